From an optimization exercise on the open Yosys and OpenROAD flow, aimed at small area; shortcuts taken in it are not production practice.
Only simulation tests tie the RTL to the original design; equivalence was not proved.
Order is by start time. A run may have started before the one above it ended, and the first run may already hold edits.
Not every run is shown, and edits may drop behaviour that the tests do not exercise.
Power figures rest on the tool's default switching activity, not on a simulated workload.

`design/flow/flow/run.sh`:
```
#!/bin/bash
# Layout flow: the standard synthesis, then an area-oriented re-mapping of
# the combinational logic only (every register instance is kept as the
# standard synthesis made it), then the standard ORFS flow from floorplan on,
# with small port buffers and a lighter clock tree.
set -euo pipefail
HERE=$(pwd)
R=$HERE/orfs/results/sky130hd/mc_core/base
LIB=$FLOW_HOME/platforms/sky130hd/lib/sky130_fd_sc_hd__tt_025C_1v80.lib

# 1. standard synthesis
bash standard.sh synth > flow_1_synth.log 2>&1

# 2. re-map combinational cells for area
cp $R/1_2_yosys.v $HERE/standard_synth.v
python3 flow/gen_map.py $LIB $HERE/cells_map.v > flow_2_genmap.log 2>&1
DU=$(awk '{printf "-dont_use %s ", $1}' flow/dont_use.txt)
cat > $HERE/remap.ys <<EOT
read_liberty -lib $LIB
read_verilog -sv $HERE/standard_synth.v
hierarchy -top $FLOW_TOP
techmap -map $HERE/cells_map.v
techmap
opt -purge
abc -script $HERE/flow/remap.abc -liberty $LIB $DU
opt_clean -purge
hilomap -singleton -hicell sky130_fd_sc_hd__conb_1 HI -locell sky130_fd_sc_hd__conb_1 LO
insbuf -buf sky130_fd_sc_hd__buf_4 A X
splitnets
opt_clean -purge
stat -liberty $LIB
check -assert -mapped
write_verilog -noattr -noexpr -nohex -nodec $HERE/remapped.v
EOT
yosys -l flow_2_remap.log -q -s $HERE/remap.ys > /dev/null 2>&1
cp $HERE/remapped.v $R/1_2_yosys.v
touch $R/1_2_yosys.v

# 3. floorplan to final layout
bash standard.sh \
  'BUFFER_PORTS_ARGS=-buffer_cell sky130_fd_sc_hd__buf_1' \
  'CTS_ARGS=-sink_clustering_enable -repair_clock_nets -dont_use_dummy_load -buf_list sky130_fd_sc_hd__clkbuf_8' \
  finish > flow_3_finish.log 2>&1
```
`design/flow/flow/dont_use.txt`:
```
sky130_fd_sc_hd__lpflow_bleeder_1
sky130_fd_sc_hd__lpflow_clkbufkapwr_1
sky130_fd_sc_hd__lpflow_clkbufkapwr_16
sky130_fd_sc_hd__lpflow_clkbufkapwr_2
sky130_fd_sc_hd__lpflow_clkbufkapwr_4
sky130_fd_sc_hd__lpflow_clkbufkapwr_8
sky130_fd_sc_hd__lpflow_clkinvkapwr_1
sky130_fd_sc_hd__lpflow_clkinvkapwr_16
sky130_fd_sc_hd__lpflow_clkinvkapwr_2
sky130_fd_sc_hd__lpflow_clkinvkapwr_4
sky130_fd_sc_hd__lpflow_clkinvkapwr_8
sky130_fd_sc_hd__lpflow_decapkapwr_12
sky130_fd_sc_hd__lpflow_decapkapwr_3
sky130_fd_sc_hd__lpflow_decapkapwr_4
sky130_fd_sc_hd__lpflow_decapkapwr_6
sky130_fd_sc_hd__lpflow_decapkapwr_8
sky130_fd_sc_hd__lpflow_inputiso0n_1
sky130_fd_sc_hd__lpflow_inputiso0p_1
sky130_fd_sc_hd__lpflow_inputiso1n_1
sky130_fd_sc_hd__lpflow_inputiso1p_1
sky130_fd_sc_hd__lpflow_inputisolatch_1
sky130_fd_sc_hd__lpflow_isobufsrc_1
sky130_fd_sc_hd__lpflow_isobufsrc_16
sky130_fd_sc_hd__lpflow_isobufsrc_2
sky130_fd_sc_hd__lpflow_isobufsrc_4
sky130_fd_sc_hd__lpflow_isobufsrc_8
sky130_fd_sc_hd__lpflow_isobufsrckapwr_16
sky130_fd_sc_hd__lpflow_lsbuf_lh_hl_isowell_tap_1
sky130_fd_sc_hd__lpflow_lsbuf_lh_hl_isowell_tap_2
sky130_fd_sc_hd__lpflow_lsbuf_lh_hl_isowell_tap_4
sky130_fd_sc_hd__lpflow_lsbuf_lh_isowell_4
sky130_fd_sc_hd__lpflow_lsbuf_lh_isowell_tap_1
sky130_fd_sc_hd__lpflow_lsbuf_lh_isowell_tap_2
sky130_fd_sc_hd__lpflow_lsbuf_lh_isowell_tap_4
sky130_fd_sc_hd__probe_p_8
sky130_fd_sc_hd__probec_p_8
```
`design/flow/flow/gen_map.py`:
```
#!/usr/bin/env python3
# Generate a Yosys techmap file that replaces every combinational sky130 cell
# by its logic function (taken from the liberty file), so that ABC can re-map it.
import re, sys
lib = open(sys.argv[1]).read()
out = open(sys.argv[2], 'w')
skip_re = re.compile(sys.argv[3]) if len(sys.argv) > 3 else None
pos = 0
cells = []
for m in re.finditer(r'\n\s*cell\s*\(\s*"?([A-Za-z0-9_]+)"?\s*\)\s*\{', lib):
    cells.append((m.start(), m.group(1)))
cells.append((len(lib), None))
n = 0
for (s, name), (e, _) in zip(cells, cells[1:]):
    body = lib[s:e]
    if re.search(r'\b(ff|latch|statetable)\s*\(', body):
        continue
    if skip_re and skip_re.search(name):
        continue
    pins = []
    for pm in re.finditer(r'\n\s*pin\s*\(\s*"?([A-Za-z0-9_]+)"?\s*\)\s*\{', body):
        pname = pm.group(1)
        # pin body until next pin( or end
        nxt = re.search(r'\n\s*pin\s*\(', body[pm.end():])
        pb = body[pm.end(): pm.end() + (nxt.start() if nxt else len(body))]
        d = re.search(r'direction\s*:\s*"?(\w+)"?', pb)
        f = re.search(r'\bfunction\s*:\s*"([^"]*)"', pb)
        pins.append((pname, d.group(1) if d else None, f.group(1) if f else None))
    ins = [p for p, d, f in pins if d == 'input']
    outs = [(p, f) for p, d, f in pins if d == 'output']
    if not outs or any(f is None for p, f in outs) or not ins and not outs:
        continue
    def conv(f):
        f = f.replace('!', '~').replace('+', '|').replace('*', '&')
        # implicit AND by whitespace between operands e.g. "A B"
        f = re.sub(r'([A-Za-z0-9_\)])\s+([A-Za-z0-9_~\(])', r'\1 & \2', f)
        return f
    ports = ins + [p for p, f in outs]
    out.write('(* techmap_celltype = "%s" *)\nmodule _map_%s (%s);\n' % (name, name, ', '.join(ports)))
    for p in ins:
        out.write('  input %s;\n' % p)
    for p, f in outs:
        out.write('  output %s;\n  assign %s = %s;\n' % (p, p, conv(f)))
    out.write('endmodule\n')
    n += 1
print("mapped", n, "cells", file=sys.stderr)
```
`design/flow/flow/remap.abc`:
```
strash
&get -n
&fraig -x
&put
scorr
dc2
strash
&get -n
&dch -f
&nf -R 1000
&put
```
`design/flow/standard.sh`:
```
#!/bin/bash
# synth_recipe.tcl (not shown) runs the flow's synth.tcl, then flattens the netlist and writes it again
# the make line also repeats each setting of config.mk as NAME=value (left out here)
make -C /OpenROAD-flow-scripts/flow DESIGN_CONFIG=/design/flow/config.mk WORK_HOME=/design/flow/orfs CLKGATE_MAP_FILE= SYNTH_SCRIPT=/design/flow/synth_recipe.tcl "${@:-finish}"
```
`design/flow/config.mk`:
```
export PLATFORM = sky130hd
export DESIGN_NAME = mc_core
export DESIGN_NICKNAME = mc_core
export VERILOG_FILES = /design/flow/design.v
export SDC_FILE = /design/flow/constraint.sdc
export NUM_CORES = 4
export LEC_CHECK = 0
export CAP_MARGIN = 20
export CORE_AREA = 10 10 710 710
export DIE_AREA = 0 0 720 720
export SLEW_MARGIN = 20
```
`design/flow/constraint.sdc`:
```
create_clock -name core_clock -period 10.0 [get_ports {clk}]
set_input_delay 2.0000 -clock core_clock [delete_from_list [all_inputs] [get_ports {clk}]]
set_output_delay 2.0000 -clock core_clock [all_outputs]
set_load 0.01 [all_outputs]
```
`design/flow/design.v`:
```
module bankmachine #(
	parameter [2:0] BA = 3'd0
) (
	input req_valid,
	output req_ready,
	input req_mw,
	input req_we,
	input [22:0] req_addr,
	output req_lock,
	output reg req_wdata_ready,
	output reg req_rdata_valid,
	input refresh_req,
	output reg refresh_gnt,
	output reg cmd_valid,
	input cmd_ready,
	input cmd_first,
	input cmd_last,
	output [16:0] cmd_payload_a,
	output [2:0] cmd_payload_ba,
	output reg cmd_payload_cas,
	output reg cmd_payload_ras,
	output reg cmd_payload_we,
	output reg cmd_payload_is_cmd,
	output reg cmd_payload_is_read,
	output reg cmd_payload_is_write,
	output reg cmd_payload_is_mw,
	input [7:0] bm_tRTP_cfg,
	input [7:0] bm_tWTP_cfg,
	input [7:0] bm_tRC_cfg,
	input [7:0] bm_tRAS_cfg,
	input [7:0] bm_tRP_cfg,
	input [7:0] bm_tRCD_cfg,
	input [7:0] bm_tCCDMW_cfg,
	input sys_clk,
	input sys_rst
);
reg [1:0] level;
reg produce;
reg consume;
reg [24:0] mem0;
reg [24:0] mem1;
wire lk_valid = (level != 2'd0);
assign req_ready = (level != 2'd2);
wire fifo_wr = req_valid & req_ready;
wire [24:0] head = consume ? mem1 : mem0;
wire [16:0] head_row = head[24:8];
reg src_valid;
reg src_we;
reg src_mw;
reg [22:0] src_addr;
wire src_ready = req_wdata_ready | req_rdata_valid;
wire load_src = (~src_valid) | src_ready;
wire fifo_rd = lk_valid & load_src;
assign req_lock = lk_valid | src_valid;
assign cmd_payload_ba = BA;
reg [16:0] row;
reg row_opened;
wire row_hit = (row == src_addr[22:6]);
reg [7:0] c_act;
reg [7:0] c_wr;
reg [7:0] c_rd;
reg [7:0] c_pre;
wire [7:0] l_rc   = bm_tRC_cfg - 8'd1;
wire [7:0] l_ras  = bm_tRAS_cfg - 8'd1;
wire [7:0] l_rcd  = bm_tRCD_cfg - 8'd1;
wire [7:0] l_wtp  = bm_tWTP_cfg - 8'd1;
wire [7:0] l_ccdmw = bm_tCCDMW_cfg - 8'd1;
wire [7:0] l_rtp  = bm_tRTP_cfg - 8'd1;
wire [7:0] l_rp   = bm_tRP_cfg - 8'd1;
wire trc_ready    = (c_act >= l_rc);
wire tras_ready   = (c_act >= l_ras);
wire trcd_ready   = (c_act >= l_rcd);
wire twtp_ready   = (c_wr >= l_wtp);
wire tccdmw_ready = (c_wr >= l_ccdmw);
wire trtp_ready   = (c_rd >= l_rtp);
wire trp_ready    = (c_pre >= l_rp);
reg [2:0] state;
reg [2:0] next_state;
reg row_open;
reg row_close;
reg row_col_n_addr_sel;
reg trp_start;
reg rdv_next;
reg wdr_next;
wire auto_precharge = lk_valid & src_valid & (head_row != src_addr[22:6]) & ~row_close;
assign cmd_payload_a = row_col_n_addr_sel ? src_addr[22:6] :
	{6'd0, auto_precharge, src_addr[5:0], 4'd0};
wire pre_ok = twtp_ready & trtp_ready & tras_ready;
always @(*) begin
	refresh_gnt = 1'b0;
	cmd_valid = 1'b0;
	cmd_payload_cas = 1'b0;
	cmd_payload_ras = 1'b0;
	cmd_payload_we = 1'b0;
	cmd_payload_is_cmd = 1'b0;
	cmd_payload_is_read = 1'b0;
	cmd_payload_is_write = 1'b0;
	cmd_payload_is_mw = 1'b0;
	row_open = 1'b0;
	row_close = 1'b1;
	row_col_n_addr_sel = 1'b0;
	trp_start = 1'b0;
	rdv_next = 1'b0;
	wdr_next = 1'b0;
	next_state = state;
	case (state)
		3'd1: begin
			if (pre_ok) begin
				cmd_valid = 1'b1;
				if (cmd_ready) begin
					next_state = 3'd5;
					trp_start = 1'b1;
				end
				cmd_payload_ras = 1'b1;
				cmd_payload_we = 1'b1;
				cmd_payload_is_cmd = 1'b1;
			end
		end
		3'd2: begin
			if (pre_ok) begin
				next_state = 3'd5;
				trp_start = 1'b1;
			end
		end
		3'd3: begin
			if (trc_ready) begin
				row_col_n_addr_sel = 1'b1;
				row_close = 1'b0;
				row_open = 1'b1;
				cmd_valid = 1'b1;
				cmd_payload_is_cmd = 1'b1;
				if (cmd_ready)
					next_state = 3'd6;
				cmd_payload_ras = 1'b1;
			end
		end
		3'd4: begin
			if (twtp_ready & tras_ready)
				refresh_gnt = 1'b1;
			cmd_payload_is_cmd = 1'b1;
			if (~refresh_req)
				next_state = 3'd0;
		end
		3'd5: begin
			row_close = 1'b0;
			if (trp_ready)
				next_state = 3'd3;
		end
		3'd6: begin
			row_close = 1'b0;
			if (trcd_ready)
				next_state = 3'd0;
		end
		default: begin
			row_close = 1'b0;
			if (refresh_req) begin
				next_state = 3'd4;
			end else if (src_valid) begin
				if (row_opened & row_hit) begin
					if (src_we) begin
						if (~src_mw | tccdmw_ready) begin
							cmd_valid = 1'b1;
							cmd_payload_is_mw = src_mw;
							wdr_next = cmd_ready;
							cmd_payload_is_write = 1'b1;
							cmd_payload_cas = 1'b1;
							cmd_payload_we = 1'b1;
						end
					end else begin
						cmd_valid = 1'b1;
						rdv_next = cmd_ready;
						cmd_payload_is_read = 1'b1;
						cmd_payload_cas = 1'b1;
					end
					if (cmd_valid & cmd_ready & auto_precharge)
						next_state = 3'd2;
				end else begin
					next_state = 3'd1;
				end
			end
		end
	endcase
end
wire acc = cmd_valid & cmd_ready;
always @(posedge sys_clk) begin
	if (fifo_wr & ~produce) mem0 <= {req_addr, req_mw, req_we};
	if (fifo_wr & produce) mem1 <= {req_addr, req_mw, req_we};
	if (load_src) begin
		{src_addr, src_mw, src_we} <= head;
	end
	if (row_open)
		row <= src_addr[22:6];
	if (sys_rst) begin
		level <= 2'd0;
		produce <= 1'b0;
		consume <= 1'b0;
		src_valid <= 1'b0;
		row_opened <= 1'b0;
		state <= 3'd0;
		req_rdata_valid <= 1'b0;
		req_wdata_ready <= 1'b0;
		c_act <= 8'hff;
		c_wr <= 8'hff;
		c_rd <= 8'hff;
		c_pre <= 8'hff;
	end else begin
		if (fifo_wr) produce <= ~produce;
		if (fifo_rd) consume <= ~consume;
		if (fifo_wr & ~fifo_rd) level <= level + 2'd1;
		else if (~fifo_wr & fifo_rd) level <= level - 2'd1;
		if (load_src) src_valid <= lk_valid;
		if (row_close) row_opened <= 1'b0;
		else if (row_open) row_opened <= 1'b1;
		state <= next_state;
		req_rdata_valid <= rdv_next;
		req_wdata_ready <= wdr_next;
		if (acc & row_open) c_act <= 8'd0; else if (c_act != 8'hff) c_act <= c_act + 8'd1;
		if (acc & cmd_payload_is_write) c_wr <= 8'd0; else if (c_wr != 8'hff) c_wr <= c_wr + 8'd1;
		if (acc & cmd_payload_is_read) c_rd <= 8'd0; else if (c_rd != 8'hff) c_rd <= c_rd + 8'd1;
		if (trp_start) c_pre <= 8'd0; else if (c_pre != 8'hff) c_pre <= c_pre + 8'd1;
	end
end
endmodule
module bankmachine_0 (
	input req_valid, output req_ready, input req_mw, input req_we, input [22:0] req_addr,
	output req_lock, output req_wdata_ready, output req_rdata_valid,
	input refresh_req, output refresh_gnt,
	output cmd_valid, input cmd_ready, input cmd_first, input cmd_last,
	output [16:0] cmd_payload_a, output [2:0] cmd_payload_ba,
	output cmd_payload_cas, output cmd_payload_ras, output cmd_payload_we,
	output cmd_payload_is_cmd, output cmd_payload_is_read, output cmd_payload_is_write, output cmd_payload_is_mw,
	input [7:0] bm_tRTP_cfg, input [7:0] bm_tWTP_cfg, input [7:0] bm_tRC_cfg, input [7:0] bm_tRAS_cfg,
	input [7:0] bm_tRP_cfg, input [7:0] bm_tRCD_cfg, input [7:0] bm_tCCDMW_cfg,
	input sys_clk, input sys_rst
);
bankmachine #(.BA(3'd0)) u (
	.req_valid(req_valid),
	.req_ready(req_ready),
	.req_mw(req_mw),
	.req_we(req_we),
	.req_addr(req_addr),
	.req_lock(req_lock),
	.req_wdata_ready(req_wdata_ready),
	.req_rdata_valid(req_rdata_valid),
	.refresh_req(refresh_req),
	.refresh_gnt(refresh_gnt),
	.cmd_valid(cmd_valid),
	.cmd_ready(cmd_ready),
	.cmd_first(cmd_first),
	.cmd_last(cmd_last),
	.cmd_payload_a(cmd_payload_a),
	.cmd_payload_ba(cmd_payload_ba),
	.cmd_payload_cas(cmd_payload_cas),
	.cmd_payload_ras(cmd_payload_ras),
	.cmd_payload_we(cmd_payload_we),
	.cmd_payload_is_cmd(cmd_payload_is_cmd),
	.cmd_payload_is_read(cmd_payload_is_read),
	.cmd_payload_is_write(cmd_payload_is_write),
	.cmd_payload_is_mw(cmd_payload_is_mw),
	.bm_tRTP_cfg(bm_tRTP_cfg),
	.bm_tWTP_cfg(bm_tWTP_cfg),
	.bm_tRC_cfg(bm_tRC_cfg),
	.bm_tRAS_cfg(bm_tRAS_cfg),
	.bm_tRP_cfg(bm_tRP_cfg),
	.bm_tRCD_cfg(bm_tRCD_cfg),
	.bm_tCCDMW_cfg(bm_tCCDMW_cfg),
	.sys_clk(sys_clk),
	.sys_rst(sys_rst)
);
endmodule
module bankmachine_1 (
	input req_valid, output req_ready, input req_mw, input req_we, input [22:0] req_addr,
	output req_lock, output req_wdata_ready, output req_rdata_valid,
	input refresh_req, output refresh_gnt,
	output cmd_valid, input cmd_ready, input cmd_first, input cmd_last,
	output [16:0] cmd_payload_a, output [2:0] cmd_payload_ba,
	output cmd_payload_cas, output cmd_payload_ras, output cmd_payload_we,
	output cmd_payload_is_cmd, output cmd_payload_is_read, output cmd_payload_is_write, output cmd_payload_is_mw,
	input [7:0] bm_tRTP_cfg, input [7:0] bm_tWTP_cfg, input [7:0] bm_tRC_cfg, input [7:0] bm_tRAS_cfg,
	input [7:0] bm_tRP_cfg, input [7:0] bm_tRCD_cfg, input [7:0] bm_tCCDMW_cfg,
	input sys_clk, input sys_rst
);
bankmachine #(.BA(3'd1)) u (
	.req_valid(req_valid),
	.req_ready(req_ready),
	.req_mw(req_mw),
	.req_we(req_we),
	.req_addr(req_addr),
	.req_lock(req_lock),
	.req_wdata_ready(req_wdata_ready),
	.req_rdata_valid(req_rdata_valid),
	.refresh_req(refresh_req),
	.refresh_gnt(refresh_gnt),
	.cmd_valid(cmd_valid),
	.cmd_ready(cmd_ready),
	.cmd_first(cmd_first),
	.cmd_last(cmd_last),
	.cmd_payload_a(cmd_payload_a),
	.cmd_payload_ba(cmd_payload_ba),
	.cmd_payload_cas(cmd_payload_cas),
	.cmd_payload_ras(cmd_payload_ras),
	.cmd_payload_we(cmd_payload_we),
	.cmd_payload_is_cmd(cmd_payload_is_cmd),
	.cmd_payload_is_read(cmd_payload_is_read),
	.cmd_payload_is_write(cmd_payload_is_write),
	.cmd_payload_is_mw(cmd_payload_is_mw),
	.bm_tRTP_cfg(bm_tRTP_cfg),
	.bm_tWTP_cfg(bm_tWTP_cfg),
	.bm_tRC_cfg(bm_tRC_cfg),
	.bm_tRAS_cfg(bm_tRAS_cfg),
	.bm_tRP_cfg(bm_tRP_cfg),
	.bm_tRCD_cfg(bm_tRCD_cfg),
	.bm_tCCDMW_cfg(bm_tCCDMW_cfg),
	.sys_clk(sys_clk),
	.sys_rst(sys_rst)
);
endmodule
module bankmachine_2 (
	input req_valid, output req_ready, input req_mw, input req_we, input [22:0] req_addr,
	output req_lock, output req_wdata_ready, output req_rdata_valid,
	input refresh_req, output refresh_gnt,
	output cmd_valid, input cmd_ready, input cmd_first, input cmd_last,
	output [16:0] cmd_payload_a, output [2:0] cmd_payload_ba,
	output cmd_payload_cas, output cmd_payload_ras, output cmd_payload_we,
	output cmd_payload_is_cmd, output cmd_payload_is_read, output cmd_payload_is_write, output cmd_payload_is_mw,
	input [7:0] bm_tRTP_cfg, input [7:0] bm_tWTP_cfg, input [7:0] bm_tRC_cfg, input [7:0] bm_tRAS_cfg,
	input [7:0] bm_tRP_cfg, input [7:0] bm_tRCD_cfg, input [7:0] bm_tCCDMW_cfg,
	input sys_clk, input sys_rst
);
bankmachine #(.BA(3'd2)) u (
	.req_valid(req_valid),
	.req_ready(req_ready),
	.req_mw(req_mw),
	.req_we(req_we),
	.req_addr(req_addr),
	.req_lock(req_lock),
	.req_wdata_ready(req_wdata_ready),
	.req_rdata_valid(req_rdata_valid),
	.refresh_req(refresh_req),
	.refresh_gnt(refresh_gnt),
	.cmd_valid(cmd_valid),
	.cmd_ready(cmd_ready),
	.cmd_first(cmd_first),
	.cmd_last(cmd_last),
	.cmd_payload_a(cmd_payload_a),
	.cmd_payload_ba(cmd_payload_ba),
	.cmd_payload_cas(cmd_payload_cas),
	.cmd_payload_ras(cmd_payload_ras),
	.cmd_payload_we(cmd_payload_we),
	.cmd_payload_is_cmd(cmd_payload_is_cmd),
	.cmd_payload_is_read(cmd_payload_is_read),
	.cmd_payload_is_write(cmd_payload_is_write),
	.cmd_payload_is_mw(cmd_payload_is_mw),
	.bm_tRTP_cfg(bm_tRTP_cfg),
	.bm_tWTP_cfg(bm_tWTP_cfg),
	.bm_tRC_cfg(bm_tRC_cfg),
	.bm_tRAS_cfg(bm_tRAS_cfg),
	.bm_tRP_cfg(bm_tRP_cfg),
	.bm_tRCD_cfg(bm_tRCD_cfg),
	.bm_tCCDMW_cfg(bm_tCCDMW_cfg),
	.sys_clk(sys_clk),
	.sys_rst(sys_rst)
);
endmodule
module bankmachine_3 (
	input req_valid, output req_ready, input req_mw, input req_we, input [22:0] req_addr,
	output req_lock, output req_wdata_ready, output req_rdata_valid,
	input refresh_req, output refresh_gnt,
	output cmd_valid, input cmd_ready, input cmd_first, input cmd_last,
	output [16:0] cmd_payload_a, output [2:0] cmd_payload_ba,
	output cmd_payload_cas, output cmd_payload_ras, output cmd_payload_we,
	output cmd_payload_is_cmd, output cmd_payload_is_read, output cmd_payload_is_write, output cmd_payload_is_mw,
	input [7:0] bm_tRTP_cfg, input [7:0] bm_tWTP_cfg, input [7:0] bm_tRC_cfg, input [7:0] bm_tRAS_cfg,
	input [7:0] bm_tRP_cfg, input [7:0] bm_tRCD_cfg, input [7:0] bm_tCCDMW_cfg,
	input sys_clk, input sys_rst
);
bankmachine #(.BA(3'd3)) u (
	.req_valid(req_valid),
	.req_ready(req_ready),
	.req_mw(req_mw),
	.req_we(req_we),
	.req_addr(req_addr),
	.req_lock(req_lock),
	.req_wdata_ready(req_wdata_ready),
	.req_rdata_valid(req_rdata_valid),
	.refresh_req(refresh_req),
	.refresh_gnt(refresh_gnt),
	.cmd_valid(cmd_valid),
	.cmd_ready(cmd_ready),
	.cmd_first(cmd_first),
	.cmd_last(cmd_last),
	.cmd_payload_a(cmd_payload_a),
	.cmd_payload_ba(cmd_payload_ba),
	.cmd_payload_cas(cmd_payload_cas),
	.cmd_payload_ras(cmd_payload_ras),
	.cmd_payload_we(cmd_payload_we),
	.cmd_payload_is_cmd(cmd_payload_is_cmd),
	.cmd_payload_is_read(cmd_payload_is_read),
	.cmd_payload_is_write(cmd_payload_is_write),
	.cmd_payload_is_mw(cmd_payload_is_mw),
	.bm_tRTP_cfg(bm_tRTP_cfg),
	.bm_tWTP_cfg(bm_tWTP_cfg),
	.bm_tRC_cfg(bm_tRC_cfg),
	.bm_tRAS_cfg(bm_tRAS_cfg),
	.bm_tRP_cfg(bm_tRP_cfg),
	.bm_tRCD_cfg(bm_tRCD_cfg),
	.bm_tCCDMW_cfg(bm_tCCDMW_cfg),
	.sys_clk(sys_clk),
	.sys_rst(sys_rst)
);
endmodule
module bankmachine_4 (
	input req_valid, output req_ready, input req_mw, input req_we, input [22:0] req_addr,
	output req_lock, output req_wdata_ready, output req_rdata_valid,
	input refresh_req, output refresh_gnt,
	output cmd_valid, input cmd_ready, input cmd_first, input cmd_last,
	output [16:0] cmd_payload_a, output [2:0] cmd_payload_ba,
	output cmd_payload_cas, output cmd_payload_ras, output cmd_payload_we,
	output cmd_payload_is_cmd, output cmd_payload_is_read, output cmd_payload_is_write, output cmd_payload_is_mw,
	input [7:0] bm_tRTP_cfg, input [7:0] bm_tWTP_cfg, input [7:0] bm_tRC_cfg, input [7:0] bm_tRAS_cfg,
	input [7:0] bm_tRP_cfg, input [7:0] bm_tRCD_cfg, input [7:0] bm_tCCDMW_cfg,
	input sys_clk, input sys_rst
);
bankmachine #(.BA(3'd4)) u (
	.req_valid(req_valid),
	.req_ready(req_ready),
	.req_mw(req_mw),
	.req_we(req_we),
	.req_addr(req_addr),
	.req_lock(req_lock),
	.req_wdata_ready(req_wdata_ready),
	.req_rdata_valid(req_rdata_valid),
	.refresh_req(refresh_req),
	.refresh_gnt(refresh_gnt),
	.cmd_valid(cmd_valid),
	.cmd_ready(cmd_ready),
	.cmd_first(cmd_first),
	.cmd_last(cmd_last),
	.cmd_payload_a(cmd_payload_a),
	.cmd_payload_ba(cmd_payload_ba),
	.cmd_payload_cas(cmd_payload_cas),
	.cmd_payload_ras(cmd_payload_ras),
	.cmd_payload_we(cmd_payload_we),
	.cmd_payload_is_cmd(cmd_payload_is_cmd),
	.cmd_payload_is_read(cmd_payload_is_read),
	.cmd_payload_is_write(cmd_payload_is_write),
	.cmd_payload_is_mw(cmd_payload_is_mw),
	.bm_tRTP_cfg(bm_tRTP_cfg),
	.bm_tWTP_cfg(bm_tWTP_cfg),
	.bm_tRC_cfg(bm_tRC_cfg),
	.bm_tRAS_cfg(bm_tRAS_cfg),
	.bm_tRP_cfg(bm_tRP_cfg),
	.bm_tRCD_cfg(bm_tRCD_cfg),
	.bm_tCCDMW_cfg(bm_tCCDMW_cfg),
	.sys_clk(sys_clk),
	.sys_rst(sys_rst)
);
endmodule
module bankmachine_5 (
	input req_valid, output req_ready, input req_mw, input req_we, input [22:0] req_addr,
	output req_lock, output req_wdata_ready, output req_rdata_valid,
	input refresh_req, output refresh_gnt,
	output cmd_valid, input cmd_ready, input cmd_first, input cmd_last,
	output [16:0] cmd_payload_a, output [2:0] cmd_payload_ba,
	output cmd_payload_cas, output cmd_payload_ras, output cmd_payload_we,
	output cmd_payload_is_cmd, output cmd_payload_is_read, output cmd_payload_is_write, output cmd_payload_is_mw,
	input [7:0] bm_tRTP_cfg, input [7:0] bm_tWTP_cfg, input [7:0] bm_tRC_cfg, input [7:0] bm_tRAS_cfg,
	input [7:0] bm_tRP_cfg, input [7:0] bm_tRCD_cfg, input [7:0] bm_tCCDMW_cfg,
	input sys_clk, input sys_rst
);
bankmachine #(.BA(3'd5)) u (
	.req_valid(req_valid),
	.req_ready(req_ready),
	.req_mw(req_mw),
	.req_we(req_we),
	.req_addr(req_addr),
	.req_lock(req_lock),
	.req_wdata_ready(req_wdata_ready),
	.req_rdata_valid(req_rdata_valid),
	.refresh_req(refresh_req),
	.refresh_gnt(refresh_gnt),
	.cmd_valid(cmd_valid),
	.cmd_ready(cmd_ready),
	.cmd_first(cmd_first),
	.cmd_last(cmd_last),
	.cmd_payload_a(cmd_payload_a),
	.cmd_payload_ba(cmd_payload_ba),
	.cmd_payload_cas(cmd_payload_cas),
	.cmd_payload_ras(cmd_payload_ras),
	.cmd_payload_we(cmd_payload_we),
	.cmd_payload_is_cmd(cmd_payload_is_cmd),
	.cmd_payload_is_read(cmd_payload_is_read),
	.cmd_payload_is_write(cmd_payload_is_write),
	.cmd_payload_is_mw(cmd_payload_is_mw),
	.bm_tRTP_cfg(bm_tRTP_cfg),
	.bm_tWTP_cfg(bm_tWTP_cfg),
	.bm_tRC_cfg(bm_tRC_cfg),
	.bm_tRAS_cfg(bm_tRAS_cfg),
	.bm_tRP_cfg(bm_tRP_cfg),
	.bm_tRCD_cfg(bm_tRCD_cfg),
	.bm_tCCDMW_cfg(bm_tCCDMW_cfg),
	.sys_clk(sys_clk),
	.sys_rst(sys_rst)
);
endmodule
module bankmachine_6 (
	input req_valid, output req_ready, input req_mw, input req_we, input [22:0] req_addr,
	output req_lock, output req_wdata_ready, output req_rdata_valid,
	input refresh_req, output refresh_gnt,
	output cmd_valid, input cmd_ready, input cmd_first, input cmd_last,
	output [16:0] cmd_payload_a, output [2:0] cmd_payload_ba,
	output cmd_payload_cas, output cmd_payload_ras, output cmd_payload_we,
	output cmd_payload_is_cmd, output cmd_payload_is_read, output cmd_payload_is_write, output cmd_payload_is_mw,
	input [7:0] bm_tRTP_cfg, input [7:0] bm_tWTP_cfg, input [7:0] bm_tRC_cfg, input [7:0] bm_tRAS_cfg,
	input [7:0] bm_tRP_cfg, input [7:0] bm_tRCD_cfg, input [7:0] bm_tCCDMW_cfg,
	input sys_clk, input sys_rst
);
bankmachine #(.BA(3'd6)) u (
	.req_valid(req_valid),
	.req_ready(req_ready),
	.req_mw(req_mw),
	.req_we(req_we),
	.req_addr(req_addr),
	.req_lock(req_lock),
	.req_wdata_ready(req_wdata_ready),
	.req_rdata_valid(req_rdata_valid),
	.refresh_req(refresh_req),
	.refresh_gnt(refresh_gnt),
	.cmd_valid(cmd_valid),
	.cmd_ready(cmd_ready),
	.cmd_first(cmd_first),
	.cmd_last(cmd_last),
	.cmd_payload_a(cmd_payload_a),
	.cmd_payload_ba(cmd_payload_ba),
	.cmd_payload_cas(cmd_payload_cas),
	.cmd_payload_ras(cmd_payload_ras),
	.cmd_payload_we(cmd_payload_we),
	.cmd_payload_is_cmd(cmd_payload_is_cmd),
	.cmd_payload_is_read(cmd_payload_is_read),
	.cmd_payload_is_write(cmd_payload_is_write),
	.cmd_payload_is_mw(cmd_payload_is_mw),
	.bm_tRTP_cfg(bm_tRTP_cfg),
	.bm_tWTP_cfg(bm_tWTP_cfg),
	.bm_tRC_cfg(bm_tRC_cfg),
	.bm_tRAS_cfg(bm_tRAS_cfg),
	.bm_tRP_cfg(bm_tRP_cfg),
	.bm_tRCD_cfg(bm_tRCD_cfg),
	.bm_tCCDMW_cfg(bm_tCCDMW_cfg),
	.sys_clk(sys_clk),
	.sys_rst(sys_rst)
);
endmodule
module bankmachine_7 (
	input req_valid, output req_ready, input req_mw, input req_we, input [22:0] req_addr,
	output req_lock, output req_wdata_ready, output req_rdata_valid,
	input refresh_req, output refresh_gnt,
	output cmd_valid, input cmd_ready, input cmd_first, input cmd_last,
	output [16:0] cmd_payload_a, output [2:0] cmd_payload_ba,
	output cmd_payload_cas, output cmd_payload_ras, output cmd_payload_we,
	output cmd_payload_is_cmd, output cmd_payload_is_read, output cmd_payload_is_write, output cmd_payload_is_mw,
	input [7:0] bm_tRTP_cfg, input [7:0] bm_tWTP_cfg, input [7:0] bm_tRC_cfg, input [7:0] bm_tRAS_cfg,
	input [7:0] bm_tRP_cfg, input [7:0] bm_tRCD_cfg, input [7:0] bm_tCCDMW_cfg,
	input sys_clk, input sys_rst
);
bankmachine #(.BA(3'd7)) u (
	.req_valid(req_valid),
	.req_ready(req_ready),
	.req_mw(req_mw),
	.req_we(req_we),
	.req_addr(req_addr),
	.req_lock(req_lock),
	.req_wdata_ready(req_wdata_ready),
	.req_rdata_valid(req_rdata_valid),
	.refresh_req(refresh_req),
	.refresh_gnt(refresh_gnt),
	.cmd_valid(cmd_valid),
	.cmd_ready(cmd_ready),
	.cmd_first(cmd_first),
	.cmd_last(cmd_last),
	.cmd_payload_a(cmd_payload_a),
	.cmd_payload_ba(cmd_payload_ba),
	.cmd_payload_cas(cmd_payload_cas),
	.cmd_payload_ras(cmd_payload_ras),
	.cmd_payload_we(cmd_payload_we),
	.cmd_payload_is_cmd(cmd_payload_is_cmd),
	.cmd_payload_is_read(cmd_payload_is_read),
	.cmd_payload_is_write(cmd_payload_is_write),
	.cmd_payload_is_mw(cmd_payload_is_mw),
	.bm_tRTP_cfg(bm_tRTP_cfg),
	.bm_tWTP_cfg(bm_tWTP_cfg),
	.bm_tRC_cfg(bm_tRC_cfg),
	.bm_tRAS_cfg(bm_tRAS_cfg),
	.bm_tRP_cfg(bm_tRP_cfg),
	.bm_tRCD_cfg(bm_tRCD_cfg),
	.bm_tCCDMW_cfg(bm_tCCDMW_cfg),
	.sys_clk(sys_clk),
	.sys_rst(sys_rst)
);
endmodule
module refresher_pos_8(
	output reg cmd_valid,
	input cmd_ready,
	output reg cmd_last,
	output reg [16:0] cmd_payload_a,
	output reg [2:0] cmd_payload_ba,
	output reg cmd_payload_cas,
	output reg cmd_payload_ras,
	output reg cmd_payload_we,
	input cmd_payload_is_mw,
	input [7:0] ref_tRP_cfg,
	input [7:0] ref_tRFC_cfg,
	input [11:0] ref_tREFI_cfg,
	input [3:0] ref_POSTPONE_cfg,
	input sys_clk,
	input sys_rst
);
wire wants_refresh;
wire timer_wait;
wire timer_done0;
wire [11:0] timer_count0;
wire timer_done1;
reg [11:0] timer_count1;
wire postponer_req_i;
reg postponer_req_o;
reg [3:0] postponer_count;
reg sequencer_start0;
wire sequencer_done0;
wire sequencer_start1;
reg sequencer_done1;
reg [7:0] sequencer_count0;
reg [3:0] sequencer_count1;
reg [1:0] refreshsequencer_state;
reg [1:0] refreshsequencer_next_state;
reg [7:0] sequencer_count0_next_value;
reg sequencer_count0_next_value_ce;
reg [1:0] fsm_state;
reg [1:0] fsm_next_state;
assign timer_wait = (~timer_done0);
assign postponer_req_i = timer_done0;
assign wants_refresh = postponer_req_o;
assign timer_done1 = (timer_count1 == 1'd0);
assign timer_done0 = timer_done1;
assign timer_count0 = timer_count1;
assign sequencer_start1 = (sequencer_start0 | (sequencer_count1 != 1'd0));
assign sequencer_done0 = (sequencer_done1 & (sequencer_count1 == 1'd0));
always @(*) begin
	cmd_payload_a <= 17'd0;
	cmd_payload_ba <= 3'd0;
	cmd_payload_cas <= 1'd0;
	cmd_payload_ras <= 1'd0;
	cmd_payload_we <= 1'd0;
	sequencer_done1 <= 1'd0;
	refreshsequencer_next_state <= 2'd0;
	sequencer_count0_next_value <= 8'd0;
	sequencer_count0_next_value_ce <= 1'd0;
	refreshsequencer_next_state <= refreshsequencer_state;
	case (refreshsequencer_state)
		1'd1: begin
			sequencer_count0_next_value <= (sequencer_count0 - 1'd1);
			sequencer_count0_next_value_ce <= 1'd1;
			if ((sequencer_count0 == (ref_tRFC_cfg - 1'd1))) begin
				cmd_payload_a <= 11'd1024;
				cmd_payload_ba <= 1'd0;
				cmd_payload_cas <= 1'd1;
				cmd_payload_ras <= 1'd1;
				cmd_payload_we <= 1'd0;
			end else begin
				if ((sequencer_count0 == 1'd0)) begin
					cmd_payload_a <= 1'd0;
					cmd_payload_ba <= 1'd0;
					cmd_payload_cas <= 1'd0;
					cmd_payload_ras <= 1'd0;
					cmd_payload_we <= 1'd0;
					refreshsequencer_next_state <= 2'd2;
				end
			end
		end
		2'd2: begin
			sequencer_done1 <= 1'd1;
			if (sequencer_start1) begin
				sequencer_count0_next_value <= ((ref_tRP_cfg + ref_tRFC_cfg) - 1'd1);
				sequencer_count0_next_value_ce <= 1'd1;
				cmd_payload_a <= 11'd1024;
				cmd_payload_ba <= 1'd0;
				cmd_payload_cas <= 1'd0;
				cmd_payload_ras <= 1'd1;
				cmd_payload_we <= 1'd1;
				refreshsequencer_next_state <= 1'd1;
			end else begin
				refreshsequencer_next_state <= 1'd0;
			end
		end
		default: begin
			if (sequencer_start1) begin
				sequencer_count0_next_value <= ((ref_tRP_cfg + ref_tRFC_cfg) - 1'd1);
				sequencer_count0_next_value_ce <= 1'd1;
				cmd_payload_a <= 11'd1024;
				cmd_payload_ba <= 1'd0;
				cmd_payload_cas <= 1'd0;
				cmd_payload_ras <= 1'd1;
				cmd_payload_we <= 1'd1;
				refreshsequencer_next_state <= 1'd1;
			end
		end
	endcase
end
always @(*) begin
	cmd_valid <= 1'd0;
	cmd_last <= 1'd0;
	sequencer_start0 <= 1'd0;
	fsm_next_state <= 2'd0;
	fsm_next_state <= fsm_state;
	case (fsm_state)
		1'd1: begin
			cmd_valid <= 1'd1;
			if (cmd_ready) begin
				sequencer_start0 <= 1'd1;
				fsm_next_state <= 2'd2;
			end
		end
		2'd2: begin
			cmd_valid <= 1'd1;
			if (sequencer_done0) begin
				cmd_valid <= 1'd0;
				cmd_last <= 1'd1;
				fsm_next_state <= 1'd0;
			end
		end
		default: begin
			if (1'd1) begin
				if (wants_refresh) begin
					fsm_next_state <= 1'd1;
				end
			end
		end
	endcase
end
always @(posedge sys_clk) begin
	if ((timer_wait & (~timer_done0))) begin
		timer_count1 <= (timer_count1 - 1'd1);
	end else begin
		timer_count1 <= (ref_tREFI_cfg - 1'd1);
	end
	postponer_req_o <= 1'd0;
	if (postponer_req_i) begin
		postponer_count <= (postponer_count - 1'd1);
		if ((postponer_count == 1'd0)) begin
			postponer_count <= (ref_POSTPONE_cfg - 1'd1);
			postponer_req_o <= 1'd1;
		end
	end
	if (sequencer_start0) begin
		sequencer_count1 <= (ref_POSTPONE_cfg - 1'd1);
	end else begin
		if (sequencer_done1) begin
			if ((sequencer_count1 != 1'd0)) begin
				sequencer_count1 <= (sequencer_count1 - 1'd1);
			end
		end
	end
	refreshsequencer_state <= refreshsequencer_next_state;
	if (sequencer_count0_next_value_ce) begin
		sequencer_count0 <= sequencer_count0_next_value;
	end
	fsm_state <= fsm_next_state;
	if (sys_rst) begin
		timer_count1 <= 12'd0;
		postponer_req_o <= 1'd0;
		postponer_count <= (ref_POSTPONE_cfg - 1'd1);
		sequencer_count0 <= 8'd0;
		sequencer_count1 <= 4'd0;
		refreshsequencer_state <= 2'd0;
		fsm_state <= 2'd0;
	end
end
endmodule
module multiplexer_b8(
	output [16:0] o_a,
	output [2:0] o_ba,
	output o_cas,
	output o_ras,
	output o_we,
	output o_mw,
	output [1:0] o_phase,
	input [255:0] interface_wdata,
	input [31:0] interface_wdata_we,
	output [255:0] interface_rdata,
	output [16:0] dfi_p0_address,
	output [2:0] dfi_p0_bank,
	output dfi_p0_cas_n,
	output dfi_p0_cs_n,
	output dfi_p0_ras_n,
	output dfi_p0_we_n,
	output dfi_p0_cke,
	output dfi_p0_odt,
	output dfi_p0_reset_n,
	input dfi_p0_act_n,
	output dfi_p0_mw,
	output [63:0] dfi_p0_wrdata,
	output dfi_p0_wrdata_en,
	output [7:0] dfi_p0_wrdata_mask,
	output dfi_p0_rddata_en,
	input [63:0] dfi_p0_rddata,
	input dfi_p0_rddata_valid,
	output [16:0] dfi_p1_address,
	output [2:0] dfi_p1_bank,
	output dfi_p1_cas_n,
	output dfi_p1_cs_n,
	output dfi_p1_ras_n,
	output dfi_p1_we_n,
	output dfi_p1_cke,
	output dfi_p1_odt,
	output dfi_p1_reset_n,
	input dfi_p1_act_n,
	output dfi_p1_mw,
	output [63:0] dfi_p1_wrdata,
	output dfi_p1_wrdata_en,
	output [7:0] dfi_p1_wrdata_mask,
	output dfi_p1_rddata_en,
	input [63:0] dfi_p1_rddata,
	input dfi_p1_rddata_valid,
	output [16:0] dfi_p2_address,
	output [2:0] dfi_p2_bank,
	output dfi_p2_cas_n,
	output dfi_p2_cs_n,
	output dfi_p2_ras_n,
	output dfi_p2_we_n,
	output dfi_p2_cke,
	output dfi_p2_odt,
	output dfi_p2_reset_n,
	input dfi_p2_act_n,
	output dfi_p2_mw,
	output [63:0] dfi_p2_wrdata,
	output dfi_p2_wrdata_en,
	output [7:0] dfi_p2_wrdata_mask,
	output dfi_p2_rddata_en,
	input [63:0] dfi_p2_rddata,
	input dfi_p2_rddata_valid,
	output [16:0] dfi_p3_address,
	output [2:0] dfi_p3_bank,
	output dfi_p3_cas_n,
	output dfi_p3_cs_n,
	output dfi_p3_ras_n,
	output dfi_p3_we_n,
	output dfi_p3_cke,
	output dfi_p3_odt,
	output dfi_p3_reset_n,
	input dfi_p3_act_n,
	output dfi_p3_mw,
	output [63:0] dfi_p3_wrdata,
	output dfi_p3_wrdata_en,
	output [7:0] dfi_p3_wrdata_mask,
	output dfi_p3_rddata_en,
	input [63:0] dfi_p3_rddata,
	input dfi_p3_rddata_valid,
	input cmd_valid,
	output reg cmd_ready,
	input cmd_first,
	input cmd_last,
	input [16:0] cmd_payload_a,
	input [2:0] cmd_payload_ba,
	input cmd_payload_cas,
	input cmd_payload_ras,
	input cmd_payload_we,
	input cmd_payload_is_cmd,
	input cmd_payload_is_read,
	input cmd_payload_is_write,
	input cmd_payload_is_mw,
	output refresh_req,
	input refresh_gnt,
	input cmd_valid_1,
	output reg cmd_ready_1,
	input cmd_first_1,
	input cmd_last_1,
	input [16:0] cmd_payload_a_1,
	input [2:0] cmd_payload_ba_1,
	input cmd_payload_cas_1,
	input cmd_payload_ras_1,
	input cmd_payload_we_1,
	input cmd_payload_is_cmd_1,
	input cmd_payload_is_read_1,
	input cmd_payload_is_write_1,
	input cmd_payload_is_mw_1,
	output refresh_req_1,
	input refresh_gnt_1,
	input cmd_valid_2,
	output reg cmd_ready_2,
	input cmd_first_2,
	input cmd_last_2,
	input [16:0] cmd_payload_a_2,
	input [2:0] cmd_payload_ba_2,
	input cmd_payload_cas_2,
	input cmd_payload_ras_2,
	input cmd_payload_we_2,
	input cmd_payload_is_cmd_2,
	input cmd_payload_is_read_2,
	input cmd_payload_is_write_2,
	input cmd_payload_is_mw_2,
	output refresh_req_2,
	input refresh_gnt_2,
	input cmd_valid_3,
	output reg cmd_ready_3,
	input cmd_first_3,
	input cmd_last_3,
	input [16:0] cmd_payload_a_3,
	input [2:0] cmd_payload_ba_3,
	input cmd_payload_cas_3,
	input cmd_payload_ras_3,
	input cmd_payload_we_3,
	input cmd_payload_is_cmd_3,
	input cmd_payload_is_read_3,
	input cmd_payload_is_write_3,
	input cmd_payload_is_mw_3,
	output refresh_req_3,
	input refresh_gnt_3,
	input cmd_valid_4,
	output reg cmd_ready_4,
	input cmd_first_4,
	input cmd_last_4,
	input [16:0] cmd_payload_a_4,
	input [2:0] cmd_payload_ba_4,
	input cmd_payload_cas_4,
	input cmd_payload_ras_4,
	input cmd_payload_we_4,
	input cmd_payload_is_cmd_4,
	input cmd_payload_is_read_4,
	input cmd_payload_is_write_4,
	input cmd_payload_is_mw_4,
	output refresh_req_4,
	input refresh_gnt_4,
	input cmd_valid_5,
	output reg cmd_ready_5,
	input cmd_first_5,
	input cmd_last_5,
	input [16:0] cmd_payload_a_5,
	input [2:0] cmd_payload_ba_5,
	input cmd_payload_cas_5,
	input cmd_payload_ras_5,
	input cmd_payload_we_5,
	input cmd_payload_is_cmd_5,
	input cmd_payload_is_read_5,
	input cmd_payload_is_write_5,
	input cmd_payload_is_mw_5,
	output refresh_req_5,
	input refresh_gnt_5,
	input cmd_valid_6,
	output reg cmd_ready_6,
	input cmd_first_6,
	input cmd_last_6,
	input [16:0] cmd_payload_a_6,
	input [2:0] cmd_payload_ba_6,
	input cmd_payload_cas_6,
	input cmd_payload_ras_6,
	input cmd_payload_we_6,
	input cmd_payload_is_cmd_6,
	input cmd_payload_is_read_6,
	input cmd_payload_is_write_6,
	input cmd_payload_is_mw_6,
	output refresh_req_6,
	input refresh_gnt_6,
	input cmd_valid_7,
	output reg cmd_ready_7,
	input cmd_first_7,
	input cmd_last_7,
	input [16:0] cmd_payload_a_7,
	input [2:0] cmd_payload_ba_7,
	input cmd_payload_cas_7,
	input cmd_payload_ras_7,
	input cmd_payload_we_7,
	input cmd_payload_is_cmd_7,
	input cmd_payload_is_read_7,
	input cmd_payload_is_write_7,
	input cmd_payload_is_mw_7,
	output refresh_req_7,
	input refresh_gnt_7,
	input cmd_valid_8,
	output reg cmd_ready_8,
	input cmd_first_8,
	input cmd_last_8,
	input [16:0] cmd_payload_a_8,
	input [2:0] cmd_payload_ba_8,
	input cmd_payload_cas_8,
	input cmd_payload_ras_8,
	input cmd_payload_we_8,
	input cmd_payload_is_cmd_8,
	input cmd_payload_is_read_8,
	input cmd_payload_is_write_8,
	input cmd_payload_is_mw_8,
	input [7:0] mul_tRRD_cfg,
	input [7:0] mul_tFAW_cfg,
	input [7:0] mul_tCCD_cfg,
	input [7:0] mul_WTR_LATENCY_cfg,
	input [7:0] mul_RTW_LATENCY_cfg,
	input [7:0] mul_READ_TIME_cfg,
	input [7:0] mul_WRITE_TIME_cfg,
	input [1:0] mul_rd_phase_cfg,
	input [1:0] mul_wr_phase_cfg,
	input [1:0] mul_rdcmd_phase_cfg,
	input [1:0] mul_wrcmd_phase_cfg,
	input sys_clk,
	input sys_rst
);
wire [7:0] b_valid   = {cmd_valid_8, cmd_valid_7, cmd_valid_6, cmd_valid_5, cmd_valid_4, cmd_valid_3, cmd_valid_2, cmd_valid_1};
wire [7:0] b_cas     = {cmd_payload_cas_8, cmd_payload_cas_7, cmd_payload_cas_6, cmd_payload_cas_5, cmd_payload_cas_4, cmd_payload_cas_3, cmd_payload_cas_2, cmd_payload_cas_1};
wire [7:0] b_ras     = {cmd_payload_ras_8, cmd_payload_ras_7, cmd_payload_ras_6, cmd_payload_ras_5, cmd_payload_ras_4, cmd_payload_ras_3, cmd_payload_ras_2, cmd_payload_ras_1};
wire [7:0] b_we      = {cmd_payload_we_8, cmd_payload_we_7, cmd_payload_we_6, cmd_payload_we_5, cmd_payload_we_4, cmd_payload_we_3, cmd_payload_we_2, cmd_payload_we_1};
wire [7:0] b_is_cmd  = {cmd_payload_is_cmd_8, cmd_payload_is_cmd_7, cmd_payload_is_cmd_6, cmd_payload_is_cmd_5, cmd_payload_is_cmd_4, cmd_payload_is_cmd_3, cmd_payload_is_cmd_2, cmd_payload_is_cmd_1};
wire [7:0] b_is_read = {cmd_payload_is_read_8, cmd_payload_is_read_7, cmd_payload_is_read_6, cmd_payload_is_read_5, cmd_payload_is_read_4, cmd_payload_is_read_3, cmd_payload_is_read_2, cmd_payload_is_read_1};
wire [7:0] b_is_write = {cmd_payload_is_write_8, cmd_payload_is_write_7, cmd_payload_is_write_6, cmd_payload_is_write_5, cmd_payload_is_write_4, cmd_payload_is_write_3, cmd_payload_is_write_2, cmd_payload_is_write_1};
wire [7:0] b_is_mw   = {cmd_payload_is_mw_8, cmd_payload_is_mw_7, cmd_payload_is_mw_6, cmd_payload_is_mw_5, cmd_payload_is_mw_4, cmd_payload_is_mw_3, cmd_payload_is_mw_2, cmd_payload_is_mw_1};
wire [16:0] b_a [0:7];
wire [2:0] b_ba [0:7];
assign b_a[0] = cmd_payload_a_1; assign b_a[1] = cmd_payload_a_2; assign b_a[2] = cmd_payload_a_3; assign b_a[3] = cmd_payload_a_4;
assign b_a[4] = cmd_payload_a_5; assign b_a[5] = cmd_payload_a_6; assign b_a[6] = cmd_payload_a_7; assign b_a[7] = cmd_payload_a_8;
assign b_ba[0] = cmd_payload_ba_1; assign b_ba[1] = cmd_payload_ba_2; assign b_ba[2] = cmd_payload_ba_3; assign b_ba[3] = cmd_payload_ba_4;
assign b_ba[4] = cmd_payload_ba_5; assign b_ba[5] = cmd_payload_ba_6; assign b_ba[6] = cmd_payload_ba_7; assign b_ba[7] = cmd_payload_ba_8;
reg [2:0] state;
reg [2:0] grant;
wire st_read  = (state == 3'd0) | (state > 3'd4);
wire st_write = (state == 3'd1);
wire st_ref   = (state == 3'd2);
wire want_reads  = st_read;
wire want_writes = st_write;
reg [7:0] c_act;       
reg [6:0] g1, g2, g3;  
reg [7:0] c_wr;        
reg [7:0] c_rd;        
reg [7:0] c_rw;        
reg tfaw_ready;
wire [7:0] l_rrd = mul_tRRD_cfg - 8'd1;
wire [7:0] l_ccd = mul_tCCD_cfg - 8'd1;
wire [7:0] l_wtr = mul_WTR_LATENCY_cfg - 8'd1;
wire [7:0] l_rtw = mul_RTW_LATENCY_cfg - 8'd1;
wire [7:0] l_rt  = mul_READ_TIME_cfg - 8'd1;
wire [7:0] l_wt  = mul_WRITE_TIME_cfg - 8'd1;
wire trrd_ready = (c_act >= l_rrd);
wire tccd_ready = (c_wr >= l_ccd) & (c_rd >= l_ccd);
wire twtr_ready = (c_wr >= l_wtr);
wire trtw_ready = (c_rd >= l_rtw);
wire max_time0 = (c_rw >= l_rt);
wire max_time1 = (c_rw >= l_wt);
wire ras_allowed = trrd_ready & tfaw_ready;
wire cas_allowed = tccd_ready;
wire g0_in = (c_act[7:6] == 2'd0) & ({2'd0, c_act[5:0]} < mul_tFAW_cfg);
wire g2_in = ~g2[6] & ({2'd0, g2[5:0]} < mul_tFAW_cfg);
wire g3_in = ~g3[6] & ({2'd0, g3[5:0]} < mul_tFAW_cfg);
wire faw_ge3 = g2_in;
wire faw_ge4 = g3_in;
wire [7:0] b_act = b_ras & ~b_cas & ~b_we;
wire [7:0] valids = b_valid & ((b_is_cmd & (~b_act | {8{ras_allowed}})) |
	(~(b_is_read ^ {8{want_reads}}) & ~(b_is_write ^ {8{want_writes}})));
wire sel_valid = valids[grant];
wire sel_cas = sel_valid & b_cas[grant];
wire sel_ras = sel_valid & b_ras[grant];
wire sel_we  = sel_valid & b_we[grant];
wire sel_mw  = sel_valid & b_is_mw[grant];
wire sel_is_read  = b_is_read[grant];
wire sel_is_write = b_is_write[grant];
wire sel_is_cmd   = b_is_cmd[grant];
wire sel_act = sel_ras & ~sel_cas & ~sel_we;
wire sel_ready = (st_read | st_write) & cas_allowed & (~sel_act | ras_allowed);
wire issue = sel_valid & sel_ready;
wire issue_read  = issue & sel_is_read;
wire issue_write = issue & sel_is_write;
wire issue_act   = issue & sel_act;
always @(*) begin
	cmd_ready_1 = issue & (grant == 3'd0);
	cmd_ready_2 = issue & (grant == 3'd1);
	cmd_ready_3 = issue & (grant == 3'd2);
	cmd_ready_4 = issue & (grant == 3'd3);
	cmd_ready_5 = issue & (grant == 3'd4);
	cmd_ready_6 = issue & (grant == 3'd5);
	cmd_ready_7 = issue & (grant == 3'd6);
	cmd_ready_8 = issue & (grant == 3'd7);
	cmd_ready = st_ref;
end
wire read_available  = |(b_valid & b_is_read);
wire write_available = |(b_valid & b_is_write);
wire go_to_refresh = refresh_gnt & refresh_gnt_1 & refresh_gnt_2 & refresh_gnt_3 &
	refresh_gnt_4 & refresh_gnt_5 & refresh_gnt_6 & refresh_gnt_7;
assign refresh_req = cmd_valid;
assign refresh_req_1 = cmd_valid;
assign refresh_req_2 = cmd_valid;
assign refresh_req_3 = cmd_valid;
assign refresh_req_4 = cmd_valid;
assign refresh_req_5 = cmd_valid;
assign refresh_req_6 = cmd_valid;
assign refresh_req_7 = cmd_valid;
reg [2:0] next_state;
always @(*) begin
	next_state = state;
	case (state)
		3'd1: begin
			if (read_available & (~write_available | max_time1)) next_state = 3'd3;
			if (go_to_refresh) next_state = 3'd2;
		end
		3'd2: if (cmd_last) next_state = 3'd0;
		3'd3: if (twtr_ready) next_state = 3'd0;
		3'd4: if (trtw_ready) next_state = 3'd1;
		default: begin
			if (write_available & (~read_available | max_time0)) next_state = 3'd4;
			if (go_to_refresh) next_state = 3'd2;
		end
	endcase
end
reg [2:0] next_grant;
integer k;
always @(*) begin
	next_grant = grant;
	for (k = 7; k >= 1; k = k - 1)
		if (valids[(grant + k) & 7]) next_grant = (grant + k) & 7;
end
wire grant_ce = sel_ready | ~sel_valid;
reg [16:0] o_a_q;
reg [2:0] o_ba_q;
reg o_cas_q, o_ras_q, o_we_q, o_mw_q;
reg [1:0] o_phase_q;
assign o_a = o_a_q; assign o_ba = o_ba_q; assign o_cas = o_cas_q; assign o_ras = o_ras_q;
assign o_we = o_we_q; assign o_mw = o_mw_q; assign o_phase = o_phase_q;
reg rd1, rd2, wr1, wr2;
wire ref_issue = st_ref & cmd_valid;
reg [1:0] cmd_phase;
always @(*) begin
	if (st_ref) cmd_phase = 2'd0;
	else if (st_write) cmd_phase = sel_is_write ? mul_wr_phase_cfg : mul_wrcmd_phase_cfg;
	else cmd_phase = sel_is_read ? mul_rd_phase_cfg : mul_rdcmd_phase_cfg;
end
always @(posedge sys_clk) begin
	o_a_q <= st_ref ? cmd_payload_a : b_a[grant];
	o_ba_q <= st_ref ? cmd_payload_ba : b_ba[grant];
	o_phase_q <= cmd_phase;
	if (sys_rst) begin
		o_cas_q <= 1'b0; o_ras_q <= 1'b0; o_we_q <= 1'b0; o_mw_q <= 1'b0;
		rd1 <= 1'b0; rd2 <= 1'b0; wr1 <= 1'b0; wr2 <= 1'b0;
		state <= 3'd0;
		grant <= 3'd0;
		c_act <= 8'hff; g1 <= 7'h7f; g2 <= 7'h7f; g3 <= 7'h7f;
		c_wr <= 8'hff; c_rd <= 8'hff; c_rw <= 8'hff;
		tfaw_ready <= 1'b1;
	end else begin
		o_cas_q <= st_ref ? (cmd_valid & cmd_payload_cas) : (issue & sel_cas);
		o_ras_q <= st_ref ? (cmd_valid & cmd_payload_ras) : (issue & sel_ras);
		o_we_q <= st_ref ? (cmd_valid & cmd_payload_we)  : (issue & sel_we);
		o_mw_q <= ~st_ref & issue & sel_mw;
		rd1 <= issue_read; rd2 <= rd1;
		wr1 <= issue_write; wr2 <= wr1;
		state <= next_state;
		if (grant_ce) grant <= next_grant;
		if (issue_act) begin
			c_act <= 8'd0;
			g1 <= (c_act[7] | (c_act[6:0] == 7'h7f)) ? 7'h7f : c_act[6:0] + 7'd1;
			g2 <= (g1 == 7'h7f) ? 7'h7f : g1 + 7'd1;
			g3 <= (g2 == 7'h7f) ? 7'h7f : g2 + 7'd1;
		end else begin
			if (c_act != 8'hff) c_act <= c_act + 8'd1;
			if (g1 != 7'h7f) g1 <= g1 + 7'd1;
			if (g2 != 7'h7f) g2 <= g2 + 7'd1;
			if (g3 != 7'h7f) g3 <= g3 + 7'd1;
		end
		if (~faw_ge4) tfaw_ready <= faw_ge3 ? ~issue_act : 1'b1;
		if (issue_write) c_wr <= 8'd0; else if (c_wr != 8'hff) c_wr <= c_wr + 8'd1;
		if (issue_read) c_rd <= 8'd0; else if (c_rd != 8'hff) c_rd <= c_rd + 8'd1;
		if (~(st_read | st_write)) c_rw <= 8'd0; else if (c_rw != 8'hff) c_rw <= c_rw + 8'd1;
	end
end
assign dfi_p0_address = o_a; assign dfi_p1_address = o_a; assign dfi_p2_address = o_a; assign dfi_p3_address = o_a;
assign dfi_p0_bank = o_ba; assign dfi_p1_bank = o_ba; assign dfi_p2_bank = o_ba; assign dfi_p3_bank = o_ba;
assign dfi_p0_cs_n = 1'b0; assign dfi_p1_cs_n = 1'b0; assign dfi_p2_cs_n = 1'b0; assign dfi_p3_cs_n = 1'b0;
assign dfi_p0_cas_n = ~(o_cas & (o_phase == 2'd0));
assign dfi_p1_cas_n = ~(o_cas & (o_phase == 2'd1));
assign dfi_p2_cas_n = ~(o_cas & (o_phase == 2'd2));
assign dfi_p3_cas_n = ~(o_cas & (o_phase == 2'd3));
assign dfi_p0_ras_n = ~(o_ras & (o_phase == 2'd0));
assign dfi_p1_ras_n = ~(o_ras & (o_phase == 2'd1));
assign dfi_p2_ras_n = ~(o_ras & (o_phase == 2'd2));
assign dfi_p3_ras_n = ~(o_ras & (o_phase == 2'd3));
assign dfi_p0_we_n = ~(o_we & (o_phase == 2'd0));
assign dfi_p1_we_n = ~(o_we & (o_phase == 2'd1));
assign dfi_p2_we_n = ~(o_we & (o_phase == 2'd2));
assign dfi_p3_we_n = ~(o_we & (o_phase == 2'd3));
assign dfi_p0_mw = o_mw & (o_phase == 2'd0);
assign dfi_p1_mw = o_mw & (o_phase == 2'd1);
assign dfi_p2_mw = o_mw & (o_phase == 2'd2);
assign dfi_p3_mw = o_mw & (o_phase == 2'd3);
assign dfi_p0_rddata_en = rd1 | rd2;
assign dfi_p1_rddata_en = 1'b0;
assign dfi_p2_rddata_en = 1'b0;
assign dfi_p3_rddata_en = 1'b0;
assign dfi_p0_wrdata_en = wr1 | wr2;
assign dfi_p1_wrdata_en = 1'b0;
assign dfi_p2_wrdata_en = 1'b0;
assign dfi_p3_wrdata_en = 1'b0;
assign dfi_p0_reset_n = 1'b1; assign dfi_p1_reset_n = 1'b1; assign dfi_p2_reset_n = 1'b1; assign dfi_p3_reset_n = 1'b1;
assign dfi_p0_cke = 1'b1; assign dfi_p1_cke = 1'b1; assign dfi_p2_cke = 1'b1; assign dfi_p3_cke = 1'b1;
assign dfi_p0_odt = 1'b1; assign dfi_p1_odt = 1'b1; assign dfi_p2_odt = 1'b1; assign dfi_p3_odt = 1'b1;
assign interface_rdata = {dfi_p3_rddata, dfi_p2_rddata, dfi_p1_rddata, dfi_p0_rddata};
assign {dfi_p3_wrdata, dfi_p2_wrdata, dfi_p1_wrdata, dfi_p0_wrdata} = interface_wdata;
assign {dfi_p3_wrdata_mask, dfi_p2_wrdata_mask, dfi_p1_wrdata_mask, dfi_p0_wrdata_mask} = ~interface_wdata_we;
endmodule
module crossbar_2ports(
	output [31:0] xb_wr_or,
	output [31:0] xb_rd_or,
	output reg interface_bank0_valid,
	input interface_bank0_ready,
	output reg interface_bank0_mw,
	output reg interface_bank0_we,
	output reg [22:0] interface_bank0_addr,
	input interface_bank0_lock,
	input interface_bank0_wdata_ready,
	input interface_bank0_rdata_valid,
	output reg interface_bank1_valid,
	input interface_bank1_ready,
	output reg interface_bank1_mw,
	output reg interface_bank1_we,
	output reg [22:0] interface_bank1_addr,
	input interface_bank1_lock,
	input interface_bank1_wdata_ready,
	input interface_bank1_rdata_valid,
	output reg interface_bank2_valid,
	input interface_bank2_ready,
	output reg interface_bank2_mw,
	output reg interface_bank2_we,
	output reg [22:0] interface_bank2_addr,
	input interface_bank2_lock,
	input interface_bank2_wdata_ready,
	input interface_bank2_rdata_valid,
	output reg interface_bank3_valid,
	input interface_bank3_ready,
	output reg interface_bank3_mw,
	output reg interface_bank3_we,
	output reg [22:0] interface_bank3_addr,
	input interface_bank3_lock,
	input interface_bank3_wdata_ready,
	input interface_bank3_rdata_valid,
	output reg interface_bank4_valid,
	input interface_bank4_ready,
	output reg interface_bank4_mw,
	output reg interface_bank4_we,
	output reg [22:0] interface_bank4_addr,
	input interface_bank4_lock,
	input interface_bank4_wdata_ready,
	input interface_bank4_rdata_valid,
	output reg interface_bank5_valid,
	input interface_bank5_ready,
	output reg interface_bank5_mw,
	output reg interface_bank5_we,
	output reg [22:0] interface_bank5_addr,
	input interface_bank5_lock,
	input interface_bank5_wdata_ready,
	input interface_bank5_rdata_valid,
	output reg interface_bank6_valid,
	input interface_bank6_ready,
	output reg interface_bank6_mw,
	output reg interface_bank6_we,
	output reg [22:0] interface_bank6_addr,
	input interface_bank6_lock,
	input interface_bank6_wdata_ready,
	input interface_bank6_rdata_valid,
	output reg interface_bank7_valid,
	input interface_bank7_ready,
	output reg interface_bank7_mw,
	output reg interface_bank7_we,
	output reg [22:0] interface_bank7_addr,
	input interface_bank7_lock,
	input interface_bank7_wdata_ready,
	input interface_bank7_rdata_valid,
	output reg [255:0] interface_wdata,
	output reg [31:0] interface_wdata_we,
	input [255:0] interface_rdata,
	input [7:0] crb_READ_LATENCY_cfg,
	input [7:0] crb_WRITE_LATENCY_cfg,
	input cmd_valid,
	output reg cmd_ready,
	input cmd_first,
	input cmd_last,
	input cmd_payload_mw,
	input cmd_payload_we,
	input [25:0] cmd_payload_addr,
	input wdata_valid,
	output reg wdata_ready,
	input wdata_first,
	input wdata_last,
	input [255:0] wdata_payload_data,
	input [31:0] wdata_payload_we,
	output reg rdata_valid,
	input rdata_ready,
	input rdata_first,
	input rdata_last,
	output reg [255:0] rdata_payload_data,
	input cmd_valid_1,
	output reg cmd_ready_1,
	input cmd_first_1,
	input cmd_last_1,
	input cmd_payload_mw_1,
	input cmd_payload_we_1,
	input [25:0] cmd_payload_addr_1,
	input wdata_valid_1,
	output reg wdata_ready_1,
	input wdata_first_1,
	input wdata_last_1,
	input [255:0] wdata_payload_data_1,
	input [31:0] wdata_payload_we_1,
	output reg rdata_valid_1,
	input rdata_ready_1,
	input rdata_first_1,
	input rdata_last_1,
	output reg [255:0] rdata_payload_data_1,
	input sys_clk,
	input sys_rst
);
wire [1:0] litedramcrossbar_roundrobin0_request;
reg litedramcrossbar_roundrobin0_grant;
wire litedramcrossbar_roundrobin0_ce;
wire [1:0] litedramcrossbar_roundrobin1_request;
reg litedramcrossbar_roundrobin1_grant;
wire litedramcrossbar_roundrobin1_ce;
wire [1:0] litedramcrossbar_roundrobin2_request;
reg litedramcrossbar_roundrobin2_grant;
wire litedramcrossbar_roundrobin2_ce;
wire [1:0] litedramcrossbar_roundrobin3_request;
reg litedramcrossbar_roundrobin3_grant;
wire litedramcrossbar_roundrobin3_ce;
wire [1:0] litedramcrossbar_roundrobin4_request;
reg litedramcrossbar_roundrobin4_grant;
wire litedramcrossbar_roundrobin4_ce;
wire [1:0] litedramcrossbar_roundrobin5_request;
reg litedramcrossbar_roundrobin5_grant;
wire litedramcrossbar_roundrobin5_ce;
wire [1:0] litedramcrossbar_roundrobin6_request;
reg litedramcrossbar_roundrobin6_grant;
wire litedramcrossbar_roundrobin6_ce;
wire [1:0] litedramcrossbar_roundrobin7_request;
reg litedramcrossbar_roundrobin7_grant;
wire litedramcrossbar_roundrobin7_ce;
wire litedramcrossbar_locked0 = 1'd0;
wire litedramcrossbar_locked1 = 1'd0;
wire litedramcrossbar_locked2 = 1'd0;
wire litedramcrossbar_locked3 = 1'd0;
wire litedramcrossbar_locked4 = 1'd0;
wire litedramcrossbar_locked5 = 1'd0;
wire litedramcrossbar_locked6 = 1'd0;
wire litedramcrossbar_locked7 = 1'd0;
wire litedramcrossbar_locked8 = 1'd0;
wire litedramcrossbar_locked9 = 1'd0;
wire litedramcrossbar_locked10 = 1'd0;
wire litedramcrossbar_locked11 = 1'd0;
wire litedramcrossbar_locked12 = 1'd0;
wire litedramcrossbar_locked13 = 1'd0;
wire litedramcrossbar_locked14 = 1'd0;
wire litedramcrossbar_locked15 = 1'd0;
reg litedramcrossbar_master_wdata_ready_dly_tappeddelayline00;
reg litedramcrossbar_master_wdata_ready_dly_tappeddelayline01;
reg litedramcrossbar_master_wdata_ready_dly_tappeddelayline02;
reg litedramcrossbar_master_wdata_ready_dly_tappeddelayline03;
reg litedramcrossbar_master_wdata_ready_dly_tappeddelayline04;
reg litedramcrossbar_master_wdata_ready_dly_tappeddelayline05;
reg litedramcrossbar_master_wdata_ready_dly_tappeddelayline06;
reg litedramcrossbar_master_wdata_ready_dly_tappeddelayline07;
reg litedramcrossbar_master_wdata_ready_dly_tappeddelayline08;
reg litedramcrossbar_master_wdata_ready_dly_tappeddelayline09;
reg litedramcrossbar_master_wdata_ready_dly_tappeddelayline010;
reg litedramcrossbar_master_wdata_ready_dly_tappeddelayline011;
reg litedramcrossbar_master_wdata_ready_dly_tappeddelayline012;
reg litedramcrossbar_master_wdata_ready_dly_tappeddelayline013;
reg litedramcrossbar_master_wdata_ready_dly_tappeddelayline014;
reg litedramcrossbar_master_wdata_ready_dly_tappeddelayline015;
reg litedramcrossbar_master_wdata_ready_dly_tappeddelayline016;
reg litedramcrossbar_master_wdata_ready_dly_tappeddelayline017;
reg litedramcrossbar_master_wdata_ready_dly_tappeddelayline018;
reg litedramcrossbar_master_wdata_ready_dly_tappeddelayline019;
reg litedramcrossbar_master_wdata_ready_dly_tappeddelayline020;
reg litedramcrossbar_master_wdata_ready_dly_tappeddelayline021;
reg litedramcrossbar_master_wdata_ready_dly_tappeddelayline022;
reg litedramcrossbar_master_wdata_ready_dly_tappeddelayline023;
reg litedramcrossbar_master_wdata_ready_dly_tappeddelayline024;
reg litedramcrossbar_master_wdata_ready_dly_tappeddelayline025;
reg litedramcrossbar_master_wdata_ready_dly_tappeddelayline026;
reg litedramcrossbar_master_wdata_ready_dly_tappeddelayline027;
reg litedramcrossbar_master_wdata_ready_dly_tappeddelayline028;
reg litedramcrossbar_master_wdata_ready_dly_tappeddelayline029;
reg litedramcrossbar_master_wdata_ready_dly_tappeddelayline030;
reg litedramcrossbar_master_wdata_ready_dly_tappeddelayline031;
reg litedramcrossbar_master_wdata_ready_dly_tappeddelayline10;
reg litedramcrossbar_master_wdata_ready_dly_tappeddelayline11;
reg litedramcrossbar_master_wdata_ready_dly_tappeddelayline12;
reg litedramcrossbar_master_wdata_ready_dly_tappeddelayline13;
reg litedramcrossbar_master_wdata_ready_dly_tappeddelayline14;
reg litedramcrossbar_master_wdata_ready_dly_tappeddelayline15;
reg litedramcrossbar_master_wdata_ready_dly_tappeddelayline16;
reg litedramcrossbar_master_wdata_ready_dly_tappeddelayline17;
reg litedramcrossbar_master_wdata_ready_dly_tappeddelayline18;
reg litedramcrossbar_master_wdata_ready_dly_tappeddelayline19;
reg litedramcrossbar_master_wdata_ready_dly_tappeddelayline110;
reg litedramcrossbar_master_wdata_ready_dly_tappeddelayline111;
reg litedramcrossbar_master_wdata_ready_dly_tappeddelayline112;
reg litedramcrossbar_master_wdata_ready_dly_tappeddelayline113;
reg litedramcrossbar_master_wdata_ready_dly_tappeddelayline114;
reg litedramcrossbar_master_wdata_ready_dly_tappeddelayline115;
reg litedramcrossbar_master_wdata_ready_dly_tappeddelayline116;
reg litedramcrossbar_master_wdata_ready_dly_tappeddelayline117;
reg litedramcrossbar_master_wdata_ready_dly_tappeddelayline118;
reg litedramcrossbar_master_wdata_ready_dly_tappeddelayline119;
reg litedramcrossbar_master_wdata_ready_dly_tappeddelayline120;
reg litedramcrossbar_master_wdata_ready_dly_tappeddelayline121;
reg litedramcrossbar_master_wdata_ready_dly_tappeddelayline122;
reg litedramcrossbar_master_wdata_ready_dly_tappeddelayline123;
reg litedramcrossbar_master_wdata_ready_dly_tappeddelayline124;
reg litedramcrossbar_master_wdata_ready_dly_tappeddelayline125;
reg litedramcrossbar_master_wdata_ready_dly_tappeddelayline126;
reg litedramcrossbar_master_wdata_ready_dly_tappeddelayline127;
reg litedramcrossbar_master_wdata_ready_dly_tappeddelayline128;
reg litedramcrossbar_master_wdata_ready_dly_tappeddelayline129;
reg litedramcrossbar_master_wdata_ready_dly_tappeddelayline130;
reg litedramcrossbar_master_wdata_ready_dly_tappeddelayline131;
reg litedramcrossbar_master_rdata_valid_dly_tappeddelayline00;
reg litedramcrossbar_master_rdata_valid_dly_tappeddelayline01;
reg litedramcrossbar_master_rdata_valid_dly_tappeddelayline02;
reg litedramcrossbar_master_rdata_valid_dly_tappeddelayline03;
reg litedramcrossbar_master_rdata_valid_dly_tappeddelayline04;
reg litedramcrossbar_master_rdata_valid_dly_tappeddelayline05;
reg litedramcrossbar_master_rdata_valid_dly_tappeddelayline06;
reg litedramcrossbar_master_rdata_valid_dly_tappeddelayline07;
reg litedramcrossbar_master_rdata_valid_dly_tappeddelayline08;
reg litedramcrossbar_master_rdata_valid_dly_tappeddelayline09;
reg litedramcrossbar_master_rdata_valid_dly_tappeddelayline010;
reg litedramcrossbar_master_rdata_valid_dly_tappeddelayline011;
reg litedramcrossbar_master_rdata_valid_dly_tappeddelayline012;
reg litedramcrossbar_master_rdata_valid_dly_tappeddelayline013;
reg litedramcrossbar_master_rdata_valid_dly_tappeddelayline014;
reg litedramcrossbar_master_rdata_valid_dly_tappeddelayline015;
reg litedramcrossbar_master_rdata_valid_dly_tappeddelayline016;
reg litedramcrossbar_master_rdata_valid_dly_tappeddelayline017;
reg litedramcrossbar_master_rdata_valid_dly_tappeddelayline018;
reg litedramcrossbar_master_rdata_valid_dly_tappeddelayline019;
reg litedramcrossbar_master_rdata_valid_dly_tappeddelayline020;
reg litedramcrossbar_master_rdata_valid_dly_tappeddelayline021;
reg litedramcrossbar_master_rdata_valid_dly_tappeddelayline022;
reg litedramcrossbar_master_rdata_valid_dly_tappeddelayline023;
reg litedramcrossbar_master_rdata_valid_dly_tappeddelayline024;
reg litedramcrossbar_master_rdata_valid_dly_tappeddelayline025;
reg litedramcrossbar_master_rdata_valid_dly_tappeddelayline026;
reg litedramcrossbar_master_rdata_valid_dly_tappeddelayline027;
reg litedramcrossbar_master_rdata_valid_dly_tappeddelayline028;
reg litedramcrossbar_master_rdata_valid_dly_tappeddelayline029;
reg litedramcrossbar_master_rdata_valid_dly_tappeddelayline030;
reg litedramcrossbar_master_rdata_valid_dly_tappeddelayline031;
reg litedramcrossbar_master_rdata_valid_dly_tappeddelayline10;
reg litedramcrossbar_master_rdata_valid_dly_tappeddelayline11;
reg litedramcrossbar_master_rdata_valid_dly_tappeddelayline12;
reg litedramcrossbar_master_rdata_valid_dly_tappeddelayline13;
reg litedramcrossbar_master_rdata_valid_dly_tappeddelayline14;
reg litedramcrossbar_master_rdata_valid_dly_tappeddelayline15;
reg litedramcrossbar_master_rdata_valid_dly_tappeddelayline16;
reg litedramcrossbar_master_rdata_valid_dly_tappeddelayline17;
reg litedramcrossbar_master_rdata_valid_dly_tappeddelayline18;
reg litedramcrossbar_master_rdata_valid_dly_tappeddelayline19;
reg litedramcrossbar_master_rdata_valid_dly_tappeddelayline110;
reg litedramcrossbar_master_rdata_valid_dly_tappeddelayline111;
reg litedramcrossbar_master_rdata_valid_dly_tappeddelayline112;
reg litedramcrossbar_master_rdata_valid_dly_tappeddelayline113;
reg litedramcrossbar_master_rdata_valid_dly_tappeddelayline114;
reg litedramcrossbar_master_rdata_valid_dly_tappeddelayline115;
reg litedramcrossbar_master_rdata_valid_dly_tappeddelayline116;
reg litedramcrossbar_master_rdata_valid_dly_tappeddelayline117;
reg litedramcrossbar_master_rdata_valid_dly_tappeddelayline118;
reg litedramcrossbar_master_rdata_valid_dly_tappeddelayline119;
reg litedramcrossbar_master_rdata_valid_dly_tappeddelayline120;
reg litedramcrossbar_master_rdata_valid_dly_tappeddelayline121;
reg litedramcrossbar_master_rdata_valid_dly_tappeddelayline122;
reg litedramcrossbar_master_rdata_valid_dly_tappeddelayline123;
reg litedramcrossbar_master_rdata_valid_dly_tappeddelayline124;
reg litedramcrossbar_master_rdata_valid_dly_tappeddelayline125;
reg litedramcrossbar_master_rdata_valid_dly_tappeddelayline126;
reg litedramcrossbar_master_rdata_valid_dly_tappeddelayline127;
reg litedramcrossbar_master_rdata_valid_dly_tappeddelayline128;
reg litedramcrossbar_master_rdata_valid_dly_tappeddelayline129;
reg litedramcrossbar_master_rdata_valid_dly_tappeddelayline130;
reg litedramcrossbar_master_rdata_valid_dly_tappeddelayline131;
reg litedramcrossbar_master_wdata_ready_dly0;
reg litedramcrossbar_master_wdata_ready_dly1;
reg litedramcrossbar_master_rdata_valid_dly0;
reg litedramcrossbar_master_rdata_valid_dly1;
wire [1:0] convert_roundrobin0_request;
reg convert_roundrobin0_grant;
wire convert_roundrobin0_ce;
wire [1:0] convert_roundrobin1_request;
reg convert_roundrobin1_grant;
wire convert_roundrobin1_ce;
wire [1:0] convert_roundrobin2_request;
reg convert_roundrobin2_grant;
wire convert_roundrobin2_ce;
wire [1:0] convert_roundrobin3_request;
reg convert_roundrobin3_grant;
wire convert_roundrobin3_ce;
wire [1:0] convert_roundrobin4_request;
reg convert_roundrobin4_grant;
wire convert_roundrobin4_ce;
wire [1:0] convert_roundrobin5_request;
reg convert_roundrobin5_grant;
wire convert_roundrobin5_ce;
wire [1:0] convert_roundrobin6_request;
reg convert_roundrobin6_grant;
wire convert_roundrobin6_ce;
wire [1:0] convert_roundrobin7_request;
reg convert_roundrobin7_grant;
wire convert_roundrobin7_ce;
wire convert_locked0 = 1'd0;
wire convert_locked1 = 1'd0;
wire convert_locked2 = 1'd0;
wire convert_locked3 = 1'd0;
wire convert_locked4 = 1'd0;
wire convert_locked5 = 1'd0;
wire convert_locked6 = 1'd0;
wire convert_locked7 = 1'd0;
wire convert_locked8 = 1'd0;
wire convert_locked9 = 1'd0;
wire convert_locked10 = 1'd0;
wire convert_locked11 = 1'd0;
wire convert_locked12 = 1'd0;
wire convert_locked13 = 1'd0;
wire convert_locked14 = 1'd0;
wire convert_locked15 = 1'd0;
reg convert_master_wdata_ready_dly_tappeddelayline00;
reg convert_master_wdata_ready_dly_tappeddelayline01;
reg convert_master_wdata_ready_dly_tappeddelayline02;
reg convert_master_wdata_ready_dly_tappeddelayline03;
reg convert_master_wdata_ready_dly_tappeddelayline04;
reg convert_master_wdata_ready_dly_tappeddelayline05;
reg convert_master_wdata_ready_dly_tappeddelayline06;
reg convert_master_wdata_ready_dly_tappeddelayline07;
reg convert_master_wdata_ready_dly_tappeddelayline08;
reg convert_master_wdata_ready_dly_tappeddelayline09;
reg convert_master_wdata_ready_dly_tappeddelayline010;
reg convert_master_wdata_ready_dly_tappeddelayline011;
reg convert_master_wdata_ready_dly_tappeddelayline012;
reg convert_master_wdata_ready_dly_tappeddelayline013;
reg convert_master_wdata_ready_dly_tappeddelayline014;
reg convert_master_wdata_ready_dly_tappeddelayline015;
reg convert_master_wdata_ready_dly_tappeddelayline016;
reg convert_master_wdata_ready_dly_tappeddelayline017;
reg convert_master_wdata_ready_dly_tappeddelayline018;
reg convert_master_wdata_ready_dly_tappeddelayline019;
reg convert_master_wdata_ready_dly_tappeddelayline020;
reg convert_master_wdata_ready_dly_tappeddelayline021;
reg convert_master_wdata_ready_dly_tappeddelayline022;
reg convert_master_wdata_ready_dly_tappeddelayline023;
reg convert_master_wdata_ready_dly_tappeddelayline024;
reg convert_master_wdata_ready_dly_tappeddelayline025;
reg convert_master_wdata_ready_dly_tappeddelayline026;
reg convert_master_wdata_ready_dly_tappeddelayline027;
reg convert_master_wdata_ready_dly_tappeddelayline028;
reg convert_master_wdata_ready_dly_tappeddelayline029;
reg convert_master_wdata_ready_dly_tappeddelayline030;
reg convert_master_wdata_ready_dly_tappeddelayline031;
reg convert_master_wdata_ready_dly_tappeddelayline10;
reg convert_master_wdata_ready_dly_tappeddelayline11;
reg convert_master_wdata_ready_dly_tappeddelayline12;
reg convert_master_wdata_ready_dly_tappeddelayline13;
reg convert_master_wdata_ready_dly_tappeddelayline14;
reg convert_master_wdata_ready_dly_tappeddelayline15;
reg convert_master_wdata_ready_dly_tappeddelayline16;
reg convert_master_wdata_ready_dly_tappeddelayline17;
reg convert_master_wdata_ready_dly_tappeddelayline18;
reg convert_master_wdata_ready_dly_tappeddelayline19;
reg convert_master_wdata_ready_dly_tappeddelayline110;
reg convert_master_wdata_ready_dly_tappeddelayline111;
reg convert_master_wdata_ready_dly_tappeddelayline112;
reg convert_master_wdata_ready_dly_tappeddelayline113;
reg convert_master_wdata_ready_dly_tappeddelayline114;
reg convert_master_wdata_ready_dly_tappeddelayline115;
reg convert_master_wdata_ready_dly_tappeddelayline116;
reg convert_master_wdata_ready_dly_tappeddelayline117;
reg convert_master_wdata_ready_dly_tappeddelayline118;
reg convert_master_wdata_ready_dly_tappeddelayline119;
reg convert_master_wdata_ready_dly_tappeddelayline120;
reg convert_master_wdata_ready_dly_tappeddelayline121;
reg convert_master_wdata_ready_dly_tappeddelayline122;
reg convert_master_wdata_ready_dly_tappeddelayline123;
reg convert_master_wdata_ready_dly_tappeddelayline124;
reg convert_master_wdata_ready_dly_tappeddelayline125;
reg convert_master_wdata_ready_dly_tappeddelayline126;
reg convert_master_wdata_ready_dly_tappeddelayline127;
reg convert_master_wdata_ready_dly_tappeddelayline128;
reg convert_master_wdata_ready_dly_tappeddelayline129;
reg convert_master_wdata_ready_dly_tappeddelayline130;
reg convert_master_wdata_ready_dly_tappeddelayline131;
reg convert_master_rdata_valid_dly_tappeddelayline00;
reg convert_master_rdata_valid_dly_tappeddelayline01;
reg convert_master_rdata_valid_dly_tappeddelayline02;
reg convert_master_rdata_valid_dly_tappeddelayline03;
reg convert_master_rdata_valid_dly_tappeddelayline04;
reg convert_master_rdata_valid_dly_tappeddelayline05;
reg convert_master_rdata_valid_dly_tappeddelayline06;
reg convert_master_rdata_valid_dly_tappeddelayline07;
reg convert_master_rdata_valid_dly_tappeddelayline08;
reg convert_master_rdata_valid_dly_tappeddelayline09;
reg convert_master_rdata_valid_dly_tappeddelayline010;
reg convert_master_rdata_valid_dly_tappeddelayline011;
reg convert_master_rdata_valid_dly_tappeddelayline012;
reg convert_master_rdata_valid_dly_tappeddelayline013;
reg convert_master_rdata_valid_dly_tappeddelayline014;
reg convert_master_rdata_valid_dly_tappeddelayline015;
reg convert_master_rdata_valid_dly_tappeddelayline016;
reg convert_master_rdata_valid_dly_tappeddelayline017;
reg convert_master_rdata_valid_dly_tappeddelayline018;
reg convert_master_rdata_valid_dly_tappeddelayline019;
reg convert_master_rdata_valid_dly_tappeddelayline020;
reg convert_master_rdata_valid_dly_tappeddelayline021;
reg convert_master_rdata_valid_dly_tappeddelayline022;
reg convert_master_rdata_valid_dly_tappeddelayline023;
reg convert_master_rdata_valid_dly_tappeddelayline024;
reg convert_master_rdata_valid_dly_tappeddelayline025;
reg convert_master_rdata_valid_dly_tappeddelayline026;
reg convert_master_rdata_valid_dly_tappeddelayline027;
reg convert_master_rdata_valid_dly_tappeddelayline028;
reg convert_master_rdata_valid_dly_tappeddelayline029;
reg convert_master_rdata_valid_dly_tappeddelayline030;
reg convert_master_rdata_valid_dly_tappeddelayline031;
reg convert_master_rdata_valid_dly_tappeddelayline10;
reg convert_master_rdata_valid_dly_tappeddelayline11;
reg convert_master_rdata_valid_dly_tappeddelayline12;
reg convert_master_rdata_valid_dly_tappeddelayline13;
reg convert_master_rdata_valid_dly_tappeddelayline14;
reg convert_master_rdata_valid_dly_tappeddelayline15;
reg convert_master_rdata_valid_dly_tappeddelayline16;
reg convert_master_rdata_valid_dly_tappeddelayline17;
reg convert_master_rdata_valid_dly_tappeddelayline18;
reg convert_master_rdata_valid_dly_tappeddelayline19;
reg convert_master_rdata_valid_dly_tappeddelayline110;
reg convert_master_rdata_valid_dly_tappeddelayline111;
reg convert_master_rdata_valid_dly_tappeddelayline112;
reg convert_master_rdata_valid_dly_tappeddelayline113;
reg convert_master_rdata_valid_dly_tappeddelayline114;
reg convert_master_rdata_valid_dly_tappeddelayline115;
reg convert_master_rdata_valid_dly_tappeddelayline116;
reg convert_master_rdata_valid_dly_tappeddelayline117;
reg convert_master_rdata_valid_dly_tappeddelayline118;
reg convert_master_rdata_valid_dly_tappeddelayline119;
reg convert_master_rdata_valid_dly_tappeddelayline120;
reg convert_master_rdata_valid_dly_tappeddelayline121;
reg convert_master_rdata_valid_dly_tappeddelayline122;
reg convert_master_rdata_valid_dly_tappeddelayline123;
reg convert_master_rdata_valid_dly_tappeddelayline124;
reg convert_master_rdata_valid_dly_tappeddelayline125;
reg convert_master_rdata_valid_dly_tappeddelayline126;
reg convert_master_rdata_valid_dly_tappeddelayline127;
reg convert_master_rdata_valid_dly_tappeddelayline128;
reg convert_master_rdata_valid_dly_tappeddelayline129;
reg convert_master_rdata_valid_dly_tappeddelayline130;
reg convert_master_rdata_valid_dly_tappeddelayline131;
reg convert_master_wdata_ready_dly0;
reg convert_master_wdata_ready_dly1;
reg convert_master_rdata_valid_dly0;
reg convert_master_rdata_valid_dly1;
reg [22:0] convert_comb_array_muxed0;
reg convert_comb_array_muxed1;
reg convert_comb_array_muxed2;
reg convert_comb_array_muxed3;
reg [22:0] convert_comb_array_muxed4;
reg convert_comb_array_muxed5;
reg convert_comb_array_muxed6;
reg convert_comb_array_muxed7;
reg [22:0] convert_comb_array_muxed8;
reg convert_comb_array_muxed9;
reg convert_comb_array_muxed10;
reg convert_comb_array_muxed11;
reg [22:0] convert_comb_array_muxed12;
reg convert_comb_array_muxed13;
reg convert_comb_array_muxed14;
reg convert_comb_array_muxed15;
reg [22:0] convert_comb_array_muxed16;
reg convert_comb_array_muxed17;
reg convert_comb_array_muxed18;
reg convert_comb_array_muxed19;
reg [22:0] convert_comb_array_muxed20;
reg convert_comb_array_muxed21;
reg convert_comb_array_muxed22;
reg convert_comb_array_muxed23;
reg [22:0] convert_comb_array_muxed24;
reg convert_comb_array_muxed25;
reg convert_comb_array_muxed26;
reg convert_comb_array_muxed27;
reg [22:0] convert_comb_array_muxed28;
reg convert_comb_array_muxed29;
reg convert_comb_array_muxed30;
reg convert_comb_array_muxed31;
reg convert_comb_array_muxed32;
reg convert_comb_array_muxed33;
reg convert_comb_array_muxed34;
reg convert_comb_array_muxed35;
reg [22:0] convert_comb_array_muxed36;
reg convert_comb_array_muxed37;
reg convert_comb_array_muxed38;
reg convert_comb_array_muxed39;
reg [22:0] convert_comb_array_muxed40;
reg convert_comb_array_muxed41;
reg convert_comb_array_muxed42;
reg convert_comb_array_muxed43;
reg [22:0] convert_comb_array_muxed44;
reg convert_comb_array_muxed45;
reg convert_comb_array_muxed46;
reg convert_comb_array_muxed47;
reg [22:0] convert_comb_array_muxed48;
reg convert_comb_array_muxed49;
reg convert_comb_array_muxed50;
reg convert_comb_array_muxed51;
reg [22:0] convert_comb_array_muxed52;
reg convert_comb_array_muxed53;
reg convert_comb_array_muxed54;
reg convert_comb_array_muxed55;
reg [22:0] convert_comb_array_muxed56;
reg convert_comb_array_muxed57;
reg convert_comb_array_muxed58;
reg convert_comb_array_muxed59;
reg [22:0] convert_comb_array_muxed60;
reg convert_comb_array_muxed61;
reg convert_comb_array_muxed62;
reg convert_comb_array_muxed63;
reg [22:0] convert_comb_array_muxed64;
reg convert_comb_array_muxed65;
reg convert_comb_array_muxed66;
reg convert_comb_array_muxed67;
reg convert_comb_array_muxed68;
reg convert_comb_array_muxed69;
reg convert_comb_array_muxed70;
reg convert_comb_array_muxed71;
reg convert_sync_array_muxed0;
reg convert_sync_array_muxed1;
reg convert_sync_array_muxed2;
reg convert_sync_array_muxed3;
reg convert_sync_array_muxed4;
reg convert_sync_array_muxed5;
reg convert_sync_array_muxed6;
reg convert_sync_array_muxed7;
assign litedramcrossbar_roundrobin0_request = {(((cmd_payload_addr_1[8:6] == 1'd0) & (~(((((((litedramcrossbar_locked1 | (interface_bank1_lock & (litedramcrossbar_roundrobin1_grant == 1'd1))) | (interface_bank2_lock & (litedramcrossbar_roundrobin2_grant == 1'd1))) | (interface_bank3_lock & (litedramcrossbar_roundrobin3_grant == 1'd1))) | (interface_bank4_lock & (litedramcrossbar_roundrobin4_grant == 1'd1))) | (interface_bank5_lock & (litedramcrossbar_roundrobin5_grant == 1'd1))) | (interface_bank6_lock & (litedramcrossbar_roundrobin6_grant == 1'd1))) | (interface_bank7_lock & (litedramcrossbar_roundrobin7_grant == 1'd1))))) & cmd_valid_1), (((cmd_payload_addr[8:6] == 1'd0) & (~(((((((litedramcrossbar_locked0 | (interface_bank1_lock & (litedramcrossbar_roundrobin1_grant == 1'd0))) | (interface_bank2_lock & (litedramcrossbar_roundrobin2_grant == 1'd0))) | (interface_bank3_lock & (litedramcrossbar_roundrobin3_grant == 1'd0))) | (interface_bank4_lock & (litedramcrossbar_roundrobin4_grant == 1'd0))) | (interface_bank5_lock & (litedramcrossbar_roundrobin5_grant == 1'd0))) | (interface_bank6_lock & (litedramcrossbar_roundrobin6_grant == 1'd0))) | (interface_bank7_lock & (litedramcrossbar_roundrobin7_grant == 1'd0))))) & cmd_valid)};
assign litedramcrossbar_roundrobin0_ce = ((~interface_bank0_valid) & (~interface_bank0_lock));
assign litedramcrossbar_roundrobin1_request = {(((cmd_payload_addr_1[8:6] == 1'd1) & (~(((((((litedramcrossbar_locked3 | (interface_bank0_lock & (litedramcrossbar_roundrobin0_grant == 1'd1))) | (interface_bank2_lock & (litedramcrossbar_roundrobin2_grant == 1'd1))) | (interface_bank3_lock & (litedramcrossbar_roundrobin3_grant == 1'd1))) | (interface_bank4_lock & (litedramcrossbar_roundrobin4_grant == 1'd1))) | (interface_bank5_lock & (litedramcrossbar_roundrobin5_grant == 1'd1))) | (interface_bank6_lock & (litedramcrossbar_roundrobin6_grant == 1'd1))) | (interface_bank7_lock & (litedramcrossbar_roundrobin7_grant == 1'd1))))) & cmd_valid_1), (((cmd_payload_addr[8:6] == 1'd1) & (~(((((((litedramcrossbar_locked2 | (interface_bank0_lock & (litedramcrossbar_roundrobin0_grant == 1'd0))) | (interface_bank2_lock & (litedramcrossbar_roundrobin2_grant == 1'd0))) | (interface_bank3_lock & (litedramcrossbar_roundrobin3_grant == 1'd0))) | (interface_bank4_lock & (litedramcrossbar_roundrobin4_grant == 1'd0))) | (interface_bank5_lock & (litedramcrossbar_roundrobin5_grant == 1'd0))) | (interface_bank6_lock & (litedramcrossbar_roundrobin6_grant == 1'd0))) | (interface_bank7_lock & (litedramcrossbar_roundrobin7_grant == 1'd0))))) & cmd_valid)};
assign litedramcrossbar_roundrobin1_ce = ((~interface_bank1_valid) & (~interface_bank1_lock));
assign litedramcrossbar_roundrobin2_request = {(((cmd_payload_addr_1[8:6] == 2'd2) & (~(((((((litedramcrossbar_locked5 | (interface_bank0_lock & (litedramcrossbar_roundrobin0_grant == 1'd1))) | (interface_bank1_lock & (litedramcrossbar_roundrobin1_grant == 1'd1))) | (interface_bank3_lock & (litedramcrossbar_roundrobin3_grant == 1'd1))) | (interface_bank4_lock & (litedramcrossbar_roundrobin4_grant == 1'd1))) | (interface_bank5_lock & (litedramcrossbar_roundrobin5_grant == 1'd1))) | (interface_bank6_lock & (litedramcrossbar_roundrobin6_grant == 1'd1))) | (interface_bank7_lock & (litedramcrossbar_roundrobin7_grant == 1'd1))))) & cmd_valid_1), (((cmd_payload_addr[8:6] == 2'd2) & (~(((((((litedramcrossbar_locked4 | (interface_bank0_lock & (litedramcrossbar_roundrobin0_grant == 1'd0))) | (interface_bank1_lock & (litedramcrossbar_roundrobin1_grant == 1'd0))) | (interface_bank3_lock & (litedramcrossbar_roundrobin3_grant == 1'd0))) | (interface_bank4_lock & (litedramcrossbar_roundrobin4_grant == 1'd0))) | (interface_bank5_lock & (litedramcrossbar_roundrobin5_grant == 1'd0))) | (interface_bank6_lock & (litedramcrossbar_roundrobin6_grant == 1'd0))) | (interface_bank7_lock & (litedramcrossbar_roundrobin7_grant == 1'd0))))) & cmd_valid)};
assign litedramcrossbar_roundrobin2_ce = ((~interface_bank2_valid) & (~interface_bank2_lock));
assign litedramcrossbar_roundrobin3_request = {(((cmd_payload_addr_1[8:6] == 2'd3) & (~(((((((litedramcrossbar_locked7 | (interface_bank0_lock & (litedramcrossbar_roundrobin0_grant == 1'd1))) | (interface_bank1_lock & (litedramcrossbar_roundrobin1_grant == 1'd1))) | (interface_bank2_lock & (litedramcrossbar_roundrobin2_grant == 1'd1))) | (interface_bank4_lock & (litedramcrossbar_roundrobin4_grant == 1'd1))) | (interface_bank5_lock & (litedramcrossbar_roundrobin5_grant == 1'd1))) | (interface_bank6_lock & (litedramcrossbar_roundrobin6_grant == 1'd1))) | (interface_bank7_lock & (litedramcrossbar_roundrobin7_grant == 1'd1))))) & cmd_valid_1), (((cmd_payload_addr[8:6] == 2'd3) & (~(((((((litedramcrossbar_locked6 | (interface_bank0_lock & (litedramcrossbar_roundrobin0_grant == 1'd0))) | (interface_bank1_lock & (litedramcrossbar_roundrobin1_grant == 1'd0))) | (interface_bank2_lock & (litedramcrossbar_roundrobin2_grant == 1'd0))) | (interface_bank4_lock & (litedramcrossbar_roundrobin4_grant == 1'd0))) | (interface_bank5_lock & (litedramcrossbar_roundrobin5_grant == 1'd0))) | (interface_bank6_lock & (litedramcrossbar_roundrobin6_grant == 1'd0))) | (interface_bank7_lock & (litedramcrossbar_roundrobin7_grant == 1'd0))))) & cmd_valid)};
assign litedramcrossbar_roundrobin3_ce = ((~interface_bank3_valid) & (~interface_bank3_lock));
assign litedramcrossbar_roundrobin4_request = {(((cmd_payload_addr_1[8:6] == 3'd4) & (~(((((((litedramcrossbar_locked9 | (interface_bank0_lock & (litedramcrossbar_roundrobin0_grant == 1'd1))) | (interface_bank1_lock & (litedramcrossbar_roundrobin1_grant == 1'd1))) | (interface_bank2_lock & (litedramcrossbar_roundrobin2_grant == 1'd1))) | (interface_bank3_lock & (litedramcrossbar_roundrobin3_grant == 1'd1))) | (interface_bank5_lock & (litedramcrossbar_roundrobin5_grant == 1'd1))) | (interface_bank6_lock & (litedramcrossbar_roundrobin6_grant == 1'd1))) | (interface_bank7_lock & (litedramcrossbar_roundrobin7_grant == 1'd1))))) & cmd_valid_1), (((cmd_payload_addr[8:6] == 3'd4) & (~(((((((litedramcrossbar_locked8 | (interface_bank0_lock & (litedramcrossbar_roundrobin0_grant == 1'd0))) | (interface_bank1_lock & (litedramcrossbar_roundrobin1_grant == 1'd0))) | (interface_bank2_lock & (litedramcrossbar_roundrobin2_grant == 1'd0))) | (interface_bank3_lock & (litedramcrossbar_roundrobin3_grant == 1'd0))) | (interface_bank5_lock & (litedramcrossbar_roundrobin5_grant == 1'd0))) | (interface_bank6_lock & (litedramcrossbar_roundrobin6_grant == 1'd0))) | (interface_bank7_lock & (litedramcrossbar_roundrobin7_grant == 1'd0))))) & cmd_valid)};
assign litedramcrossbar_roundrobin4_ce = ((~interface_bank4_valid) & (~interface_bank4_lock));
assign litedramcrossbar_roundrobin5_request = {(((cmd_payload_addr_1[8:6] == 3'd5) & (~(((((((litedramcrossbar_locked11 | (interface_bank0_lock & (litedramcrossbar_roundrobin0_grant == 1'd1))) | (interface_bank1_lock & (litedramcrossbar_roundrobin1_grant == 1'd1))) | (interface_bank2_lock & (litedramcrossbar_roundrobin2_grant == 1'd1))) | (interface_bank3_lock & (litedramcrossbar_roundrobin3_grant == 1'd1))) | (interface_bank4_lock & (litedramcrossbar_roundrobin4_grant == 1'd1))) | (interface_bank6_lock & (litedramcrossbar_roundrobin6_grant == 1'd1))) | (interface_bank7_lock & (litedramcrossbar_roundrobin7_grant == 1'd1))))) & cmd_valid_1), (((cmd_payload_addr[8:6] == 3'd5) & (~(((((((litedramcrossbar_locked10 | (interface_bank0_lock & (litedramcrossbar_roundrobin0_grant == 1'd0))) | (interface_bank1_lock & (litedramcrossbar_roundrobin1_grant == 1'd0))) | (interface_bank2_lock & (litedramcrossbar_roundrobin2_grant == 1'd0))) | (interface_bank3_lock & (litedramcrossbar_roundrobin3_grant == 1'd0))) | (interface_bank4_lock & (litedramcrossbar_roundrobin4_grant == 1'd0))) | (interface_bank6_lock & (litedramcrossbar_roundrobin6_grant == 1'd0))) | (interface_bank7_lock & (litedramcrossbar_roundrobin7_grant == 1'd0))))) & cmd_valid)};
assign litedramcrossbar_roundrobin5_ce = ((~interface_bank5_valid) & (~interface_bank5_lock));
assign litedramcrossbar_roundrobin6_request = {(((cmd_payload_addr_1[8:6] == 3'd6) & (~(((((((litedramcrossbar_locked13 | (interface_bank0_lock & (litedramcrossbar_roundrobin0_grant == 1'd1))) | (interface_bank1_lock & (litedramcrossbar_roundrobin1_grant == 1'd1))) | (interface_bank2_lock & (litedramcrossbar_roundrobin2_grant == 1'd1))) | (interface_bank3_lock & (litedramcrossbar_roundrobin3_grant == 1'd1))) | (interface_bank4_lock & (litedramcrossbar_roundrobin4_grant == 1'd1))) | (interface_bank5_lock & (litedramcrossbar_roundrobin5_grant == 1'd1))) | (interface_bank7_lock & (litedramcrossbar_roundrobin7_grant == 1'd1))))) & cmd_valid_1), (((cmd_payload_addr[8:6] == 3'd6) & (~(((((((litedramcrossbar_locked12 | (interface_bank0_lock & (litedramcrossbar_roundrobin0_grant == 1'd0))) | (interface_bank1_lock & (litedramcrossbar_roundrobin1_grant == 1'd0))) | (interface_bank2_lock & (litedramcrossbar_roundrobin2_grant == 1'd0))) | (interface_bank3_lock & (litedramcrossbar_roundrobin3_grant == 1'd0))) | (interface_bank4_lock & (litedramcrossbar_roundrobin4_grant == 1'd0))) | (interface_bank5_lock & (litedramcrossbar_roundrobin5_grant == 1'd0))) | (interface_bank7_lock & (litedramcrossbar_roundrobin7_grant == 1'd0))))) & cmd_valid)};
assign litedramcrossbar_roundrobin6_ce = ((~interface_bank6_valid) & (~interface_bank6_lock));
assign litedramcrossbar_roundrobin7_request = {(((cmd_payload_addr_1[8:6] == 3'd7) & (~(((((((litedramcrossbar_locked15 | (interface_bank0_lock & (litedramcrossbar_roundrobin0_grant == 1'd1))) | (interface_bank1_lock & (litedramcrossbar_roundrobin1_grant == 1'd1))) | (interface_bank2_lock & (litedramcrossbar_roundrobin2_grant == 1'd1))) | (interface_bank3_lock & (litedramcrossbar_roundrobin3_grant == 1'd1))) | (interface_bank4_lock & (litedramcrossbar_roundrobin4_grant == 1'd1))) | (interface_bank5_lock & (litedramcrossbar_roundrobin5_grant == 1'd1))) | (interface_bank6_lock & (litedramcrossbar_roundrobin6_grant == 1'd1))))) & cmd_valid_1), (((cmd_payload_addr[8:6] == 3'd7) & (~(((((((litedramcrossbar_locked14 | (interface_bank0_lock & (litedramcrossbar_roundrobin0_grant == 1'd0))) | (interface_bank1_lock & (litedramcrossbar_roundrobin1_grant == 1'd0))) | (interface_bank2_lock & (litedramcrossbar_roundrobin2_grant == 1'd0))) | (interface_bank3_lock & (litedramcrossbar_roundrobin3_grant == 1'd0))) | (interface_bank4_lock & (litedramcrossbar_roundrobin4_grant == 1'd0))) | (interface_bank5_lock & (litedramcrossbar_roundrobin5_grant == 1'd0))) | (interface_bank6_lock & (litedramcrossbar_roundrobin6_grant == 1'd0))))) & cmd_valid)};
assign litedramcrossbar_roundrobin7_ce = ((~interface_bank7_valid) & (~interface_bank7_lock));
assign convert_roundrobin0_request = {(((cmd_payload_addr_1[8:6] == 1'd0) & (~(((((((convert_locked1 | (interface_bank1_lock & (convert_roundrobin1_grant == 1'd1))) | (interface_bank2_lock & (convert_roundrobin2_grant == 1'd1))) | (interface_bank3_lock & (convert_roundrobin3_grant == 1'd1))) | (interface_bank4_lock & (convert_roundrobin4_grant == 1'd1))) | (interface_bank5_lock & (convert_roundrobin5_grant == 1'd1))) | (interface_bank6_lock & (convert_roundrobin6_grant == 1'd1))) | (interface_bank7_lock & (convert_roundrobin7_grant == 1'd1))))) & cmd_valid_1), (((cmd_payload_addr[8:6] == 1'd0) & (~(((((((convert_locked0 | (interface_bank1_lock & (convert_roundrobin1_grant == 1'd0))) | (interface_bank2_lock & (convert_roundrobin2_grant == 1'd0))) | (interface_bank3_lock & (convert_roundrobin3_grant == 1'd0))) | (interface_bank4_lock & (convert_roundrobin4_grant == 1'd0))) | (interface_bank5_lock & (convert_roundrobin5_grant == 1'd0))) | (interface_bank6_lock & (convert_roundrobin6_grant == 1'd0))) | (interface_bank7_lock & (convert_roundrobin7_grant == 1'd0))))) & cmd_valid)};
assign convert_roundrobin0_ce = ((~interface_bank0_valid) & (~interface_bank0_lock));
always @(*) begin
	interface_bank0_addr <= 23'd0;
	interface_bank0_addr <= convert_comb_array_muxed0;
	interface_bank0_addr <= convert_comb_array_muxed36;
end
always @(*) begin
	interface_bank0_we <= 1'd0;
	interface_bank0_we <= convert_comb_array_muxed1;
	interface_bank0_we <= convert_comb_array_muxed37;
end
always @(*) begin
	interface_bank0_mw <= 1'd0;
	interface_bank0_mw <= convert_comb_array_muxed2;
	interface_bank0_mw <= convert_comb_array_muxed38;
end
always @(*) begin
	interface_bank0_valid <= 1'd0;
	interface_bank0_valid <= convert_comb_array_muxed3;
	interface_bank0_valid <= convert_comb_array_muxed39;
end
assign convert_roundrobin1_request = {(((cmd_payload_addr_1[8:6] == 1'd1) & (~(((((((convert_locked3 | (interface_bank0_lock & (convert_roundrobin0_grant == 1'd1))) | (interface_bank2_lock & (convert_roundrobin2_grant == 1'd1))) | (interface_bank3_lock & (convert_roundrobin3_grant == 1'd1))) | (interface_bank4_lock & (convert_roundrobin4_grant == 1'd1))) | (interface_bank5_lock & (convert_roundrobin5_grant == 1'd1))) | (interface_bank6_lock & (convert_roundrobin6_grant == 1'd1))) | (interface_bank7_lock & (convert_roundrobin7_grant == 1'd1))))) & cmd_valid_1), (((cmd_payload_addr[8:6] == 1'd1) & (~(((((((convert_locked2 | (interface_bank0_lock & (convert_roundrobin0_grant == 1'd0))) | (interface_bank2_lock & (convert_roundrobin2_grant == 1'd0))) | (interface_bank3_lock & (convert_roundrobin3_grant == 1'd0))) | (interface_bank4_lock & (convert_roundrobin4_grant == 1'd0))) | (interface_bank5_lock & (convert_roundrobin5_grant == 1'd0))) | (interface_bank6_lock & (convert_roundrobin6_grant == 1'd0))) | (interface_bank7_lock & (convert_roundrobin7_grant == 1'd0))))) & cmd_valid)};
assign convert_roundrobin1_ce = ((~interface_bank1_valid) & (~interface_bank1_lock));
always @(*) begin
	interface_bank1_addr <= 23'd0;
	interface_bank1_addr <= convert_comb_array_muxed4;
	interface_bank1_addr <= convert_comb_array_muxed40;
end
always @(*) begin
	interface_bank1_we <= 1'd0;
	interface_bank1_we <= convert_comb_array_muxed5;
	interface_bank1_we <= convert_comb_array_muxed41;
end
always @(*) begin
	interface_bank1_mw <= 1'd0;
	interface_bank1_mw <= convert_comb_array_muxed6;
	interface_bank1_mw <= convert_comb_array_muxed42;
end
always @(*) begin
	interface_bank1_valid <= 1'd0;
	interface_bank1_valid <= convert_comb_array_muxed7;
	interface_bank1_valid <= convert_comb_array_muxed43;
end
assign convert_roundrobin2_request = {(((cmd_payload_addr_1[8:6] == 2'd2) & (~(((((((convert_locked5 | (interface_bank0_lock & (convert_roundrobin0_grant == 1'd1))) | (interface_bank1_lock & (convert_roundrobin1_grant == 1'd1))) | (interface_bank3_lock & (convert_roundrobin3_grant == 1'd1))) | (interface_bank4_lock & (convert_roundrobin4_grant == 1'd1))) | (interface_bank5_lock & (convert_roundrobin5_grant == 1'd1))) | (interface_bank6_lock & (convert_roundrobin6_grant == 1'd1))) | (interface_bank7_lock & (convert_roundrobin7_grant == 1'd1))))) & cmd_valid_1), (((cmd_payload_addr[8:6] == 2'd2) & (~(((((((convert_locked4 | (interface_bank0_lock & (convert_roundrobin0_grant == 1'd0))) | (interface_bank1_lock & (convert_roundrobin1_grant == 1'd0))) | (interface_bank3_lock & (convert_roundrobin3_grant == 1'd0))) | (interface_bank4_lock & (convert_roundrobin4_grant == 1'd0))) | (interface_bank5_lock & (convert_roundrobin5_grant == 1'd0))) | (interface_bank6_lock & (convert_roundrobin6_grant == 1'd0))) | (interface_bank7_lock & (convert_roundrobin7_grant == 1'd0))))) & cmd_valid)};
assign convert_roundrobin2_ce = ((~interface_bank2_valid) & (~interface_bank2_lock));
always @(*) begin
	interface_bank2_addr <= 23'd0;
	interface_bank2_addr <= convert_comb_array_muxed8;
	interface_bank2_addr <= convert_comb_array_muxed44;
end
always @(*) begin
	interface_bank2_we <= 1'd0;
	interface_bank2_we <= convert_comb_array_muxed9;
	interface_bank2_we <= convert_comb_array_muxed45;
end
always @(*) begin
	interface_bank2_mw <= 1'd0;
	interface_bank2_mw <= convert_comb_array_muxed10;
	interface_bank2_mw <= convert_comb_array_muxed46;
end
always @(*) begin
	interface_bank2_valid <= 1'd0;
	interface_bank2_valid <= convert_comb_array_muxed11;
	interface_bank2_valid <= convert_comb_array_muxed47;
end
assign convert_roundrobin3_request = {(((cmd_payload_addr_1[8:6] == 2'd3) & (~(((((((convert_locked7 | (interface_bank0_lock & (convert_roundrobin0_grant == 1'd1))) | (interface_bank1_lock & (convert_roundrobin1_grant == 1'd1))) | (interface_bank2_lock & (convert_roundrobin2_grant == 1'd1))) | (interface_bank4_lock & (convert_roundrobin4_grant == 1'd1))) | (interface_bank5_lock & (convert_roundrobin5_grant == 1'd1))) | (interface_bank6_lock & (convert_roundrobin6_grant == 1'd1))) | (interface_bank7_lock & (convert_roundrobin7_grant == 1'd1))))) & cmd_valid_1), (((cmd_payload_addr[8:6] == 2'd3) & (~(((((((convert_locked6 | (interface_bank0_lock & (convert_roundrobin0_grant == 1'd0))) | (interface_bank1_lock & (convert_roundrobin1_grant == 1'd0))) | (interface_bank2_lock & (convert_roundrobin2_grant == 1'd0))) | (interface_bank4_lock & (convert_roundrobin4_grant == 1'd0))) | (interface_bank5_lock & (convert_roundrobin5_grant == 1'd0))) | (interface_bank6_lock & (convert_roundrobin6_grant == 1'd0))) | (interface_bank7_lock & (convert_roundrobin7_grant == 1'd0))))) & cmd_valid)};
assign convert_roundrobin3_ce = ((~interface_bank3_valid) & (~interface_bank3_lock));
always @(*) begin
	interface_bank3_addr <= 23'd0;
	interface_bank3_addr <= convert_comb_array_muxed12;
	interface_bank3_addr <= convert_comb_array_muxed48;
end
always @(*) begin
	interface_bank3_we <= 1'd0;
	interface_bank3_we <= convert_comb_array_muxed13;
	interface_bank3_we <= convert_comb_array_muxed49;
end
always @(*) begin
	interface_bank3_mw <= 1'd0;
	interface_bank3_mw <= convert_comb_array_muxed14;
	interface_bank3_mw <= convert_comb_array_muxed50;
end
always @(*) begin
	interface_bank3_valid <= 1'd0;
	interface_bank3_valid <= convert_comb_array_muxed15;
	interface_bank3_valid <= convert_comb_array_muxed51;
end
assign convert_roundrobin4_request = {(((cmd_payload_addr_1[8:6] == 3'd4) & (~(((((((convert_locked9 | (interface_bank0_lock & (convert_roundrobin0_grant == 1'd1))) | (interface_bank1_lock & (convert_roundrobin1_grant == 1'd1))) | (interface_bank2_lock & (convert_roundrobin2_grant == 1'd1))) | (interface_bank3_lock & (convert_roundrobin3_grant == 1'd1))) | (interface_bank5_lock & (convert_roundrobin5_grant == 1'd1))) | (interface_bank6_lock & (convert_roundrobin6_grant == 1'd1))) | (interface_bank7_lock & (convert_roundrobin7_grant == 1'd1))))) & cmd_valid_1), (((cmd_payload_addr[8:6] == 3'd4) & (~(((((((convert_locked8 | (interface_bank0_lock & (convert_roundrobin0_grant == 1'd0))) | (interface_bank1_lock & (convert_roundrobin1_grant == 1'd0))) | (interface_bank2_lock & (convert_roundrobin2_grant == 1'd0))) | (interface_bank3_lock & (convert_roundrobin3_grant == 1'd0))) | (interface_bank5_lock & (convert_roundrobin5_grant == 1'd0))) | (interface_bank6_lock & (convert_roundrobin6_grant == 1'd0))) | (interface_bank7_lock & (convert_roundrobin7_grant == 1'd0))))) & cmd_valid)};
assign convert_roundrobin4_ce = ((~interface_bank4_valid) & (~interface_bank4_lock));
always @(*) begin
	interface_bank4_addr <= 23'd0;
	interface_bank4_addr <= convert_comb_array_muxed16;
	interface_bank4_addr <= convert_comb_array_muxed52;
end
always @(*) begin
	interface_bank4_we <= 1'd0;
	interface_bank4_we <= convert_comb_array_muxed17;
	interface_bank4_we <= convert_comb_array_muxed53;
end
always @(*) begin
	interface_bank4_mw <= 1'd0;
	interface_bank4_mw <= convert_comb_array_muxed18;
	interface_bank4_mw <= convert_comb_array_muxed54;
end
always @(*) begin
	interface_bank4_valid <= 1'd0;
	interface_bank4_valid <= convert_comb_array_muxed19;
	interface_bank4_valid <= convert_comb_array_muxed55;
end
assign convert_roundrobin5_request = {(((cmd_payload_addr_1[8:6] == 3'd5) & (~(((((((convert_locked11 | (interface_bank0_lock & (convert_roundrobin0_grant == 1'd1))) | (interface_bank1_lock & (convert_roundrobin1_grant == 1'd1))) | (interface_bank2_lock & (convert_roundrobin2_grant == 1'd1))) | (interface_bank3_lock & (convert_roundrobin3_grant == 1'd1))) | (interface_bank4_lock & (convert_roundrobin4_grant == 1'd1))) | (interface_bank6_lock & (convert_roundrobin6_grant == 1'd1))) | (interface_bank7_lock & (convert_roundrobin7_grant == 1'd1))))) & cmd_valid_1), (((cmd_payload_addr[8:6] == 3'd5) & (~(((((((convert_locked10 | (interface_bank0_lock & (convert_roundrobin0_grant == 1'd0))) | (interface_bank1_lock & (convert_roundrobin1_grant == 1'd0))) | (interface_bank2_lock & (convert_roundrobin2_grant == 1'd0))) | (interface_bank3_lock & (convert_roundrobin3_grant == 1'd0))) | (interface_bank4_lock & (convert_roundrobin4_grant == 1'd0))) | (interface_bank6_lock & (convert_roundrobin6_grant == 1'd0))) | (interface_bank7_lock & (convert_roundrobin7_grant == 1'd0))))) & cmd_valid)};
assign convert_roundrobin5_ce = ((~interface_bank5_valid) & (~interface_bank5_lock));
always @(*) begin
	interface_bank5_addr <= 23'd0;
	interface_bank5_addr <= convert_comb_array_muxed20;
	interface_bank5_addr <= convert_comb_array_muxed56;
end
always @(*) begin
	interface_bank5_we <= 1'd0;
	interface_bank5_we <= convert_comb_array_muxed21;
	interface_bank5_we <= convert_comb_array_muxed57;
end
always @(*) begin
	interface_bank5_mw <= 1'd0;
	interface_bank5_mw <= convert_comb_array_muxed22;
	interface_bank5_mw <= convert_comb_array_muxed58;
end
always @(*) begin
	interface_bank5_valid <= 1'd0;
	interface_bank5_valid <= convert_comb_array_muxed23;
	interface_bank5_valid <= convert_comb_array_muxed59;
end
assign convert_roundrobin6_request = {(((cmd_payload_addr_1[8:6] == 3'd6) & (~(((((((convert_locked13 | (interface_bank0_lock & (convert_roundrobin0_grant == 1'd1))) | (interface_bank1_lock & (convert_roundrobin1_grant == 1'd1))) | (interface_bank2_lock & (convert_roundrobin2_grant == 1'd1))) | (interface_bank3_lock & (convert_roundrobin3_grant == 1'd1))) | (interface_bank4_lock & (convert_roundrobin4_grant == 1'd1))) | (interface_bank5_lock & (convert_roundrobin5_grant == 1'd1))) | (interface_bank7_lock & (convert_roundrobin7_grant == 1'd1))))) & cmd_valid_1), (((cmd_payload_addr[8:6] == 3'd6) & (~(((((((convert_locked12 | (interface_bank0_lock & (convert_roundrobin0_grant == 1'd0))) | (interface_bank1_lock & (convert_roundrobin1_grant == 1'd0))) | (interface_bank2_lock & (convert_roundrobin2_grant == 1'd0))) | (interface_bank3_lock & (convert_roundrobin3_grant == 1'd0))) | (interface_bank4_lock & (convert_roundrobin4_grant == 1'd0))) | (interface_bank5_lock & (convert_roundrobin5_grant == 1'd0))) | (interface_bank7_lock & (convert_roundrobin7_grant == 1'd0))))) & cmd_valid)};
assign convert_roundrobin6_ce = ((~interface_bank6_valid) & (~interface_bank6_lock));
always @(*) begin
	interface_bank6_addr <= 23'd0;
	interface_bank6_addr <= convert_comb_array_muxed24;
	interface_bank6_addr <= convert_comb_array_muxed60;
end
always @(*) begin
	interface_bank6_we <= 1'd0;
	interface_bank6_we <= convert_comb_array_muxed25;
	interface_bank6_we <= convert_comb_array_muxed61;
end
always @(*) begin
	interface_bank6_mw <= 1'd0;
	interface_bank6_mw <= convert_comb_array_muxed26;
	interface_bank6_mw <= convert_comb_array_muxed62;
end
always @(*) begin
	interface_bank6_valid <= 1'd0;
	interface_bank6_valid <= convert_comb_array_muxed27;
	interface_bank6_valid <= convert_comb_array_muxed63;
end
assign convert_roundrobin7_request = {(((cmd_payload_addr_1[8:6] == 3'd7) & (~(((((((convert_locked15 | (interface_bank0_lock & (convert_roundrobin0_grant == 1'd1))) | (interface_bank1_lock & (convert_roundrobin1_grant == 1'd1))) | (interface_bank2_lock & (convert_roundrobin2_grant == 1'd1))) | (interface_bank3_lock & (convert_roundrobin3_grant == 1'd1))) | (interface_bank4_lock & (convert_roundrobin4_grant == 1'd1))) | (interface_bank5_lock & (convert_roundrobin5_grant == 1'd1))) | (interface_bank6_lock & (convert_roundrobin6_grant == 1'd1))))) & cmd_valid_1), (((cmd_payload_addr[8:6] == 3'd7) & (~(((((((convert_locked14 | (interface_bank0_lock & (convert_roundrobin0_grant == 1'd0))) | (interface_bank1_lock & (convert_roundrobin1_grant == 1'd0))) | (interface_bank2_lock & (convert_roundrobin2_grant == 1'd0))) | (interface_bank3_lock & (convert_roundrobin3_grant == 1'd0))) | (interface_bank4_lock & (convert_roundrobin4_grant == 1'd0))) | (interface_bank5_lock & (convert_roundrobin5_grant == 1'd0))) | (interface_bank6_lock & (convert_roundrobin6_grant == 1'd0))))) & cmd_valid)};
assign convert_roundrobin7_ce = ((~interface_bank7_valid) & (~interface_bank7_lock));
always @(*) begin
	interface_bank7_addr <= 23'd0;
	interface_bank7_addr <= convert_comb_array_muxed28;
	interface_bank7_addr <= convert_comb_array_muxed64;
end
always @(*) begin
	interface_bank7_we <= 1'd0;
	interface_bank7_we <= convert_comb_array_muxed29;
	interface_bank7_we <= convert_comb_array_muxed65;
end
always @(*) begin
	interface_bank7_mw <= 1'd0;
	interface_bank7_mw <= convert_comb_array_muxed30;
	interface_bank7_mw <= convert_comb_array_muxed66;
end
always @(*) begin
	interface_bank7_valid <= 1'd0;
	interface_bank7_valid <= convert_comb_array_muxed31;
	interface_bank7_valid <= convert_comb_array_muxed67;
end
always @(*) begin
	cmd_ready <= 1'd0;
	cmd_ready <= ((((((((1'd0 | (((litedramcrossbar_roundrobin0_grant == 1'd0) & ((cmd_payload_addr[8:6] == 1'd0) & (~(((((((litedramcrossbar_locked0 | (interface_bank1_lock & (litedramcrossbar_roundrobin1_grant == 1'd0))) | (interface_bank2_lock & (litedramcrossbar_roundrobin2_grant == 1'd0))) | (interface_bank3_lock & (litedramcrossbar_roundrobin3_grant == 1'd0))) | (interface_bank4_lock & (litedramcrossbar_roundrobin4_grant == 1'd0))) | (interface_bank5_lock & (litedramcrossbar_roundrobin5_grant == 1'd0))) | (interface_bank6_lock & (litedramcrossbar_roundrobin6_grant == 1'd0))) | (interface_bank7_lock & (litedramcrossbar_roundrobin7_grant == 1'd0)))))) & interface_bank0_ready)) | (((litedramcrossbar_roundrobin1_grant == 1'd0) & ((cmd_payload_addr[8:6] == 1'd1) & (~(((((((litedramcrossbar_locked2 | (interface_bank0_lock & (litedramcrossbar_roundrobin0_grant == 1'd0))) | (interface_bank2_lock & (litedramcrossbar_roundrobin2_grant == 1'd0))) | (interface_bank3_lock & (litedramcrossbar_roundrobin3_grant == 1'd0))) | (interface_bank4_lock & (litedramcrossbar_roundrobin4_grant == 1'd0))) | (interface_bank5_lock & (litedramcrossbar_roundrobin5_grant == 1'd0))) | (interface_bank6_lock & (litedramcrossbar_roundrobin6_grant == 1'd0))) | (interface_bank7_lock & (litedramcrossbar_roundrobin7_grant == 1'd0)))))) & interface_bank1_ready)) | (((litedramcrossbar_roundrobin2_grant == 1'd0) & ((cmd_payload_addr[8:6] == 2'd2) & (~(((((((litedramcrossbar_locked4 | (interface_bank0_lock & (litedramcrossbar_roundrobin0_grant == 1'd0))) | (interface_bank1_lock & (litedramcrossbar_roundrobin1_grant == 1'd0))) | (interface_bank3_lock & (litedramcrossbar_roundrobin3_grant == 1'd0))) | (interface_bank4_lock & (litedramcrossbar_roundrobin4_grant == 1'd0))) | (interface_bank5_lock & (litedramcrossbar_roundrobin5_grant == 1'd0))) | (interface_bank6_lock & (litedramcrossbar_roundrobin6_grant == 1'd0))) | (interface_bank7_lock & (litedramcrossbar_roundrobin7_grant == 1'd0)))))) & interface_bank2_ready)) | (((litedramcrossbar_roundrobin3_grant == 1'd0) & ((cmd_payload_addr[8:6] == 2'd3) & (~(((((((litedramcrossbar_locked6 | (interface_bank0_lock & (litedramcrossbar_roundrobin0_grant == 1'd0))) | (interface_bank1_lock & (litedramcrossbar_roundrobin1_grant == 1'd0))) | (interface_bank2_lock & (litedramcrossbar_roundrobin2_grant == 1'd0))) | (interface_bank4_lock & (litedramcrossbar_roundrobin4_grant == 1'd0))) | (interface_bank5_lock & (litedramcrossbar_roundrobin5_grant == 1'd0))) | (interface_bank6_lock & (litedramcrossbar_roundrobin6_grant == 1'd0))) | (interface_bank7_lock & (litedramcrossbar_roundrobin7_grant == 1'd0)))))) & interface_bank3_ready)) | (((litedramcrossbar_roundrobin4_grant == 1'd0) & ((cmd_payload_addr[8:6] == 3'd4) & (~(((((((litedramcrossbar_locked8 | (interface_bank0_lock & (litedramcrossbar_roundrobin0_grant == 1'd0))) | (interface_bank1_lock & (litedramcrossbar_roundrobin1_grant == 1'd0))) | (interface_bank2_lock & (litedramcrossbar_roundrobin2_grant == 1'd0))) | (interface_bank3_lock & (litedramcrossbar_roundrobin3_grant == 1'd0))) | (interface_bank5_lock & (litedramcrossbar_roundrobin5_grant == 1'd0))) | (interface_bank6_lock & (litedramcrossbar_roundrobin6_grant == 1'd0))) | (interface_bank7_lock & (litedramcrossbar_roundrobin7_grant == 1'd0)))))) & interface_bank4_ready)) | (((litedramcrossbar_roundrobin5_grant == 1'd0) & ((cmd_payload_addr[8:6] == 3'd5) & (~(((((((litedramcrossbar_locked10 | (interface_bank0_lock & (litedramcrossbar_roundrobin0_grant == 1'd0))) | (interface_bank1_lock & (litedramcrossbar_roundrobin1_grant == 1'd0))) | (interface_bank2_lock & (litedramcrossbar_roundrobin2_grant == 1'd0))) | (interface_bank3_lock & (litedramcrossbar_roundrobin3_grant == 1'd0))) | (interface_bank4_lock & (litedramcrossbar_roundrobin4_grant == 1'd0))) | (interface_bank6_lock & (litedramcrossbar_roundrobin6_grant == 1'd0))) | (interface_bank7_lock & (litedramcrossbar_roundrobin7_grant == 1'd0)))))) & interface_bank5_ready)) | (((litedramcrossbar_roundrobin6_grant == 1'd0) & ((cmd_payload_addr[8:6] == 3'd6) & (~(((((((litedramcrossbar_locked12 | (interface_bank0_lock & (litedramcrossbar_roundrobin0_grant == 1'd0))) | (interface_bank1_lock & (litedramcrossbar_roundrobin1_grant == 1'd0))) | (interface_bank2_lock & (litedramcrossbar_roundrobin2_grant == 1'd0))) | (interface_bank3_lock & (litedramcrossbar_roundrobin3_grant == 1'd0))) | (interface_bank4_lock & (litedramcrossbar_roundrobin4_grant == 1'd0))) | (interface_bank5_lock & (litedramcrossbar_roundrobin5_grant == 1'd0))) | (interface_bank7_lock & (litedramcrossbar_roundrobin7_grant == 1'd0)))))) & interface_bank6_ready)) | (((litedramcrossbar_roundrobin7_grant == 1'd0) & ((cmd_payload_addr[8:6] == 3'd7) & (~(((((((litedramcrossbar_locked14 | (interface_bank0_lock & (litedramcrossbar_roundrobin0_grant == 1'd0))) | (interface_bank1_lock & (litedramcrossbar_roundrobin1_grant == 1'd0))) | (interface_bank2_lock & (litedramcrossbar_roundrobin2_grant == 1'd0))) | (interface_bank3_lock & (litedramcrossbar_roundrobin3_grant == 1'd0))) | (interface_bank4_lock & (litedramcrossbar_roundrobin4_grant == 1'd0))) | (interface_bank5_lock & (litedramcrossbar_roundrobin5_grant == 1'd0))) | (interface_bank6_lock & (litedramcrossbar_roundrobin6_grant == 1'd0)))))) & interface_bank7_ready));
	cmd_ready <= ((((((((1'd0 | (((convert_roundrobin0_grant == 1'd0) & ((cmd_payload_addr[8:6] == 1'd0) & (~(((((((convert_locked0 | (interface_bank1_lock & (convert_roundrobin1_grant == 1'd0))) | (interface_bank2_lock & (convert_roundrobin2_grant == 1'd0))) | (interface_bank3_lock & (convert_roundrobin3_grant == 1'd0))) | (interface_bank4_lock & (convert_roundrobin4_grant == 1'd0))) | (interface_bank5_lock & (convert_roundrobin5_grant == 1'd0))) | (interface_bank6_lock & (convert_roundrobin6_grant == 1'd0))) | (interface_bank7_lock & (convert_roundrobin7_grant == 1'd0)))))) & interface_bank0_ready)) | (((convert_roundrobin1_grant == 1'd0) & ((cmd_payload_addr[8:6] == 1'd1) & (~(((((((convert_locked2 | (interface_bank0_lock & (convert_roundrobin0_grant == 1'd0))) | (interface_bank2_lock & (convert_roundrobin2_grant == 1'd0))) | (interface_bank3_lock & (convert_roundrobin3_grant == 1'd0))) | (interface_bank4_lock & (convert_roundrobin4_grant == 1'd0))) | (interface_bank5_lock & (convert_roundrobin5_grant == 1'd0))) | (interface_bank6_lock & (convert_roundrobin6_grant == 1'd0))) | (interface_bank7_lock & (convert_roundrobin7_grant == 1'd0)))))) & interface_bank1_ready)) | (((convert_roundrobin2_grant == 1'd0) & ((cmd_payload_addr[8:6] == 2'd2) & (~(((((((convert_locked4 | (interface_bank0_lock & (convert_roundrobin0_grant == 1'd0))) | (interface_bank1_lock & (convert_roundrobin1_grant == 1'd0))) | (interface_bank3_lock & (convert_roundrobin3_grant == 1'd0))) | (interface_bank4_lock & (convert_roundrobin4_grant == 1'd0))) | (interface_bank5_lock & (convert_roundrobin5_grant == 1'd0))) | (interface_bank6_lock & (convert_roundrobin6_grant == 1'd0))) | (interface_bank7_lock & (convert_roundrobin7_grant == 1'd0)))))) & interface_bank2_ready)) | (((convert_roundrobin3_grant == 1'd0) & ((cmd_payload_addr[8:6] == 2'd3) & (~(((((((convert_locked6 | (interface_bank0_lock & (convert_roundrobin0_grant == 1'd0))) | (interface_bank1_lock & (convert_roundrobin1_grant == 1'd0))) | (interface_bank2_lock & (convert_roundrobin2_grant == 1'd0))) | (interface_bank4_lock & (convert_roundrobin4_grant == 1'd0))) | (interface_bank5_lock & (convert_roundrobin5_grant == 1'd0))) | (interface_bank6_lock & (convert_roundrobin6_grant == 1'd0))) | (interface_bank7_lock & (convert_roundrobin7_grant == 1'd0)))))) & interface_bank3_ready)) | (((convert_roundrobin4_grant == 1'd0) & ((cmd_payload_addr[8:6] == 3'd4) & (~(((((((convert_locked8 | (interface_bank0_lock & (convert_roundrobin0_grant == 1'd0))) | (interface_bank1_lock & (convert_roundrobin1_grant == 1'd0))) | (interface_bank2_lock & (convert_roundrobin2_grant == 1'd0))) | (interface_bank3_lock & (convert_roundrobin3_grant == 1'd0))) | (interface_bank5_lock & (convert_roundrobin5_grant == 1'd0))) | (interface_bank6_lock & (convert_roundrobin6_grant == 1'd0))) | (interface_bank7_lock & (convert_roundrobin7_grant == 1'd0)))))) & interface_bank4_ready)) | (((convert_roundrobin5_grant == 1'd0) & ((cmd_payload_addr[8:6] == 3'd5) & (~(((((((convert_locked10 | (interface_bank0_lock & (convert_roundrobin0_grant == 1'd0))) | (interface_bank1_lock & (convert_roundrobin1_grant == 1'd0))) | (interface_bank2_lock & (convert_roundrobin2_grant == 1'd0))) | (interface_bank3_lock & (convert_roundrobin3_grant == 1'd0))) | (interface_bank4_lock & (convert_roundrobin4_grant == 1'd0))) | (interface_bank6_lock & (convert_roundrobin6_grant == 1'd0))) | (interface_bank7_lock & (convert_roundrobin7_grant == 1'd0)))))) & interface_bank5_ready)) | (((convert_roundrobin6_grant == 1'd0) & ((cmd_payload_addr[8:6] == 3'd6) & (~(((((((convert_locked12 | (interface_bank0_lock & (convert_roundrobin0_grant == 1'd0))) | (interface_bank1_lock & (convert_roundrobin1_grant == 1'd0))) | (interface_bank2_lock & (convert_roundrobin2_grant == 1'd0))) | (interface_bank3_lock & (convert_roundrobin3_grant == 1'd0))) | (interface_bank4_lock & (convert_roundrobin4_grant == 1'd0))) | (interface_bank5_lock & (convert_roundrobin5_grant == 1'd0))) | (interface_bank7_lock & (convert_roundrobin7_grant == 1'd0)))))) & interface_bank6_ready)) | (((convert_roundrobin7_grant == 1'd0) & ((cmd_payload_addr[8:6] == 3'd7) & (~(((((((convert_locked14 | (interface_bank0_lock & (convert_roundrobin0_grant == 1'd0))) | (interface_bank1_lock & (convert_roundrobin1_grant == 1'd0))) | (interface_bank2_lock & (convert_roundrobin2_grant == 1'd0))) | (interface_bank3_lock & (convert_roundrobin3_grant == 1'd0))) | (interface_bank4_lock & (convert_roundrobin4_grant == 1'd0))) | (interface_bank5_lock & (convert_roundrobin5_grant == 1'd0))) | (interface_bank6_lock & (convert_roundrobin6_grant == 1'd0)))))) & interface_bank7_ready));
end
always @(*) begin
	cmd_ready_1 <= 1'd0;
	cmd_ready_1 <= ((((((((1'd0 | (((litedramcrossbar_roundrobin0_grant == 1'd1) & ((cmd_payload_addr_1[8:6] == 1'd0) & (~(((((((litedramcrossbar_locked1 | (interface_bank1_lock & (litedramcrossbar_roundrobin1_grant == 1'd1))) | (interface_bank2_lock & (litedramcrossbar_roundrobin2_grant == 1'd1))) | (interface_bank3_lock & (litedramcrossbar_roundrobin3_grant == 1'd1))) | (interface_bank4_lock & (litedramcrossbar_roundrobin4_grant == 1'd1))) | (interface_bank5_lock & (litedramcrossbar_roundrobin5_grant == 1'd1))) | (interface_bank6_lock & (litedramcrossbar_roundrobin6_grant == 1'd1))) | (interface_bank7_lock & (litedramcrossbar_roundrobin7_grant == 1'd1)))))) & interface_bank0_ready)) | (((litedramcrossbar_roundrobin1_grant == 1'd1) & ((cmd_payload_addr_1[8:6] == 1'd1) & (~(((((((litedramcrossbar_locked3 | (interface_bank0_lock & (litedramcrossbar_roundrobin0_grant == 1'd1))) | (interface_bank2_lock & (litedramcrossbar_roundrobin2_grant == 1'd1))) | (interface_bank3_lock & (litedramcrossbar_roundrobin3_grant == 1'd1))) | (interface_bank4_lock & (litedramcrossbar_roundrobin4_grant == 1'd1))) | (interface_bank5_lock & (litedramcrossbar_roundrobin5_grant == 1'd1))) | (interface_bank6_lock & (litedramcrossbar_roundrobin6_grant == 1'd1))) | (interface_bank7_lock & (litedramcrossbar_roundrobin7_grant == 1'd1)))))) & interface_bank1_ready)) | (((litedramcrossbar_roundrobin2_grant == 1'd1) & ((cmd_payload_addr_1[8:6] == 2'd2) & (~(((((((litedramcrossbar_locked5 | (interface_bank0_lock & (litedramcrossbar_roundrobin0_grant == 1'd1))) | (interface_bank1_lock & (litedramcrossbar_roundrobin1_grant == 1'd1))) | (interface_bank3_lock & (litedramcrossbar_roundrobin3_grant == 1'd1))) | (interface_bank4_lock & (litedramcrossbar_roundrobin4_grant == 1'd1))) | (interface_bank5_lock & (litedramcrossbar_roundrobin5_grant == 1'd1))) | (interface_bank6_lock & (litedramcrossbar_roundrobin6_grant == 1'd1))) | (interface_bank7_lock & (litedramcrossbar_roundrobin7_grant == 1'd1)))))) & interface_bank2_ready)) | (((litedramcrossbar_roundrobin3_grant == 1'd1) & ((cmd_payload_addr_1[8:6] == 2'd3) & (~(((((((litedramcrossbar_locked7 | (interface_bank0_lock & (litedramcrossbar_roundrobin0_grant == 1'd1))) | (interface_bank1_lock & (litedramcrossbar_roundrobin1_grant == 1'd1))) | (interface_bank2_lock & (litedramcrossbar_roundrobin2_grant == 1'd1))) | (interface_bank4_lock & (litedramcrossbar_roundrobin4_grant == 1'd1))) | (interface_bank5_lock & (litedramcrossbar_roundrobin5_grant == 1'd1))) | (interface_bank6_lock & (litedramcrossbar_roundrobin6_grant == 1'd1))) | (interface_bank7_lock & (litedramcrossbar_roundrobin7_grant == 1'd1)))))) & interface_bank3_ready)) | (((litedramcrossbar_roundrobin4_grant == 1'd1) & ((cmd_payload_addr_1[8:6] == 3'd4) & (~(((((((litedramcrossbar_locked9 | (interface_bank0_lock & (litedramcrossbar_roundrobin0_grant == 1'd1))) | (interface_bank1_lock & (litedramcrossbar_roundrobin1_grant == 1'd1))) | (interface_bank2_lock & (litedramcrossbar_roundrobin2_grant == 1'd1))) | (interface_bank3_lock & (litedramcrossbar_roundrobin3_grant == 1'd1))) | (interface_bank5_lock & (litedramcrossbar_roundrobin5_grant == 1'd1))) | (interface_bank6_lock & (litedramcrossbar_roundrobin6_grant == 1'd1))) | (interface_bank7_lock & (litedramcrossbar_roundrobin7_grant == 1'd1)))))) & interface_bank4_ready)) | (((litedramcrossbar_roundrobin5_grant == 1'd1) & ((cmd_payload_addr_1[8:6] == 3'd5) & (~(((((((litedramcrossbar_locked11 | (interface_bank0_lock & (litedramcrossbar_roundrobin0_grant == 1'd1))) | (interface_bank1_lock & (litedramcrossbar_roundrobin1_grant == 1'd1))) | (interface_bank2_lock & (litedramcrossbar_roundrobin2_grant == 1'd1))) | (interface_bank3_lock & (litedramcrossbar_roundrobin3_grant == 1'd1))) | (interface_bank4_lock & (litedramcrossbar_roundrobin4_grant == 1'd1))) | (interface_bank6_lock & (litedramcrossbar_roundrobin6_grant == 1'd1))) | (interface_bank7_lock & (litedramcrossbar_roundrobin7_grant == 1'd1)))))) & interface_bank5_ready)) | (((litedramcrossbar_roundrobin6_grant == 1'd1) & ((cmd_payload_addr_1[8:6] == 3'd6) & (~(((((((litedramcrossbar_locked13 | (interface_bank0_lock & (litedramcrossbar_roundrobin0_grant == 1'd1))) | (interface_bank1_lock & (litedramcrossbar_roundrobin1_grant == 1'd1))) | (interface_bank2_lock & (litedramcrossbar_roundrobin2_grant == 1'd1))) | (interface_bank3_lock & (litedramcrossbar_roundrobin3_grant == 1'd1))) | (interface_bank4_lock & (litedramcrossbar_roundrobin4_grant == 1'd1))) | (interface_bank5_lock & (litedramcrossbar_roundrobin5_grant == 1'd1))) | (interface_bank7_lock & (litedramcrossbar_roundrobin7_grant == 1'd1)))))) & interface_bank6_ready)) | (((litedramcrossbar_roundrobin7_grant == 1'd1) & ((cmd_payload_addr_1[8:6] == 3'd7) & (~(((((((litedramcrossbar_locked15 | (interface_bank0_lock & (litedramcrossbar_roundrobin0_grant == 1'd1))) | (interface_bank1_lock & (litedramcrossbar_roundrobin1_grant == 1'd1))) | (interface_bank2_lock & (litedramcrossbar_roundrobin2_grant == 1'd1))) | (interface_bank3_lock & (litedramcrossbar_roundrobin3_grant == 1'd1))) | (interface_bank4_lock & (litedramcrossbar_roundrobin4_grant == 1'd1))) | (interface_bank5_lock & (litedramcrossbar_roundrobin5_grant == 1'd1))) | (interface_bank6_lock & (litedramcrossbar_roundrobin6_grant == 1'd1)))))) & interface_bank7_ready));
	cmd_ready_1 <= ((((((((1'd0 | (((convert_roundrobin0_grant == 1'd1) & ((cmd_payload_addr_1[8:6] == 1'd0) & (~(((((((convert_locked1 | (interface_bank1_lock & (convert_roundrobin1_grant == 1'd1))) | (interface_bank2_lock & (convert_roundrobin2_grant == 1'd1))) | (interface_bank3_lock & (convert_roundrobin3_grant == 1'd1))) | (interface_bank4_lock & (convert_roundrobin4_grant == 1'd1))) | (interface_bank5_lock & (convert_roundrobin5_grant == 1'd1))) | (interface_bank6_lock & (convert_roundrobin6_grant == 1'd1))) | (interface_bank7_lock & (convert_roundrobin7_grant == 1'd1)))))) & interface_bank0_ready)) | (((convert_roundrobin1_grant == 1'd1) & ((cmd_payload_addr_1[8:6] == 1'd1) & (~(((((((convert_locked3 | (interface_bank0_lock & (convert_roundrobin0_grant == 1'd1))) | (interface_bank2_lock & (convert_roundrobin2_grant == 1'd1))) | (interface_bank3_lock & (convert_roundrobin3_grant == 1'd1))) | (interface_bank4_lock & (convert_roundrobin4_grant == 1'd1))) | (interface_bank5_lock & (convert_roundrobin5_grant == 1'd1))) | (interface_bank6_lock & (convert_roundrobin6_grant == 1'd1))) | (interface_bank7_lock & (convert_roundrobin7_grant == 1'd1)))))) & interface_bank1_ready)) | (((convert_roundrobin2_grant == 1'd1) & ((cmd_payload_addr_1[8:6] == 2'd2) & (~(((((((convert_locked5 | (interface_bank0_lock & (convert_roundrobin0_grant == 1'd1))) | (interface_bank1_lock & (convert_roundrobin1_grant == 1'd1))) | (interface_bank3_lock & (convert_roundrobin3_grant == 1'd1))) | (interface_bank4_lock & (convert_roundrobin4_grant == 1'd1))) | (interface_bank5_lock & (convert_roundrobin5_grant == 1'd1))) | (interface_bank6_lock & (convert_roundrobin6_grant == 1'd1))) | (interface_bank7_lock & (convert_roundrobin7_grant == 1'd1)))))) & interface_bank2_ready)) | (((convert_roundrobin3_grant == 1'd1) & ((cmd_payload_addr_1[8:6] == 2'd3) & (~(((((((convert_locked7 | (interface_bank0_lock & (convert_roundrobin0_grant == 1'd1))) | (interface_bank1_lock & (convert_roundrobin1_grant == 1'd1))) | (interface_bank2_lock & (convert_roundrobin2_grant == 1'd1))) | (interface_bank4_lock & (convert_roundrobin4_grant == 1'd1))) | (interface_bank5_lock & (convert_roundrobin5_grant == 1'd1))) | (interface_bank6_lock & (convert_roundrobin6_grant == 1'd1))) | (interface_bank7_lock & (convert_roundrobin7_grant == 1'd1)))))) & interface_bank3_ready)) | (((convert_roundrobin4_grant == 1'd1) & ((cmd_payload_addr_1[8:6] == 3'd4) & (~(((((((convert_locked9 | (interface_bank0_lock & (convert_roundrobin0_grant == 1'd1))) | (interface_bank1_lock & (convert_roundrobin1_grant == 1'd1))) | (interface_bank2_lock & (convert_roundrobin2_grant == 1'd1))) | (interface_bank3_lock & (convert_roundrobin3_grant == 1'd1))) | (interface_bank5_lock & (convert_roundrobin5_grant == 1'd1))) | (interface_bank6_lock & (convert_roundrobin6_grant == 1'd1))) | (interface_bank7_lock & (convert_roundrobin7_grant == 1'd1)))))) & interface_bank4_ready)) | (((convert_roundrobin5_grant == 1'd1) & ((cmd_payload_addr_1[8:6] == 3'd5) & (~(((((((convert_locked11 | (interface_bank0_lock & (convert_roundrobin0_grant == 1'd1))) | (interface_bank1_lock & (convert_roundrobin1_grant == 1'd1))) | (interface_bank2_lock & (convert_roundrobin2_grant == 1'd1))) | (interface_bank3_lock & (convert_roundrobin3_grant == 1'd1))) | (interface_bank4_lock & (convert_roundrobin4_grant == 1'd1))) | (interface_bank6_lock & (convert_roundrobin6_grant == 1'd1))) | (interface_bank7_lock & (convert_roundrobin7_grant == 1'd1)))))) & interface_bank5_ready)) | (((convert_roundrobin6_grant == 1'd1) & ((cmd_payload_addr_1[8:6] == 3'd6) & (~(((((((convert_locked13 | (interface_bank0_lock & (convert_roundrobin0_grant == 1'd1))) | (interface_bank1_lock & (convert_roundrobin1_grant == 1'd1))) | (interface_bank2_lock & (convert_roundrobin2_grant == 1'd1))) | (interface_bank3_lock & (convert_roundrobin3_grant == 1'd1))) | (interface_bank4_lock & (convert_roundrobin4_grant == 1'd1))) | (interface_bank5_lock & (convert_roundrobin5_grant == 1'd1))) | (interface_bank7_lock & (convert_roundrobin7_grant == 1'd1)))))) & interface_bank6_ready)) | (((convert_roundrobin7_grant == 1'd1) & ((cmd_payload_addr_1[8:6] == 3'd7) & (~(((((((convert_locked15 | (interface_bank0_lock & (convert_roundrobin0_grant == 1'd1))) | (interface_bank1_lock & (convert_roundrobin1_grant == 1'd1))) | (interface_bank2_lock & (convert_roundrobin2_grant == 1'd1))) | (interface_bank3_lock & (convert_roundrobin3_grant == 1'd1))) | (interface_bank4_lock & (convert_roundrobin4_grant == 1'd1))) | (interface_bank5_lock & (convert_roundrobin5_grant == 1'd1))) | (interface_bank6_lock & (convert_roundrobin6_grant == 1'd1)))))) & interface_bank7_ready));
end
always @(*) begin
	wdata_ready <= 1'd0;
	wdata_ready <= (convert_comb_array_muxed32 | litedramcrossbar_master_wdata_ready_dly0);
	wdata_ready <= (convert_comb_array_muxed68 | convert_master_wdata_ready_dly0);
end
always @(*) begin
	wdata_ready_1 <= 1'd0;
	wdata_ready_1 <= (convert_comb_array_muxed33 | litedramcrossbar_master_wdata_ready_dly1);
	wdata_ready_1 <= (convert_comb_array_muxed69 | convert_master_wdata_ready_dly1);
end
always @(*) begin
	rdata_valid <= 1'd0;
	rdata_valid <= (convert_comb_array_muxed34 | litedramcrossbar_master_rdata_valid_dly0);
	rdata_valid <= (convert_comb_array_muxed70 | convert_master_rdata_valid_dly0);
end
always @(*) begin
	rdata_valid_1 <= 1'd0;
	rdata_valid_1 <= (convert_comb_array_muxed35 | litedramcrossbar_master_rdata_valid_dly1);
	rdata_valid_1 <= (convert_comb_array_muxed71 | convert_master_rdata_valid_dly1);
end
always @(*) begin
	interface_wdata <= 256'd0;
	interface_wdata_we <= 32'd0;
	case ({wdata_ready_1, wdata_ready})
		1'd1: begin
			interface_wdata <= wdata_payload_data;
			interface_wdata_we <= wdata_payload_we;
		end
		2'd2: begin
			interface_wdata <= wdata_payload_data_1;
			interface_wdata_we <= wdata_payload_we_1;
		end
		default: begin
			interface_wdata <= 1'd0;
			interface_wdata_we <= 1'd0;
		end
	endcase
	case ({wdata_ready_1, wdata_ready})
		1'd1: begin
			interface_wdata <= wdata_payload_data;
			interface_wdata_we <= wdata_payload_we;
		end
		2'd2: begin
			interface_wdata <= wdata_payload_data_1;
			interface_wdata_we <= wdata_payload_we_1;
		end
		default: begin
			interface_wdata <= 1'd0;
			interface_wdata_we <= 1'd0;
		end
	endcase
end
always @(*) begin
	rdata_payload_data <= 256'd0;
	rdata_payload_data <= interface_rdata;
	rdata_payload_data <= interface_rdata;
end
always @(*) begin
	rdata_payload_data_1 <= 256'd0;
	rdata_payload_data_1 <= interface_rdata;
	rdata_payload_data_1 <= interface_rdata;
end
always @(*) begin
	convert_comb_array_muxed0 <= 23'd0;
	case (litedramcrossbar_roundrobin0_grant)
		1'd0: begin
			convert_comb_array_muxed0 <= {cmd_payload_addr[25:9], cmd_payload_addr[5:0]};
		end
		default: begin
			convert_comb_array_muxed0 <= {cmd_payload_addr_1[25:9], cmd_payload_addr_1[5:0]};
		end
	endcase
end
always @(*) begin
	convert_comb_array_muxed1 <= 1'd0;
	case (litedramcrossbar_roundrobin0_grant)
		1'd0: begin
			convert_comb_array_muxed1 <= cmd_payload_we;
		end
		default: begin
			convert_comb_array_muxed1 <= cmd_payload_we_1;
		end
	endcase
end
always @(*) begin
	convert_comb_array_muxed2 <= 1'd0;
	case (litedramcrossbar_roundrobin0_grant)
		1'd0: begin
			convert_comb_array_muxed2 <= cmd_payload_mw;
		end
		default: begin
			convert_comb_array_muxed2 <= cmd_payload_mw_1;
		end
	endcase
end
always @(*) begin
	convert_comb_array_muxed3 <= 1'd0;
	case (litedramcrossbar_roundrobin0_grant)
		1'd0: begin
			convert_comb_array_muxed3 <= (((cmd_payload_addr[8:6] == 1'd0) & (~(((((((litedramcrossbar_locked0 | (interface_bank1_lock & (litedramcrossbar_roundrobin1_grant == 1'd0))) | (interface_bank2_lock & (litedramcrossbar_roundrobin2_grant == 1'd0))) | (interface_bank3_lock & (litedramcrossbar_roundrobin3_grant == 1'd0))) | (interface_bank4_lock & (litedramcrossbar_roundrobin4_grant == 1'd0))) | (interface_bank5_lock & (litedramcrossbar_roundrobin5_grant == 1'd0))) | (interface_bank6_lock & (litedramcrossbar_roundrobin6_grant == 1'd0))) | (interface_bank7_lock & (litedramcrossbar_roundrobin7_grant == 1'd0))))) & cmd_valid);
		end
		default: begin
			convert_comb_array_muxed3 <= (((cmd_payload_addr_1[8:6] == 1'd0) & (~(((((((litedramcrossbar_locked1 | (interface_bank1_lock & (litedramcrossbar_roundrobin1_grant == 1'd1))) | (interface_bank2_lock & (litedramcrossbar_roundrobin2_grant == 1'd1))) | (interface_bank3_lock & (litedramcrossbar_roundrobin3_grant == 1'd1))) | (interface_bank4_lock & (litedramcrossbar_roundrobin4_grant == 1'd1))) | (interface_bank5_lock & (litedramcrossbar_roundrobin5_grant == 1'd1))) | (interface_bank6_lock & (litedramcrossbar_roundrobin6_grant == 1'd1))) | (interface_bank7_lock & (litedramcrossbar_roundrobin7_grant == 1'd1))))) & cmd_valid_1);
		end
	endcase
end
always @(*) begin
	convert_comb_array_muxed4 <= 23'd0;
	case (litedramcrossbar_roundrobin1_grant)
		1'd0: begin
			convert_comb_array_muxed4 <= {cmd_payload_addr[25:9], cmd_payload_addr[5:0]};
		end
		default: begin
			convert_comb_array_muxed4 <= {cmd_payload_addr_1[25:9], cmd_payload_addr_1[5:0]};
		end
	endcase
end
always @(*) begin
	convert_comb_array_muxed5 <= 1'd0;
	case (litedramcrossbar_roundrobin1_grant)
		1'd0: begin
			convert_comb_array_muxed5 <= cmd_payload_we;
		end
		default: begin
			convert_comb_array_muxed5 <= cmd_payload_we_1;
		end
	endcase
end
always @(*) begin
	convert_comb_array_muxed6 <= 1'd0;
	case (litedramcrossbar_roundrobin1_grant)
		1'd0: begin
			convert_comb_array_muxed6 <= cmd_payload_mw;
		end
		default: begin
			convert_comb_array_muxed6 <= cmd_payload_mw_1;
		end
	endcase
end
always @(*) begin
	convert_comb_array_muxed7 <= 1'd0;
	case (litedramcrossbar_roundrobin1_grant)
		1'd0: begin
			convert_comb_array_muxed7 <= (((cmd_payload_addr[8:6] == 1'd1) & (~(((((((litedramcrossbar_locked2 | (interface_bank0_lock & (litedramcrossbar_roundrobin0_grant == 1'd0))) | (interface_bank2_lock & (litedramcrossbar_roundrobin2_grant == 1'd0))) | (interface_bank3_lock & (litedramcrossbar_roundrobin3_grant == 1'd0))) | (interface_bank4_lock & (litedramcrossbar_roundrobin4_grant == 1'd0))) | (interface_bank5_lock & (litedramcrossbar_roundrobin5_grant == 1'd0))) | (interface_bank6_lock & (litedramcrossbar_roundrobin6_grant == 1'd0))) | (interface_bank7_lock & (litedramcrossbar_roundrobin7_grant == 1'd0))))) & cmd_valid);
		end
		default: begin
			convert_comb_array_muxed7 <= (((cmd_payload_addr_1[8:6] == 1'd1) & (~(((((((litedramcrossbar_locked3 | (interface_bank0_lock & (litedramcrossbar_roundrobin0_grant == 1'd1))) | (interface_bank2_lock & (litedramcrossbar_roundrobin2_grant == 1'd1))) | (interface_bank3_lock & (litedramcrossbar_roundrobin3_grant == 1'd1))) | (interface_bank4_lock & (litedramcrossbar_roundrobin4_grant == 1'd1))) | (interface_bank5_lock & (litedramcrossbar_roundrobin5_grant == 1'd1))) | (interface_bank6_lock & (litedramcrossbar_roundrobin6_grant == 1'd1))) | (interface_bank7_lock & (litedramcrossbar_roundrobin7_grant == 1'd1))))) & cmd_valid_1);
		end
	endcase
end
always @(*) begin
	convert_comb_array_muxed8 <= 23'd0;
	case (litedramcrossbar_roundrobin2_grant)
		1'd0: begin
			convert_comb_array_muxed8 <= {cmd_payload_addr[25:9], cmd_payload_addr[5:0]};
		end
		default: begin
			convert_comb_array_muxed8 <= {cmd_payload_addr_1[25:9], cmd_payload_addr_1[5:0]};
		end
	endcase
end
always @(*) begin
	convert_comb_array_muxed9 <= 1'd0;
	case (litedramcrossbar_roundrobin2_grant)
		1'd0: begin
			convert_comb_array_muxed9 <= cmd_payload_we;
		end
		default: begin
			convert_comb_array_muxed9 <= cmd_payload_we_1;
		end
	endcase
end
always @(*) begin
	convert_comb_array_muxed10 <= 1'd0;
	case (litedramcrossbar_roundrobin2_grant)
		1'd0: begin
			convert_comb_array_muxed10 <= cmd_payload_mw;
		end
		default: begin
			convert_comb_array_muxed10 <= cmd_payload_mw_1;
		end
	endcase
end
always @(*) begin
	convert_comb_array_muxed11 <= 1'd0;
	case (litedramcrossbar_roundrobin2_grant)
		1'd0: begin
			convert_comb_array_muxed11 <= (((cmd_payload_addr[8:6] == 2'd2) & (~(((((((litedramcrossbar_locked4 | (interface_bank0_lock & (litedramcrossbar_roundrobin0_grant == 1'd0))) | (interface_bank1_lock & (litedramcrossbar_roundrobin1_grant == 1'd0))) | (interface_bank3_lock & (litedramcrossbar_roundrobin3_grant == 1'd0))) | (interface_bank4_lock & (litedramcrossbar_roundrobin4_grant == 1'd0))) | (interface_bank5_lock & (litedramcrossbar_roundrobin5_grant == 1'd0))) | (interface_bank6_lock & (litedramcrossbar_roundrobin6_grant == 1'd0))) | (interface_bank7_lock & (litedramcrossbar_roundrobin7_grant == 1'd0))))) & cmd_valid);
		end
		default: begin
			convert_comb_array_muxed11 <= (((cmd_payload_addr_1[8:6] == 2'd2) & (~(((((((litedramcrossbar_locked5 | (interface_bank0_lock & (litedramcrossbar_roundrobin0_grant == 1'd1))) | (interface_bank1_lock & (litedramcrossbar_roundrobin1_grant == 1'd1))) | (interface_bank3_lock & (litedramcrossbar_roundrobin3_grant == 1'd1))) | (interface_bank4_lock & (litedramcrossbar_roundrobin4_grant == 1'd1))) | (interface_bank5_lock & (litedramcrossbar_roundrobin5_grant == 1'd1))) | (interface_bank6_lock & (litedramcrossbar_roundrobin6_grant == 1'd1))) | (interface_bank7_lock & (litedramcrossbar_roundrobin7_grant == 1'd1))))) & cmd_valid_1);
		end
	endcase
end
always @(*) begin
	convert_comb_array_muxed12 <= 23'd0;
	case (litedramcrossbar_roundrobin3_grant)
		1'd0: begin
			convert_comb_array_muxed12 <= {cmd_payload_addr[25:9], cmd_payload_addr[5:0]};
		end
		default: begin
			convert_comb_array_muxed12 <= {cmd_payload_addr_1[25:9], cmd_payload_addr_1[5:0]};
		end
	endcase
end
always @(*) begin
	convert_comb_array_muxed13 <= 1'd0;
	case (litedramcrossbar_roundrobin3_grant)
		1'd0: begin
			convert_comb_array_muxed13 <= cmd_payload_we;
		end
		default: begin
			convert_comb_array_muxed13 <= cmd_payload_we_1;
		end
	endcase
end
always @(*) begin
	convert_comb_array_muxed14 <= 1'd0;
	case (litedramcrossbar_roundrobin3_grant)
		1'd0: begin
			convert_comb_array_muxed14 <= cmd_payload_mw;
		end
		default: begin
			convert_comb_array_muxed14 <= cmd_payload_mw_1;
		end
	endcase
end
always @(*) begin
	convert_comb_array_muxed15 <= 1'd0;
	case (litedramcrossbar_roundrobin3_grant)
		1'd0: begin
			convert_comb_array_muxed15 <= (((cmd_payload_addr[8:6] == 2'd3) & (~(((((((litedramcrossbar_locked6 | (interface_bank0_lock & (litedramcrossbar_roundrobin0_grant == 1'd0))) | (interface_bank1_lock & (litedramcrossbar_roundrobin1_grant == 1'd0))) | (interface_bank2_lock & (litedramcrossbar_roundrobin2_grant == 1'd0))) | (interface_bank4_lock & (litedramcrossbar_roundrobin4_grant == 1'd0))) | (interface_bank5_lock & (litedramcrossbar_roundrobin5_grant == 1'd0))) | (interface_bank6_lock & (litedramcrossbar_roundrobin6_grant == 1'd0))) | (interface_bank7_lock & (litedramcrossbar_roundrobin7_grant == 1'd0))))) & cmd_valid);
		end
		default: begin
			convert_comb_array_muxed15 <= (((cmd_payload_addr_1[8:6] == 2'd3) & (~(((((((litedramcrossbar_locked7 | (interface_bank0_lock & (litedramcrossbar_roundrobin0_grant == 1'd1))) | (interface_bank1_lock & (litedramcrossbar_roundrobin1_grant == 1'd1))) | (interface_bank2_lock & (litedramcrossbar_roundrobin2_grant == 1'd1))) | (interface_bank4_lock & (litedramcrossbar_roundrobin4_grant == 1'd1))) | (interface_bank5_lock & (litedramcrossbar_roundrobin5_grant == 1'd1))) | (interface_bank6_lock & (litedramcrossbar_roundrobin6_grant == 1'd1))) | (interface_bank7_lock & (litedramcrossbar_roundrobin7_grant == 1'd1))))) & cmd_valid_1);
		end
	endcase
end
always @(*) begin
	convert_comb_array_muxed16 <= 23'd0;
	case (litedramcrossbar_roundrobin4_grant)
		1'd0: begin
			convert_comb_array_muxed16 <= {cmd_payload_addr[25:9], cmd_payload_addr[5:0]};
		end
		default: begin
			convert_comb_array_muxed16 <= {cmd_payload_addr_1[25:9], cmd_payload_addr_1[5:0]};
		end
	endcase
end
always @(*) begin
	convert_comb_array_muxed17 <= 1'd0;
	case (litedramcrossbar_roundrobin4_grant)
		1'd0: begin
			convert_comb_array_muxed17 <= cmd_payload_we;
		end
		default: begin
			convert_comb_array_muxed17 <= cmd_payload_we_1;
		end
	endcase
end
always @(*) begin
	convert_comb_array_muxed18 <= 1'd0;
	case (litedramcrossbar_roundrobin4_grant)
		1'd0: begin
			convert_comb_array_muxed18 <= cmd_payload_mw;
		end
		default: begin
			convert_comb_array_muxed18 <= cmd_payload_mw_1;
		end
	endcase
end
always @(*) begin
	convert_comb_array_muxed19 <= 1'd0;
	case (litedramcrossbar_roundrobin4_grant)
		1'd0: begin
			convert_comb_array_muxed19 <= (((cmd_payload_addr[8:6] == 3'd4) & (~(((((((litedramcrossbar_locked8 | (interface_bank0_lock & (litedramcrossbar_roundrobin0_grant == 1'd0))) | (interface_bank1_lock & (litedramcrossbar_roundrobin1_grant == 1'd0))) | (interface_bank2_lock & (litedramcrossbar_roundrobin2_grant == 1'd0))) | (interface_bank3_lock & (litedramcrossbar_roundrobin3_grant == 1'd0))) | (interface_bank5_lock & (litedramcrossbar_roundrobin5_grant == 1'd0))) | (interface_bank6_lock & (litedramcrossbar_roundrobin6_grant == 1'd0))) | (interface_bank7_lock & (litedramcrossbar_roundrobin7_grant == 1'd0))))) & cmd_valid);
		end
		default: begin
			convert_comb_array_muxed19 <= (((cmd_payload_addr_1[8:6] == 3'd4) & (~(((((((litedramcrossbar_locked9 | (interface_bank0_lock & (litedramcrossbar_roundrobin0_grant == 1'd1))) | (interface_bank1_lock & (litedramcrossbar_roundrobin1_grant == 1'd1))) | (interface_bank2_lock & (litedramcrossbar_roundrobin2_grant == 1'd1))) | (interface_bank3_lock & (litedramcrossbar_roundrobin3_grant == 1'd1))) | (interface_bank5_lock & (litedramcrossbar_roundrobin5_grant == 1'd1))) | (interface_bank6_lock & (litedramcrossbar_roundrobin6_grant == 1'd1))) | (interface_bank7_lock & (litedramcrossbar_roundrobin7_grant == 1'd1))))) & cmd_valid_1);
		end
	endcase
end
always @(*) begin
	convert_comb_array_muxed20 <= 23'd0;
	case (litedramcrossbar_roundrobin5_grant)
		1'd0: begin
			convert_comb_array_muxed20 <= {cmd_payload_addr[25:9], cmd_payload_addr[5:0]};
		end
		default: begin
			convert_comb_array_muxed20 <= {cmd_payload_addr_1[25:9], cmd_payload_addr_1[5:0]};
		end
	endcase
end
always @(*) begin
	convert_comb_array_muxed21 <= 1'd0;
	case (litedramcrossbar_roundrobin5_grant)
		1'd0: begin
			convert_comb_array_muxed21 <= cmd_payload_we;
		end
		default: begin
			convert_comb_array_muxed21 <= cmd_payload_we_1;
		end
	endcase
end
always @(*) begin
	convert_comb_array_muxed22 <= 1'd0;
	case (litedramcrossbar_roundrobin5_grant)
		1'd0: begin
			convert_comb_array_muxed22 <= cmd_payload_mw;
		end
		default: begin
			convert_comb_array_muxed22 <= cmd_payload_mw_1;
		end
	endcase
end
always @(*) begin
	convert_comb_array_muxed23 <= 1'd0;
	case (litedramcrossbar_roundrobin5_grant)
		1'd0: begin
			convert_comb_array_muxed23 <= (((cmd_payload_addr[8:6] == 3'd5) & (~(((((((litedramcrossbar_locked10 | (interface_bank0_lock & (litedramcrossbar_roundrobin0_grant == 1'd0))) | (interface_bank1_lock & (litedramcrossbar_roundrobin1_grant == 1'd0))) | (interface_bank2_lock & (litedramcrossbar_roundrobin2_grant == 1'd0))) | (interface_bank3_lock & (litedramcrossbar_roundrobin3_grant == 1'd0))) | (interface_bank4_lock & (litedramcrossbar_roundrobin4_grant == 1'd0))) | (interface_bank6_lock & (litedramcrossbar_roundrobin6_grant == 1'd0))) | (interface_bank7_lock & (litedramcrossbar_roundrobin7_grant == 1'd0))))) & cmd_valid);
		end
		default: begin
			convert_comb_array_muxed23 <= (((cmd_payload_addr_1[8:6] == 3'd5) & (~(((((((litedramcrossbar_locked11 | (interface_bank0_lock & (litedramcrossbar_roundrobin0_grant == 1'd1))) | (interface_bank1_lock & (litedramcrossbar_roundrobin1_grant == 1'd1))) | (interface_bank2_lock & (litedramcrossbar_roundrobin2_grant == 1'd1))) | (interface_bank3_lock & (litedramcrossbar_roundrobin3_grant == 1'd1))) | (interface_bank4_lock & (litedramcrossbar_roundrobin4_grant == 1'd1))) | (interface_bank6_lock & (litedramcrossbar_roundrobin6_grant == 1'd1))) | (interface_bank7_lock & (litedramcrossbar_roundrobin7_grant == 1'd1))))) & cmd_valid_1);
		end
	endcase
end
always @(*) begin
	convert_comb_array_muxed24 <= 23'd0;
	case (litedramcrossbar_roundrobin6_grant)
		1'd0: begin
			convert_comb_array_muxed24 <= {cmd_payload_addr[25:9], cmd_payload_addr[5:0]};
		end
		default: begin
			convert_comb_array_muxed24 <= {cmd_payload_addr_1[25:9], cmd_payload_addr_1[5:0]};
		end
	endcase
end
always @(*) begin
	convert_comb_array_muxed25 <= 1'd0;
	case (litedramcrossbar_roundrobin6_grant)
		1'd0: begin
			convert_comb_array_muxed25 <= cmd_payload_we;
		end
		default: begin
			convert_comb_array_muxed25 <= cmd_payload_we_1;
		end
	endcase
end
always @(*) begin
	convert_comb_array_muxed26 <= 1'd0;
	case (litedramcrossbar_roundrobin6_grant)
		1'd0: begin
			convert_comb_array_muxed26 <= cmd_payload_mw;
		end
		default: begin
			convert_comb_array_muxed26 <= cmd_payload_mw_1;
		end
	endcase
end
always @(*) begin
	convert_comb_array_muxed27 <= 1'd0;
	case (litedramcrossbar_roundrobin6_grant)
		1'd0: begin
			convert_comb_array_muxed27 <= (((cmd_payload_addr[8:6] == 3'd6) & (~(((((((litedramcrossbar_locked12 | (interface_bank0_lock & (litedramcrossbar_roundrobin0_grant == 1'd0))) | (interface_bank1_lock & (litedramcrossbar_roundrobin1_grant == 1'd0))) | (interface_bank2_lock & (litedramcrossbar_roundrobin2_grant == 1'd0))) | (interface_bank3_lock & (litedramcrossbar_roundrobin3_grant == 1'd0))) | (interface_bank4_lock & (litedramcrossbar_roundrobin4_grant == 1'd0))) | (interface_bank5_lock & (litedramcrossbar_roundrobin5_grant == 1'd0))) | (interface_bank7_lock & (litedramcrossbar_roundrobin7_grant == 1'd0))))) & cmd_valid);
		end
		default: begin
			convert_comb_array_muxed27 <= (((cmd_payload_addr_1[8:6] == 3'd6) & (~(((((((litedramcrossbar_locked13 | (interface_bank0_lock & (litedramcrossbar_roundrobin0_grant == 1'd1))) | (interface_bank1_lock & (litedramcrossbar_roundrobin1_grant == 1'd1))) | (interface_bank2_lock & (litedramcrossbar_roundrobin2_grant == 1'd1))) | (interface_bank3_lock & (litedramcrossbar_roundrobin3_grant == 1'd1))) | (interface_bank4_lock & (litedramcrossbar_roundrobin4_grant == 1'd1))) | (interface_bank5_lock & (litedramcrossbar_roundrobin5_grant == 1'd1))) | (interface_bank7_lock & (litedramcrossbar_roundrobin7_grant == 1'd1))))) & cmd_valid_1);
		end
	endcase
end
always @(*) begin
	convert_comb_array_muxed28 <= 23'd0;
	case (litedramcrossbar_roundrobin7_grant)
		1'd0: begin
			convert_comb_array_muxed28 <= {cmd_payload_addr[25:9], cmd_payload_addr[5:0]};
		end
		default: begin
			convert_comb_array_muxed28 <= {cmd_payload_addr_1[25:9], cmd_payload_addr_1[5:0]};
		end
	endcase
end
always @(*) begin
	convert_comb_array_muxed29 <= 1'd0;
	case (litedramcrossbar_roundrobin7_grant)
		1'd0: begin
			convert_comb_array_muxed29 <= cmd_payload_we;
		end
		default: begin
			convert_comb_array_muxed29 <= cmd_payload_we_1;
		end
	endcase
end
always @(*) begin
	convert_comb_array_muxed30 <= 1'd0;
	case (litedramcrossbar_roundrobin7_grant)
		1'd0: begin
			convert_comb_array_muxed30 <= cmd_payload_mw;
		end
		default: begin
			convert_comb_array_muxed30 <= cmd_payload_mw_1;
		end
	endcase
end
always @(*) begin
	convert_comb_array_muxed31 <= 1'd0;
	case (litedramcrossbar_roundrobin7_grant)
		1'd0: begin
			convert_comb_array_muxed31 <= (((cmd_payload_addr[8:6] == 3'd7) & (~(((((((litedramcrossbar_locked14 | (interface_bank0_lock & (litedramcrossbar_roundrobin0_grant == 1'd0))) | (interface_bank1_lock & (litedramcrossbar_roundrobin1_grant == 1'd0))) | (interface_bank2_lock & (litedramcrossbar_roundrobin2_grant == 1'd0))) | (interface_bank3_lock & (litedramcrossbar_roundrobin3_grant == 1'd0))) | (interface_bank4_lock & (litedramcrossbar_roundrobin4_grant == 1'd0))) | (interface_bank5_lock & (litedramcrossbar_roundrobin5_grant == 1'd0))) | (interface_bank6_lock & (litedramcrossbar_roundrobin6_grant == 1'd0))))) & cmd_valid);
		end
		default: begin
			convert_comb_array_muxed31 <= (((cmd_payload_addr_1[8:6] == 3'd7) & (~(((((((litedramcrossbar_locked15 | (interface_bank0_lock & (litedramcrossbar_roundrobin0_grant == 1'd1))) | (interface_bank1_lock & (litedramcrossbar_roundrobin1_grant == 1'd1))) | (interface_bank2_lock & (litedramcrossbar_roundrobin2_grant == 1'd1))) | (interface_bank3_lock & (litedramcrossbar_roundrobin3_grant == 1'd1))) | (interface_bank4_lock & (litedramcrossbar_roundrobin4_grant == 1'd1))) | (interface_bank5_lock & (litedramcrossbar_roundrobin5_grant == 1'd1))) | (interface_bank6_lock & (litedramcrossbar_roundrobin6_grant == 1'd1))))) & cmd_valid_1);
		end
	endcase
end
always @(*) begin
	convert_comb_array_muxed32 <= 1'd0;
	case (crb_WRITE_LATENCY_cfg)
		1'd0: begin
			convert_comb_array_muxed32 <= litedramcrossbar_master_wdata_ready_dly_tappeddelayline00;
		end
		1'd1: begin
			convert_comb_array_muxed32 <= litedramcrossbar_master_wdata_ready_dly_tappeddelayline01;
		end
		2'd2: begin
			convert_comb_array_muxed32 <= litedramcrossbar_master_wdata_ready_dly_tappeddelayline02;
		end
		2'd3: begin
			convert_comb_array_muxed32 <= litedramcrossbar_master_wdata_ready_dly_tappeddelayline03;
		end
		3'd4: begin
			convert_comb_array_muxed32 <= litedramcrossbar_master_wdata_ready_dly_tappeddelayline04;
		end
		3'd5: begin
			convert_comb_array_muxed32 <= litedramcrossbar_master_wdata_ready_dly_tappeddelayline05;
		end
		3'd6: begin
			convert_comb_array_muxed32 <= litedramcrossbar_master_wdata_ready_dly_tappeddelayline06;
		end
		3'd7: begin
			convert_comb_array_muxed32 <= litedramcrossbar_master_wdata_ready_dly_tappeddelayline07;
		end
		4'd8: begin
			convert_comb_array_muxed32 <= litedramcrossbar_master_wdata_ready_dly_tappeddelayline08;
		end
		4'd9: begin
			convert_comb_array_muxed32 <= litedramcrossbar_master_wdata_ready_dly_tappeddelayline09;
		end
		4'd10: begin
			convert_comb_array_muxed32 <= litedramcrossbar_master_wdata_ready_dly_tappeddelayline010;
		end
		4'd11: begin
			convert_comb_array_muxed32 <= litedramcrossbar_master_wdata_ready_dly_tappeddelayline011;
		end
		4'd12: begin
			convert_comb_array_muxed32 <= litedramcrossbar_master_wdata_ready_dly_tappeddelayline012;
		end
		4'd13: begin
			convert_comb_array_muxed32 <= litedramcrossbar_master_wdata_ready_dly_tappeddelayline013;
		end
		4'd14: begin
			convert_comb_array_muxed32 <= litedramcrossbar_master_wdata_ready_dly_tappeddelayline014;
		end
		4'd15: begin
			convert_comb_array_muxed32 <= litedramcrossbar_master_wdata_ready_dly_tappeddelayline015;
		end
		5'd16: begin
			convert_comb_array_muxed32 <= litedramcrossbar_master_wdata_ready_dly_tappeddelayline016;
		end
		5'd17: begin
			convert_comb_array_muxed32 <= litedramcrossbar_master_wdata_ready_dly_tappeddelayline017;
		end
		5'd18: begin
			convert_comb_array_muxed32 <= litedramcrossbar_master_wdata_ready_dly_tappeddelayline018;
		end
		5'd19: begin
			convert_comb_array_muxed32 <= litedramcrossbar_master_wdata_ready_dly_tappeddelayline019;
		end
		5'd20: begin
			convert_comb_array_muxed32 <= litedramcrossbar_master_wdata_ready_dly_tappeddelayline020;
		end
		5'd21: begin
			convert_comb_array_muxed32 <= litedramcrossbar_master_wdata_ready_dly_tappeddelayline021;
		end
		5'd22: begin
			convert_comb_array_muxed32 <= litedramcrossbar_master_wdata_ready_dly_tappeddelayline022;
		end
		5'd23: begin
			convert_comb_array_muxed32 <= litedramcrossbar_master_wdata_ready_dly_tappeddelayline023;
		end
		5'd24: begin
			convert_comb_array_muxed32 <= litedramcrossbar_master_wdata_ready_dly_tappeddelayline024;
		end
		5'd25: begin
			convert_comb_array_muxed32 <= litedramcrossbar_master_wdata_ready_dly_tappeddelayline025;
		end
		5'd26: begin
			convert_comb_array_muxed32 <= litedramcrossbar_master_wdata_ready_dly_tappeddelayline026;
		end
		5'd27: begin
			convert_comb_array_muxed32 <= litedramcrossbar_master_wdata_ready_dly_tappeddelayline027;
		end
		5'd28: begin
			convert_comb_array_muxed32 <= litedramcrossbar_master_wdata_ready_dly_tappeddelayline028;
		end
		5'd29: begin
			convert_comb_array_muxed32 <= litedramcrossbar_master_wdata_ready_dly_tappeddelayline029;
		end
		5'd30: begin
			convert_comb_array_muxed32 <= litedramcrossbar_master_wdata_ready_dly_tappeddelayline030;
		end
		default: begin
			convert_comb_array_muxed32 <= litedramcrossbar_master_wdata_ready_dly_tappeddelayline031;
		end
	endcase
end
always @(*) begin
	convert_comb_array_muxed33 <= 1'd0;
	case (crb_WRITE_LATENCY_cfg)
		1'd0: begin
			convert_comb_array_muxed33 <= litedramcrossbar_master_wdata_ready_dly_tappeddelayline10;
		end
		1'd1: begin
			convert_comb_array_muxed33 <= litedramcrossbar_master_wdata_ready_dly_tappeddelayline11;
		end
		2'd2: begin
			convert_comb_array_muxed33 <= litedramcrossbar_master_wdata_ready_dly_tappeddelayline12;
		end
		2'd3: begin
			convert_comb_array_muxed33 <= litedramcrossbar_master_wdata_ready_dly_tappeddelayline13;
		end
		3'd4: begin
			convert_comb_array_muxed33 <= litedramcrossbar_master_wdata_ready_dly_tappeddelayline14;
		end
		3'd5: begin
			convert_comb_array_muxed33 <= litedramcrossbar_master_wdata_ready_dly_tappeddelayline15;
		end
		3'd6: begin
			convert_comb_array_muxed33 <= litedramcrossbar_master_wdata_ready_dly_tappeddelayline16;
		end
		3'd7: begin
			convert_comb_array_muxed33 <= litedramcrossbar_master_wdata_ready_dly_tappeddelayline17;
		end
		4'd8: begin
			convert_comb_array_muxed33 <= litedramcrossbar_master_wdata_ready_dly_tappeddelayline18;
		end
		4'd9: begin
			convert_comb_array_muxed33 <= litedramcrossbar_master_wdata_ready_dly_tappeddelayline19;
		end
		4'd10: begin
			convert_comb_array_muxed33 <= litedramcrossbar_master_wdata_ready_dly_tappeddelayline110;
		end
		4'd11: begin
			convert_comb_array_muxed33 <= litedramcrossbar_master_wdata_ready_dly_tappeddelayline111;
		end
		4'd12: begin
			convert_comb_array_muxed33 <= litedramcrossbar_master_wdata_ready_dly_tappeddelayline112;
		end
		4'd13: begin
			convert_comb_array_muxed33 <= litedramcrossbar_master_wdata_ready_dly_tappeddelayline113;
		end
		4'd14: begin
			convert_comb_array_muxed33 <= litedramcrossbar_master_wdata_ready_dly_tappeddelayline114;
		end
		4'd15: begin
			convert_comb_array_muxed33 <= litedramcrossbar_master_wdata_ready_dly_tappeddelayline115;
		end
		5'd16: begin
			convert_comb_array_muxed33 <= litedramcrossbar_master_wdata_ready_dly_tappeddelayline116;
		end
		5'd17: begin
			convert_comb_array_muxed33 <= litedramcrossbar_master_wdata_ready_dly_tappeddelayline117;
		end
		5'd18: begin
			convert_comb_array_muxed33 <= litedramcrossbar_master_wdata_ready_dly_tappeddelayline118;
		end
		5'd19: begin
			convert_comb_array_muxed33 <= litedramcrossbar_master_wdata_ready_dly_tappeddelayline119;
		end
		5'd20: begin
			convert_comb_array_muxed33 <= litedramcrossbar_master_wdata_ready_dly_tappeddelayline120;
		end
		5'd21: begin
			convert_comb_array_muxed33 <= litedramcrossbar_master_wdata_ready_dly_tappeddelayline121;
		end
		5'd22: begin
			convert_comb_array_muxed33 <= litedramcrossbar_master_wdata_ready_dly_tappeddelayline122;
		end
		5'd23: begin
			convert_comb_array_muxed33 <= litedramcrossbar_master_wdata_ready_dly_tappeddelayline123;
		end
		5'd24: begin
			convert_comb_array_muxed33 <= litedramcrossbar_master_wdata_ready_dly_tappeddelayline124;
		end
		5'd25: begin
			convert_comb_array_muxed33 <= litedramcrossbar_master_wdata_ready_dly_tappeddelayline125;
		end
		5'd26: begin
			convert_comb_array_muxed33 <= litedramcrossbar_master_wdata_ready_dly_tappeddelayline126;
		end
		5'd27: begin
			convert_comb_array_muxed33 <= litedramcrossbar_master_wdata_ready_dly_tappeddelayline127;
		end
		5'd28: begin
			convert_comb_array_muxed33 <= litedramcrossbar_master_wdata_ready_dly_tappeddelayline128;
		end
		5'd29: begin
			convert_comb_array_muxed33 <= litedramcrossbar_master_wdata_ready_dly_tappeddelayline129;
		end
		5'd30: begin
			convert_comb_array_muxed33 <= litedramcrossbar_master_wdata_ready_dly_tappeddelayline130;
		end
		default: begin
			convert_comb_array_muxed33 <= litedramcrossbar_master_wdata_ready_dly_tappeddelayline131;
		end
	endcase
end
always @(*) begin
	convert_comb_array_muxed34 <= 1'd0;
	case (crb_READ_LATENCY_cfg)
		1'd0: begin
			convert_comb_array_muxed34 <= litedramcrossbar_master_rdata_valid_dly_tappeddelayline00;
		end
		1'd1: begin
			convert_comb_array_muxed34 <= litedramcrossbar_master_rdata_valid_dly_tappeddelayline01;
		end
		2'd2: begin
			convert_comb_array_muxed34 <= litedramcrossbar_master_rdata_valid_dly_tappeddelayline02;
		end
		2'd3: begin
			convert_comb_array_muxed34 <= litedramcrossbar_master_rdata_valid_dly_tappeddelayline03;
		end
		3'd4: begin
			convert_comb_array_muxed34 <= litedramcrossbar_master_rdata_valid_dly_tappeddelayline04;
		end
		3'd5: begin
			convert_comb_array_muxed34 <= litedramcrossbar_master_rdata_valid_dly_tappeddelayline05;
		end
		3'd6: begin
			convert_comb_array_muxed34 <= litedramcrossbar_master_rdata_valid_dly_tappeddelayline06;
		end
		3'd7: begin
			convert_comb_array_muxed34 <= litedramcrossbar_master_rdata_valid_dly_tappeddelayline07;
		end
		4'd8: begin
			convert_comb_array_muxed34 <= litedramcrossbar_master_rdata_valid_dly_tappeddelayline08;
		end
		4'd9: begin
			convert_comb_array_muxed34 <= litedramcrossbar_master_rdata_valid_dly_tappeddelayline09;
		end
		4'd10: begin
			convert_comb_array_muxed34 <= litedramcrossbar_master_rdata_valid_dly_tappeddelayline010;
		end
		4'd11: begin
			convert_comb_array_muxed34 <= litedramcrossbar_master_rdata_valid_dly_tappeddelayline011;
		end
		4'd12: begin
			convert_comb_array_muxed34 <= litedramcrossbar_master_rdata_valid_dly_tappeddelayline012;
		end
		4'd13: begin
			convert_comb_array_muxed34 <= litedramcrossbar_master_rdata_valid_dly_tappeddelayline013;
		end
		4'd14: begin
			convert_comb_array_muxed34 <= litedramcrossbar_master_rdata_valid_dly_tappeddelayline014;
		end
		4'd15: begin
			convert_comb_array_muxed34 <= litedramcrossbar_master_rdata_valid_dly_tappeddelayline015;
		end
		5'd16: begin
			convert_comb_array_muxed34 <= litedramcrossbar_master_rdata_valid_dly_tappeddelayline016;
		end
		5'd17: begin
			convert_comb_array_muxed34 <= litedramcrossbar_master_rdata_valid_dly_tappeddelayline017;
		end
		5'd18: begin
			convert_comb_array_muxed34 <= litedramcrossbar_master_rdata_valid_dly_tappeddelayline018;
		end
		5'd19: begin
			convert_comb_array_muxed34 <= litedramcrossbar_master_rdata_valid_dly_tappeddelayline019;
		end
		5'd20: begin
			convert_comb_array_muxed34 <= litedramcrossbar_master_rdata_valid_dly_tappeddelayline020;
		end
		5'd21: begin
			convert_comb_array_muxed34 <= litedramcrossbar_master_rdata_valid_dly_tappeddelayline021;
		end
		5'd22: begin
			convert_comb_array_muxed34 <= litedramcrossbar_master_rdata_valid_dly_tappeddelayline022;
		end
		5'd23: begin
			convert_comb_array_muxed34 <= litedramcrossbar_master_rdata_valid_dly_tappeddelayline023;
		end
		5'd24: begin
			convert_comb_array_muxed34 <= litedramcrossbar_master_rdata_valid_dly_tappeddelayline024;
		end
		5'd25: begin
			convert_comb_array_muxed34 <= litedramcrossbar_master_rdata_valid_dly_tappeddelayline025;
		end
		5'd26: begin
			convert_comb_array_muxed34 <= litedramcrossbar_master_rdata_valid_dly_tappeddelayline026;
		end
		5'd27: begin
			convert_comb_array_muxed34 <= litedramcrossbar_master_rdata_valid_dly_tappeddelayline027;
		end
		5'd28: begin
			convert_comb_array_muxed34 <= litedramcrossbar_master_rdata_valid_dly_tappeddelayline028;
		end
		5'd29: begin
			convert_comb_array_muxed34 <= litedramcrossbar_master_rdata_valid_dly_tappeddelayline029;
		end
		5'd30: begin
			convert_comb_array_muxed34 <= litedramcrossbar_master_rdata_valid_dly_tappeddelayline030;
		end
		default: begin
			convert_comb_array_muxed34 <= litedramcrossbar_master_rdata_valid_dly_tappeddelayline031;
		end
	endcase
end
always @(*) begin
	convert_comb_array_muxed35 <= 1'd0;
	case (crb_READ_LATENCY_cfg)
		1'd0: begin
			convert_comb_array_muxed35 <= litedramcrossbar_master_rdata_valid_dly_tappeddelayline10;
		end
		1'd1: begin
			convert_comb_array_muxed35 <= litedramcrossbar_master_rdata_valid_dly_tappeddelayline11;
		end
		2'd2: begin
			convert_comb_array_muxed35 <= litedramcrossbar_master_rdata_valid_dly_tappeddelayline12;
		end
		2'd3: begin
			convert_comb_array_muxed35 <= litedramcrossbar_master_rdata_valid_dly_tappeddelayline13;
		end
		3'd4: begin
			convert_comb_array_muxed35 <= litedramcrossbar_master_rdata_valid_dly_tappeddelayline14;
		end
		3'd5: begin
			convert_comb_array_muxed35 <= litedramcrossbar_master_rdata_valid_dly_tappeddelayline15;
		end
		3'd6: begin
			convert_comb_array_muxed35 <= litedramcrossbar_master_rdata_valid_dly_tappeddelayline16;
		end
		3'd7: begin
			convert_comb_array_muxed35 <= litedramcrossbar_master_rdata_valid_dly_tappeddelayline17;
		end
		4'd8: begin
			convert_comb_array_muxed35 <= litedramcrossbar_master_rdata_valid_dly_tappeddelayline18;
		end
		4'd9: begin
			convert_comb_array_muxed35 <= litedramcrossbar_master_rdata_valid_dly_tappeddelayline19;
		end
		4'd10: begin
			convert_comb_array_muxed35 <= litedramcrossbar_master_rdata_valid_dly_tappeddelayline110;
		end
		4'd11: begin
			convert_comb_array_muxed35 <= litedramcrossbar_master_rdata_valid_dly_tappeddelayline111;
		end
		4'd12: begin
			convert_comb_array_muxed35 <= litedramcrossbar_master_rdata_valid_dly_tappeddelayline112;
		end
		4'd13: begin
			convert_comb_array_muxed35 <= litedramcrossbar_master_rdata_valid_dly_tappeddelayline113;
		end
		4'd14: begin
			convert_comb_array_muxed35 <= litedramcrossbar_master_rdata_valid_dly_tappeddelayline114;
		end
		4'd15: begin
			convert_comb_array_muxed35 <= litedramcrossbar_master_rdata_valid_dly_tappeddelayline115;
		end
		5'd16: begin
			convert_comb_array_muxed35 <= litedramcrossbar_master_rdata_valid_dly_tappeddelayline116;
		end
		5'd17: begin
			convert_comb_array_muxed35 <= litedramcrossbar_master_rdata_valid_dly_tappeddelayline117;
		end
		5'd18: begin
			convert_comb_array_muxed35 <= litedramcrossbar_master_rdata_valid_dly_tappeddelayline118;
		end
		5'd19: begin
			convert_comb_array_muxed35 <= litedramcrossbar_master_rdata_valid_dly_tappeddelayline119;
		end
		5'd20: begin
			convert_comb_array_muxed35 <= litedramcrossbar_master_rdata_valid_dly_tappeddelayline120;
		end
		5'd21: begin
			convert_comb_array_muxed35 <= litedramcrossbar_master_rdata_valid_dly_tappeddelayline121;
		end
		5'd22: begin
			convert_comb_array_muxed35 <= litedramcrossbar_master_rdata_valid_dly_tappeddelayline122;
		end
		5'd23: begin
			convert_comb_array_muxed35 <= litedramcrossbar_master_rdata_valid_dly_tappeddelayline123;
		end
		5'd24: begin
			convert_comb_array_muxed35 <= litedramcrossbar_master_rdata_valid_dly_tappeddelayline124;
		end
		5'd25: begin
			convert_comb_array_muxed35 <= litedramcrossbar_master_rdata_valid_dly_tappeddelayline125;
		end
		5'd26: begin
			convert_comb_array_muxed35 <= litedramcrossbar_master_rdata_valid_dly_tappeddelayline126;
		end
		5'd27: begin
			convert_comb_array_muxed35 <= litedramcrossbar_master_rdata_valid_dly_tappeddelayline127;
		end
		5'd28: begin
			convert_comb_array_muxed35 <= litedramcrossbar_master_rdata_valid_dly_tappeddelayline128;
		end
		5'd29: begin
			convert_comb_array_muxed35 <= litedramcrossbar_master_rdata_valid_dly_tappeddelayline129;
		end
		5'd30: begin
			convert_comb_array_muxed35 <= litedramcrossbar_master_rdata_valid_dly_tappeddelayline130;
		end
		default: begin
			convert_comb_array_muxed35 <= litedramcrossbar_master_rdata_valid_dly_tappeddelayline131;
		end
	endcase
end
always @(*) begin
	convert_comb_array_muxed36 <= 23'd0;
	case (convert_roundrobin0_grant)
		1'd0: begin
			convert_comb_array_muxed36 <= {cmd_payload_addr[25:9], cmd_payload_addr[5:0]};
		end
		default: begin
			convert_comb_array_muxed36 <= {cmd_payload_addr_1[25:9], cmd_payload_addr_1[5:0]};
		end
	endcase
end
always @(*) begin
	convert_comb_array_muxed37 <= 1'd0;
	case (convert_roundrobin0_grant)
		1'd0: begin
			convert_comb_array_muxed37 <= cmd_payload_we;
		end
		default: begin
			convert_comb_array_muxed37 <= cmd_payload_we_1;
		end
	endcase
end
always @(*) begin
	convert_comb_array_muxed38 <= 1'd0;
	case (convert_roundrobin0_grant)
		1'd0: begin
			convert_comb_array_muxed38 <= cmd_payload_mw;
		end
		default: begin
			convert_comb_array_muxed38 <= cmd_payload_mw_1;
		end
	endcase
end
always @(*) begin
	convert_comb_array_muxed39 <= 1'd0;
	case (convert_roundrobin0_grant)
		1'd0: begin
			convert_comb_array_muxed39 <= (((cmd_payload_addr[8:6] == 1'd0) & (~(((((((convert_locked0 | (interface_bank1_lock & (convert_roundrobin1_grant == 1'd0))) | (interface_bank2_lock & (convert_roundrobin2_grant == 1'd0))) | (interface_bank3_lock & (convert_roundrobin3_grant == 1'd0))) | (interface_bank4_lock & (convert_roundrobin4_grant == 1'd0))) | (interface_bank5_lock & (convert_roundrobin5_grant == 1'd0))) | (interface_bank6_lock & (convert_roundrobin6_grant == 1'd0))) | (interface_bank7_lock & (convert_roundrobin7_grant == 1'd0))))) & cmd_valid);
		end
		default: begin
			convert_comb_array_muxed39 <= (((cmd_payload_addr_1[8:6] == 1'd0) & (~(((((((convert_locked1 | (interface_bank1_lock & (convert_roundrobin1_grant == 1'd1))) | (interface_bank2_lock & (convert_roundrobin2_grant == 1'd1))) | (interface_bank3_lock & (convert_roundrobin3_grant == 1'd1))) | (interface_bank4_lock & (convert_roundrobin4_grant == 1'd1))) | (interface_bank5_lock & (convert_roundrobin5_grant == 1'd1))) | (interface_bank6_lock & (convert_roundrobin6_grant == 1'd1))) | (interface_bank7_lock & (convert_roundrobin7_grant == 1'd1))))) & cmd_valid_1);
		end
	endcase
end
always @(*) begin
	convert_comb_array_muxed40 <= 23'd0;
	case (convert_roundrobin1_grant)
		1'd0: begin
			convert_comb_array_muxed40 <= {cmd_payload_addr[25:9], cmd_payload_addr[5:0]};
		end
		default: begin
			convert_comb_array_muxed40 <= {cmd_payload_addr_1[25:9], cmd_payload_addr_1[5:0]};
		end
	endcase
end
always @(*) begin
	convert_comb_array_muxed41 <= 1'd0;
	case (convert_roundrobin1_grant)
		1'd0: begin
			convert_comb_array_muxed41 <= cmd_payload_we;
		end
		default: begin
			convert_comb_array_muxed41 <= cmd_payload_we_1;
		end
	endcase
end
always @(*) begin
	convert_comb_array_muxed42 <= 1'd0;
	case (convert_roundrobin1_grant)
		1'd0: begin
			convert_comb_array_muxed42 <= cmd_payload_mw;
		end
		default: begin
			convert_comb_array_muxed42 <= cmd_payload_mw_1;
		end
	endcase
end
always @(*) begin
	convert_comb_array_muxed43 <= 1'd0;
	case (convert_roundrobin1_grant)
		1'd0: begin
			convert_comb_array_muxed43 <= (((cmd_payload_addr[8:6] == 1'd1) & (~(((((((convert_locked2 | (interface_bank0_lock & (convert_roundrobin0_grant == 1'd0))) | (interface_bank2_lock & (convert_roundrobin2_grant == 1'd0))) | (interface_bank3_lock & (convert_roundrobin3_grant == 1'd0))) | (interface_bank4_lock & (convert_roundrobin4_grant == 1'd0))) | (interface_bank5_lock & (convert_roundrobin5_grant == 1'd0))) | (interface_bank6_lock & (convert_roundrobin6_grant == 1'd0))) | (interface_bank7_lock & (convert_roundrobin7_grant == 1'd0))))) & cmd_valid);
		end
		default: begin
			convert_comb_array_muxed43 <= (((cmd_payload_addr_1[8:6] == 1'd1) & (~(((((((convert_locked3 | (interface_bank0_lock & (convert_roundrobin0_grant == 1'd1))) | (interface_bank2_lock & (convert_roundrobin2_grant == 1'd1))) | (interface_bank3_lock & (convert_roundrobin3_grant == 1'd1))) | (interface_bank4_lock & (convert_roundrobin4_grant == 1'd1))) | (interface_bank5_lock & (convert_roundrobin5_grant == 1'd1))) | (interface_bank6_lock & (convert_roundrobin6_grant == 1'd1))) | (interface_bank7_lock & (convert_roundrobin7_grant == 1'd1))))) & cmd_valid_1);
		end
	endcase
end
always @(*) begin
	convert_comb_array_muxed44 <= 23'd0;
	case (convert_roundrobin2_grant)
		1'd0: begin
			convert_comb_array_muxed44 <= {cmd_payload_addr[25:9], cmd_payload_addr[5:0]};
		end
		default: begin
			convert_comb_array_muxed44 <= {cmd_payload_addr_1[25:9], cmd_payload_addr_1[5:0]};
		end
	endcase
end
always @(*) begin
	convert_comb_array_muxed45 <= 1'd0;
	case (convert_roundrobin2_grant)
		1'd0: begin
			convert_comb_array_muxed45 <= cmd_payload_we;
		end
		default: begin
			convert_comb_array_muxed45 <= cmd_payload_we_1;
		end
	endcase
end
always @(*) begin
	convert_comb_array_muxed46 <= 1'd0;
	case (convert_roundrobin2_grant)
		1'd0: begin
			convert_comb_array_muxed46 <= cmd_payload_mw;
		end
		default: begin
			convert_comb_array_muxed46 <= cmd_payload_mw_1;
		end
	endcase
end
always @(*) begin
	convert_comb_array_muxed47 <= 1'd0;
	case (convert_roundrobin2_grant)
		1'd0: begin
			convert_comb_array_muxed47 <= (((cmd_payload_addr[8:6] == 2'd2) & (~(((((((convert_locked4 | (interface_bank0_lock & (convert_roundrobin0_grant == 1'd0))) | (interface_bank1_lock & (convert_roundrobin1_grant == 1'd0))) | (interface_bank3_lock & (convert_roundrobin3_grant == 1'd0))) | (interface_bank4_lock & (convert_roundrobin4_grant == 1'd0))) | (interface_bank5_lock & (convert_roundrobin5_grant == 1'd0))) | (interface_bank6_lock & (convert_roundrobin6_grant == 1'd0))) | (interface_bank7_lock & (convert_roundrobin7_grant == 1'd0))))) & cmd_valid);
		end
		default: begin
			convert_comb_array_muxed47 <= (((cmd_payload_addr_1[8:6] == 2'd2) & (~(((((((convert_locked5 | (interface_bank0_lock & (convert_roundrobin0_grant == 1'd1))) | (interface_bank1_lock & (convert_roundrobin1_grant == 1'd1))) | (interface_bank3_lock & (convert_roundrobin3_grant == 1'd1))) | (interface_bank4_lock & (convert_roundrobin4_grant == 1'd1))) | (interface_bank5_lock & (convert_roundrobin5_grant == 1'd1))) | (interface_bank6_lock & (convert_roundrobin6_grant == 1'd1))) | (interface_bank7_lock & (convert_roundrobin7_grant == 1'd1))))) & cmd_valid_1);
		end
	endcase
end
always @(*) begin
	convert_comb_array_muxed48 <= 23'd0;
	case (convert_roundrobin3_grant)
		1'd0: begin
			convert_comb_array_muxed48 <= {cmd_payload_addr[25:9], cmd_payload_addr[5:0]};
		end
		default: begin
			convert_comb_array_muxed48 <= {cmd_payload_addr_1[25:9], cmd_payload_addr_1[5:0]};
		end
	endcase
end
always @(*) begin
	convert_comb_array_muxed49 <= 1'd0;
	case (convert_roundrobin3_grant)
		1'd0: begin
			convert_comb_array_muxed49 <= cmd_payload_we;
		end
		default: begin
			convert_comb_array_muxed49 <= cmd_payload_we_1;
		end
	endcase
end
always @(*) begin
	convert_comb_array_muxed50 <= 1'd0;
	case (convert_roundrobin3_grant)
		1'd0: begin
			convert_comb_array_muxed50 <= cmd_payload_mw;
		end
		default: begin
			convert_comb_array_muxed50 <= cmd_payload_mw_1;
		end
	endcase
end
always @(*) begin
	convert_comb_array_muxed51 <= 1'd0;
	case (convert_roundrobin3_grant)
		1'd0: begin
			convert_comb_array_muxed51 <= (((cmd_payload_addr[8:6] == 2'd3) & (~(((((((convert_locked6 | (interface_bank0_lock & (convert_roundrobin0_grant == 1'd0))) | (interface_bank1_lock & (convert_roundrobin1_grant == 1'd0))) | (interface_bank2_lock & (convert_roundrobin2_grant == 1'd0))) | (interface_bank4_lock & (convert_roundrobin4_grant == 1'd0))) | (interface_bank5_lock & (convert_roundrobin5_grant == 1'd0))) | (interface_bank6_lock & (convert_roundrobin6_grant == 1'd0))) | (interface_bank7_lock & (convert_roundrobin7_grant == 1'd0))))) & cmd_valid);
		end
		default: begin
			convert_comb_array_muxed51 <= (((cmd_payload_addr_1[8:6] == 2'd3) & (~(((((((convert_locked7 | (interface_bank0_lock & (convert_roundrobin0_grant == 1'd1))) | (interface_bank1_lock & (convert_roundrobin1_grant == 1'd1))) | (interface_bank2_lock & (convert_roundrobin2_grant == 1'd1))) | (interface_bank4_lock & (convert_roundrobin4_grant == 1'd1))) | (interface_bank5_lock & (convert_roundrobin5_grant == 1'd1))) | (interface_bank6_lock & (convert_roundrobin6_grant == 1'd1))) | (interface_bank7_lock & (convert_roundrobin7_grant == 1'd1))))) & cmd_valid_1);
		end
	endcase
end
always @(*) begin
	convert_comb_array_muxed52 <= 23'd0;
	case (convert_roundrobin4_grant)
		1'd0: begin
			convert_comb_array_muxed52 <= {cmd_payload_addr[25:9], cmd_payload_addr[5:0]};
		end
		default: begin
			convert_comb_array_muxed52 <= {cmd_payload_addr_1[25:9], cmd_payload_addr_1[5:0]};
		end
	endcase
end
always @(*) begin
	convert_comb_array_muxed53 <= 1'd0;
	case (convert_roundrobin4_grant)
		1'd0: begin
			convert_comb_array_muxed53 <= cmd_payload_we;
		end
		default: begin
			convert_comb_array_muxed53 <= cmd_payload_we_1;
		end
	endcase
end
always @(*) begin
	convert_comb_array_muxed54 <= 1'd0;
	case (convert_roundrobin4_grant)
		1'd0: begin
			convert_comb_array_muxed54 <= cmd_payload_mw;
		end
		default: begin
			convert_comb_array_muxed54 <= cmd_payload_mw_1;
		end
	endcase
end
always @(*) begin
	convert_comb_array_muxed55 <= 1'd0;
	case (convert_roundrobin4_grant)
		1'd0: begin
			convert_comb_array_muxed55 <= (((cmd_payload_addr[8:6] == 3'd4) & (~(((((((convert_locked8 | (interface_bank0_lock & (convert_roundrobin0_grant == 1'd0))) | (interface_bank1_lock & (convert_roundrobin1_grant == 1'd0))) | (interface_bank2_lock & (convert_roundrobin2_grant == 1'd0))) | (interface_bank3_lock & (convert_roundrobin3_grant == 1'd0))) | (interface_bank5_lock & (convert_roundrobin5_grant == 1'd0))) | (interface_bank6_lock & (convert_roundrobin6_grant == 1'd0))) | (interface_bank7_lock & (convert_roundrobin7_grant == 1'd0))))) & cmd_valid);
		end
		default: begin
			convert_comb_array_muxed55 <= (((cmd_payload_addr_1[8:6] == 3'd4) & (~(((((((convert_locked9 | (interface_bank0_lock & (convert_roundrobin0_grant == 1'd1))) | (interface_bank1_lock & (convert_roundrobin1_grant == 1'd1))) | (interface_bank2_lock & (convert_roundrobin2_grant == 1'd1))) | (interface_bank3_lock & (convert_roundrobin3_grant == 1'd1))) | (interface_bank5_lock & (convert_roundrobin5_grant == 1'd1))) | (interface_bank6_lock & (convert_roundrobin6_grant == 1'd1))) | (interface_bank7_lock & (convert_roundrobin7_grant == 1'd1))))) & cmd_valid_1);
		end
	endcase
end
always @(*) begin
	convert_comb_array_muxed56 <= 23'd0;
	case (convert_roundrobin5_grant)
		1'd0: begin
			convert_comb_array_muxed56 <= {cmd_payload_addr[25:9], cmd_payload_addr[5:0]};
		end
		default: begin
			convert_comb_array_muxed56 <= {cmd_payload_addr_1[25:9], cmd_payload_addr_1[5:0]};
		end
	endcase
end
always @(*) begin
	convert_comb_array_muxed57 <= 1'd0;
	case (convert_roundrobin5_grant)
		1'd0: begin
			convert_comb_array_muxed57 <= cmd_payload_we;
		end
		default: begin
			convert_comb_array_muxed57 <= cmd_payload_we_1;
		end
	endcase
end
always @(*) begin
	convert_comb_array_muxed58 <= 1'd0;
	case (convert_roundrobin5_grant)
		1'd0: begin
			convert_comb_array_muxed58 <= cmd_payload_mw;
		end
		default: begin
			convert_comb_array_muxed58 <= cmd_payload_mw_1;
		end
	endcase
end
always @(*) begin
	convert_comb_array_muxed59 <= 1'd0;
	case (convert_roundrobin5_grant)
		1'd0: begin
			convert_comb_array_muxed59 <= (((cmd_payload_addr[8:6] == 3'd5) & (~(((((((convert_locked10 | (interface_bank0_lock & (convert_roundrobin0_grant == 1'd0))) | (interface_bank1_lock & (convert_roundrobin1_grant == 1'd0))) | (interface_bank2_lock & (convert_roundrobin2_grant == 1'd0))) | (interface_bank3_lock & (convert_roundrobin3_grant == 1'd0))) | (interface_bank4_lock & (convert_roundrobin4_grant == 1'd0))) | (interface_bank6_lock & (convert_roundrobin6_grant == 1'd0))) | (interface_bank7_lock & (convert_roundrobin7_grant == 1'd0))))) & cmd_valid);
		end
		default: begin
			convert_comb_array_muxed59 <= (((cmd_payload_addr_1[8:6] == 3'd5) & (~(((((((convert_locked11 | (interface_bank0_lock & (convert_roundrobin0_grant == 1'd1))) | (interface_bank1_lock & (convert_roundrobin1_grant == 1'd1))) | (interface_bank2_lock & (convert_roundrobin2_grant == 1'd1))) | (interface_bank3_lock & (convert_roundrobin3_grant == 1'd1))) | (interface_bank4_lock & (convert_roundrobin4_grant == 1'd1))) | (interface_bank6_lock & (convert_roundrobin6_grant == 1'd1))) | (interface_bank7_lock & (convert_roundrobin7_grant == 1'd1))))) & cmd_valid_1);
		end
	endcase
end
always @(*) begin
	convert_comb_array_muxed60 <= 23'd0;
	case (convert_roundrobin6_grant)
		1'd0: begin
			convert_comb_array_muxed60 <= {cmd_payload_addr[25:9], cmd_payload_addr[5:0]};
		end
		default: begin
			convert_comb_array_muxed60 <= {cmd_payload_addr_1[25:9], cmd_payload_addr_1[5:0]};
		end
	endcase
end
always @(*) begin
	convert_comb_array_muxed61 <= 1'd0;
	case (convert_roundrobin6_grant)
		1'd0: begin
			convert_comb_array_muxed61 <= cmd_payload_we;
		end
		default: begin
			convert_comb_array_muxed61 <= cmd_payload_we_1;
		end
	endcase
end
always @(*) begin
	convert_comb_array_muxed62 <= 1'd0;
	case (convert_roundrobin6_grant)
		1'd0: begin
			convert_comb_array_muxed62 <= cmd_payload_mw;
		end
		default: begin
			convert_comb_array_muxed62 <= cmd_payload_mw_1;
		end
	endcase
end
always @(*) begin
	convert_comb_array_muxed63 <= 1'd0;
	case (convert_roundrobin6_grant)
		1'd0: begin
			convert_comb_array_muxed63 <= (((cmd_payload_addr[8:6] == 3'd6) & (~(((((((convert_locked12 | (interface_bank0_lock & (convert_roundrobin0_grant == 1'd0))) | (interface_bank1_lock & (convert_roundrobin1_grant == 1'd0))) | (interface_bank2_lock & (convert_roundrobin2_grant == 1'd0))) | (interface_bank3_lock & (convert_roundrobin3_grant == 1'd0))) | (interface_bank4_lock & (convert_roundrobin4_grant == 1'd0))) | (interface_bank5_lock & (convert_roundrobin5_grant == 1'd0))) | (interface_bank7_lock & (convert_roundrobin7_grant == 1'd0))))) & cmd_valid);
		end
		default: begin
			convert_comb_array_muxed63 <= (((cmd_payload_addr_1[8:6] == 3'd6) & (~(((((((convert_locked13 | (interface_bank0_lock & (convert_roundrobin0_grant == 1'd1))) | (interface_bank1_lock & (convert_roundrobin1_grant == 1'd1))) | (interface_bank2_lock & (convert_roundrobin2_grant == 1'd1))) | (interface_bank3_lock & (convert_roundrobin3_grant == 1'd1))) | (interface_bank4_lock & (convert_roundrobin4_grant == 1'd1))) | (interface_bank5_lock & (convert_roundrobin5_grant == 1'd1))) | (interface_bank7_lock & (convert_roundrobin7_grant == 1'd1))))) & cmd_valid_1);
		end
	endcase
end
always @(*) begin
	convert_comb_array_muxed64 <= 23'd0;
	case (convert_roundrobin7_grant)
		1'd0: begin
			convert_comb_array_muxed64 <= {cmd_payload_addr[25:9], cmd_payload_addr[5:0]};
		end
		default: begin
			convert_comb_array_muxed64 <= {cmd_payload_addr_1[25:9], cmd_payload_addr_1[5:0]};
		end
	endcase
end
always @(*) begin
	convert_comb_array_muxed65 <= 1'd0;
	case (convert_roundrobin7_grant)
		1'd0: begin
			convert_comb_array_muxed65 <= cmd_payload_we;
		end
		default: begin
			convert_comb_array_muxed65 <= cmd_payload_we_1;
		end
	endcase
end
always @(*) begin
	convert_comb_array_muxed66 <= 1'd0;
	case (convert_roundrobin7_grant)
		1'd0: begin
			convert_comb_array_muxed66 <= cmd_payload_mw;
		end
		default: begin
			convert_comb_array_muxed66 <= cmd_payload_mw_1;
		end
	endcase
end
always @(*) begin
	convert_comb_array_muxed67 <= 1'd0;
	case (convert_roundrobin7_grant)
		1'd0: begin
			convert_comb_array_muxed67 <= (((cmd_payload_addr[8:6] == 3'd7) & (~(((((((convert_locked14 | (interface_bank0_lock & (convert_roundrobin0_grant == 1'd0))) | (interface_bank1_lock & (convert_roundrobin1_grant == 1'd0))) | (interface_bank2_lock & (convert_roundrobin2_grant == 1'd0))) | (interface_bank3_lock & (convert_roundrobin3_grant == 1'd0))) | (interface_bank4_lock & (convert_roundrobin4_grant == 1'd0))) | (interface_bank5_lock & (convert_roundrobin5_grant == 1'd0))) | (interface_bank6_lock & (convert_roundrobin6_grant == 1'd0))))) & cmd_valid);
		end
		default: begin
			convert_comb_array_muxed67 <= (((cmd_payload_addr_1[8:6] == 3'd7) & (~(((((((convert_locked15 | (interface_bank0_lock & (convert_roundrobin0_grant == 1'd1))) | (interface_bank1_lock & (convert_roundrobin1_grant == 1'd1))) | (interface_bank2_lock & (convert_roundrobin2_grant == 1'd1))) | (interface_bank3_lock & (convert_roundrobin3_grant == 1'd1))) | (interface_bank4_lock & (convert_roundrobin4_grant == 1'd1))) | (interface_bank5_lock & (convert_roundrobin5_grant == 1'd1))) | (interface_bank6_lock & (convert_roundrobin6_grant == 1'd1))))) & cmd_valid_1);
		end
	endcase
end
always @(*) begin
	convert_comb_array_muxed68 <= 1'd0;
	case (crb_WRITE_LATENCY_cfg)
		1'd0: begin
			convert_comb_array_muxed68 <= convert_master_wdata_ready_dly_tappeddelayline00;
		end
		1'd1: begin
			convert_comb_array_muxed68 <= convert_master_wdata_ready_dly_tappeddelayline01;
		end
		2'd2: begin
			convert_comb_array_muxed68 <= convert_master_wdata_ready_dly_tappeddelayline02;
		end
		2'd3: begin
			convert_comb_array_muxed68 <= convert_master_wdata_ready_dly_tappeddelayline03;
		end
		3'd4: begin
			convert_comb_array_muxed68 <= convert_master_wdata_ready_dly_tappeddelayline04;
		end
		3'd5: begin
			convert_comb_array_muxed68 <= convert_master_wdata_ready_dly_tappeddelayline05;
		end
		3'd6: begin
			convert_comb_array_muxed68 <= convert_master_wdata_ready_dly_tappeddelayline06;
		end
		3'd7: begin
			convert_comb_array_muxed68 <= convert_master_wdata_ready_dly_tappeddelayline07;
		end
		4'd8: begin
			convert_comb_array_muxed68 <= convert_master_wdata_ready_dly_tappeddelayline08;
		end
		4'd9: begin
			convert_comb_array_muxed68 <= convert_master_wdata_ready_dly_tappeddelayline09;
		end
		4'd10: begin
			convert_comb_array_muxed68 <= convert_master_wdata_ready_dly_tappeddelayline010;
		end
		4'd11: begin
			convert_comb_array_muxed68 <= convert_master_wdata_ready_dly_tappeddelayline011;
		end
		4'd12: begin
			convert_comb_array_muxed68 <= convert_master_wdata_ready_dly_tappeddelayline012;
		end
		4'd13: begin
			convert_comb_array_muxed68 <= convert_master_wdata_ready_dly_tappeddelayline013;
		end
		4'd14: begin
			convert_comb_array_muxed68 <= convert_master_wdata_ready_dly_tappeddelayline014;
		end
		4'd15: begin
			convert_comb_array_muxed68 <= convert_master_wdata_ready_dly_tappeddelayline015;
		end
		5'd16: begin
			convert_comb_array_muxed68 <= convert_master_wdata_ready_dly_tappeddelayline016;
		end
		5'd17: begin
			convert_comb_array_muxed68 <= convert_master_wdata_ready_dly_tappeddelayline017;
		end
		5'd18: begin
			convert_comb_array_muxed68 <= convert_master_wdata_ready_dly_tappeddelayline018;
		end
		5'd19: begin
			convert_comb_array_muxed68 <= convert_master_wdata_ready_dly_tappeddelayline019;
		end
		5'd20: begin
			convert_comb_array_muxed68 <= convert_master_wdata_ready_dly_tappeddelayline020;
		end
		5'd21: begin
			convert_comb_array_muxed68 <= convert_master_wdata_ready_dly_tappeddelayline021;
		end
		5'd22: begin
			convert_comb_array_muxed68 <= convert_master_wdata_ready_dly_tappeddelayline022;
		end
		5'd23: begin
			convert_comb_array_muxed68 <= convert_master_wdata_ready_dly_tappeddelayline023;
		end
		5'd24: begin
			convert_comb_array_muxed68 <= convert_master_wdata_ready_dly_tappeddelayline024;
		end
		5'd25: begin
			convert_comb_array_muxed68 <= convert_master_wdata_ready_dly_tappeddelayline025;
		end
		5'd26: begin
			convert_comb_array_muxed68 <= convert_master_wdata_ready_dly_tappeddelayline026;
		end
		5'd27: begin
			convert_comb_array_muxed68 <= convert_master_wdata_ready_dly_tappeddelayline027;
		end
		5'd28: begin
			convert_comb_array_muxed68 <= convert_master_wdata_ready_dly_tappeddelayline028;
		end
		5'd29: begin
			convert_comb_array_muxed68 <= convert_master_wdata_ready_dly_tappeddelayline029;
		end
		5'd30: begin
			convert_comb_array_muxed68 <= convert_master_wdata_ready_dly_tappeddelayline030;
		end
		default: begin
			convert_comb_array_muxed68 <= convert_master_wdata_ready_dly_tappeddelayline031;
		end
	endcase
end
always @(*) begin
	convert_comb_array_muxed69 <= 1'd0;
	case (crb_WRITE_LATENCY_cfg)
		1'd0: begin
			convert_comb_array_muxed69 <= convert_master_wdata_ready_dly_tappeddelayline10;
		end
		1'd1: begin
			convert_comb_array_muxed69 <= convert_master_wdata_ready_dly_tappeddelayline11;
		end
		2'd2: begin
			convert_comb_array_muxed69 <= convert_master_wdata_ready_dly_tappeddelayline12;
		end
		2'd3: begin
			convert_comb_array_muxed69 <= convert_master_wdata_ready_dly_tappeddelayline13;
		end
		3'd4: begin
			convert_comb_array_muxed69 <= convert_master_wdata_ready_dly_tappeddelayline14;
		end
		3'd5: begin
			convert_comb_array_muxed69 <= convert_master_wdata_ready_dly_tappeddelayline15;
		end
		3'd6: begin
			convert_comb_array_muxed69 <= convert_master_wdata_ready_dly_tappeddelayline16;
		end
		3'd7: begin
			convert_comb_array_muxed69 <= convert_master_wdata_ready_dly_tappeddelayline17;
		end
		4'd8: begin
			convert_comb_array_muxed69 <= convert_master_wdata_ready_dly_tappeddelayline18;
		end
		4'd9: begin
			convert_comb_array_muxed69 <= convert_master_wdata_ready_dly_tappeddelayline19;
		end
		4'd10: begin
			convert_comb_array_muxed69 <= convert_master_wdata_ready_dly_tappeddelayline110;
		end
		4'd11: begin
			convert_comb_array_muxed69 <= convert_master_wdata_ready_dly_tappeddelayline111;
		end
		4'd12: begin
			convert_comb_array_muxed69 <= convert_master_wdata_ready_dly_tappeddelayline112;
		end
		4'd13: begin
			convert_comb_array_muxed69 <= convert_master_wdata_ready_dly_tappeddelayline113;
		end
		4'd14: begin
			convert_comb_array_muxed69 <= convert_master_wdata_ready_dly_tappeddelayline114;
		end
		4'd15: begin
			convert_comb_array_muxed69 <= convert_master_wdata_ready_dly_tappeddelayline115;
		end
		5'd16: begin
			convert_comb_array_muxed69 <= convert_master_wdata_ready_dly_tappeddelayline116;
		end
		5'd17: begin
			convert_comb_array_muxed69 <= convert_master_wdata_ready_dly_tappeddelayline117;
		end
		5'd18: begin
			convert_comb_array_muxed69 <= convert_master_wdata_ready_dly_tappeddelayline118;
		end
		5'd19: begin
			convert_comb_array_muxed69 <= convert_master_wdata_ready_dly_tappeddelayline119;
		end
		5'd20: begin
			convert_comb_array_muxed69 <= convert_master_wdata_ready_dly_tappeddelayline120;
		end
		5'd21: begin
			convert_comb_array_muxed69 <= convert_master_wdata_ready_dly_tappeddelayline121;
		end
		5'd22: begin
			convert_comb_array_muxed69 <= convert_master_wdata_ready_dly_tappeddelayline122;
		end
		5'd23: begin
			convert_comb_array_muxed69 <= convert_master_wdata_ready_dly_tappeddelayline123;
		end
		5'd24: begin
			convert_comb_array_muxed69 <= convert_master_wdata_ready_dly_tappeddelayline124;
		end
		5'd25: begin
			convert_comb_array_muxed69 <= convert_master_wdata_ready_dly_tappeddelayline125;
		end
		5'd26: begin
			convert_comb_array_muxed69 <= convert_master_wdata_ready_dly_tappeddelayline126;
		end
		5'd27: begin
			convert_comb_array_muxed69 <= convert_master_wdata_ready_dly_tappeddelayline127;
		end
		5'd28: begin
			convert_comb_array_muxed69 <= convert_master_wdata_ready_dly_tappeddelayline128;
		end
		5'd29: begin
			convert_comb_array_muxed69 <= convert_master_wdata_ready_dly_tappeddelayline129;
		end
		5'd30: begin
			convert_comb_array_muxed69 <= convert_master_wdata_ready_dly_tappeddelayline130;
		end
		default: begin
			convert_comb_array_muxed69 <= convert_master_wdata_ready_dly_tappeddelayline131;
		end
	endcase
end
always @(*) begin
	convert_comb_array_muxed70 <= 1'd0;
	case (crb_READ_LATENCY_cfg)
		1'd0: begin
			convert_comb_array_muxed70 <= convert_master_rdata_valid_dly_tappeddelayline00;
		end
		1'd1: begin
			convert_comb_array_muxed70 <= convert_master_rdata_valid_dly_tappeddelayline01;
		end
		2'd2: begin
			convert_comb_array_muxed70 <= convert_master_rdata_valid_dly_tappeddelayline02;
		end
		2'd3: begin
			convert_comb_array_muxed70 <= convert_master_rdata_valid_dly_tappeddelayline03;
		end
		3'd4: begin
			convert_comb_array_muxed70 <= convert_master_rdata_valid_dly_tappeddelayline04;
		end
		3'd5: begin
			convert_comb_array_muxed70 <= convert_master_rdata_valid_dly_tappeddelayline05;
		end
		3'd6: begin
			convert_comb_array_muxed70 <= convert_master_rdata_valid_dly_tappeddelayline06;
		end
		3'd7: begin
			convert_comb_array_muxed70 <= convert_master_rdata_valid_dly_tappeddelayline07;
		end
		4'd8: begin
			convert_comb_array_muxed70 <= convert_master_rdata_valid_dly_tappeddelayline08;
		end
		4'd9: begin
			convert_comb_array_muxed70 <= convert_master_rdata_valid_dly_tappeddelayline09;
		end
		4'd10: begin
			convert_comb_array_muxed70 <= convert_master_rdata_valid_dly_tappeddelayline010;
		end
		4'd11: begin
			convert_comb_array_muxed70 <= convert_master_rdata_valid_dly_tappeddelayline011;
		end
		4'd12: begin
			convert_comb_array_muxed70 <= convert_master_rdata_valid_dly_tappeddelayline012;
		end
		4'd13: begin
			convert_comb_array_muxed70 <= convert_master_rdata_valid_dly_tappeddelayline013;
		end
		4'd14: begin
			convert_comb_array_muxed70 <= convert_master_rdata_valid_dly_tappeddelayline014;
		end
		4'd15: begin
			convert_comb_array_muxed70 <= convert_master_rdata_valid_dly_tappeddelayline015;
		end
		5'd16: begin
			convert_comb_array_muxed70 <= convert_master_rdata_valid_dly_tappeddelayline016;
		end
		5'd17: begin
			convert_comb_array_muxed70 <= convert_master_rdata_valid_dly_tappeddelayline017;
		end
		5'd18: begin
			convert_comb_array_muxed70 <= convert_master_rdata_valid_dly_tappeddelayline018;
		end
		5'd19: begin
			convert_comb_array_muxed70 <= convert_master_rdata_valid_dly_tappeddelayline019;
		end
		5'd20: begin
			convert_comb_array_muxed70 <= convert_master_rdata_valid_dly_tappeddelayline020;
		end
		5'd21: begin
			convert_comb_array_muxed70 <= convert_master_rdata_valid_dly_tappeddelayline021;
		end
		5'd22: begin
			convert_comb_array_muxed70 <= convert_master_rdata_valid_dly_tappeddelayline022;
		end
		5'd23: begin
			convert_comb_array_muxed70 <= convert_master_rdata_valid_dly_tappeddelayline023;
		end
		5'd24: begin
			convert_comb_array_muxed70 <= convert_master_rdata_valid_dly_tappeddelayline024;
		end
		5'd25: begin
			convert_comb_array_muxed70 <= convert_master_rdata_valid_dly_tappeddelayline025;
		end
		5'd26: begin
			convert_comb_array_muxed70 <= convert_master_rdata_valid_dly_tappeddelayline026;
		end
		5'd27: begin
			convert_comb_array_muxed70 <= convert_master_rdata_valid_dly_tappeddelayline027;
		end
		5'd28: begin
			convert_comb_array_muxed70 <= convert_master_rdata_valid_dly_tappeddelayline028;
		end
		5'd29: begin
			convert_comb_array_muxed70 <= convert_master_rdata_valid_dly_tappeddelayline029;
		end
		5'd30: begin
			convert_comb_array_muxed70 <= convert_master_rdata_valid_dly_tappeddelayline030;
		end
		default: begin
			convert_comb_array_muxed70 <= convert_master_rdata_valid_dly_tappeddelayline031;
		end
	endcase
end
always @(*) begin
	convert_comb_array_muxed71 <= 1'd0;
	case (crb_READ_LATENCY_cfg)
		1'd0: begin
			convert_comb_array_muxed71 <= convert_master_rdata_valid_dly_tappeddelayline10;
		end
		1'd1: begin
			convert_comb_array_muxed71 <= convert_master_rdata_valid_dly_tappeddelayline11;
		end
		2'd2: begin
			convert_comb_array_muxed71 <= convert_master_rdata_valid_dly_tappeddelayline12;
		end
		2'd3: begin
			convert_comb_array_muxed71 <= convert_master_rdata_valid_dly_tappeddelayline13;
		end
		3'd4: begin
			convert_comb_array_muxed71 <= convert_master_rdata_valid_dly_tappeddelayline14;
		end
		3'd5: begin
			convert_comb_array_muxed71 <= convert_master_rdata_valid_dly_tappeddelayline15;
		end
		3'd6: begin
			convert_comb_array_muxed71 <= convert_master_rdata_valid_dly_tappeddelayline16;
		end
		3'd7: begin
			convert_comb_array_muxed71 <= convert_master_rdata_valid_dly_tappeddelayline17;
		end
		4'd8: begin
			convert_comb_array_muxed71 <= convert_master_rdata_valid_dly_tappeddelayline18;
		end
		4'd9: begin
			convert_comb_array_muxed71 <= convert_master_rdata_valid_dly_tappeddelayline19;
		end
		4'd10: begin
			convert_comb_array_muxed71 <= convert_master_rdata_valid_dly_tappeddelayline110;
		end
		4'd11: begin
			convert_comb_array_muxed71 <= convert_master_rdata_valid_dly_tappeddelayline111;
		end
		4'd12: begin
			convert_comb_array_muxed71 <= convert_master_rdata_valid_dly_tappeddelayline112;
		end
		4'd13: begin
			convert_comb_array_muxed71 <= convert_master_rdata_valid_dly_tappeddelayline113;
		end
		4'd14: begin
			convert_comb_array_muxed71 <= convert_master_rdata_valid_dly_tappeddelayline114;
		end
		4'd15: begin
			convert_comb_array_muxed71 <= convert_master_rdata_valid_dly_tappeddelayline115;
		end
		5'd16: begin
			convert_comb_array_muxed71 <= convert_master_rdata_valid_dly_tappeddelayline116;
		end
		5'd17: begin
			convert_comb_array_muxed71 <= convert_master_rdata_valid_dly_tappeddelayline117;
		end
		5'd18: begin
			convert_comb_array_muxed71 <= convert_master_rdata_valid_dly_tappeddelayline118;
		end
		5'd19: begin
			convert_comb_array_muxed71 <= convert_master_rdata_valid_dly_tappeddelayline119;
		end
		5'd20: begin
			convert_comb_array_muxed71 <= convert_master_rdata_valid_dly_tappeddelayline120;
		end
		5'd21: begin
			convert_comb_array_muxed71 <= convert_master_rdata_valid_dly_tappeddelayline121;
		end
		5'd22: begin
			convert_comb_array_muxed71 <= convert_master_rdata_valid_dly_tappeddelayline122;
		end
		5'd23: begin
			convert_comb_array_muxed71 <= convert_master_rdata_valid_dly_tappeddelayline123;
		end
		5'd24: begin
			convert_comb_array_muxed71 <= convert_master_rdata_valid_dly_tappeddelayline124;
		end
		5'd25: begin
			convert_comb_array_muxed71 <= convert_master_rdata_valid_dly_tappeddelayline125;
		end
		5'd26: begin
			convert_comb_array_muxed71 <= convert_master_rdata_valid_dly_tappeddelayline126;
		end
		5'd27: begin
			convert_comb_array_muxed71 <= convert_master_rdata_valid_dly_tappeddelayline127;
		end
		5'd28: begin
			convert_comb_array_muxed71 <= convert_master_rdata_valid_dly_tappeddelayline128;
		end
		5'd29: begin
			convert_comb_array_muxed71 <= convert_master_rdata_valid_dly_tappeddelayline129;
		end
		5'd30: begin
			convert_comb_array_muxed71 <= convert_master_rdata_valid_dly_tappeddelayline130;
		end
		default: begin
			convert_comb_array_muxed71 <= convert_master_rdata_valid_dly_tappeddelayline131;
		end
	endcase
end
always @(*) begin
	convert_sync_array_muxed0 <= 1'd0;
	case (crb_WRITE_LATENCY_cfg)
		1'd0: begin
			convert_sync_array_muxed0 <= litedramcrossbar_master_wdata_ready_dly_tappeddelayline00;
		end
		1'd1: begin
			convert_sync_array_muxed0 <= litedramcrossbar_master_wdata_ready_dly_tappeddelayline01;
		end
		2'd2: begin
			convert_sync_array_muxed0 <= litedramcrossbar_master_wdata_ready_dly_tappeddelayline02;
		end
		2'd3: begin
			convert_sync_array_muxed0 <= litedramcrossbar_master_wdata_ready_dly_tappeddelayline03;
		end
		3'd4: begin
			convert_sync_array_muxed0 <= litedramcrossbar_master_wdata_ready_dly_tappeddelayline04;
		end
		3'd5: begin
			convert_sync_array_muxed0 <= litedramcrossbar_master_wdata_ready_dly_tappeddelayline05;
		end
		3'd6: begin
			convert_sync_array_muxed0 <= litedramcrossbar_master_wdata_ready_dly_tappeddelayline06;
		end
		3'd7: begin
			convert_sync_array_muxed0 <= litedramcrossbar_master_wdata_ready_dly_tappeddelayline07;
		end
		4'd8: begin
			convert_sync_array_muxed0 <= litedramcrossbar_master_wdata_ready_dly_tappeddelayline08;
		end
		4'd9: begin
			convert_sync_array_muxed0 <= litedramcrossbar_master_wdata_ready_dly_tappeddelayline09;
		end
		4'd10: begin
			convert_sync_array_muxed0 <= litedramcrossbar_master_wdata_ready_dly_tappeddelayline010;
		end
		4'd11: begin
			convert_sync_array_muxed0 <= litedramcrossbar_master_wdata_ready_dly_tappeddelayline011;
		end
		4'd12: begin
			convert_sync_array_muxed0 <= litedramcrossbar_master_wdata_ready_dly_tappeddelayline012;
		end
		4'd13: begin
			convert_sync_array_muxed0 <= litedramcrossbar_master_wdata_ready_dly_tappeddelayline013;
		end
		4'd14: begin
			convert_sync_array_muxed0 <= litedramcrossbar_master_wdata_ready_dly_tappeddelayline014;
		end
		4'd15: begin
			convert_sync_array_muxed0 <= litedramcrossbar_master_wdata_ready_dly_tappeddelayline015;
		end
		5'd16: begin
			convert_sync_array_muxed0 <= litedramcrossbar_master_wdata_ready_dly_tappeddelayline016;
		end
		5'd17: begin
			convert_sync_array_muxed0 <= litedramcrossbar_master_wdata_ready_dly_tappeddelayline017;
		end
		5'd18: begin
			convert_sync_array_muxed0 <= litedramcrossbar_master_wdata_ready_dly_tappeddelayline018;
		end
		5'd19: begin
			convert_sync_array_muxed0 <= litedramcrossbar_master_wdata_ready_dly_tappeddelayline019;
		end
		5'd20: begin
			convert_sync_array_muxed0 <= litedramcrossbar_master_wdata_ready_dly_tappeddelayline020;
		end
		5'd21: begin
			convert_sync_array_muxed0 <= litedramcrossbar_master_wdata_ready_dly_tappeddelayline021;
		end
		5'd22: begin
			convert_sync_array_muxed0 <= litedramcrossbar_master_wdata_ready_dly_tappeddelayline022;
		end
		5'd23: begin
			convert_sync_array_muxed0 <= litedramcrossbar_master_wdata_ready_dly_tappeddelayline023;
		end
		5'd24: begin
			convert_sync_array_muxed0 <= litedramcrossbar_master_wdata_ready_dly_tappeddelayline024;
		end
		5'd25: begin
			convert_sync_array_muxed0 <= litedramcrossbar_master_wdata_ready_dly_tappeddelayline025;
		end
		5'd26: begin
			convert_sync_array_muxed0 <= litedramcrossbar_master_wdata_ready_dly_tappeddelayline026;
		end
		5'd27: begin
			convert_sync_array_muxed0 <= litedramcrossbar_master_wdata_ready_dly_tappeddelayline027;
		end
		5'd28: begin
			convert_sync_array_muxed0 <= litedramcrossbar_master_wdata_ready_dly_tappeddelayline028;
		end
		5'd29: begin
			convert_sync_array_muxed0 <= litedramcrossbar_master_wdata_ready_dly_tappeddelayline029;
		end
		5'd30: begin
			convert_sync_array_muxed0 <= litedramcrossbar_master_wdata_ready_dly_tappeddelayline030;
		end
		default: begin
			convert_sync_array_muxed0 <= litedramcrossbar_master_wdata_ready_dly_tappeddelayline031;
		end
	endcase
end
always @(*) begin
	convert_sync_array_muxed1 <= 1'd0;
	case (crb_WRITE_LATENCY_cfg)
		1'd0: begin
			convert_sync_array_muxed1 <= litedramcrossbar_master_wdata_ready_dly_tappeddelayline10;
		end
		1'd1: begin
			convert_sync_array_muxed1 <= litedramcrossbar_master_wdata_ready_dly_tappeddelayline11;
		end
		2'd2: begin
			convert_sync_array_muxed1 <= litedramcrossbar_master_wdata_ready_dly_tappeddelayline12;
		end
		2'd3: begin
			convert_sync_array_muxed1 <= litedramcrossbar_master_wdata_ready_dly_tappeddelayline13;
		end
		3'd4: begin
			convert_sync_array_muxed1 <= litedramcrossbar_master_wdata_ready_dly_tappeddelayline14;
		end
		3'd5: begin
			convert_sync_array_muxed1 <= litedramcrossbar_master_wdata_ready_dly_tappeddelayline15;
		end
		3'd6: begin
			convert_sync_array_muxed1 <= litedramcrossbar_master_wdata_ready_dly_tappeddelayline16;
		end
		3'd7: begin
			convert_sync_array_muxed1 <= litedramcrossbar_master_wdata_ready_dly_tappeddelayline17;
		end
		4'd8: begin
			convert_sync_array_muxed1 <= litedramcrossbar_master_wdata_ready_dly_tappeddelayline18;
		end
		4'd9: begin
			convert_sync_array_muxed1 <= litedramcrossbar_master_wdata_ready_dly_tappeddelayline19;
		end
		4'd10: begin
			convert_sync_array_muxed1 <= litedramcrossbar_master_wdata_ready_dly_tappeddelayline110;
		end
		4'd11: begin
			convert_sync_array_muxed1 <= litedramcrossbar_master_wdata_ready_dly_tappeddelayline111;
		end
		4'd12: begin
			convert_sync_array_muxed1 <= litedramcrossbar_master_wdata_ready_dly_tappeddelayline112;
		end
		4'd13: begin
			convert_sync_array_muxed1 <= litedramcrossbar_master_wdata_ready_dly_tappeddelayline113;
		end
		4'd14: begin
			convert_sync_array_muxed1 <= litedramcrossbar_master_wdata_ready_dly_tappeddelayline114;
		end
		4'd15: begin
			convert_sync_array_muxed1 <= litedramcrossbar_master_wdata_ready_dly_tappeddelayline115;
		end
		5'd16: begin
			convert_sync_array_muxed1 <= litedramcrossbar_master_wdata_ready_dly_tappeddelayline116;
		end
		5'd17: begin
			convert_sync_array_muxed1 <= litedramcrossbar_master_wdata_ready_dly_tappeddelayline117;
		end
		5'd18: begin
			convert_sync_array_muxed1 <= litedramcrossbar_master_wdata_ready_dly_tappeddelayline118;
		end
		5'd19: begin
			convert_sync_array_muxed1 <= litedramcrossbar_master_wdata_ready_dly_tappeddelayline119;
		end
		5'd20: begin
			convert_sync_array_muxed1 <= litedramcrossbar_master_wdata_ready_dly_tappeddelayline120;
		end
		5'd21: begin
			convert_sync_array_muxed1 <= litedramcrossbar_master_wdata_ready_dly_tappeddelayline121;
		end
		5'd22: begin
			convert_sync_array_muxed1 <= litedramcrossbar_master_wdata_ready_dly_tappeddelayline122;
		end
		5'd23: begin
			convert_sync_array_muxed1 <= litedramcrossbar_master_wdata_ready_dly_tappeddelayline123;
		end
		5'd24: begin
			convert_sync_array_muxed1 <= litedramcrossbar_master_wdata_ready_dly_tappeddelayline124;
		end
		5'd25: begin
			convert_sync_array_muxed1 <= litedramcrossbar_master_wdata_ready_dly_tappeddelayline125;
		end
		5'd26: begin
			convert_sync_array_muxed1 <= litedramcrossbar_master_wdata_ready_dly_tappeddelayline126;
		end
		5'd27: begin
			convert_sync_array_muxed1 <= litedramcrossbar_master_wdata_ready_dly_tappeddelayline127;
		end
		5'd28: begin
			convert_sync_array_muxed1 <= litedramcrossbar_master_wdata_ready_dly_tappeddelayline128;
		end
		5'd29: begin
			convert_sync_array_muxed1 <= litedramcrossbar_master_wdata_ready_dly_tappeddelayline129;
		end
		5'd30: begin
			convert_sync_array_muxed1 <= litedramcrossbar_master_wdata_ready_dly_tappeddelayline130;
		end
		default: begin
			convert_sync_array_muxed1 <= litedramcrossbar_master_wdata_ready_dly_tappeddelayline131;
		end
	endcase
end
always @(*) begin
	convert_sync_array_muxed2 <= 1'd0;
	case (crb_READ_LATENCY_cfg)
		1'd0: begin
			convert_sync_array_muxed2 <= litedramcrossbar_master_rdata_valid_dly_tappeddelayline00;
		end
		1'd1: begin
			convert_sync_array_muxed2 <= litedramcrossbar_master_rdata_valid_dly_tappeddelayline01;
		end
		2'd2: begin
			convert_sync_array_muxed2 <= litedramcrossbar_master_rdata_valid_dly_tappeddelayline02;
		end
		2'd3: begin
			convert_sync_array_muxed2 <= litedramcrossbar_master_rdata_valid_dly_tappeddelayline03;
		end
		3'd4: begin
			convert_sync_array_muxed2 <= litedramcrossbar_master_rdata_valid_dly_tappeddelayline04;
		end
		3'd5: begin
			convert_sync_array_muxed2 <= litedramcrossbar_master_rdata_valid_dly_tappeddelayline05;
		end
		3'd6: begin
			convert_sync_array_muxed2 <= litedramcrossbar_master_rdata_valid_dly_tappeddelayline06;
		end
		3'd7: begin
			convert_sync_array_muxed2 <= litedramcrossbar_master_rdata_valid_dly_tappeddelayline07;
		end
		4'd8: begin
			convert_sync_array_muxed2 <= litedramcrossbar_master_rdata_valid_dly_tappeddelayline08;
		end
		4'd9: begin
			convert_sync_array_muxed2 <= litedramcrossbar_master_rdata_valid_dly_tappeddelayline09;
		end
		4'd10: begin
			convert_sync_array_muxed2 <= litedramcrossbar_master_rdata_valid_dly_tappeddelayline010;
		end
		4'd11: begin
			convert_sync_array_muxed2 <= litedramcrossbar_master_rdata_valid_dly_tappeddelayline011;
		end
		4'd12: begin
			convert_sync_array_muxed2 <= litedramcrossbar_master_rdata_valid_dly_tappeddelayline012;
		end
		4'd13: begin
			convert_sync_array_muxed2 <= litedramcrossbar_master_rdata_valid_dly_tappeddelayline013;
		end
		4'd14: begin
			convert_sync_array_muxed2 <= litedramcrossbar_master_rdata_valid_dly_tappeddelayline014;
		end
		4'd15: begin
			convert_sync_array_muxed2 <= litedramcrossbar_master_rdata_valid_dly_tappeddelayline015;
		end
		5'd16: begin
			convert_sync_array_muxed2 <= litedramcrossbar_master_rdata_valid_dly_tappeddelayline016;
		end
		5'd17: begin
			convert_sync_array_muxed2 <= litedramcrossbar_master_rdata_valid_dly_tappeddelayline017;
		end
		5'd18: begin
			convert_sync_array_muxed2 <= litedramcrossbar_master_rdata_valid_dly_tappeddelayline018;
		end
		5'd19: begin
			convert_sync_array_muxed2 <= litedramcrossbar_master_rdata_valid_dly_tappeddelayline019;
		end
		5'd20: begin
			convert_sync_array_muxed2 <= litedramcrossbar_master_rdata_valid_dly_tappeddelayline020;
		end
		5'd21: begin
			convert_sync_array_muxed2 <= litedramcrossbar_master_rdata_valid_dly_tappeddelayline021;
		end
		5'd22: begin
			convert_sync_array_muxed2 <= litedramcrossbar_master_rdata_valid_dly_tappeddelayline022;
		end
		5'd23: begin
			convert_sync_array_muxed2 <= litedramcrossbar_master_rdata_valid_dly_tappeddelayline023;
		end
		5'd24: begin
			convert_sync_array_muxed2 <= litedramcrossbar_master_rdata_valid_dly_tappeddelayline024;
		end
		5'd25: begin
			convert_sync_array_muxed2 <= litedramcrossbar_master_rdata_valid_dly_tappeddelayline025;
		end
		5'd26: begin
			convert_sync_array_muxed2 <= litedramcrossbar_master_rdata_valid_dly_tappeddelayline026;
		end
		5'd27: begin
			convert_sync_array_muxed2 <= litedramcrossbar_master_rdata_valid_dly_tappeddelayline027;
		end
		5'd28: begin
			convert_sync_array_muxed2 <= litedramcrossbar_master_rdata_valid_dly_tappeddelayline028;
		end
		5'd29: begin
			convert_sync_array_muxed2 <= litedramcrossbar_master_rdata_valid_dly_tappeddelayline029;
		end
		5'd30: begin
			convert_sync_array_muxed2 <= litedramcrossbar_master_rdata_valid_dly_tappeddelayline030;
		end
		default: begin
			convert_sync_array_muxed2 <= litedramcrossbar_master_rdata_valid_dly_tappeddelayline031;
		end
	endcase
end
always @(*) begin
	convert_sync_array_muxed3 <= 1'd0;
	case (crb_READ_LATENCY_cfg)
		1'd0: begin
			convert_sync_array_muxed3 <= litedramcrossbar_master_rdata_valid_dly_tappeddelayline10;
		end
		1'd1: begin
			convert_sync_array_muxed3 <= litedramcrossbar_master_rdata_valid_dly_tappeddelayline11;
		end
		2'd2: begin
			convert_sync_array_muxed3 <= litedramcrossbar_master_rdata_valid_dly_tappeddelayline12;
		end
		2'd3: begin
			convert_sync_array_muxed3 <= litedramcrossbar_master_rdata_valid_dly_tappeddelayline13;
		end
		3'd4: begin
			convert_sync_array_muxed3 <= litedramcrossbar_master_rdata_valid_dly_tappeddelayline14;
		end
		3'd5: begin
			convert_sync_array_muxed3 <= litedramcrossbar_master_rdata_valid_dly_tappeddelayline15;
		end
		3'd6: begin
			convert_sync_array_muxed3 <= litedramcrossbar_master_rdata_valid_dly_tappeddelayline16;
		end
		3'd7: begin
			convert_sync_array_muxed3 <= litedramcrossbar_master_rdata_valid_dly_tappeddelayline17;
		end
		4'd8: begin
			convert_sync_array_muxed3 <= litedramcrossbar_master_rdata_valid_dly_tappeddelayline18;
		end
		4'd9: begin
			convert_sync_array_muxed3 <= litedramcrossbar_master_rdata_valid_dly_tappeddelayline19;
		end
		4'd10: begin
			convert_sync_array_muxed3 <= litedramcrossbar_master_rdata_valid_dly_tappeddelayline110;
		end
		4'd11: begin
			convert_sync_array_muxed3 <= litedramcrossbar_master_rdata_valid_dly_tappeddelayline111;
		end
		4'd12: begin
			convert_sync_array_muxed3 <= litedramcrossbar_master_rdata_valid_dly_tappeddelayline112;
		end
		4'd13: begin
			convert_sync_array_muxed3 <= litedramcrossbar_master_rdata_valid_dly_tappeddelayline113;
		end
		4'd14: begin
			convert_sync_array_muxed3 <= litedramcrossbar_master_rdata_valid_dly_tappeddelayline114;
		end
		4'd15: begin
			convert_sync_array_muxed3 <= litedramcrossbar_master_rdata_valid_dly_tappeddelayline115;
		end
		5'd16: begin
			convert_sync_array_muxed3 <= litedramcrossbar_master_rdata_valid_dly_tappeddelayline116;
		end
		5'd17: begin
			convert_sync_array_muxed3 <= litedramcrossbar_master_rdata_valid_dly_tappeddelayline117;
		end
		5'd18: begin
			convert_sync_array_muxed3 <= litedramcrossbar_master_rdata_valid_dly_tappeddelayline118;
		end
		5'd19: begin
			convert_sync_array_muxed3 <= litedramcrossbar_master_rdata_valid_dly_tappeddelayline119;
		end
		5'd20: begin
			convert_sync_array_muxed3 <= litedramcrossbar_master_rdata_valid_dly_tappeddelayline120;
		end
		5'd21: begin
			convert_sync_array_muxed3 <= litedramcrossbar_master_rdata_valid_dly_tappeddelayline121;
		end
		5'd22: begin
			convert_sync_array_muxed3 <= litedramcrossbar_master_rdata_valid_dly_tappeddelayline122;
		end
		5'd23: begin
			convert_sync_array_muxed3 <= litedramcrossbar_master_rdata_valid_dly_tappeddelayline123;
		end
		5'd24: begin
			convert_sync_array_muxed3 <= litedramcrossbar_master_rdata_valid_dly_tappeddelayline124;
		end
		5'd25: begin
			convert_sync_array_muxed3 <= litedramcrossbar_master_rdata_valid_dly_tappeddelayline125;
		end
		5'd26: begin
			convert_sync_array_muxed3 <= litedramcrossbar_master_rdata_valid_dly_tappeddelayline126;
		end
		5'd27: begin
			convert_sync_array_muxed3 <= litedramcrossbar_master_rdata_valid_dly_tappeddelayline127;
		end
		5'd28: begin
			convert_sync_array_muxed3 <= litedramcrossbar_master_rdata_valid_dly_tappeddelayline128;
		end
		5'd29: begin
			convert_sync_array_muxed3 <= litedramcrossbar_master_rdata_valid_dly_tappeddelayline129;
		end
		5'd30: begin
			convert_sync_array_muxed3 <= litedramcrossbar_master_rdata_valid_dly_tappeddelayline130;
		end
		default: begin
			convert_sync_array_muxed3 <= litedramcrossbar_master_rdata_valid_dly_tappeddelayline131;
		end
	endcase
end
always @(*) begin
	convert_sync_array_muxed4 <= 1'd0;
	case (crb_WRITE_LATENCY_cfg)
		1'd0: begin
			convert_sync_array_muxed4 <= convert_master_wdata_ready_dly_tappeddelayline00;
		end
		1'd1: begin
			convert_sync_array_muxed4 <= convert_master_wdata_ready_dly_tappeddelayline01;
		end
		2'd2: begin
			convert_sync_array_muxed4 <= convert_master_wdata_ready_dly_tappeddelayline02;
		end
		2'd3: begin
			convert_sync_array_muxed4 <= convert_master_wdata_ready_dly_tappeddelayline03;
		end
		3'd4: begin
			convert_sync_array_muxed4 <= convert_master_wdata_ready_dly_tappeddelayline04;
		end
		3'd5: begin
			convert_sync_array_muxed4 <= convert_master_wdata_ready_dly_tappeddelayline05;
		end
		3'd6: begin
			convert_sync_array_muxed4 <= convert_master_wdata_ready_dly_tappeddelayline06;
		end
		3'd7: begin
			convert_sync_array_muxed4 <= convert_master_wdata_ready_dly_tappeddelayline07;
		end
		4'd8: begin
			convert_sync_array_muxed4 <= convert_master_wdata_ready_dly_tappeddelayline08;
		end
		4'd9: begin
			convert_sync_array_muxed4 <= convert_master_wdata_ready_dly_tappeddelayline09;
		end
		4'd10: begin
			convert_sync_array_muxed4 <= convert_master_wdata_ready_dly_tappeddelayline010;
		end
		4'd11: begin
			convert_sync_array_muxed4 <= convert_master_wdata_ready_dly_tappeddelayline011;
		end
		4'd12: begin
			convert_sync_array_muxed4 <= convert_master_wdata_ready_dly_tappeddelayline012;
		end
		4'd13: begin
			convert_sync_array_muxed4 <= convert_master_wdata_ready_dly_tappeddelayline013;
		end
		4'd14: begin
			convert_sync_array_muxed4 <= convert_master_wdata_ready_dly_tappeddelayline014;
		end
		4'd15: begin
			convert_sync_array_muxed4 <= convert_master_wdata_ready_dly_tappeddelayline015;
		end
		5'd16: begin
			convert_sync_array_muxed4 <= convert_master_wdata_ready_dly_tappeddelayline016;
		end
		5'd17: begin
			convert_sync_array_muxed4 <= convert_master_wdata_ready_dly_tappeddelayline017;
		end
		5'd18: begin
			convert_sync_array_muxed4 <= convert_master_wdata_ready_dly_tappeddelayline018;
		end
		5'd19: begin
			convert_sync_array_muxed4 <= convert_master_wdata_ready_dly_tappeddelayline019;
		end
		5'd20: begin
			convert_sync_array_muxed4 <= convert_master_wdata_ready_dly_tappeddelayline020;
		end
		5'd21: begin
			convert_sync_array_muxed4 <= convert_master_wdata_ready_dly_tappeddelayline021;
		end
		5'd22: begin
			convert_sync_array_muxed4 <= convert_master_wdata_ready_dly_tappeddelayline022;
		end
		5'd23: begin
			convert_sync_array_muxed4 <= convert_master_wdata_ready_dly_tappeddelayline023;
		end
		5'd24: begin
			convert_sync_array_muxed4 <= convert_master_wdata_ready_dly_tappeddelayline024;
		end
		5'd25: begin
			convert_sync_array_muxed4 <= convert_master_wdata_ready_dly_tappeddelayline025;
		end
		5'd26: begin
			convert_sync_array_muxed4 <= convert_master_wdata_ready_dly_tappeddelayline026;
		end
		5'd27: begin
			convert_sync_array_muxed4 <= convert_master_wdata_ready_dly_tappeddelayline027;
		end
		5'd28: begin
			convert_sync_array_muxed4 <= convert_master_wdata_ready_dly_tappeddelayline028;
		end
		5'd29: begin
			convert_sync_array_muxed4 <= convert_master_wdata_ready_dly_tappeddelayline029;
		end
		5'd30: begin
			convert_sync_array_muxed4 <= convert_master_wdata_ready_dly_tappeddelayline030;
		end
		default: begin
			convert_sync_array_muxed4 <= convert_master_wdata_ready_dly_tappeddelayline031;
		end
	endcase
end
always @(*) begin
	convert_sync_array_muxed5 <= 1'd0;
	case (crb_WRITE_LATENCY_cfg)
		1'd0: begin
			convert_sync_array_muxed5 <= convert_master_wdata_ready_dly_tappeddelayline10;
		end
		1'd1: begin
			convert_sync_array_muxed5 <= convert_master_wdata_ready_dly_tappeddelayline11;
		end
		2'd2: begin
			convert_sync_array_muxed5 <= convert_master_wdata_ready_dly_tappeddelayline12;
		end
		2'd3: begin
			convert_sync_array_muxed5 <= convert_master_wdata_ready_dly_tappeddelayline13;
		end
		3'd4: begin
			convert_sync_array_muxed5 <= convert_master_wdata_ready_dly_tappeddelayline14;
		end
		3'd5: begin
			convert_sync_array_muxed5 <= convert_master_wdata_ready_dly_tappeddelayline15;
		end
		3'd6: begin
			convert_sync_array_muxed5 <= convert_master_wdata_ready_dly_tappeddelayline16;
		end
		3'd7: begin
			convert_sync_array_muxed5 <= convert_master_wdata_ready_dly_tappeddelayline17;
		end
		4'd8: begin
			convert_sync_array_muxed5 <= convert_master_wdata_ready_dly_tappeddelayline18;
		end
		4'd9: begin
			convert_sync_array_muxed5 <= convert_master_wdata_ready_dly_tappeddelayline19;
		end
		4'd10: begin
			convert_sync_array_muxed5 <= convert_master_wdata_ready_dly_tappeddelayline110;
		end
		4'd11: begin
			convert_sync_array_muxed5 <= convert_master_wdata_ready_dly_tappeddelayline111;
		end
		4'd12: begin
			convert_sync_array_muxed5 <= convert_master_wdata_ready_dly_tappeddelayline112;
		end
		4'd13: begin
			convert_sync_array_muxed5 <= convert_master_wdata_ready_dly_tappeddelayline113;
		end
		4'd14: begin
			convert_sync_array_muxed5 <= convert_master_wdata_ready_dly_tappeddelayline114;
		end
		4'd15: begin
			convert_sync_array_muxed5 <= convert_master_wdata_ready_dly_tappeddelayline115;
		end
		5'd16: begin
			convert_sync_array_muxed5 <= convert_master_wdata_ready_dly_tappeddelayline116;
		end
		5'd17: begin
			convert_sync_array_muxed5 <= convert_master_wdata_ready_dly_tappeddelayline117;
		end
		5'd18: begin
			convert_sync_array_muxed5 <= convert_master_wdata_ready_dly_tappeddelayline118;
		end
		5'd19: begin
			convert_sync_array_muxed5 <= convert_master_wdata_ready_dly_tappeddelayline119;
		end
		5'd20: begin
			convert_sync_array_muxed5 <= convert_master_wdata_ready_dly_tappeddelayline120;
		end
		5'd21: begin
			convert_sync_array_muxed5 <= convert_master_wdata_ready_dly_tappeddelayline121;
		end
		5'd22: begin
			convert_sync_array_muxed5 <= convert_master_wdata_ready_dly_tappeddelayline122;
		end
		5'd23: begin
			convert_sync_array_muxed5 <= convert_master_wdata_ready_dly_tappeddelayline123;
		end
		5'd24: begin
			convert_sync_array_muxed5 <= convert_master_wdata_ready_dly_tappeddelayline124;
		end
		5'd25: begin
			convert_sync_array_muxed5 <= convert_master_wdata_ready_dly_tappeddelayline125;
		end
		5'd26: begin
			convert_sync_array_muxed5 <= convert_master_wdata_ready_dly_tappeddelayline126;
		end
		5'd27: begin
			convert_sync_array_muxed5 <= convert_master_wdata_ready_dly_tappeddelayline127;
		end
		5'd28: begin
			convert_sync_array_muxed5 <= convert_master_wdata_ready_dly_tappeddelayline128;
		end
		5'd29: begin
			convert_sync_array_muxed5 <= convert_master_wdata_ready_dly_tappeddelayline129;
		end
		5'd30: begin
			convert_sync_array_muxed5 <= convert_master_wdata_ready_dly_tappeddelayline130;
		end
		default: begin
			convert_sync_array_muxed5 <= convert_master_wdata_ready_dly_tappeddelayline131;
		end
	endcase
end
always @(*) begin
	convert_sync_array_muxed6 <= 1'd0;
	case (crb_READ_LATENCY_cfg)
		1'd0: begin
			convert_sync_array_muxed6 <= convert_master_rdata_valid_dly_tappeddelayline00;
		end
		1'd1: begin
			convert_sync_array_muxed6 <= convert_master_rdata_valid_dly_tappeddelayline01;
		end
		2'd2: begin
			convert_sync_array_muxed6 <= convert_master_rdata_valid_dly_tappeddelayline02;
		end
		2'd3: begin
			convert_sync_array_muxed6 <= convert_master_rdata_valid_dly_tappeddelayline03;
		end
		3'd4: begin
			convert_sync_array_muxed6 <= convert_master_rdata_valid_dly_tappeddelayline04;
		end
		3'd5: begin
			convert_sync_array_muxed6 <= convert_master_rdata_valid_dly_tappeddelayline05;
		end
		3'd6: begin
			convert_sync_array_muxed6 <= convert_master_rdata_valid_dly_tappeddelayline06;
		end
		3'd7: begin
			convert_sync_array_muxed6 <= convert_master_rdata_valid_dly_tappeddelayline07;
		end
		4'd8: begin
			convert_sync_array_muxed6 <= convert_master_rdata_valid_dly_tappeddelayline08;
		end
		4'd9: begin
			convert_sync_array_muxed6 <= convert_master_rdata_valid_dly_tappeddelayline09;
		end
		4'd10: begin
			convert_sync_array_muxed6 <= convert_master_rdata_valid_dly_tappeddelayline010;
		end
		4'd11: begin
			convert_sync_array_muxed6 <= convert_master_rdata_valid_dly_tappeddelayline011;
		end
		4'd12: begin
			convert_sync_array_muxed6 <= convert_master_rdata_valid_dly_tappeddelayline012;
		end
		4'd13: begin
			convert_sync_array_muxed6 <= convert_master_rdata_valid_dly_tappeddelayline013;
		end
		4'd14: begin
			convert_sync_array_muxed6 <= convert_master_rdata_valid_dly_tappeddelayline014;
		end
		4'd15: begin
			convert_sync_array_muxed6 <= convert_master_rdata_valid_dly_tappeddelayline015;
		end
		5'd16: begin
			convert_sync_array_muxed6 <= convert_master_rdata_valid_dly_tappeddelayline016;
		end
		5'd17: begin
			convert_sync_array_muxed6 <= convert_master_rdata_valid_dly_tappeddelayline017;
		end
		5'd18: begin
			convert_sync_array_muxed6 <= convert_master_rdata_valid_dly_tappeddelayline018;
		end
		5'd19: begin
			convert_sync_array_muxed6 <= convert_master_rdata_valid_dly_tappeddelayline019;
		end
		5'd20: begin
			convert_sync_array_muxed6 <= convert_master_rdata_valid_dly_tappeddelayline020;
		end
		5'd21: begin
			convert_sync_array_muxed6 <= convert_master_rdata_valid_dly_tappeddelayline021;
		end
		5'd22: begin
			convert_sync_array_muxed6 <= convert_master_rdata_valid_dly_tappeddelayline022;
		end
		5'd23: begin
			convert_sync_array_muxed6 <= convert_master_rdata_valid_dly_tappeddelayline023;
		end
		5'd24: begin
			convert_sync_array_muxed6 <= convert_master_rdata_valid_dly_tappeddelayline024;
		end
		5'd25: begin
			convert_sync_array_muxed6 <= convert_master_rdata_valid_dly_tappeddelayline025;
		end
		5'd26: begin
			convert_sync_array_muxed6 <= convert_master_rdata_valid_dly_tappeddelayline026;
		end
		5'd27: begin
			convert_sync_array_muxed6 <= convert_master_rdata_valid_dly_tappeddelayline027;
		end
		5'd28: begin
			convert_sync_array_muxed6 <= convert_master_rdata_valid_dly_tappeddelayline028;
		end
		5'd29: begin
			convert_sync_array_muxed6 <= convert_master_rdata_valid_dly_tappeddelayline029;
		end
		5'd30: begin
			convert_sync_array_muxed6 <= convert_master_rdata_valid_dly_tappeddelayline030;
		end
		default: begin
			convert_sync_array_muxed6 <= convert_master_rdata_valid_dly_tappeddelayline031;
		end
	endcase
end
always @(*) begin
	convert_sync_array_muxed7 <= 1'd0;
	case (crb_READ_LATENCY_cfg)
		1'd0: begin
			convert_sync_array_muxed7 <= convert_master_rdata_valid_dly_tappeddelayline10;
		end
		1'd1: begin
			convert_sync_array_muxed7 <= convert_master_rdata_valid_dly_tappeddelayline11;
		end
		2'd2: begin
			convert_sync_array_muxed7 <= convert_master_rdata_valid_dly_tappeddelayline12;
		end
		2'd3: begin
			convert_sync_array_muxed7 <= convert_master_rdata_valid_dly_tappeddelayline13;
		end
		3'd4: begin
			convert_sync_array_muxed7 <= convert_master_rdata_valid_dly_tappeddelayline14;
		end
		3'd5: begin
			convert_sync_array_muxed7 <= convert_master_rdata_valid_dly_tappeddelayline15;
		end
		3'd6: begin
			convert_sync_array_muxed7 <= convert_master_rdata_valid_dly_tappeddelayline16;
		end
		3'd7: begin
			convert_sync_array_muxed7 <= convert_master_rdata_valid_dly_tappeddelayline17;
		end
		4'd8: begin
			convert_sync_array_muxed7 <= convert_master_rdata_valid_dly_tappeddelayline18;
		end
		4'd9: begin
			convert_sync_array_muxed7 <= convert_master_rdata_valid_dly_tappeddelayline19;
		end
		4'd10: begin
			convert_sync_array_muxed7 <= convert_master_rdata_valid_dly_tappeddelayline110;
		end
		4'd11: begin
			convert_sync_array_muxed7 <= convert_master_rdata_valid_dly_tappeddelayline111;
		end
		4'd12: begin
			convert_sync_array_muxed7 <= convert_master_rdata_valid_dly_tappeddelayline112;
		end
		4'd13: begin
			convert_sync_array_muxed7 <= convert_master_rdata_valid_dly_tappeddelayline113;
		end
		4'd14: begin
			convert_sync_array_muxed7 <= convert_master_rdata_valid_dly_tappeddelayline114;
		end
		4'd15: begin
			convert_sync_array_muxed7 <= convert_master_rdata_valid_dly_tappeddelayline115;
		end
		5'd16: begin
			convert_sync_array_muxed7 <= convert_master_rdata_valid_dly_tappeddelayline116;
		end
		5'd17: begin
			convert_sync_array_muxed7 <= convert_master_rdata_valid_dly_tappeddelayline117;
		end
		5'd18: begin
			convert_sync_array_muxed7 <= convert_master_rdata_valid_dly_tappeddelayline118;
		end
		5'd19: begin
			convert_sync_array_muxed7 <= convert_master_rdata_valid_dly_tappeddelayline119;
		end
		5'd20: begin
			convert_sync_array_muxed7 <= convert_master_rdata_valid_dly_tappeddelayline120;
		end
		5'd21: begin
			convert_sync_array_muxed7 <= convert_master_rdata_valid_dly_tappeddelayline121;
		end
		5'd22: begin
			convert_sync_array_muxed7 <= convert_master_rdata_valid_dly_tappeddelayline122;
		end
		5'd23: begin
			convert_sync_array_muxed7 <= convert_master_rdata_valid_dly_tappeddelayline123;
		end
		5'd24: begin
			convert_sync_array_muxed7 <= convert_master_rdata_valid_dly_tappeddelayline124;
		end
		5'd25: begin
			convert_sync_array_muxed7 <= convert_master_rdata_valid_dly_tappeddelayline125;
		end
		5'd26: begin
			convert_sync_array_muxed7 <= convert_master_rdata_valid_dly_tappeddelayline126;
		end
		5'd27: begin
			convert_sync_array_muxed7 <= convert_master_rdata_valid_dly_tappeddelayline127;
		end
		5'd28: begin
			convert_sync_array_muxed7 <= convert_master_rdata_valid_dly_tappeddelayline128;
		end
		5'd29: begin
			convert_sync_array_muxed7 <= convert_master_rdata_valid_dly_tappeddelayline129;
		end
		5'd30: begin
			convert_sync_array_muxed7 <= convert_master_rdata_valid_dly_tappeddelayline130;
		end
		default: begin
			convert_sync_array_muxed7 <= convert_master_rdata_valid_dly_tappeddelayline131;
		end
	endcase
end
always @(posedge sys_clk) begin
	litedramcrossbar_master_wdata_ready_dly0 <= convert_sync_array_muxed0;
	litedramcrossbar_master_wdata_ready_dly1 <= convert_sync_array_muxed1;
	litedramcrossbar_master_rdata_valid_dly0 <= convert_sync_array_muxed2;
	litedramcrossbar_master_rdata_valid_dly1 <= convert_sync_array_muxed3;
	convert_master_wdata_ready_dly0 <= convert_sync_array_muxed4;
	convert_master_wdata_ready_dly1 <= convert_sync_array_muxed5;
	convert_master_rdata_valid_dly0 <= convert_sync_array_muxed6;
	convert_master_rdata_valid_dly1 <= convert_sync_array_muxed7;
	if (litedramcrossbar_roundrobin0_ce) begin
		case (litedramcrossbar_roundrobin0_grant)
			1'd0: begin
				if (litedramcrossbar_roundrobin0_request[1]) begin
					litedramcrossbar_roundrobin0_grant <= 1'd1;
				end
			end
			1'd1: begin
				if (litedramcrossbar_roundrobin0_request[0]) begin
					litedramcrossbar_roundrobin0_grant <= 1'd0;
				end
			end
		endcase
	end
	if (litedramcrossbar_roundrobin1_ce) begin
		case (litedramcrossbar_roundrobin1_grant)
			1'd0: begin
				if (litedramcrossbar_roundrobin1_request[1]) begin
					litedramcrossbar_roundrobin1_grant <= 1'd1;
				end
			end
			1'd1: begin
				if (litedramcrossbar_roundrobin1_request[0]) begin
					litedramcrossbar_roundrobin1_grant <= 1'd0;
				end
			end
		endcase
	end
	if (litedramcrossbar_roundrobin2_ce) begin
		case (litedramcrossbar_roundrobin2_grant)
			1'd0: begin
				if (litedramcrossbar_roundrobin2_request[1]) begin
					litedramcrossbar_roundrobin2_grant <= 1'd1;
				end
			end
			1'd1: begin
				if (litedramcrossbar_roundrobin2_request[0]) begin
					litedramcrossbar_roundrobin2_grant <= 1'd0;
				end
			end
		endcase
	end
	if (litedramcrossbar_roundrobin3_ce) begin
		case (litedramcrossbar_roundrobin3_grant)
			1'd0: begin
				if (litedramcrossbar_roundrobin3_request[1]) begin
					litedramcrossbar_roundrobin3_grant <= 1'd1;
				end
			end
			1'd1: begin
				if (litedramcrossbar_roundrobin3_request[0]) begin
					litedramcrossbar_roundrobin3_grant <= 1'd0;
				end
			end
		endcase
	end
	if (litedramcrossbar_roundrobin4_ce) begin
		case (litedramcrossbar_roundrobin4_grant)
			1'd0: begin
				if (litedramcrossbar_roundrobin4_request[1]) begin
					litedramcrossbar_roundrobin4_grant <= 1'd1;
				end
			end
			1'd1: begin
				if (litedramcrossbar_roundrobin4_request[0]) begin
					litedramcrossbar_roundrobin4_grant <= 1'd0;
				end
			end
		endcase
	end
	if (litedramcrossbar_roundrobin5_ce) begin
		case (litedramcrossbar_roundrobin5_grant)
			1'd0: begin
				if (litedramcrossbar_roundrobin5_request[1]) begin
					litedramcrossbar_roundrobin5_grant <= 1'd1;
				end
			end
			1'd1: begin
				if (litedramcrossbar_roundrobin5_request[0]) begin
					litedramcrossbar_roundrobin5_grant <= 1'd0;
				end
			end
		endcase
	end
	if (litedramcrossbar_roundrobin6_ce) begin
		case (litedramcrossbar_roundrobin6_grant)
			1'd0: begin
				if (litedramcrossbar_roundrobin6_request[1]) begin
					litedramcrossbar_roundrobin6_grant <= 1'd1;
				end
			end
			1'd1: begin
				if (litedramcrossbar_roundrobin6_request[0]) begin
					litedramcrossbar_roundrobin6_grant <= 1'd0;
				end
			end
		endcase
	end
	if (litedramcrossbar_roundrobin7_ce) begin
		case (litedramcrossbar_roundrobin7_grant)
			1'd0: begin
				if (litedramcrossbar_roundrobin7_request[1]) begin
					litedramcrossbar_roundrobin7_grant <= 1'd1;
				end
			end
			1'd1: begin
				if (litedramcrossbar_roundrobin7_request[0]) begin
					litedramcrossbar_roundrobin7_grant <= 1'd0;
				end
			end
		endcase
	end
	litedramcrossbar_master_wdata_ready_dly_tappeddelayline00 <= ((((((((1'd0 | ((litedramcrossbar_roundrobin0_grant == 1'd0) & interface_bank0_wdata_ready)) | ((litedramcrossbar_roundrobin1_grant == 1'd0) & interface_bank1_wdata_ready)) | ((litedramcrossbar_roundrobin2_grant == 1'd0) & interface_bank2_wdata_ready)) | ((litedramcrossbar_roundrobin3_grant == 1'd0) & interface_bank3_wdata_ready)) | ((litedramcrossbar_roundrobin4_grant == 1'd0) & interface_bank4_wdata_ready)) | ((litedramcrossbar_roundrobin5_grant == 1'd0) & interface_bank5_wdata_ready)) | ((litedramcrossbar_roundrobin6_grant == 1'd0) & interface_bank6_wdata_ready)) | ((litedramcrossbar_roundrobin7_grant == 1'd0) & interface_bank7_wdata_ready));
	litedramcrossbar_master_wdata_ready_dly_tappeddelayline01 <= litedramcrossbar_master_wdata_ready_dly_tappeddelayline00;
	litedramcrossbar_master_wdata_ready_dly_tappeddelayline02 <= litedramcrossbar_master_wdata_ready_dly_tappeddelayline01;
	litedramcrossbar_master_wdata_ready_dly_tappeddelayline03 <= litedramcrossbar_master_wdata_ready_dly_tappeddelayline02;
	litedramcrossbar_master_wdata_ready_dly_tappeddelayline04 <= litedramcrossbar_master_wdata_ready_dly_tappeddelayline03;
	litedramcrossbar_master_wdata_ready_dly_tappeddelayline05 <= litedramcrossbar_master_wdata_ready_dly_tappeddelayline04;
	litedramcrossbar_master_wdata_ready_dly_tappeddelayline06 <= litedramcrossbar_master_wdata_ready_dly_tappeddelayline05;
	litedramcrossbar_master_wdata_ready_dly_tappeddelayline07 <= litedramcrossbar_master_wdata_ready_dly_tappeddelayline06;
	litedramcrossbar_master_wdata_ready_dly_tappeddelayline08 <= litedramcrossbar_master_wdata_ready_dly_tappeddelayline07;
	litedramcrossbar_master_wdata_ready_dly_tappeddelayline09 <= litedramcrossbar_master_wdata_ready_dly_tappeddelayline08;
	litedramcrossbar_master_wdata_ready_dly_tappeddelayline010 <= litedramcrossbar_master_wdata_ready_dly_tappeddelayline09;
	litedramcrossbar_master_wdata_ready_dly_tappeddelayline011 <= litedramcrossbar_master_wdata_ready_dly_tappeddelayline010;
	litedramcrossbar_master_wdata_ready_dly_tappeddelayline012 <= litedramcrossbar_master_wdata_ready_dly_tappeddelayline011;
	litedramcrossbar_master_wdata_ready_dly_tappeddelayline013 <= litedramcrossbar_master_wdata_ready_dly_tappeddelayline012;
	litedramcrossbar_master_wdata_ready_dly_tappeddelayline014 <= litedramcrossbar_master_wdata_ready_dly_tappeddelayline013;
	litedramcrossbar_master_wdata_ready_dly_tappeddelayline015 <= litedramcrossbar_master_wdata_ready_dly_tappeddelayline014;
	litedramcrossbar_master_wdata_ready_dly_tappeddelayline016 <= litedramcrossbar_master_wdata_ready_dly_tappeddelayline015;
	litedramcrossbar_master_wdata_ready_dly_tappeddelayline017 <= litedramcrossbar_master_wdata_ready_dly_tappeddelayline016;
	litedramcrossbar_master_wdata_ready_dly_tappeddelayline018 <= litedramcrossbar_master_wdata_ready_dly_tappeddelayline017;
	litedramcrossbar_master_wdata_ready_dly_tappeddelayline019 <= litedramcrossbar_master_wdata_ready_dly_tappeddelayline018;
	litedramcrossbar_master_wdata_ready_dly_tappeddelayline020 <= litedramcrossbar_master_wdata_ready_dly_tappeddelayline019;
	litedramcrossbar_master_wdata_ready_dly_tappeddelayline021 <= litedramcrossbar_master_wdata_ready_dly_tappeddelayline020;
	litedramcrossbar_master_wdata_ready_dly_tappeddelayline022 <= litedramcrossbar_master_wdata_ready_dly_tappeddelayline021;
	litedramcrossbar_master_wdata_ready_dly_tappeddelayline023 <= litedramcrossbar_master_wdata_ready_dly_tappeddelayline022;
	litedramcrossbar_master_wdata_ready_dly_tappeddelayline024 <= litedramcrossbar_master_wdata_ready_dly_tappeddelayline023;
	litedramcrossbar_master_wdata_ready_dly_tappeddelayline025 <= litedramcrossbar_master_wdata_ready_dly_tappeddelayline024;
	litedramcrossbar_master_wdata_ready_dly_tappeddelayline026 <= litedramcrossbar_master_wdata_ready_dly_tappeddelayline025;
	litedramcrossbar_master_wdata_ready_dly_tappeddelayline027 <= litedramcrossbar_master_wdata_ready_dly_tappeddelayline026;
	litedramcrossbar_master_wdata_ready_dly_tappeddelayline028 <= litedramcrossbar_master_wdata_ready_dly_tappeddelayline027;
	litedramcrossbar_master_wdata_ready_dly_tappeddelayline029 <= litedramcrossbar_master_wdata_ready_dly_tappeddelayline028;
	litedramcrossbar_master_wdata_ready_dly_tappeddelayline030 <= litedramcrossbar_master_wdata_ready_dly_tappeddelayline029;
	litedramcrossbar_master_wdata_ready_dly_tappeddelayline031 <= litedramcrossbar_master_wdata_ready_dly_tappeddelayline030;
	litedramcrossbar_master_wdata_ready_dly_tappeddelayline10 <= ((((((((1'd0 | ((litedramcrossbar_roundrobin0_grant == 1'd1) & interface_bank0_wdata_ready)) | ((litedramcrossbar_roundrobin1_grant == 1'd1) & interface_bank1_wdata_ready)) | ((litedramcrossbar_roundrobin2_grant == 1'd1) & interface_bank2_wdata_ready)) | ((litedramcrossbar_roundrobin3_grant == 1'd1) & interface_bank3_wdata_ready)) | ((litedramcrossbar_roundrobin4_grant == 1'd1) & interface_bank4_wdata_ready)) | ((litedramcrossbar_roundrobin5_grant == 1'd1) & interface_bank5_wdata_ready)) | ((litedramcrossbar_roundrobin6_grant == 1'd1) & interface_bank6_wdata_ready)) | ((litedramcrossbar_roundrobin7_grant == 1'd1) & interface_bank7_wdata_ready));
	litedramcrossbar_master_wdata_ready_dly_tappeddelayline11 <= litedramcrossbar_master_wdata_ready_dly_tappeddelayline10;
	litedramcrossbar_master_wdata_ready_dly_tappeddelayline12 <= litedramcrossbar_master_wdata_ready_dly_tappeddelayline11;
	litedramcrossbar_master_wdata_ready_dly_tappeddelayline13 <= litedramcrossbar_master_wdata_ready_dly_tappeddelayline12;
	litedramcrossbar_master_wdata_ready_dly_tappeddelayline14 <= litedramcrossbar_master_wdata_ready_dly_tappeddelayline13;
	litedramcrossbar_master_wdata_ready_dly_tappeddelayline15 <= litedramcrossbar_master_wdata_ready_dly_tappeddelayline14;
	litedramcrossbar_master_wdata_ready_dly_tappeddelayline16 <= litedramcrossbar_master_wdata_ready_dly_tappeddelayline15;
	litedramcrossbar_master_wdata_ready_dly_tappeddelayline17 <= litedramcrossbar_master_wdata_ready_dly_tappeddelayline16;
	litedramcrossbar_master_wdata_ready_dly_tappeddelayline18 <= litedramcrossbar_master_wdata_ready_dly_tappeddelayline17;
	litedramcrossbar_master_wdata_ready_dly_tappeddelayline19 <= litedramcrossbar_master_wdata_ready_dly_tappeddelayline18;
	litedramcrossbar_master_wdata_ready_dly_tappeddelayline110 <= litedramcrossbar_master_wdata_ready_dly_tappeddelayline19;
	litedramcrossbar_master_wdata_ready_dly_tappeddelayline111 <= litedramcrossbar_master_wdata_ready_dly_tappeddelayline110;
	litedramcrossbar_master_wdata_ready_dly_tappeddelayline112 <= litedramcrossbar_master_wdata_ready_dly_tappeddelayline111;
	litedramcrossbar_master_wdata_ready_dly_tappeddelayline113 <= litedramcrossbar_master_wdata_ready_dly_tappeddelayline112;
	litedramcrossbar_master_wdata_ready_dly_tappeddelayline114 <= litedramcrossbar_master_wdata_ready_dly_tappeddelayline113;
	litedramcrossbar_master_wdata_ready_dly_tappeddelayline115 <= litedramcrossbar_master_wdata_ready_dly_tappeddelayline114;
	litedramcrossbar_master_wdata_ready_dly_tappeddelayline116 <= litedramcrossbar_master_wdata_ready_dly_tappeddelayline115;
	litedramcrossbar_master_wdata_ready_dly_tappeddelayline117 <= litedramcrossbar_master_wdata_ready_dly_tappeddelayline116;
	litedramcrossbar_master_wdata_ready_dly_tappeddelayline118 <= litedramcrossbar_master_wdata_ready_dly_tappeddelayline117;
	litedramcrossbar_master_wdata_ready_dly_tappeddelayline119 <= litedramcrossbar_master_wdata_ready_dly_tappeddelayline118;
	litedramcrossbar_master_wdata_ready_dly_tappeddelayline120 <= litedramcrossbar_master_wdata_ready_dly_tappeddelayline119;
	litedramcrossbar_master_wdata_ready_dly_tappeddelayline121 <= litedramcrossbar_master_wdata_ready_dly_tappeddelayline120;
	litedramcrossbar_master_wdata_ready_dly_tappeddelayline122 <= litedramcrossbar_master_wdata_ready_dly_tappeddelayline121;
	litedramcrossbar_master_wdata_ready_dly_tappeddelayline123 <= litedramcrossbar_master_wdata_ready_dly_tappeddelayline122;
	litedramcrossbar_master_wdata_ready_dly_tappeddelayline124 <= litedramcrossbar_master_wdata_ready_dly_tappeddelayline123;
	litedramcrossbar_master_wdata_ready_dly_tappeddelayline125 <= litedramcrossbar_master_wdata_ready_dly_tappeddelayline124;
	litedramcrossbar_master_wdata_ready_dly_tappeddelayline126 <= litedramcrossbar_master_wdata_ready_dly_tappeddelayline125;
	litedramcrossbar_master_wdata_ready_dly_tappeddelayline127 <= litedramcrossbar_master_wdata_ready_dly_tappeddelayline126;
	litedramcrossbar_master_wdata_ready_dly_tappeddelayline128 <= litedramcrossbar_master_wdata_ready_dly_tappeddelayline127;
	litedramcrossbar_master_wdata_ready_dly_tappeddelayline129 <= litedramcrossbar_master_wdata_ready_dly_tappeddelayline128;
	litedramcrossbar_master_wdata_ready_dly_tappeddelayline130 <= litedramcrossbar_master_wdata_ready_dly_tappeddelayline129;
	litedramcrossbar_master_wdata_ready_dly_tappeddelayline131 <= litedramcrossbar_master_wdata_ready_dly_tappeddelayline130;
	litedramcrossbar_master_rdata_valid_dly_tappeddelayline00 <= ((((((((1'd0 | ((litedramcrossbar_roundrobin0_grant == 1'd0) & interface_bank0_rdata_valid)) | ((litedramcrossbar_roundrobin1_grant == 1'd0) & interface_bank1_rdata_valid)) | ((litedramcrossbar_roundrobin2_grant == 1'd0) & interface_bank2_rdata_valid)) | ((litedramcrossbar_roundrobin3_grant == 1'd0) & interface_bank3_rdata_valid)) | ((litedramcrossbar_roundrobin4_grant == 1'd0) & interface_bank4_rdata_valid)) | ((litedramcrossbar_roundrobin5_grant == 1'd0) & interface_bank5_rdata_valid)) | ((litedramcrossbar_roundrobin6_grant == 1'd0) & interface_bank6_rdata_valid)) | ((litedramcrossbar_roundrobin7_grant == 1'd0) & interface_bank7_rdata_valid));
	litedramcrossbar_master_rdata_valid_dly_tappeddelayline01 <= litedramcrossbar_master_rdata_valid_dly_tappeddelayline00;
	litedramcrossbar_master_rdata_valid_dly_tappeddelayline02 <= litedramcrossbar_master_rdata_valid_dly_tappeddelayline01;
	litedramcrossbar_master_rdata_valid_dly_tappeddelayline03 <= litedramcrossbar_master_rdata_valid_dly_tappeddelayline02;
	litedramcrossbar_master_rdata_valid_dly_tappeddelayline04 <= litedramcrossbar_master_rdata_valid_dly_tappeddelayline03;
	litedramcrossbar_master_rdata_valid_dly_tappeddelayline05 <= litedramcrossbar_master_rdata_valid_dly_tappeddelayline04;
	litedramcrossbar_master_rdata_valid_dly_tappeddelayline06 <= litedramcrossbar_master_rdata_valid_dly_tappeddelayline05;
	litedramcrossbar_master_rdata_valid_dly_tappeddelayline07 <= litedramcrossbar_master_rdata_valid_dly_tappeddelayline06;
	litedramcrossbar_master_rdata_valid_dly_tappeddelayline08 <= litedramcrossbar_master_rdata_valid_dly_tappeddelayline07;
	litedramcrossbar_master_rdata_valid_dly_tappeddelayline09 <= litedramcrossbar_master_rdata_valid_dly_tappeddelayline08;
	litedramcrossbar_master_rdata_valid_dly_tappeddelayline010 <= litedramcrossbar_master_rdata_valid_dly_tappeddelayline09;
	litedramcrossbar_master_rdata_valid_dly_tappeddelayline011 <= litedramcrossbar_master_rdata_valid_dly_tappeddelayline010;
	litedramcrossbar_master_rdata_valid_dly_tappeddelayline012 <= litedramcrossbar_master_rdata_valid_dly_tappeddelayline011;
	litedramcrossbar_master_rdata_valid_dly_tappeddelayline013 <= litedramcrossbar_master_rdata_valid_dly_tappeddelayline012;
	litedramcrossbar_master_rdata_valid_dly_tappeddelayline014 <= litedramcrossbar_master_rdata_valid_dly_tappeddelayline013;
	litedramcrossbar_master_rdata_valid_dly_tappeddelayline015 <= litedramcrossbar_master_rdata_valid_dly_tappeddelayline014;
	litedramcrossbar_master_rdata_valid_dly_tappeddelayline016 <= litedramcrossbar_master_rdata_valid_dly_tappeddelayline015;
	litedramcrossbar_master_rdata_valid_dly_tappeddelayline017 <= litedramcrossbar_master_rdata_valid_dly_tappeddelayline016;
	litedramcrossbar_master_rdata_valid_dly_tappeddelayline018 <= litedramcrossbar_master_rdata_valid_dly_tappeddelayline017;
	litedramcrossbar_master_rdata_valid_dly_tappeddelayline019 <= litedramcrossbar_master_rdata_valid_dly_tappeddelayline018;
	litedramcrossbar_master_rdata_valid_dly_tappeddelayline020 <= litedramcrossbar_master_rdata_valid_dly_tappeddelayline019;
	litedramcrossbar_master_rdata_valid_dly_tappeddelayline021 <= litedramcrossbar_master_rdata_valid_dly_tappeddelayline020;
	litedramcrossbar_master_rdata_valid_dly_tappeddelayline022 <= litedramcrossbar_master_rdata_valid_dly_tappeddelayline021;
	litedramcrossbar_master_rdata_valid_dly_tappeddelayline023 <= litedramcrossbar_master_rdata_valid_dly_tappeddelayline022;
	litedramcrossbar_master_rdata_valid_dly_tappeddelayline024 <= litedramcrossbar_master_rdata_valid_dly_tappeddelayline023;
	litedramcrossbar_master_rdata_valid_dly_tappeddelayline025 <= litedramcrossbar_master_rdata_valid_dly_tappeddelayline024;
	litedramcrossbar_master_rdata_valid_dly_tappeddelayline026 <= litedramcrossbar_master_rdata_valid_dly_tappeddelayline025;
	litedramcrossbar_master_rdata_valid_dly_tappeddelayline027 <= litedramcrossbar_master_rdata_valid_dly_tappeddelayline026;
	litedramcrossbar_master_rdata_valid_dly_tappeddelayline028 <= litedramcrossbar_master_rdata_valid_dly_tappeddelayline027;
	litedramcrossbar_master_rdata_valid_dly_tappeddelayline029 <= litedramcrossbar_master_rdata_valid_dly_tappeddelayline028;
	litedramcrossbar_master_rdata_valid_dly_tappeddelayline030 <= litedramcrossbar_master_rdata_valid_dly_tappeddelayline029;
	litedramcrossbar_master_rdata_valid_dly_tappeddelayline031 <= litedramcrossbar_master_rdata_valid_dly_tappeddelayline030;
	litedramcrossbar_master_rdata_valid_dly_tappeddelayline10 <= ((((((((1'd0 | ((litedramcrossbar_roundrobin0_grant == 1'd1) & interface_bank0_rdata_valid)) | ((litedramcrossbar_roundrobin1_grant == 1'd1) & interface_bank1_rdata_valid)) | ((litedramcrossbar_roundrobin2_grant == 1'd1) & interface_bank2_rdata_valid)) | ((litedramcrossbar_roundrobin3_grant == 1'd1) & interface_bank3_rdata_valid)) | ((litedramcrossbar_roundrobin4_grant == 1'd1) & interface_bank4_rdata_valid)) | ((litedramcrossbar_roundrobin5_grant == 1'd1) & interface_bank5_rdata_valid)) | ((litedramcrossbar_roundrobin6_grant == 1'd1) & interface_bank6_rdata_valid)) | ((litedramcrossbar_roundrobin7_grant == 1'd1) & interface_bank7_rdata_valid));
	litedramcrossbar_master_rdata_valid_dly_tappeddelayline11 <= litedramcrossbar_master_rdata_valid_dly_tappeddelayline10;
	litedramcrossbar_master_rdata_valid_dly_tappeddelayline12 <= litedramcrossbar_master_rdata_valid_dly_tappeddelayline11;
	litedramcrossbar_master_rdata_valid_dly_tappeddelayline13 <= litedramcrossbar_master_rdata_valid_dly_tappeddelayline12;
	litedramcrossbar_master_rdata_valid_dly_tappeddelayline14 <= litedramcrossbar_master_rdata_valid_dly_tappeddelayline13;
	litedramcrossbar_master_rdata_valid_dly_tappeddelayline15 <= litedramcrossbar_master_rdata_valid_dly_tappeddelayline14;
	litedramcrossbar_master_rdata_valid_dly_tappeddelayline16 <= litedramcrossbar_master_rdata_valid_dly_tappeddelayline15;
	litedramcrossbar_master_rdata_valid_dly_tappeddelayline17 <= litedramcrossbar_master_rdata_valid_dly_tappeddelayline16;
	litedramcrossbar_master_rdata_valid_dly_tappeddelayline18 <= litedramcrossbar_master_rdata_valid_dly_tappeddelayline17;
	litedramcrossbar_master_rdata_valid_dly_tappeddelayline19 <= litedramcrossbar_master_rdata_valid_dly_tappeddelayline18;
	litedramcrossbar_master_rdata_valid_dly_tappeddelayline110 <= litedramcrossbar_master_rdata_valid_dly_tappeddelayline19;
	litedramcrossbar_master_rdata_valid_dly_tappeddelayline111 <= litedramcrossbar_master_rdata_valid_dly_tappeddelayline110;
	litedramcrossbar_master_rdata_valid_dly_tappeddelayline112 <= litedramcrossbar_master_rdata_valid_dly_tappeddelayline111;
	litedramcrossbar_master_rdata_valid_dly_tappeddelayline113 <= litedramcrossbar_master_rdata_valid_dly_tappeddelayline112;
	litedramcrossbar_master_rdata_valid_dly_tappeddelayline114 <= litedramcrossbar_master_rdata_valid_dly_tappeddelayline113;
	litedramcrossbar_master_rdata_valid_dly_tappeddelayline115 <= litedramcrossbar_master_rdata_valid_dly_tappeddelayline114;
	litedramcrossbar_master_rdata_valid_dly_tappeddelayline116 <= litedramcrossbar_master_rdata_valid_dly_tappeddelayline115;
	litedramcrossbar_master_rdata_valid_dly_tappeddelayline117 <= litedramcrossbar_master_rdata_valid_dly_tappeddelayline116;
	litedramcrossbar_master_rdata_valid_dly_tappeddelayline118 <= litedramcrossbar_master_rdata_valid_dly_tappeddelayline117;
	litedramcrossbar_master_rdata_valid_dly_tappeddelayline119 <= litedramcrossbar_master_rdata_valid_dly_tappeddelayline118;
	litedramcrossbar_master_rdata_valid_dly_tappeddelayline120 <= litedramcrossbar_master_rdata_valid_dly_tappeddelayline119;
	litedramcrossbar_master_rdata_valid_dly_tappeddelayline121 <= litedramcrossbar_master_rdata_valid_dly_tappeddelayline120;
	litedramcrossbar_master_rdata_valid_dly_tappeddelayline122 <= litedramcrossbar_master_rdata_valid_dly_tappeddelayline121;
	litedramcrossbar_master_rdata_valid_dly_tappeddelayline123 <= litedramcrossbar_master_rdata_valid_dly_tappeddelayline122;
	litedramcrossbar_master_rdata_valid_dly_tappeddelayline124 <= litedramcrossbar_master_rdata_valid_dly_tappeddelayline123;
	litedramcrossbar_master_rdata_valid_dly_tappeddelayline125 <= litedramcrossbar_master_rdata_valid_dly_tappeddelayline124;
	litedramcrossbar_master_rdata_valid_dly_tappeddelayline126 <= litedramcrossbar_master_rdata_valid_dly_tappeddelayline125;
	litedramcrossbar_master_rdata_valid_dly_tappeddelayline127 <= litedramcrossbar_master_rdata_valid_dly_tappeddelayline126;
	litedramcrossbar_master_rdata_valid_dly_tappeddelayline128 <= litedramcrossbar_master_rdata_valid_dly_tappeddelayline127;
	litedramcrossbar_master_rdata_valid_dly_tappeddelayline129 <= litedramcrossbar_master_rdata_valid_dly_tappeddelayline128;
	litedramcrossbar_master_rdata_valid_dly_tappeddelayline130 <= litedramcrossbar_master_rdata_valid_dly_tappeddelayline129;
	litedramcrossbar_master_rdata_valid_dly_tappeddelayline131 <= litedramcrossbar_master_rdata_valid_dly_tappeddelayline130;
	if (convert_roundrobin0_ce) begin
		case (convert_roundrobin0_grant)
			1'd0: begin
				if (convert_roundrobin0_request[1]) begin
					convert_roundrobin0_grant <= 1'd1;
				end
			end
			1'd1: begin
				if (convert_roundrobin0_request[0]) begin
					convert_roundrobin0_grant <= 1'd0;
				end
			end
		endcase
	end
	if (convert_roundrobin1_ce) begin
		case (convert_roundrobin1_grant)
			1'd0: begin
				if (convert_roundrobin1_request[1]) begin
					convert_roundrobin1_grant <= 1'd1;
				end
			end
			1'd1: begin
				if (convert_roundrobin1_request[0]) begin
					convert_roundrobin1_grant <= 1'd0;
				end
			end
		endcase
	end
	if (convert_roundrobin2_ce) begin
		case (convert_roundrobin2_grant)
			1'd0: begin
				if (convert_roundrobin2_request[1]) begin
					convert_roundrobin2_grant <= 1'd1;
				end
			end
			1'd1: begin
				if (convert_roundrobin2_request[0]) begin
					convert_roundrobin2_grant <= 1'd0;
				end
			end
		endcase
	end
	if (convert_roundrobin3_ce) begin
		case (convert_roundrobin3_grant)
			1'd0: begin
				if (convert_roundrobin3_request[1]) begin
					convert_roundrobin3_grant <= 1'd1;
				end
			end
			1'd1: begin
				if (convert_roundrobin3_request[0]) begin
					convert_roundrobin3_grant <= 1'd0;
				end
			end
		endcase
	end
	if (convert_roundrobin4_ce) begin
		case (convert_roundrobin4_grant)
			1'd0: begin
				if (convert_roundrobin4_request[1]) begin
					convert_roundrobin4_grant <= 1'd1;
				end
			end
			1'd1: begin
				if (convert_roundrobin4_request[0]) begin
					convert_roundrobin4_grant <= 1'd0;
				end
			end
		endcase
	end
	if (convert_roundrobin5_ce) begin
		case (convert_roundrobin5_grant)
			1'd0: begin
				if (convert_roundrobin5_request[1]) begin
					convert_roundrobin5_grant <= 1'd1;
				end
			end
			1'd1: begin
				if (convert_roundrobin5_request[0]) begin
					convert_roundrobin5_grant <= 1'd0;
				end
			end
		endcase
	end
	if (convert_roundrobin6_ce) begin
		case (convert_roundrobin6_grant)
			1'd0: begin
				if (convert_roundrobin6_request[1]) begin
					convert_roundrobin6_grant <= 1'd1;
				end
			end
			1'd1: begin
				if (convert_roundrobin6_request[0]) begin
					convert_roundrobin6_grant <= 1'd0;
				end
			end
		endcase
	end
	if (convert_roundrobin7_ce) begin
		case (convert_roundrobin7_grant)
			1'd0: begin
				if (convert_roundrobin7_request[1]) begin
					convert_roundrobin7_grant <= 1'd1;
				end
			end
			1'd1: begin
				if (convert_roundrobin7_request[0]) begin
					convert_roundrobin7_grant <= 1'd0;
				end
			end
		endcase
	end
	convert_master_wdata_ready_dly_tappeddelayline00 <= ((((((((1'd0 | ((convert_roundrobin0_grant == 1'd0) & interface_bank0_wdata_ready)) | ((convert_roundrobin1_grant == 1'd0) & interface_bank1_wdata_ready)) | ((convert_roundrobin2_grant == 1'd0) & interface_bank2_wdata_ready)) | ((convert_roundrobin3_grant == 1'd0) & interface_bank3_wdata_ready)) | ((convert_roundrobin4_grant == 1'd0) & interface_bank4_wdata_ready)) | ((convert_roundrobin5_grant == 1'd0) & interface_bank5_wdata_ready)) | ((convert_roundrobin6_grant == 1'd0) & interface_bank6_wdata_ready)) | ((convert_roundrobin7_grant == 1'd0) & interface_bank7_wdata_ready));
	convert_master_wdata_ready_dly_tappeddelayline01 <= convert_master_wdata_ready_dly_tappeddelayline00;
	convert_master_wdata_ready_dly_tappeddelayline02 <= convert_master_wdata_ready_dly_tappeddelayline01;
	convert_master_wdata_ready_dly_tappeddelayline03 <= convert_master_wdata_ready_dly_tappeddelayline02;
	convert_master_wdata_ready_dly_tappeddelayline04 <= convert_master_wdata_ready_dly_tappeddelayline03;
	convert_master_wdata_ready_dly_tappeddelayline05 <= convert_master_wdata_ready_dly_tappeddelayline04;
	convert_master_wdata_ready_dly_tappeddelayline06 <= convert_master_wdata_ready_dly_tappeddelayline05;
	convert_master_wdata_ready_dly_tappeddelayline07 <= convert_master_wdata_ready_dly_tappeddelayline06;
	convert_master_wdata_ready_dly_tappeddelayline08 <= convert_master_wdata_ready_dly_tappeddelayline07;
	convert_master_wdata_ready_dly_tappeddelayline09 <= convert_master_wdata_ready_dly_tappeddelayline08;
	convert_master_wdata_ready_dly_tappeddelayline010 <= convert_master_wdata_ready_dly_tappeddelayline09;
	convert_master_wdata_ready_dly_tappeddelayline011 <= convert_master_wdata_ready_dly_tappeddelayline010;
	convert_master_wdata_ready_dly_tappeddelayline012 <= convert_master_wdata_ready_dly_tappeddelayline011;
	convert_master_wdata_ready_dly_tappeddelayline013 <= convert_master_wdata_ready_dly_tappeddelayline012;
	convert_master_wdata_ready_dly_tappeddelayline014 <= convert_master_wdata_ready_dly_tappeddelayline013;
	convert_master_wdata_ready_dly_tappeddelayline015 <= convert_master_wdata_ready_dly_tappeddelayline014;
	convert_master_wdata_ready_dly_tappeddelayline016 <= convert_master_wdata_ready_dly_tappeddelayline015;
	convert_master_wdata_ready_dly_tappeddelayline017 <= convert_master_wdata_ready_dly_tappeddelayline016;
	convert_master_wdata_ready_dly_tappeddelayline018 <= convert_master_wdata_ready_dly_tappeddelayline017;
	convert_master_wdata_ready_dly_tappeddelayline019 <= convert_master_wdata_ready_dly_tappeddelayline018;
	convert_master_wdata_ready_dly_tappeddelayline020 <= convert_master_wdata_ready_dly_tappeddelayline019;
	convert_master_wdata_ready_dly_tappeddelayline021 <= convert_master_wdata_ready_dly_tappeddelayline020;
	convert_master_wdata_ready_dly_tappeddelayline022 <= convert_master_wdata_ready_dly_tappeddelayline021;
	convert_master_wdata_ready_dly_tappeddelayline023 <= convert_master_wdata_ready_dly_tappeddelayline022;
	convert_master_wdata_ready_dly_tappeddelayline024 <= convert_master_wdata_ready_dly_tappeddelayline023;
	convert_master_wdata_ready_dly_tappeddelayline025 <= convert_master_wdata_ready_dly_tappeddelayline024;
	convert_master_wdata_ready_dly_tappeddelayline026 <= convert_master_wdata_ready_dly_tappeddelayline025;
	convert_master_wdata_ready_dly_tappeddelayline027 <= convert_master_wdata_ready_dly_tappeddelayline026;
	convert_master_wdata_ready_dly_tappeddelayline028 <= convert_master_wdata_ready_dly_tappeddelayline027;
	convert_master_wdata_ready_dly_tappeddelayline029 <= convert_master_wdata_ready_dly_tappeddelayline028;
	convert_master_wdata_ready_dly_tappeddelayline030 <= convert_master_wdata_ready_dly_tappeddelayline029;
	convert_master_wdata_ready_dly_tappeddelayline031 <= convert_master_wdata_ready_dly_tappeddelayline030;
	convert_master_wdata_ready_dly_tappeddelayline10 <= ((((((((1'd0 | ((convert_roundrobin0_grant == 1'd1) & interface_bank0_wdata_ready)) | ((convert_roundrobin1_grant == 1'd1) & interface_bank1_wdata_ready)) | ((convert_roundrobin2_grant == 1'd1) & interface_bank2_wdata_ready)) | ((convert_roundrobin3_grant == 1'd1) & interface_bank3_wdata_ready)) | ((convert_roundrobin4_grant == 1'd1) & interface_bank4_wdata_ready)) | ((convert_roundrobin5_grant == 1'd1) & interface_bank5_wdata_ready)) | ((convert_roundrobin6_grant == 1'd1) & interface_bank6_wdata_ready)) | ((convert_roundrobin7_grant == 1'd1) & interface_bank7_wdata_ready));
	convert_master_wdata_ready_dly_tappeddelayline11 <= convert_master_wdata_ready_dly_tappeddelayline10;
	convert_master_wdata_ready_dly_tappeddelayline12 <= convert_master_wdata_ready_dly_tappeddelayline11;
	convert_master_wdata_ready_dly_tappeddelayline13 <= convert_master_wdata_ready_dly_tappeddelayline12;
	convert_master_wdata_ready_dly_tappeddelayline14 <= convert_master_wdata_ready_dly_tappeddelayline13;
	convert_master_wdata_ready_dly_tappeddelayline15 <= convert_master_wdata_ready_dly_tappeddelayline14;
	convert_master_wdata_ready_dly_tappeddelayline16 <= convert_master_wdata_ready_dly_tappeddelayline15;
	convert_master_wdata_ready_dly_tappeddelayline17 <= convert_master_wdata_ready_dly_tappeddelayline16;
	convert_master_wdata_ready_dly_tappeddelayline18 <= convert_master_wdata_ready_dly_tappeddelayline17;
	convert_master_wdata_ready_dly_tappeddelayline19 <= convert_master_wdata_ready_dly_tappeddelayline18;
	convert_master_wdata_ready_dly_tappeddelayline110 <= convert_master_wdata_ready_dly_tappeddelayline19;
	convert_master_wdata_ready_dly_tappeddelayline111 <= convert_master_wdata_ready_dly_tappeddelayline110;
	convert_master_wdata_ready_dly_tappeddelayline112 <= convert_master_wdata_ready_dly_tappeddelayline111;
	convert_master_wdata_ready_dly_tappeddelayline113 <= convert_master_wdata_ready_dly_tappeddelayline112;
	convert_master_wdata_ready_dly_tappeddelayline114 <= convert_master_wdata_ready_dly_tappeddelayline113;
	convert_master_wdata_ready_dly_tappeddelayline115 <= convert_master_wdata_ready_dly_tappeddelayline114;
	convert_master_wdata_ready_dly_tappeddelayline116 <= convert_master_wdata_ready_dly_tappeddelayline115;
	convert_master_wdata_ready_dly_tappeddelayline117 <= convert_master_wdata_ready_dly_tappeddelayline116;
	convert_master_wdata_ready_dly_tappeddelayline118 <= convert_master_wdata_ready_dly_tappeddelayline117;
	convert_master_wdata_ready_dly_tappeddelayline119 <= convert_master_wdata_ready_dly_tappeddelayline118;
	convert_master_wdata_ready_dly_tappeddelayline120 <= convert_master_wdata_ready_dly_tappeddelayline119;
	convert_master_wdata_ready_dly_tappeddelayline121 <= convert_master_wdata_ready_dly_tappeddelayline120;
	convert_master_wdata_ready_dly_tappeddelayline122 <= convert_master_wdata_ready_dly_tappeddelayline121;
	convert_master_wdata_ready_dly_tappeddelayline123 <= convert_master_wdata_ready_dly_tappeddelayline122;
	convert_master_wdata_ready_dly_tappeddelayline124 <= convert_master_wdata_ready_dly_tappeddelayline123;
	convert_master_wdata_ready_dly_tappeddelayline125 <= convert_master_wdata_ready_dly_tappeddelayline124;
	convert_master_wdata_ready_dly_tappeddelayline126 <= convert_master_wdata_ready_dly_tappeddelayline125;
	convert_master_wdata_ready_dly_tappeddelayline127 <= convert_master_wdata_ready_dly_tappeddelayline126;
	convert_master_wdata_ready_dly_tappeddelayline128 <= convert_master_wdata_ready_dly_tappeddelayline127;
	convert_master_wdata_ready_dly_tappeddelayline129 <= convert_master_wdata_ready_dly_tappeddelayline128;
	convert_master_wdata_ready_dly_tappeddelayline130 <= convert_master_wdata_ready_dly_tappeddelayline129;
	convert_master_wdata_ready_dly_tappeddelayline131 <= convert_master_wdata_ready_dly_tappeddelayline130;
	convert_master_rdata_valid_dly_tappeddelayline00 <= ((((((((1'd0 | ((convert_roundrobin0_grant == 1'd0) & interface_bank0_rdata_valid)) | ((convert_roundrobin1_grant == 1'd0) & interface_bank1_rdata_valid)) | ((convert_roundrobin2_grant == 1'd0) & interface_bank2_rdata_valid)) | ((convert_roundrobin3_grant == 1'd0) & interface_bank3_rdata_valid)) | ((convert_roundrobin4_grant == 1'd0) & interface_bank4_rdata_valid)) | ((convert_roundrobin5_grant == 1'd0) & interface_bank5_rdata_valid)) | ((convert_roundrobin6_grant == 1'd0) & interface_bank6_rdata_valid)) | ((convert_roundrobin7_grant == 1'd0) & interface_bank7_rdata_valid));
	convert_master_rdata_valid_dly_tappeddelayline01 <= convert_master_rdata_valid_dly_tappeddelayline00;
	convert_master_rdata_valid_dly_tappeddelayline02 <= convert_master_rdata_valid_dly_tappeddelayline01;
	convert_master_rdata_valid_dly_tappeddelayline03 <= convert_master_rdata_valid_dly_tappeddelayline02;
	convert_master_rdata_valid_dly_tappeddelayline04 <= convert_master_rdata_valid_dly_tappeddelayline03;
	convert_master_rdata_valid_dly_tappeddelayline05 <= convert_master_rdata_valid_dly_tappeddelayline04;
	convert_master_rdata_valid_dly_tappeddelayline06 <= convert_master_rdata_valid_dly_tappeddelayline05;
	convert_master_rdata_valid_dly_tappeddelayline07 <= convert_master_rdata_valid_dly_tappeddelayline06;
	convert_master_rdata_valid_dly_tappeddelayline08 <= convert_master_rdata_valid_dly_tappeddelayline07;
	convert_master_rdata_valid_dly_tappeddelayline09 <= convert_master_rdata_valid_dly_tappeddelayline08;
	convert_master_rdata_valid_dly_tappeddelayline010 <= convert_master_rdata_valid_dly_tappeddelayline09;
	convert_master_rdata_valid_dly_tappeddelayline011 <= convert_master_rdata_valid_dly_tappeddelayline010;
	convert_master_rdata_valid_dly_tappeddelayline012 <= convert_master_rdata_valid_dly_tappeddelayline011;
	convert_master_rdata_valid_dly_tappeddelayline013 <= convert_master_rdata_valid_dly_tappeddelayline012;
	convert_master_rdata_valid_dly_tappeddelayline014 <= convert_master_rdata_valid_dly_tappeddelayline013;
	convert_master_rdata_valid_dly_tappeddelayline015 <= convert_master_rdata_valid_dly_tappeddelayline014;
	convert_master_rdata_valid_dly_tappeddelayline016 <= convert_master_rdata_valid_dly_tappeddelayline015;
	convert_master_rdata_valid_dly_tappeddelayline017 <= convert_master_rdata_valid_dly_tappeddelayline016;
	convert_master_rdata_valid_dly_tappeddelayline018 <= convert_master_rdata_valid_dly_tappeddelayline017;
	convert_master_rdata_valid_dly_tappeddelayline019 <= convert_master_rdata_valid_dly_tappeddelayline018;
	convert_master_rdata_valid_dly_tappeddelayline020 <= convert_master_rdata_valid_dly_tappeddelayline019;
	convert_master_rdata_valid_dly_tappeddelayline021 <= convert_master_rdata_valid_dly_tappeddelayline020;
	convert_master_rdata_valid_dly_tappeddelayline022 <= convert_master_rdata_valid_dly_tappeddelayline021;
	convert_master_rdata_valid_dly_tappeddelayline023 <= convert_master_rdata_valid_dly_tappeddelayline022;
	convert_master_rdata_valid_dly_tappeddelayline024 <= convert_master_rdata_valid_dly_tappeddelayline023;
	convert_master_rdata_valid_dly_tappeddelayline025 <= convert_master_rdata_valid_dly_tappeddelayline024;
	convert_master_rdata_valid_dly_tappeddelayline026 <= convert_master_rdata_valid_dly_tappeddelayline025;
	convert_master_rdata_valid_dly_tappeddelayline027 <= convert_master_rdata_valid_dly_tappeddelayline026;
	convert_master_rdata_valid_dly_tappeddelayline028 <= convert_master_rdata_valid_dly_tappeddelayline027;
	convert_master_rdata_valid_dly_tappeddelayline029 <= convert_master_rdata_valid_dly_tappeddelayline028;
	convert_master_rdata_valid_dly_tappeddelayline030 <= convert_master_rdata_valid_dly_tappeddelayline029;
	convert_master_rdata_valid_dly_tappeddelayline031 <= convert_master_rdata_valid_dly_tappeddelayline030;
	convert_master_rdata_valid_dly_tappeddelayline10 <= ((((((((1'd0 | ((convert_roundrobin0_grant == 1'd1) & interface_bank0_rdata_valid)) | ((convert_roundrobin1_grant == 1'd1) & interface_bank1_rdata_valid)) | ((convert_roundrobin2_grant == 1'd1) & interface_bank2_rdata_valid)) | ((convert_roundrobin3_grant == 1'd1) & interface_bank3_rdata_valid)) | ((convert_roundrobin4_grant == 1'd1) & interface_bank4_rdata_valid)) | ((convert_roundrobin5_grant == 1'd1) & interface_bank5_rdata_valid)) | ((convert_roundrobin6_grant == 1'd1) & interface_bank6_rdata_valid)) | ((convert_roundrobin7_grant == 1'd1) & interface_bank7_rdata_valid));
	convert_master_rdata_valid_dly_tappeddelayline11 <= convert_master_rdata_valid_dly_tappeddelayline10;
	convert_master_rdata_valid_dly_tappeddelayline12 <= convert_master_rdata_valid_dly_tappeddelayline11;
	convert_master_rdata_valid_dly_tappeddelayline13 <= convert_master_rdata_valid_dly_tappeddelayline12;
	convert_master_rdata_valid_dly_tappeddelayline14 <= convert_master_rdata_valid_dly_tappeddelayline13;
	convert_master_rdata_valid_dly_tappeddelayline15 <= convert_master_rdata_valid_dly_tappeddelayline14;
	convert_master_rdata_valid_dly_tappeddelayline16 <= convert_master_rdata_valid_dly_tappeddelayline15;
	convert_master_rdata_valid_dly_tappeddelayline17 <= convert_master_rdata_valid_dly_tappeddelayline16;
	convert_master_rdata_valid_dly_tappeddelayline18 <= convert_master_rdata_valid_dly_tappeddelayline17;
	convert_master_rdata_valid_dly_tappeddelayline19 <= convert_master_rdata_valid_dly_tappeddelayline18;
	convert_master_rdata_valid_dly_tappeddelayline110 <= convert_master_rdata_valid_dly_tappeddelayline19;
	convert_master_rdata_valid_dly_tappeddelayline111 <= convert_master_rdata_valid_dly_tappeddelayline110;
	convert_master_rdata_valid_dly_tappeddelayline112 <= convert_master_rdata_valid_dly_tappeddelayline111;
	convert_master_rdata_valid_dly_tappeddelayline113 <= convert_master_rdata_valid_dly_tappeddelayline112;
	convert_master_rdata_valid_dly_tappeddelayline114 <= convert_master_rdata_valid_dly_tappeddelayline113;
	convert_master_rdata_valid_dly_tappeddelayline115 <= convert_master_rdata_valid_dly_tappeddelayline114;
	convert_master_rdata_valid_dly_tappeddelayline116 <= convert_master_rdata_valid_dly_tappeddelayline115;
	convert_master_rdata_valid_dly_tappeddelayline117 <= convert_master_rdata_valid_dly_tappeddelayline116;
	convert_master_rdata_valid_dly_tappeddelayline118 <= convert_master_rdata_valid_dly_tappeddelayline117;
	convert_master_rdata_valid_dly_tappeddelayline119 <= convert_master_rdata_valid_dly_tappeddelayline118;
	convert_master_rdata_valid_dly_tappeddelayline120 <= convert_master_rdata_valid_dly_tappeddelayline119;
	convert_master_rdata_valid_dly_tappeddelayline121 <= convert_master_rdata_valid_dly_tappeddelayline120;
	convert_master_rdata_valid_dly_tappeddelayline122 <= convert_master_rdata_valid_dly_tappeddelayline121;
	convert_master_rdata_valid_dly_tappeddelayline123 <= convert_master_rdata_valid_dly_tappeddelayline122;
	convert_master_rdata_valid_dly_tappeddelayline124 <= convert_master_rdata_valid_dly_tappeddelayline123;
	convert_master_rdata_valid_dly_tappeddelayline125 <= convert_master_rdata_valid_dly_tappeddelayline124;
	convert_master_rdata_valid_dly_tappeddelayline126 <= convert_master_rdata_valid_dly_tappeddelayline125;
	convert_master_rdata_valid_dly_tappeddelayline127 <= convert_master_rdata_valid_dly_tappeddelayline126;
	convert_master_rdata_valid_dly_tappeddelayline128 <= convert_master_rdata_valid_dly_tappeddelayline127;
	convert_master_rdata_valid_dly_tappeddelayline129 <= convert_master_rdata_valid_dly_tappeddelayline128;
	convert_master_rdata_valid_dly_tappeddelayline130 <= convert_master_rdata_valid_dly_tappeddelayline129;
	convert_master_rdata_valid_dly_tappeddelayline131 <= convert_master_rdata_valid_dly_tappeddelayline130;
	if (sys_rst) begin
		litedramcrossbar_roundrobin0_grant <= 1'd0;
		litedramcrossbar_roundrobin1_grant <= 1'd0;
		litedramcrossbar_roundrobin2_grant <= 1'd0;
		litedramcrossbar_roundrobin3_grant <= 1'd0;
		litedramcrossbar_roundrobin4_grant <= 1'd0;
		litedramcrossbar_roundrobin5_grant <= 1'd0;
		litedramcrossbar_roundrobin6_grant <= 1'd0;
		litedramcrossbar_roundrobin7_grant <= 1'd0;
		litedramcrossbar_master_wdata_ready_dly_tappeddelayline00 <= 1'd0;
		litedramcrossbar_master_wdata_ready_dly_tappeddelayline01 <= 1'd0;
		litedramcrossbar_master_wdata_ready_dly_tappeddelayline02 <= 1'd0;
		litedramcrossbar_master_wdata_ready_dly_tappeddelayline03 <= 1'd0;
		litedramcrossbar_master_wdata_ready_dly_tappeddelayline04 <= 1'd0;
		litedramcrossbar_master_wdata_ready_dly_tappeddelayline05 <= 1'd0;
		litedramcrossbar_master_wdata_ready_dly_tappeddelayline06 <= 1'd0;
		litedramcrossbar_master_wdata_ready_dly_tappeddelayline07 <= 1'd0;
		litedramcrossbar_master_wdata_ready_dly_tappeddelayline08 <= 1'd0;
		litedramcrossbar_master_wdata_ready_dly_tappeddelayline09 <= 1'd0;
		litedramcrossbar_master_wdata_ready_dly_tappeddelayline010 <= 1'd0;
		litedramcrossbar_master_wdata_ready_dly_tappeddelayline011 <= 1'd0;
		litedramcrossbar_master_wdata_ready_dly_tappeddelayline012 <= 1'd0;
		litedramcrossbar_master_wdata_ready_dly_tappeddelayline013 <= 1'd0;
		litedramcrossbar_master_wdata_ready_dly_tappeddelayline014 <= 1'd0;
		litedramcrossbar_master_wdata_ready_dly_tappeddelayline015 <= 1'd0;
		litedramcrossbar_master_wdata_ready_dly_tappeddelayline016 <= 1'd0;
		litedramcrossbar_master_wdata_ready_dly_tappeddelayline017 <= 1'd0;
		litedramcrossbar_master_wdata_ready_dly_tappeddelayline018 <= 1'd0;
		litedramcrossbar_master_wdata_ready_dly_tappeddelayline019 <= 1'd0;
		litedramcrossbar_master_wdata_ready_dly_tappeddelayline020 <= 1'd0;
		litedramcrossbar_master_wdata_ready_dly_tappeddelayline021 <= 1'd0;
		litedramcrossbar_master_wdata_ready_dly_tappeddelayline022 <= 1'd0;
		litedramcrossbar_master_wdata_ready_dly_tappeddelayline023 <= 1'd0;
		litedramcrossbar_master_wdata_ready_dly_tappeddelayline024 <= 1'd0;
		litedramcrossbar_master_wdata_ready_dly_tappeddelayline025 <= 1'd0;
		litedramcrossbar_master_wdata_ready_dly_tappeddelayline026 <= 1'd0;
		litedramcrossbar_master_wdata_ready_dly_tappeddelayline027 <= 1'd0;
		litedramcrossbar_master_wdata_ready_dly_tappeddelayline028 <= 1'd0;
		litedramcrossbar_master_wdata_ready_dly_tappeddelayline029 <= 1'd0;
		litedramcrossbar_master_wdata_ready_dly_tappeddelayline030 <= 1'd0;
		litedramcrossbar_master_wdata_ready_dly_tappeddelayline031 <= 1'd0;
		litedramcrossbar_master_wdata_ready_dly_tappeddelayline10 <= 1'd0;
		litedramcrossbar_master_wdata_ready_dly_tappeddelayline11 <= 1'd0;
		litedramcrossbar_master_wdata_ready_dly_tappeddelayline12 <= 1'd0;
		litedramcrossbar_master_wdata_ready_dly_tappeddelayline13 <= 1'd0;
		litedramcrossbar_master_wdata_ready_dly_tappeddelayline14 <= 1'd0;
		litedramcrossbar_master_wdata_ready_dly_tappeddelayline15 <= 1'd0;
		litedramcrossbar_master_wdata_ready_dly_tappeddelayline16 <= 1'd0;
		litedramcrossbar_master_wdata_ready_dly_tappeddelayline17 <= 1'd0;
		litedramcrossbar_master_wdata_ready_dly_tappeddelayline18 <= 1'd0;
		litedramcrossbar_master_wdata_ready_dly_tappeddelayline19 <= 1'd0;
		litedramcrossbar_master_wdata_ready_dly_tappeddelayline110 <= 1'd0;
		litedramcrossbar_master_wdata_ready_dly_tappeddelayline111 <= 1'd0;
		litedramcrossbar_master_wdata_ready_dly_tappeddelayline112 <= 1'd0;
		litedramcrossbar_master_wdata_ready_dly_tappeddelayline113 <= 1'd0;
		litedramcrossbar_master_wdata_ready_dly_tappeddelayline114 <= 1'd0;
		litedramcrossbar_master_wdata_ready_dly_tappeddelayline115 <= 1'd0;
		litedramcrossbar_master_wdata_ready_dly_tappeddelayline116 <= 1'd0;
		litedramcrossbar_master_wdata_ready_dly_tappeddelayline117 <= 1'd0;
		litedramcrossbar_master_wdata_ready_dly_tappeddelayline118 <= 1'd0;
		litedramcrossbar_master_wdata_ready_dly_tappeddelayline119 <= 1'd0;
		litedramcrossbar_master_wdata_ready_dly_tappeddelayline120 <= 1'd0;
		litedramcrossbar_master_wdata_ready_dly_tappeddelayline121 <= 1'd0;
		litedramcrossbar_master_wdata_ready_dly_tappeddelayline122 <= 1'd0;
		litedramcrossbar_master_wdata_ready_dly_tappeddelayline123 <= 1'd0;
		litedramcrossbar_master_wdata_ready_dly_tappeddelayline124 <= 1'd0;
		litedramcrossbar_master_wdata_ready_dly_tappeddelayline125 <= 1'd0;
		litedramcrossbar_master_wdata_ready_dly_tappeddelayline126 <= 1'd0;
		litedramcrossbar_master_wdata_ready_dly_tappeddelayline127 <= 1'd0;
		litedramcrossbar_master_wdata_ready_dly_tappeddelayline128 <= 1'd0;
		litedramcrossbar_master_wdata_ready_dly_tappeddelayline129 <= 1'd0;
		litedramcrossbar_master_wdata_ready_dly_tappeddelayline130 <= 1'd0;
		litedramcrossbar_master_wdata_ready_dly_tappeddelayline131 <= 1'd0;
		litedramcrossbar_master_rdata_valid_dly_tappeddelayline00 <= 1'd0;
		litedramcrossbar_master_rdata_valid_dly_tappeddelayline01 <= 1'd0;
		litedramcrossbar_master_rdata_valid_dly_tappeddelayline02 <= 1'd0;
		litedramcrossbar_master_rdata_valid_dly_tappeddelayline03 <= 1'd0;
		litedramcrossbar_master_rdata_valid_dly_tappeddelayline04 <= 1'd0;
		litedramcrossbar_master_rdata_valid_dly_tappeddelayline05 <= 1'd0;
		litedramcrossbar_master_rdata_valid_dly_tappeddelayline06 <= 1'd0;
		litedramcrossbar_master_rdata_valid_dly_tappeddelayline07 <= 1'd0;
		litedramcrossbar_master_rdata_valid_dly_tappeddelayline08 <= 1'd0;
		litedramcrossbar_master_rdata_valid_dly_tappeddelayline09 <= 1'd0;
		litedramcrossbar_master_rdata_valid_dly_tappeddelayline010 <= 1'd0;
		litedramcrossbar_master_rdata_valid_dly_tappeddelayline011 <= 1'd0;
		litedramcrossbar_master_rdata_valid_dly_tappeddelayline012 <= 1'd0;
		litedramcrossbar_master_rdata_valid_dly_tappeddelayline013 <= 1'd0;
		litedramcrossbar_master_rdata_valid_dly_tappeddelayline014 <= 1'd0;
		litedramcrossbar_master_rdata_valid_dly_tappeddelayline015 <= 1'd0;
		litedramcrossbar_master_rdata_valid_dly_tappeddelayline016 <= 1'd0;
		litedramcrossbar_master_rdata_valid_dly_tappeddelayline017 <= 1'd0;
		litedramcrossbar_master_rdata_valid_dly_tappeddelayline018 <= 1'd0;
		litedramcrossbar_master_rdata_valid_dly_tappeddelayline019 <= 1'd0;
		litedramcrossbar_master_rdata_valid_dly_tappeddelayline020 <= 1'd0;
		litedramcrossbar_master_rdata_valid_dly_tappeddelayline021 <= 1'd0;
		litedramcrossbar_master_rdata_valid_dly_tappeddelayline022 <= 1'd0;
		litedramcrossbar_master_rdata_valid_dly_tappeddelayline023 <= 1'd0;
		litedramcrossbar_master_rdata_valid_dly_tappeddelayline024 <= 1'd0;
		litedramcrossbar_master_rdata_valid_dly_tappeddelayline025 <= 1'd0;
		litedramcrossbar_master_rdata_valid_dly_tappeddelayline026 <= 1'd0;
		litedramcrossbar_master_rdata_valid_dly_tappeddelayline027 <= 1'd0;
		litedramcrossbar_master_rdata_valid_dly_tappeddelayline028 <= 1'd0;
		litedramcrossbar_master_rdata_valid_dly_tappeddelayline029 <= 1'd0;
		litedramcrossbar_master_rdata_valid_dly_tappeddelayline030 <= 1'd0;
		litedramcrossbar_master_rdata_valid_dly_tappeddelayline031 <= 1'd0;
		litedramcrossbar_master_rdata_valid_dly_tappeddelayline10 <= 1'd0;
		litedramcrossbar_master_rdata_valid_dly_tappeddelayline11 <= 1'd0;
		litedramcrossbar_master_rdata_valid_dly_tappeddelayline12 <= 1'd0;
		litedramcrossbar_master_rdata_valid_dly_tappeddelayline13 <= 1'd0;
		litedramcrossbar_master_rdata_valid_dly_tappeddelayline14 <= 1'd0;
		litedramcrossbar_master_rdata_valid_dly_tappeddelayline15 <= 1'd0;
		litedramcrossbar_master_rdata_valid_dly_tappeddelayline16 <= 1'd0;
		litedramcrossbar_master_rdata_valid_dly_tappeddelayline17 <= 1'd0;
		litedramcrossbar_master_rdata_valid_dly_tappeddelayline18 <= 1'd0;
		litedramcrossbar_master_rdata_valid_dly_tappeddelayline19 <= 1'd0;
		litedramcrossbar_master_rdata_valid_dly_tappeddelayline110 <= 1'd0;
		litedramcrossbar_master_rdata_valid_dly_tappeddelayline111 <= 1'd0;
		litedramcrossbar_master_rdata_valid_dly_tappeddelayline112 <= 1'd0;
		litedramcrossbar_master_rdata_valid_dly_tappeddelayline113 <= 1'd0;
		litedramcrossbar_master_rdata_valid_dly_tappeddelayline114 <= 1'd0;
		litedramcrossbar_master_rdata_valid_dly_tappeddelayline115 <= 1'd0;
		litedramcrossbar_master_rdata_valid_dly_tappeddelayline116 <= 1'd0;
		litedramcrossbar_master_rdata_valid_dly_tappeddelayline117 <= 1'd0;
		litedramcrossbar_master_rdata_valid_dly_tappeddelayline118 <= 1'd0;
		litedramcrossbar_master_rdata_valid_dly_tappeddelayline119 <= 1'd0;
		litedramcrossbar_master_rdata_valid_dly_tappeddelayline120 <= 1'd0;
		litedramcrossbar_master_rdata_valid_dly_tappeddelayline121 <= 1'd0;
		litedramcrossbar_master_rdata_valid_dly_tappeddelayline122 <= 1'd0;
		litedramcrossbar_master_rdata_valid_dly_tappeddelayline123 <= 1'd0;
		litedramcrossbar_master_rdata_valid_dly_tappeddelayline124 <= 1'd0;
		litedramcrossbar_master_rdata_valid_dly_tappeddelayline125 <= 1'd0;
		litedramcrossbar_master_rdata_valid_dly_tappeddelayline126 <= 1'd0;
		litedramcrossbar_master_rdata_valid_dly_tappeddelayline127 <= 1'd0;
		litedramcrossbar_master_rdata_valid_dly_tappeddelayline128 <= 1'd0;
		litedramcrossbar_master_rdata_valid_dly_tappeddelayline129 <= 1'd0;
		litedramcrossbar_master_rdata_valid_dly_tappeddelayline130 <= 1'd0;
		litedramcrossbar_master_rdata_valid_dly_tappeddelayline131 <= 1'd0;
		litedramcrossbar_master_wdata_ready_dly0 <= 1'd0;
		litedramcrossbar_master_wdata_ready_dly1 <= 1'd0;
		litedramcrossbar_master_rdata_valid_dly0 <= 1'd0;
		litedramcrossbar_master_rdata_valid_dly1 <= 1'd0;
		convert_roundrobin0_grant <= 1'd0;
		convert_roundrobin1_grant <= 1'd0;
		convert_roundrobin2_grant <= 1'd0;
		convert_roundrobin3_grant <= 1'd0;
		convert_roundrobin4_grant <= 1'd0;
		convert_roundrobin5_grant <= 1'd0;
		convert_roundrobin6_grant <= 1'd0;
		convert_roundrobin7_grant <= 1'd0;
		convert_master_wdata_ready_dly_tappeddelayline00 <= 1'd0;
		convert_master_wdata_ready_dly_tappeddelayline01 <= 1'd0;
		convert_master_wdata_ready_dly_tappeddelayline02 <= 1'd0;
		convert_master_wdata_ready_dly_tappeddelayline03 <= 1'd0;
		convert_master_wdata_ready_dly_tappeddelayline04 <= 1'd0;
		convert_master_wdata_ready_dly_tappeddelayline05 <= 1'd0;
		convert_master_wdata_ready_dly_tappeddelayline06 <= 1'd0;
		convert_master_wdata_ready_dly_tappeddelayline07 <= 1'd0;
		convert_master_wdata_ready_dly_tappeddelayline08 <= 1'd0;
		convert_master_wdata_ready_dly_tappeddelayline09 <= 1'd0;
		convert_master_wdata_ready_dly_tappeddelayline010 <= 1'd0;
		convert_master_wdata_ready_dly_tappeddelayline011 <= 1'd0;
		convert_master_wdata_ready_dly_tappeddelayline012 <= 1'd0;
		convert_master_wdata_ready_dly_tappeddelayline013 <= 1'd0;
		convert_master_wdata_ready_dly_tappeddelayline014 <= 1'd0;
		convert_master_wdata_ready_dly_tappeddelayline015 <= 1'd0;
		convert_master_wdata_ready_dly_tappeddelayline016 <= 1'd0;
		convert_master_wdata_ready_dly_tappeddelayline017 <= 1'd0;
		convert_master_wdata_ready_dly_tappeddelayline018 <= 1'd0;
		convert_master_wdata_ready_dly_tappeddelayline019 <= 1'd0;
		convert_master_wdata_ready_dly_tappeddelayline020 <= 1'd0;
		convert_master_wdata_ready_dly_tappeddelayline021 <= 1'd0;
		convert_master_wdata_ready_dly_tappeddelayline022 <= 1'd0;
		convert_master_wdata_ready_dly_tappeddelayline023 <= 1'd0;
		convert_master_wdata_ready_dly_tappeddelayline024 <= 1'd0;
		convert_master_wdata_ready_dly_tappeddelayline025 <= 1'd0;
		convert_master_wdata_ready_dly_tappeddelayline026 <= 1'd0;
		convert_master_wdata_ready_dly_tappeddelayline027 <= 1'd0;
		convert_master_wdata_ready_dly_tappeddelayline028 <= 1'd0;
		convert_master_wdata_ready_dly_tappeddelayline029 <= 1'd0;
		convert_master_wdata_ready_dly_tappeddelayline030 <= 1'd0;
		convert_master_wdata_ready_dly_tappeddelayline031 <= 1'd0;
		convert_master_wdata_ready_dly_tappeddelayline10 <= 1'd0;
		convert_master_wdata_ready_dly_tappeddelayline11 <= 1'd0;
		convert_master_wdata_ready_dly_tappeddelayline12 <= 1'd0;
		convert_master_wdata_ready_dly_tappeddelayline13 <= 1'd0;
		convert_master_wdata_ready_dly_tappeddelayline14 <= 1'd0;
		convert_master_wdata_ready_dly_tappeddelayline15 <= 1'd0;
		convert_master_wdata_ready_dly_tappeddelayline16 <= 1'd0;
		convert_master_wdata_ready_dly_tappeddelayline17 <= 1'd0;
		convert_master_wdata_ready_dly_tappeddelayline18 <= 1'd0;
		convert_master_wdata_ready_dly_tappeddelayline19 <= 1'd0;
		convert_master_wdata_ready_dly_tappeddelayline110 <= 1'd0;
		convert_master_wdata_ready_dly_tappeddelayline111 <= 1'd0;
		convert_master_wdata_ready_dly_tappeddelayline112 <= 1'd0;
		convert_master_wdata_ready_dly_tappeddelayline113 <= 1'd0;
		convert_master_wdata_ready_dly_tappeddelayline114 <= 1'd0;
		convert_master_wdata_ready_dly_tappeddelayline115 <= 1'd0;
		convert_master_wdata_ready_dly_tappeddelayline116 <= 1'd0;
		convert_master_wdata_ready_dly_tappeddelayline117 <= 1'd0;
		convert_master_wdata_ready_dly_tappeddelayline118 <= 1'd0;
		convert_master_wdata_ready_dly_tappeddelayline119 <= 1'd0;
		convert_master_wdata_ready_dly_tappeddelayline120 <= 1'd0;
		convert_master_wdata_ready_dly_tappeddelayline121 <= 1'd0;
		convert_master_wdata_ready_dly_tappeddelayline122 <= 1'd0;
		convert_master_wdata_ready_dly_tappeddelayline123 <= 1'd0;
		convert_master_wdata_ready_dly_tappeddelayline124 <= 1'd0;
		convert_master_wdata_ready_dly_tappeddelayline125 <= 1'd0;
		convert_master_wdata_ready_dly_tappeddelayline126 <= 1'd0;
		convert_master_wdata_ready_dly_tappeddelayline127 <= 1'd0;
		convert_master_wdata_ready_dly_tappeddelayline128 <= 1'd0;
		convert_master_wdata_ready_dly_tappeddelayline129 <= 1'd0;
		convert_master_wdata_ready_dly_tappeddelayline130 <= 1'd0;
		convert_master_wdata_ready_dly_tappeddelayline131 <= 1'd0;
		convert_master_rdata_valid_dly_tappeddelayline00 <= 1'd0;
		convert_master_rdata_valid_dly_tappeddelayline01 <= 1'd0;
		convert_master_rdata_valid_dly_tappeddelayline02 <= 1'd0;
		convert_master_rdata_valid_dly_tappeddelayline03 <= 1'd0;
		convert_master_rdata_valid_dly_tappeddelayline04 <= 1'd0;
		convert_master_rdata_valid_dly_tappeddelayline05 <= 1'd0;
		convert_master_rdata_valid_dly_tappeddelayline06 <= 1'd0;
		convert_master_rdata_valid_dly_tappeddelayline07 <= 1'd0;
		convert_master_rdata_valid_dly_tappeddelayline08 <= 1'd0;
		convert_master_rdata_valid_dly_tappeddelayline09 <= 1'd0;
		convert_master_rdata_valid_dly_tappeddelayline010 <= 1'd0;
		convert_master_rdata_valid_dly_tappeddelayline011 <= 1'd0;
		convert_master_rdata_valid_dly_tappeddelayline012 <= 1'd0;
		convert_master_rdata_valid_dly_tappeddelayline013 <= 1'd0;
		convert_master_rdata_valid_dly_tappeddelayline014 <= 1'd0;
		convert_master_rdata_valid_dly_tappeddelayline015 <= 1'd0;
		convert_master_rdata_valid_dly_tappeddelayline016 <= 1'd0;
		convert_master_rdata_valid_dly_tappeddelayline017 <= 1'd0;
		convert_master_rdata_valid_dly_tappeddelayline018 <= 1'd0;
		convert_master_rdata_valid_dly_tappeddelayline019 <= 1'd0;
		convert_master_rdata_valid_dly_tappeddelayline020 <= 1'd0;
		convert_master_rdata_valid_dly_tappeddelayline021 <= 1'd0;
		convert_master_rdata_valid_dly_tappeddelayline022 <= 1'd0;
		convert_master_rdata_valid_dly_tappeddelayline023 <= 1'd0;
		convert_master_rdata_valid_dly_tappeddelayline024 <= 1'd0;
		convert_master_rdata_valid_dly_tappeddelayline025 <= 1'd0;
		convert_master_rdata_valid_dly_tappeddelayline026 <= 1'd0;
		convert_master_rdata_valid_dly_tappeddelayline027 <= 1'd0;
		convert_master_rdata_valid_dly_tappeddelayline028 <= 1'd0;
		convert_master_rdata_valid_dly_tappeddelayline029 <= 1'd0;
		convert_master_rdata_valid_dly_tappeddelayline030 <= 1'd0;
		convert_master_rdata_valid_dly_tappeddelayline031 <= 1'd0;
		convert_master_rdata_valid_dly_tappeddelayline10 <= 1'd0;
		convert_master_rdata_valid_dly_tappeddelayline11 <= 1'd0;
		convert_master_rdata_valid_dly_tappeddelayline12 <= 1'd0;
		convert_master_rdata_valid_dly_tappeddelayline13 <= 1'd0;
		convert_master_rdata_valid_dly_tappeddelayline14 <= 1'd0;
		convert_master_rdata_valid_dly_tappeddelayline15 <= 1'd0;
		convert_master_rdata_valid_dly_tappeddelayline16 <= 1'd0;
		convert_master_rdata_valid_dly_tappeddelayline17 <= 1'd0;
		convert_master_rdata_valid_dly_tappeddelayline18 <= 1'd0;
		convert_master_rdata_valid_dly_tappeddelayline19 <= 1'd0;
		convert_master_rdata_valid_dly_tappeddelayline110 <= 1'd0;
		convert_master_rdata_valid_dly_tappeddelayline111 <= 1'd0;
		convert_master_rdata_valid_dly_tappeddelayline112 <= 1'd0;
		convert_master_rdata_valid_dly_tappeddelayline113 <= 1'd0;
		convert_master_rdata_valid_dly_tappeddelayline114 <= 1'd0;
		convert_master_rdata_valid_dly_tappeddelayline115 <= 1'd0;
		convert_master_rdata_valid_dly_tappeddelayline116 <= 1'd0;
		convert_master_rdata_valid_dly_tappeddelayline117 <= 1'd0;
		convert_master_rdata_valid_dly_tappeddelayline118 <= 1'd0;
		convert_master_rdata_valid_dly_tappeddelayline119 <= 1'd0;
		convert_master_rdata_valid_dly_tappeddelayline120 <= 1'd0;
		convert_master_rdata_valid_dly_tappeddelayline121 <= 1'd0;
		convert_master_rdata_valid_dly_tappeddelayline122 <= 1'd0;
		convert_master_rdata_valid_dly_tappeddelayline123 <= 1'd0;
		convert_master_rdata_valid_dly_tappeddelayline124 <= 1'd0;
		convert_master_rdata_valid_dly_tappeddelayline125 <= 1'd0;
		convert_master_rdata_valid_dly_tappeddelayline126 <= 1'd0;
		convert_master_rdata_valid_dly_tappeddelayline127 <= 1'd0;
		convert_master_rdata_valid_dly_tappeddelayline128 <= 1'd0;
		convert_master_rdata_valid_dly_tappeddelayline129 <= 1'd0;
		convert_master_rdata_valid_dly_tappeddelayline130 <= 1'd0;
		convert_master_rdata_valid_dly_tappeddelayline131 <= 1'd0;
		convert_master_wdata_ready_dly0 <= 1'd0;
		convert_master_wdata_ready_dly1 <= 1'd0;
		convert_master_rdata_valid_dly0 <= 1'd0;
		convert_master_rdata_valid_dly1 <= 1'd0;
	end
end
assign xb_wr_or = {convert_master_wdata_ready_dly_tappeddelayline031 | convert_master_wdata_ready_dly_tappeddelayline131, convert_master_wdata_ready_dly_tappeddelayline030 | convert_master_wdata_ready_dly_tappeddelayline130, convert_master_wdata_ready_dly_tappeddelayline029 | convert_master_wdata_ready_dly_tappeddelayline129, convert_master_wdata_ready_dly_tappeddelayline028 | convert_master_wdata_ready_dly_tappeddelayline128, convert_master_wdata_ready_dly_tappeddelayline027 | convert_master_wdata_ready_dly_tappeddelayline127, convert_master_wdata_ready_dly_tappeddelayline026 | convert_master_wdata_ready_dly_tappeddelayline126, convert_master_wdata_ready_dly_tappeddelayline025 | convert_master_wdata_ready_dly_tappeddelayline125, convert_master_wdata_ready_dly_tappeddelayline024 | convert_master_wdata_ready_dly_tappeddelayline124, convert_master_wdata_ready_dly_tappeddelayline023 | convert_master_wdata_ready_dly_tappeddelayline123, convert_master_wdata_ready_dly_tappeddelayline022 | convert_master_wdata_ready_dly_tappeddelayline122, convert_master_wdata_ready_dly_tappeddelayline021 | convert_master_wdata_ready_dly_tappeddelayline121, convert_master_wdata_ready_dly_tappeddelayline020 | convert_master_wdata_ready_dly_tappeddelayline120, convert_master_wdata_ready_dly_tappeddelayline019 | convert_master_wdata_ready_dly_tappeddelayline119, convert_master_wdata_ready_dly_tappeddelayline018 | convert_master_wdata_ready_dly_tappeddelayline118, convert_master_wdata_ready_dly_tappeddelayline017 | convert_master_wdata_ready_dly_tappeddelayline117, convert_master_wdata_ready_dly_tappeddelayline016 | convert_master_wdata_ready_dly_tappeddelayline116, convert_master_wdata_ready_dly_tappeddelayline015 | convert_master_wdata_ready_dly_tappeddelayline115, convert_master_wdata_ready_dly_tappeddelayline014 | convert_master_wdata_ready_dly_tappeddelayline114, convert_master_wdata_ready_dly_tappeddelayline013 | convert_master_wdata_ready_dly_tappeddelayline113, convert_master_wdata_ready_dly_tappeddelayline012 | convert_master_wdata_ready_dly_tappeddelayline112, convert_master_wdata_ready_dly_tappeddelayline011 | convert_master_wdata_ready_dly_tappeddelayline111, convert_master_wdata_ready_dly_tappeddelayline010 | convert_master_wdata_ready_dly_tappeddelayline110, convert_master_wdata_ready_dly_tappeddelayline09 | convert_master_wdata_ready_dly_tappeddelayline19, convert_master_wdata_ready_dly_tappeddelayline08 | convert_master_wdata_ready_dly_tappeddelayline18, convert_master_wdata_ready_dly_tappeddelayline07 | convert_master_wdata_ready_dly_tappeddelayline17, convert_master_wdata_ready_dly_tappeddelayline06 | convert_master_wdata_ready_dly_tappeddelayline16, convert_master_wdata_ready_dly_tappeddelayline05 | convert_master_wdata_ready_dly_tappeddelayline15, convert_master_wdata_ready_dly_tappeddelayline04 | convert_master_wdata_ready_dly_tappeddelayline14, convert_master_wdata_ready_dly_tappeddelayline03 | convert_master_wdata_ready_dly_tappeddelayline13, convert_master_wdata_ready_dly_tappeddelayline02 | convert_master_wdata_ready_dly_tappeddelayline12, convert_master_wdata_ready_dly_tappeddelayline01 | convert_master_wdata_ready_dly_tappeddelayline11, convert_master_wdata_ready_dly_tappeddelayline00 | convert_master_wdata_ready_dly_tappeddelayline10};
assign xb_rd_or = {convert_master_rdata_valid_dly_tappeddelayline031 | convert_master_rdata_valid_dly_tappeddelayline131, convert_master_rdata_valid_dly_tappeddelayline030 | convert_master_rdata_valid_dly_tappeddelayline130, convert_master_rdata_valid_dly_tappeddelayline029 | convert_master_rdata_valid_dly_tappeddelayline129, convert_master_rdata_valid_dly_tappeddelayline028 | convert_master_rdata_valid_dly_tappeddelayline128, convert_master_rdata_valid_dly_tappeddelayline027 | convert_master_rdata_valid_dly_tappeddelayline127, convert_master_rdata_valid_dly_tappeddelayline026 | convert_master_rdata_valid_dly_tappeddelayline126, convert_master_rdata_valid_dly_tappeddelayline025 | convert_master_rdata_valid_dly_tappeddelayline125, convert_master_rdata_valid_dly_tappeddelayline024 | convert_master_rdata_valid_dly_tappeddelayline124, convert_master_rdata_valid_dly_tappeddelayline023 | convert_master_rdata_valid_dly_tappeddelayline123, convert_master_rdata_valid_dly_tappeddelayline022 | convert_master_rdata_valid_dly_tappeddelayline122, convert_master_rdata_valid_dly_tappeddelayline021 | convert_master_rdata_valid_dly_tappeddelayline121, convert_master_rdata_valid_dly_tappeddelayline020 | convert_master_rdata_valid_dly_tappeddelayline120, convert_master_rdata_valid_dly_tappeddelayline019 | convert_master_rdata_valid_dly_tappeddelayline119, convert_master_rdata_valid_dly_tappeddelayline018 | convert_master_rdata_valid_dly_tappeddelayline118, convert_master_rdata_valid_dly_tappeddelayline017 | convert_master_rdata_valid_dly_tappeddelayline117, convert_master_rdata_valid_dly_tappeddelayline016 | convert_master_rdata_valid_dly_tappeddelayline116, convert_master_rdata_valid_dly_tappeddelayline015 | convert_master_rdata_valid_dly_tappeddelayline115, convert_master_rdata_valid_dly_tappeddelayline014 | convert_master_rdata_valid_dly_tappeddelayline114, convert_master_rdata_valid_dly_tappeddelayline013 | convert_master_rdata_valid_dly_tappeddelayline113, convert_master_rdata_valid_dly_tappeddelayline012 | convert_master_rdata_valid_dly_tappeddelayline112, convert_master_rdata_valid_dly_tappeddelayline011 | convert_master_rdata_valid_dly_tappeddelayline111, convert_master_rdata_valid_dly_tappeddelayline010 | convert_master_rdata_valid_dly_tappeddelayline110, convert_master_rdata_valid_dly_tappeddelayline09 | convert_master_rdata_valid_dly_tappeddelayline19, convert_master_rdata_valid_dly_tappeddelayline08 | convert_master_rdata_valid_dly_tappeddelayline18, convert_master_rdata_valid_dly_tappeddelayline07 | convert_master_rdata_valid_dly_tappeddelayline17, convert_master_rdata_valid_dly_tappeddelayline06 | convert_master_rdata_valid_dly_tappeddelayline16, convert_master_rdata_valid_dly_tappeddelayline05 | convert_master_rdata_valid_dly_tappeddelayline15, convert_master_rdata_valid_dly_tappeddelayline04 | convert_master_rdata_valid_dly_tappeddelayline14, convert_master_rdata_valid_dly_tappeddelayline03 | convert_master_rdata_valid_dly_tappeddelayline13, convert_master_rdata_valid_dly_tappeddelayline02 | convert_master_rdata_valid_dly_tappeddelayline12, convert_master_rdata_valid_dly_tappeddelayline01 | convert_master_rdata_valid_dly_tappeddelayline11, convert_master_rdata_valid_dly_tappeddelayline00 | convert_master_rdata_valid_dly_tappeddelayline10};
endmodule
module DFIAdapter(
	input [16:0] a,
	input [2:0] ba,
	input cas,
	input ras,
	input we,
	input mw,
	input [1:0] phase,
	output [3:0] cs,
	output [3:0] ca,
	output [3:0] ca_1,
	output [3:0] ca_2,
	output [3:0] ca_3,
	output [3:0] ca_4,
	output [3:0] ca_5,
	input sys_clk,
	input sys_rst
);
wire [5:0] bank6 = {3'd0, ba};
wire [2:0] d_dfi_cmd = {cas, ras, we};
reg d_valid;
reg [1:0] d_command0_cs0;
reg [5:0] d_command00;
reg [5:0] d_command01;
reg [1:0] d_command0_cs1;
reg [5:0] d_command02;
reg [5:0] d_command03;
always @(*) begin
	d_valid = 1'd0;
	d_command0_cs0 = 2'd0;
	d_command00 = 6'd0;
	d_command01 = 6'd0;
	d_command0_cs1 = 2'd0;
	d_command02 = 6'd0;
	d_command03 = 6'd0;
	if ((1'b1)) begin
		case (d_dfi_cmd)
			1'd1: begin
				case (bank6)
					1'd0: begin
						d_command00[0] = 1'd0;
						d_command00[1] = 1'd0;
						d_command00[2] = 1'd0;
						d_command00[3] = 1'd0;
						d_command00[4] = 1'd0;
						d_command00[5] = 1'd0;
						d_command01[0] = 1'd0;
						d_command01[1] = 1'd0;
						d_command01[2] = 1'd0;
						d_command01[3] = 1'd0;
						d_command01[4] = 1'd0;
						d_command01[5] = 1'd0;
						d_command02[0] = 1'd0;
						d_command02[1] = 1'd0;
						d_command02[2] = 1'd0;
						d_command02[3] = 1'd0;
						d_command02[4] = 1'd0;
						d_command02[5] = a[6];
						d_command03[0] = a[0];
						d_command03[1] = a[1];
						d_command03[2] = a[2];
						d_command03[3] = a[3];
						d_command03[4] = a[4];
						d_command03[5] = a[5];
						d_command0_cs1[0] = 1'd1;
						d_valid = 1'd1;
					end
					1'd1: begin
						d_command00[0] = 1'd0;
						d_command00[1] = 1'd1;
						d_command00[2] = 1'd1;
						d_command00[3] = 1'd1;
						d_command00[4] = 1'd0;
						d_command00[5] = 1'd0;
						d_command01[0] = a[0];
						d_command01[1] = a[1];
						d_command01[2] = a[2];
						d_command01[3] = a[3];
						d_command01[4] = a[4];
						d_command01[5] = a[5];
						d_command0_cs0[0] = 1'd1;
						d_command02[0] = 1'd0;
						d_command02[1] = 1'd1;
						d_command02[2] = 1'd0;
						d_command02[3] = 1'd0;
						d_command02[4] = 1'd1;
						d_command02[5] = a[8];
						d_command03[0] = a[2];
						d_command03[1] = a[3];
						d_command03[2] = a[4];
						d_command03[3] = a[5];
						d_command03[4] = a[6];
						d_command03[5] = a[7];
						d_command0_cs1[0] = 1'd1;
						d_valid = 1'd1;
					end
					default: begin
						d_command00[0] = 1'd0;
						d_command00[1] = 1'd0;
						d_command00[2] = 1'd0;
						d_command00[3] = 1'd0;
						d_command00[4] = 1'd0;
						d_command00[5] = 1'd0;
						d_command01[0] = 1'd0;
						d_command01[1] = 1'd0;
						d_command01[2] = 1'd0;
						d_command01[3] = 1'd0;
						d_command01[4] = 1'd0;
						d_command01[5] = 1'd0;
						d_command02[0] = 1'd0;
						d_command02[1] = 1'd0;
						d_command02[2] = 1'd0;
						d_command02[3] = 1'd0;
						d_command02[4] = 1'd0;
						d_command02[5] = 1'd0;
						d_command03[0] = 1'd0;
						d_command03[1] = 1'd0;
						d_command03[2] = 1'd0;
						d_command03[3] = 1'd0;
						d_command03[4] = 1'd0;
						d_command03[5] = 1'd0;
						d_valid = 1'd0;
					end
				endcase
			end
			2'd2: begin
				d_command00[0] = 1'd1;
				d_command00[1] = 1'd0;
				d_command00[2] = a[12];
				d_command00[3] = a[13];
				d_command00[4] = a[14];
				d_command00[5] = a[15];
				d_command01[0] = bank6[0];
				d_command01[1] = bank6[1];
				d_command01[2] = bank6[2];
				d_command01[3] = a[16];
				d_command01[4] = a[10];
				d_command01[5] = a[11];
				d_command0_cs0[0] = 1'd1;
				d_command02[0] = 1'd1;
				d_command02[1] = 1'd1;
				d_command02[2] = a[6];
				d_command02[3] = a[7];
				d_command02[4] = a[8];
				d_command02[5] = a[9];
				d_command03[0] = a[0];
				d_command03[1] = a[1];
				d_command03[2] = a[2];
				d_command03[3] = a[3];
				d_command03[4] = a[4];
				d_command03[5] = a[5];
				d_command0_cs1[0] = 1'd1;
				d_valid = 1'd1;
			end
			2'd3: begin
				d_command00[0] = 1'd0;
				d_command00[1] = 1'd0;
				d_command00[2] = 1'd0;
				d_command00[3] = 1'd0;
				d_command00[4] = 1'd0;
				d_command00[5] = 1'd0;
				d_command01[0] = 1'd0;
				d_command01[1] = 1'd0;
				d_command01[2] = 1'd0;
				d_command01[3] = 1'd0;
				d_command01[4] = 1'd0;
				d_command01[5] = 1'd0;
				d_command02[0] = 1'd0;
				d_command02[1] = 1'd0;
				d_command02[2] = 1'd0;
				d_command02[3] = 1'd0;
				d_command02[4] = 1'd1;
				d_command02[5] = a[10];
				d_command03[0] = bank6[0];
				d_command03[1] = bank6[1];
				d_command03[2] = bank6[2];
				d_command03[3] = 1'd0;
				d_command03[4] = 1'd0;
				d_command03[5] = 1'd0;
				d_command0_cs1[0] = 1'd1;
				d_valid = 1'd1;
			end
			3'd4: begin
				d_command00[0] = 1'd0;
				d_command00[1] = 1'd1;
				d_command00[2] = 1'd0;
				d_command00[3] = 1'd0;
				d_command00[4] = 1'd0;
				d_command00[5] = 1'd0;
				d_command01[0] = bank6[0];
				d_command01[1] = bank6[1];
				d_command01[2] = bank6[2];
				d_command01[3] = 1'd0;
				d_command01[4] = a[9];
				d_command01[5] = a[10];
				d_command0_cs0[0] = 1'd1;
				d_command02[0] = 1'd0;
				d_command02[1] = 1'd1;
				d_command02[2] = 1'd0;
				d_command02[3] = 1'd0;
				d_command02[4] = 1'd1;
				d_command02[5] = a[8];
				d_command03[0] = a[2];
				d_command03[1] = a[3];
				d_command03[2] = a[4];
				d_command03[3] = a[5];
				d_command03[4] = a[6];
				d_command03[5] = a[7];
				d_command0_cs1[0] = 1'd1;
				d_valid = 1'd1;
			end
			3'd5: begin
				case (mw)
					1'd0: begin
						d_command00[0] = 1'd0;
						d_command00[1] = 1'd0;
						d_command00[2] = 1'd1;
						d_command00[3] = 1'd0;
						d_command00[4] = 1'd0;
						d_command00[5] = 1'd0;
						d_command01[0] = bank6[0];
						d_command01[1] = bank6[1];
						d_command01[2] = bank6[2];
						d_command01[3] = 1'd0;
						d_command01[4] = a[9];
						d_command01[5] = a[10];
						d_command0_cs0[0] = 1'd1;
						d_command02[0] = 1'd0;
						d_command02[1] = 1'd1;
						d_command02[2] = 1'd0;
						d_command02[3] = 1'd0;
						d_command02[4] = 1'd1;
						d_command02[5] = a[8];
						d_command03[0] = a[2];
						d_command03[1] = a[3];
						d_command03[2] = a[4];
						d_command03[3] = a[5];
						d_command03[4] = a[6];
						d_command03[5] = a[7];
						d_command0_cs1[0] = 1'd1;
						d_valid = 1'd1;
					end
					1'd1: begin
						d_command00[0] = 1'd0;
						d_command00[1] = 1'd0;
						d_command00[2] = 1'd1;
						d_command00[3] = 1'd1;
						d_command00[4] = 1'd0;
						d_command00[5] = 1'd0;
						d_command01[0] = bank6[0];
						d_command01[1] = bank6[1];
						d_command01[2] = bank6[2];
						d_command01[3] = 1'd0;
						d_command01[4] = a[9];
						d_command01[5] = a[10];
						d_command0_cs0[0] = 1'd1;
						d_command02[0] = 1'd0;
						d_command02[1] = 1'd1;
						d_command02[2] = 1'd0;
						d_command02[3] = 1'd0;
						d_command02[4] = 1'd1;
						d_command02[5] = a[8];
						d_command03[0] = a[2];
						d_command03[1] = a[3];
						d_command03[2] = a[4];
						d_command03[3] = a[5];
						d_command03[4] = a[6];
						d_command03[5] = a[7];
						d_command0_cs1[0] = 1'd1;
						d_valid = 1'd1;
					end
				endcase
			end
			3'd6: begin
				d_command00[0] = 1'd0;
				d_command00[1] = 1'd0;
				d_command00[2] = 1'd0;
				d_command00[3] = 1'd0;
				d_command00[4] = 1'd0;
				d_command00[5] = 1'd0;
				d_command01[0] = 1'd0;
				d_command01[1] = 1'd0;
				d_command01[2] = 1'd0;
				d_command01[3] = 1'd0;
				d_command01[4] = 1'd0;
				d_command01[5] = 1'd0;
				d_command02[0] = 1'd0;
				d_command02[1] = 1'd0;
				d_command02[2] = 1'd0;
				d_command02[3] = 1'd1;
				d_command02[4] = 1'd0;
				d_command02[5] = a[10];
				d_command03[0] = bank6[0];
				d_command03[1] = bank6[1];
				d_command03[2] = bank6[2];
				d_command03[3] = 1'd0;
				d_command03[4] = 1'd0;
				d_command03[5] = 1'd0;
				d_command0_cs1[0] = 1'd1;
				d_valid = 1'd1;
			end
			3'd7: begin
				d_command00[0] = 1'd0;
				d_command00[1] = 1'd1;
				d_command00[2] = 1'd1;
				d_command00[3] = 1'd0;
				d_command00[4] = 1'd0;
				d_command00[5] = a[7];
				d_command01[0] = bank6[0];
				d_command01[1] = bank6[1];
				d_command01[2] = bank6[2];
				d_command01[3] = bank6[3];
				d_command01[4] = bank6[4];
				d_command01[5] = bank6[5];
				d_command0_cs0[0] = 1'd1;
				d_command02[0] = 1'd0;
				d_command02[1] = 1'd1;
				d_command02[2] = 1'd1;
				d_command02[3] = 1'd0;
				d_command02[4] = 1'd1;
				d_command02[5] = a[6];
				d_command03[0] = a[0];
				d_command03[1] = a[1];
				d_command03[2] = a[2];
				d_command03[3] = a[3];
				d_command03[4] = a[4];
				d_command03[5] = a[5];
				d_command0_cs1[0] = 1'd1;
				d_valid = 1'd1;
			end
			default: begin
				d_command00[0] = 1'd0;
				d_command00[1] = 1'd0;
				d_command00[2] = 1'd0;
				d_command00[3] = 1'd0;
				d_command00[4] = 1'd0;
				d_command00[5] = 1'd0;
				d_command01[0] = 1'd0;
				d_command01[1] = 1'd0;
				d_command01[2] = 1'd0;
				d_command01[3] = 1'd0;
				d_command01[4] = 1'd0;
				d_command01[5] = 1'd0;
				d_command02[0] = 1'd0;
				d_command02[1] = 1'd0;
				d_command02[2] = 1'd0;
				d_command02[3] = 1'd0;
				d_command02[4] = 1'd0;
				d_command02[5] = 1'd0;
				d_command03[0] = 1'd0;
				d_command03[1] = 1'd0;
				d_command03[2] = 1'd0;
				d_command03[3] = 1'd0;
				d_command03[4] = 1'd0;
				d_command03[5] = 1'd0;
				d_valid = 1'd0;
			end
		endcase
	end
end
wire [6:0] beat0 = {d_command00, d_command0_cs0[0]};
wire [6:0] beat1 = {d_command01, d_command0_cs0[1]};
wire [6:0] beat2 = {d_command02, d_command0_cs1[0]};
wire [6:0] beat3 = {d_command03, d_command0_cs1[1]};
reg prev_valid;
reg [1:0] prev_phase;
wire blocked = prev_valid & (prev_phase > phase);
wire [27:0] beats = blocked ? 28'd0 : {beat3, beat2, beat1, beat0};
wire [48:0] slots = {21'd0, beats} << (7 * phase);
reg [27:0] out_q;
reg [20:0] spill_q;
always @(posedge sys_clk) begin
	if (sys_rst) begin
		out_q <= 28'd0;
		spill_q <= 21'd0;
		prev_valid <= 1'b0;
		prev_phase <= 2'd0;
	end else begin
		out_q <= slots[27:0] | {7'd0, spill_q};
		spill_q <= slots[48:28];
		prev_valid <= d_valid;
		prev_phase <= phase;
	end
end
genvar q;
generate
	for (q = 0; q < 4; q = q + 1) begin : g_out
		assign cs[q]   = out_q[7*q + 0];
		assign ca[q]   = out_q[7*q + 1];
		assign ca_1[q] = out_q[7*q + 2];
		assign ca_2[q] = out_q[7*q + 3];
		assign ca_3[q] = out_q[7*q + 4];
		assign ca_4[q] = out_q[7*q + 5];
		assign ca_5[q] = out_q[7*q + 6];
	end
endgenerate
endmodule
module tapped_delay_line32 #(
    parameter WIDTH=1
)
(
    input wire clk,
    input wire rst,
    input wire [WIDTH-1:0] i_d,
    output reg [32*WIDTH-1:0] o_d_dly
);
    always @(posedge clk) begin
        if(rst) o_d_dly<=32'd0;
        else begin
            o_d_dly<={o_d_dly[31*WIDTH-1:0],i_d};
        end
    end
endmodule
module mc_core(
	input wire clk,
	input wire rst,
    input wire cmd_valid,
	output wire cmd_ready,
	input wire cmd_first,
	input wire cmd_last,
	input wire cmd_payload_mw,
	input wire cmd_payload_we,
	input wire [25:0] cmd_payload_addr,
	input wire wdata_valid,
	output wire wdata_ready,
	input wire wdata_first,
	input wire wdata_last,
	input wire [255:0] wdata_payload_data,
	input wire [31:0] wdata_payload_we,
	output wire rdata_valid,
	input wire rdata_ready,
	input wire rdata_first,
	input wire rdata_last,
	output wire [255:0] rdata_payload_data,
	input wire cmd_valid_1,
	output wire cmd_ready_1,
	input wire cmd_first_1,
	input wire cmd_last_1,
	input wire cmd_payload_mw_1,
	input wire cmd_payload_we_1,
	input wire [25:0] cmd_payload_addr_1,
	input wire wdata_valid_1,
	output wire wdata_ready_1,
	input wire wdata_first_1,
	input wire wdata_last_1,
	input wire [255:0] wdata_payload_data_1,
	input wire [31:0] wdata_payload_we_1,
	output wire rdata_valid_1,
	input wire rdata_ready_1,
	input wire rdata_first_1,
	input wire rdata_last_1,
	output wire [255:0] rdata_payload_data_1,
    output wire dfi_lpddr4_if_dfi_cs_0,
    output wire [5:0] dfi_lpddr4_if_dfi_ca_0,
    output wire dfi_lpddr4_if_dfi_cke_0,
    output wire dfi_lpddr4_if_dfi_odt_0,
    output wire dfi_lpddr4_if_dfi_reset_n_0,
    output wire dfi_lpddr4_if_dfi_act_n_0,
    output wire [63:0] dfi_lpddr4_if_dfi_wrdata_0,
    output wire [7:0] dfi_lpddr4_if_dfi_wrdata_mask_0,
    input wire [63:0] dfi_lpddr4_if_dfi_rdata_0,
    input wire dfi_lpddr4_if_dfi_rddata_valid_0,
    output wire dfi_lpddr4_if_dfi_rddata_en_0,
    output wire dfi_lpddr4_if_dfi_wrdata_en_0,
    output wire dfi_lpddr4_if_dfi_cs_1,
    output wire [5:0] dfi_lpddr4_if_dfi_ca_1,
    output wire dfi_lpddr4_if_dfi_cke_1,
    output wire dfi_lpddr4_if_dfi_odt_1,
    output wire dfi_lpddr4_if_dfi_reset_n_1,
    output wire dfi_lpddr4_if_dfi_act_n_1,
    output wire [63:0] dfi_lpddr4_if_dfi_wrdata_1,
    output wire [7:0] dfi_lpddr4_if_dfi_wrdata_mask_1,
    input wire [63:0] dfi_lpddr4_if_dfi_rdata_1,
    input wire dfi_lpddr4_if_dfi_rddata_valid_1,
    output wire dfi_lpddr4_if_dfi_rddata_en_1,
    output wire dfi_lpddr4_if_dfi_wrdata_en_1,
    output wire dfi_lpddr4_if_dfi_cs_2,
    output wire [5:0] dfi_lpddr4_if_dfi_ca_2,
    output wire dfi_lpddr4_if_dfi_cke_2,
    output wire dfi_lpddr4_if_dfi_odt_2,
    output wire dfi_lpddr4_if_dfi_reset_n_2,
    output wire dfi_lpddr4_if_dfi_act_n_2,
    output wire [63:0] dfi_lpddr4_if_dfi_wrdata_2,
    output wire [7:0] dfi_lpddr4_if_dfi_wrdata_mask_2,
    input wire [63:0] dfi_lpddr4_if_dfi_rdata_2,
    input wire dfi_lpddr4_if_dfi_rddata_valid_2,
    output wire dfi_lpddr4_if_dfi_rddata_en_2,
    output wire dfi_lpddr4_if_dfi_wrdata_en_2,
    output wire dfi_lpddr4_if_dfi_cs_3,
    output wire [5:0] dfi_lpddr4_if_dfi_ca_3,
    output wire dfi_lpddr4_if_dfi_cke_3,
    output wire dfi_lpddr4_if_dfi_odt_3,
    output wire dfi_lpddr4_if_dfi_reset_n_3,
    output wire dfi_lpddr4_if_dfi_act_n_3,
    output wire [63:0] dfi_lpddr4_if_dfi_wrdata_3,
    output wire [7:0] dfi_lpddr4_if_dfi_wrdata_mask_3,
    input wire [63:0] dfi_lpddr4_if_dfi_rdata_3,
    input wire dfi_lpddr4_if_dfi_rddata_valid_3,
    output wire dfi_lpddr4_if_dfi_rddata_en_3,
    output wire dfi_lpddr4_if_dfi_wrdata_en_3,
    input wire [1:0] mul_rd_phase_cfg,
    input wire [1:0] mul_wr_phase_cfg,
    input wire [1:0] mul_rdcmd_phase_cfg,
    input wire [1:0] mul_wrcmd_phase_cfg,
    input wire [7:0] mul_tRRD_cfg,
    input wire [7:0] mul_tFAW_cfg,
    input wire [7:0] mul_tCCD_cfg,
    input wire [7:0] mul_WTR_LATENCY_cfg,
    input wire [7:0] mul_RTW_LATENCY_cfg,
    input wire [7:0] mul_READ_TIME_cfg,
    input wire [7:0] mul_WRITE_TIME_cfg,
    input wire [11:0] ref_tREFI_cfg,
    input wire [3:0] ref_POSTPONE_cfg,
    input wire [7:0] ref_tRP_cfg,
    input wire [7:0] ref_tRFC_cfg,
    input wire [7:0] bm_tWTP_cfg,
    input wire [7:0] bm_tRTP_cfg,
    input wire [7:0] bm_tRAS_cfg,
    input wire [7:0] bm_tRC_cfg,
    input wire [7:0] bm_tRP_cfg,
    input wire [7:0] bm_tRCD_cfg,
    input wire [7:0] bm_tCCDMW_cfg,
    input wire [7:0] crb_READ_LATENCY_cfg,
    input wire [7:0] crb_WRITE_LATENCY_cfg,
    input wire [7:0] dfi_rddata_en_latency_cfg,
    input wire [7:0] dfi_wrdata_en_latency_cfg,
    input wire [7:0] dfi_wdqs_preamble_cfg
);
wire bank0_valid;
wire bank0_ready;
wire bank0_we;
wire bank0_mw;
wire [22:0] bank0_addr;
wire bank0_lock;
wire bank0_wdata_ready;
wire bank0_rdata_valid;
wire bank1_valid;
wire bank1_ready;
wire bank1_we;
wire bank1_mw;
wire [22:0] bank1_addr;
wire bank1_lock;
wire bank1_wdata_ready;
wire bank1_rdata_valid;
wire bank2_valid;
wire bank2_ready;
wire bank2_we;
wire bank2_mw;
wire [22:0] bank2_addr;
wire bank2_lock;
wire bank2_wdata_ready;
wire bank2_rdata_valid;
wire bank3_valid;
wire bank3_ready;
wire bank3_we;
wire bank3_mw;
wire [22:0] bank3_addr;
wire bank3_lock;
wire bank3_wdata_ready;
wire bank3_rdata_valid;
wire bank4_valid;
wire bank4_ready;
wire bank4_we;
wire bank4_mw;
wire [22:0] bank4_addr;
wire bank4_lock;
wire bank4_wdata_ready;
wire bank4_rdata_valid;
wire bank5_valid;
wire bank5_ready;
wire bank5_we;
wire bank5_mw;
wire [22:0] bank5_addr;
wire bank5_lock;
wire bank5_wdata_ready;
wire bank5_rdata_valid;
wire bank6_valid;
wire bank6_ready;
wire bank6_we;
wire bank6_mw;
wire [22:0] bank6_addr;
wire bank6_lock;
wire bank6_wdata_ready;
wire bank6_rdata_valid;
wire bank7_valid;
wire bank7_ready;
wire bank7_we;
wire bank7_mw;
wire [22:0] bank7_addr;
wire bank7_lock;
wire bank7_wdata_ready;
wire bank7_rdata_valid;
wire [255:0] ldata_wdata;
wire [31:0] ldata_wdata_we;
wire [255:0] ldata_rdata;
wire crw0_cmd_valid;
wire crw0_cmd_ready;
wire crw0_cmd_first;
wire crw0_cmd_last;
wire [16:0] crw0_cmd_payload_a;
wire [2:0] crw0_cmd_payload_ba;
wire crw0_cmd_payload_cas;
wire crw0_cmd_payload_ras;
wire crw0_cmd_payload_we;
wire crw0_cmd_payload_is_cmd;
wire crw0_cmd_payload_is_read;
wire crw0_cmd_payload_is_write;
wire crw0_cmd_payload_is_mw;
wire crw0_refresh_req;
wire crw0_refresh_gnt;
wire crw1_cmd_valid;
wire crw1_cmd_ready;
wire crw1_cmd_first;
wire crw1_cmd_last;
wire [16:0] crw1_cmd_payload_a;
wire [2:0] crw1_cmd_payload_ba;
wire crw1_cmd_payload_cas;
wire crw1_cmd_payload_ras;
wire crw1_cmd_payload_we;
wire crw1_cmd_payload_is_cmd;
wire crw1_cmd_payload_is_read;
wire crw1_cmd_payload_is_write;
wire crw1_cmd_payload_is_mw;
wire crw1_refresh_req;
wire crw1_refresh_gnt;
wire crw2_cmd_valid;
wire crw2_cmd_ready;
wire crw2_cmd_first;
wire crw2_cmd_last;
wire [16:0] crw2_cmd_payload_a;
wire [2:0] crw2_cmd_payload_ba;
wire crw2_cmd_payload_cas;
wire crw2_cmd_payload_ras;
wire crw2_cmd_payload_we;
wire crw2_cmd_payload_is_cmd;
wire crw2_cmd_payload_is_read;
wire crw2_cmd_payload_is_write;
wire crw2_cmd_payload_is_mw;
wire crw2_refresh_req;
wire crw2_refresh_gnt;
wire crw3_cmd_valid;
wire crw3_cmd_ready;
wire crw3_cmd_first;
wire crw3_cmd_last;
wire [16:0] crw3_cmd_payload_a;
wire [2:0] crw3_cmd_payload_ba;
wire crw3_cmd_payload_cas;
wire crw3_cmd_payload_ras;
wire crw3_cmd_payload_we;
wire crw3_cmd_payload_is_cmd;
wire crw3_cmd_payload_is_read;
wire crw3_cmd_payload_is_write;
wire crw3_cmd_payload_is_mw;
wire crw3_refresh_req;
wire crw3_refresh_gnt;
wire crw4_cmd_valid;
wire crw4_cmd_ready;
wire crw4_cmd_first;
wire crw4_cmd_last;
wire [16:0] crw4_cmd_payload_a;
wire [2:0] crw4_cmd_payload_ba;
wire crw4_cmd_payload_cas;
wire crw4_cmd_payload_ras;
wire crw4_cmd_payload_we;
wire crw4_cmd_payload_is_cmd;
wire crw4_cmd_payload_is_read;
wire crw4_cmd_payload_is_write;
wire crw4_cmd_payload_is_mw;
wire crw4_refresh_req;
wire crw4_refresh_gnt;
wire crw5_cmd_valid;
wire crw5_cmd_ready;
wire crw5_cmd_first;
wire crw5_cmd_last;
wire [16:0] crw5_cmd_payload_a;
wire [2:0] crw5_cmd_payload_ba;
wire crw5_cmd_payload_cas;
wire crw5_cmd_payload_ras;
wire crw5_cmd_payload_we;
wire crw5_cmd_payload_is_cmd;
wire crw5_cmd_payload_is_read;
wire crw5_cmd_payload_is_write;
wire crw5_cmd_payload_is_mw;
wire crw5_refresh_req;
wire crw5_refresh_gnt;
wire crw6_cmd_valid;
wire crw6_cmd_ready;
wire crw6_cmd_first;
wire crw6_cmd_last;
wire [16:0] crw6_cmd_payload_a;
wire [2:0] crw6_cmd_payload_ba;
wire crw6_cmd_payload_cas;
wire crw6_cmd_payload_ras;
wire crw6_cmd_payload_we;
wire crw6_cmd_payload_is_cmd;
wire crw6_cmd_payload_is_read;
wire crw6_cmd_payload_is_write;
wire crw6_cmd_payload_is_mw;
wire crw6_refresh_req;
wire crw6_refresh_gnt;
wire crw7_cmd_valid;
wire crw7_cmd_ready;
wire crw7_cmd_first;
wire crw7_cmd_last;
wire [16:0] crw7_cmd_payload_a;
wire [2:0] crw7_cmd_payload_ba;
wire crw7_cmd_payload_cas;
wire crw7_cmd_payload_ras;
wire crw7_cmd_payload_we;
wire crw7_cmd_payload_is_cmd;
wire crw7_cmd_payload_is_read;
wire crw7_cmd_payload_is_write;
wire crw7_cmd_payload_is_mw;
wire crw7_refresh_req;
wire crw7_refresh_gnt;
wire refr_cmd_valid;
wire refr_cmd_ready;
wire refr_cmd_first;
wire refr_cmd_last;
wire [16:0] refr_cmd_payload_a;
wire [2:0] refr_cmd_payload_ba;
wire refr_cmd_payload_cas;
wire refr_cmd_payload_ras;
wire refr_cmd_payload_we;
wire refr_cmd_payload_is_cmd;
wire refr_cmd_payload_is_read;
wire refr_cmd_payload_is_write;
wire refr_cmd_payload_is_mw;
wire refr_refresh_req;
wire refr_refresh_gnt;
wire [16:0] dfi0_address;
wire [2:0] dfi0_bank;
wire dfi0_cas_n;
wire dfi0_cs_n;
wire dfi0_ras_n;
wire dfi0_we_n;
wire dfi0_mw;
wire dfi0_cke;
wire dfi0_odt;
wire dfi0_reset_n;
wire dfi0_act_n;
wire [63:0] dfi0_wrdata;
wire dfi0_wrdata_en;
wire [7:0] dfi0_wrdata_mask;
wire dfi0_rddata_en;
wire [63:0] dfi0_rddata;
wire dfi0_rddata_valid;
wire [16:0] dfi1_address;
wire [2:0] dfi1_bank;
wire dfi1_cas_n;
wire dfi1_cs_n;
wire dfi1_ras_n;
wire dfi1_we_n;
wire dfi1_mw;
wire dfi1_cke;
wire dfi1_odt;
wire dfi1_reset_n;
wire dfi1_act_n;
wire [63:0] dfi1_wrdata;
wire dfi1_wrdata_en;
wire [7:0] dfi1_wrdata_mask;
wire dfi1_rddata_en;
wire [63:0] dfi1_rddata;
wire dfi1_rddata_valid;
wire [16:0] dfi2_address;
wire [2:0] dfi2_bank;
wire dfi2_cas_n;
wire dfi2_cs_n;
wire dfi2_ras_n;
wire dfi2_we_n;
wire dfi2_mw;
wire dfi2_cke;
wire dfi2_odt;
wire dfi2_reset_n;
wire dfi2_act_n;
wire [63:0] dfi2_wrdata;
wire dfi2_wrdata_en;
wire [7:0] dfi2_wrdata_mask;
wire dfi2_rddata_en;
wire [63:0] dfi2_rddata;
wire dfi2_rddata_valid;
wire [16:0] dfi3_address;
wire [2:0] dfi3_bank;
wire dfi3_cas_n;
wire dfi3_cs_n;
wire dfi3_ras_n;
wire dfi3_we_n;
wire dfi3_mw;
wire dfi3_cke;
wire dfi3_odt;
wire dfi3_reset_n;
wire dfi3_act_n;
wire [63:0] dfi3_wrdata;
wire dfi3_wrdata_en;
wire [7:0] dfi3_wrdata_mask;
wire dfi3_rddata_en;
wire [63:0] dfi3_rddata;
wire dfi3_rddata_valid;
assign crw0_cmd_first = 1'b0;
assign crw0_cmd_last = 1'b0;
assign crw1_cmd_first = 1'b0;
assign crw1_cmd_last = 1'b0;
assign crw2_cmd_first = 1'b0;
assign crw2_cmd_last = 1'b0;
assign crw3_cmd_first = 1'b0;
assign crw3_cmd_last = 1'b0;
assign crw4_cmd_first = 1'b0;
assign crw4_cmd_last = 1'b0;
assign crw5_cmd_first = 1'b0;
assign crw5_cmd_last = 1'b0;
assign crw6_cmd_first = 1'b0;
assign crw6_cmd_last = 1'b0;
assign crw7_cmd_first = 1'b0;
assign crw7_cmd_last = 1'b0;
assign refr_cmd_first = 1'b0;
assign dfi0_act_n = 1'b1;
assign dfi1_act_n = 1'b1;
assign dfi2_act_n = 1'b1;
assign dfi3_act_n = 1'b1;
bankmachine_0 u_bankmachine_0 (
    .req_valid               (bank0_valid),
    .req_ready               (bank0_ready),
    .req_mw                  (bank0_mw),
    .req_we                  (bank0_we),
    .req_addr                (bank0_addr),
    .req_lock                (bank0_lock),
    .req_wdata_ready         (bank0_wdata_ready),
    .req_rdata_valid         (bank0_rdata_valid),
    .refresh_req             (crw0_refresh_req),
    .refresh_gnt             (crw0_refresh_gnt),
    .cmd_valid               (crw0_cmd_valid),
    .cmd_ready               (crw0_cmd_ready),
    .cmd_first               (crw0_cmd_first),
    .cmd_last                (crw0_cmd_last),
    .cmd_payload_a           (crw0_cmd_payload_a),
    .cmd_payload_ba          (crw0_cmd_payload_ba),
    .cmd_payload_cas         (crw0_cmd_payload_cas),
    .cmd_payload_ras         (crw0_cmd_payload_ras),
    .cmd_payload_we          (crw0_cmd_payload_we),
    .cmd_payload_is_cmd      (crw0_cmd_payload_is_cmd),
    .cmd_payload_is_read     (crw0_cmd_payload_is_read),
    .cmd_payload_is_write    (crw0_cmd_payload_is_write),
    .cmd_payload_is_mw       (crw0_cmd_payload_is_mw),
    .bm_tRTP_cfg             (bm_tRTP_cfg),
    .bm_tWTP_cfg             (bm_tWTP_cfg),
    .bm_tRC_cfg              (bm_tRC_cfg),
    .bm_tRAS_cfg             (bm_tRAS_cfg),
    .bm_tRP_cfg              (bm_tRP_cfg),
    .bm_tRCD_cfg             (bm_tRCD_cfg),
    .bm_tCCDMW_cfg           (bm_tCCDMW_cfg),
    .sys_clk                 (clk),
    .sys_rst                 (rst)
);
bankmachine_1 u_bankmachine_1 (
    .req_valid               (bank1_valid),
    .req_ready               (bank1_ready),
    .req_mw                  (bank1_mw),
    .req_we                  (bank1_we),
    .req_addr                (bank1_addr),
    .req_lock                (bank1_lock),
    .req_wdata_ready         (bank1_wdata_ready),
    .req_rdata_valid         (bank1_rdata_valid),
    .refresh_req             (crw1_refresh_req),
    .refresh_gnt             (crw1_refresh_gnt),
    .cmd_valid               (crw1_cmd_valid),
    .cmd_ready               (crw1_cmd_ready),
    .cmd_first               (crw1_cmd_first),
    .cmd_last                (crw1_cmd_last),
    .cmd_payload_a           (crw1_cmd_payload_a),
    .cmd_payload_ba          (crw1_cmd_payload_ba),
    .cmd_payload_cas         (crw1_cmd_payload_cas),
    .cmd_payload_ras         (crw1_cmd_payload_ras),
    .cmd_payload_we          (crw1_cmd_payload_we),
    .cmd_payload_is_cmd      (crw1_cmd_payload_is_cmd),
    .cmd_payload_is_read     (crw1_cmd_payload_is_read),
    .cmd_payload_is_write    (crw1_cmd_payload_is_write),
    .cmd_payload_is_mw       (crw1_cmd_payload_is_mw),
    .bm_tRTP_cfg             (bm_tRTP_cfg),
    .bm_tWTP_cfg             (bm_tWTP_cfg),
    .bm_tRC_cfg              (bm_tRC_cfg),
    .bm_tRAS_cfg             (bm_tRAS_cfg),
    .bm_tRP_cfg              (bm_tRP_cfg),
    .bm_tRCD_cfg             (bm_tRCD_cfg),
    .bm_tCCDMW_cfg           (bm_tCCDMW_cfg),
    .sys_clk                 (clk),
    .sys_rst                 (rst)
);
bankmachine_2 u_bankmachine_2 (
    .req_valid               (bank2_valid),
    .req_ready               (bank2_ready),
    .req_mw                  (bank2_mw),
    .req_we                  (bank2_we),
    .req_addr                (bank2_addr),
    .req_lock                (bank2_lock),
    .req_wdata_ready         (bank2_wdata_ready),
    .req_rdata_valid         (bank2_rdata_valid),
    .refresh_req             (crw2_refresh_req),
    .refresh_gnt             (crw2_refresh_gnt),
    .cmd_valid               (crw2_cmd_valid),
    .cmd_ready               (crw2_cmd_ready),
    .cmd_first               (crw2_cmd_first),
    .cmd_last                (crw2_cmd_last),
    .cmd_payload_a           (crw2_cmd_payload_a),
    .cmd_payload_ba          (crw2_cmd_payload_ba),
    .cmd_payload_cas         (crw2_cmd_payload_cas),
    .cmd_payload_ras         (crw2_cmd_payload_ras),
    .cmd_payload_we          (crw2_cmd_payload_we),
    .cmd_payload_is_cmd      (crw2_cmd_payload_is_cmd),
    .cmd_payload_is_read     (crw2_cmd_payload_is_read),
    .cmd_payload_is_write    (crw2_cmd_payload_is_write),
    .cmd_payload_is_mw       (crw2_cmd_payload_is_mw),
    .bm_tRTP_cfg             (bm_tRTP_cfg),
    .bm_tWTP_cfg             (bm_tWTP_cfg),
    .bm_tRC_cfg              (bm_tRC_cfg),
    .bm_tRAS_cfg             (bm_tRAS_cfg),
    .bm_tRP_cfg              (bm_tRP_cfg),
    .bm_tRCD_cfg             (bm_tRCD_cfg),
    .bm_tCCDMW_cfg           (bm_tCCDMW_cfg),
    .sys_clk                 (clk),
    .sys_rst                 (rst)
);
bankmachine_3 u_bankmachine_3 (
    .req_valid               (bank3_valid),
    .req_ready               (bank3_ready),
    .req_mw                  (bank3_mw),
    .req_we                  (bank3_we),
    .req_addr                (bank3_addr),
    .req_lock                (bank3_lock),
    .req_wdata_ready         (bank3_wdata_ready),
    .req_rdata_valid         (bank3_rdata_valid),
    .refresh_req             (crw3_refresh_req),
    .refresh_gnt             (crw3_refresh_gnt),
    .cmd_valid               (crw3_cmd_valid),
    .cmd_ready               (crw3_cmd_ready),
    .cmd_first               (crw3_cmd_first),
    .cmd_last                (crw3_cmd_last),
    .cmd_payload_a           (crw3_cmd_payload_a),
    .cmd_payload_ba          (crw3_cmd_payload_ba),
    .cmd_payload_cas         (crw3_cmd_payload_cas),
    .cmd_payload_ras         (crw3_cmd_payload_ras),
    .cmd_payload_we          (crw3_cmd_payload_we),
    .cmd_payload_is_cmd      (crw3_cmd_payload_is_cmd),
    .cmd_payload_is_read     (crw3_cmd_payload_is_read),
    .cmd_payload_is_write    (crw3_cmd_payload_is_write),
    .cmd_payload_is_mw       (crw3_cmd_payload_is_mw),
    .bm_tRTP_cfg             (bm_tRTP_cfg),
    .bm_tWTP_cfg             (bm_tWTP_cfg),
    .bm_tRC_cfg              (bm_tRC_cfg),
    .bm_tRAS_cfg             (bm_tRAS_cfg),
    .bm_tRP_cfg              (bm_tRP_cfg),
    .bm_tRCD_cfg             (bm_tRCD_cfg),
    .bm_tCCDMW_cfg           (bm_tCCDMW_cfg),
    .sys_clk                 (clk),
    .sys_rst                 (rst)
);
bankmachine_4 u_bankmachine_4 (
    .req_valid               (bank4_valid),
    .req_ready               (bank4_ready),
    .req_mw                  (bank4_mw),
    .req_we                  (bank4_we),
    .req_addr                (bank4_addr),
    .req_lock                (bank4_lock),
    .req_wdata_ready         (bank4_wdata_ready),
    .req_rdata_valid         (bank4_rdata_valid),
    .refresh_req             (crw4_refresh_req),
    .refresh_gnt             (crw4_refresh_gnt),
    .cmd_valid               (crw4_cmd_valid),
    .cmd_ready               (crw4_cmd_ready),
    .cmd_first               (crw4_cmd_first),
    .cmd_last                (crw4_cmd_last),
    .cmd_payload_a           (crw4_cmd_payload_a),
    .cmd_payload_ba          (crw4_cmd_payload_ba),
    .cmd_payload_cas         (crw4_cmd_payload_cas),
    .cmd_payload_ras         (crw4_cmd_payload_ras),
    .cmd_payload_we          (crw4_cmd_payload_we),
    .cmd_payload_is_cmd      (crw4_cmd_payload_is_cmd),
    .cmd_payload_is_read     (crw4_cmd_payload_is_read),
    .cmd_payload_is_write    (crw4_cmd_payload_is_write),
    .cmd_payload_is_mw       (crw4_cmd_payload_is_mw),
    .bm_tRTP_cfg             (bm_tRTP_cfg),
    .bm_tWTP_cfg             (bm_tWTP_cfg),
    .bm_tRC_cfg              (bm_tRC_cfg),
    .bm_tRAS_cfg             (bm_tRAS_cfg),
    .bm_tRP_cfg              (bm_tRP_cfg),
    .bm_tRCD_cfg             (bm_tRCD_cfg),
    .bm_tCCDMW_cfg           (bm_tCCDMW_cfg),
    .sys_clk                 (clk),
    .sys_rst                 (rst)
);
bankmachine_5 u_bankmachine_5 (
    .req_valid               (bank5_valid),
    .req_ready               (bank5_ready),
    .req_mw                  (bank5_mw),
    .req_we                  (bank5_we),
    .req_addr                (bank5_addr),
    .req_lock                (bank5_lock),
    .req_wdata_ready         (bank5_wdata_ready),
    .req_rdata_valid         (bank5_rdata_valid),
    .refresh_req             (crw5_refresh_req),
    .refresh_gnt             (crw5_refresh_gnt),
    .cmd_valid               (crw5_cmd_valid),
    .cmd_ready               (crw5_cmd_ready),
    .cmd_first               (crw5_cmd_first),
    .cmd_last                (crw5_cmd_last),
    .cmd_payload_a           (crw5_cmd_payload_a),
    .cmd_payload_ba          (crw5_cmd_payload_ba),
    .cmd_payload_cas         (crw5_cmd_payload_cas),
    .cmd_payload_ras         (crw5_cmd_payload_ras),
    .cmd_payload_we          (crw5_cmd_payload_we),
    .cmd_payload_is_cmd      (crw5_cmd_payload_is_cmd),
    .cmd_payload_is_read     (crw5_cmd_payload_is_read),
    .cmd_payload_is_write    (crw5_cmd_payload_is_write),
    .cmd_payload_is_mw       (crw5_cmd_payload_is_mw),
    .bm_tRTP_cfg             (bm_tRTP_cfg),
    .bm_tWTP_cfg             (bm_tWTP_cfg),
    .bm_tRC_cfg              (bm_tRC_cfg),
    .bm_tRAS_cfg             (bm_tRAS_cfg),
    .bm_tRP_cfg              (bm_tRP_cfg),
    .bm_tRCD_cfg             (bm_tRCD_cfg),
    .bm_tCCDMW_cfg           (bm_tCCDMW_cfg),
    .sys_clk                 (clk),
    .sys_rst                 (rst)
);
bankmachine_6 u_bankmachine_6 (
    .req_valid               (bank6_valid),
    .req_ready               (bank6_ready),
    .req_mw                  (bank6_mw),
    .req_we                  (bank6_we),
    .req_addr                (bank6_addr),
    .req_lock                (bank6_lock),
    .req_wdata_ready         (bank6_wdata_ready),
    .req_rdata_valid         (bank6_rdata_valid),
    .refresh_req             (crw6_refresh_req),
    .refresh_gnt             (crw6_refresh_gnt),
    .cmd_valid               (crw6_cmd_valid),
    .cmd_ready               (crw6_cmd_ready),
    .cmd_first               (crw6_cmd_first),
    .cmd_last                (crw6_cmd_last),
    .cmd_payload_a           (crw6_cmd_payload_a),
    .cmd_payload_ba          (crw6_cmd_payload_ba),
    .cmd_payload_cas         (crw6_cmd_payload_cas),
    .cmd_payload_ras         (crw6_cmd_payload_ras),
    .cmd_payload_we          (crw6_cmd_payload_we),
    .cmd_payload_is_cmd      (crw6_cmd_payload_is_cmd),
    .cmd_payload_is_read     (crw6_cmd_payload_is_read),
    .cmd_payload_is_write    (crw6_cmd_payload_is_write),
    .cmd_payload_is_mw       (crw6_cmd_payload_is_mw),
    .bm_tRTP_cfg             (bm_tRTP_cfg),
    .bm_tWTP_cfg             (bm_tWTP_cfg),
    .bm_tRC_cfg              (bm_tRC_cfg),
    .bm_tRAS_cfg             (bm_tRAS_cfg),
    .bm_tRP_cfg              (bm_tRP_cfg),
    .bm_tRCD_cfg             (bm_tRCD_cfg),
    .bm_tCCDMW_cfg           (bm_tCCDMW_cfg),
    .sys_clk                 (clk),
    .sys_rst                 (rst)
);
bankmachine_7 u_bankmachine_7 (
    .req_valid               (bank7_valid),
    .req_ready               (bank7_ready),
    .req_mw                  (bank7_mw),
    .req_we                  (bank7_we),
    .req_addr                (bank7_addr),
    .req_lock                (bank7_lock),
    .req_wdata_ready         (bank7_wdata_ready),
    .req_rdata_valid         (bank7_rdata_valid),
    .refresh_req             (crw7_refresh_req),
    .refresh_gnt             (crw7_refresh_gnt),
    .cmd_valid               (crw7_cmd_valid),
    .cmd_ready               (crw7_cmd_ready),
    .cmd_first               (crw7_cmd_first),
    .cmd_last                (crw7_cmd_last),
    .cmd_payload_a           (crw7_cmd_payload_a),
    .cmd_payload_ba          (crw7_cmd_payload_ba),
    .cmd_payload_cas         (crw7_cmd_payload_cas),
    .cmd_payload_ras         (crw7_cmd_payload_ras),
    .cmd_payload_we          (crw7_cmd_payload_we),
    .cmd_payload_is_cmd      (crw7_cmd_payload_is_cmd),
    .cmd_payload_is_read     (crw7_cmd_payload_is_read),
    .cmd_payload_is_write    (crw7_cmd_payload_is_write),
    .cmd_payload_is_mw       (crw7_cmd_payload_is_mw),
    .bm_tRTP_cfg             (bm_tRTP_cfg),
    .bm_tWTP_cfg             (bm_tWTP_cfg),
    .bm_tRC_cfg              (bm_tRC_cfg),
    .bm_tRAS_cfg             (bm_tRAS_cfg),
    .bm_tRP_cfg              (bm_tRP_cfg),
    .bm_tRCD_cfg             (bm_tRCD_cfg),
    .bm_tCCDMW_cfg           (bm_tCCDMW_cfg),
    .sys_clk                 (clk),
    .sys_rst                 (rst)
);
refresher_pos_8 u_refresher_pos_8 (
    .cmd_valid           (refr_cmd_valid),
    .cmd_ready           (refr_cmd_ready),
    .cmd_last            (refr_cmd_last),
    .cmd_payload_a       (refr_cmd_payload_a),
    .cmd_payload_ba      (refr_cmd_payload_ba),
    .cmd_payload_cas     (refr_cmd_payload_cas),
    .cmd_payload_ras     (refr_cmd_payload_ras),
    .cmd_payload_we      (refr_cmd_payload_we),
    .ref_tRP_cfg         (ref_tRP_cfg),
    .ref_tRFC_cfg        (ref_tRFC_cfg),
    .ref_tREFI_cfg       (ref_tREFI_cfg),
    .ref_POSTPONE_cfg    (ref_POSTPONE_cfg),
    .sys_clk             (clk),
    .sys_rst             (rst)
);
wire [16:0] mx_a;
wire [2:0] mx_ba;
wire mx_cas, mx_ras, mx_we, mx_mw;
wire [1:0] mx_phase;
multiplexer_b8 u_multiplexer_b8 (
    .o_a                       (mx_a),
    .o_ba                      (mx_ba),
    .o_cas                     (mx_cas),
    .o_ras                     (mx_ras),
    .o_we                      (mx_we),
    .o_mw                      (mx_mw),
    .o_phase                   (mx_phase),
    .interface_wdata           (ldata_wdata),
    .interface_wdata_we        (ldata_wdata_we),
    .interface_rdata           (ldata_rdata),
    .dfi_p0_address            (dfi0_address),
    .dfi_p0_bank               (dfi0_bank),
    .dfi_p0_cas_n              (dfi0_cas_n),
    .dfi_p0_cs_n               (dfi0_cs_n),
    .dfi_p0_ras_n              (dfi0_ras_n),
    .dfi_p0_we_n               (dfi0_we_n),
    .dfi_p0_cke                (dfi0_cke),
    .dfi_p0_odt                (dfi0_odt),
    .dfi_p0_reset_n            (dfi0_reset_n),
    .dfi_p0_act_n              (dfi0_act_n),
    .dfi_p0_mw                 (dfi0_mw),
    .dfi_p0_wrdata             (dfi0_wrdata),
    .dfi_p0_wrdata_en          (dfi0_wrdata_en),
    .dfi_p0_wrdata_mask        (dfi0_wrdata_mask),
    .dfi_p0_rddata_en          (dfi0_rddata_en),
    .dfi_p0_rddata             (dfi0_rddata),
    .dfi_p0_rddata_valid       (dfi0_rddata_valid),
    .dfi_p1_address            (dfi1_address),
    .dfi_p1_bank               (dfi1_bank),
    .dfi_p1_cas_n              (dfi1_cas_n),
    .dfi_p1_cs_n               (dfi1_cs_n),
    .dfi_p1_ras_n              (dfi1_ras_n),
    .dfi_p1_we_n               (dfi1_we_n),
    .dfi_p1_cke                (dfi1_cke),
    .dfi_p1_odt                (dfi1_odt),
    .dfi_p1_reset_n            (dfi1_reset_n),
    .dfi_p1_act_n              (dfi1_act_n),
    .dfi_p1_mw                 (dfi1_mw),
    .dfi_p1_wrdata             (dfi1_wrdata),
    .dfi_p1_wrdata_en          (dfi1_wrdata_en),
    .dfi_p1_wrdata_mask        (dfi1_wrdata_mask),
    .dfi_p1_rddata_en          (dfi1_rddata_en),
    .dfi_p1_rddata             (dfi1_rddata),
    .dfi_p1_rddata_valid       (dfi1_rddata_valid),
    .dfi_p2_address            (dfi2_address),
    .dfi_p2_bank               (dfi2_bank),
    .dfi_p2_cas_n              (dfi2_cas_n),
    .dfi_p2_cs_n               (dfi2_cs_n),
    .dfi_p2_ras_n              (dfi2_ras_n),
    .dfi_p2_we_n               (dfi2_we_n),
    .dfi_p2_cke                (dfi2_cke),
    .dfi_p2_odt                (dfi2_odt),
    .dfi_p2_reset_n            (dfi2_reset_n),
    .dfi_p2_act_n              (dfi2_act_n),
    .dfi_p2_mw                 (dfi2_mw),
    .dfi_p2_wrdata             (dfi2_wrdata),
    .dfi_p2_wrdata_en          (dfi2_wrdata_en),
    .dfi_p2_wrdata_mask        (dfi2_wrdata_mask),
    .dfi_p2_rddata_en          (dfi2_rddata_en),
    .dfi_p2_rddata             (dfi2_rddata),
    .dfi_p2_rddata_valid       (dfi2_rddata_valid),
    .dfi_p3_address            (dfi3_address),
    .dfi_p3_bank               (dfi3_bank),
    .dfi_p3_cas_n              (dfi3_cas_n),
    .dfi_p3_cs_n               (dfi3_cs_n),
    .dfi_p3_ras_n              (dfi3_ras_n),
    .dfi_p3_we_n               (dfi3_we_n),
    .dfi_p3_cke                (dfi3_cke),
    .dfi_p3_odt                (dfi3_odt),
    .dfi_p3_reset_n            (dfi3_reset_n),
    .dfi_p3_act_n              (dfi3_act_n),
    .dfi_p3_mw                 (dfi3_mw),
    .dfi_p3_wrdata             (dfi3_wrdata),
    .dfi_p3_wrdata_en          (dfi3_wrdata_en),
    .dfi_p3_wrdata_mask        (dfi3_wrdata_mask),
    .dfi_p3_rddata_en          (dfi3_rddata_en),
    .dfi_p3_rddata             (dfi3_rddata),
    .dfi_p3_rddata_valid       (dfi3_rddata_valid),
    .cmd_valid                 (refr_cmd_valid),
    .cmd_ready                 (refr_cmd_ready),
    .cmd_first                 (refr_cmd_first),
    .cmd_last                  (refr_cmd_last),
    .cmd_payload_a             (refr_cmd_payload_a),
    .cmd_payload_ba            (refr_cmd_payload_ba),
    .cmd_payload_cas           (refr_cmd_payload_cas),
    .cmd_payload_ras           (refr_cmd_payload_ras),
    .cmd_payload_we            (refr_cmd_payload_we),
    .cmd_payload_is_cmd        (1'b0),
    .cmd_payload_is_read       (1'b0),
    .cmd_payload_is_write      (1'b0),
    .cmd_payload_is_mw         (1'b0),
    .refresh_req               (crw0_refresh_req),
    .refresh_gnt               (crw0_refresh_gnt),
    .cmd_valid_1               (crw0_cmd_valid),
    .cmd_ready_1               (crw0_cmd_ready),
    .cmd_first_1               (crw0_cmd_first),
    .cmd_last_1                (crw0_cmd_last),
    .cmd_payload_a_1           (crw0_cmd_payload_a),
    .cmd_payload_ba_1          (crw0_cmd_payload_ba),
    .cmd_payload_cas_1         (crw0_cmd_payload_cas),
    .cmd_payload_ras_1         (crw0_cmd_payload_ras),
    .cmd_payload_we_1          (crw0_cmd_payload_we),
    .cmd_payload_is_cmd_1      (crw0_cmd_payload_is_cmd),
    .cmd_payload_is_read_1     (crw0_cmd_payload_is_read),
    .cmd_payload_is_write_1    (crw0_cmd_payload_is_write),
    .cmd_payload_is_mw_1       (crw0_cmd_payload_is_mw),
    .refresh_req_1             (crw1_refresh_req),
    .refresh_gnt_1             (crw1_refresh_gnt),
    .cmd_valid_2               (crw1_cmd_valid),
    .cmd_ready_2               (crw1_cmd_ready),
    .cmd_first_2               (crw1_cmd_first),
    .cmd_last_2                (crw1_cmd_last),
    .cmd_payload_a_2           (crw1_cmd_payload_a),
    .cmd_payload_ba_2          (crw1_cmd_payload_ba),
    .cmd_payload_cas_2         (crw1_cmd_payload_cas),
    .cmd_payload_ras_2         (crw1_cmd_payload_ras),
    .cmd_payload_we_2          (crw1_cmd_payload_we),
    .cmd_payload_is_cmd_2      (crw1_cmd_payload_is_cmd),
    .cmd_payload_is_read_2     (crw1_cmd_payload_is_read),
    .cmd_payload_is_write_2    (crw1_cmd_payload_is_write),
    .cmd_payload_is_mw_2       (crw1_cmd_payload_is_mw),
    .refresh_req_2             (crw2_refresh_req),
    .refresh_gnt_2             (crw2_refresh_gnt),
    .cmd_valid_3               (crw2_cmd_valid),
    .cmd_ready_3               (crw2_cmd_ready),
    .cmd_first_3               (crw2_cmd_first),
    .cmd_last_3                (crw2_cmd_last),
    .cmd_payload_a_3           (crw2_cmd_payload_a),
    .cmd_payload_ba_3          (crw2_cmd_payload_ba),
    .cmd_payload_cas_3         (crw2_cmd_payload_cas),
    .cmd_payload_ras_3         (crw2_cmd_payload_ras),
    .cmd_payload_we_3          (crw2_cmd_payload_we),
    .cmd_payload_is_cmd_3      (crw2_cmd_payload_is_cmd),
    .cmd_payload_is_read_3     (crw2_cmd_payload_is_read),
    .cmd_payload_is_write_3    (crw2_cmd_payload_is_write),
    .cmd_payload_is_mw_3       (crw2_cmd_payload_is_mw),
    .refresh_req_3             (crw3_refresh_req),
    .refresh_gnt_3             (crw3_refresh_gnt),
    .cmd_valid_4               (crw3_cmd_valid),
    .cmd_ready_4               (crw3_cmd_ready),
    .cmd_first_4               (crw3_cmd_first),
    .cmd_last_4                (crw3_cmd_last),
    .cmd_payload_a_4           (crw3_cmd_payload_a),
    .cmd_payload_ba_4          (crw3_cmd_payload_ba),
    .cmd_payload_cas_4         (crw3_cmd_payload_cas),
    .cmd_payload_ras_4         (crw3_cmd_payload_ras),
    .cmd_payload_we_4          (crw3_cmd_payload_we),
    .cmd_payload_is_cmd_4      (crw3_cmd_payload_is_cmd),
    .cmd_payload_is_read_4     (crw3_cmd_payload_is_read),
    .cmd_payload_is_write_4    (crw3_cmd_payload_is_write),
    .cmd_payload_is_mw_4       (crw3_cmd_payload_is_mw),
    .refresh_req_4             (crw4_refresh_req),
    .refresh_gnt_4             (crw4_refresh_gnt),
    .cmd_valid_5               (crw4_cmd_valid),
    .cmd_ready_5               (crw4_cmd_ready),
    .cmd_first_5               (crw4_cmd_first),
    .cmd_last_5                (crw4_cmd_last),
    .cmd_payload_a_5           (crw4_cmd_payload_a),
    .cmd_payload_ba_5          (crw4_cmd_payload_ba),
    .cmd_payload_cas_5         (crw4_cmd_payload_cas),
    .cmd_payload_ras_5         (crw4_cmd_payload_ras),
    .cmd_payload_we_5          (crw4_cmd_payload_we),
    .cmd_payload_is_cmd_5      (crw4_cmd_payload_is_cmd),
    .cmd_payload_is_read_5     (crw4_cmd_payload_is_read),
    .cmd_payload_is_write_5    (crw4_cmd_payload_is_write),
    .cmd_payload_is_mw_5       (crw4_cmd_payload_is_mw),
    .refresh_req_5             (crw5_refresh_req),
    .refresh_gnt_5             (crw5_refresh_gnt),
    .cmd_valid_6               (crw5_cmd_valid),
    .cmd_ready_6               (crw5_cmd_ready),
    .cmd_first_6               (crw5_cmd_first),
    .cmd_last_6                (crw5_cmd_last),
    .cmd_payload_a_6           (crw5_cmd_payload_a),
    .cmd_payload_ba_6          (crw5_cmd_payload_ba),
    .cmd_payload_cas_6         (crw5_cmd_payload_cas),
    .cmd_payload_ras_6         (crw5_cmd_payload_ras),
    .cmd_payload_we_6          (crw5_cmd_payload_we),
    .cmd_payload_is_cmd_6      (crw5_cmd_payload_is_cmd),
    .cmd_payload_is_read_6     (crw5_cmd_payload_is_read),
    .cmd_payload_is_write_6    (crw5_cmd_payload_is_write),
    .cmd_payload_is_mw_6       (crw5_cmd_payload_is_mw),
    .refresh_req_6             (crw6_refresh_req),
    .refresh_gnt_6             (crw6_refresh_gnt),
    .cmd_valid_7               (crw6_cmd_valid),
    .cmd_ready_7               (crw6_cmd_ready),
    .cmd_first_7               (crw6_cmd_first),
    .cmd_last_7                (crw6_cmd_last),
    .cmd_payload_a_7           (crw6_cmd_payload_a),
    .cmd_payload_ba_7          (crw6_cmd_payload_ba),
    .cmd_payload_cas_7         (crw6_cmd_payload_cas),
    .cmd_payload_ras_7         (crw6_cmd_payload_ras),
    .cmd_payload_we_7          (crw6_cmd_payload_we),
    .cmd_payload_is_cmd_7      (crw6_cmd_payload_is_cmd),
    .cmd_payload_is_read_7     (crw6_cmd_payload_is_read),
    .cmd_payload_is_write_7    (crw6_cmd_payload_is_write),
    .cmd_payload_is_mw_7       (crw6_cmd_payload_is_mw),
    .refresh_req_7             (crw7_refresh_req),
    .refresh_gnt_7             (crw7_refresh_gnt),
    .cmd_valid_8               (crw7_cmd_valid),
    .cmd_ready_8               (crw7_cmd_ready),
    .cmd_first_8               (crw7_cmd_first),
    .cmd_last_8                (crw7_cmd_last),
    .cmd_payload_a_8           (crw7_cmd_payload_a),
    .cmd_payload_ba_8          (crw7_cmd_payload_ba),
    .cmd_payload_cas_8         (crw7_cmd_payload_cas),
    .cmd_payload_ras_8         (crw7_cmd_payload_ras),
    .cmd_payload_we_8          (crw7_cmd_payload_we),
    .cmd_payload_is_cmd_8      (crw7_cmd_payload_is_cmd),
    .cmd_payload_is_read_8     (crw7_cmd_payload_is_read),
    .cmd_payload_is_write_8    (crw7_cmd_payload_is_write),
    .cmd_payload_is_mw_8       (crw7_cmd_payload_is_mw),
    .mul_tRRD_cfg              (mul_tRRD_cfg),
    .mul_tFAW_cfg              (mul_tFAW_cfg),
    .mul_tCCD_cfg              (mul_tCCD_cfg),
    .mul_WTR_LATENCY_cfg       (mul_WTR_LATENCY_cfg),
    .mul_RTW_LATENCY_cfg       (mul_RTW_LATENCY_cfg),
    .mul_READ_TIME_cfg         (mul_READ_TIME_cfg),
    .mul_WRITE_TIME_cfg        (mul_WRITE_TIME_cfg),
    .mul_rd_phase_cfg          (mul_rd_phase_cfg),
    .mul_wr_phase_cfg          (mul_wr_phase_cfg),
    .mul_rdcmd_phase_cfg       (mul_rdcmd_phase_cfg),
    .mul_wrcmd_phase_cfg       (mul_wrcmd_phase_cfg),
    .sys_clk                   (clk),
    .sys_rst                   (rst)
);
wire [31:0] xb_wr_or;
wire [31:0] xb_rd_or;
crossbar_2ports u_crossbar_2ports (
    .xb_wr_or                     (xb_wr_or),
    .xb_rd_or                     (xb_rd_or),
    .sys_clk                      (clk),
    .sys_rst                      (rst),
    .crb_READ_LATENCY_cfg     (crb_READ_LATENCY_cfg),
    .crb_WRITE_LATENCY_cfg    (crb_WRITE_LATENCY_cfg),
    .cmd_valid                 (cmd_valid),
    .cmd_ready                 (cmd_ready),
    .cmd_first                 (cmd_first),
    .cmd_last                  (cmd_last),
    .cmd_payload_mw            (cmd_payload_mw),
    .cmd_payload_we            (cmd_payload_we),
    .cmd_payload_addr          (cmd_payload_addr),
    .wdata_valid               (wdata_valid),
    .wdata_ready               (wdata_ready),
    .wdata_first               (wdata_first),
    .wdata_last                (wdata_last),
    .wdata_payload_data        (wdata_payload_data),
    .wdata_payload_we          (wdata_payload_we),
    .rdata_valid               (rdata_valid),
    .rdata_ready               (rdata_ready),
    .rdata_first               (rdata_first),
    .rdata_last                (rdata_last),
    .rdata_payload_data        (rdata_payload_data),
    .cmd_valid_1                 (cmd_valid_1),
    .cmd_ready_1                 (cmd_ready_1),
    .cmd_first_1                 (cmd_first_1),
    .cmd_last_1                  (cmd_last_1),
    .cmd_payload_mw_1            (cmd_payload_mw_1),
    .cmd_payload_we_1            (cmd_payload_we_1),
    .cmd_payload_addr_1          (cmd_payload_addr_1),
    .wdata_valid_1               (wdata_valid_1),
    .wdata_ready_1               (wdata_ready_1),
    .wdata_first_1               (wdata_first_1),
    .wdata_last_1                (wdata_last_1),
    .wdata_payload_data_1        (wdata_payload_data_1),
    .wdata_payload_we_1          (wdata_payload_we_1),
    .rdata_valid_1               (rdata_valid_1),
    .rdata_ready_1               (rdata_ready_1),
    .rdata_first_1               (rdata_first_1),
    .rdata_last_1                (rdata_last_1),
    .rdata_payload_data_1        (rdata_payload_data_1),
    .interface_bank0_valid          (bank0_valid),
    .interface_bank0_ready          (bank0_ready),
    .interface_bank0_mw             (bank0_mw),
    .interface_bank0_we             (bank0_we),
    .interface_bank0_addr           (bank0_addr),
    .interface_bank0_lock           (bank0_lock),
    .interface_bank0_wdata_ready    (bank0_wdata_ready),
    .interface_bank0_rdata_valid    (bank0_rdata_valid),
    .interface_bank1_valid          (bank1_valid),
    .interface_bank1_ready          (bank1_ready),
    .interface_bank1_mw             (bank1_mw),
    .interface_bank1_we             (bank1_we),
    .interface_bank1_addr           (bank1_addr),
    .interface_bank1_lock           (bank1_lock),
    .interface_bank1_wdata_ready    (bank1_wdata_ready),
    .interface_bank1_rdata_valid    (bank1_rdata_valid),
    .interface_bank2_valid          (bank2_valid),
    .interface_bank2_ready          (bank2_ready),
    .interface_bank2_mw             (bank2_mw),
    .interface_bank2_we             (bank2_we),
    .interface_bank2_addr           (bank2_addr),
    .interface_bank2_lock           (bank2_lock),
    .interface_bank2_wdata_ready    (bank2_wdata_ready),
    .interface_bank2_rdata_valid    (bank2_rdata_valid),
    .interface_bank3_valid          (bank3_valid),
    .interface_bank3_ready          (bank3_ready),
    .interface_bank3_mw             (bank3_mw),
    .interface_bank3_we             (bank3_we),
    .interface_bank3_addr           (bank3_addr),
    .interface_bank3_lock           (bank3_lock),
    .interface_bank3_wdata_ready    (bank3_wdata_ready),
    .interface_bank3_rdata_valid    (bank3_rdata_valid),
    .interface_bank4_valid          (bank4_valid),
    .interface_bank4_ready          (bank4_ready),
    .interface_bank4_mw             (bank4_mw),
    .interface_bank4_we             (bank4_we),
    .interface_bank4_addr           (bank4_addr),
    .interface_bank4_lock           (bank4_lock),
    .interface_bank4_wdata_ready    (bank4_wdata_ready),
    .interface_bank4_rdata_valid    (bank4_rdata_valid),
    .interface_bank5_valid          (bank5_valid),
    .interface_bank5_ready          (bank5_ready),
    .interface_bank5_mw             (bank5_mw),
    .interface_bank5_we             (bank5_we),
    .interface_bank5_addr           (bank5_addr),
    .interface_bank5_lock           (bank5_lock),
    .interface_bank5_wdata_ready    (bank5_wdata_ready),
    .interface_bank5_rdata_valid    (bank5_rdata_valid),
    .interface_bank6_valid          (bank6_valid),
    .interface_bank6_ready          (bank6_ready),
    .interface_bank6_mw             (bank6_mw),
    .interface_bank6_we             (bank6_we),
    .interface_bank6_addr           (bank6_addr),
    .interface_bank6_lock           (bank6_lock),
    .interface_bank6_wdata_ready    (bank6_wdata_ready),
    .interface_bank6_rdata_valid    (bank6_rdata_valid),
    .interface_bank7_valid          (bank7_valid),
    .interface_bank7_ready          (bank7_ready),
    .interface_bank7_mw             (bank7_mw),
    .interface_bank7_we             (bank7_we),
    .interface_bank7_addr           (bank7_addr),
    .interface_bank7_lock           (bank7_lock),
    .interface_bank7_wdata_ready    (bank7_wdata_ready),
    .interface_bank7_rdata_valid    (bank7_rdata_valid),
    .interface_wdata                (ldata_wdata),
    .interface_wdata_we             (ldata_wdata_we),
    .interface_rdata                (ldata_rdata)
);
DFIAdapter u_DFIAdapter (
    .a                 (mx_a),
    .ba                (mx_ba),
    .cas               (mx_cas),
    .ras               (mx_ras),
    .we                (mx_we),
    .mw                (mx_mw),
    .phase             (mx_phase),
    .cs                ({dfi_lpddr4_if_dfi_cs_3,dfi_lpddr4_if_dfi_cs_2,dfi_lpddr4_if_dfi_cs_1,dfi_lpddr4_if_dfi_cs_0}),
    .ca                ({dfi_lpddr4_if_dfi_ca_3[0],dfi_lpddr4_if_dfi_ca_2[0],dfi_lpddr4_if_dfi_ca_1[0],dfi_lpddr4_if_dfi_ca_0[0]}),
    .ca_1              ({dfi_lpddr4_if_dfi_ca_3[1],dfi_lpddr4_if_dfi_ca_2[1],dfi_lpddr4_if_dfi_ca_1[1],dfi_lpddr4_if_dfi_ca_0[1]}),
    .ca_2              ({dfi_lpddr4_if_dfi_ca_3[2],dfi_lpddr4_if_dfi_ca_2[2],dfi_lpddr4_if_dfi_ca_1[2],dfi_lpddr4_if_dfi_ca_0[2]}),
    .ca_3              ({dfi_lpddr4_if_dfi_ca_3[3],dfi_lpddr4_if_dfi_ca_2[3],dfi_lpddr4_if_dfi_ca_1[3],dfi_lpddr4_if_dfi_ca_0[3]}),
    .ca_4              ({dfi_lpddr4_if_dfi_ca_3[4],dfi_lpddr4_if_dfi_ca_2[4],dfi_lpddr4_if_dfi_ca_1[4],dfi_lpddr4_if_dfi_ca_0[4]}),
    .ca_5              ({dfi_lpddr4_if_dfi_ca_3[5],dfi_lpddr4_if_dfi_ca_2[5],dfi_lpddr4_if_dfi_ca_1[5],dfi_lpddr4_if_dfi_ca_0[5]}),
    .sys_clk           (clk),
    .sys_rst           (rst)
);
        assign dfi_lpddr4_if_dfi_cke_0 = dfi0_cke;
        assign dfi_lpddr4_if_dfi_cke_1 = dfi1_cke;
        assign dfi_lpddr4_if_dfi_cke_2 = dfi2_cke;
        assign dfi_lpddr4_if_dfi_cke_3 = dfi3_cke;
        assign dfi_lpddr4_if_dfi_odt_0 = dfi0_odt;
        assign dfi_lpddr4_if_dfi_odt_1 = dfi1_odt;
        assign dfi_lpddr4_if_dfi_odt_2 = dfi2_odt;
        assign dfi_lpddr4_if_dfi_odt_3 = dfi3_odt;
        assign dfi_lpddr4_if_dfi_reset_n_0 = dfi0_reset_n;
        assign dfi_lpddr4_if_dfi_reset_n_1 = dfi1_reset_n;
        assign dfi_lpddr4_if_dfi_reset_n_2 = dfi2_reset_n;
        assign dfi_lpddr4_if_dfi_reset_n_3 = dfi3_reset_n;
        assign dfi_lpddr4_if_dfi_act_n_0 = dfi0_act_n;
        assign dfi_lpddr4_if_dfi_act_n_1 = dfi1_act_n;
        assign dfi_lpddr4_if_dfi_act_n_2 = dfi2_act_n;
        assign dfi_lpddr4_if_dfi_act_n_3 = dfi3_act_n;
        assign dfi_lpddr4_if_dfi_wrdata_0 = dfi0_wrdata;
        assign dfi_lpddr4_if_dfi_wrdata_1 = dfi1_wrdata;
        assign dfi_lpddr4_if_dfi_wrdata_2 = dfi2_wrdata;
        assign dfi_lpddr4_if_dfi_wrdata_3 = dfi3_wrdata;
        assign dfi_lpddr4_if_dfi_wrdata_mask_0 = dfi0_wrdata_mask;
        assign dfi_lpddr4_if_dfi_wrdata_mask_1 = dfi1_wrdata_mask;
        assign dfi_lpddr4_if_dfi_wrdata_mask_2 = dfi2_wrdata_mask;
        assign dfi_lpddr4_if_dfi_wrdata_mask_3 = dfi3_wrdata_mask;
        assign dfi0_rddata = dfi_lpddr4_if_dfi_rdata_0;
        assign dfi1_rddata = dfi_lpddr4_if_dfi_rdata_1;
        assign dfi2_rddata = dfi_lpddr4_if_dfi_rdata_2;
        assign dfi3_rddata = dfi_lpddr4_if_dfi_rdata_3;
        assign dfi0_rddata_valid = dfi_lpddr4_if_dfi_rddata_valid_0;
        assign dfi1_rddata_valid = dfi_lpddr4_if_dfi_rddata_valid_1;
        assign dfi2_rddata_valid = dfi_lpddr4_if_dfi_rddata_valid_2;
        assign dfi3_rddata_valid = dfi_lpddr4_if_dfi_rddata_valid_3;
wire [31:0] rddata_en_dly_line;
wire rddata_en_dly;
wire [31:0] wrdata_en_dly_line;
reg wrdata_en_dly_pre;
wire wrdata_en_dly;
reg rd_ext;
always @(posedge clk) begin
    if (rst) rd_ext <= 1'b0;
    else rd_ext <= xb_rd_or[31];
end
wire [32:0] rd_v = {rd_ext, xb_rd_or};
assign rddata_en_dly_line = rd_v[31:0] | rd_v[32:1];
assign rddata_en_dly=rddata_en_dly_line[dfi_rddata_en_latency_cfg];
assign dfi_lpddr4_if_dfi_rddata_en_0 = rddata_en_dly;
assign dfi_lpddr4_if_dfi_rddata_en_1 = rddata_en_dly;
assign dfi_lpddr4_if_dfi_rddata_en_2 = rddata_en_dly;
assign dfi_lpddr4_if_dfi_rddata_en_3 = rddata_en_dly;
reg wr_ext;
always @(posedge clk) begin
    if (rst) wr_ext <= 1'b0;
    else wr_ext <= xb_wr_or[31];
end
wire [32:0] wr_v = {wr_ext, xb_wr_or};
assign wrdata_en_dly_line = wr_v[31:0] | wr_v[32:1];
always @(posedge clk) begin
    if(rst) wrdata_en_dly_pre<=0;
    else wrdata_en_dly_pre<=wrdata_en_dly;
end
assign wrdata_en_dly=wrdata_en_dly_line[dfi_wrdata_en_latency_cfg];
assign dfi_lpddr4_if_dfi_wrdata_en_0 = (~wrdata_en_dly_pre && wrdata_en_dly)? dfi_wdqs_preamble_cfg[1]:wrdata_en_dly;
assign dfi_lpddr4_if_dfi_wrdata_en_1 = (~wrdata_en_dly_pre && wrdata_en_dly)? dfi_wdqs_preamble_cfg[3]:wrdata_en_dly;
assign dfi_lpddr4_if_dfi_wrdata_en_2 = (~wrdata_en_dly_pre && wrdata_en_dly)? dfi_wdqs_preamble_cfg[5]:wrdata_en_dly;
assign dfi_lpddr4_if_dfi_wrdata_en_3 = (~wrdata_en_dly_pre && wrdata_en_dly)? dfi_wdqs_preamble_cfg[7]:wrdata_en_dly;
endmodule
```
==> results.py, run 1 <==
metrics = {
    "floorplanning": {
        "start_util_pct": 15.55,
        "rows": 257,
        "pin_count": 1962,
        "die_w_um": 720,
        "dieArea_um2": 518400,
        "die_y_um": 720,
        "core_area_um2": 489100,
    },
    "place": {
        "place_area_um2": 87040,
        "gp_congestion": 1.055,
        "hpwl_mm": 612.4,
        "portBuffers": 1147,
    },
    "min_path": {
        "whs_path_depth": 2,
        "hold_path.class": "reg2reg",
    },
    "logic_synthesis": {
        "postSynthCellCount": 7847,
        "avgSynthCellArea_um2": 9.690,
        "netlist_area_um2": 76040,
        "synth_warnings": 13,
    },
    "drt": {
        "postRouteAntennaNets": 0,
        "drt_pass1_iterations": 6,
        "vias": 74620,
        "wl_mm": 703.0,
        "drt_iter0_markers": 10070,
        "drc": 0,
        "routed_via_density": 4.624,
        "wl_per_cell_um": 43.56,
    },
    "pwr": {
        "p_int_mw": 12.19,
        "power.density_nw_per_um2": 231.5,
        "power_switching_mw": 9.192,
        "p_seq_share_pct": 39.2,
        "vdd_drop_max_mv": 0.1594,
        "total_power_mw": 21.38,
        "power_frac_comb_pct": 39.0,
        "p_sw_share_pct": 42.99,
        "leakagePower_nw": 29.40,
        "clockPowerShare_pct": 21.8,
    },
    "clock_tree": {
        "clockBufferDepth": 4,
        "numCtsBuffers": 262,
        "postCtsResizedCells": 0,
        "clock-root-buffer": "clkbuf_8",
        "cts_sinks": 1394,
        "cts_tree": "built",
        "insertion_delay_ns": 1.04,
        "path_clk_slew_ns": 0.06,
        "cts_hold_buf": 0,
        "postCtsSetupBuffers": 0,
        "cts_htree_levels": 5,
    },
    "sta": {
        "fin_skew_ns": 0.1558,
        "post-route-min-period_ns": 8.919,
        "rsz0062_at_grt": "no",
        "worstMarginPinSlew_ns": 1.326,
        "period_share_pct": 89.19,
        "fmax_ghz": 0.1121,
        "report.final.slew_viol_count": 0,
        "slew_headroom_pct": 10.81,
        "finalHoldViolations": 0,
        "setup_viol": 0,
        "setup_tns_ns": 0,
    },
    "finish": {
        "nets": 10080,
        "stdcell_area_um2": 92370,
        "largest_reg_flops": 28,
        "syn_to_final_growth_pct": 21.48,
        "final_layout_size_suffix_gt1_share_pct": 7.095,
        "fillers": 54660,
        "utilization_pct": 18.89,
        "regMostFlops": "u_DFIAdapter.out_q",
    },
    "job": {
        "max_cap_violations": 0,
    },
    "global_route": {
        "overflow": 0,
        "antenna_found_initial": 406,
        "grt_pass1_wl_mm": 842.1,
        "grt.total_usage_pct": 25.68,
        "grt_pass1_vias": 67410,
        "grt_start_max_net_pins": 169,
    },
    "critical_path": {
        "path_max_fanout": 68,
        "cp.arrival_ns": 6.92,
        "rr_worst_depth": 22,
        "required_ns": 8.00,
        "cp-end-kind": "output port",
        "crit_type": "in2out",
        "start_kind": "input pin",
    },
    "run_status": {
        "status": "timing/DRC/antenna clean",
    },
}
cell type report:
cell class              instances  area [um^2]  area share [%]
multi-input cells            5721        36270           39.26
clock buffers                 262         3606           3.904
inverters                     216        818.3          0.8859
flip-flops and latches       1394        35320           38.24
well taps                    6475         8102           8.771
repair buffers               1385         6546           7.087
diodes                        684         1712           1.853
power groups by stage:
stage               registers (mW)  clock network [mW]  logic (mW)
finish                        8.38                4.66        8.34
floorplan                     8.10                   0        5.00
detailed placement            8.43                   0        8.18
CTS                           8.32                4.75        8.22
global route                  8.50                4.96        8.98
global placement              8.40                   0        8.16
critical path, stage by stage:
cell      delay (ns)
buf_1           0.62
nor2b_1         0.43
a222oi_1        0.36
clkinv_1        0.09
o21ai_0         0.25
o211ai_1        0.15
o22a_1          0.25
nor2_1          0.38
clkinv_1        0.25
nor2_4          0.53
buf_12          0.34
a22o_1          0.68
buf_1           0.43
layout by cell type, fill, tap and decap left out, drive strengths merged, types with 186 or more instances in the layout:
master and n:
dfxtp 654, clkbuf 267, mux2 364, a22o 278, clkinv 215, nor2b 250, o21ai 523, diode 684
xnor2 196, nand2b 186, buf 1380, a21oi 500, nor2 649, edfxtp 740, nand3 203, nand2 699
routing by layer:
metal	global-route usage, %	vias to the layer above	share of wire [%]
met1	28.00	35950	35
li1	-	32030	-
met5	1.923	-	0.37
met3	19.14	1150	19
met4	12.17	188	5.7
met2	36.56	5297	40
stage by stage:
step / instances / hold slack, ns / setup slack (ns)
finish: 16140 / 0.4103 / 1.081
CTS: 15450 / 0.4113 / 1.143
detailed placement: 15190 / 0.4178 / 1.116
global placement: 15190 / 0.4153 / 1.089
floorplan: 7862 / 0.4078 / 0.3586
global route: 15820 / 0.4288 / 0.8766
final timing paths:
kind / from / endpoint / slack, ns
worst max-delay path: crb_WRITE_LATENCY_cfg[2] / dfi_lpddr4_if_dfi_wrdata_1[57] / 1.08
worst min-delay path: u_DFIAdapter.spill_q[10] / u_DFIAdapter.out_q[10] / 0.41
worst max register to register: u_refresher_pos_8.sequencer_count1[2] / u_bankmachine_0.u.c_wr[3] / 2.95
worst min register to register: u_DFIAdapter.spill_q[10] / u_DFIAdapter.out_q[10] / 0.41
==> inputs of run 2 (changes only) <==
--- a/design/flow/design.v
+++ b/design/flow/design.v
@@ -1,20 +1,64 @@
-module bankmachine #(
+module bm_port_queue (
+	input clk,
+	input rst,
+	input wr,
+	input [24:0] din,        
+	input [2:0] din_bank,
+	input src_ready,         
+	output [1:0] level,
+	output lk_valid,
+	output reg src_valid,
+	output reg [22:0] src_addr,
+	output reg src_mw,
+	output reg src_we,
+	output row_neq,          
+	output reg [2:0] bank
+);
+reg [1:0] lvl;
+reg produce;
+reg consume;
+reg [24:0] mem0;
+reg [24:0] mem1;
+assign level = lvl;
+assign lk_valid = (lvl != 2'd0);
+wire [24:0] head = consume ? mem1 : mem0;
+assign row_neq = (head[24:8] != src_addr[22:6]);
+wire load_src = (~src_valid) | src_ready;
+wire rd = lk_valid & load_src;
+always @(posedge clk) begin
+	if (wr & ~produce) mem0 <= din;
+	if (wr & produce) mem1 <= din;
+	if (wr) bank <= din_bank;
+	if (load_src) {src_addr, src_mw, src_we} <= head;
+	if (rst) begin
+		lvl <= 2'd0;
+		produce <= 1'b0;
+		consume <= 1'b0;
+		src_valid <= 1'b0;
+	end else begin
+		if (wr) produce <= ~produce;
+		if (rd) consume <= ~consume;
+		if (wr & ~rd) lvl <= lvl + 2'd1;
+		else if (~wr & rd) lvl <= lvl - 2'd1;
+		if (load_src) src_valid <= lk_valid;
+	end
+end
+endmodule
+module bm_engine #(
 	parameter [2:0] BA = 3'd0
 ) (
-	input req_valid,
-	output req_ready,
-	input req_mw,
-	input req_we,
-	input [22:0] req_addr,
-	output req_lock,
-	output reg req_wdata_ready,
-	output reg req_rdata_valid,
+	input clk,
+	input rst,
+	input src_valid,
+	input src_we,
+	input src_mw,
+	input [22:0] src_addr,
+	input lk_valid,
+	input row_neq,
 	input refresh_req,
 	output reg refresh_gnt,
 	output reg cmd_valid,
 	input cmd_ready,
-	input cmd_first,
-	input cmd_last,
 	output [16:0] cmd_payload_a,
 	output [2:0] cmd_payload_ba,
 	output reg cmd_payload_cas,
@@ -24,34 +68,16 @@
 	output reg cmd_payload_is_read,
 	output reg cmd_payload_is_write,
 	output reg cmd_payload_is_mw,
-	input [7:0] bm_tRTP_cfg,
-	input [7:0] bm_tWTP_cfg,
-	input [7:0] bm_tRC_cfg,
-	input [7:0] bm_tRAS_cfg,
-	input [7:0] bm_tRP_cfg,
-	input [7:0] bm_tRCD_cfg,
-	input [7:0] bm_tCCDMW_cfg,
-	input sys_clk,
-	input sys_rst
+	output reg rdv_next,
+	output reg wdr_next,
+	input [7:0] l_rtp,
+	input [7:0] l_wtp,
+	input [7:0] l_rc,
+	input [7:0] l_ras,
+	input [7:0] l_rp,
+	input [7:0] l_rcd,
+	input [7:0] l_ccdmw
 );
-reg [1:0] level;
-reg produce;
-reg consume;
-reg [24:0] mem0;
-reg [24:0] mem1;
-wire lk_valid = (level != 2'd0);
-assign req_ready = (level != 2'd2);
-wire fifo_wr = req_valid & req_ready;
-wire [24:0] head = consume ? mem1 : mem0;
-wire [16:0] head_row = head[24:8];
-reg src_valid;
-reg src_we;
-reg src_mw;
-reg [22:0] src_addr;
-wire src_ready = req_wdata_ready | req_rdata_valid;
-wire load_src = (~src_valid) | src_ready;
-wire fifo_rd = lk_valid & load_src;
-assign req_lock = lk_valid | src_valid;
 assign cmd_payload_ba = BA;
 reg [16:0] row;
 reg row_opened;
@@ -60,13 +86,6 @@
 reg [7:0] c_wr;
 reg [7:0] c_rd;
 reg [7:0] c_pre;
-wire [7:0] l_rc   = bm_tRC_cfg - 8'd1;
-wire [7:0] l_ras  = bm_tRAS_cfg - 8'd1;
-wire [7:0] l_rcd  = bm_tRCD_cfg - 8'd1;
-wire [7:0] l_wtp  = bm_tWTP_cfg - 8'd1;
-wire [7:0] l_ccdmw = bm_tCCDMW_cfg - 8'd1;
-wire [7:0] l_rtp  = bm_tRTP_cfg - 8'd1;
-wire [7:0] l_rp   = bm_tRP_cfg - 8'd1;
 wire trc_ready    = (c_act >= l_rc);
 wire tras_ready   = (c_act >= l_ras);
 wire trcd_ready   = (c_act >= l_rcd);
@@ -80,10 +99,9 @@
 reg row_close;
 reg row_col_n_addr_sel;
 reg trp_start;
-reg rdv_next;
-reg wdr_next;
-wire auto_precharge = lk_valid & src_valid & (head_row != src_addr[22:6]) & ~row_close;
-assign cmd_payload_a = row_col_n_addr_sel ? src_addr[22:6] :
+wire auto_precharge = lk_valid & src_valid & row_neq & ~row_close;
+wire [16:0] act_row = src_valid ? src_addr[22:6] : row;
+assign cmd_payload_a = row_col_n_addr_sel ? act_row :
 	{6'd0, auto_precharge, src_addr[5:0], 4'd0};
 wire pre_ok = twtp_ready & trtp_ready & tras_ready;
 always @(*) begin
@@ -182,420 +200,138 @@
 	endcase
 end
 wire acc = cmd_valid & cmd_ready;
-always @(posedge sys_clk) begin
-	if (fifo_wr & ~produce) mem0 <= {req_addr, req_mw, req_we};
-	if (fifo_wr & produce) mem1 <= {req_addr, req_mw, req_we};
-	if (load_src) begin
-		{src_addr, src_mw, src_we} <= head;
-	end
+always @(posedge clk) begin
 	if (row_open)
-		row <= src_addr[22:6];
-	if (sys_rst) begin
-		level <= 2'd0;
-		produce <= 1'b0;
-		consume <= 1'b0;
-		src_valid <= 1'b0;
+		row <= act_row;
+	if (trp_start) c_pre <= 8'd0; else if (c_pre != 8'hff) c_pre <= c_pre + 8'd1;
+	if (rst) begin
 		row_opened <= 1'b0;
 		state <= 3'd0;
-		req_rdata_valid <= 1'b0;
-		req_wdata_ready <= 1'b0;
 		c_act <= 8'hff;
 		c_wr <= 8'hff;
 		c_rd <= 8'hff;
-		c_pre <= 8'hff;
 	end else begin
-		if (fifo_wr) produce <= ~produce;
-		if (fifo_rd) consume <= ~consume;
-		if (fifo_wr & ~fifo_rd) level <= level + 2'd1;
-		else if (~fifo_wr & fifo_rd) level <= level - 2'd1;
-		if (load_src) src_valid <= lk_valid;
 		if (row_close) row_opened <= 1'b0;
 		else if (row_open) row_opened <= 1'b1;
 		state <= next_state;
-		req_rdata_valid <= rdv_next;
-		req_wdata_ready <= wdr_next;
 		if (acc & row_open) c_act <= 8'd0; else if (c_act != 8'hff) c_act <= c_act + 8'd1;
 		if (acc & cmd_payload_is_write) c_wr <= 8'd0; else if (c_wr != 8'hff) c_wr <= c_wr + 8'd1;
 		if (acc & cmd_payload_is_read) c_rd <= 8'd0; else if (c_rd != 8'hff) c_rd <= c_rd + 8'd1;
-		if (trp_start) c_pre <= 8'd0; else if (c_pre != 8'hff) c_pre <= c_pre + 8'd1;
 	end
 end
 endmodule
 module bankmachine_0 (
-	input req_valid, output req_ready, input req_mw, input req_we, input [22:0] req_addr,
-	output req_lock, output req_wdata_ready, output req_rdata_valid,
-	input refresh_req, output refresh_gnt,
-	output cmd_valid, input cmd_ready, input cmd_first, input cmd_last,
-	output [16:0] cmd_payload_a, output [2:0] cmd_payload_ba,
-	output cmd_payload_cas, output cmd_payload_ras, output cmd_payload_we,
-	output cmd_payload_is_cmd, output cmd_payload_is_read, output cmd_payload_is_write, output cmd_payload_is_mw,
-	input [7:0] bm_tRTP_cfg, input [7:0] bm_tWTP_cfg, input [7:0] bm_tRC_cfg, input [7:0] bm_tRAS_cfg,
-	input [7:0] bm_tRP_cfg, input [7:0] bm_tRCD_cfg, input [7:0] bm_tCCDMW_cfg,
-	input sys_clk, input sys_rst
-);
-bankmachine #(.BA(3'd0)) u (
-	.req_valid(req_valid),
-	.req_ready(req_ready),
-	.req_mw(req_mw),
-	.req_we(req_we),
-	.req_addr(req_addr),
-	.req_lock(req_lock),
-	.req_wdata_ready(req_wdata_ready),
-	.req_rdata_valid(req_rdata_valid),
-	.refresh_req(refresh_req),
-	.refresh_gnt(refresh_gnt),
-	.cmd_valid(cmd_valid),
-	.cmd_ready(cmd_ready),
-	.cmd_first(cmd_first),
-	.cmd_last(cmd_last),
-	.cmd_payload_a(cmd_payload_a),
-	.cmd_payload_ba(cmd_payload_ba),
-	.cmd_payload_cas(cmd_payload_cas),
-	.cmd_payload_ras(cmd_payload_ras),
-	.cmd_payload_we(cmd_payload_we),
-	.cmd_payload_is_cmd(cmd_payload_is_cmd),
-	.cmd_payload_is_read(cmd_payload_is_read),
-	.cmd_payload_is_write(cmd_payload_is_write),
-	.cmd_payload_is_mw(cmd_payload_is_mw),
-	.bm_tRTP_cfg(bm_tRTP_cfg),
-	.bm_tWTP_cfg(bm_tWTP_cfg),
-	.bm_tRC_cfg(bm_tRC_cfg),
-	.bm_tRAS_cfg(bm_tRAS_cfg),
-	.bm_tRP_cfg(bm_tRP_cfg),
-	.bm_tRCD_cfg(bm_tRCD_cfg),
-	.bm_tCCDMW_cfg(bm_tCCDMW_cfg),
-	.sys_clk(sys_clk),
-	.sys_rst(sys_rst)
-);
-endmodule
-module bankmachine_1 (
-	input req_valid, output req_ready, input req_mw, input req_we, input [22:0] req_addr,
-	output req_lock, output req_wdata_ready, output req_rdata_valid,
-	input refresh_req, output refresh_gnt,
-	output cmd_valid, input cmd_ready, input cmd_first, input cmd_last,
-	output [16:0] cmd_payload_a, output [2:0] cmd_payload_ba,
-	output cmd_payload_cas, output cmd_payload_ras, output cmd_payload_we,
-	output cmd_payload_is_cmd, output cmd_payload_is_read, output cmd_payload_is_write, output cmd_payload_is_mw,
-	input [7:0] bm_tRTP_cfg, input [7:0] bm_tWTP_cfg, input [7:0] bm_tRC_cfg, input [7:0] bm_tRAS_cfg,
-	input [7:0] bm_tRP_cfg, input [7:0] bm_tRCD_cfg, input [7:0] bm_tCCDMW_cfg,
-	input sys_clk, input sys_rst
-);
-bankmachine #(.BA(3'd1)) u (
-	.req_valid(req_valid),
-	.req_ready(req_ready),
-	.req_mw(req_mw),
-	.req_we(req_we),
-	.req_addr(req_addr),
-	.req_lock(req_lock),
-	.req_wdata_ready(req_wdata_ready),
-	.req_rdata_valid(req_rdata_valid),
-	.refresh_req(refresh_req),
-	.refresh_gnt(refresh_gnt),
-	.cmd_valid(cmd_valid),
-	.cmd_ready(cmd_ready),
-	.cmd_first(cmd_first),
-	.cmd_last(cmd_last),
-	.cmd_payload_a(cmd_payload_a),
-	.cmd_payload_ba(cmd_payload_ba),
-	.cmd_payload_cas(cmd_payload_cas),
-	.cmd_payload_ras(cmd_payload_ras),
-	.cmd_payload_we(cmd_payload_we),
-	.cmd_payload_is_cmd(cmd_payload_is_cmd),
-	.cmd_payload_is_read(cmd_payload_is_read),
-	.cmd_payload_is_write(cmd_payload_is_write),
-	.cmd_payload_is_mw(cmd_payload_is_mw),
-	.bm_tRTP_cfg(bm_tRTP_cfg),
-	.bm_tWTP_cfg(bm_tWTP_cfg),
-	.bm_tRC_cfg(bm_tRC_cfg),
-	.bm_tRAS_cfg(bm_tRAS_cfg),
-	.bm_tRP_cfg(bm_tRP_cfg),
-	.bm_tRCD_cfg(bm_tRCD_cfg),
-	.bm_tCCDMW_cfg(bm_tCCDMW_cfg),
-	.sys_clk(sys_clk),
-	.sys_rst(sys_rst)
-);
-endmodule
-module bankmachine_2 (
-	input req_valid, output req_ready, input req_mw, input req_we, input [22:0] req_addr,
-	output req_lock, output req_wdata_ready, output req_rdata_valid,
-	input refresh_req, output refresh_gnt,
-	output cmd_valid, input cmd_ready, input cmd_first, input cmd_last,
-	output [16:0] cmd_payload_a, output [2:0] cmd_payload_ba,
-	output cmd_payload_cas, output cmd_payload_ras, output cmd_payload_we,
-	output cmd_payload_is_cmd, output cmd_payload_is_read, output cmd_payload_is_write, output cmd_payload_is_mw,
-	input [7:0] bm_tRTP_cfg, input [7:0] bm_tWTP_cfg, input [7:0] bm_tRC_cfg, input [7:0] bm_tRAS_cfg,
-	input [7:0] bm_tRP_cfg, input [7:0] bm_tRCD_cfg, input [7:0] bm_tCCDMW_cfg,
-	input sys_clk, input sys_rst
-);
-bankmachine #(.BA(3'd2)) u (
-	.req_valid(req_valid),
-	.req_ready(req_ready),
-	.req_mw(req_mw),
-	.req_we(req_we),
-	.req_addr(req_addr),
-	.req_lock(req_lock),
-	.req_wdata_ready(req_wdata_ready),
-	.req_rdata_valid(req_rdata_valid),
-	.refresh_req(refresh_req),
-	.refresh_gnt(refresh_gnt),
-	.cmd_valid(cmd_valid),
-	.cmd_ready(cmd_ready),
-	.cmd_first(cmd_first),
-	.cmd_last(cmd_last),
-	.cmd_payload_a(cmd_payload_a),
-	.cmd_payload_ba(cmd_payload_ba),
-	.cmd_payload_cas(cmd_payload_cas),
-	.cmd_payload_ras(cmd_payload_ras),
-	.cmd_payload_we(cmd_payload_we),
-	.cmd_payload_is_cmd(cmd_payload_is_cmd),
-	.cmd_payload_is_read(cmd_payload_is_read),
-	.cmd_payload_is_write(cmd_payload_is_write),
-	.cmd_payload_is_mw(cmd_payload_is_mw),
-	.bm_tRTP_cfg(bm_tRTP_cfg),
-	.bm_tWTP_cfg(bm_tWTP_cfg),
-	.bm_tRC_cfg(bm_tRC_cfg),
-	.bm_tRAS_cfg(bm_tRAS_cfg),
-	.bm_tRP_cfg(bm_tRP_cfg),
-	.bm_tRCD_cfg(bm_tRCD_cfg),
-	.bm_tCCDMW_cfg(bm_tCCDMW_cfg),
-	.sys_clk(sys_clk),
-	.sys_rst(sys_rst)
-);
-endmodule
-module bankmachine_3 (
-	input req_valid, output req_ready, input req_mw, input req_we, input [22:0] req_addr,
-	output req_lock, output req_wdata_ready, output req_rdata_valid,
-	input refresh_req, output refresh_gnt,
-	output cmd_valid, input cmd_ready, input cmd_first, input cmd_last,
-	output [16:0] cmd_payload_a, output [2:0] cmd_payload_ba,
-	output cmd_payload_cas, output cmd_payload_ras, output cmd_payload_we,
-	output cmd_payload_is_cmd, output cmd_payload_is_read, output cmd_payload_is_write, output cmd_payload_is_mw,
-	input [7:0] bm_tRTP_cfg, input [7:0] bm_tWTP_cfg, input [7:0] bm_tRC_cfg, input [7:0] bm_tRAS_cfg,
-	input [7:0] bm_tRP_cfg, input [7:0] bm_tRCD_cfg, input [7:0] bm_tCCDMW_cfg,
-	input sys_clk, input sys_rst
-);
-bankmachine #(.BA(3'd3)) u (
-	.req_valid(req_valid),
-	.req_ready(req_ready),
-	.req_mw(req_mw),
-	.req_we(req_we),
-	.req_addr(req_addr),
-	.req_lock(req_lock),
-	.req_wdata_ready(req_wdata_ready),
-	.req_rdata_valid(req_rdata_valid),
-	.refresh_req(refresh_req),
-	.refresh_gnt(refresh_gnt),
-	.cmd_valid(cmd_valid),
-	.cmd_ready(cmd_ready),
-	.cmd_first(cmd_first),
-	.cmd_last(cmd_last),
-	.cmd_payload_a(cmd_payload_a),
-	.cmd_payload_ba(cmd_payload_ba),
-	.cmd_payload_cas(cmd_payload_cas),
-	.cmd_payload_ras(cmd_payload_ras),
-	.cmd_payload_we(cmd_payload_we),
-	.cmd_payload_is_cmd(cmd_payload_is_cmd),
-	.cmd_payload_is_read(cmd_payload_is_read),
-	.cmd_payload_is_write(cmd_payload_is_write),
-	.cmd_payload_is_mw(cmd_payload_is_mw),
-	.bm_tRTP_cfg(bm_tRTP_cfg),
-	.bm_tWTP_cfg(bm_tWTP_cfg),
-	.bm_tRC_cfg(bm_tRC_cfg),
-	.bm_tRAS_cfg(bm_tRAS_cfg),
-	.bm_tRP_cfg(bm_tRP_cfg),
-	.bm_tRCD_cfg(bm_tRCD_cfg),
-	.bm_tCCDMW_cfg(bm_tCCDMW_cfg),
-	.sys_clk(sys_clk),
-	.sys_rst(sys_rst)
-);
-endmodule
-module bankmachine_4 (
-	input req_valid, output req_ready, input req_mw, input req_we, input [22:0] req_addr,
-	output req_lock, output req_wdata_ready, output req_rdata_valid,
-	input refresh_req, output refresh_gnt,
-	output cmd_valid, input cmd_ready, input cmd_first, input cmd_last,
-	output [16:0] cmd_payload_a, output [2:0] cmd_payload_ba,
-	output cmd_payload_cas, output cmd_payload_ras, output cmd_payload_we,
-	output cmd_payload_is_cmd, output cmd_payload_is_read, output cmd_payload_is_write, output cmd_payload_is_mw,
-	input [7:0] bm_tRTP_cfg, input [7:0] bm_tWTP_cfg, input [7:0] bm_tRC_cfg, input [7:0] bm_tRAS_cfg,
-	input [7:0] bm_tRP_cfg, input [7:0] bm_tRCD_cfg, input [7:0] bm_tCCDMW_cfg,
-	input sys_clk, input sys_rst
-);
-bankmachine #(.BA(3'd4)) u (
-	.req_valid(req_valid),
-	.req_ready(req_ready),
-	.req_mw(req_mw),
-	.req_we(req_we),
-	.req_addr(req_addr),
-	.req_lock(req_lock),
-	.req_wdata_ready(req_wdata_ready),
-	.req_rdata_valid(req_rdata_valid),
-	.refresh_req(refresh_req),
-	.refresh_gnt(refresh_gnt),
-	.cmd_valid(cmd_valid),
-	.cmd_ready(cmd_ready),
-	.cmd_first(cmd_first),
-	.cmd_last(cmd_last),
-	.cmd_payload_a(cmd_payload_a),
-	.cmd_payload_ba(cmd_payload_ba),
-	.cmd_payload_cas(cmd_payload_cas),
-	.cmd_payload_ras(cmd_payload_ras),
-	.cmd_payload_we(cmd_payload_we),
-	.cmd_payload_is_cmd(cmd_payload_is_cmd),
-	.cmd_payload_is_read(cmd_payload_is_read),
-	.cmd_payload_is_write(cmd_payload_is_write),
-	.cmd_payload_is_mw(cmd_payload_is_mw),
-	.bm_tRTP_cfg(bm_tRTP_cfg),
-	.bm_tWTP_cfg(bm_tWTP_cfg),
-	.bm_tRC_cfg(bm_tRC_cfg),
-	.bm_tRAS_cfg(bm_tRAS_cfg),
-	.bm_tRP_cfg(bm_tRP_cfg),
-	.bm_tRCD_cfg(bm_tRCD_cfg),
-	.bm_tCCDMW_cfg(bm_tCCDMW_cfg),
-	.sys_clk(sys_clk),
-	.sys_rst(sys_rst)
-);
-endmodule
-module bankmachine_5 (
-	input req_valid, output req_ready, input req_mw, input req_we, input [22:0] req_addr,
-	output req_lock, output req_wdata_ready, output req_rdata_valid,
-	input refresh_req, output refresh_gnt,
-	output cmd_valid, input cmd_ready, input cmd_first, input cmd_last,
-	output [16:0] cmd_payload_a, output [2:0] cmd_payload_ba,
-	output cmd_payload_cas, output cmd_payload_ras, output cmd_payload_we,
-	output cmd_payload_is_cmd, output cmd_payload_is_read, output cmd_payload_is_write, output cmd_payload_is_mw,
-	input [7:0] bm_tRTP_cfg, input [7:0] bm_tWTP_cfg, input [7:0] bm_tRC_cfg, input [7:0] bm_tRAS_cfg,
-	input [7:0] bm_tRP_cfg, input [7:0] bm_tRCD_cfg, input [7:0] bm_tCCDMW_cfg,
-	input sys_clk, input sys_rst
-);
-bankmachine #(.BA(3'd5)) u (
-	.req_valid(req_valid),
-	.req_ready(req_ready),
-	.req_mw(req_mw),
-	.req_we(req_we),
-	.req_addr(req_addr),
-	.req_lock(req_lock),
-	.req_wdata_ready(req_wdata_ready),
-	.req_rdata_valid(req_rdata_valid),
-	.refresh_req(refresh_req),
-	.refresh_gnt(refresh_gnt),
-	.cmd_valid(cmd_valid),
-	.cmd_ready(cmd_ready),
-	.cmd_first(cmd_first),
-	.cmd_last(cmd_last),
-	.cmd_payload_a(cmd_payload_a),
-	.cmd_payload_ba(cmd_payload_ba),
-	.cmd_payload_cas(cmd_payload_cas),
-	.cmd_payload_ras(cmd_payload_ras),
-	.cmd_payload_we(cmd_payload_we),
-	.cmd_payload_is_cmd(cmd_payload_is_cmd),
-	.cmd_payload_is_read(cmd_payload_is_read),
-	.cmd_payload_is_write(cmd_payload_is_write),
-	.cmd_payload_is_mw(cmd_payload_is_mw),
-	.bm_tRTP_cfg(bm_tRTP_cfg),
-	.bm_tWTP_cfg(bm_tWTP_cfg),
-	.bm_tRC_cfg(bm_tRC_cfg),
-	.bm_tRAS_cfg(bm_tRAS_cfg),
-	.bm_tRP_cfg(bm_tRP_cfg),
-	.bm_tRCD_cfg(bm_tRCD_cfg),
-	.bm_tCCDMW_cfg(bm_tCCDMW_cfg),
-	.sys_clk(sys_clk),
-	.sys_rst(sys_rst)
-);
-endmodule
-module bankmachine_6 (
-	input req_valid, output req_ready, input req_mw, input req_we, input [22:0] req_addr,
-	output req_lock, output req_wdata_ready, output req_rdata_valid,
-	input refresh_req, output refresh_gnt,
-	output cmd_valid, input cmd_ready, input cmd_first, input cmd_last,
-	output [16:0] cmd_payload_a, output [2:0] cmd_payload_ba,
-	output cmd_payload_cas, output cmd_payload_ras, output cmd_payload_we,
-	output cmd_payload_is_cmd, output cmd_payload_is_read, output cmd_payload_is_write, output cmd_payload_is_mw,
-	input [7:0] bm_tRTP_cfg, input [7:0] bm_tWTP_cfg, input [7:0] bm_tRC_cfg, input [7:0] bm_tRAS_cfg,
-	input [7:0] bm_tRP_cfg, input [7:0] bm_tRCD_cfg, input [7:0] bm_tCCDMW_cfg,
-	input sys_clk, input sys_rst
-);
-bankmachine #(.BA(3'd6)) u (
-	.req_valid(req_valid),
-	.req_ready(req_ready),
-	.req_mw(req_mw),
-	.req_we(req_we),
-	.req_addr(req_addr),
-	.req_lock(req_lock),
-	.req_wdata_ready(req_wdata_ready),
-	.req_rdata_valid(req_rdata_valid),
-	.refresh_req(refresh_req),
-	.refresh_gnt(refresh_gnt),
-	.cmd_valid(cmd_valid),
-	.cmd_ready(cmd_ready),
-	.cmd_first(cmd_first),
-	.cmd_last(cmd_last),
-	.cmd_payload_a(cmd_payload_a),
-	.cmd_payload_ba(cmd_payload_ba),
-	.cmd_payload_cas(cmd_payload_cas),
-	.cmd_payload_ras(cmd_payload_ras),
-	.cmd_payload_we(cmd_payload_we),
-	.cmd_payload_is_cmd(cmd_payload_is_cmd),
-	.cmd_payload_is_read(cmd_payload_is_read),
-	.cmd_payload_is_write(cmd_payload_is_write),
-	.cmd_payload_is_mw(cmd_payload_is_mw),
-	.bm_tRTP_cfg(bm_tRTP_cfg),
-	.bm_tWTP_cfg(bm_tWTP_cfg),
-	.bm_tRC_cfg(bm_tRC_cfg),
-	.bm_tRAS_cfg(bm_tRAS_cfg),
-	.bm_tRP_cfg(bm_tRP_cfg),
-	.bm_tRCD_cfg(bm_tRCD_cfg),
-	.bm_tCCDMW_cfg(bm_tCCDMW_cfg),
-	.sys_clk(sys_clk),
-	.sys_rst(sys_rst)
+	input sys_clk,
+	input sys_rst,
+	input [7:0] xb_grant,         
+	input wr0,                    
+	input [25:0] addr0,
+	input we0,
+	input mw0,
+	input wr1,                    
+	input [25:0] addr1,
+	input we1,
+	input mw1,
+	output [7:0] bank_ready,
+	output [7:0] bank_lock,
+	output reg rdata_valid0,      
+	output reg rdata_valid1,
+	output reg wdata_ready0,
+	output reg wdata_ready1,
+	output [7:0] refresh_gnt,
+	input refresh_req,
+	output [7:0] cmd_valid,
+	input [7:0] cmd_ready,
+	output [17*8-1:0] cmd_payload_a,
+	output [3*8-1:0] cmd_payload_ba,
+	output [7:0] cmd_payload_cas,
+	output [7:0] cmd_payload_ras,
+	output [7:0] cmd_payload_we,
+	output [7:0] cmd_payload_is_cmd,
+	output [7:0] cmd_payload_is_read,
+	output [7:0] cmd_payload_is_write,
+	output [7:0] cmd_payload_is_mw,
+	input [7:0] bm_tRTP_cfg,
+	input [7:0] bm_tWTP_cfg,
+	input [7:0] bm_tRC_cfg,
+	input [7:0] bm_tRAS_cfg,
+	input [7:0] bm_tRP_cfg,
+	input [7:0] bm_tRCD_cfg,
+	input [7:0] bm_tCCDMW_cfg
 );
-endmodule
-module bankmachine_7 (
-	input req_valid, output req_ready, input req_mw, input req_we, input [22:0] req_addr,
-	output req_lock, output req_wdata_ready, output req_rdata_valid,
-	input refresh_req, output refresh_gnt,
-	output cmd_valid, input cmd_ready, input cmd_first, input cmd_last,
-	output [16:0] cmd_payload_a, output [2:0] cmd_payload_ba,
-	output cmd_payload_cas, output cmd_payload_ras, output cmd_payload_we,
-	output cmd_payload_is_cmd, output cmd_payload_is_read, output cmd_payload_is_write, output cmd_payload_is_mw,
-	input [7:0] bm_tRTP_cfg, input [7:0] bm_tWTP_cfg, input [7:0] bm_tRC_cfg, input [7:0] bm_tRAS_cfg,
-	input [7:0] bm_tRP_cfg, input [7:0] bm_tRCD_cfg, input [7:0] bm_tCCDMW_cfg,
-	input sys_clk, input sys_rst
+wire [7:0] l_rc    = bm_tRC_cfg - 8'd1;
+wire [7:0] l_ras   = bm_tRAS_cfg - 8'd1;
+wire [7:0] l_rcd   = bm_tRCD_cfg - 8'd1;
+wire [7:0] l_wtp   = bm_tWTP_cfg - 8'd1;
+wire [7:0] l_ccdmw = bm_tCCDMW_cfg - 8'd1;
+wire [7:0] l_rtp   = bm_tRTP_cfg - 8'd1;
+wire [7:0] l_rp    = bm_tRP_cfg - 8'd1;
+wire [7:0] rdv_next;
+wire [7:0] wdr_next;
+wire [1:0] q_level [0:1];
+wire q_lk_valid [0:1];
+wire q_src_valid [0:1];
+wire [22:0] q_src_addr [0:1];
+wire q_src_mw [0:1];
+wire q_src_we [0:1];
+wire q_row_neq [0:1];
+wire [2:0] q_bank [0:1];
+wire src_ready0 = rdata_valid0 | wdata_ready0;
+wire src_ready1 = rdata_valid1 | wdata_ready1;
+bm_port_queue u_q0 (
+	.clk(sys_clk), .rst(sys_rst),
+	.wr(wr0), .din({addr0[25:9], addr0[5:0], mw0, we0}), .din_bank(addr0[8:6]),
+	.src_ready(src_ready0),
+	.level(q_level[0]), .lk_valid(q_lk_valid[0]), .src_valid(q_src_valid[0]),
+	.src_addr(q_src_addr[0]), .src_mw(q_src_mw[0]), .src_we(q_src_we[0]),
+	.row_neq(q_row_neq[0]), .bank(q_bank[0])
 );
-bankmachine #(.BA(3'd7)) u (
-	.req_valid(req_valid),
-	.req_ready(req_ready),
-	.req_mw(req_mw),
-	.req_we(req_we),
-	.req_addr(req_addr),
-	.req_lock(req_lock),
-	.req_wdata_ready(req_wdata_ready),
-	.req_rdata_valid(req_rdata_valid),
-	.refresh_req(refresh_req),
-	.refresh_gnt(refresh_gnt),
-	.cmd_valid(cmd_valid),
-	.cmd_ready(cmd_ready),
-	.cmd_first(cmd_first),
-	.cmd_last(cmd_last),
-	.cmd_payload_a(cmd_payload_a),
-	.cmd_payload_ba(cmd_payload_ba),
-	.cmd_payload_cas(cmd_payload_cas),
-	.cmd_payload_ras(cmd_payload_ras),
-	.cmd_payload_we(cmd_payload_we),
-	.cmd_payload_is_cmd(cmd_payload_is_cmd),
-	.cmd_payload_is_read(cmd_payload_is_read),
-	.cmd_payload_is_write(cmd_payload_is_write),
-	.cmd_payload_is_mw(cmd_payload_is_mw),
-	.bm_tRTP_cfg(bm_tRTP_cfg),
-	.bm_tWTP_cfg(bm_tWTP_cfg),
-	.bm_tRC_cfg(bm_tRC_cfg),
-	.bm_tRAS_cfg(bm_tRAS_cfg),
-	.bm_tRP_cfg(bm_tRP_cfg),
-	.bm_tRCD_cfg(bm_tRCD_cfg),
-	.bm_tCCDMW_cfg(bm_tCCDMW_cfg),
-	.sys_clk(sys_clk),
-	.sys_rst(sys_rst)
+bm_port_queue u_q1 (
+	.clk(sys_clk), .rst(sys_rst),
+	.wr(wr1), .din({addr1[25:9], addr1[5:0], mw1, we1}), .din_bank(addr1[8:6]),
+	.src_ready(src_ready1),
+	.level(q_level[1]), .lk_valid(q_lk_valid[1]), .src_valid(q_src_valid[1]),
+	.src_addr(q_src_addr[1]), .src_mw(q_src_mw[1]), .src_we(q_src_we[1]),
+	.row_neq(q_row_neq[1]), .bank(q_bank[1])
 );
+always @(posedge sys_clk) begin
+	if (sys_rst) begin
+		rdata_valid0 <= 1'b0;
+		rdata_valid1 <= 1'b0;
+		wdata_ready0 <= 1'b0;
+		wdata_ready1 <= 1'b0;
+	end else begin
+		rdata_valid0 <= |(rdv_next & ~xb_grant);
+		rdata_valid1 <= |(rdv_next & xb_grant);
+		wdata_ready0 <= |(wdr_next & ~xb_grant);
+		wdata_ready1 <= |(wdr_next & xb_grant);
+	end
+end
+genvar b;
+generate
+	for (b = 0; b < 8; b = b + 1) begin : g_bank
+		wire p = xb_grant[b];
+		wire own = (q_bank[p] == b);
+		wire v_src_valid = own & q_src_valid[p];
+		wire v_lk_valid = own & q_lk_valid[p];
+		assign bank_lock[b] = v_src_valid | v_lk_valid;
+		assign bank_ready[b] = ~(own & (q_level[p] == 2'd2));
+		bm_engine #(.BA(b)) u_e (
+			.clk(sys_clk), .rst(sys_rst),
+			.src_valid(v_src_valid), .src_we(q_src_we[p]), .src_mw(q_src_mw[p]),
+			.src_addr(q_src_addr[p]), .lk_valid(v_lk_valid), .row_neq(q_row_neq[p]),
+			.refresh_req(refresh_req), .refresh_gnt(refresh_gnt[b]),
+			.cmd_valid(cmd_valid[b]), .cmd_ready(cmd_ready[b]),
+			.cmd_payload_a(cmd_payload_a[17*b +: 17]), .cmd_payload_ba(cmd_payload_ba[3*b +: 3]),
+			.cmd_payload_cas(cmd_payload_cas[b]), .cmd_payload_ras(cmd_payload_ras[b]),
+			.cmd_payload_we(cmd_payload_we[b]), .cmd_payload_is_cmd(cmd_payload_is_cmd[b]),
+			.cmd_payload_is_read(cmd_payload_is_read[b]), .cmd_payload_is_write(cmd_payload_is_write[b]),
+			.cmd_payload_is_mw(cmd_payload_is_mw[b]),
+			.rdv_next(rdv_next[b]), .wdr_next(wdr_next[b]),
+			.l_rtp(l_rtp), .l_wtp(l_wtp), .l_rc(l_rc), .l_ras(l_ras), .l_rp(l_rp), .l_rcd(l_rcd), .l_ccdmw(l_ccdmw)
+		);
+	end
+endgenerate
 endmodule
 module refresher_pos_8(
 	output reg cmd_valid,
@@ -1198,6 +934,11 @@
 assign {dfi_p3_wrdata_mask, dfi_p2_wrdata_mask, dfi_p1_wrdata_mask, dfi_p0_wrdata_mask} = ~interface_wdata_we;
 endmodule
 module crossbar_2ports(
+	output [7:0] xb_grant,
+	input xb_wdata_ready0,
+	input xb_wdata_ready1,
+	input xb_rdata_valid0,
+	input xb_rdata_valid1,
 	output [31:0] xb_wr_or,
 	output [31:0] xb_rd_or,
 	output reg interface_bank0_valid,
@@ -4437,7 +4178,7 @@
 			end
 		endcase
 	end
-	litedramcrossbar_master_wdata_ready_dly_tappeddelayline00 <= ((((((((1'd0 | ((litedramcrossbar_roundrobin0_grant == 1'd0) & interface_bank0_wdata_ready)) | ((litedramcrossbar_roundrobin1_grant == 1'd0) & interface_bank1_wdata_ready)) | ((litedramcrossbar_roundrobin2_grant == 1'd0) & interface_bank2_wdata_ready)) | ((litedramcrossbar_roundrobin3_grant == 1'd0) & interface_bank3_wdata_ready)) | ((litedramcrossbar_roundrobin4_grant == 1'd0) & interface_bank4_wdata_ready)) | ((litedramcrossbar_roundrobin5_grant == 1'd0) & interface_bank5_wdata_ready)) | ((litedramcrossbar_roundrobin6_grant == 1'd0) & interface_bank6_wdata_ready)) | ((litedramcrossbar_roundrobin7_grant == 1'd0) & interface_bank7_wdata_ready));
+	litedramcrossbar_master_wdata_ready_dly_tappeddelayline00 <= xb_wdata_ready0;
 	litedramcrossbar_master_wdata_ready_dly_tappeddelayline01 <= litedramcrossbar_master_wdata_ready_dly_tappeddelayline00;
 	litedramcrossbar_master_wdata_ready_dly_tappeddelayline02 <= litedramcrossbar_master_wdata_ready_dly_tappeddelayline01;
 	litedramcrossbar_master_wdata_ready_dly_tappeddelayline03 <= litedramcrossbar_master_wdata_ready_dly_tappeddelayline02;
@@ -4469,7 +4210,7 @@
 	litedramcrossbar_master_wdata_ready_dly_tappeddelayline029 <= litedramcrossbar_master_wdata_ready_dly_tappeddelayline028;
 	litedramcrossbar_master_wdata_ready_dly_tappeddelayline030 <= litedramcrossbar_master_wdata_ready_dly_tappeddelayline029;
 	litedramcrossbar_master_wdata_ready_dly_tappeddelayline031 <= litedramcrossbar_master_wdata_ready_dly_tappeddelayline030;
-	litedramcrossbar_master_wdata_ready_dly_tappeddelayline10 <= ((((((((1'd0 | ((litedramcrossbar_roundrobin0_grant == 1'd1) & interface_bank0_wdata_ready)) | ((litedramcrossbar_roundrobin1_grant == 1'd1) & interface_bank1_wdata_ready)) | ((litedramcrossbar_roundrobin2_grant == 1'd1) & interface_bank2_wdata_ready)) | ((litedramcrossbar_roundrobin3_grant == 1'd1) & interface_bank3_wdata_ready)) | ((litedramcrossbar_roundrobin4_grant == 1'd1) & interface_bank4_wdata_ready)) | ((litedramcrossbar_roundrobin5_grant == 1'd1) & interface_bank5_wdata_ready)) | ((litedramcrossbar_roundrobin6_grant == 1'd1) & interface_bank6_wdata_ready)) | ((litedramcrossbar_roundrobin7_grant == 1'd1) & interface_bank7_wdata_ready));
+	litedramcrossbar_master_wdata_ready_dly_tappeddelayline10 <= xb_wdata_ready1;
 	litedramcrossbar_master_wdata_ready_dly_tappeddelayline11 <= litedramcrossbar_master_wdata_ready_dly_tappeddelayline10;
 	litedramcrossbar_master_wdata_ready_dly_tappeddelayline12 <= litedramcrossbar_master_wdata_ready_dly_tappeddelayline11;
 	litedramcrossbar_master_wdata_ready_dly_tappeddelayline13 <= litedramcrossbar_master_wdata_ready_dly_tappeddelayline12;
@@ -4501,7 +4242,7 @@
 	litedramcrossbar_master_wdata_ready_dly_tappeddelayline129 <= litedramcrossbar_master_wdata_ready_dly_tappeddelayline128;
 	litedramcrossbar_master_wdata_ready_dly_tappeddelayline130 <= litedramcrossbar_master_wdata_ready_dly_tappeddelayline129;
 	litedramcrossbar_master_wdata_ready_dly_tappeddelayline131 <= litedramcrossbar_master_wdata_ready_dly_tappeddelayline130;
-	litedramcrossbar_master_rdata_valid_dly_tappeddelayline00 <= ((((((((1'd0 | ((litedramcrossbar_roundrobin0_grant == 1'd0) & interface_bank0_rdata_valid)) | ((litedramcrossbar_roundrobin1_grant == 1'd0) & interface_bank1_rdata_valid)) | ((litedramcrossbar_roundrobin2_grant == 1'd0) & interface_bank2_rdata_valid)) | ((litedramcrossbar_roundrobin3_grant == 1'd0) & interface_bank3_rdata_valid)) | ((litedramcrossbar_roundrobin4_grant == 1'd0) & interface_bank4_rdata_valid)) | ((litedramcrossbar_roundrobin5_grant == 1'd0) & interface_bank5_rdata_valid)) | ((litedramcrossbar_roundrobin6_grant == 1'd0) & interface_bank6_rdata_valid)) | ((litedramcrossbar_roundrobin7_grant == 1'd0) & interface_bank7_rdata_valid));
+	litedramcrossbar_master_rdata_valid_dly_tappeddelayline00 <= xb_rdata_valid0;
 	litedramcrossbar_master_rdata_valid_dly_tappeddelayline01 <= litedramcrossbar_master_rdata_valid_dly_tappeddelayline00;
 	litedramcrossbar_master_rdata_valid_dly_tappeddelayline02 <= litedramcrossbar_master_rdata_valid_dly_tappeddelayline01;
 	litedramcrossbar_master_rdata_valid_dly_tappeddelayline03 <= litedramcrossbar_master_rdata_valid_dly_tappeddelayline02;
@@ -4533,7 +4274,7 @@
 	litedramcrossbar_master_rdata_valid_dly_tappeddelayline029 <= litedramcrossbar_master_rdata_valid_dly_tappeddelayline028;
 	litedramcrossbar_master_rdata_valid_dly_tappeddelayline030 <= litedramcrossbar_master_rdata_valid_dly_tappeddelayline029;
 	litedramcrossbar_master_rdata_valid_dly_tappeddelayline031 <= litedramcrossbar_master_rdata_valid_dly_tappeddelayline030;
-	litedramcrossbar_master_rdata_valid_dly_tappeddelayline10 <= ((((((((1'd0 | ((litedramcrossbar_roundrobin0_grant == 1'd1) & interface_bank0_rdata_valid)) | ((litedramcrossbar_roundrobin1_grant == 1'd1) & interface_bank1_rdata_valid)) | ((litedramcrossbar_roundrobin2_grant == 1'd1) & interface_bank2_rdata_valid)) | ((litedramcrossbar_roundrobin3_grant == 1'd1) & interface_bank3_rdata_valid)) | ((litedramcrossbar_roundrobin4_grant == 1'd1) & interface_bank4_rdata_valid)) | ((litedramcrossbar_roundrobin5_grant == 1'd1) & interface_bank5_rdata_valid)) | ((litedramcrossbar_roundrobin6_grant == 1'd1) & interface_bank6_rdata_valid)) | ((litedramcrossbar_roundrobin7_grant == 1'd1) & interface_bank7_rdata_valid));
+	litedramcrossbar_master_rdata_valid_dly_tappeddelayline10 <= xb_rdata_valid1;
 	litedramcrossbar_master_rdata_valid_dly_tappeddelayline11 <= litedramcrossbar_master_rdata_valid_dly_tappeddelayline10;
 	litedramcrossbar_master_rdata_valid_dly_tappeddelayline12 <= litedramcrossbar_master_rdata_valid_dly_tappeddelayline11;
 	litedramcrossbar_master_rdata_valid_dly_tappeddelayline13 <= litedramcrossbar_master_rdata_valid_dly_tappeddelayline12;
@@ -4677,7 +4418,7 @@
 			end
 		endcase
 	end
-	convert_master_wdata_ready_dly_tappeddelayline00 <= ((((((((1'd0 | ((convert_roundrobin0_grant == 1'd0) & interface_bank0_wdata_ready)) | ((convert_roundrobin1_grant == 1'd0) & interface_bank1_wdata_ready)) | ((convert_roundrobin2_grant == 1'd0) & interface_bank2_wdata_ready)) | ((convert_roundrobin3_grant == 1'd0) & interface_bank3_wdata_ready)) | ((convert_roundrobin4_grant == 1'd0) & interface_bank4_wdata_ready)) | ((convert_roundrobin5_grant == 1'd0) & interface_bank5_wdata_ready)) | ((convert_roundrobin6_grant == 1'd0) & interface_bank6_wdata_ready)) | ((convert_roundrobin7_grant == 1'd0) & interface_bank7_wdata_ready));
+	convert_master_wdata_ready_dly_tappeddelayline00 <= xb_wdata_ready0;
 	convert_master_wdata_ready_dly_tappeddelayline01 <= convert_master_wdata_ready_dly_tappeddelayline00;
 	convert_master_wdata_ready_dly_tappeddelayline02 <= convert_master_wdata_ready_dly_tappeddelayline01;
 	convert_master_wdata_ready_dly_tappeddelayline03 <= convert_master_wdata_ready_dly_tappeddelayline02;
@@ -4709,7 +4450,7 @@
 	convert_master_wdata_ready_dly_tappeddelayline029 <= convert_master_wdata_ready_dly_tappeddelayline028;
 	convert_master_wdata_ready_dly_tappeddelayline030 <= convert_master_wdata_ready_dly_tappeddelayline029;
 	convert_master_wdata_ready_dly_tappeddelayline031 <= convert_master_wdata_ready_dly_tappeddelayline030;
-	convert_master_wdata_ready_dly_tappeddelayline10 <= ((((((((1'd0 | ((convert_roundrobin0_grant == 1'd1) & interface_bank0_wdata_ready)) | ((convert_roundrobin1_grant == 1'd1) & interface_bank1_wdata_ready)) | ((convert_roundrobin2_grant == 1'd1) & interface_bank2_wdata_ready)) | ((convert_roundrobin3_grant == 1'd1) & interface_bank3_wdata_ready)) | ((convert_roundrobin4_grant == 1'd1) & interface_bank4_wdata_ready)) | ((convert_roundrobin5_grant == 1'd1) & interface_bank5_wdata_ready)) | ((convert_roundrobin6_grant == 1'd1) & interface_bank6_wdata_ready)) | ((convert_roundrobin7_grant == 1'd1) & interface_bank7_wdata_ready));
+	convert_master_wdata_ready_dly_tappeddelayline10 <= xb_wdata_ready1;
 	convert_master_wdata_ready_dly_tappeddelayline11 <= convert_master_wdata_ready_dly_tappeddelayline10;
 	convert_master_wdata_ready_dly_tappeddelayline12 <= convert_master_wdata_ready_dly_tappeddelayline11;
 	convert_master_wdata_ready_dly_tappeddelayline13 <= convert_master_wdata_ready_dly_tappeddelayline12;
@@ -4741,7 +4482,7 @@
 	convert_master_wdata_ready_dly_tappeddelayline129 <= convert_master_wdata_ready_dly_tappeddelayline128;
 	convert_master_wdata_ready_dly_tappeddelayline130 <= convert_master_wdata_ready_dly_tappeddelayline129;
 	convert_master_wdata_ready_dly_tappeddelayline131 <= convert_master_wdata_ready_dly_tappeddelayline130;
-	convert_master_rdata_valid_dly_tappeddelayline00 <= ((((((((1'd0 | ((convert_roundrobin0_grant == 1'd0) & interface_bank0_rdata_valid)) | ((convert_roundrobin1_grant == 1'd0) & interface_bank1_rdata_valid)) | ((convert_roundrobin2_grant == 1'd0) & interface_bank2_rdata_valid)) | ((convert_roundrobin3_grant == 1'd0) & interface_bank3_rdata_valid)) | ((convert_roundrobin4_grant == 1'd0) & interface_bank4_rdata_valid)) | ((convert_roundrobin5_grant == 1'd0) & interface_bank5_rdata_valid)) | ((convert_roundrobin6_grant == 1'd0) & interface_bank6_rdata_valid)) | ((convert_roundrobin7_grant == 1'd0) & interface_bank7_rdata_valid));
+	convert_master_rdata_valid_dly_tappeddelayline00 <= xb_rdata_valid0;
 	convert_master_rdata_valid_dly_tappeddelayline01 <= convert_master_rdata_valid_dly_tappeddelayline00;
 	convert_master_rdata_valid_dly_tappeddelayline02 <= convert_master_rdata_valid_dly_tappeddelayline01;
 	convert_master_rdata_valid_dly_tappeddelayline03 <= convert_master_rdata_valid_dly_tappeddelayline02;
@@ -4773,7 +4514,7 @@
 	convert_master_rdata_valid_dly_tappeddelayline029 <= convert_master_rdata_valid_dly_tappeddelayline028;
 	convert_master_rdata_valid_dly_tappeddelayline030 <= convert_master_rdata_valid_dly_tappeddelayline029;
 	convert_master_rdata_valid_dly_tappeddelayline031 <= convert_master_rdata_valid_dly_tappeddelayline030;
-	convert_master_rdata_valid_dly_tappeddelayline10 <= ((((((((1'd0 | ((convert_roundrobin0_grant == 1'd1) & interface_bank0_rdata_valid)) | ((convert_roundrobin1_grant == 1'd1) & interface_bank1_rdata_valid)) | ((convert_roundrobin2_grant == 1'd1) & interface_bank2_rdata_valid)) | ((convert_roundrobin3_grant == 1'd1) & interface_bank3_rdata_valid)) | ((convert_roundrobin4_grant == 1'd1) & interface_bank4_rdata_valid)) | ((convert_roundrobin5_grant == 1'd1) & interface_bank5_rdata_valid)) | ((convert_roundrobin6_grant == 1'd1) & interface_bank6_rdata_valid)) | ((convert_roundrobin7_grant == 1'd1) & interface_bank7_rdata_valid));
+	convert_master_rdata_valid_dly_tappeddelayline10 <= xb_rdata_valid1;
 	convert_master_rdata_valid_dly_tappeddelayline11 <= convert_master_rdata_valid_dly_tappeddelayline10;
 	convert_master_rdata_valid_dly_tappeddelayline12 <= convert_master_rdata_valid_dly_tappeddelayline11;
 	convert_master_rdata_valid_dly_tappeddelayline13 <= convert_master_rdata_valid_dly_tappeddelayline12;
@@ -5090,6 +4831,7 @@
 end
 assign xb_wr_or = {convert_master_wdata_ready_dly_tappeddelayline031 | convert_master_wdata_ready_dly_tappeddelayline131, convert_master_wdata_ready_dly_tappeddelayline030 | convert_master_wdata_ready_dly_tappeddelayline130, convert_master_wdata_ready_dly_tappeddelayline029 | convert_master_wdata_ready_dly_tappeddelayline129, convert_master_wdata_ready_dly_tappeddelayline028 | convert_master_wdata_ready_dly_tappeddelayline128, convert_master_wdata_ready_dly_tappeddelayline027 | convert_master_wdata_ready_dly_tappeddelayline127, convert_master_wdata_ready_dly_tappeddelayline026 | convert_master_wdata_ready_dly_tappeddelayline126, convert_master_wdata_ready_dly_tappeddelayline025 | convert_master_wdata_ready_dly_tappeddelayline125, convert_master_wdata_ready_dly_tappeddelayline024 | convert_master_wdata_ready_dly_tappeddelayline124, convert_master_wdata_ready_dly_tappeddelayline023 | convert_master_wdata_ready_dly_tappeddelayline123, convert_master_wdata_ready_dly_tappeddelayline022 | convert_master_wdata_ready_dly_tappeddelayline122, convert_master_wdata_ready_dly_tappeddelayline021 | convert_master_wdata_ready_dly_tappeddelayline121, convert_master_wdata_ready_dly_tappeddelayline020 | convert_master_wdata_ready_dly_tappeddelayline120, convert_master_wdata_ready_dly_tappeddelayline019 | convert_master_wdata_ready_dly_tappeddelayline119, convert_master_wdata_ready_dly_tappeddelayline018 | convert_master_wdata_ready_dly_tappeddelayline118, convert_master_wdata_ready_dly_tappeddelayline017 | convert_master_wdata_ready_dly_tappeddelayline117, convert_master_wdata_ready_dly_tappeddelayline016 | convert_master_wdata_ready_dly_tappeddelayline116, convert_master_wdata_ready_dly_tappeddelayline015 | convert_master_wdata_ready_dly_tappeddelayline115, convert_master_wdata_ready_dly_tappeddelayline014 | convert_master_wdata_ready_dly_tappeddelayline114, convert_master_wdata_ready_dly_tappeddelayline013 | convert_master_wdata_ready_dly_tappeddelayline113, convert_master_wdata_ready_dly_tappeddelayline012 | convert_master_wdata_ready_dly_tappeddelayline112, convert_master_wdata_ready_dly_tappeddelayline011 | convert_master_wdata_ready_dly_tappeddelayline111, convert_master_wdata_ready_dly_tappeddelayline010 | convert_master_wdata_ready_dly_tappeddelayline110, convert_master_wdata_ready_dly_tappeddelayline09 | convert_master_wdata_ready_dly_tappeddelayline19, convert_master_wdata_ready_dly_tappeddelayline08 | convert_master_wdata_ready_dly_tappeddelayline18, convert_master_wdata_ready_dly_tappeddelayline07 | convert_master_wdata_ready_dly_tappeddelayline17, convert_master_wdata_ready_dly_tappeddelayline06 | convert_master_wdata_ready_dly_tappeddelayline16, convert_master_wdata_ready_dly_tappeddelayline05 | convert_master_wdata_ready_dly_tappeddelayline15, convert_master_wdata_ready_dly_tappeddelayline04 | convert_master_wdata_ready_dly_tappeddelayline14, convert_master_wdata_ready_dly_tappeddelayline03 | convert_master_wdata_ready_dly_tappeddelayline13, convert_master_wdata_ready_dly_tappeddelayline02 | convert_master_wdata_ready_dly_tappeddelayline12, convert_master_wdata_ready_dly_tappeddelayline01 | convert_master_wdata_ready_dly_tappeddelayline11, convert_master_wdata_ready_dly_tappeddelayline00 | convert_master_wdata_ready_dly_tappeddelayline10};
 assign xb_rd_or = {convert_master_rdata_valid_dly_tappeddelayline031 | convert_master_rdata_valid_dly_tappeddelayline131, convert_master_rdata_valid_dly_tappeddelayline030 | convert_master_rdata_valid_dly_tappeddelayline130, convert_master_rdata_valid_dly_tappeddelayline029 | convert_master_rdata_valid_dly_tappeddelayline129, convert_master_rdata_valid_dly_tappeddelayline028 | convert_master_rdata_valid_dly_tappeddelayline128, convert_master_rdata_valid_dly_tappeddelayline027 | convert_master_rdata_valid_dly_tappeddelayline127, convert_master_rdata_valid_dly_tappeddelayline026 | convert_master_rdata_valid_dly_tappeddelayline126, convert_master_rdata_valid_dly_tappeddelayline025 | convert_master_rdata_valid_dly_tappeddelayline125, convert_master_rdata_valid_dly_tappeddelayline024 | convert_master_rdata_valid_dly_tappeddelayline124, convert_master_rdata_valid_dly_tappeddelayline023 | convert_master_rdata_valid_dly_tappeddelayline123, convert_master_rdata_valid_dly_tappeddelayline022 | convert_master_rdata_valid_dly_tappeddelayline122, convert_master_rdata_valid_dly_tappeddelayline021 | convert_master_rdata_valid_dly_tappeddelayline121, convert_master_rdata_valid_dly_tappeddelayline020 | convert_master_rdata_valid_dly_tappeddelayline120, convert_master_rdata_valid_dly_tappeddelayline019 | convert_master_rdata_valid_dly_tappeddelayline119, convert_master_rdata_valid_dly_tappeddelayline018 | convert_master_rdata_valid_dly_tappeddelayline118, convert_master_rdata_valid_dly_tappeddelayline017 | convert_master_rdata_valid_dly_tappeddelayline117, convert_master_rdata_valid_dly_tappeddelayline016 | convert_master_rdata_valid_dly_tappeddelayline116, convert_master_rdata_valid_dly_tappeddelayline015 | convert_master_rdata_valid_dly_tappeddelayline115, convert_master_rdata_valid_dly_tappeddelayline014 | convert_master_rdata_valid_dly_tappeddelayline114, convert_master_rdata_valid_dly_tappeddelayline013 | convert_master_rdata_valid_dly_tappeddelayline113, convert_master_rdata_valid_dly_tappeddelayline012 | convert_master_rdata_valid_dly_tappeddelayline112, convert_master_rdata_valid_dly_tappeddelayline011 | convert_master_rdata_valid_dly_tappeddelayline111, convert_master_rdata_valid_dly_tappeddelayline010 | convert_master_rdata_valid_dly_tappeddelayline110, convert_master_rdata_valid_dly_tappeddelayline09 | convert_master_rdata_valid_dly_tappeddelayline19, convert_master_rdata_valid_dly_tappeddelayline08 | convert_master_rdata_valid_dly_tappeddelayline18, convert_master_rdata_valid_dly_tappeddelayline07 | convert_master_rdata_valid_dly_tappeddelayline17, convert_master_rdata_valid_dly_tappeddelayline06 | convert_master_rdata_valid_dly_tappeddelayline16, convert_master_rdata_valid_dly_tappeddelayline05 | convert_master_rdata_valid_dly_tappeddelayline15, convert_master_rdata_valid_dly_tappeddelayline04 | convert_master_rdata_valid_dly_tappeddelayline14, convert_master_rdata_valid_dly_tappeddelayline03 | convert_master_rdata_valid_dly_tappeddelayline13, convert_master_rdata_valid_dly_tappeddelayline02 | convert_master_rdata_valid_dly_tappeddelayline12, convert_master_rdata_valid_dly_tappeddelayline01 | convert_master_rdata_valid_dly_tappeddelayline11, convert_master_rdata_valid_dly_tappeddelayline00 | convert_master_rdata_valid_dly_tappeddelayline10};
+assign xb_grant = {convert_roundrobin7_grant, convert_roundrobin6_grant, convert_roundrobin5_grant, convert_roundrobin4_grant, convert_roundrobin3_grant, convert_roundrobin2_grant, convert_roundrobin1_grant, convert_roundrobin0_grant};
 endmodule
 module DFIAdapter(
 	input [16:0] a,
@@ -5910,278 +5652,6 @@
 assign dfi1_act_n = 1'b1;
 assign dfi2_act_n = 1'b1;
 assign dfi3_act_n = 1'b1;
-bankmachine_0 u_bankmachine_0 (
-    .req_valid               (bank0_valid),
-    .req_ready               (bank0_ready),
-    .req_mw                  (bank0_mw),
-    .req_we                  (bank0_we),
-    .req_addr                (bank0_addr),
-    .req_lock                (bank0_lock),
-    .req_wdata_ready         (bank0_wdata_ready),
-    .req_rdata_valid         (bank0_rdata_valid),
-    .refresh_req             (crw0_refresh_req),
-    .refresh_gnt             (crw0_refresh_gnt),
-    .cmd_valid               (crw0_cmd_valid),
-    .cmd_ready               (crw0_cmd_ready),
-    .cmd_first               (crw0_cmd_first),
-    .cmd_last                (crw0_cmd_last),
-    .cmd_payload_a           (crw0_cmd_payload_a),
-    .cmd_payload_ba          (crw0_cmd_payload_ba),
-    .cmd_payload_cas         (crw0_cmd_payload_cas),
-    .cmd_payload_ras         (crw0_cmd_payload_ras),
-    .cmd_payload_we          (crw0_cmd_payload_we),
-    .cmd_payload_is_cmd      (crw0_cmd_payload_is_cmd),
-    .cmd_payload_is_read     (crw0_cmd_payload_is_read),
-    .cmd_payload_is_write    (crw0_cmd_payload_is_write),
-    .cmd_payload_is_mw       (crw0_cmd_payload_is_mw),
-    .bm_tRTP_cfg             (bm_tRTP_cfg),
-    .bm_tWTP_cfg             (bm_tWTP_cfg),
-    .bm_tRC_cfg              (bm_tRC_cfg),
-    .bm_tRAS_cfg             (bm_tRAS_cfg),
-    .bm_tRP_cfg              (bm_tRP_cfg),
-    .bm_tRCD_cfg             (bm_tRCD_cfg),
-    .bm_tCCDMW_cfg           (bm_tCCDMW_cfg),
-    .sys_clk                 (clk),
-    .sys_rst                 (rst)
-);
-bankmachine_1 u_bankmachine_1 (
-    .req_valid               (bank1_valid),
-    .req_ready               (bank1_ready),
-    .req_mw                  (bank1_mw),
-    .req_we                  (bank1_we),
-    .req_addr                (bank1_addr),
-    .req_lock                (bank1_lock),
-    .req_wdata_ready         (bank1_wdata_ready),
-    .req_rdata_valid         (bank1_rdata_valid),
-    .refresh_req             (crw1_refresh_req),
-    .refresh_gnt             (crw1_refresh_gnt),
-    .cmd_valid               (crw1_cmd_valid),
-    .cmd_ready               (crw1_cmd_ready),
-    .cmd_first               (crw1_cmd_first),
-    .cmd_last                (crw1_cmd_last),
-    .cmd_payload_a           (crw1_cmd_payload_a),
-    .cmd_payload_ba          (crw1_cmd_payload_ba),
-    .cmd_payload_cas         (crw1_cmd_payload_cas),
-    .cmd_payload_ras         (crw1_cmd_payload_ras),
-    .cmd_payload_we          (crw1_cmd_payload_we),
-    .cmd_payload_is_cmd      (crw1_cmd_payload_is_cmd),
-    .cmd_payload_is_read     (crw1_cmd_payload_is_read),
-    .cmd_payload_is_write    (crw1_cmd_payload_is_write),
-    .cmd_payload_is_mw       (crw1_cmd_payload_is_mw),
-    .bm_tRTP_cfg             (bm_tRTP_cfg),
-    .bm_tWTP_cfg             (bm_tWTP_cfg),
-    .bm_tRC_cfg              (bm_tRC_cfg),
-    .bm_tRAS_cfg             (bm_tRAS_cfg),
-    .bm_tRP_cfg              (bm_tRP_cfg),
-    .bm_tRCD_cfg             (bm_tRCD_cfg),
-    .bm_tCCDMW_cfg           (bm_tCCDMW_cfg),
-    .sys_clk                 (clk),
-    .sys_rst                 (rst)
-);
-bankmachine_2 u_bankmachine_2 (
-    .req_valid               (bank2_valid),
-    .req_ready               (bank2_ready),
-    .req_mw                  (bank2_mw),
-    .req_we                  (bank2_we),
-    .req_addr                (bank2_addr),
-    .req_lock                (bank2_lock),
-    .req_wdata_ready         (bank2_wdata_ready),
-    .req_rdata_valid         (bank2_rdata_valid),
-    .refresh_req             (crw2_refresh_req),
-    .refresh_gnt             (crw2_refresh_gnt),
-    .cmd_valid               (crw2_cmd_valid),
-    .cmd_ready               (crw2_cmd_ready),
-    .cmd_first               (crw2_cmd_first),
-    .cmd_last                (crw2_cmd_last),
-    .cmd_payload_a           (crw2_cmd_payload_a),
-    .cmd_payload_ba          (crw2_cmd_payload_ba),
-    .cmd_payload_cas         (crw2_cmd_payload_cas),
-    .cmd_payload_ras         (crw2_cmd_payload_ras),
-    .cmd_payload_we          (crw2_cmd_payload_we),
-    .cmd_payload_is_cmd      (crw2_cmd_payload_is_cmd),
-    .cmd_payload_is_read     (crw2_cmd_payload_is_read),
-    .cmd_payload_is_write    (crw2_cmd_payload_is_write),
-    .cmd_payload_is_mw       (crw2_cmd_payload_is_mw),
-    .bm_tRTP_cfg             (bm_tRTP_cfg),
-    .bm_tWTP_cfg             (bm_tWTP_cfg),
-    .bm_tRC_cfg              (bm_tRC_cfg),
-    .bm_tRAS_cfg             (bm_tRAS_cfg),
-    .bm_tRP_cfg              (bm_tRP_cfg),
-    .bm_tRCD_cfg             (bm_tRCD_cfg),
-    .bm_tCCDMW_cfg           (bm_tCCDMW_cfg),
-    .sys_clk                 (clk),
-    .sys_rst                 (rst)
-);
-bankmachine_3 u_bankmachine_3 (
-    .req_valid               (bank3_valid),
-    .req_ready               (bank3_ready),
-    .req_mw                  (bank3_mw),
-    .req_we                  (bank3_we),
-    .req_addr                (bank3_addr),
-    .req_lock                (bank3_lock),
-    .req_wdata_ready         (bank3_wdata_ready),
-    .req_rdata_valid         (bank3_rdata_valid),
-    .refresh_req             (crw3_refresh_req),
-    .refresh_gnt             (crw3_refresh_gnt),
-    .cmd_valid               (crw3_cmd_valid),
-    .cmd_ready               (crw3_cmd_ready),
-    .cmd_first               (crw3_cmd_first),
-    .cmd_last                (crw3_cmd_last),
-    .cmd_payload_a           (crw3_cmd_payload_a),
-    .cmd_payload_ba          (crw3_cmd_payload_ba),
-    .cmd_payload_cas         (crw3_cmd_payload_cas),
-    .cmd_payload_ras         (crw3_cmd_payload_ras),
-    .cmd_payload_we          (crw3_cmd_payload_we),
-    .cmd_payload_is_cmd      (crw3_cmd_payload_is_cmd),
-    .cmd_payload_is_read     (crw3_cmd_payload_is_read),
-    .cmd_payload_is_write    (crw3_cmd_payload_is_write),
-    .cmd_payload_is_mw       (crw3_cmd_payload_is_mw),
-    .bm_tRTP_cfg             (bm_tRTP_cfg),
-    .bm_tWTP_cfg             (bm_tWTP_cfg),
-    .bm_tRC_cfg              (bm_tRC_cfg),
-    .bm_tRAS_cfg             (bm_tRAS_cfg),
-    .bm_tRP_cfg              (bm_tRP_cfg),
-    .bm_tRCD_cfg             (bm_tRCD_cfg),
-    .bm_tCCDMW_cfg           (bm_tCCDMW_cfg),
-    .sys_clk                 (clk),
-    .sys_rst                 (rst)
-);
-bankmachine_4 u_bankmachine_4 (
-    .req_valid               (bank4_valid),
-    .req_ready               (bank4_ready),
-    .req_mw                  (bank4_mw),
-    .req_we                  (bank4_we),
-    .req_addr                (bank4_addr),
-    .req_lock                (bank4_lock),
-    .req_wdata_ready         (bank4_wdata_ready),
-    .req_rdata_valid         (bank4_rdata_valid),
-    .refresh_req             (crw4_refresh_req),
-    .refresh_gnt             (crw4_refresh_gnt),
-    .cmd_valid               (crw4_cmd_valid),
-    .cmd_ready               (crw4_cmd_ready),
-    .cmd_first               (crw4_cmd_first),
-    .cmd_last                (crw4_cmd_last),
-    .cmd_payload_a           (crw4_cmd_payload_a),
-    .cmd_payload_ba          (crw4_cmd_payload_ba),
-    .cmd_payload_cas         (crw4_cmd_payload_cas),
-    .cmd_payload_ras         (crw4_cmd_payload_ras),
-    .cmd_payload_we          (crw4_cmd_payload_we),
-    .cmd_payload_is_cmd      (crw4_cmd_payload_is_cmd),
-    .cmd_payload_is_read     (crw4_cmd_payload_is_read),
-    .cmd_payload_is_write    (crw4_cmd_payload_is_write),
-    .cmd_payload_is_mw       (crw4_cmd_payload_is_mw),
-    .bm_tRTP_cfg             (bm_tRTP_cfg),
-    .bm_tWTP_cfg             (bm_tWTP_cfg),
-    .bm_tRC_cfg              (bm_tRC_cfg),
-    .bm_tRAS_cfg             (bm_tRAS_cfg),
-    .bm_tRP_cfg              (bm_tRP_cfg),
-    .bm_tRCD_cfg             (bm_tRCD_cfg),
-    .bm_tCCDMW_cfg           (bm_tCCDMW_cfg),
-    .sys_clk                 (clk),
-    .sys_rst                 (rst)
-);
-bankmachine_5 u_bankmachine_5 (
-    .req_valid               (bank5_valid),
-    .req_ready               (bank5_ready),
-    .req_mw                  (bank5_mw),
-    .req_we                  (bank5_we),
-    .req_addr                (bank5_addr),
-    .req_lock                (bank5_lock),
-    .req_wdata_ready         (bank5_wdata_ready),
-    .req_rdata_valid         (bank5_rdata_valid),
-    .refresh_req             (crw5_refresh_req),
-    .refresh_gnt             (crw5_refresh_gnt),
-    .cmd_valid               (crw5_cmd_valid),
-    .cmd_ready               (crw5_cmd_ready),
-    .cmd_first               (crw5_cmd_first),
-    .cmd_last                (crw5_cmd_last),
-    .cmd_payload_a           (crw5_cmd_payload_a),
-    .cmd_payload_ba          (crw5_cmd_payload_ba),
-    .cmd_payload_cas         (crw5_cmd_payload_cas),
-    .cmd_payload_ras         (crw5_cmd_payload_ras),
-    .cmd_payload_we          (crw5_cmd_payload_we),
-    .cmd_payload_is_cmd      (crw5_cmd_payload_is_cmd),
-    .cmd_payload_is_read     (crw5_cmd_payload_is_read),
-    .cmd_payload_is_write    (crw5_cmd_payload_is_write),
-    .cmd_payload_is_mw       (crw5_cmd_payload_is_mw),
-    .bm_tRTP_cfg             (bm_tRTP_cfg),
-    .bm_tWTP_cfg             (bm_tWTP_cfg),
-    .bm_tRC_cfg              (bm_tRC_cfg),
-    .bm_tRAS_cfg             (bm_tRAS_cfg),
-    .bm_tRP_cfg              (bm_tRP_cfg),
-    .bm_tRCD_cfg             (bm_tRCD_cfg),
-    .bm_tCCDMW_cfg           (bm_tCCDMW_cfg),
-    .sys_clk                 (clk),
-    .sys_rst                 (rst)
-);
-bankmachine_6 u_bankmachine_6 (
-    .req_valid               (bank6_valid),
-    .req_ready               (bank6_ready),
-    .req_mw                  (bank6_mw),
-    .req_we                  (bank6_we),
-    .req_addr                (bank6_addr),
-    .req_lock                (bank6_lock),
-    .req_wdata_ready         (bank6_wdata_ready),
-    .req_rdata_valid         (bank6_rdata_valid),
-    .refresh_req             (crw6_refresh_req),
-    .refresh_gnt             (crw6_refresh_gnt),
-    .cmd_valid               (crw6_cmd_valid),
-    .cmd_ready               (crw6_cmd_ready),
-    .cmd_first               (crw6_cmd_first),
-    .cmd_last                (crw6_cmd_last),
-    .cmd_payload_a           (crw6_cmd_payload_a),
-    .cmd_payload_ba          (crw6_cmd_payload_ba),
-    .cmd_payload_cas         (crw6_cmd_payload_cas),
-    .cmd_payload_ras         (crw6_cmd_payload_ras),
-    .cmd_payload_we          (crw6_cmd_payload_we),
-    .cmd_payload_is_cmd      (crw6_cmd_payload_is_cmd),
-    .cmd_payload_is_read     (crw6_cmd_payload_is_read),
-    .cmd_payload_is_write    (crw6_cmd_payload_is_write),
-    .cmd_payload_is_mw       (crw6_cmd_payload_is_mw),
-    .bm_tRTP_cfg             (bm_tRTP_cfg),
-    .bm_tWTP_cfg             (bm_tWTP_cfg),
-    .bm_tRC_cfg              (bm_tRC_cfg),
-    .bm_tRAS_cfg             (bm_tRAS_cfg),
-    .bm_tRP_cfg              (bm_tRP_cfg),
-    .bm_tRCD_cfg             (bm_tRCD_cfg),
-    .bm_tCCDMW_cfg           (bm_tCCDMW_cfg),
-    .sys_clk                 (clk),
-    .sys_rst                 (rst)
-);
-bankmachine_7 u_bankmachine_7 (
-    .req_valid               (bank7_valid),
-    .req_ready               (bank7_ready),
-    .req_mw                  (bank7_mw),
-    .req_we                  (bank7_we),
-    .req_addr                (bank7_addr),
-    .req_lock                (bank7_lock),
-    .req_wdata_ready         (bank7_wdata_ready),
-    .req_rdata_valid         (bank7_rdata_valid),
-    .refresh_req             (crw7_refresh_req),
-    .refresh_gnt             (crw7_refresh_gnt),
-    .cmd_valid               (crw7_cmd_valid),
-    .cmd_ready               (crw7_cmd_ready),
-    .cmd_first               (crw7_cmd_first),
-    .cmd_last                (crw7_cmd_last),
-    .cmd_payload_a           (crw7_cmd_payload_a),
-    .cmd_payload_ba          (crw7_cmd_payload_ba),
-    .cmd_payload_cas         (crw7_cmd_payload_cas),
-    .cmd_payload_ras         (crw7_cmd_payload_ras),
-    .cmd_payload_we          (crw7_cmd_payload_we),
-    .cmd_payload_is_cmd      (crw7_cmd_payload_is_cmd),
-    .cmd_payload_is_read     (crw7_cmd_payload_is_read),
-    .cmd_payload_is_write    (crw7_cmd_payload_is_write),
-    .cmd_payload_is_mw       (crw7_cmd_payload_is_mw),
-    .bm_tRTP_cfg             (bm_tRTP_cfg),
-    .bm_tWTP_cfg             (bm_tWTP_cfg),
-    .bm_tRC_cfg              (bm_tRC_cfg),
-    .bm_tRAS_cfg             (bm_tRAS_cfg),
-    .bm_tRP_cfg              (bm_tRP_cfg),
-    .bm_tRCD_cfg             (bm_tRCD_cfg),
-    .bm_tCCDMW_cfg           (bm_tCCDMW_cfg),
-    .sys_clk                 (clk),
-    .sys_rst                 (rst)
-);
 refresher_pos_8 u_refresher_pos_8 (
     .cmd_valid           (refr_cmd_valid),
     .cmd_ready           (refr_cmd_ready),
@@ -6198,6 +5668,179 @@
     .sys_clk             (clk),
     .sys_rst             (rst)
 );
+wire [7:0] xb_grant;
+wire xb_wdata_ready0, xb_wdata_ready1, xb_rdata_valid0, xb_rdata_valid1;
+wire [7:0] bk_ready, bk_lock, bk_refresh_gnt, bk_cmd_valid, bk_cmd_ready;
+wire [17*8-1:0] bk_a;
+wire [3*8-1:0] bk_ba;
+wire [7:0] bk_cas, bk_ras, bk_we, bk_is_cmd, bk_is_read, bk_is_write, bk_is_mw;
+bankmachine_0 u_banks (
+    .sys_clk             (clk),
+    .sys_rst             (rst),
+    .xb_grant            (xb_grant),
+    .wr0                 (cmd_valid & cmd_ready),
+    .addr0               (cmd_payload_addr),
+    .we0                 (cmd_payload_we),
+    .mw0                 (cmd_payload_mw),
+    .wr1                 (cmd_valid_1 & cmd_ready_1),
+    .addr1               (cmd_payload_addr_1),
+    .we1                 (cmd_payload_we_1),
+    .mw1                 (cmd_payload_mw_1),
+    .bank_ready          (bk_ready),
+    .bank_lock           (bk_lock),
+    .rdata_valid0        (xb_rdata_valid0),
+    .rdata_valid1        (xb_rdata_valid1),
+    .wdata_ready0        (xb_wdata_ready0),
+    .wdata_ready1        (xb_wdata_ready1),
+    .refresh_gnt         (bk_refresh_gnt),
+    .refresh_req         (crw0_refresh_req),
+    .cmd_valid           (bk_cmd_valid),
+    .cmd_ready           (bk_cmd_ready),
+    .cmd_payload_a       (bk_a),
+    .cmd_payload_ba      (bk_ba),
+    .cmd_payload_cas     (bk_cas),
+    .cmd_payload_ras     (bk_ras),
+    .cmd_payload_we      (bk_we),
+    .cmd_payload_is_cmd  (bk_is_cmd),
+    .cmd_payload_is_read (bk_is_read),
+    .cmd_payload_is_write(bk_is_write),
+    .cmd_payload_is_mw   (bk_is_mw),
+    .bm_tRTP_cfg         (bm_tRTP_cfg),
+    .bm_tWTP_cfg         (bm_tWTP_cfg),
+    .bm_tRC_cfg          (bm_tRC_cfg),
+    .bm_tRAS_cfg         (bm_tRAS_cfg),
+    .bm_tRP_cfg          (bm_tRP_cfg),
+    .bm_tRCD_cfg         (bm_tRCD_cfg),
+    .bm_tCCDMW_cfg       (bm_tCCDMW_cfg)
+);
+assign bank0_ready = bk_ready[0];
+assign bank0_lock = bk_lock[0];
+assign bank0_wdata_ready = 1'b0;
+assign bank0_rdata_valid = 1'b0;
+assign crw0_refresh_gnt = bk_refresh_gnt[0];
+assign crw0_cmd_valid = bk_cmd_valid[0];
+assign bk_cmd_ready[0] = crw0_cmd_ready;
+assign crw0_cmd_payload_a = bk_a[0 +: 17];
+assign crw0_cmd_payload_ba = bk_ba[0 +: 3];
+assign crw0_cmd_payload_cas = bk_cas[0];
+assign crw0_cmd_payload_ras = bk_ras[0];
+assign crw0_cmd_payload_we = bk_we[0];
+assign crw0_cmd_payload_is_cmd = bk_is_cmd[0];
+assign crw0_cmd_payload_is_read = bk_is_read[0];
+assign crw0_cmd_payload_is_write = bk_is_write[0];
+assign crw0_cmd_payload_is_mw = bk_is_mw[0];
+assign bank1_ready = bk_ready[1];
+assign bank1_lock = bk_lock[1];
+assign bank1_wdata_ready = 1'b0;
+assign bank1_rdata_valid = 1'b0;
+assign crw1_refresh_gnt = bk_refresh_gnt[1];
+assign crw1_cmd_valid = bk_cmd_valid[1];
+assign bk_cmd_ready[1] = crw1_cmd_ready;
+assign crw1_cmd_payload_a = bk_a[17 +: 17];
+assign crw1_cmd_payload_ba = bk_ba[3 +: 3];
+assign crw1_cmd_payload_cas = bk_cas[1];
+assign crw1_cmd_payload_ras = bk_ras[1];
+assign crw1_cmd_payload_we = bk_we[1];
+assign crw1_cmd_payload_is_cmd = bk_is_cmd[1];
+assign crw1_cmd_payload_is_read = bk_is_read[1];
+assign crw1_cmd_payload_is_write = bk_is_write[1];
+assign crw1_cmd_payload_is_mw = bk_is_mw[1];
+assign bank2_ready = bk_ready[2];
+assign bank2_lock = bk_lock[2];
+assign bank2_wdata_ready = 1'b0;
+assign bank2_rdata_valid = 1'b0;
+assign crw2_refresh_gnt = bk_refresh_gnt[2];
+assign crw2_cmd_valid = bk_cmd_valid[2];
+assign bk_cmd_ready[2] = crw2_cmd_ready;
+assign crw2_cmd_payload_a = bk_a[34 +: 17];
+assign crw2_cmd_payload_ba = bk_ba[6 +: 3];
+assign crw2_cmd_payload_cas = bk_cas[2];
+assign crw2_cmd_payload_ras = bk_ras[2];
+assign crw2_cmd_payload_we = bk_we[2];
+assign crw2_cmd_payload_is_cmd = bk_is_cmd[2];
+assign crw2_cmd_payload_is_read = bk_is_read[2];
+assign crw2_cmd_payload_is_write = bk_is_write[2];
+assign crw2_cmd_payload_is_mw = bk_is_mw[2];
+assign bank3_ready = bk_ready[3];
+assign bank3_lock = bk_lock[3];
+assign bank3_wdata_ready = 1'b0;
+assign bank3_rdata_valid = 1'b0;
+assign crw3_refresh_gnt = bk_refresh_gnt[3];
+assign crw3_cmd_valid = bk_cmd_valid[3];
+assign bk_cmd_ready[3] = crw3_cmd_ready;
+assign crw3_cmd_payload_a = bk_a[51 +: 17];
+assign crw3_cmd_payload_ba = bk_ba[9 +: 3];
+assign crw3_cmd_payload_cas = bk_cas[3];
+assign crw3_cmd_payload_ras = bk_ras[3];
+assign crw3_cmd_payload_we = bk_we[3];
+assign crw3_cmd_payload_is_cmd = bk_is_cmd[3];
+assign crw3_cmd_payload_is_read = bk_is_read[3];
+assign crw3_cmd_payload_is_write = bk_is_write[3];
+assign crw3_cmd_payload_is_mw = bk_is_mw[3];
+assign bank4_ready = bk_ready[4];
+assign bank4_lock = bk_lock[4];
+assign bank4_wdata_ready = 1'b0;
+assign bank4_rdata_valid = 1'b0;
+assign crw4_refresh_gnt = bk_refresh_gnt[4];
+assign crw4_cmd_valid = bk_cmd_valid[4];
+assign bk_cmd_ready[4] = crw4_cmd_ready;
+assign crw4_cmd_payload_a = bk_a[68 +: 17];
+assign crw4_cmd_payload_ba = bk_ba[12 +: 3];
+assign crw4_cmd_payload_cas = bk_cas[4];
+assign crw4_cmd_payload_ras = bk_ras[4];
+assign crw4_cmd_payload_we = bk_we[4];
+assign crw4_cmd_payload_is_cmd = bk_is_cmd[4];
+assign crw4_cmd_payload_is_read = bk_is_read[4];
+assign crw4_cmd_payload_is_write = bk_is_write[4];
+assign crw4_cmd_payload_is_mw = bk_is_mw[4];
+assign bank5_ready = bk_ready[5];
+assign bank5_lock = bk_lock[5];
+assign bank5_wdata_ready = 1'b0;
+assign bank5_rdata_valid = 1'b0;
+assign crw5_refresh_gnt = bk_refresh_gnt[5];
+assign crw5_cmd_valid = bk_cmd_valid[5];
+assign bk_cmd_ready[5] = crw5_cmd_ready;
+assign crw5_cmd_payload_a = bk_a[85 +: 17];
+assign crw5_cmd_payload_ba = bk_ba[15 +: 3];
+assign crw5_cmd_payload_cas = bk_cas[5];
+assign crw5_cmd_payload_ras = bk_ras[5];
+assign crw5_cmd_payload_we = bk_we[5];
+assign crw5_cmd_payload_is_cmd = bk_is_cmd[5];
+assign crw5_cmd_payload_is_read = bk_is_read[5];
+assign crw5_cmd_payload_is_write = bk_is_write[5];
+assign crw5_cmd_payload_is_mw = bk_is_mw[5];
+assign bank6_ready = bk_ready[6];
+assign bank6_lock = bk_lock[6];
+assign bank6_wdata_ready = 1'b0;
+assign bank6_rdata_valid = 1'b0;
+assign crw6_refresh_gnt = bk_refresh_gnt[6];
+assign crw6_cmd_valid = bk_cmd_valid[6];
+assign bk_cmd_ready[6] = crw6_cmd_ready;
+assign crw6_cmd_payload_a = bk_a[102 +: 17];
+assign crw6_cmd_payload_ba = bk_ba[18 +: 3];
+assign crw6_cmd_payload_cas = bk_cas[6];
+assign crw6_cmd_payload_ras = bk_ras[6];
+assign crw6_cmd_payload_we = bk_we[6];
+assign crw6_cmd_payload_is_cmd = bk_is_cmd[6];
+assign crw6_cmd_payload_is_read = bk_is_read[6];
+assign crw6_cmd_payload_is_write = bk_is_write[6];
+assign crw6_cmd_payload_is_mw = bk_is_mw[6];
+assign bank7_ready = bk_ready[7];
+assign bank7_lock = bk_lock[7];
+assign bank7_wdata_ready = 1'b0;
+assign bank7_rdata_valid = 1'b0;
+assign crw7_refresh_gnt = bk_refresh_gnt[7];
+assign crw7_cmd_valid = bk_cmd_valid[7];
+assign bk_cmd_ready[7] = crw7_cmd_ready;
+assign crw7_cmd_payload_a = bk_a[119 +: 17];
+assign crw7_cmd_payload_ba = bk_ba[21 +: 3];
+assign crw7_cmd_payload_cas = bk_cas[7];
+assign crw7_cmd_payload_ras = bk_ras[7];
+assign crw7_cmd_payload_we = bk_we[7];
+assign crw7_cmd_payload_is_cmd = bk_is_cmd[7];
+assign crw7_cmd_payload_is_read = bk_is_read[7];
+assign crw7_cmd_payload_is_write = bk_is_write[7];
+assign crw7_cmd_payload_is_mw = bk_is_mw[7];
 wire [16:0] mx_a;
 wire [2:0] mx_ba;
 wire mx_cas, mx_ras, mx_we, mx_mw;
@@ -6431,6 +6074,11 @@
 wire [31:0] xb_wr_or;
 wire [31:0] xb_rd_or;
 crossbar_2ports u_crossbar_2ports (
+    .xb_grant                     (xb_grant),
+    .xb_wdata_ready0              (xb_wdata_ready0),
+    .xb_wdata_ready1              (xb_wdata_ready1),
+    .xb_rdata_valid0              (xb_rdata_valid0),
+    .xb_rdata_valid1              (xb_rdata_valid1),
     .xb_wr_or                     (xb_wr_or),
     .xb_rd_or                     (xb_rd_or),
     .sys_clk                      (clk),
==> run 2 against run 1 <==
Final area fell by 18%. Wire length fell by 5.0%. Still clean on timing, DRC and antenna. Maximum frequency rose by 0.71%. Highest routed layer unchanged. Die area did not move. Hold slack improved by 0.027 ns. Critical endpoint is now dfi_lpddr4_if_dfi_wrdata_1[7]. First-iteration DRC count fell by 4.9%.
==> results.py, run 2 <==
metrics = {
    "run_status": {
        "status": "timing/DRC/antenna clean",
    },
    "min_path": {
        "whs_path_depth": 1,
        "hold_path.class": "reg2reg",
    },
    "drt": {
        "drc": 0,
        "drt_iter0_markers": 9575,
        "postRouteAntennaNets": 0,
        "wl_per_cell_um": 41.97,
        "drt_pass1_iterations": 8,
        "vias": 69170,
        "routed_via_density": 4.348,
        "wl_mm": 667.6,
    },
    "critical_path": {
        "cp.arrival_ns": 6.86,
        "rr_worst_depth": 26,
        "crit_type": "in2out",
        "path_max_fanout": 82,
        "start_kind": "input pin",
        "cp-end-kind": "output port",
        "required_ns": 8.00,
    },
    "clock_tree": {
        "cts_hold_buf": 0,
        "postCtsResizedCells": 0,
        "cts_tree": "built",
        "insertion_delay_ns": 1.16,
        "numCtsBuffers": 186,
        "clockBufferDepth": 4,
        "cts_htree_levels": 4,
        "clock-root-buffer": "clkbuf_8",
        "cts_sinks": 908,
        "path_clk_slew_ns": 0.06,
        "postCtsSetupBuffers": 0,
    },
    "pwr": {
        "leakagePower_nw": 24.07,
        "vdd_drop_max_mv": 0.1181,
        "power.density_nw_per_um2": 205.6,
    },
    "sta": {
        "fin_ws_ns": 1.144,
        "worstMarginPinSlew_ns": 1.184,
        "holdWs_ns": 0.4376,
        "fmax_ghz": 0.1129,
        "period_share_pct": 88.56,
        "rsz0062_at_grt": "no",
        "fin_skew_ns": 0.2231,
        "setup_tns_ns": 0,
        "post-route-min-period_ns": 8.856,
        "report.final.slew_viol_count": 0,
        "slew_headroom_pct": 20.93,
        "setup_viol": 0,
        "finalHoldViolations": 0,
    },
    "logic_synthesis": {
        "netlist_area_um2": 58890,
        "postSynthCellCount": 7151,
        "synth_warnings": 15,
        "avgSynthCellArea_um2": 8.235,
    },
    "finish": {
        "layout_commonest_cell": "buf_1",
        "syn_to_final_growth_pct": 29.37,
        "nets": 9325,
        "final_cell_mix": "buf_1, nand2_1, nor2_1",
        "final_layout_size_suffix_gt1_share_pct": 7.933,
        "stdcell_area_um2": 76180,
        "fillers": 56370,
    },
    "place": {
        "gp_congestion": 1.100,
        "place_area_um2": 70580,
        "hpwl_mm": 587.1,
        "place_ws_ns": 1.093,
        "portBuffers": 1147,
    },
    "floorplanning": {
        "rows": 257,
        "die_y_um": 720,
        "pin_count": 1962,
        "dieArea_um2": 518400,
        "start_util_pct": 12.04,
        "core_area_um2": 489100,
        "die_w_um": 720,
    },
    "global_route": {
        "overflow": 0,
        "antenna_found_initial": 403,
        "grt.total_usage_pct": 24.28,
        "grt_pass1_vias": 60710,
        "grt_pass1_wl_mm": 791.2,
        "grt_start_max_net_pins": 143,
    },
    "job": {
        "max_cap_violations": 0,
    },
}
-- run 2: changes by cell type in the layout (fill, tap and decap cells not counted), sizes merged, moves of 42 or more --
cell and change:
nand2b -79, diode +529, xor2 +45, nand2 +114
nor2b -73, o21ai +114, mux2i +133, clkinv -86
dfxtp -42, clkbuf -80, mux2 -324, edfxtp -444
xnor2 -59
-- run 2: critical path: stages --
cell,delay [ns]
buf_1,0.59
clkinv_1,0.25
and3_1,0.29
a222oi_1,0.36
nand3_1,0.15
nand3_1,0.10
o21ai_0,0.12
a311oi_1,0.60
nor2b_1,0.43
and2_4,0.35
buf_12,0.33
a22o_1,0.59
buf_1,0.40
-- run 2: cell type report --
class / count / area [um^2] / area share [%]
diodes: 1213 / 3035 / 3.985
clock buffers: 186 / 2560 / 3.360
inverters: 130 / 495.5 / 0.6504
multi-input cells: 5597 / 33510 / 43.99
flip-flops and latches: 908 / 21150 / 27.76
well taps: 6475 / 8102 / 10.63
repair buffers: 1398 / 7325 / 9.615
-- run 2: report_power, final --
part	leakage, nW	switching, mW	internal [mW]	total, mW
Combinational	15.0	4.68	2.24	6.92
Sequential	7.75	0.943	4.43	5.37
Clock	1.35	1.75	1.62	3.37
Total	24.1	7.37	8.29	15.7
-- run 2: metal layers --
metal / vias up / GRT usage, % / wire length, um
met5: - / 2.758 / 2655
met3: 1130 / 16.06 / 107300
met1: 33160 / 25.50 / 232100
li1: 29820 / - / -
met2: 4952 / 34.23 / 269400
met4: 111 / 17.84 / 56100
-- run 2: final timing paths --
| check | endpoint | slack [ns] | start |
|---|---|---|---|
| max | dfi_lpddr4_if_dfi_wrdata_1[7] | 1.14 | crb_WRITE_LATENCY_cfg[4] |
| min | u_DFIAdapter.out_q[19] | 0.44 | u_DFIAdapter.spill_q[19] |
| max reg2reg | u_banks.g_bank[7].u_e.c_act[2] | 2.30 | u_crossbar_2ports.convert_roundrobin4_grant |
| min reg2reg | u_DFIAdapter.out_q[19] | 0.44 | u_DFIAdapter.spill_q[19] |
-- run 2: through the flow --
step	utilization, %	cells	power [mW]
after floorplan	-	7166	8.994
after global routing	15.40	15560	16.44
after global placement	14.43	14510	12.14
after CTS	14.95	14690	15.57
final	15.58	15910	15.66
after detailed placement	14.43	14510	12.17
--- run 3: outline of the changes from run 2 ---
design/flow/design.v: 6275 -> 2617 lines; modules unchanged: 4
  bm_engine: edited, 176 -> 183 lines
  bankmachine_0: edited, 113 -> 125 lines
  multiplexer_b8: edited, 423 -> 426 lines
  crossbar_2ports: edited, 3900 -> 214 lines
  mc_core: edited, 1027 -> 1033 lines
==> module bm_engine, changes in run 3 <==
@@ -24,6 +24,9 @@
 	output reg cmd_payload_is_mw,
 	output reg rdv_next,
 	output reg wdr_next,
+	output [16:0] row_o,
+	output addr_sel_o,
+	output auto_precharge_o,
 	input [7:0] l_rtp,
 	input [7:0] l_wtp,
 	input [7:0] l_rc,
@@ -39,14 +42,14 @@
 reg [7:0] c_act;
 reg [7:0] c_wr;
 reg [7:0] c_rd;
-reg [7:0] c_pre;
+reg rd_since_pre;
 wire trc_ready    = (c_act >= l_rc);
 wire tras_ready   = (c_act >= l_ras);
 wire trcd_ready   = (c_act >= l_rcd);
 wire twtp_ready   = (c_wr >= l_wtp);
 wire tccdmw_ready = (c_wr >= l_ccdmw);
-wire trtp_ready   = (c_rd >= l_rtp);
-wire trp_ready    = (c_pre >= l_rp);
+wire trtp_ready   = ~rd_since_pre | (c_rd >= l_rtp);
+wire trp_ready    = (c_rd >= l_rp);
 reg [2:0] state;
 reg [2:0] next_state;
 reg row_open;
@@ -57,6 +60,9 @@
 wire [16:0] act_row = src_valid ? src_addr[22:6] : row;
 assign cmd_payload_a = row_col_n_addr_sel ? act_row :
 	{6'd0, auto_precharge, src_addr[5:0], 4'd0};
+assign row_o = row;
+assign addr_sel_o = row_col_n_addr_sel;
+assign auto_precharge_o = auto_precharge;
 wire pre_ok = twtp_ready & trtp_ready & tras_ready;
 always @(*) begin
 	refresh_gnt = 1'b0;
@@ -157,20 +163,21 @@
 always @(posedge clk) begin
 	if (row_open)
 		row <= act_row;
-	if (trp_start) c_pre <= 8'd0; else if (c_pre != 8'hff) c_pre <= c_pre + 8'd1;
 	if (rst) begin
 		row_opened <= 1'b0;
 		state <= 3'd0;
 		c_act <= 8'hff;
 		c_wr <= 8'hff;
 		c_rd <= 8'hff;
+		rd_since_pre <= 1'b0;
 	end else begin
 		if (row_close) row_opened <= 1'b0;
 		else if (row_open) row_opened <= 1'b1;
 		state <= next_state;
 		if (acc & row_open) c_act <= 8'd0; else if (c_act != 8'hff) c_act <= c_act + 8'd1;
 		if (acc & cmd_payload_is_write) c_wr <= 8'd0; else if (c_wr != 8'hff) c_wr <= c_wr + 8'd1;
-		if (acc & cmd_payload_is_read) c_rd <= 8'd0; else if (c_rd != 8'hff) c_rd <= c_rd + 8'd1;
+		if ((acc & cmd_payload_is_read) | trp_start) c_rd <= 8'd0; else if (c_rd != 8'hff) c_rd <= c_rd + 8'd1;
+		if (acc & cmd_payload_is_read) rd_since_pre <= 1'b1; else if (trp_start) rd_since_pre <= 1'b0;
 	end
 end
 endmodule
==> module bankmachine_0, changes in run 3 <==
@@ -20,6 +20,8 @@
 	input refresh_req,
 	output [7:0] cmd_valid,
 	input [7:0] cmd_ready,
+	input [2:0] mux_grant,        
+	output [16:0] mux_a,          
 	output [17*8-1:0] cmd_payload_a,
 	output [3*8-1:0] cmd_payload_ba,
 	output [7:0] cmd_payload_cas,
@@ -85,6 +87,14 @@
 		wdata_ready1 <= |(wdr_next & xb_grant);
 	end
 end
+wire [16:0] e_row [0:7];
+wire [7:0] e_sel;
+wire [7:0] e_ap;
+wire [7:0] e_src_valid;
+wire mg_p = xb_grant[mux_grant];
+wire [22:0] mg_src = mg_p ? q_src_addr[1] : q_src_addr[0];
+wire [16:0] mg_act_row = e_src_valid[mux_grant] ? mg_src[22:6] : e_row[mux_grant];
+assign mux_a = e_sel[mux_grant] ? mg_act_row : {6'd0, e_ap[mux_grant], mg_src[5:0], 4'd0};
 genvar b;
 generate
 	for (b = 0; b < 8; b = b + 1) begin : g_bank
@@ -93,6 +103,7 @@
 		wire v_src_valid = own & q_src_valid[p];
 		wire v_lk_valid = own & q_lk_valid[p];
 		assign bank_lock[b] = v_src_valid | v_lk_valid;
+		assign e_src_valid[b] = v_src_valid;
 		assign bank_ready[b] = ~(own & (q_level[p] == 2'd2));
 		bm_engine #(.BA(b)) u_e (
 			.clk(sys_clk), .rst(sys_rst),
@@ -106,6 +117,7 @@
 			.cmd_payload_is_read(cmd_payload_is_read[b]), .cmd_payload_is_write(cmd_payload_is_write[b]),
 			.cmd_payload_is_mw(cmd_payload_is_mw[b]),
 			.rdv_next(rdv_next[b]), .wdr_next(wdr_next[b]),
+			.row_o(e_row[b]), .addr_sel_o(e_sel[b]), .auto_precharge_o(e_ap[b]),
 			.l_rtp(l_rtp), .l_wtp(l_wtp), .l_rc(l_rc), .l_ras(l_ras), .l_rp(l_rp), .l_rcd(l_rcd), .l_ccdmw(l_ccdmw)
 		);
 	end
==> module multiplexer_b8, changes in run 3 <==
@@ -1,4 +1,6 @@
 module multiplexer_b8(
+	output [2:0] o_grant,
+	input [16:0] chosen_a,
 	output [16:0] o_a,
 	output [2:0] o_ba,
 	output o_cas,
@@ -243,6 +245,7 @@
 wire st_read  = (state == 3'd0) | (state > 3'd4);
 wire st_write = (state == 3'd1);
 wire st_ref   = (state == 3'd2);
+assign o_grant = grant;
 wire want_reads  = st_read;
 wire want_writes = st_write;
 reg [7:0] c_act;       
@@ -350,7 +353,7 @@
 	else cmd_phase = sel_is_read ? mul_rd_phase_cfg : mul_rdcmd_phase_cfg;
 end
 always @(posedge sys_clk) begin
-	o_a_q <= st_ref ? cmd_payload_a : b_a[grant];
+	o_a_q <= st_ref ? cmd_payload_a : chosen_a;
 	o_ba_q <= st_ref ? cmd_payload_ba : b_ba[grant];
 	o_phase_q <= cmd_phase;
 	if (sys_rst) begin
==> module crossbar_2ports as of run 3 <==
module crossbar_2ports(
	output [7:0] xb_grant,
	input xb_wdata_ready0,
	input xb_wdata_ready1,
	input xb_rdata_valid0,
	input xb_rdata_valid1,
	output [31:0] xb_wr_or,
	output [31:0] xb_rd_or,
	output interface_bank0_valid,
	input interface_bank0_ready,
	output interface_bank0_mw,
	output interface_bank0_we,
	output [22:0] interface_bank0_addr,
	input interface_bank0_lock,
	input interface_bank0_wdata_ready,
	input interface_bank0_rdata_valid,
	output interface_bank1_valid,
	input interface_bank1_ready,
	output interface_bank1_mw,
	output interface_bank1_we,
	output [22:0] interface_bank1_addr,
	input interface_bank1_lock,
	input interface_bank1_wdata_ready,
	input interface_bank1_rdata_valid,
	output interface_bank2_valid,
	input interface_bank2_ready,
	output interface_bank2_mw,
	output interface_bank2_we,
	output [22:0] interface_bank2_addr,
	input interface_bank2_lock,
	input interface_bank2_wdata_ready,
	input interface_bank2_rdata_valid,
	output interface_bank3_valid,
	input interface_bank3_ready,
	output interface_bank3_mw,
	output interface_bank3_we,
	output [22:0] interface_bank3_addr,
	input interface_bank3_lock,
	input interface_bank3_wdata_ready,
	input interface_bank3_rdata_valid,
	output interface_bank4_valid,
	input interface_bank4_ready,
	output interface_bank4_mw,
	output interface_bank4_we,
	output [22:0] interface_bank4_addr,
	input interface_bank4_lock,
	input interface_bank4_wdata_ready,
	input interface_bank4_rdata_valid,
	output interface_bank5_valid,
	input interface_bank5_ready,
	output interface_bank5_mw,
	output interface_bank5_we,
	output [22:0] interface_bank5_addr,
	input interface_bank5_lock,
	input interface_bank5_wdata_ready,
	input interface_bank5_rdata_valid,
	output interface_bank6_valid,
	input interface_bank6_ready,
	output interface_bank6_mw,
	output interface_bank6_we,
	output [22:0] interface_bank6_addr,
	input interface_bank6_lock,
	input interface_bank6_wdata_ready,
	input interface_bank6_rdata_valid,
	output interface_bank7_valid,
	input interface_bank7_ready,
	output interface_bank7_mw,
	output interface_bank7_we,
	output [22:0] interface_bank7_addr,
	input interface_bank7_lock,
	input interface_bank7_wdata_ready,
	input interface_bank7_rdata_valid,
	output [255:0] interface_wdata,
	output [31:0] interface_wdata_we,
	input [255:0] interface_rdata,
	input [7:0] crb_READ_LATENCY_cfg,
	input [7:0] crb_WRITE_LATENCY_cfg,
	input cmd_valid,
	output reg cmd_ready,
	input cmd_first,
	input cmd_last,
	input cmd_payload_mw,
	input cmd_payload_we,
	input [25:0] cmd_payload_addr,
	input wdata_valid,
	output reg wdata_ready,
	input wdata_first,
	input wdata_last,
	input [255:0] wdata_payload_data,
	input [31:0] wdata_payload_we,
	output reg rdata_valid,
	input rdata_ready,
	input rdata_first,
	input rdata_last,
	output [255:0] rdata_payload_data,
	input cmd_valid_1,
	output reg cmd_ready_1,
	input cmd_first_1,
	input cmd_last_1,
	input cmd_payload_mw_1,
	input cmd_payload_we_1,
	input [25:0] cmd_payload_addr_1,
	input wdata_valid_1,
	output reg wdata_ready_1,
	input wdata_first_1,
	input wdata_last_1,
	input [255:0] wdata_payload_data_1,
	input [31:0] wdata_payload_we_1,
	output reg rdata_valid_1,
	input rdata_ready_1,
	input rdata_first_1,
	input rdata_last_1,
	output [255:0] rdata_payload_data_1,
	input sys_clk,
	input sys_rst
);
wire [2:0] ba0 = cmd_payload_addr[8:6];
wire [2:0] ba1 = cmd_payload_addr_1[8:6];
reg [7:0] grant;
wire [7:0] lock = {interface_bank7_lock, interface_bank6_lock, interface_bank5_lock, interface_bank4_lock,
	interface_bank3_lock, interface_bank2_lock, interface_bank1_lock, interface_bank0_lock};
wire [7:0] ready = {interface_bank7_ready, interface_bank6_ready, interface_bank5_ready, interface_bank4_ready,
	interface_bank3_ready, interface_bank2_ready, interface_bank1_ready, interface_bank0_ready};
wire [7:0] lock0 = lock & ~grant;   
wire [7:0] lock1 = lock & grant;    
wire [7:0] hit0 = 8'd1 << ba0;
wire [7:0] hit1 = 8'd1 << ba1;
wire free0 = ((lock0 & ~hit0) == 8'd0);
wire free1 = ((lock1 & ~hit1) == 8'd0);
wire [7:0] req0 = hit0 & {8{free0 & cmd_valid}};
wire [7:0] req1 = hit1 & {8{free1 & cmd_valid_1}};
wire [7:0] bvalid = (req0 & ~grant) | (req1 & grant);
wire [7:0] ce = ~bvalid & ~lock;
always @(*) begin
	cmd_ready = |(hit0 & ~grant & ready) & free0;
	cmd_ready_1 = |(hit1 & grant & ready) & free1;
end
always @(posedge sys_clk) begin
	if (sys_rst)
		grant <= 8'd0;
	else
		grant <= (grant & ~(ce & grant & req0)) | (ce & ~grant & req1);
end
assign xb_grant = grant;
wire [22:0] a0 = {cmd_payload_addr[25:9], cmd_payload_addr[5:0]};
wire [22:0] a1 = {cmd_payload_addr_1[25:9], cmd_payload_addr_1[5:0]};
assign interface_bank0_valid = bvalid[0]; assign interface_bank1_valid = bvalid[1];
assign interface_bank2_valid = bvalid[2]; assign interface_bank3_valid = bvalid[3];
assign interface_bank4_valid = bvalid[4]; assign interface_bank5_valid = bvalid[5];
assign interface_bank6_valid = bvalid[6]; assign interface_bank7_valid = bvalid[7];
assign interface_bank0_addr = grant[0] ? a1 : a0; assign interface_bank1_addr = grant[1] ? a1 : a0;
assign interface_bank2_addr = grant[2] ? a1 : a0; assign interface_bank3_addr = grant[3] ? a1 : a0;
assign interface_bank4_addr = grant[4] ? a1 : a0; assign interface_bank5_addr = grant[5] ? a1 : a0;
assign interface_bank6_addr = grant[6] ? a1 : a0; assign interface_bank7_addr = grant[7] ? a1 : a0;
assign interface_bank0_we = grant[0] ? cmd_payload_we_1 : cmd_payload_we; assign interface_bank1_we = grant[1] ? cmd_payload_we_1 : cmd_payload_we;
assign interface_bank2_we = grant[2] ? cmd_payload_we_1 : cmd_payload_we; assign interface_bank3_we = grant[3] ? cmd_payload_we_1 : cmd_payload_we;
assign interface_bank4_we = grant[4] ? cmd_payload_we_1 : cmd_payload_we; assign interface_bank5_we = grant[5] ? cmd_payload_we_1 : cmd_payload_we;
assign interface_bank6_we = grant[6] ? cmd_payload_we_1 : cmd_payload_we; assign interface_bank7_we = grant[7] ? cmd_payload_we_1 : cmd_payload_we;
assign interface_bank0_mw = grant[0] ? cmd_payload_mw_1 : cmd_payload_mw; assign interface_bank1_mw = grant[1] ? cmd_payload_mw_1 : cmd_payload_mw;
assign interface_bank2_mw = grant[2] ? cmd_payload_mw_1 : cmd_payload_mw; assign interface_bank3_mw = grant[3] ? cmd_payload_mw_1 : cmd_payload_mw;
assign interface_bank4_mw = grant[4] ? cmd_payload_mw_1 : cmd_payload_mw; assign interface_bank5_mw = grant[5] ? cmd_payload_mw_1 : cmd_payload_mw;
assign interface_bank6_mw = grant[6] ? cmd_payload_mw_1 : cmd_payload_mw; assign interface_bank7_mw = grant[7] ? cmd_payload_mw_1 : cmd_payload_mw;
reg [31:0] rd_line;
reg [31:0] wr_line;
reg [31:0] port_line;
always @(posedge sys_clk) begin
	port_line <= {port_line[30:0], xb_rdata_valid1 | xb_wdata_ready1};
	if (sys_rst) begin
		rd_line <= 32'd0;
		wr_line <= 32'd0;
	end else begin
		rd_line <= {rd_line[30:0], xb_rdata_valid0 | xb_rdata_valid1};
		wr_line <= {wr_line[30:0], xb_wdata_ready0 | xb_wdata_ready1};
	end
end
assign xb_rd_or = rd_line;
assign xb_wr_or = wr_line;
wire [4:0] rl = (crb_READ_LATENCY_cfg > 8'd30) ? 5'd31 : crb_READ_LATENCY_cfg[4:0];
wire [4:0] wl = (crb_WRITE_LATENCY_cfg > 8'd30) ? 5'd31 : crb_WRITE_LATENCY_cfg[4:0];
wire r_tap = rd_line[rl];
wire r_port = port_line[rl];
wire w_tap = wr_line[wl];
wire w_port = port_line[wl];
wire r_tap0 = r_tap & ~r_port;
wire r_tap1 = r_tap & r_port;
wire w_tap0 = w_tap & ~w_port;
wire w_tap1 = w_tap & w_port;
reg r_dly0, r_dly1, w_dly0, w_dly1;
always @(posedge sys_clk) begin
	if (sys_rst) begin
		r_dly0 <= 1'b0;
		r_dly1 <= 1'b0;
		w_dly0 <= 1'b0;
		w_dly1 <= 1'b0;
	end else begin
		r_dly0 <= r_tap0;
		r_dly1 <= r_tap1;
		w_dly0 <= w_tap0;
		w_dly1 <= w_tap1;
	end
end
always @(*) begin
	rdata_valid = r_tap0 | r_dly0;
	rdata_valid_1 = r_tap1 | r_dly1;
	wdata_ready = w_tap0 | w_dly0;
	wdata_ready_1 = w_tap1 | w_dly1;
end
wire wsel0 = wdata_ready & ~wdata_ready_1;
wire wsel1 = wdata_ready_1 & ~wdata_ready;
assign interface_wdata = ({256{wsel0}} & wdata_payload_data) | ({256{wsel1}} & wdata_payload_data_1);
assign interface_wdata_we = ({32{wsel0}} & wdata_payload_we) | ({32{wsel1}} & wdata_payload_we_1);
assign rdata_payload_data = interface_rdata;
assign rdata_payload_data_1 = interface_rdata;
endmodule
==> module mc_core, changes in run 3 <==
@@ -421,6 +421,8 @@
     .sys_rst             (rst)
 );
 wire [7:0] xb_grant;
+wire [2:0] mx_grant;
+wire [16:0] bk_mux_a;
 wire xb_wdata_ready0, xb_wdata_ready1, xb_rdata_valid0, xb_rdata_valid1;
 wire [7:0] bk_ready, bk_lock, bk_refresh_gnt, bk_cmd_valid, bk_cmd_ready;
 wire [17*8-1:0] bk_a;
@@ -448,6 +450,8 @@
     .refresh_req         (crw0_refresh_req),
     .cmd_valid           (bk_cmd_valid),
     .cmd_ready           (bk_cmd_ready),
+    .mux_grant           (mx_grant),
+    .mux_a               (bk_mux_a),
     .cmd_payload_a       (bk_a),
     .cmd_payload_ba      (bk_ba),
     .cmd_payload_cas     (bk_cas),
@@ -598,6 +602,8 @@
 wire mx_cas, mx_ras, mx_we, mx_mw;
 wire [1:0] mx_phase;
 multiplexer_b8 u_multiplexer_b8 (
+    .o_grant                   (mx_grant),
+    .chosen_a                  (bk_mux_a),
     .o_a                       (mx_a),
     .o_ba                      (mx_ba),
     .o_cas                     (mx_cas),
--- a/design/flow/flow/run.sh
+++ b/design/flow/flow/run.sh
@@ -2,7 +2,9 @@
 # Layout flow: the standard synthesis, then an area-oriented re-mapping of
 # the combinational logic only (every register instance is kept as the
 # standard synthesis made it), then the standard ORFS flow from floorplan on,
-# with small port buffers and a lighter clock tree.
+# with small port buffers, a lighter clock tree and placement that is not
+# timing-driven (timing is repaired after clock-tree synthesis and global
+# routing, with a setup margin).
 set -euo pipefail
 HERE=$(pwd)
 R=$HERE/orfs/results/sky130hd/mc_core/base
@@ -25,7 +27,6 @@
 abc -script $HERE/flow/remap.abc -liberty $LIB $DU
 opt_clean -purge
 hilomap -singleton -hicell sky130_fd_sc_hd__conb_1 HI -locell sky130_fd_sc_hd__conb_1 LO
-insbuf -buf sky130_fd_sc_hd__buf_4 A X
 splitnets
 opt_clean -purge
 stat -liberty $LIB
@@ -40,4 +41,7 @@
 bash standard.sh \
   'BUFFER_PORTS_ARGS=-buffer_cell sky130_fd_sc_hd__buf_1' \
   'CTS_ARGS=-sink_clustering_enable -repair_clock_nets -dont_use_dummy_load -buf_list sky130_fd_sc_hd__clkbuf_8' \
+  'PLACE_DENSITY=0.70' \
+  'GPL_TIMING_DRIVEN=0' \
+  'SETUP_SLACK_MARGIN=0.3' \
   finish > flow_3_finish.log 2>&1
==> run 3 against run 2 <==
First-iteration DRC count is 9.2% lower. Synthesized cell count shrank 15%. Combinational power hardly changed. Wire length decreased by 35%. Still clean on timing, DRC and antenna. Global-route usage decreased by 8.6 points. Clock-buffer cell count fell by 38. Largest power group unchanged. Maximum frequency shrank 8.2%.
==> results.py, run 3 <==
metrics = {
    "critical_path": {
        "cp-end-kind": "flip-flop",
        "path_max_fanout": 14,
        "cp.arrival_ns": 10.40,
        "crit_type": "in2reg",
        "reg2reg_slack_ns": 1.38,
        "required_ns": 10.75,
        "start_kind": "input pin",
    },
    "finish": {
        "regMostFlops": "u_banks.g_bank.u_e.row",
        "syn_to_final_growth_pct": 33.92,
        "layout.cells.non_filler": 14200,
        "final_cell_mix": "buf_1, nand2_1, nor2_1",
        "utilization_pct": 13.95,
        "nets": 8589,
        "layout_commonest_cell": "buf_1",
        "largest_reg_flops": 136,
        "fillers": 56180,
        "final_layout_size_suffix_gt1_share_pct": 4.878,
    },
    "drt": {
        "wl_per_cell_um": 30.52,
        "drc": 0,
        "wl_mm": 433.2,
        "postRouteAntennaNets": 0,
        "drt_iter0_markers": 8696,
        "vias": 60830,
        "drt_pass1_iterations": 10,
        "routed_via_density": 4.285,
    },
    "clock_tree": {
        "cts_tree": "built",
        "path_clk_slew_ns": 0.06,
        "clock-root-buffer": "clkbuf_8",
        "cts_htree_levels": 4,
        "cts_hold_buf": 0,
        "postCtsResizedCells": 4,
        "numCtsBuffers": 148,
        "insertion_delay_ns": 0.91,
        "clockBufferDepth": 3,
        "cts_sinks": 820,
        "postCtsSetupBuffers": 0,
    },
    "floorplanning": {
        "start_util_pct": 10.42,
        "die_w_um": 720,
        "die_y_um": 720,
        "pin_count": 1962,
        "dieArea_um2": 518400,
        "rows": 257,
        "core_area_um2": 489100,
    },
    "sta": {
        "post-route-min-period_ns": 9.650,
        "rsz0062_at_grt": "yes",
        "fmax_ghz": 0.1036,
        "slew_headroom_pct": 11.03,
        "worstMarginPinSlew_ns": 1.322,
        "setup_tns_ns": 0,
        "setup_viol": 0,
        "fin_skew_ns": 0.09200,
        "finalHoldViolations": 0,
        "report.final.slew_viol_count": 0,
        "period_share_pct": 96.50,
    },
    "pwr": {
        "leakagePower_nw": 20.92,
        "p_sw_share_pct": 47.07,
        "clockPowerShare_pct": 17.8,
        "p_seq_share_pct": 35.6,
        "vdd_drop_max_mv": 0.1256,
        "p_int_mw": 7.887,
        "power_frac_comb_pct": 46.6,
        "power_switching_mw": 7.013,
        "power.density_nw_per_um2": 218.4,
    },
    "global_route": {
        "grt.total_usage_pct": 15.64,
        "antenna_found_initial": 313,
        "grt_pass1_vias": 53520,
        "grt_start_max_net_pins": 111,
        "grt_pass1_wl_mm": 542.1,
        "overflow": 0,
    },
    "logic_synthesis": {
        "avgSynthCellArea_um2": 8.381,
        "postSynthCellCount": 6078,
        "synth_warnings": 15,
        "netlist_area_um2": 50940,
    },
    "min_path": {
        "hold_path.class": "reg2reg",
    },
    "place": {
        "portBuffers": 1147,
        "hpwl_mm": 369.9,
        "gp_congestion": 1.138,
        "dp.cells": 13810,
    },
    "job": {
        "max_cap_violations": 0,
    },
    "run_status": {
        "status": "timing/DRC/antenna clean",
    },
}
run 3: path summary, 6_finish.rpt:
| kind | start | end | cells past startpoint |
|---|---|---|---|
| setup / recovery | bm_tRAS_cfg[1] | u_banks.g_bank[3].u_e.c_rd[2] | 26 |
| hold / removal | u_crossbar_2ports.port_line[29] | u_crossbar_2ports.port_line[30] | 0 |
| setup reg to reg | u_banks.u_q0.src_addr[11] | u_banks.g_bank[3].u_e.c_rd[2] | 21 |
| hold reg to reg | u_crossbar_2ports.port_line[29] | u_crossbar_2ports.port_line[30] | 0 |
run 3: per-stage QoR:
| step | power, mW | cell area (um^2) | setup WS, ns | hold WS, ns |
|---|---|---|---|---|
| CTS | 14.73 | 67580 | 0.3287 | 0.3471 |
| finish | 14.90 | 68220 | 0.3497 | 0.3521 |
| global route | 15.71 | 68000 | 0.2992 | 0.3575 |
| floorplan | 9.302 | 51020 | 0.3841 | 0.3380 |
| global placement | 11.84 | 63430 | -12.98 | 0.3442 |
| detailed placement | 12.03 | 65530 | -1.088 | 0.3545 |
run 3: per-layer routing:
layer | GRT usage [%] | vias up | part of all wire [%]
met4 | 9.744 | 102 | 7.3
met3 | 6.537 | 1018 | 12
met5 | 0 | - | 0.15
met2 | 25.85 | 4300 | 46
met1 | 16.51 | 29090 | 34
li1 | - | 26330 | -
run 3: layout make-up:
cell class / instances / area [um^2] / share of cell area (%)
Timing Repair Buffer: 1242 / 5931 / 8.693
Sequential cell: 820 / 19390 / 28.43
Multi-Input combinational cell: 5023 / 31220 / 45.76
Antenna cell: 238 / 595.6 / 0.8730
Tap cell: 6475 / 8102 / 11.87
Inverter: 250 / 943.4 / 1.383
Clock buffer: 148 / 2037 / 2.986
run 3: worst max-delay path: stages:
cell	delay (ns)
buf_1	0.41
or2_0	0.57
or3_1	0.30
xor2_2	0.70
a22oi_1	0.20
o21ai_0	0.14
o21ai_0	0.12
a21oi_1	0.18
a221oi_1	0.08
nor3_2	0.49
o311ai_0	0.49
nor2_1	0.39
a21oi_1	0.16
and2_0	0.22
a22o_1	0.27
a31oi_1	0.13
o21ai_0	0.27
o21ai_0	0.40
nor2b_4	0.51
clkinv_1	0.40
nor2_1	0.68
nor2_1	0.10
nor4_1	0.59
nor2_1	0.31
o211ai_1	0.18
nand2_1	0.07
run 3: power groups by stage:
stage	sequential [mW]	combinational (mW)	clock (mW)
after floorplan	4.90	4.40	0
after global placement	5.38	6.47	0
after detailed placement	5.32	6.71	0
after CTS	5.26	6.75	2.73
after global routing	5.37	7.49	2.85
final	5.31	6.94	2.65
==> inputs of run 4 (changes only) <==
--- a/design/flow/flow/run.sh
+++ b/design/flow/flow/run.sh
@@ -40,7 +40,7 @@
 # 3. floorplan to final layout
 bash standard.sh \
   'BUFFER_PORTS_ARGS=-buffer_cell sky130_fd_sc_hd__buf_1' \
-  'CTS_ARGS=-sink_clustering_enable -repair_clock_nets -dont_use_dummy_load -buf_list sky130_fd_sc_hd__clkbuf_8' \
+  'CTS_ARGS=-sink_clustering_enable -repair_clock_nets -dont_use_dummy_load -buf_list sky130_fd_sc_hd__clkbuf_8 -sink_clustering_size 12' \
   'PLACE_DENSITY=0.70' \
   'GPL_TIMING_DRIVEN=0' \
   'SETUP_SLACK_MARGIN=0.3' \
==> run 4 against run 3 <==
Still clean. Via count about the same. Clock skew rose by 0.00074 ns. Final cell count is essentially flat. Combinational power about the same. Global-route usage about the same. Wire length about the same. Power about the same. Setup slack improved by 0.080 ns. Critical path depth down 8. Synthesized cell count unchanged. Sequential share of layout area about the same. Maximum frequency up 0.84%. Largest cell class unchanged. Highest routed layer unchanged.
==> results.py, run 4 <==
metrics = {
    "finish": {
        "nets": 8589,
        "regMostFlops": "u_banks.g_bank.u_e.row",
        "final_layout_size_suffix_gt1_share_pct": 4.878,
        "largest_reg_flops": 136,
        "fillers": 56190,
        "seq_area_um2": 19390,
        "multi_input_area_um2": 31220,
        "layout_commonest_cell": "buf_1",
        "syn_to_final_growth_pct": 33.87,
        "final_cell_mix": "buf_1, nand2_1, nor2_1",
    },
    "clock_tree": {
        "cts_tree": "built",
        "insertion_delay_ns": 0.92,
        "cts_htree_levels": 4,
        "clock-root-buffer": "clkbuf_8",
        "numCtsBuffers": 148,
        "path_clk_slew_ns": 0.06,
        "cts_sinks": 820,
        "clockBufferDepth": 3,
    },
    "pwr": {
        "p_sw_share_pct": 47.06,
        "p_int_mw": 7.887,
        "vdd_drop_max_mv": 0.1263,
        "total_power_mw": 14.90,
        "power_switching_mw": 7.011,
        "power.density_nw_per_um2": 218.4,
        "leakagePower_nw": 20.92,
        "p_seq_share_pct": 35.7,
        "power_frac_comb_pct": 46.5,
        "clockPowerShare_pct": 17.8,
    },
    "global_route": {
        "grt.total_usage_pct": 15.64,
        "grt_pass1_vias": 53510,
        "grt_pass1_wl_mm": 542.1,
        "antenna_found_initial": 313,
        "top_usage_layer": "met2",
        "grt_util_met1_pct": 16.51,
        "grt_start_max_net_pins": 111,
        "grt_use_met2_pct": 25.85,
        "overflow": 0,
        "use_met3_pct": 6.536,
    },
    "sta": {
        "fin_skew_ns": 0.09275,
        "worstMarginPinSlew_ns": 1.371,
        "report.final.slew_viol_count": 0,
        "finalHoldViolations": 0,
        "fin_ws_ns": 0.4302,
        "setup_viol": 0,
        "slew_headroom_pct": 8.980,
        "period_share_pct": 95.70,
        "rsz0062_at_grt": "yes",
        "post-route-min-period_ns": 9.570,
        "fmax_ghz": 0.1045,
    },
    "floorplanning": {
        "start_util_pct": 10.42,
        "pin_count": 1962,
        "rows": 257,
        "core_area_um2": 489100,
        "die_w_um": 720,
        "dieArea_um2": 518400,
        "die_y_um": 720,
    },
    "logic_synthesis": {
        "synth_warnings": 15,
        "avgSynthCellArea_um2": 8.381,
        "postSynthCellCount": 6078,
        "netlist_area_um2": 50940,
    },
    "critical_path": {
        "cp-end-kind": "output port",
        "cp.arrival_ns": 7.57,
        "start_kind": "input pin",
        "path_max_fanout": 32,
        "required_ns": 8.00,
        "crit_type": "in2out",
    },
    "drt": {
        "drt_iter0_markers": 8824,
        "drc": 0,
        "drt_pass1_iterations": 9,
        "vias": 60870,
        "routed_via_density": 4.291,
        "postRouteAntennaNets": 0,
        "wl_per_cell_um": 30.53,
        "wl_mm": 433.2,
    },
    "job": {
        "max_cap_violations": 0,
    },
    "run_status": {
        "status": "timing/DRC/antenna clean",
    },
    "place": {
        "gp_congestion": 1.138,
        "place_ws_ns": -1.088,
        "portBuffers": 1147,
        "hpwl_mm": 369.9,
    },
    "min_path": {
        "hold_path.class": "reg2reg",
    },
}
## run 4: path summary, 6_finish.rpt
check / startpoint / end / slack (ns) / cells past startpoint
hold / removal: u_crossbar_2ports.port_line[29] / u_crossbar_2ports.port_line[30] / 0.35 / 0
setup / recovery: crb_WRITE_LATENCY_cfg[5] / dfi_lpddr4_if_dfi_wrdata_mask_3[2] / 0.43 / 18
setup reg to reg: u_banks.u_q0.src_addr[11] / u_banks.g_bank[3].u_e.c_rd[2] / 1.35 / 21
hold reg to reg: u_crossbar_2ports.port_line[29] / u_crossbar_2ports.port_line[30] / 0.35 / 0
## run 4: worst max-delay path, cell delays in order
cell,delay (ns)
buf_1,0.07
or3_1,0.63
nor2_2,0.44
mux4_2,0.58
a21oi_1,0.18
mux2i_1,0.12
a21oi_1,0.38
nand2b_1,0.18
nand2b_1,0.12
nor2b_4,0.24
buf_12,0.22
buf_12,0.18
buf_12,0.18
buf_12,0.18
buf_12,0.18
buf_12,0.18
a22oi_1,0.94
buf_1,0.38
## run 4: area by class of cell
class | instances | area share (%)
tap | 6475 | 11.88
antenna | 228 | 0.8366
timing repair buffer | 1242 | 8.696
sequential | 820 | 28.44
inverter | 250 | 1.383
multi-input combinational | 5023 | 45.78
clock buffer | 148 | 2.987
## run 4: layer usage
metal	up-vias	part of all wire [%]
li1	26300	-
met1	29120	34
met2	4345	46
met3	1001	12
met4	108	7.3
met5	-	0.16
## run 4: repair_timing
action / 4_1_cts / 5_1_grt
gates resized for setup: 4 / 7
hold buffers: 0 / 0
endpoints found under the setup margin: 10 / 10
buffers inserted: 0 / 0
## run 4: power groups by stage
stage / registers (mW) / clock network [mW] / logic [mW]
floorplan: 4.90 / 0 / 4.40
global route: 5.37 / 2.85 / 7.49
detailed placement: 5.32 / 0 / 6.71
finish: 5.31 / 2.65 / 6.93
global placement: 5.38 / 0 / 6.47
CTS: 5.26 / 2.73 / 6.75
## run 4: through the flow
step	setup TNS (ns)	instances	instance area (um^2)	util, %	hold slack (ns)
after global routing	0	14110	68000	13.90	0.3575
after global placement	-4444.46	13720	63430	12.97	0.3442
after CTS	0	13960	67580	13.82	0.3471
final	0	14190	68200	13.94	0.3476
after floorplan	0	6093	51020	-	0.3380
after detailed placement	-26.80	13810	65530	13.40	0.3545
==> inputs of run 5 (changes only) <==
--- a/design/flow/flow/run.sh
+++ b/design/flow/flow/run.sh
@@ -2,9 +2,7 @@
 # Layout flow: the standard synthesis, then an area-oriented re-mapping of
 # the combinational logic only (every register instance is kept as the
 # standard synthesis made it), then the standard ORFS flow from floorplan on,
-# with small port buffers, a lighter clock tree and placement that is not
-# timing-driven (timing is repaired after clock-tree synthesis and global
-# routing, with a setup margin).
+# with small port buffers and a lighter clock tree.
 set -euo pipefail
 HERE=$(pwd)
 R=$HERE/orfs/results/sky130hd/mc_core/base
@@ -27,6 +25,7 @@
 abc -script $HERE/flow/remap.abc -liberty $LIB $DU
 opt_clean -purge
 hilomap -singleton -hicell sky130_fd_sc_hd__conb_1 HI -locell sky130_fd_sc_hd__conb_1 LO
+insbuf -buf sky130_fd_sc_hd__buf_4 A X
 splitnets
 opt_clean -purge
 stat -liberty $LIB
@@ -40,8 +39,5 @@
 # 3. floorplan to final layout
 bash standard.sh \
   'BUFFER_PORTS_ARGS=-buffer_cell sky130_fd_sc_hd__buf_1' \
-  'CTS_ARGS=-sink_clustering_enable -repair_clock_nets -dont_use_dummy_load -buf_list sky130_fd_sc_hd__clkbuf_8 -sink_clustering_size 12' \
-  'PLACE_DENSITY=0.70' \
-  'GPL_TIMING_DRIVEN=0' \
-  'SETUP_SLACK_MARGIN=0.3' \
+  'CTS_ARGS=-sink_clustering_enable -repair_clock_nets -dont_use_dummy_load -buf_list sky130_fd_sc_hd__clkbuf_8' \
   finish > flow_3_finish.log 2>&1
--- a/design/flow/config.mk
+++ b/design/flow/config.mk
@@ -5,7 +5,7 @@
 export SDC_FILE = /design/flow/constraint.sdc
 export NUM_CORES = 4
 export LEC_CHECK = 0
-export CAP_MARGIN = 20
+export CAP_MARGIN = 40
 export CORE_AREA = 10 10 710 710
 export DIE_AREA = 0 0 720 720
-export SLEW_MARGIN = 20
+export SLEW_MARGIN = 40
==> run 5 against run 4 <==
Still clean. Global-route usage rose by 7.3 points. First-iteration DRC count decreased by 7.9%. Clock-buffer cell count up 1. Final cell count grew 4.7%. Sequential power down 4.1%. Flip-flop and latch count stayed put. Power rose by 2.5%. Via count up 4.0%. Wire length rose by 45%. Maximum frequency is 6.7% higher. Critical endpoint is now dfi_lpddr4_if_dfi_wrdata_2[3].
==> results.py, run 5 <==
metrics = {
    "run_status": {
        "status": "timing/DRC/antenna clean",
    },
    "drt": {
        "drc": 0,
        "postRouteAntennaNets": 0,
        "wl_per_cell_um": 42.37,
        "drt_iter0_markers": 8127,
        "routed_via_density": 4.265,
        "wl_mm": 629.1,
        "drt_pass1_iterations": 7,
        "vias": 63330,
    },
    "critical_path": {
        "cp.arrival_ns": 6.97,
        "endpoint": "dfi_lpddr4_if_dfi_wrdata_2[3]",
        "reg2reg_slack_ns": 2.53,
        "path_max_fanout": 40,
        "crit_type": "in2out",
        "required_ns": 8.00,
        "start_kind": "input pin",
        "cp-end-kind": "output port",
        "reg2reg_to": "u_banks.g_bank[3].u_e.c_rd[2]",
        "r2r-start": "u_banks.u_q0.src_addr[22]",
        "rr_worst_depth": 24,
        "crit_path_start": "crb_WRITE_LATENCY_cfg[5]",
    },
    "clock_tree": {
        "postCtsResizedCells": 0,
        "numCtsBuffers": 149,
        "clockBufferDepth": 4,
        "path_clk_slew_ns": 0.06,
        "postCtsSetupBuffers": 0,
        "cts_hold_buf": 0,
        "cts_htree_levels": 4,
        "cts_tree": "built",
        "cts_sinks": 820,
        "insertion_delay_ns": 0.99,
        "clock-root-buffer": "clkbuf_8",
    },
    "logic_synthesis": {
        "netlist_area_um2": 54930,
        "avgSynthCellArea_um2": 8.311,
        "synth_warnings": 15,
        "postSynthCellCount": 6609,
    },
    "sta": {
        "holdWs_ns": 0.3337,
        "worstMarginPinSlew_ns": 1.050,
        "fin_skew_ns": 0.1658,
        "rsz0062_at_grt": "no",
        "setup_tns_ns": 0,
        "post-route-min-period_ns": 8.965,
        "setup_viol": 0,
        "fmax_ghz": 0.1115,
        "report.final.slew_viol_count": 0,
        "period_share_pct": 89.65,
        "finalHoldViolations": 0,
        "slew_headroom_pct": 30.27,
    },
    "floorplanning": {
        "rows": 257,
        "dieArea_um2": 518400,
        "start_util_pct": 11.23,
        "die_w_um": 720,
        "die_y_um": 720,
        "core_area_um2": 489100,
        "pin_count": 1962,
    },
    "global_route": {
        "overflow": 0,
        "grt_pass1_wl_mm": 745.2,
        "grt_start_max_net_pins": 107,
        "grt.total_usage_pct": 22.92,
        "grt_pass1_vias": 55130,
        "antenna_found_initial": 516,
    },
    "min_path": {
        "hold_path.class": "reg2reg",
    },
    "finish": {
        "syn_to_final_growth_pct": 26.91,
        "nets": 8687,
        "utilization_pct": 14.25,
        "largest_reg_flops": 136,
        "layout_commonest_cell": "buf_1",
        "fillers": 56170,
        "final_layout_size_suffix_gt1_share_pct": 6.727,
        "final_cell_mix": "buf_1, nand2_1, nor2_1",
        "regMostFlops": "u_banks.g_bank.u_e.row",
    },
    "place": {
        "hpwl_mm": 557.4,
        "portBuffers": 1147,
        "gp_congestion": 1.115,
    },
    "job": {
        "max_cap_violations": 0,
    },
    "pwr": {
        "power.density_nw_per_um2": 219.0,
        "vdd_drop_max_mv": 0.1441,
        "total_power_mw": 15.27,
        "leakagePower_nw": 21.41,
    },
}
[run 5: worst min path at each step]
stage / cells past startpoint / startpoint / to
floorplan: 0 / u_crossbar_2ports.port_line[29] / u_crossbar_2ports.port_line[30]
global placement: 0 / u_crossbar_2ports.port_line[29] / u_crossbar_2ports.port_line[30]
detailed placement: 0 / u_crossbar_2ports.port_line[29] / u_crossbar_2ports.port_line[30]
CTS: 0 / u_crossbar_2ports.port_line[16] / u_crossbar_2ports.port_line[17]
global route: 0 / u_crossbar_2ports.port_line[16] / u_crossbar_2ports.port_line[17]
finish: 0 / u_crossbar_2ports.port_line[16] / u_crossbar_2ports.port_line[17]
[run 5: layout make-up]
type	instances	area [um^2]	area share [%]
Multi-Input combinational cell	5023	31090	44.60
Sequential cell	820	19380	27.80
Tap cell	6475	8102	11.62
Timing Repair Buffer	1339	6157	8.832
Clock buffer	149	2051	2.942
Antenna cell	793	1984	2.847
Inverter	250	945.9	1.357
[run 5: power by group]
group	switching, mW	internal [mW]
clock	1.44	1.31
sequential	0.928	4.17
combinational	4.95	2.46
total	7.32	7.94
[run 5: routing by layer]
metal | up-vias | wire [um] | track usage [%]
met4 | 282 | 26020 | 7.560
met5 | - | 4084 | 3.284
met3 | 1378 | 129200 | 21.84
met2 | 4824 | 271700 | 35.48
met1 | 29720 | 198100 | 20.92
li1 | 27130 | - | -
[run 5: worst max-delay path, stage by stage]
cell	delay, ns
buf_1	0.07
or3_1	0.58
nor2_1	0.61
mux4_2	0.58
mux2i_1	0.17
a21oi_1	0.09
a21oi_1	0.28
nand2b_1	0.18
nand2b_1	0.13
nor2b_4	0.64
buf_4	0.57
a22o_1	0.35
buf_1	0.62
[run 5: through the flow]
| stage | instances | worst slack, ns | instance area, um^2 |
|---|---|---|---|
| after floorplan | 6624 | 0.2826 | 55000 |
| after detailed placement | 13910 | 0.8764 | 65660 |
| final | 14850 | 1.035 | 69710 |
| after global placement | 13900 | 1.022 | 65390 |
| after global routing | 14280 | 0.8553 | 68280 |
| after CTS | 14060 | 1.041 | 67710 |

-- afterwards: timing with drivers on the ports --
No port has a modelled driver above. Below, the same layouts with a new extraction and two added sets of constraints. Step 1 sets driving cells, clkbuf_16 on the clock port and buf_2 on the other inputs (assumed; they add their load-dependent delay and slew). Step 2 also shifts input and output timing later by t, the mid clock arrival at the registers, as if the neighbouring blocks saw the same clock. a / b / c = no drivers / after step 1 / after step 2; a / b = the first two.
run | t, ns | setup slack, ns | hold WS [ns] | worst setup path at the end
run 1 | 1.042 | 1.081 / 0.912 / 0.745 | 0.410 / 0.410 / 0.410 | input to register
run 2 | 1.145 | 1.144 / 1.107 / 0.940 | 0.438 / 0.438 / 0.438 | input to register
run 3 | 0.980 | 0.350 / 0.333 / -0.646 | 0.352 / 0.352 / 0.352 | input to register
run 4 | 0.980 | 0.430 / 0.400 / -0.549 | 0.348 / 0.348 / 0.348 | input to register
run 5 | 0.997 | 1.035 / 1.009 / 0.840 | 0.334 / 0.334 / 0.334 | input to register
With both steps, setup timing fails in run 3 and run 4, where it was met with ideal ports. For run 3, which loses most, drivers alone change the setup slack by -0.017 ns; drivers and shift together by -0.996 ns.
